From an optimization exercise on the open Yosys and OpenROAD flow, aimed at small area, a short achievable clock period and few clock cycles per item; shortcuts taken in it are not production practice. RTL that was checked went through simulation tests only; none was proved equivalent to the original. Runs are listed by start time; runs that overlapped did not see each other's results, and the first one shown may already differ from the original design. Some runs may be left out. An edit can pass the tests and still lose a function that they never use. Only the layout flow was run in runs 1, 3 to 6, 9, 11, 15, 41, 42, 46 and 52 to 55; the RTL was not checked for function there. No activity file was given, so power comes from the tool's default toggle rates.

File: constraint.sdc
create_clock -name core_clock -period 6.0 [get_ports {clk}]
set_input_delay 1.2000 -clock core_clock [delete_from_list [all_inputs] [get_ports {clk}]]
set_output_delay 1.2000 -clock core_clock [all_outputs]
set_load 0.01 [all_outputs]
File: design.v
module magma_enc(
    input  clk,
    input  rst,
    input  start,
    input  [255:0] key,
    input  [63:0] block_in,
    output ready,
    output reg valid,
    output reg [31:0] data,
    output reg [31:0] data_out
);
wire [31:0] replace;
wire [31:0] addmod32;
wire [31:0] shift11;
reg [31:0] key_storage[7:0];
reg [63:0] inf_buf;
reg [3:0]  space[0:127];
reg [31:0] iteration_key[31:0];
reg [5:0]  kindex;
reg        busy;
reg        iteration_keys_flag;
reg        EN_CLK;
reg        RUN;
integer i;
reg [3:0] j;
    initial begin
        $readmemh("table.hex", space);
    end
assign ready = !busy;
assign addmod32 = iteration_key[kindex[4:0]] + inf_buf[31:0];
assign replace[31:24] = {space[{3'd0, addmod32[31:28]}], space[{3'd1, addmod32[27:24]}]};
assign replace[23:16] = {space[{3'd2, addmod32[23:20]}], space[{3'd3, addmod32[19:16]}]};
assign replace[15:8]  = {space[{3'd4, addmod32[15:12]}], space[{3'd5, addmod32[11:8]}]};
assign replace[7:0]   = {space[{3'd6, addmod32[7:4]}],   space[{3'd7, addmod32[3:0]}]};
assign shift11 = {replace[20:0], replace[31:21]};
    always @(posedge clk) begin
        if(start && !busy && !rst) begin
            key_storage[0] <= key[255:224];
            key_storage[1] <= key[223:192];
            key_storage[2] <= key[191:160];
            key_storage[3] <= key[159:128];
            key_storage[4] <= key[127:96];
            key_storage[5] <= key[95:64];
            key_storage[6] <= key[63:32];
            key_storage[7] <= key[31:0];
        end
    end
    always @(posedge clk) begin
        if(iteration_keys_flag) begin
            j = 4'b0000;
            for(i = 0; i <= 31; i = i + 1) begin
                if(i == 24) j = 7;
                if(i <= 23) begin
                    if(j == 8) j = 0;
                    iteration_key[i] <= key_storage[j[2:0]];
                    j = j + 1;
                end else begin
                    iteration_key[i] <= key_storage[j[2:0]];
                    j = j - 1;
                end
            end
        end
    end
    always @(posedge clk) begin
        if(start && !busy && !rst) begin
            inf_buf <= block_in;
        end else if(EN_CLK) begin
            if(kindex == 31) begin
                {inf_buf[63:32]} <= {inf_buf[63:32]^shift11};
            end else begin
                {inf_buf[63:32], inf_buf[31:0]} <= {inf_buf[31:0],inf_buf[63:32]^shift11};
            end
        end
    end
    always @(posedge clk) begin
        if(rst) begin
            busy <= 1'b0;
            iteration_keys_flag <= 1'b0;
            EN_CLK <= 1'b0;
            RUN <= 1'b0;
            kindex <= 6'd0;
            valid <= 1'b0;
        end else begin
            valid <= 1'b0;
            RUN <= 1'b0;
            if(start && !busy) begin
                busy <= 1'b1;
                iteration_keys_flag <= 1'b1;
            end
            if(iteration_keys_flag) begin
                iteration_keys_flag <= 1'b0;
                EN_CLK <= 1'b1;
                kindex <= 6'd0;
            end
            if(EN_CLK) begin
                if(kindex == 31) begin
                    kindex <= 6'd0;
                    EN_CLK <= 1'b0;
                    RUN <= 1'b1;
                end else begin
                    kindex <= kindex + 1'b1;
                end
            end
            if(RUN) begin
                valid <= 1'b1;
                busy <= 1'b0;
            end
        end
    end
    always @(posedge clk) begin
        if(RUN) begin
            data <= inf_buf[31:0];
            data_out <= inf_buf[63:32];
        end
    end
endmodule
File: config.mk
export PLATFORM = sky130hd
export DESIGN_NAME = magma_enc
export DESIGN_NICKNAME = magma_enc
export VERILOG_FILES = /design/flow/design.v
export SDC_FILE = /design/flow/constraint.sdc
export NUM_CORES = 4
export LEC_CHECK = 0
export CAP_MARGIN = 20
export CORE_MARGIN = 2
export CORE_UTILIZATION = 40
export PLACE_DENSITY = 0.6
export SLEW_MARGIN = 20
File: table.hex
1 7 E D 0 5 8 3 4 F A 6 9 C B 2
8 E 2 5 6 9 1 C F 4 B 0 D A 3 7
5 D F 6 9 2 C A B 7 8 1 4 3 E 0
7 F 5 A 8 1 6 D 0 9 3 E B 4 2 C
C 8 2 1 D 4 F 6 7 0 A 5 3 E 9 B
B 3 5 8 2 F A D E 1 7 4 C 9 6 0
6 8 2 3 9 A 5 C 1 E 4 7 B D 0 F
C 4 6 2 A 5 B 9 E 8 D 7 0 3 F 1
File: run.sh
#!/bin/bash
# synth_recipe.tcl (not shown) runs the flow's synth.tcl, then flattens the netlist and writes it again
# the make line also repeats each setting of config.mk as NAME=value (left out here)
make -C /OpenROAD-flow-scripts/flow DESIGN_CONFIG=/design/flow/config.mk WORK_HOME=/design/flow/orfs CLKGATE_MAP_FILE= SYNTH_SCRIPT=/design/flow/synth_recipe.tcl finish
==> results of run 1 <==
cells by family (layout without fill, tap and decap cells):
kind of cell / Yosys count / in the layout
AO/OA/AOI/OAI: 366 / 366
XOR/XNOR: 64 / 64
adder cells (fa/ha/maj): 79 / 79
buffers and inverters: 117 / 707
flip-flops: 651 / 651
multiplexers: 37 / 37
other: 0 / 2
AND/OR/NAND/NOR: 347 / 347
critical path, stage by stage, from the launching register on:
cell,delay (ns)
dfxtp_2,0.37
ha_1,0.17
inv_1,0.08
nor2_4,0.15
ha_2,0.21
nor4_1,0.06
o21a_1,0.15
a31o_2,0.29
or2_4,0.27
a222oi_1,0.41
nand3_1,0.25
ha_4,0.31
a21oi_2,0.18
o21ai_4,0.10
a2111oi_4,0.22
buf_4,0.17
a211oi_2,0.06
nor2_1,0.17
buf_4,0.15
mux2i_1,0.08
or2_2,0.36
inv_1,0.11
ha_1,0.16
inv_1,0.05
mux4_2,0.48
xor2_2,0.16
o211ai_1,0.11
o21a_1,0.15
what timing repair did:
item | CTS | global route
setup buffers | 3 | 1
gates resized for setup | 6 | 40
pin swaps | 3 | 11
setup endpoints to repair | 16 | 29
routing by layer:
metal,part of all wire,up-vias,GRT usage
met5,0.00014,-,0
met4,0.020,2,0.05843
met3,0.063,83,0.03417
met2,0.47,666,0.3513
met1,0.45,8270,0.3105
li1,-,7582,-
where the power goes:
part	total (mW)	switching [mW]	internal (mW)
registers	5.87	0.317	5.55
logic	6.18	3.21	2.98
clock network	4.07	1.69	2.37
total	16.1	5.22	10.9
layout make-up:
type | count | area [um^2]
diodes | 2 | 5.005
clock buffers | 85 | 1775
clock inverters | 34 | 366.6
multi-input cells | 893 | 6500
repair buffers | 538 | 5122
flip-flops and latches | 651 | 19450
fillers | 5186 | 29980
inverters | 50 | 195.2
well taps | 855 | 1070
cell usage in the layout (no fill, tap or decap), drive strengths merged, types with 10 or more instances in the layout:
master and count:
clkbuf 85, o21ai 67, buf 150, dfxtp 11, a221oi 30, nor2 69
nand3 42, xor2 28, nor3 14, ha 78, nand4 14, clkinv 22
a211oi 12, a21o 15, xnor2 36, nand2 147, and3 20, a31oi 18
mux2i 20, a222oi 33, clkdlybuf4s50 388, a22oi 21, inv 54, mux4 12
a22o 21, o21a 10, a21oi 85, edfxtp 640
how the worst min path moves through the flow:
stage	start	end	slack, ns
2_1_floorplan	key_storage[1][31]$_DFFE_PP_	iteration_key[1][31]$_DFFE_PP_	0.40
3_3_place_gp	key_storage[5][13]$_DFFE_PP_	iteration_key[26][13]$_DFFE_PP_	0.40
3_5_place_dp	key_storage[6][28]$_DFFE_PP_	iteration_key[25][28]$_DFFE_PP_	0.40
4_1_cts	key_storage[5][19]$_DFFE_PP_	iteration_key[26][19]$_DFFE_PP_	0.41
5_1_grt	key_storage[5][19]$_DFFE_PP_	iteration_key[26][19]$_DFFE_PP_	0.41
6_report	key_storage[2][17]$_DFFE_PP_	iteration_key[29][17]$_DFFE_PP_	0.41
flip-flops by register name, indices dropped and copies added, names as in the netlist:
| name | flops |
|---|---|
| iteration_key | 256 |
| key_storage | 256 |
| inf_buf | 64 |
| data | 32 |
| data_out | 32 |
| kindex | 6 |
| EN_CLK | 1 |
| RUN | 1 |
| busy | 1 |
| iteration_keys_flag | 1 |
| valid | 1 |
==> results.json, run 1 <==
{
  "clk_pin_slew_ns": 0.06,
  "outcome": "no timing/DRC/antenna violations",
  "cts.sinks": 651,
  "ant_nets": 0,
  "synthFlopType": "edfxtp_1",
  "final_area_um2": 34480,
  "fp.coreArea_um2": 64460,
  "synth_cell_types": 68,
  "slew_violations": 0,
  "area_growth_pct": 32.04,
  "final_util": 0.5349,
  "port_buffers": 388,
  "hold_viol": 0,
  "ys_ff_latch": 651,
  "drt-initial-drc-count": 1462,
  "slew-limit-headroom": 0.3409,
  "p_per_area_nw_per_um2": 467.4,
  "synth_top_cell_by_area": "edfxtp_1",
  "crit_type": "flip-flop to flip-flop",
  "ios": 389,
  "synth_fa_ha_area_frac": 0.03814,
  "crit_start": "kindex[0]$_SDFFE_PP0P_",
  "p_leak_nw": 12.14,
  "synthesis.area_um2": 26110,
  "worst_pin_slew_ns": 0.9886,
  "drc": 0,
  "syn_avg_cell_area_um2": 15.72,
  "die_y_um": 259.5,
  "crit_fanout": 6,
  "cts_inserted_buffers": 67,
  "synthArstFlopShare": 0,
  "clock_path_buffers": 3,
  "floorplan.initialDensity": 0.4051,
  "h-tree-depth": 3,
  "cts_hold_buf": 0,
  "fmax_ghz": 0.1754,
  "reg2reg_slack_ns": 0.30,
  "worst_hold_path_type": "flip-flop to flip-flop",
  "grt_pass1_wl_um": 108000,
  "synth_top_family_by_area": "compound AO/OA/AOI/OAI gates",
  "clock-skew-final_ns": 0.01813,
  "cts_tree": "built",
  "cp-end-kind": "flip-flop",
  "synth_mux_area_frac": 0.02017,
  "die_w_um": 259.5,
  "fin_crit_ns": 5.700,
  "layoutNonFillerInstCount": 3108,
  "vias": 16600,
  "synth_edf_count": 640,
  "setup_violations": 0,
  "hpwl_um": 55000,
  "arrival_ns": 6.06,
  "netlist_top_cells_area": "edfxtp_1 74%, ha_1 3.7%, nand2_1 2.1%, a21oi_1 1.6%, a222oi_1 1.3%",
  "power.total_mw": 16.12,
  "placed_cells": 2983,
  "yosys.area_share.simple": 0.06085,
  "synthCells": 1661,
  "overflow": 0,
  "die-area_um2": 67350,
  "drive_above_1_share": 0.1408,
  "wirelength_um": 73630,
  "synth.most_common_cell": "edfxtp_1",
  "track_usage": 0.2186,
  "fin_nets": 2603,
  "holdWs_ns": 0.4117,
  "syn_nets": 2063,
  "place_area_um2": 32070,
  "setup_tns_ns": 0,
  "yosysTopAreaCellShare": 0.7359,
  "place_ws_ns": -0.2046,
  "r2r_start": "kindex[0]$_SDFFE_PP0P_",
  "required_ns": 6.36,
  "grt_start_max_net_pins": 171,
  "root_buffer": "clkbuf_16",
  "maxCapViolations": 0,
  "wire_per_inst_um": 23.69,
  "ys_seq_area_frac": 0.7444,
  "synth_commonest_cells": "640 x edfxtp_1, 146 x nand2_1, 85 x a21oi_1",
  "drt_pre_antenna_iters": 7,
  "whs_path_depth": 0,
  "insertion_delay_ns": 0.60,
  "fin_ws_ns": 0.3001,
  "antenna_found_initial": 3,
  "critPathLaunchType": "flip-flop",
  "synth_compound_area_frac": 0.09765,
  "place.gp.congestion": 0.9247,
  "ys_warn_count": 3,
  "viasPerCell": 5.342,
  "worst_r2r_path_depth": 27,
  "regToRegEndpoint": "inf_buf[39]$_DFFE_PP_",
  "num_rows": 93,
  "vdd_drop_max_mv": 0.2341,
  "period_share": 0.9500,
  "synth-xor-area-share": 0.02147,
  "crit_end": "inf_buf[39]$_DFFE_PP_",
  "grt_pass1_vias": 16600
}
==> inputs of run 2 (changes only) <==
==> design.v (replaced) <==
module magma_enc(
    input  clk,
    input  rst,
    input  start,
    input  [255:0] key,
    input  [63:0] block_in,
    output ready,
    output reg valid,
    output [31:0] data,
    output [31:0] data_out
);
reg [3:0]  space[0:127];
initial begin
    $readmemh("table.hex", space);
end
reg [31:0] k0, k1, k2, k3, k4, k5, k6, k7;
reg [31:0] a1, a0;
reg [4:0]  cnt;
reg        busy;
wire load = start && !busy;
assign ready = !busy;
wire [2:0] idx = (cnt[4:3] == 2'b11) ? ~cnt[2:0] : cnt[2:0];
reg  [31:0] rk;
always @(*) begin
    case (idx)
        3'd0: rk = k0;
        3'd1: rk = k1;
        3'd2: rk = k2;
        3'd3: rk = k3;
        3'd4: rk = k4;
        3'd5: rk = k5;
        3'd6: rk = k6;
        default: rk = k7;
    endcase
end
wire [31:0] sum = a0 + rk;
wire [31:0] sb = {space[{3'd0, sum[31:28]}], space[{3'd1, sum[27:24]}],
                  space[{3'd2, sum[23:20]}], space[{3'd3, sum[19:16]}],
                  space[{3'd4, sum[15:12]}], space[{3'd5, sum[11:8]}],
                  space[{3'd6, sum[7:4]}],   space[{3'd7, sum[3:0]}]};
wire [31:0] g = {sb[20:0], sb[31:21]};
assign data_out = a0;
assign data     = a1;
always @(posedge clk) begin
    if (load) begin
        k0 <= key[255:224];
        k1 <= key[223:192];
        k2 <= key[191:160];
        k3 <= key[159:128];
        k4 <= key[127:96];
        k5 <= key[95:64];
        k6 <= key[63:32];
        k7 <= key[31:0];
    end
end
always @(posedge clk) begin
    if (load) begin
        a1 <= block_in[63:32];
        a0 <= block_in[31:0];
        cnt <= 5'd0;
    end else begin
        a1 <= a0;
        a0 <= a1 ^ g;
        cnt <= cnt + 5'd1;
    end
end
always @(posedge clk) begin
    if (rst) begin
        busy  <= 1'b0;
        valid <= 1'b0;
    end else begin
        valid <= busy && (cnt == 5'd31);
        if (load)
            busy <= 1'b1;
        else if (cnt == 5'd31)
            busy <= 1'b0;
    end
end
endmodule
==> results.json, run 2 <==
{
  "vdd_drop_max_mv": 0.3151,
  "intPower_mw": 7.965,
  "cts_inserted_buffers": 36,
  "num_rows": 70,
  "syn_avg_cell_area_um2": 12.32,
  "p_comb_frac": 0.615,
  "synthesis.area_um2": 15010,
  "slowest_stage": "dfxtp_1",
  "rsz0062_at_grt": "no",
  "grt_pass1_vias": 11350,
  "ys_seq_area_frac": 0.6068,
  "synth.most_common_cell": "edfxtp_1",
  "clock-skew-final_ns": 0.01762,
  "drt_pre_antenna_iters": 8,
  "slowest_delay_ns": 0.54,
  "ant_nets": 0,
  "slew-limit-headroom": 0.3752,
  "drt-initial-drc-count": 840,
  "setup_tns_ns": 0,
  "hold_viol": 0,
  "slew_violations": 0,
  "p_leak_nw": 7.825,
  "cts_hold_buf": 0,
  "synth_commonest_cells": "256 x edfxtp_1, 141 x nand2_1, 77 x a22oi_1, 77 x nor2_1",
  "ios": 389,
  "vias": 11330,
  "insertion_delay_ns": 0.52,
  "drive_above_1_share": 0.07360,
  "switching_power_mw": 5.767,
  "die-area_um2": 39090,
  "power.total_mw": 13.73,
  "netlist_top_cells_area": "edfxtp_1 51%, dfxtp_1 9.5%, ha_1 5.9%, a22oi_1 3.9%, nand2_1 3.5%",
  "grt_start_max_net_pins": 140,
  "critical_path_buf_inv_count": 1,
  "p_seq_frac": 0.229,
  "viasPerCell": 5.361,
  "worst_pin_slew_ns": 0.9371,
  "ys_ff_latch": 327,
  "antenna_found_initial": 5,
  "final_common_cell": "clkdlybuf4s50_1",
  "swShare": 0.4199,
  "overflow": 0,
  "setup_violations": 0,
  "syn_nets": 1613,
  "fmax_ghz": 0.1766,
  "fp.coreArea_um2": 36790,
  "clockPowerShare": 0.157,
  "die_w_um": 197.7,
  "clk_pin_slew_ns": 0.06,
  "synth_cell_types": 70,
  "crit_chain": "nand2b_1, o22ai_4, a22o_1, a221oi_1, a31oi_1, ha_1, fa_1, a21oi_2, nor2_1, o31a_1, o41a_1, a211oi_2, nor3_1, a31oi_1, xnor2_1, inv_1, ha_1, nor2_1, nor3_1, a21oi_1, mux2_1, nand4_1",
  "place.gp.congestion": 0.9055,
  "synthArstFlopShare": 0,
  "worst_hold_path_type": "flip-flop to flip-flop",
  "fin_crit_ns": 5.661,
  "yosysTopAreaCellShare": 0.5121,
  "p_per_area_nw_per_um2": 660.7,
  "cp_top_family": "compound AO/OA/AOI/OAI gates",
  "fin_nets": 2013,
  "crit_fanout": 11,
  "arrival_ns": 6.12,
  "synthCells": 1218,
  "clock_path_buffers": 3,
  "period_share": 0.9436,
  "cts.sinks": 327,
  "grt_pass1_wl_um": 68870,
  "place_ws_ns": 0.2809,
  "root_buffer": "clkbuf_16",
  "drc": 0,
  "outcome": "no timing/DRC/antenna violations",
  "synthFlopType": "edfxtp_1",
  "floorplan.initialDensity": 0.4081,
  "holdWs_ns": 0.4846,
  "die_y_um": 197.7,
  "cts_tree": "built",
  "cp-end-kind": "flip-flop",
  "hpwl_um": 36690,
  "fin_ws_ns": 0.3386,
  "h-tree-depth": 2,
  "wire_per_inst_um": 22.26,
  "ys_warn_count": 1,
  "synth_edf_count": 256,
  "critPathLaunchType": "flip-flop",
  "port_buffers": 388,
  "track_usage": 0.2385,
  "required_ns": 6.46,
  "wirelength_um": 47050,
  "area_growth_pct": 38.47,
  "maxCapViolations": 0,
  "crit_type": "flip-flop to flip-flop",
  "synth_top_cell_by_area": "edfxtp_1",
  "mostFrequentLayoutCells": "388 x clkdlybuf4s50_1, 256 x edfxtp_1, 139 x nand2_1"
}
run 2: power groups by stage:
stage | Clock (mW) | Sequential, mW | Combinational, mW
finish | 2.15 | 3.14 | 8.44
detailed placement | 0 | 3.20 | 8.44
CTS | 2.19 | 3.15 | 8.48
global route | 2.28 | 3.18 | 9.45
global placement | 0 | 3.20 | 8.25
floorplan | 0 | 3.12 | 6.10
run 2: final cells by class:
cell class	instances	area (um^2)
Clock inverter	18	198.9
Antenna cell	2	5.005
Tap cell	468	585.6
Clock buffer	46	938.4
Multi-Input combinational cell	803	5675
Fill cell	3087	16000
Inverter	36	142.6
Timing Repair Buffer	414	4129
Sequential cell	327	9110
run 2: cell families (layout without fill, tap and decap cells):
logic type	Yosys count	after routing	share of synthesized area
buffers and inverters	88	514	0.02209
AND/OR/NAND/NOR	316	316	0.09444
XOR/XNOR	55	55	0.03309
multiplexers	28	28	0.02817
AO/OA/AOI/OAI	332	332	0.1549
other	0	2	0
adder cells (fa/ha/maj)	72	72	0.06052
flip-flops	327	327	0.6068
run 2: through the flow:
| stage | utilization | cells | instance area (um^2) |
|---|---|---|---|
| 3_3_place_gp | 0.5337 | 2048 | 19630 |
| 5_1_grt | 0.5650 | 2114 | 20780 |
| 2_1_floorplan | - | 1218 | 15020 |
| 6_report | 0.5650 | 2114 | 20780 |
| 3_5_place_dp | 0.5337 | 2048 | 19630 |
| 4_1_cts | 0.5647 | 2112 | 20770 |
run 2: worst paths after layout:
check | start | end | slack, ns | cells past startpoint
setup / recovery | cnt[1]$_SDFF_PP0_ | a0[7]$_DFF_P_ | 0.34 | 22
hold / removal | a0[18]$_DFF_P_ | a1[18]$_DFF_P_ | 0.48 | 2
hold reg to reg | a0[18]$_DFF_P_ | a1[18]$_DFF_P_ | 0.48 | 2
setup reg to reg | cnt[1]$_SDFF_PP0_ | a0[7]$_DFF_P_ | 0.34 | 22
run 2: timing repair:
action	in CTS	in global routing
setup endpoints to repair	0	3
gates resized for setup	0	4
buffers inserted	0	0
run 2: per-layer routing:
layer / global-route usage / part of all wire / vias to the layer above
met3: 0.03883 / 0.056 / 67
met4: 0.07240 / 0.026 / 6
li1: - / - / 5416
met1: 0.3112 / 0.42 / 5433
met2: 0.4086 / 0.50 / 412
met5: 0 / 0.00087 / -
Testbench counts for the RTL of run 2, summed over its fixed seeds: cycles 25,344, items 768.
==> inputs of run 3 (changes only) <==
==> design.v (replaced) <==
module magma_enc(
    input  clk,
    input  rst,
    input  start,
    input  [255:0] key,
    input  [63:0] block_in,
    output ready,
    output reg valid,
    output [31:0] data,
    output [31:0] data_out
);
reg [3:0]  space[0:127];
initial begin
    $readmemh("table.hex", space);
end
reg [31:0] kr0, kr1, kr2, kr3, kr4, kr5, kr6, kr7;
reg [31:0] rk;
reg [31:0] a1, a0;
reg [4:0]  cnt;
reg        busy;
assign ready = !busy;
assign data_out = a0;
assign data     = a1;
wire [7:0]  gen, prop;
wire [31:0] t0, t1;
genvar n;
generate
    for (n = 0; n < 8; n = n + 1) begin : nib
        wire [4:0] s  = {1'b0, a0[4*n+3:4*n]} + {1'b0, rk[4*n+3:4*n]};
        wire [3:0] s1 = s[3:0] + 4'd1;
        assign gen[n]  = s[4];
        assign prop[n] = &s[3:0];
        assign t0[4*n+3:4*n] = space[{3'd7 - n[2:0], s[3:0]}];
        assign t1[4*n+3:4*n] = space[{3'd7 - n[2:0], s1}];
    end
endgenerate
wire [7:0] cin;
assign cin[0] = 1'b0;
generate
    for (n = 1; n < 8; n = n + 1) begin : cy
        assign cin[n] = gen[n-1] | (prop[n-1] & cin[n-1]);
    end
endgenerate
wire [31:0] sb;
generate
    for (n = 0; n < 8; n = n + 1) begin : sel
        assign sb[4*n+3:4*n] = cin[n] ? t1[4*n+3:4*n] : t0[4*n+3:4*n];
    end
endgenerate
wire [31:0] g = {sb[20:0], sb[31:21]};
reg [31:0] rk_next;
always @(*) begin
    if (cnt < 5'd23)
        rk_next = kr1;
    else
        case (cnt[1:0])
            2'd3: rk_next = kr0;    
            2'd0: rk_next = kr6;    
            2'd1: rk_next = kr4;    
            default: rk_next = kr2;  
        endcase
end
always @(posedge clk) begin
    if (!busy) begin
        kr0 <= key[255:224];
        kr1 <= key[223:192];
        kr2 <= key[191:160];
        kr3 <= key[159:128];
        kr4 <= key[127:96];
        kr5 <= key[95:64];
        kr6 <= key[63:32];
        kr7 <= key[31:0];
        rk  <= key[255:224];
        a1  <= block_in[63:32];
        a0  <= block_in[31:0];
        cnt <= 5'd0;
    end else begin
        kr0 <= kr1;
        kr1 <= kr2;
        kr2 <= kr3;
        kr3 <= kr4;
        kr4 <= kr5;
        kr5 <= kr6;
        kr6 <= kr7;
        kr7 <= kr0;
        rk  <= rk_next;
        a1  <= a0;
        a0  <= a1 ^ g;
        cnt <= cnt + 5'd1;
    end
end
always @(posedge clk) begin
    if (rst) begin
        busy  <= 1'b0;
        valid <= 1'b0;
    end else begin
        valid <= busy && (cnt == 5'd31);
        if (!busy)
            busy <= start;
        else if (cnt == 5'd31)
            busy <= 1'b0;
    end
end
endmodule
==> results.json, run 3 <==
{
  "outcome": "no timing/DRC/antenna violations",
  "crit_type": "flip-flop to flip-flop",
  "vias": 13290,
  "ys_ff_latch": 359,
  "cts_hold_buf": 0,
  "slew_violations": 0,
  "synthCells": 1613,
  "ant_nets": 0,
  "synthFlopType": "dfxtp_1",
  "track_usage": 0.2303,
  "drc": 0,
  "vdd_drop_max_mv": 0.2079,
  "wirelength_um": 52460,
  "hold_viol": 0,
  "netlist_top_cells_area": "dfxtp_1 42%, mux2_2 20%, ha_1 6.3%, a21oi_1 4.4%, nor2_1 3.1%",
  "root_buffer": "clkbuf_16",
  "insertion_delay_ns": 0.56,
  "cp_top_family": "compound AO/OA/AOI/OAI gates",
  "rsz0062_at_grt": "no",
  "gr-usage-met1": 0.2909,
  "p_leak_nw": 9.074,
  "p_per_area_nw_per_um2": 547.4,
  "overflow": 0,
  "drive_above_1_share": 0.2117,
  "post_cts_buffers": 0,
  "cp-end-kind": "flip-flop",
  "yosysTopAreaCellShare": 0.4174,
  "period_share": 0.6668,
  "slowest_delay_ns": 0.65,
  "final_util": 0.5331,
  "drt_pre_antenna_iters": 5,
  "clock-skew-final_ns": 0.01076,
  "busiest_layer": "met2",
  "hpwl_um": 39570,
  "worst_hold_path_type": "flip-flop to flip-flop",
  "clk_pin_slew_ns": 0.06,
  "worst_pin_slew_ns": 1.048,
  "mostFrequentLayoutCells": "388 x clkdlybuf4s50_1, 358 x dfxtp_1, 307 x mux2_2",
  "critical_path_buf_inv_count": 1,
  "setup_violations": 0,
  "maxCapViolations": 0,
  "required_ns": 6.50,
  "die_w_um": 211.5,
  "synth_cell_types": 88,
  "grt_start_max_net_pins": 189,
  "drt-initial-drc-count": 790,
  "place_area_um2": 21500,
  "num_rows": 76,
  "synth_top_cell_by_area": "dfxtp_1",
  "critPathLaunchType": "flip-flop",
  "placed_cells": 2471,
  "fp.coreArea_um2": 42790,
  "area_growth_pct": 32.48,
  "antenna_found_initial": 17,
  "slowest_stage": "fa_1",
  "final_common_cell": "clkdlybuf4s50_1",
  "grt_pass1_wl_um": 78010,
  "crit_chain": "ha_1, fa_1, ha_1, inv_1, or3_1, mux2_4, o2bb2ai_4, o31ai_4, a21boi_0, o311ai_0, a22o_1",
  "die-area_um2": 44720,
  "fin_crit_ns": 4.001,
  "grt_use_met3": 0.06290,
  "h-tree-depth": 2,
  "place.gp.congestion": 0.8493,
  "ys_seq_area_frac": 0.4174,
  "setup_tns_ns": 0,
  "viasPerCell": 5.219,
  "synth_commonest_cells": "359 x dfxtp_1, 307 x mux2_2, 152 x a21oi_1",
  "ios": 389,
  "synthArstFlopShare": 0,
  "synth_edf_count": 0,
  "floorplan.initialDensity": 0.4024,
  "cts.sinks": 359,
  "cts-resized-gates": 0,
  "clock_path_buffers": 3,
  "final_area_um2": 22810,
  "power.total_mw": 12.49,
  "grtUsageMet2": 0.3732,
  "slew-limit-headroom": 0.2982,
  "layoutNonFillerInstCount": 2547,
  "cts_inserted_buffers": 41,
  "syn_avg_cell_area_um2": 10.67,
  "grt_pass1_vias": 13410,
  "fmax_ghz": 0.2500,
  "synth.most_common_cell": "dfxtp_1",
  "crit_top_cell": "ha_1",
  "arrival_ns": 4.50,
  "port_buffers": 388,
  "synthesis.area_um2": 17220,
  "crit_fanout": 12,
  "syn_nets": 2031,
  "cts_tree": "built",
  "wire_per_inst_um": 20.60,
  "die_y_um": 211.5,
  "fin_nets": 2386,
  "ys_warn_count": 1
}
[run 3: changes by cell type in the layout (fill, tap and decap cells not counted), sizes merged, moves of 32 or more]
| cell | change |
|---|---|
| a21oi | +92 |
| a222oi | +32 |
| a22oi | -74 |
| dfxtp | +288 |
| edfxtp | -256 |
| mux2 | +304 |
| nand2 | -94 |
| nor2 | +67 |
[run 3: power by group]
part,internal (mW),total [mW],switching [mW]
clock network,1.43,2.43,1.01
logic,3.17,6.97,3.80
registers,2.77,3.08,0.315
[run 3: kinds of logic after synthesis]
kind of cell	count (synthesis)	share of synthesized area
mux	350	0.2365
flops	359	0.4174
simple gates	282	0.07296
fa+ha+maj	96	0.07310
compound gates	325	0.1269
buf+inv	135	0.03350
xor+xnor	66	0.03968
[run 3: stage by stage]
step / worst slack, ns / hold slack (ns)
floorplan: 2.729 / 0.4253
global placement: 2.102 / 0.4351
detailed placement: 2.054 / 0.4383
CTS: 2.027 / 0.4545
global route: 1.769 / 0.4610
finish: 1.999 / 0.4489
[run 3: area by class of cell]
class / count / area (um^2)
inverter: 48 / 180.2
fill: 3858 / 19980
tap: 546 / 683.2
clock buffer: 64 / 1212
multi-input combinational: 1119 / 9478
clock inverter: 9 / 80.08
timing repair buffer: 399 / 3979
antenna: 3 / 7.507
sequential: 359 / 7191
[run 3: worst register-to-register path, stage by stage (launching register included)]
cell and delay, ns:
dfxtp_1 0.32, ha_1 0.23, fa_1 0.65, ha_1 0.27
inv_1 0.09, or3_1 0.34, mux2_4 0.29, o2bb2ai_4 0.14
o31ai_4 0.64, a21boi_0 0.32, o311ai_0 0.47, a22o_1 0.19
[run 3: final timing paths]
path,from,endpoint,slack [ns],cells past startpoint
max reg2reg,a0[12]$_DFF_P_,a0[10]$_DFF_P_,2.00,11
min,kr3[1]$_DFF_P_,kr2[1]$_DFF_P_,0.45,1
min reg2reg,kr3[1]$_DFF_P_,kr2[1]$_DFF_P_,0.45,1
max,a0[12]$_DFF_P_,a0[10]$_DFF_P_,2.00,11
[run 3: per-layer routing]
layer | up-vias | share of wire
li1 | 6570 | -
met1 | 6205 | 0.43
met2 | 400 | 0.46
met3 | 98 | 0.073
met4 | 20 | 0.033
met5 | - | 0.0028
==> inputs of run 4 (changes only) <==
--- a/config.mk
+++ b/config.mk
@@ -7,2 +7,3 @@
 export LEC_CHECK = 0
+export ABC_CLOCK_PERIOD_IN_PS = 1500
 export CAP_MARGIN = 20
==> results.json, run 4 <==
{
  "grt_start_max_net_pins": 189,
  "synth_cell_types": 88,
  "cts.sinks": 359,
  "cp-end-kind": "flip-flop",
  "fin_nets": 2386,
  "synthesis.area_um2": 17220,
  "ys_ff_latch": 359,
  "whs_endpoint": "kr2[1]$_DFF_P_",
  "p_per_area_nw_per_um2": 547.4,
  "clock_path_buffers": 3,
  "r2r_start": "a0[12]$_DFF_P_",
  "grt_pass1_wl_um": 78010,
  "synth-xor-area-share": 0.03968,
  "clock-skew-final_ns": 0.01076,
  "synth_edf_count": 0,
  "yosysTopAreaCellShare": 0.4174,
  "ios": 389,
  "cp_top_family": "compound AO/OA/AOI/OAI gates",
  "synth.most_common_cell": "dfxtp_1",
  "drive_above_1_share": 0.2117,
  "h-tree-depth": 2,
  "whs_path_depth": 1,
  "worst_r2r_path_depth": 11,
  "synthFlopType": "dfxtp_1",
  "min_from": "kr3[1]$_DFF_P_",
  "setup_tns_ns": 0,
  "viasPerCell": 5.219,
  "cts_tree": "built",
  "p_leak_nw": 9.074,
  "cts-resized-gates": 0,
  "floorplan.initialDensity": 0.4024,
  "crit_fanout": 12,
  "die_y_um": 211.5,
  "met1Wirelength_um": 22820,
  "reg2reg_slack_ns": 2.00,
  "final_util": 0.5331,
  "synth_fa_ha_area_frac": 0.07311,
  "final_common_cell": "clkdlybuf4s50_1",
  "overflow": 0,
  "netlist_top_cells_area": "dfxtp_1 42%, mux2_2 20%, ha_1 6.3%, a21oi_1 4.4%, nor2_1 3.1%",
  "hpwl_um": 39570,
  "setup_violations": 0,
  "port_buffers": 388,
  "arrival_ns": 4.50,
  "grt_pass1_vias": 13410,
  "synthCells": 1613,
  "dr_wl_met3_um": 3816,
  "root_buffer": "clkbuf_16",
  "slowest_delay_ns": 0.65,
  "antenna_found_initial": 17,
  "ys_seq_area_frac": 0.4174,
  "fillers": 3858,
  "cts_hold_buf": 0,
  "synth_top_cell_by_area": "dfxtp_1",
  "fin_crit_ns": 4.001,
  "drc": 0,
  "insertion_delay_ns": 0.56,
  "vias": 13290,
  "ant_nets": 0,
  "required_ns": 6.50,
  "synthArstFlopShare": 0,
  "vdd_drop_max_mv": 0.2079,
  "fp.coreArea_um2": 42790,
  "fmax_ghz": 0.2500,
  "outcome": "no timing/DRC/antenna violations",
  "critPathLaunchType": "flip-flop",
  "regToRegEndpoint": "a0[10]$_DFF_P_",
  "wire_per_inst_um": 20.60,
  "hold_viol": 0,
  "track_usage": 0.2303,
  "synth_mux_area_frac": 0.2365,
  "drt-initial-drc-count": 790,
  "rsz0062_at_grt": "no",
  "final_area_um2": 22810,
  "slew_violations": 0,
  "syn_nets": 2031,
  "place_area_um2": 21500,
  "mostFrequentLayoutCells": "388 x clkdlybuf4s50_1, 358 x dfxtp_1, 307 x mux2_2",
  "area_growth_pct": 32.48,
  "die-area_um2": 44720,
  "holdWs_ns": 0.4489,
  "clk_pin_slew_ns": 0.06,
  "worst_pin_slew_ns": 1.048,
  "place.gp.congestion": 0.8493,
  "critical_path_buf_inv_count": 1,
  "wl_met2_um": 23960,
  "top_layer": "met5",
  "wirelength_um": 52460,
  "num_rows": 76,
  "period_share": 0.6668,
  "synth_compound_area_frac": 0.1269,
  "slew-limit-headroom": 0.2982,
  "ys_warn_count": 1,
  "crit_top_cell": "ha_1",
  "drt_pre_antenna_iters": 5,
  "cts_inserted_buffers": 41,
  "crit_chain": "ha_1, fa_1, ha_1, inv_1, or3_1, mux2_4, o2bb2ai_4, o31ai_4, a21boi_0, o311ai_0, a22o_1",
  "crit_type": "flip-flop to flip-flop",
  "place_ws_ns": 2.054,
  "synth_commonest_cells": "359 x dfxtp_1, 307 x mux2_2, 152 x a21oi_1",
  "worst_hold_path_type": "flip-flop to flip-flop",
  "synth_top_family_by_area": "multiplexers",
  "fin_ws_ns": 1.999,
  "yosys.area_share.simple": 0.07296,
  "post_cts_buffers": 0,
  "die_w_um": 211.5,
  "syn_avg_cell_area_um2": 10.67,
  "maxCapViolations": 0,
  "slowest_stage": "fa_1"
}
-- run 4: cell counts after synthesis --
Identical to the previous run, type by type.
-- run 4: how the worst max path moves through the flow --
stage                                 to           start  cells after the start  slack, ns
after global routing      a0[10]$_DFF_P_  a0[12]$_DFF_P_                     11       1.77
after CTS                  a0[6]$_DFF_P_  a0[12]$_DFF_P_                     11       2.03
after global placement     a0[6]$_DFF_P_  a0[12]$_DFF_P_                     11       2.10
final                     a0[10]$_DFF_P_  a0[12]$_DFF_P_                     11       2.00
after detailed placement   a0[6]$_DFF_P_  a0[12]$_DFF_P_                     11       2.05
after floorplan           a0[10]$_DFF_P_  a0[12]$_DFF_P_                     12       2.73
-- run 4: power breakdown --
part | leakage (nW) | internal, mW | total (mW) | switching [mW]
Combinational | 5.41 | 3.17 | 6.97 | 3.80
Clock | 0.635 | 1.43 | 2.43 | 1.01
Sequential | 3.03 | 2.77 | 3.08 | 0.315
-- run 4: layer usage --
layer  vias up  global-route usage
met2       400              0.3732
li1       6570                   -
met5         -                   0
met3        98             0.06290
met1      6205              0.2909
met4        20             0.09082
-- run 4: through the flow --
stage	power, mW	std cells
final	12.49	2547
after global routing	13.35	2547
after CTS	12.55	2544
after detailed placement	10.05	2471
after global placement	10.07	2471
after floorplan	8.078	1613
-- run 4: cell type report --
cell class / count / area, um^2 / share of cell area
Antenna cell: 3 / 7.507 / 0.0003291
Clock buffer: 64 / 1212 / 0.05315
Clock inverter: 9 / 80.08 / 0.003511
Inverter: 48 / 180.2 / 0.007899
Multi-Input combinational cell: 1119 / 9478 / 0.4155
Sequential cell: 359 / 7191 / 0.3152
Tap cell: 546 / 683.2 / 0.02995
Timing Repair Buffer: 399 / 3979 / 0.1744
-- run 4: cells by family after synthesis --
logic type,Yosys count
adder cells (fa/ha/maj),96
multiplexers,350
XOR/XNOR,66
AO/OA/AOI/OAI,325
buffers and inverters,135
flip-flops,359
AND/OR/NAND/NOR,282
==> inputs of run 5 (changes only) <==
--- a/design.v
+++ b/design.v
@@ -28,7 +28,11 @@
     for (n = 0; n < 8; n = n + 1) begin : nib
-        wire [4:0] s  = {1'b0, a0[4*n+3:4*n]} + {1'b0, rk[4*n+3:4*n]};
-        wire [3:0] s1 = s[3:0] + 4'd1;
-        assign gen[n]  = s[4];
-        assign prop[n] = &s[3:0];
-        assign t0[4*n+3:4*n] = space[{3'd7 - n[2:0], s[3:0]}];
+        wire [3:0] x = a0[4*n+3:4*n];
+        wire [3:0] k = rk[4*n+3:4*n];
+        wire [3:0] gg = x & k;
+        wire [3:0] tt = x | k;
+        wire [3:0] s  = x + k;
+        wire [3:0] s1 = x + k + 4'd1;
+        assign gen[n]  = gg[3] | tt[3] & (gg[2] | tt[2] & (gg[1] | tt[1] & gg[0]));
+        assign prop[n] = gg[3] | tt[3] & (gg[2] | tt[2] & (gg[1] | tt[1] & tt[0]));
+        assign t0[4*n+3:4*n] = space[{3'd7 - n[2:0], s}];
         assign t1[4*n+3:4*n] = space[{3'd7 - n[2:0], s1}];
==> flow/run.sh (new file) <==
#!/bin/bash
cp standard.sh standard_sh.txt
export BUFFER_PORTS_ARGS="-buffer_cell sky130_fd_sc_hd__buf_1"
bash standard.sh > standard.log 2>&1
==> standard.sh (new file) <==
#!/bin/bash
# synth_recipe.tcl (not shown) runs the flow's synth.tcl, then flattens the netlist and writes it again
# the make line also repeats each setting of config.mk as NAME=value (left out here)
make -C /OpenROAD-flow-scripts/flow DESIGN_CONFIG=/design/flow/config.mk WORK_HOME=/design/flow/orfs CLKGATE_MAP_FILE= SYNTH_SCRIPT=/design/flow/synth_recipe.tcl "${@:-finish}"
--- a/config.mk
+++ b/config.mk
@@ -7,3 +7,2 @@
 export LEC_CHECK = 0
-export ABC_CLOCK_PERIOD_IN_PS = 1500
 export CAP_MARGIN = 20
@@ -12,2 +11,3 @@
 export PLACE_DENSITY = 0.6
+export SETUP_SLACK_MARGIN = 2.0
 export SLEW_MARGIN = 20
removed: run.sh
==> results.json, run 5 <==
{
  "outcome": "no timing/DRC/antenna violations",
  "p_leak_nw": 8.567,
  "mostFrequentLayoutCells": "388 x buf_1, 358 x dfxtp_1, 302 x mux2_2",
  "crit_type": "flip-flop to flip-flop",
  "fp.coreArea_um2": 44030,
  "grt_start_max_net_pins": 184,
  "final_util": 0.4779,
  "worst_hold_path_type": "flip-flop to flip-flop",
  "setup_tns_ns": 0,
  "synth.most_common_cell": "dfxtp_1",
  "worst_pin_slew_ns": 1.036,
  "final_common_cell": "buf_1",
  "place.gp.congestion": 0.8756,
  "synth_commonest_cells": "359 x dfxtp_1, 302 x mux2_2, 167 x nor2_1",
  "overflow": 0,
  "setup_violations": 0,
  "crit_top_cell": "inv_1",
  "seq_power_mw": 3.14,
  "fin_crit_ns": 3.610,
  "drc": 0,
  "fin_ws_ns": 2.390,
  "netlist_top_cells_area": "dfxtp_1 41%, mux2_2 19%, ha_1 8.1%, a21oi_1 4.3%, nor2_1 3.5%",
  "power-top-group": "combinational logic",
  "ys_seq_area_frac": 0.4050,
  "syn_avg_cell_area_um2": 10.21,
  "swShare": 0.4208,
  "critPathLaunchType": "flip-flop",
  "clockPowerShare": 0.199,
  "synthArstFlopShare": 0,
  "p_seq_frac": 0.257,
  "die_y_um": 214.6,
  "ant_nets": 0,
  "holdWs_ns": 0.4491,
  "area_growth_pct": 18.59,
  "crit_fanout": 9,
  "cp-end-kind": "flip-flop",
  "cts_hold_buf": 0,
  "cts_tree": "built",
  "die_w_um": 214.6,
  "place_area_um2": 19740,
  "slowest_stage": "fa_1",
  "clock-skew-final_ns": 0.01994,
  "reg2reg_slack_ns": 2.39,
  "drt_pre_antenna_iters": 7,
  "p_comb_mw": 6.64,
  "viasPerCell": 5.127,
  "clock_path_buffers": 3,
  "p_per_area_nw_per_um2": 580.4,
  "synthFlopType": "dfxtp_1",
  "intPower_mw": 7.073,
  "r2r_start": "a0[8]$_DFF_P_",
  "cts_inserted_buffers": 41,
  "yosysTopAreaCellShare": 0.4050,
  "ys_ff_latch": 359,
  "clk_pin_slew_ns": 0.06,
  "wire_per_inst_um": 18.53,
  "num_rows": 77,
  "drt-initial-drc-count": 956,
  "grt_pass1_vias": 13930,
  "rsz0062_at_grt": "no",
  "synthCells": 1738,
  "vias": 13940,
  "min_from": "kr7[7]$_DFF_P_",
  "placed_cells": 2644,
  "vdd_drop_max_mv": 0.2330,
  "post_cts_buffers": 0,
  "track_usage": 0.2124,
  "whs_endpoint": "kr6[7]$_DFF_P_",
  "slew_violations": 0,
  "fin_nets": 2541,
  "layoutNonFillerInstCount": 2719,
  "die-area_um2": 46060,
  "ios": 389,
  "synth_edf_count": 0,
  "critical_path_buf_inv_count": 3,
  "required_ns": 6.45,
  "h-tree-depth": 2,
  "fmax_ghz": 0.2770,
  "ys_warn_count": 1,
  "power_clock_mw": 2.43,
  "power.total_mw": 12.21,
  "crit_chain": "ha_1, inv_1, fa_1, inv_1, ha_1, inv_1, xnor2_1, nor2_1, a21o_1, a211o_1, o21ai_0, xor2_1, mux2_2",
  "final_area_um2": 21040,
  "hpwl_um": 37850,
  "cp_top_family": "adder cells",
  "worst_r2r_path_depth": 13,
  "synth_cell_types": 75,
  "regToRegEndpoint": "a0[21]$_DFF_P_",
  "slowest_delay_ns": 0.59,
  "p_comb_frac": 0.544,
  "synthesis.area_um2": 17740,
  "synth_top_cell_by_area": "dfxtp_1",
  "cts.sinks": 359,
  "period_share": 0.6017,
  "root_buffer": "clkbuf_16",
  "insertion_delay_ns": 0.56,
  "drive_above_1_share": 0.1922,
  "hold_viol": 0,
  "floorplan.initialDensity": 0.4030,
  "port_buffers": 388,
  "slew-limit-headroom": 0.3042,
  "switching_power_mw": 5.138,
  "cts-resized-gates": 0,
  "grt_pass1_wl_um": 77160,
  "maxCapViolations": 0,
  "whs_path_depth": 1,
  "wirelength_um": 50390,
  "syn_nets": 2184,
  "antenna_found_initial": 6,
  "arrival_ns": 4.06,
  "place_ws_ns": 2.410
}
==> run 5: cell types whose count changed in the layout (fill, tap and decap cells not counted), sizes merged, moves of 7 or more <==
| cell | change |
|---|---|
| clkbuf | -10 |
| o21ai | +7 |
| clkdlybuf4s50 | -388 |
| a211oi | +11 |
| ha | +28 |
| inv | +60 |
| nand2b | +7 |
| nor2 | +24 |
| buf | +387 |
==> run 5: kinds of logic after synthesis <==
family          synth area share
simple gates             0.08074
buf+inv                  0.04041
xor+xnor                 0.03639
compound gates            0.1269
fa+ha+maj                0.09068
mux                       0.2199
flops                     0.4050
==> run 5: worst reg2reg max path, cell delays in order (launching register included) <==
cell	delay (ns)
dfxtp_1	0.47
ha_1	0.23
inv_1	0.06
fa_1	0.59
inv_1	0.18
ha_1	0.22
inv_1	0.08
xnor2_1	0.55
nor2_1	0.15
a21o_1	0.19
a211o_1	0.28
o21ai_0	0.14
xor2_1	0.10
mux2_2	0.27
==> run 5: layout make-up <==
cell class	count	area (um^2)
antenna	4	10.01
clock buffer	54	1125
clock inverter	17	156.4
fill	4222	22990
inverter	107	401.6
multi-input combinational	1188	9861
sequential	359	7191
tap	592	740.7
timing repair buffer	398	1556
==> run 5: worst max-delay path by stage <==
| stage | startpoint | to | slack (ns) | cells past startpoint |
|---|---|---|---|---|
| 3_5_place_dp | a0[9]$_DFF_P_ | a0[22]$_DFF_P_ | 2.41 | 9 |
| 2_1_floorplan | a0[24]$_DFF_P_ | a0[6]$_DFF_P_ | 2.86 | 11 |
| 6_report | a0[8]$_DFF_P_ | a0[21]$_DFF_P_ | 2.39 | 13 |
| 5_1_grt | a0[9]$_DFF_P_ | a0[21]$_DFF_P_ | 2.12 | 10 |
| 4_1_cts | a0[9]$_DFF_P_ | a0[22]$_DFF_P_ | 2.39 | 9 |
| 3_3_place_gp | a0[9]$_DFF_P_ | a0[22]$_DFF_P_ | 2.54 | 9 |
==> run 5: metal layers <==
metal  GRT usage  wire length [um]
met1      0.2784             22880
met5           0                13
met2      0.3488             23030
met4     0.05741              1124
met3     0.05234              3340
==> inputs of run 6 (changes only) <==
--- a/config.mk
+++ b/config.mk
@@ -11,3 +11,3 @@
 export PLACE_DENSITY = 0.6
-export SETUP_SLACK_MARGIN = 2.0
+export SETUP_SLACK_MARGIN = 3.0
 export SLEW_MARGIN = 20
==> results.json, run 6 <==
{
  "worst_hold_path_type": "flip-flop to flip-flop",
  "ys_seq_area_frac": 0.4050,
  "port_buffers": 388,
  "p_leak_nw": 8.783,
  "wire_per_inst_um": 18.49,
  "netlist_top_cells_area": "dfxtp_1 41%, mux2_2 19%, ha_1 8.1%, a21oi_1 4.3%, nor2_1 3.5%",
  "outcome": "no timing/DRC/antenna violations",
  "maxCapViolations": 0,
  "final_common_cell": "buf_1",
  "cts.sinks": 359,
  "grt_pass1_vias": 13820,
  "setup_violations": 0,
  "yosys.area_share.simple": 0.08074,
  "slowest_delay_ns": 0.66,
  "synth_mux_area_frac": 0.2199,
  "p_comb_frac": 0.571,
  "clockPowerShare": 0.190,
  "switching_power_mw": 5.484,
  "clock_path_buffers": 3,
  "place.gp.congestion": 0.8897,
  "intPower_mw": 7.705,
  "drt_pre_antenna_iters": 9,
  "worst_pin_slew_ns": 1.238,
  "viasPerCell": 5.166,
  "synthFlopType": "dfxtp_1",
  "track_usage": 0.2124,
  "power.total_mw": 13.19,
  "syn_nets": 2184,
  "grt_pass1_wl_um": 76940,
  "fmax_ghz": 0.3406,
  "crit_fanout": 8,
  "slew-limit-headroom": 0.1744,
  "h-tree-depth": 2,
  "vias": 14180,
  "die_w_um": 214.6,
  "setup_tns_ns": 0,
  "antenna_found_initial": 7,
  "synth_fa_ha_area_frac": 0.09068,
  "fin_crit_ns": 2.936,
  "slowest_stage": "fa_2",
  "p_seq_frac": 0.239,
  "arrival_ns": 3.39,
  "synth_edf_count": 0,
  "yosysTopAreaCellShare": 0.4050,
  "holdWs_ns": 0.4507,
  "ys_ff_latch": 359,
  "critPathLaunchType": "flip-flop",
  "fp.coreArea_um2": 44030,
  "ios": 389,
  "insertion_delay_ns": 0.57,
  "fin_nets": 2566,
  "swShare": 0.4158,
  "syn_avg_cell_area_um2": 10.21,
  "synthesis.area_um2": 17740,
  "drc": 0,
  "rsz0062_at_grt": "yes",
  "required_ns": 6.45,
  "overflow": 0,
  "cts_inserted_buffers": 41,
  "die-area_um2": 46060,
  "place_area_um2": 19770,
  "crit_type": "flip-flop to flip-flop",
  "ys_warn_count": 1,
  "grt_start_max_net_pins": 194,
  "cp-end-kind": "flip-flop",
  "final_area_um2": 21800,
  "p_per_area_nw_per_um2": 605.1,
  "wirelength_um": 50750,
  "num_rows": 77,
  "cts_tree": "built",
  "synth_commonest_cells": "359 x dfxtp_1, 302 x mux2_2, 167 x nor2_1",
  "synth.most_common_cell": "dfxtp_1",
  "floorplan.initialDensity": 0.4030,
  "synth_top_cell_by_area": "dfxtp_1",
  "hold_viol": 0,
  "synth-xor-area-share": 0.03639,
  "drt-initial-drc-count": 1122,
  "hpwl_um": 37030,
  "crit_chain": "ha_2, fa_2, ha_4, clkinvlp_4, o31ai_1, a21oi_1, o221ai_1, mux2i_1, xor2_1, mux2_2",
  "period_share": 0.4893,
  "ant_nets": 0,
  "die_y_um": 214.6,
  "mostFrequentLayoutCells": "388 x buf_1, 353 x dfxtp_1, 302 x mux2_2",
  "drive_above_1_share": 0.2356,
  "synth_top_family_by_area": "multiplexers",
  "synth_cell_types": 75,
  "synthCells": 1738,
  "vdd_drop_max_mv": 0.2735,
  "area_growth_pct": 22.84,
  "slew_violations": 0,
  "synthArstFlopShare": 0,
  "synth_compound_area_frac": 0.1269,
  "clock-skew-final_ns": 0.01417,
  "root_buffer": "clkbuf_16",
  "clk_pin_slew_ns": 0.06
}
run 6: cell counts after synthesis:
No cell type changed its count.
run 6: worst max-delay path, delay by kind of cell, from the launching register on:
kind	cells	cell delay, ns
AOI/OAI and AO/OA	3	0.55
xor gates and xnor gates	1	0.17
adders and majority gates	3	1.09
buffers and inverters	1	0.18
DFF	1	0.37
muxes	2	0.44
run 6: kinds of logic after synthesis:
kind of cell / count (synthesis)
flops: 359
simple gates: 320
fa+ha+maj: 124
buf+inv: 191
compound gates: 346
mux: 337
xor+xnor: 61
run 6: final timing paths:
check,start,endpoint,slack (ns),depth (start not counted)
max,a0[16]$_DFF_P_,a0[28]$_DFF_P_,3.06,10
min,kr5[1]$_DFF_P_,kr4[1]$_DFF_P_,0.45,1
max reg2reg,a0[16]$_DFF_P_,a0[28]$_DFF_P_,3.06,10
min reg2reg,kr5[1]$_DFF_P_,kr4[1]$_DFF_P_,0.45,1
run 6: routing by layer:
layer  routed length [um]  part of all wire  up-vias  track usage
met1                22320              0.44     6660       0.2782
met4                 1225             0.024        4      0.06620
met5                   27           0.00053        -            0
li1                     -                 -     6935            -
met2                22980              0.45      505       0.3381
met3                 4207             0.083       76      0.06113
run 6: stage by stage:
step / cells / worst slack (ns) / utilization
after floorplan: 1738 / 2.961 / -
after global placement: 2645 / 2.608 / 0.4489
after detailed placement: 2645 / 2.553 / 0.4489
after CTS: 2721 / 2.950 / 0.4852
after global routing: 2742 / 2.897 / 0.4949
final: 2745 / 3.064 / 0.4950
run 6: power groups by stage:
stage               registers [mW]  clock network (mW)  logic (mW)
global placement              3.18                   0        6.48
global route                  3.19                2.68        8.22
detailed placement            3.20                   0        6.58
CTS                           3.15                2.58        6.93
finish                        3.15                2.51        7.53
floorplan                     3.08                   0        5.11
run 6: cell type report:
| class | instances | area (um^2) |
|---|---|---|
| clock inverter | 15 | 185.2 |
| fill | 4122 | 22230 |
| timing repair buffer | 423 | 1744 |
| tap | 592 | 740.7 |
| antenna | 5 | 12.51 |
| clock buffer | 56 | 1174 |
| sequential | 359 | 7199 |
| multi-input combinational | 1188 | 10330 |
| inverter | 107 | 412.9 |
run 6: repair_timing:
item / CTS / global route
hold buffers: 0 / 0
resized for setup: 38 / 56
endpoints found under the setup margin: 28 / 27
setup buffers: 5 / 19
pin swaps: 3 / 20
==> inputs of run 7 (changes only) <==
--- a/design.v
+++ b/design.v
@@ -32,6 +32,14 @@
         wire [3:0] tt = x | k;
-        wire [3:0] s  = x + k;
-        wire [3:0] s1 = x + k + 4'd1;
-        assign gen[n]  = gg[3] | tt[3] & (gg[2] | tt[2] & (gg[1] | tt[1] & gg[0]));
-        assign prop[n] = gg[3] | tt[3] & (gg[2] | tt[2] & (gg[1] | tt[1] & tt[0]));
+        wire [3:0] pp = x ^ k;
+        wire [3:0] s, s1;
+        assign s[0]  = pp[0];
+        assign s[1]  = pp[1] ^ gg[0];
+        assign s[2]  = pp[2] ^ (gg[1] | tt[1] & x[0] & k[0]);
+        assign s[3]  = pp[3] ^ (gg[2] | tt[2] & x[1] & k[1] | tt[2] & tt[1] & x[0] & k[0]);
+        assign s1[0] = ~pp[0];
+        assign s1[1] = pp[1] ^ tt[0];
+        assign s1[2] = pp[2] ^ (gg[1] | tt[1] & (x[0] | k[0]));
+        assign s1[3] = pp[3] ^ (gg[2] | tt[2] & x[1] & k[1] | tt[2] & tt[1] & (x[0] | k[0]));
+        assign gen[n]  = gg[3] | tt[3] & gg[2] | tt[3] & tt[2] & gg[1] | tt[3] & tt[2] & tt[1] & gg[0];
+        assign prop[n] = gg[3] | tt[3] & gg[2] | tt[3] & tt[2] & gg[1] | tt[3] & tt[2] & tt[1] & tt[0];
         assign t0[4*n+3:4*n] = space[{3'd7 - n[2:0], s}];
@@ -44,3 +52,12 @@
     for (n = 1; n < 8; n = n + 1) begin : cy
-        assign cin[n] = gen[n-1] | (prop[n-1] & cin[n-1]);
+        wire [n-1:0] term;
+        genvar j;
+        for (j = 0; j < n; j = j + 1) begin : tm
+            if (j == n - 1) begin : last
+                assign term[j] = gen[j];
+            end else begin : mid
+                assign term[j] = gen[j] & (&prop[n-1:j+1]);
+            end
+        end
+        assign cin[n] = |term;
     end
--- a/config.mk
+++ b/config.mk
@@ -11,3 +11,3 @@
 export PLACE_DENSITY = 0.6
-export SETUP_SLACK_MARGIN = 3.0
+export SETUP_SLACK_MARGIN = 4.0
 export SLEW_MARGIN = 20
==> results.json, run 7 <==
{
  "outcome": "no timing/DRC/antenna violations",
  "grt_start_max_net_pins": 206,
  "fin_crit_ns": 2.748,
  "worst_hold_path_type": "flip-flop to flip-flop",
  "place_area_um2": 20290,
  "track_usage": 0.2223,
  "num_rows": 77,
  "switching_power_mw": 5.623,
  "ys_seq_area_frac": 0.4048,
  "area_growth_pct": 39.27,
  "swShare": 0.3855,
  "crit_type": "flip-flop to flip-flop",
  "synth_edf_count": 0,
  "synthCells": 1655,
  "final_util": 0.5615,
  "layoutNonFillerInstCount": 2794,
  "root_buffer": "clkbuf_16",
  "vdd_drop_max_mv": 0.3023,
  "syn_nets": 2134,
  "synth_cell_types": 58,
  "slew_violations": 0,
  "cts.sinks": 359,
  "cp-end-kind": "flip-flop",
  "cts_hold_buf": 0,
  "intPower_mw": 8.962,
  "wirelength_um": 54040,
  "p_comb_frac": 0.603,
  "vias": 14060,
  "p_per_area_nw_per_um2": 589.9,
  "syn_avg_cell_area_um2": 10.73,
  "cp.depth": 11,
  "rsz0062_at_grt": "yes",
  "arrival_ns": 3.19,
  "slew-limit-headroom": 0.4772,
  "slowest_delay_ns": 0.64,
  "synth_top_family_by_area": "multiplexers",
  "power.total_mw": 14.59,
  "wire_per_inst_um": 19.34,
  "die_y_um": 214.7,
  "place.gp.congestion": 0.8283,
  "die_w_um": 214.7,
  "die-area_um2": 46080,
  "worst_pin_slew_ns": 0.7770,
  "fin_ws_ns": 3.252,
  "yosysTopAreaCellShare": 0.4048,
  "required_ns": 6.44,
  "crit_chain": "inv_2, ha_4, fa_2, inv_2, buf_4, maj3_1, nor2_2, a21oi_2, mux2i_4, xor2_1, mux2_2",
  "drive_above_1_share": 0.4277,
  "ys_warn_count": 1,
  "ys_ff_latch": 359,
  "crit_top_cell": "inv_2",
  "insertion_delay_ns": 0.57,
  "drt_pre_antenna_iters": 7,
  "holdWs_ns": 0.4471,
  "period_share": 0.4581,
  "placed_cells": 2569,
  "setup_violations": 0,
  "netlist_top_cells_area": "dfxtp_1 40%, mux2_2 19%, ha_1 11%, a21oi_1 4.3%, mux4_2 3.7%",
  "synth_compound_area_frac": 0.08972,
  "drc": 0,
  "cp_top_family": "adder cells",
  "synth.most_common_cell": "dfxtp_1",
  "critPathLaunchType": "flip-flop",
  "antenna_found_initial": 10,
  "synth_mux_area_frac": 0.2518,
  "drt-initial-drc-count": 761,
  "whs_path_depth": 1,
  "synthesis.area_um2": 17750,
  "ant_nets": 0,
  "synth_commonest_cells": "359 x dfxtp_1, 307 x mux2_2, 154 x a21oi_1",
  "cts_tree": "built",
  "crit_fanout": 6,
  "final_area_um2": 24720,
  "hold_viol": 0,
  "mostFrequentLayoutCells": "322 x buf_1, 301 x mux2_2, 274 x dfxtp_1",
  "synthFlopType": "dfxtp_1",
  "hpwl_um": 36380,
  "clock-skew-final_ns": 0.01927,
  "p_leak_nw": 10.03,
  "fmax_ghz": 0.3638,
  "place_ws_ns": 2.879,
  "worst_r2r_path_depth": 11,
  "clockPowerShare": 0.177,
  "maxCapViolations": 0,
  "floorplan.initialDensity": 0.4032,
  "p_seq_frac": 0.221,
  "grt_pass1_wl_um": 80200,
  "overflow": 0,
  "final_common_cell": "buf_1",
  "fp.coreArea_um2": 44030,
  "ios": 389,
  "viasPerCell": 5.031,
  "cts_inserted_buffers": 40,
  "synthArstFlopShare": 0,
  "critical_path_buf_inv_count": 3,
  "h-tree-depth": 2,
  "port_buffers": 388,
  "setup_tns_ns": 0,
  "slowest_stage": "fa_2",
  "yosys.area_share.simple": 0.05794,
  "clk_pin_slew_ns": 0.06,
  "synth-xor-area-share": 0.03693,
  "fin_nets": 2646,
  "grt_pass1_vias": 14390,
  "clock_path_buffers": 3,
  "synth_fa_ha_area_frac": 0.1140,
  "synth_top_cell_by_area": "dfxtp_1"
}
-- run 7: changes by cell type after synthesis, sizes merged, moves of 11 or more --
cell	change
ha	+34
inv	+32
o21ai	-29
nand2	-21
nor3	-20
mux4	+17
nor2	-17
a21o	-13
mux2i	+13
nand3	-13
xnor2	+11
-- run 7: kinds of logic after synthesis --
| group | Yosys count |
|---|---|
| simple gates | 234 |
| buf+inv | 209 |
| xor+xnor | 74 |
| compound gates | 249 |
| flops | 359 |
| mux | 372 |
| fa+ha+maj | 158 |
-- run 7: timing repair --
| action | CTS | global route |
|---|---|---|
| gates resized for setup | 383 | 91 |
| pin swaps | 71 | 51 |
| buffers inserted | 116 | 29 |
| endpoints found under the setup margin | 368 | 160 |
| cloned | 0 | 3 |
-- run 7: area by class of cell --
class / instances / area, um^2
fill: 3822 / 19300
multi-input combinational: 1087 / 11230
sequential: 359 / 7391
timing repair buffer: 541 / 3415
clock buffer: 59 / 1142
tap: 592 / 740.7
inverter: 138 / 549.3
clock inverter: 14 / 242.7
antenna: 4 / 10.01
-- run 7: metal layers --
layer / part of all wire / routed length (um) / vias up / track usage
li1: - / - / 6780 / -
met1: 0.42 / 22760 / 6794 / 0.2737
met2: 0.49 / 26280 / 399 / 0.3787
met3: 0.062 / 3373 / 80 / 0.05078
met4: 0.030 / 1604 / 4 / 0.08287
met5: 0.00048 / 26 / - / 0
-- run 7: power by group through the flow --
stage / clock [mW] / combinational (mW) / sequential (mW)
2_1_floorplan: 0 / 4.75 / 3.14
3_3_place_gp: 0 / 6.04 / 3.22
3_5_place_dp: 0 / 6.21 / 3.24
4_1_cts: 2.65 / 8.25 / 3.21
5_1_grt: 2.73 / 9.46 / 3.26
6_report: 2.58 / 8.79 / 3.22
-- run 7: path summary, 6_finish.rpt --
check                                     start         endpoint  slack, ns
worst min-delay path            kr7[15]$_DFF_P_  kr6[15]$_DFF_P_       0.45
worst min register to register  kr7[15]$_DFF_P_  kr6[15]$_DFF_P_       0.45
worst max-delay path             a0[24]$_DFF_P_    a0[6]$_DFF_P_       3.25
worst max register to register   a0[24]$_DFF_P_    a0[6]$_DFF_P_       3.25
Testbench counts for the RTL of run 7, summed over its fixed seeds: cycles 25,344, items 768.
==> inputs of run 8 (changes only) <==
--- a/config.mk
+++ b/config.mk
@@ -9,5 +9,6 @@
 export CORE_MARGIN = 2
-export CORE_UTILIZATION = 40
-export PLACE_DENSITY = 0.6
-export SETUP_SLACK_MARGIN = 4.0
+export CORE_UTILIZATION = 60
+export CTS_BUF_LIST = sky130_fd_sc_hd__clkbuf_4 sky130_fd_sc_hd__clkbuf_8
+export PLACE_DENSITY = 0.7
+export SETUP_SLACK_MARGIN = 3.5
 export SLEW_MARGIN = 20
==> results.json, run 8 <==
{
  "reg2reg_slack_ns": 3.32,
  "synthCells": 1655,
  "cts_hold_buf": 0,
  "hold_viol": 0,
  "r2r_start": "rk[6]$_DFF_P_",
  "p_per_area_nw_per_um2": 598.0,
  "die_w_um": 176.0,
  "clock-skew-final_ns": 0.02888,
  "slew_violations": 0,
  "num_rows": 62,
  "grt_start_max_net_pins": 96,
  "fin_crit_ns": 2.677,
  "ys_seq_area_frac": 0.4048,
  "rsz0062_at_grt": "yes",
  "overflow": 0,
  "die-area_um2": 30980,
  "synthFlopType": "dfxtp_1",
  "fin_nets": 2611,
  "vias": 14280,
  "track_usage": 0.3120,
  "regToRegEndpoint": "a0[5]$_DFF_P_",
  "area_growth_pct": 29.98,
  "crit_start": "rk[6]$_DFF_P_",
  "ys_ff_latch": 359,
  "drc": 0,
  "clk_pin_slew_ns": 0.06,
  "worst_hold_path_type": "flip-flop to flip-flop",
  "root_buffer": "clkbuf_8",
  "syn_nets": 2134,
  "crit_top_cell": "inv_2",
  "synth_commonest_cells": "359 x dfxtp_1, 307 x mux2_2, 154 x a21oi_1",
  "power.total_mw": 13.80,
  "insertion_delay_ns": 0.62,
  "p_leak_nw": 9.398,
  "slowest_stage": "dfxtp_2",
  "final_area_um2": 23070,
  "die_y_um": 176.0,
  "fmax_ghz": 0.3736,
  "fillers": 1881,
  "hpwl_um": 34650,
  "viasPerCell": 5.549,
  "critPathLaunchType": "flip-flop",
  "final_common_cell": "buf_1",
  "critical_path_buf_inv_count": 3,
  "setup_violations": 0,
  "synthesis.area_um2": 17750,
  "place.gp.congestion": 0.8871,
  "synth_cell_types": 58,
  "drive_above_1_share": 0.3652,
  "slowest_delay_ns": 0.34,
  "synth_top_cell_by_area": "dfxtp_1",
  "synth.most_common_cell": "dfxtp_1",
  "floorplan.initialDensity": 0.6135,
  "cts.sinks": 359,
  "synth_edf_count": 0,
  "grt_pass1_vias": 14160,
  "cts_inserted_buffers": 57,
  "cp_top_family": "compound AO/OA/AOI/OAI gates",
  "grt_pass1_wl_um": 75070,
  "netlist_top_cells_area": "dfxtp_1 40%, mux2_2 19%, ha_1 11%, a21oi_1 4.3%, mux4_2 3.7%",
  "cts_tree": "built",
  "whs_endpoint": "kr4[19]$_DFF_P_",
  "crit_fanout": 4,
  "crit_chain": "inv_2, ha_4, inv_2, a221oi_2, nor2_2, a211oi_2, o311ai_4, a211oi_4, buf_6, mux2i_4, xnor2_1, mux2_4",
  "fp.coreArea_um2": 28940,
  "clock_path_buffers": 3,
  "synthArstFlopShare": 0,
  "drt-initial-drc-count": 889,
  "ios": 389,
  "worst_r2r_path_depth": 12,
  "vdd_drop_max_mv": 0.2812,
  "cp-end-kind": "flip-flop",
  "whs_path_depth": 1,
  "crit_type": "flip-flop to flip-flop",
  "maxCapViolations": 0,
  "antenna_found_initial": 19,
  "outcome": "no timing/DRC/antenna violations",
  "min_from": "kr5[19]$_DFF_P_",
  "yosysTopAreaCellShare": 0.4048,
  "port_buffers": 388,
  "place_area_um2": 19740,
  "wirelength_um": 51620,
  "slew-limit-headroom": 0.2813,
  "h-tree-depth": 2,
  "period_share": 0.4461,
  "ys_warn_count": 1,
  "drt_pre_antenna_iters": 5,
  "ant_nets": 0,
  "setup_tns_ns": 0,
  "worst_pin_slew_ns": 1.078,
  "mostFrequentLayoutCells": "385 x buf_1, 316 x dfxtp_1, 298 x mux2_2",
  "arrival_ns": 3.15,
  "syn_avg_cell_area_um2": 10.73,
  "wire_per_inst_um": 20.06,
  "required_ns": 6.48
}
[run 8: cell counts after synthesis]
Identical to the previous run, type by type.
[run 8: per-stage QoR]
step             util  setup slack (ns)  hold slack [ns]  cells
6_report       0.7975             3.323           0.4476   2573
5_1_grt        0.7969             3.218           0.4631   2567
4_1_cts        0.7729             3.332           0.4529   2535
3_5_place_dp   0.6823             2.901           0.4394   2365
3_3_place_gp   0.6823             2.930           0.4346   2365
2_1_floorplan       -             3.420           0.4329   1655
[run 8: per-layer routing]
layer  wire length, um  share of wire  global-route usage
met5                88         0.0017                   0
met2             25380           0.49              0.5420
met4              1916          0.037              0.1305
met3              3963          0.077             0.07687
met1             20270           0.39              0.3689
[run 8: logic make-up (layout without fill, tap and decap cells)]
group                    Yosys count  after routing  synth area share
AND/OR/NAND/NOR                  234            234           0.05793
other                              0             12                 0
AO/OA/AOI/OAI                    249            250           0.08973
buffers and inverters            209            730           0.04469
multiplexers                     372            372            0.2518
XOR/XNOR                          74             74           0.03693
flip-flops                       359            359            0.4048
adder cells (fa/ha/maj)          158            158            0.1140
[run 8: what timing repair did]
item                       in CTS  in global routing
gates resized for setup       174                107
setup endpoints to repair      95                 38
pin swaps                      65                 68
cloned                          1                  0
buffers inserted               65                 26
[run 8: how the worst max path moves through the flow]
stage	depth (start not counted)	end	slack [ns]
2_1_floorplan	9	a0[10]$_DFF_P_	3.42
3_3_place_gp	11	a0[25]$_DFF_P_	2.93
3_5_place_dp	11	a0[26]$_DFF_P_	2.90
4_1_cts	10	a0[28]$_DFF_P_	3.33
5_1_grt	12	a0[6]$_DFF_P_	3.22
6_report	12	a0[5]$_DFF_P_	3.32
[run 8: final cells by class]
cell class | count | area, um^2 | share of cell area
flip-flops and latches | 359 | 7296 | 0.3162
inverters | 138 | 533.0 | 0.02310
clock inverters | 14 | 217.7 | 0.009435
well taps | 384 | 480.5 | 0.02082
clock buffers | 90 | 1139 | 0.04934
repair buffers | 488 | 2307 | 0.09999
diodes | 12 | 30.03 | 0.001301
multi-input cells | 1088 | 11070 | 0.4798
[run 8: power by group]
group          leakage [nW]  total, mW  internal (mW)  switching (mW)
logic                  5.65       8.22           4.07            4.15
clock network         0.718       2.42           1.43           0.996
registers              3.03       3.15           2.82           0.337
total                  9.40       13.8           8.31            5.49
==> inputs of run 9 (changes only) <==
--- a/design.v
+++ b/design.v
@@ -23,4 +23,4 @@
 assign data     = a1;
-wire [7:0]  gen, prop;
-wire [31:0] t0, t1;
+wire [31:0] sum = a0 + rk;
+wire [31:0] sb;
 genvar n;
@@ -28,42 +28,3 @@
     for (n = 0; n < 8; n = n + 1) begin : nib
-        wire [3:0] x = a0[4*n+3:4*n];
-        wire [3:0] k = rk[4*n+3:4*n];
-        wire [3:0] gg = x & k;
-        wire [3:0] tt = x | k;
-        wire [3:0] pp = x ^ k;
-        wire [3:0] s, s1;
-        assign s[0]  = pp[0];
-        assign s[1]  = pp[1] ^ gg[0];
-        assign s[2]  = pp[2] ^ (gg[1] | tt[1] & x[0] & k[0]);
-        assign s[3]  = pp[3] ^ (gg[2] | tt[2] & x[1] & k[1] | tt[2] & tt[1] & x[0] & k[0]);
-        assign s1[0] = ~pp[0];
-        assign s1[1] = pp[1] ^ tt[0];
-        assign s1[2] = pp[2] ^ (gg[1] | tt[1] & (x[0] | k[0]));
-        assign s1[3] = pp[3] ^ (gg[2] | tt[2] & x[1] & k[1] | tt[2] & tt[1] & (x[0] | k[0]));
-        assign gen[n]  = gg[3] | tt[3] & gg[2] | tt[3] & tt[2] & gg[1] | tt[3] & tt[2] & tt[1] & gg[0];
-        assign prop[n] = gg[3] | tt[3] & gg[2] | tt[3] & tt[2] & gg[1] | tt[3] & tt[2] & tt[1] & tt[0];
-        assign t0[4*n+3:4*n] = space[{3'd7 - n[2:0], s}];
-        assign t1[4*n+3:4*n] = space[{3'd7 - n[2:0], s1}];
-    end
-endgenerate
-wire [7:0] cin;
-assign cin[0] = 1'b0;
-generate
-    for (n = 1; n < 8; n = n + 1) begin : cy
-        wire [n-1:0] term;
-        genvar j;
-        for (j = 0; j < n; j = j + 1) begin : tm
-            if (j == n - 1) begin : last
-                assign term[j] = gen[j];
-            end else begin : mid
-                assign term[j] = gen[j] & (&prop[n-1:j+1]);
-            end
-        end
-        assign cin[n] = |term;
-    end
-endgenerate
-wire [31:0] sb;
-generate
-    for (n = 0; n < 8; n = n + 1) begin : sel
-        assign sb[4*n+3:4*n] = cin[n] ? t1[4*n+3:4*n] : t0[4*n+3:4*n];
+        assign sb[4*n+3:4*n] = space[{3'd7 - n[2:0], sum[4*n+3:4*n]}];
     end
--- a/config.mk
+++ b/config.mk
@@ -9,5 +9,4 @@
 export CORE_MARGIN = 2
-export CORE_UTILIZATION = 60
-export CTS_BUF_LIST = sky130_fd_sc_hd__clkbuf_4 sky130_fd_sc_hd__clkbuf_8
-export PLACE_DENSITY = 0.7
+export CORE_UTILIZATION = 40
+export PLACE_DENSITY = 0.6
 export SETUP_SLACK_MARGIN = 3.5
==> results.json, run 9 <==
{
  "outcome": "no timing/DRC/antenna violations",
  "synth_cell_types": 65,
  "ys_seq_area_frac": 0.4521,
  "critPathLaunchType": "flip-flop",
  "place_area_um2": 18070,
  "num_rows": 73,
  "syn_avg_cell_area_um2": 10.73,
  "port_buffers": 388,
  "slew_violations": 0,
  "arrival_ns": 3.75,
  "vdd_drop_max_mv": 0.3177,
  "synthCells": 1481,
  "wire_per_inst_um": 19.37,
  "fillers": 3525,
  "synthArstFlopShare": 0,
  "final_util": 0.5327,
  "cts_inserted_buffers": 40,
  "setup_violations": 0,
  "hold_viol": 0,
  "grt_pass1_wl_um": 70190,
  "synthesis.area_um2": 15900,
  "setup_tns_ns": 0,
  "drc": 0,
  "netlist_top_cells_area": "dfxtp_1 45%, mux2_2 22%, ha_1 5.7%, a21oi_1 4.5%, nor2_1 3.3%",
  "fin_crit_ns": 3.313,
  "syn_nets": 1878,
  "ios": 389,
  "wirelength_um": 47830,
  "drt-initial-drc-count": 769,
  "regToRegEndpoint": "a0[22]$_DFF_P_",
  "maxCapViolations": 0,
  "grt_pass1_vias": 12600,
  "clk_pin_slew_ns": 0.06,
  "worst_pin_slew_ns": 0.9257,
  "whs_path_depth": 1,
  "crit_type": "flip-flop to flip-flop",
  "cts_hold_buf": 0,
  "final_common_cell": "buf_1",
  "r2r_start": "a0[0]$_DFF_P_",
  "placed_cells": 2330,
  "die-area_um2": 41350,
  "synth_edf_count": 0,
  "synthFlopType": "dfxtp_1",
  "holdWs_ns": 0.4505,
  "viasPerCell": 5.144,
  "ys_warn_count": 1,
  "track_usage": 0.2201,
  "overflow": 0,
  "insertion_delay_ns": 0.57,
  "slowest_stage": "or4b_4",
  "min_from": "kr5[6]$_DFF_P_",
  "worst_r2r_path_depth": 15,
  "fp.coreArea_um2": 39460,
  "yosysTopAreaCellShare": 0.4521,
  "power.total_mw": 12.76,
  "mostFrequentLayoutCells": "387 x buf_1, 342 x dfxtp_1, 300 x mux2_2",
  "reg2reg_slack_ns": 2.69,
  "cp-end-kind": "flip-flop",
  "fin_ws_ns": 2.687,
  "cts_tree": "built",
  "die_y_um": 203.4,
  "floorplan.initialDensity": 0.4029,
  "p_per_area_nw_per_um2": 607.1,
  "antenna_found_initial": 5,
  "drive_above_1_share": 0.3273,
  "hpwl_um": 34370,
  "cp.depth": 15,
  "worst_hold_path_type": "flip-flop to flip-flop",
  "cts.sinks": 359,
  "h-tree-depth": 2,
  "slowest_delay_ns": 0.53,
  "slew-limit-headroom": 0.3829,
  "vias": 12700,
  "required_ns": 6.44,
  "whs_endpoint": "kr4[6]$_DFF_P_",
  "p_leak_nw": 8.020,
  "place_ws_ns": 2.405,
  "ys_ff_latch": 359,
  "critical_path_buf_inv_count": 3,
  "rsz0062_at_grt": "yes",
  "fin_nets": 2311,
  "drt_pre_antenna_iters": 6,
  "area_growth_pct": 32.22,
  "cp_top_family": "simple AND/OR/NAND/NOR gates",
  "layoutNonFillerInstCount": 2469,
  "crit_chain": "ha_4, inv_2, fa_2, nand2b_4, a21oi_4, buf_4, buf_6, o21a_1, o21ai_2, a21boi_2, or4b_4, nand3_4, mux4_2, xnor2_1, mux2_2",
  "synth_commonest_cells": "359 x dfxtp_1, 305 x mux2_2, 143 x a21oi_1",
  "root_buffer": "clkbuf_16",
  "grt_start_max_net_pins": 165,
  "final_area_um2": 21020,
  "ant_nets": 0,
  "crit_fanout": 2,
  "period_share": 0.5521,
  "clock-skew-final_ns": 0.02474,
  "die_w_um": 203.4,
  "synth_top_cell_by_area": "dfxtp_1",
  "fmax_ghz": 0.3019,
  "clock_path_buffers": 3,
  "synth.most_common_cell": "dfxtp_1",
  "place.gp.congestion": 0.8936
}
## run 9: where the power goes
part | leakage (nW) | internal [mW] | total, mW | switching (mW)
sequential | 3.03 | 2.79 | 3.11 | 0.318
combinational | 4.36 | 3.54 | 7.23 | 3.69
clock | 0.625 | 1.41 | 2.42 | 1.01
total | 8.02 | 7.74 | 12.8 | 5.02
## run 9: cells by family (layout without fill, tap and decap cells)
group | Yosys count | in the layout | share of synthesized area
flip-flops | 359 | 359 | 0.4521
multiplexers | 327 | 327 | 0.2378
AO/OA/AOI/OAI | 296 | 296 | 0.1223
AND/OR/NAND/NOR | 260 | 260 | 0.07233
buffers and inverters | 110 | 569 | 0.02597
adder cells (fa/ha/maj) | 74 | 74 | 0.05872
XOR/XNOR | 55 | 55 | 0.03078
other | 0 | 4 | 0
## run 9: routing by layer
| metal | global-route usage | routed length [um] | up-vias |
|---|---|---|---|
| met5 | 0 | 13 | - |
| met4 | 0.09098 | 1477 | 2 |
| met3 | 0.05289 | 3089 | 82 |
| met2 | 0.3726 | 23410 | 380 |
| met1 | 0.2679 | 19840 | 6033 |
| li1 | - | - | 6203 |
## run 9: worst max-delay path by stage
| stage | from | endpoint | slack [ns] |
|---|---|---|---|
| 2_1_floorplan | a0[9]$_DFF_P_ | a0[7]$_DFF_P_ | 2.83 |
| 3_3_place_gp | a0[8]$_DFF_P_ | a0[27]$_DFF_P_ | 2.43 |
| 3_5_place_dp | a0[12]$_DFF_P_ | a0[27]$_DFF_P_ | 2.40 |
| 4_1_cts | a0[8]$_DFF_P_ | a0[27]$_DFF_P_ | 2.69 |
| 5_1_grt | rk[0]$_DFF_P_ | a0[27]$_DFF_P_ | 2.60 |
| 6_report | a0[0]$_DFF_P_ | a0[22]$_DFF_P_ | 2.69 |
## run 9: layout make-up
class / count / area, um^2 / share of cell area
flip-flops and latches: 359 / 7231 / 0.3440
clock inverters: 11 / 153.9 / 0.007322
multi-input cells: 1012 / 9584 / 0.4560
repair buffers: 464 / 2090 / 0.09941
well taps: 525 / 656.9 / 0.03125
diodes: 4 / 10.01 / 0.0004762
inverters: 37 / 158.9 / 0.007560
clock buffers: 57 / 1135 / 0.05399
## run 9: repair_timing
action	in CTS	in global routing
buffers inserted	31	36
resized for setup	133	96
setup endpoints to repair	107	66
pin swaps	59	50
==> inputs of run 10 (changes only) <==
--- a/design.v
+++ b/design.v
@@ -23,4 +23,4 @@
 assign data     = a1;
-wire [31:0] sum = a0 + rk;
-wire [31:0] sb;
+wire [7:0]  gen, prop;
+wire [31:0] t0, t1;
 genvar n;
@@ -28,3 +28,42 @@
     for (n = 0; n < 8; n = n + 1) begin : nib
-        assign sb[4*n+3:4*n] = space[{3'd7 - n[2:0], sum[4*n+3:4*n]}];
+        wire [3:0] x = a0[4*n+3:4*n];
+        wire [3:0] k = rk[4*n+3:4*n];
+        wire [3:0] gg = x & k;
+        wire [3:0] tt = x | k;
+        wire [3:0] pp = x ^ k;
+        wire [3:0] s, s1;
+        assign s[0]  = pp[0];
+        assign s[1]  = pp[1] ^ gg[0];
+        assign s[2]  = pp[2] ^ (gg[1] | tt[1] & x[0] & k[0]);
+        assign s[3]  = pp[3] ^ (gg[2] | tt[2] & x[1] & k[1] | tt[2] & tt[1] & x[0] & k[0]);
+        assign s1[0] = ~pp[0];
+        assign s1[1] = pp[1] ^ tt[0];
+        assign s1[2] = pp[2] ^ (gg[1] | tt[1] & (x[0] | k[0]));
+        assign s1[3] = pp[3] ^ (gg[2] | tt[2] & x[1] & k[1] | tt[2] & tt[1] & (x[0] | k[0]));
+        assign gen[n]  = gg[3] | tt[3] & gg[2] | tt[3] & tt[2] & gg[1] | tt[3] & tt[2] & tt[1] & gg[0];
+        assign prop[n] = gg[3] | tt[3] & gg[2] | tt[3] & tt[2] & gg[1] | tt[3] & tt[2] & tt[1] & tt[0];
+        assign t0[4*n+3:4*n] = space[{3'd7 - n[2:0], s}];
+        assign t1[4*n+3:4*n] = space[{3'd7 - n[2:0], s1}];
+    end
+endgenerate
+wire [7:0] cin;
+assign cin[0] = 1'b0;
+generate
+    for (n = 1; n < 8; n = n + 1) begin : cy
+        wire [n-1:0] term;
+        genvar j;
+        for (j = 0; j < n; j = j + 1) begin : tm
+            if (j == n - 1) begin : last
+                assign term[j] = gen[j];
+            end else begin : mid
+                assign term[j] = gen[j] & (&prop[n-1:j+1]);
+            end
+        end
+        assign cin[n] = |term;
+    end
+endgenerate
+wire [31:0] sb;
+generate
+    for (n = 0; n < 8; n = n + 1) begin : sel
+        assign sb[4*n+3:4*n] = cin[n] ? t1[4*n+3:4*n] : t0[4*n+3:4*n];
     end
==> results.json, run 10 <==
{
  "outcome": "no timing/DRC/antenna violations",
  "ys_warn_count": 1,
  "overflow": 0,
  "p_leak_nw": 9.386,
  "synthArstFlopShare": 0,
  "fillers": 3923,
  "vdd_drop_max_mv": 0.2725,
  "h-tree-depth": 2,
  "synthesis.area_um2": 17750,
  "die_w_um": 214.7,
  "track_usage": 0.2202,
  "mostFrequentLayoutCells": "384 x buf_1, 315 x dfxtp_1, 305 x mux2_2",
  "antenna_found_initial": 14,
  "intPower_mw": 8.511,
  "syn_avg_cell_area_um2": 10.73,
  "period_share": 0.4398,
  "synth_cell_types": 58,
  "cts_inserted_buffers": 41,
  "power_clock_mw": 2.70,
  "root_buffer": "clkbuf_16",
  "setup_violations": 0,
  "wire_per_inst_um": 19.04,
  "cts_tree": "built",
  "whs_path_depth": 1,
  "synth_commonest_cells": "359 x dfxtp_1, 307 x mux2_2, 154 x a21oi_1",
  "setup_tns_ns": 0,
  "multi_input_area_um2": 11030,
  "syn_nets": 2134,
  "wirelength_um": 52160,
  "wl_met2_um": 23990,
  "fin_ws_ns": 3.361,
  "synth.most_common_cell": "dfxtp_1",
  "holdWs_ns": 0.4512,
  "clockPowerShare": 0.196,
  "viasPerCell": 5.052,
  "synth_edf_count": 0,
  "crit_fanout": 6,
  "final_area_um2": 23420,
  "slew_violations": 0,
  "drt_pre_antenna_iters": 6,
  "p_comb_mw": 7.95,
  "gr-usage-met1": 0.2784,
  "met1Wirelength_um": 22740,
  "p_per_area_nw_per_um2": 589.6,
  "place.gp.congestion": 0.8698,
  "hold_viol": 0,
  "slew-limit-headroom": 0.3104,
  "synth_top_cell_by_area": "dfxtp_1",
  "floorplan.initialDensity": 0.4032,
  "cts_hold_buf": 0,
  "fp.coreArea_um2": 44030,
  "arrival_ns": 3.13,
  "p_comb_frac": 0.575,
  "top_layer": "met5",
  "required_ns": 6.49,
  "die-area_um2": 46080,
  "num_rows": 77,
  "final_common_cell": "buf_1",
  "place_area_um2": 20020,
  "cts.sinks": 359,
  "fin_nets": 2596,
  "worst_hold_path_type": "flip-flop to flip-flop",
  "power-top-group": "combinational logic",
  "clock-skew-final_ns": 0.01475,
  "clk_pin_slew_ns": 0.06,
  "die_y_um": 214.7,
  "ff_latch_area_um2": 7317,
  "port_buffers": 388,
  "seq_power_mw": 3.16,
  "p_seq_frac": 0.229,
  "insertion_delay_ns": 0.56,
  "switching_power_mw": 5.298,
  "busiest_layer": "met2",
  "grt_pass1_vias": 13990,
  "fmax_ghz": 0.3790,
  "yosysTopAreaCellShare": 0.4048,
  "ys_seq_area_frac": 0.4048,
  "grt_use_met3": 0.05887,
  "ios": 389,
  "worst_pin_slew_ns": 1.034,
  "drive_above_1_share": 0.3566,
  "fin_crit_ns": 2.639,
  "worst_r2r_path_depth": 10,
  "ant_nets": 0,
  "vias": 13840,
  "netlist_top_cells_area": "dfxtp_1 40%, mux2_2 19%, ha_1 11%, a21oi_1 4.3%, mux4_2 3.7%",
  "drc": 0,
  "grt_pass1_wl_um": 78690,
  "swShare": 0.3837,
  "critPathLaunchType": "flip-flop",
  "area_growth_pct": 31.94,
  "maxCapViolations": 0,
  "rsz0062_at_grt": "yes",
  "synthCells": 1655,
  "place_ws_ns": 2.789,
  "synthFlopType": "dfxtp_1",
  "grtUsageMet2": 0.3557,
  "crit_type": "flip-flop to flip-flop",
  "dr_wl_met3_um": 3453,
  "drt-initial-drc-count": 813,
  "hpwl_um": 37040,
  "clock_path_buffers": 3,
  "cp-end-kind": "flip-flop",
  "grt_start_max_net_pins": 206,
  "ys_ff_latch": 359
}
-- run 10: cell types whose count changed after synthesis, moves of 6 or more --
cell / change
fa_1: +6
nor2_1: +12
and3_1: -7
mux2i_1: +24
o21ai_0: -11
mux4_2: +19
inv_1: +102
xnor2_1: +17
a21oi_1: +11
nor3_1: -12
ha_1: +76
a21o_1: -13
nand2_1: -15
-- run 10: cell type report --
cell class / instances / share of cell area
Tap cell: 592 / 0.03162
Clock inverter: 19 / 0.01314
Antenna cell: 3 / 0.0003205
Sequential cell: 359 / 0.3124
Multi-Input combinational cell: 1088 / 0.4709
Clock buffer: 52 / 0.04947
Timing Repair Buffer: 489 / 0.09909
Inverter: 138 / 0.02302
-- run 10: cells by family (layout without fill, tap and decap cells) --
| logic type | after synthesis | after routing | synth area share |
|---|---|---|---|
| buffers and inverters | 209 | 698 | 0.04469 |
| AO/OA/AOI/OAI | 249 | 250 | 0.08973 |
| multiplexers | 372 | 372 | 0.2518 |
| adder cells (fa/ha/maj) | 158 | 158 | 0.1140 |
| AND/OR/NAND/NOR | 234 | 234 | 0.05793 |
| other | 0 | 3 | 0 |
| flip-flops | 359 | 359 | 0.4048 |
| XOR/XNOR | 74 | 74 | 0.03693 |
-- run 10: critical path, stage by stage, from the launching register on --
cell and delay [ns]:
dfxtp_2 0.38, inv_1 0.06, ha_2 0.22, nor4_4 0.31, nand2_2 0.14, o311ai_4 0.42
buf_4 0.18, a211oi_1 0.06, or2_4 0.32, or4_1 0.40, nand4_1 0.09
-- run 10: path summary, 6_finish.rpt --
kind / from / slack, ns / to
setup / recovery: a0[18]$_DFF_P_ / 3.36 / a0[9]$_DFF_P_
hold / removal: kr3[17]$_DFF_P_ / 0.45 / kr2[17]$_DFF_P_
setup reg to reg: a0[18]$_DFF_P_ / 3.36 / a0[9]$_DFF_P_
hold reg to reg: kr3[17]$_DFF_P_ / 0.45 / kr2[17]$_DFF_P_
-- run 10: timing repair --
item,in CTS,in global routing
buffers inserted,64,28
cloned,1,0
gates resized for setup,192,94
pin swaps,54,57
endpoints found under the setup margin,42,47
-- run 10: metrics by stage --
step	std cells	util	power (mW)
finish	2740	0.5320	13.81
global route	2739	0.5319	14.72
CTS	2709	0.5185	13.20
detailed placement	2573	0.4546	9.102
global placement	2573	0.4546	8.921
floorplan	1655	-	7.647
Testbench counts for the RTL of run 10, summed over its fixed seeds: cycles 25,344, items 768.
==> inputs of run 11 (changes only) <==
--- a/design.v
+++ b/design.v
@@ -11,6 +11,2 @@
 );
-reg [3:0]  space[0:127];
-initial begin
-    $readmemh("table.hex", space);
-end
 reg [31:0] kr0, kr1, kr2, kr3, kr4, kr5, kr6, kr7;
@@ -40,8 +36,8 @@
         assign s1[1] = pp[1] ^ tt[0];
-        assign s1[2] = pp[2] ^ (gg[1] | tt[1] & (x[0] | k[0]));
-        assign s1[3] = pp[3] ^ (gg[2] | tt[2] & x[1] & k[1] | tt[2] & tt[1] & (x[0] | k[0]));
+        assign s1[2] = pp[2] ^ (gg[1] | tt[1] & x[0] | tt[1] & k[0]);
+        assign s1[3] = pp[3] ^ (gg[2] | tt[2] & x[1] & k[1] | tt[2] & tt[1] & x[0] | tt[2] & tt[1] & k[0]);
         assign gen[n]  = gg[3] | tt[3] & gg[2] | tt[3] & tt[2] & gg[1] | tt[3] & tt[2] & tt[1] & gg[0];
         assign prop[n] = gg[3] | tt[3] & gg[2] | tt[3] & tt[2] & gg[1] | tt[3] & tt[2] & tt[1] & tt[0];
-        assign t0[4*n+3:4*n] = space[{3'd7 - n[2:0], s}];
-        assign t1[4*n+3:4*n] = space[{3'd7 - n[2:0], s1}];
+        sbox #(.ROW(7 - n)) sb0 (.a(s),  .y(t0[4*n+3:4*n]));
+        sbox #(.ROW(7 - n)) sb1 (.a(s1), .y(t1[4*n+3:4*n]));
     end
@@ -64,9 +60,13 @@
 endgenerate
-wire [31:0] sb;
+wire [31:0] a1r = {a1[10:0], a1[31:11]};
+wire [31:0] blr = {block_in[10:0], block_in[31:11]};
+wire [31:0] v0 = busy ? (a1r ^ t0) : blr;
+wire [31:0] v1 = busy ? (a1r ^ t1) : blr;
+wire [31:0] sbx;
 generate
     for (n = 0; n < 8; n = n + 1) begin : sel
-        assign sb[4*n+3:4*n] = cin[n] ? t1[4*n+3:4*n] : t0[4*n+3:4*n];
+        assign sbx[4*n+3:4*n] = cin[n] ? v1[4*n+3:4*n] : v0[4*n+3:4*n];
     end
 endgenerate
-wire [31:0] g = {sb[20:0], sb[31:21]};
+wire [31:0] a0_next = {sbx[20:0], sbx[31:21]};
 reg [31:0] rk_next;
@@ -95,3 +95,2 @@
         a1  <= block_in[63:32];
-        a0  <= block_in[31:0];
         cnt <= 5'd0;
@@ -108,5 +107,7 @@
         a1  <= a0;
-        a0  <= a1 ^ g;
         cnt <= cnt + 5'd1;
     end
+end
+always @(posedge clk) begin
+    a0 <= a0_next;
 end
@@ -125 +126,151 @@
 endmodule
+module sbox #(parameter ROW = 0) (input [3:0] a, output reg [3:0] y);
+always @(*) begin
+    case (ROW)
+    0: case (a)
+        4'h0: y = 4'h1;
+        4'h1: y = 4'h7;
+        4'h2: y = 4'he;
+        4'h3: y = 4'hd;
+        4'h4: y = 4'h0;
+        4'h5: y = 4'h5;
+        4'h6: y = 4'h8;
+        4'h7: y = 4'h3;
+        4'h8: y = 4'h4;
+        4'h9: y = 4'hf;
+        4'ha: y = 4'ha;
+        4'hb: y = 4'h6;
+        4'hc: y = 4'h9;
+        4'hd: y = 4'hc;
+        4'he: y = 4'hb;
+        4'hf: y = 4'h2;
+        endcase
+    1: case (a)
+        4'h0: y = 4'h8;
+        4'h1: y = 4'he;
+        4'h2: y = 4'h2;
+        4'h3: y = 4'h5;
+        4'h4: y = 4'h6;
+        4'h5: y = 4'h9;
+        4'h6: y = 4'h1;
+        4'h7: y = 4'hc;
+        4'h8: y = 4'hf;
+        4'h9: y = 4'h4;
+        4'ha: y = 4'hb;
+        4'hb: y = 4'h0;
+        4'hc: y = 4'hd;
+        4'hd: y = 4'ha;
+        4'he: y = 4'h3;
+        4'hf: y = 4'h7;
+        endcase
+    2: case (a)
+        4'h0: y = 4'h5;
+        4'h1: y = 4'hd;
+        4'h2: y = 4'hf;
+        4'h3: y = 4'h6;
+        4'h4: y = 4'h9;
+        4'h5: y = 4'h2;
+        4'h6: y = 4'hc;
+        4'h7: y = 4'ha;
+        4'h8: y = 4'hb;
+        4'h9: y = 4'h7;
+        4'ha: y = 4'h8;
+        4'hb: y = 4'h1;
+        4'hc: y = 4'h4;
+        4'hd: y = 4'h3;
+        4'he: y = 4'he;
+        4'hf: y = 4'h0;
+        endcase
+    3: case (a)
+        4'h0: y = 4'h7;
+        4'h1: y = 4'hf;
+        4'h2: y = 4'h5;
+        4'h3: y = 4'ha;
+        4'h4: y = 4'h8;
+        4'h5: y = 4'h1;
+        4'h6: y = 4'h6;
+        4'h7: y = 4'hd;
+        4'h8: y = 4'h0;
+        4'h9: y = 4'h9;
+        4'ha: y = 4'h3;
+        4'hb: y = 4'he;
+        4'hc: y = 4'hb;
+        4'hd: y = 4'h4;
+        4'he: y = 4'h2;
+        4'hf: y = 4'hc;
+        endcase
+    4: case (a)
+        4'h0: y = 4'hc;
+        4'h1: y = 4'h8;
+        4'h2: y = 4'h2;
+        4'h3: y = 4'h1;
+        4'h4: y = 4'hd;
+        4'h5: y = 4'h4;
+        4'h6: y = 4'hf;
+        4'h7: y = 4'h6;
+        4'h8: y = 4'h7;
+        4'h9: y = 4'h0;
+        4'ha: y = 4'ha;
+        4'hb: y = 4'h5;
+        4'hc: y = 4'h3;
+        4'hd: y = 4'he;
+        4'he: y = 4'h9;
+        4'hf: y = 4'hb;
+        endcase
+    5: case (a)
+        4'h0: y = 4'hb;
+        4'h1: y = 4'h3;
+        4'h2: y = 4'h5;
+        4'h3: y = 4'h8;
+        4'h4: y = 4'h2;
+        4'h5: y = 4'hf;
+        4'h6: y = 4'ha;
+        4'h7: y = 4'hd;
+        4'h8: y = 4'he;
+        4'h9: y = 4'h1;
+        4'ha: y = 4'h7;
+        4'hb: y = 4'h4;
+        4'hc: y = 4'hc;
+        4'hd: y = 4'h9;
+        4'he: y = 4'h6;
+        4'hf: y = 4'h0;
+        endcase
+    6: case (a)
+        4'h0: y = 4'h6;
+        4'h1: y = 4'h8;
+        4'h2: y = 4'h2;
+        4'h3: y = 4'h3;
+        4'h4: y = 4'h9;
+        4'h5: y = 4'ha;
+        4'h6: y = 4'h5;
+        4'h7: y = 4'hc;
+        4'h8: y = 4'h1;
+        4'h9: y = 4'he;
+        4'ha: y = 4'h4;
+        4'hb: y = 4'h7;
+        4'hc: y = 4'hb;
+        4'hd: y = 4'hd;
+        4'he: y = 4'h0;
+        4'hf: y = 4'hf;
+        endcase
+    7: case (a)
+        4'h0: y = 4'hc;
+        4'h1: y = 4'h4;
+        4'h2: y = 4'h6;
+        4'h3: y = 4'h2;
+        4'h4: y = 4'ha;
+        4'h5: y = 4'h5;
+        4'h6: y = 4'hb;
+        4'h7: y = 4'h9;
+        4'h8: y = 4'he;
+        4'h9: y = 4'h8;
+        4'ha: y = 4'hd;
+        4'hb: y = 4'h7;
+        4'hc: y = 4'h0;
+        4'hd: y = 4'h3;
+        4'he: y = 4'hf;
+        4'hf: y = 4'h1;
+        endcase
+    endcase
+end
+endmodule
removed: table.hex
==> results.json, run 11 <==
{
  "synthArstFlopShare": 0,
  "gr-usage-met1": 0.2684,
  "maxCapViolations": 0,
  "slew_violations": 0,
  "layoutNonFillerInstCount": 2762,
  "setup_violations": 0,
  "p_leak_nw": 9.351,
  "synthFlopType": "dfxtp_1",
  "worst_hold_path_type": "flip-flop to flip-flop",
  "placed_cells": 2630,
  "drt_pre_antenna_iters": 6,
  "grt_start_max_net_pins": 174,
  "slowest_delay_ns": 0.56,
  "grt_pass1_wl_um": 80990,
  "yosys.area_share.simple": 0.07240,
  "clock_path_buffers": 3,
  "viasPerCell": 5.122,
  "multi_input_area_um2": 11030,
  "ys_warn_count": 9,
  "track_usage": 0.2242,
  "mostFrequentLayoutCells": "382 x buf_1, 328 x dfxtp_1, 301 x mux2_2",
  "drt-initial-drc-count": 905,
  "hpwl_um": 39200,
  "floorplan.initialDensity": 0.4078,
  "syn_avg_cell_area_um2": 10.57,
  "slew-limit-headroom": 0.3190,
  "critPathLaunchType": "flip-flop",
  "ys_seq_area_frac": 0.3968,
  "fmax_ghz": 0.3685,
  "synth_compound_area_frac": 0.1120,
  "cts_hold_buf": 0,
  "ff_latch_area_um2": 7251,
  "grt_use_met3": 0.05507,
  "h-tree-depth": 2,
  "grt_pass1_vias": 14250,
  "yosysTopAreaCellShare": 0.3968,
  "rsz0062_at_grt": "yes",
  "syn_nets": 2184,
  "vias": 14150,
  "fillers": 4050,
  "cp-end-kind": "flip-flop",
  "area_growth_pct": 26.93,
  "die_y_um": 216.8,
  "drc": 0,
  "fin_ws_ns": 3.286,
  "final_area_um2": 22990,
  "fp.coreArea_um2": 44410,
  "outcome": "no timing/DRC/antenna violations",
  "setup_tns_ns": 0,
  "synth_edf_count": 0,
  "synth_cell_types": 77,
  "synth_top_cell_by_area": "dfxtp_1",
  "synth_top_family_by_area": "multiplexers",
  "ant_nets": 0,
  "clk_pin_slew_ns": 0.06,
  "synth_commonest_cells": "359 x dfxtp_1, 302 x mux2_2, 147 x ha_1",
  "crit_type": "flip-flop to flip-flop",
  "insertion_delay_ns": 0.57,
  "die_w_um": 216.8,
  "root_buffer": "clkbuf_16",
  "netlist_top_cells_area": "dfxtp_1 40%, mux2_2 19%, ha_1 10%, a21oi_1 4.0%, mux4_2 3.9%",
  "power.total_mw": 12.33,
  "synthesis.area_um2": 18110,
  "fin_crit_ns": 2.714,
  "synthCells": 1714,
  "grtUsageMet2": 0.3942,
  "place_area_um2": 20260,
  "slowest_stage": "or4_4",
  "required_ns": 6.45,
  "place.gp.congestion": 0.8516,
  "vdd_drop_max_mv": 0.3112,
  "place_ws_ns": 2.892,
  "synth_fa_ha_area_frac": 0.1027,
  "worst_pin_slew_ns": 1.022,
  "fin_nets": 2606,
  "crit_fanout": 5,
  "cts.sinks": 359,
  "die-area_um2": 47000,
  "drive_above_1_share": 0.3036,
  "cts_tree": "built",
  "period_share": 0.4523,
  "ios": 389,
  "synth_mux_area_frac": 0.2390,
  "hold_viol": 0,
  "crit_chain": "inv_2, ha_4, or4_4, a221oi_4, a2111oi_4, buf_6, o21a_4, o21ai_4, a2111oi_2, or3b_1",
  "port_buffers": 388,
  "p_per_area_nw_per_um2": 536.1,
  "num_rows": 77,
  "cts_inserted_buffers": 41,
  "antenna_found_initial": 12,
  "wire_per_inst_um": 19.74,
  "busiest_layer": "met2",
  "ys_ff_latch": 359,
  "clock-skew-final_ns": 0.01934,
  "arrival_ns": 3.16,
  "synth-xor-area-share": 0.03316,
  "final_common_cell": "buf_1",
  "wirelength_um": 54530,
  "overflow": 0,
  "synth.most_common_cell": "dfxtp_1"
}
## run 11: changes by cell type after synthesis, moves of 6 or more
cell	before	now
or3_1	4	10
nor2_1	151	141
a21oi_1	154	145
o2111ai_1	0	6
nor3_1	3	9
mux2i_1	36	23
o21ai_0	16	24
a211oi_1	5	12
fa_1	7	0
and2_1	2	9
nor2b_1	4	11
## run 11: final cells by class
class                      count  area share
multi-input combinational   1144      0.4797
sequential                   359      0.3154
timing repair buffer         453     0.08991
clock buffer                  56     0.05198
tap                          592     0.03222
inverter                     137     0.02308
clock inverter                18    0.007402
antenna                        3   0.0003265
## run 11: per-layer routing
layer  vias up  routed length, um
li1       6917                  -
met1      6731              22690
met2       406              26770
met3        82               3639
met4        10               1364
met5         -                 63
## run 11: logic make-up after synthesis
kind of cell	count (synthesis)
AOI/OAI and AO/OA	299
muxes	356
DFF	359
and+or+nand+nor	272
xor gates and xnor gates	67
adders and majority gates	149
buffers and inverters	212
## run 11: path summary, 6_finish.rpt
kind | startpoint | to | slack, ns | cells past startpoint
setup reg to reg | a0[11]$_DFF_P_ | a0[5]$_DFF_P_ | 3.29 | 10
hold reg to reg | kr3[29]$_DFF_P_ | kr2[29]$_DFF_P_ | 0.45 | 1
hold / removal | kr3[29]$_DFF_P_ | kr2[29]$_DFF_P_ | 0.45 | 1
setup / recovery | a0[11]$_DFF_P_ | a0[5]$_DFF_P_ | 3.29 | 10
## run 11: critical path, delay by kind of cell (launching register included)
family                   cells  cell delay, ns
AND/OR/NAND/NOR              2            0.93
AO/OA/AOI/OAI                5            0.90
flip-flops                   1            0.38
buffers and inverters        2            0.21
adder cells (fa/ha/maj)      1            0.18
## run 11: metrics by stage
step | hold WS [ns] | util
finish | 0.4466 | 0.5176
global route | 0.4610 | 0.5175
CTS | 0.4508 | 0.5100
detailed placement | 0.4390 | 0.4562
global placement | 0.4339 | 0.4562
floorplan | 0.4256 | -
## run 11: power breakdown
group | leakage (nW) | internal [mW] | total, mW | switching, mW
clock network | 0.678 | 1.46 | 2.51 | 1.05
registers | 3.03 | 2.79 | 3.14 | 0.354
logic | 5.64 | 3.24 | 6.67 | 3.43
## run 11: what timing repair did
action | in CTS | in global routing
cloned | 2 | 0
buffers inserted | 41 | 12
pin swaps | 53 | 20
gates resized for setup | 152 | 59
setup endpoints to repair | 77 | 60
==> inputs of run 12 (changes only) <==
==> design.v: back to that of run 7 <==
==> table.hex (new file) <==
1 7 E D 0 5 8 3 4 F A 6 9 C B 2
8 E 2 5 6 9 1 C F 4 B 0 D A 3 7
5 D F 6 9 2 C A B 7 8 1 4 3 E 0
7 F 5 A 8 1 6 D 0 9 3 E B 4 2 C
C 8 2 1 D 4 F 6 7 0 A 5 3 E 9 B
B 3 5 8 2 F A D E 1 7 4 C 9 6 0
6 8 2 3 9 A 5 C 1 E 4 7 B D 0 F
C 4 6 2 A 5 B 9 E 8 D 7 0 3 F 1
--- a/config.mk
+++ b/config.mk
@@ -10,2 +10,4 @@
 export CORE_UTILIZATION = 40
+export CTS_CLUSTER_DIAMETER = 150
+export CTS_CLUSTER_SIZE = 30
 export PLACE_DENSITY = 0.6
==> results.json, run 12 <==
{
  "outcome": "no timing/DRC/antenna violations",
  "p_leak_nw": 8.862,
  "track_usage": 0.2170,
  "insertion_delay_ns": 0.54,
  "r2r_start": "rk[6]$_DFF_P_",
  "synthFlopType": "dfxtp_1",
  "place.gp.congestion": 0.8698,
  "ys_seq_area_frac": 0.4048,
  "fin_nets": 2566,
  "viasPerCell": 5.100,
  "cp.depth": 13,
  "synth_top_cell_by_area": "dfxtp_1",
  "vias": 13710,
  "synthArstFlopShare": 0,
  "hpwl_um": 37040,
  "ff_latch_area_um2": 7308,
  "vdd_drop_max_mv": 0.2620,
  "synthesis.area_um2": 17750,
  "maxCapViolations": 0,
  "clock-skew-final_ns": 0.02053,
  "slowest_delay_ns": 0.35,
  "grt_pass1_vias": 13700,
  "place_area_um2": 20020,
  "area_growth_pct": 25.71,
  "ant_nets": 0,
  "intPower_mw": 7.263,
  "root_buffer": "clkbuf_16",
  "grt_pass1_wl_um": 77980,
  "final_common_cell": "buf_1",
  "worst_r2r_path_depth": 13,
  "synth.most_common_cell": "dfxtp_1",
  "mostFrequentLayoutCells": "382 x buf_1, 314 x dfxtp_1, 302 x mux2_2",
  "synthCells": 1655,
  "setup_violations": 0,
  "arrival_ns": 3.15,
  "swShare": 0.4095,
  "ys_warn_count": 1,
  "fmax_ghz": 0.3694,
  "multi_input_area_um2": 10960,
  "crit_chain": "inv_2, ha_4, nor2_2, a221oi_2, nor2_2, a211oi_2, o311ai_4, buf_6, a211oi_4, buf_6, mux2i_4, xor2_1, mux2_2",
  "cts_inserted_buffers": 16,
  "critical_path_buf_inv_count": 3,
  "hold_viol": 0,
  "fin_crit_ns": 2.707,
  "wirelength_um": 51770,
  "synth_edf_count": 0,
  "ios": 389,
  "floorplan.initialDensity": 0.4032,
  "cts_hold_buf": 0,
  "ys_ff_latch": 359,
  "drt_pre_antenna_iters": 8,
  "clk_pin_slew_ns": 0.12,
  "p_comb_frac": 0.638,
  "fillers": 4024,
  "yosysTopAreaCellShare": 0.4048,
  "crit_end": "a0[6]$_DFF_P_",
  "die_y_um": 214.7,
  "drive_above_1_share": 0.3321,
  "fp.coreArea_um2": 44030,
  "cts.sinks": 359,
  "h-tree-depth": 1,
  "period_share": 0.4511,
  "syn_nets": 2134,
  "num_rows": 77,
  "synth_cell_types": 58,
  "setup_tns_ns": 0,
  "clock_path_buffers": 3,
  "regToRegEndpoint": "a0[6]$_DFF_P_",
  "slew-limit-headroom": 0.3281,
  "cts_tree": "built",
  "wire_per_inst_um": 19.26,
  "clockPowerShare": 0.107,
  "overflow": 0,
  "crit_type": "flip-flop to flip-flop",
  "worst_hold_path_type": "flip-flop to flip-flop",
  "rsz0062_at_grt": "yes",
  "p_per_area_nw_per_um2": 551.2,
  "worst_pin_slew_ns": 1.008,
  "required_ns": 6.44,
  "slew_violations": 0,
  "cp_top_family": "compound AO/OA/AOI/OAI gates",
  "p_seq_frac": 0.255,
  "reg2reg_slack_ns": 3.29,
  "netlist_top_cells_area": "dfxtp_1 40%, mux2_2 19%, ha_1 11%, a21oi_1 4.3%, mux4_2 3.7%",
  "cp-end-kind": "flip-flop",
  "die-area_um2": 46080,
  "switching_power_mw": 5.038,
  "crit_fanout": 4,
  "syn_avg_cell_area_um2": 10.73,
  "final_area_um2": 22320,
  "critPathLaunchType": "flip-flop",
  "drt-initial-drc-count": 853,
  "whs_path_depth": 1,
  "slowest_stage": "dfxtp_2",
  "port_buffers": 388,
  "grt_start_max_net_pins": 206,
  "die_w_um": 214.7,
  "antenna_found_initial": 15,
  "crit_start": "rk[6]$_DFF_P_",
  "drc": 0,
  "synth_commonest_cells": "359 x dfxtp_1, 307 x mux2_2, 154 x a21oi_1"
}
-- run 12: cell types whose count changed after synthesis, moves of 8 or more --
cell / before / now
o21ai_0: 24 / 16
mux2i_1: 23 / 36
nor2_1: 141 / 151
a21oi_1: 145 / 154
-- run 12: worst min path at each step --
stage                    startpoint               to  slack, ns
finish              kr5[28]$_DFF_P_  kr4[28]$_DFF_P_       0.45
global route        kr5[30]$_DFF_P_  kr4[30]$_DFF_P_       0.45
CTS                 kr5[30]$_DFF_P_  kr4[30]$_DFF_P_       0.45
detailed placement  kr3[27]$_DFF_P_  kr2[27]$_DFF_P_       0.44
global placement    kr5[24]$_DFF_P_  kr4[24]$_DFF_P_       0.44
floorplan            kr3[0]$_DFF_P_   kr2[0]$_DFF_P_       0.43
-- run 12: logic make-up after synthesis --
kind of cell | share of synthesized area
simple gates | 0.05793
flops | 0.4048
compound gates | 0.08973
xor+xnor | 0.03693
buf+inv | 0.04469
mux | 0.2518
fa+ha+maj | 0.1140
-- run 12: layout make-up --
cell class              instances  area share
diodes                          5   0.0005607
inverters                     138     0.02394
repair buffers                484      0.1031
multi-input cells            1088      0.4911
well taps                     592     0.03319
flip-flops and latches        359      0.3275
clock buffers                  18     0.01828
clock inverters                 3    0.002355
-- run 12: routing by layer --
metal  vias up  wire, um  track usage
met1      6607     22440       0.2819
met3        69      3464      0.04596
li1       6610         -            -
met4        12      1278      0.06412
met5         -        80            0
met2       407     24500       0.3626
-- run 12: per-stage QoR --
stage	util	worst slack, ns	cells	power [mW]	hold WS (ns)
finish	0.5069	3.293	2687	12.30	0.4496
global route	0.5067	3.189	2685	13.16	0.4500
CTS	0.4965	3.309	2660	11.83	0.4504
detailed placement	0.4546	2.789	2573	9.102	0.4392
global placement	0.4546	2.815	2573	8.921	0.4355
floorplan	-	3.420	1655	7.647	0.4329
-- run 12: power groups by stage --
stage,registers (mW),logic (mW),clock network (mW)
after global routing,3.19,8.52,1.45
after floorplan,3.12,4.53,0
after global placement,3.18,5.74,0
after CTS,3.13,7.32,1.37
final,3.14,7.85,1.31
after detailed placement,3.20,5.90,0
-- run 12: timing repair --
action / CTS / global route
setup buffers: 65 / 22
resized for setup: 194 / 77
endpoints found under the setup margin: 43 / 50
endpoints found under the hold margin: 0 / 0
pin swaps: 52 / 59
gates cloned: 1 / 0
Testbench counts for the RTL of run 12, summed over its fixed seeds: cycles 25,344, items 768.
==> inputs of run 13 (changes only) <==
--- a/config.mk
+++ b/config.mk
@@ -10,4 +10,4 @@
 export CORE_UTILIZATION = 40
-export CTS_CLUSTER_DIAMETER = 150
-export CTS_CLUSTER_SIZE = 30
+export CTS_CLUSTER_DIAMETER = 100
+export CTS_CLUSTER_SIZE = 20
 export PLACE_DENSITY = 0.6
==> results.json, run 13 <==
{
  "outcome": "no timing/DRC/antenna violations",
  "fillers": 4003,
  "synth.most_common_cell": "dfxtp_1",
  "synth_cell_types": 58,
  "track_usage": 0.2151,
  "worst_hold_path_type": "flip-flop to flip-flop",
  "overflow": 0,
  "crit_fanout": 4,
  "die_y_um": 214.7,
  "fin_crit_ns": 2.771,
  "ios": 389,
  "fin_nets": 2574,
  "synthFlopType": "dfxtp_1",
  "root_buffer": "clkbuf_16",
  "cp-end-kind": "flip-flop",
  "multi_input_area_um2": 10930,
  "antenna_found_initial": 15,
  "vdd_drop_max_mv": 0.2894,
  "place.gp.congestion": 0.8698,
  "cts_tree": "built",
  "required_ns": 6.47,
  "ant_nets": 0,
  "vias": 13650,
  "floorplan.initialDensity": 0.4032,
  "clk_pin_slew_ns": 0.09,
  "netlist_top_cells_area": "dfxtp_1 40%, mux2_2 19%, ha_1 11%, a21oi_1 4.3%, mux4_2 3.7%",
  "period_share": 0.4618,
  "final_area_um2": 22490,
  "grt_pass1_wl_um": 77400,
  "setup_violations": 0,
  "synthCells": 1655,
  "cts_hold_buf": 0,
  "insertion_delay_ns": 0.57,
  "slew_violations": 0,
  "place_area_um2": 20020,
  "place_ws_ns": 2.789,
  "fmax_ghz": 0.3609,
  "drt_pre_antenna_iters": 7,
  "die-area_um2": 46080,
  "syn_nets": 2134,
  "port_buffers": 388,
  "drt-initial-drc-count": 823,
  "critPathLaunchType": "flip-flop",
  "crit_type": "flip-flop to flip-flop",
  "clock-skew-final_ns": 0.01458,
  "synthesis.area_um2": 17750,
  "cts_inserted_buffers": 22,
  "p_leak_nw": 8.977,
  "wirelength_um": 51570,
  "hpwl_um": 37040,
  "power.total_mw": 12.54,
  "synth_top_cell_by_area": "dfxtp_1",
  "fin_ws_ns": 3.229,
  "ff_latch_area_um2": 7307,
  "worst_pin_slew_ns": 1.024,
  "p_per_area_nw_per_um2": 557.6,
  "ys_seq_area_frac": 0.4048,
  "hold_viol": 0,
  "ys_ff_latch": 359,
  "h-tree-depth": 1,
  "setup_tns_ns": 0,
  "drc": 0,
  "die_w_um": 214.7,
  "synth_edf_count": 0,
  "slew-limit-headroom": 0.3171,
  "rsz0062_at_grt": "yes",
  "arrival_ns": 3.24,
  "grt_start_max_net_pins": 206,
  "fp.coreArea_um2": 44030,
  "area_growth_pct": 26.68,
  "synthArstFlopShare": 0,
  "syn_avg_cell_area_um2": 10.73,
  "clock_path_buffers": 3,
  "wire_per_inst_um": 19.12,
  "maxCapViolations": 0,
  "viasPerCell": 5.059,
  "cts.sinks": 359,
  "ys_warn_count": 1,
  "grt_pass1_vias": 13710,
  "final_common_cell": "buf_1",
  "mostFrequentLayoutCells": "384 x buf_1, 317 x dfxtp_1, 305 x mux2_2",
  "yosysTopAreaCellShare": 0.4048,
  "num_rows": 77,
  "final_util": 0.5108,
  "synth_commonest_cells": "359 x dfxtp_1, 307 x mux2_2, 154 x a21oi_1",
  "drive_above_1_share": 0.3356
}
==> run 13: cell counts after synthesis <==
Identical to the previous run, type by type.
==> run 13: layer usage <==
metal | track usage | routed length (um)
met1 | 0.2754 | 22400
met5 | 0 | 71
met3 | 0.05348 | 3342
met2 | 0.3560 | 24210
met4 | 0.06782 | 1546
==> run 13: where the power goes <==
| part | internal [mW] | switching (mW) |
|---|---|---|
| clock network | 0.702 | 0.842 |
| logic | 3.96 | 3.87 |
| registers | 2.81 | 0.347 |
| total | 7.48 | 5.06 |
==> run 13: cell type report <==
| type | instances | area share |
|---|---|---|
| well taps | 592 | 0.03294 |
| diodes | 5 | 0.0005564 |
| inverters | 138 | 0.02448 |
| flip-flops and latches | 359 | 0.3249 |
| clock inverters | 4 | 0.002281 |
| clock buffers | 26 | 0.02604 |
| repair buffers | 486 | 0.1029 |
| multi-input cells | 1088 | 0.4859 |
==> run 13: repair_timing <==
item | CTS | global route
cloned | 1 | 0
pin swaps | 44 | 61
resized for setup | 165 | 97
setup buffers | 63 | 26
endpoints found under the setup margin | 43 | 46
==> run 13: cells by family after synthesis <==
group	share of synthesized area
XOR/XNOR	0.03693
adder cells (fa/ha/maj)	0.1140
buffers and inverters	0.04469
AO/OA/AOI/OAI	0.08973
flip-flops	0.4048
AND/OR/NAND/NOR	0.05793
multiplexers	0.2518
==> run 13: metrics by stage <==
step	hold WS (ns)	instances
2_1_floorplan	0.4329	1655
3_3_place_gp	0.4355	2573
3_5_place_dp	0.4392	2573
4_1_cts	0.4561	2667
5_1_grt	0.4551	2696
6_report	0.4540	2698
==> run 13: worst max-delay path, stage by stage (launching register included) <==
cell      delay, ns
dfxtp_4        0.38
inv_4          0.06
ha_4           0.15
inv_2          0.05
a221oi_2       0.29
nor2_2         0.09
a211oi_2       0.32
o311ai_4       0.18
buf_6          0.16
a211oi_4       0.19
buf_6          0.18
mux2i_4        0.27
xor2_1         0.09
mux2_2         0.25
==> run 13: worst paths after layout <==
check,start,end,slack (ns),cells after the start
max reg2reg,a0[6]$_DFF_P_,a0[6]$_DFF_P_,3.23,13
min reg2reg,kr3[20]$_DFF_P_,kr2[20]$_DFF_P_,0.45,1
max,a0[6]$_DFF_P_,a0[6]$_DFF_P_,3.23,13
min,kr3[20]$_DFF_P_,kr2[20]$_DFF_P_,0.45,1
==> inputs of run 14 (changes only) <==
--- a/config.mk
+++ b/config.mk
@@ -9,6 +9,6 @@
 export CORE_MARGIN = 2
-export CORE_UTILIZATION = 40
+export CORE_UTILIZATION = 55
 export CTS_CLUSTER_DIAMETER = 100
-export CTS_CLUSTER_SIZE = 20
-export PLACE_DENSITY = 0.6
+export CTS_CLUSTER_SIZE = 24
+export PLACE_DENSITY = 0.7
 export SETUP_SLACK_MARGIN = 3.5
==> results.json, run 14 <==
{
  "drive_above_1_share": 0.3287,
  "outcome": "no timing/DRC/antenna violations",
  "synthFlopType": "dfxtp_1",
  "place_ws_ns": 2.912,
  "maxCapViolations": 0,
  "p_seq_frac": 0.252,
  "intPower_mw": 7.395,
  "drt_pre_antenna_iters": 6,
  "die_y_um": 183.7,
  "setup_violations": 0,
  "ys_seq_area_frac": 0.4048,
  "wirelength_um": 49890,
  "clock_path_buffers": 3,
  "fin_nets": 2557,
  "syn_nets": 2134,
  "placed_cells": 2381,
  "drc": 0,
  "crit_fanout": 4,
  "layoutNonFillerInstCount": 2499,
  "fmax_ghz": 0.3682,
  "gr-usage-met1": 0.3411,
  "grtUsageMet2": 0.4814,
  "crit_start": "a0[10]$_DFF_P_",
  "fin_crit_ns": 2.716,
  "rsz0062_at_grt": "yes",
  "area_growth_pct": 24.59,
  "wire_per_inst_um": 19.96,
  "ys_warn_count": 1,
  "fin_ws_ns": 3.284,
  "synthesis.area_um2": 17750,
  "grt_pass1_wl_um": 73370,
  "vias": 13690,
  "yosysTopAreaCellShare": 0.4048,
  "port_buffers": 388,
  "floorplan.initialDensity": 0.5611,
  "setup_tns_ns": 0,
  "crit_end": "a0[5]$_DFF_P_",
  "regToRegEndpoint": "a0[5]$_DFF_P_",
  "drt-initial-drc-count": 903,
  "clock-skew-final_ns": 0.01551,
  "switching_power_mw": 5.136,
  "p_comb_frac": 0.630,
  "power-top-group": "combinational logic",
  "p_per_area_nw_per_um2": 566.6,
  "synth_top_cell_by_area": "dfxtp_1",
  "netlist_top_cells_area": "dfxtp_1 40%, mux2_2 19%, ha_1 11%, a21oi_1 4.3%, mux4_2 3.7%",
  "p_leak_nw": 8.872,
  "synth_edf_count": 0,
  "slew-limit-headroom": 0.3806,
  "wl_met2_um": 24140,
  "dr_wl_met3_um": 3927,
  "final_common_cell": "buf_1",
  "cts-resized-gates": 142,
  "worst_r2r_path_depth": 11,
  "clk_pin_slew_ns": 0.10,
  "cts_inserted_buffers": 19,
  "met1Wirelength_um": 20030,
  "ant_nets": 0,
  "num_rows": 65,
  "grt_use_met3": 0.07191,
  "viasPerCell": 5.479,
  "root_buffer": "clkbuf_16",
  "h-tree-depth": 1,
  "die-area_um2": 33730,
  "slew_violations": 0,
  "swShare": 0.4099,
  "cts_tree": "built",
  "synth_commonest_cells": "359 x dfxtp_1, 307 x mux2_2, 154 x a21oi_1",
  "arrival_ns": 3.15,
  "vdd_drop_max_mv": 0.3083,
  "critPathLaunchType": "flip-flop",
  "insertion_delay_ns": 0.55,
  "top_layer": "met5",
  "synth.most_common_cell": "dfxtp_1",
  "r2r_start": "a0[10]$_DFF_P_",
  "ys_ff_latch": 359,
  "synthArstFlopShare": 0,
  "fp.coreArea_um2": 31640,
  "hold_viol": 0,
  "fillers": 2331,
  "mostFrequentLayoutCells": "386 x buf_1, 314 x dfxtp_1, 302 x mux2_2",
  "hpwl_um": 35080,
  "cp-end-kind": "flip-flop",
  "syn_avg_cell_area_um2": 10.73,
  "crit_type": "flip-flop to flip-flop",
  "cts_hold_buf": 0,
  "busiest_layer": "met2",
  "required_ns": 6.43,
  "synth_cell_types": 58,
  "final_area_um2": 22120,
  "reg2reg_slack_ns": 3.28,
  "synthCells": 1655,
  "ios": 389,
  "worst_pin_slew_ns": 0.9290,
  "post_cts_buffers": 45,
  "grt_pass1_vias": 13540,
  "die_w_um": 183.7,
  "seq_power_mw": 3.16,
  "antenna_found_initial": 12,
  "overflow": 0,
  "cts.sinks": 359,
  "worst_hold_path_type": "flip-flop to flip-flop",
  "power_clock_mw": 1.47,
  "place_area_um2": 19780,
  "p_comb_mw": 7.90,
  "track_usage": 0.2795,
  "period_share": 0.4527,
  "clockPowerShare": 0.117,
  "grt_start_max_net_pins": 167,
  "place.gp.congestion": 0.8623
}
## run 14: final cells by class
class,instances,area (um^2),area share
diodes,13,32.53,0.001471
clock buffers,23,511.7,0.02314
clock inverters,4,60.06,0.002715
inverters,138,535.5,0.02421
multi-input cells,1089,10990,0.4968
flip-flops and latches,359,7301,0.3301
well taps,402,503.0,0.02274
repair buffers,471,2186,0.09883
## run 14: per-stage QoR
step	total power, mW	hold WS, ns	utilization
after floorplan	7.647	0.4329	-
after global placement	8.880	0.4347	0.6251
after detailed placement	9.066	0.4413	0.6251
after CTS	11.54	0.4584	0.6746
after global routing	13.28	0.4682	0.6985
final	12.53	0.4526	0.6991
## run 14: logic make-up (layout without fill, tap and decap cells)
| group | after synthesis | count (layout) | synth area share |
|---|---|---|---|
| flip-flops | 359 | 359 | 0.4048 |
| other | 0 | 13 | 0 |
| multiplexers | 372 | 372 | 0.2518 |
| buffers and inverters | 209 | 636 | 0.04469 |
| AND/OR/NAND/NOR | 234 | 235 | 0.05793 |
| AO/OA/AOI/OAI | 249 | 250 | 0.08973 |
| XOR/XNOR | 74 | 74 | 0.03693 |
| adder cells (fa/ha/maj) | 158 | 158 | 0.1140 |
## run 14: critical path, cell delays in order, from the launching register on
cell,delay [ns]
dfxtp_2,0.36
ha_1,0.27
a221oi_4,0.37
inv_2,0.09
a21oi_2,0.19
o311ai_4,0.15
buf_6,0.16
a211oi_4,0.20
buf_6,0.18
mux2i_4,0.27
xnor2_1,0.10
mux2_2,0.26
## run 14: worst min-delay path by stage
stage / start / to / slack [ns] / cells past startpoint
finish: kr5[24]$_DFF_P_ / kr4[24]$_DFF_P_ / 0.45 / 1
global route: kr3[29]$_DFF_P_ / kr2[29]$_DFF_P_ / 0.47 / 1
CTS: kr5[24]$_DFF_P_ / kr4[24]$_DFF_P_ / 0.46 / 1
detailed placement: kr7[9]$_DFF_P_ / kr6[9]$_DFF_P_ / 0.44 / 1
global placement: kr5[1]$_DFF_P_ / kr4[1]$_DFF_P_ / 0.43 / 1
floorplan: kr3[0]$_DFF_P_ / kr2[0]$_DFF_P_ / 0.43 / 1
==> inputs of run 15 (changes only) <==
--- a/design.v
+++ b/design.v
@@ -11,6 +11,2 @@
 );
-reg [3:0]  space[0:127];
-initial begin
-    $readmemh("table.hex", space);
-end
 reg [31:0] kr0, kr1, kr2, kr3, kr4, kr5, kr6, kr7;
@@ -40,33 +36,50 @@
         assign s1[1] = pp[1] ^ tt[0];
-        assign s1[2] = pp[2] ^ (gg[1] | tt[1] & (x[0] | k[0]));
-        assign s1[3] = pp[3] ^ (gg[2] | tt[2] & x[1] & k[1] | tt[2] & tt[1] & (x[0] | k[0]));
-        assign gen[n]  = gg[3] | tt[3] & gg[2] | tt[3] & tt[2] & gg[1] | tt[3] & tt[2] & tt[1] & gg[0];
-        assign prop[n] = gg[3] | tt[3] & gg[2] | tt[3] & tt[2] & gg[1] | tt[3] & tt[2] & tt[1] & tt[0];
-        assign t0[4*n+3:4*n] = space[{3'd7 - n[2:0], s}];
-        assign t1[4*n+3:4*n] = space[{3'd7 - n[2:0], s1}];
+        assign s1[2] = pp[2] ^ (gg[1] | tt[1] & x[0] | tt[1] & k[0]);
+        assign s1[3] = pp[3] ^ (gg[2] | tt[2] & x[1] & k[1] | tt[2] & tt[1] & x[0] | tt[2] & tt[1] & k[0]);
+        wire g10 = gg[1] | tt[1] & x[0] & k[0];
+        wire t10 = gg[1] | tt[1] & x[0] | tt[1] & k[0];
+        wire g32 = gg[3] | tt[3] & x[2] & k[2];
+        wire t32 = tt[3] & tt[2];
+        assign gen[n]  = g32 | t32 & g10;
+        assign prop[n] = g32 | t32 & t10;
+        sbox #(.ROW(7 - n)) sb0 (.a(s),  .y(t0[4*n+3:4*n]));
+        sbox #(.ROW(7 - n)) sb1 (.a(s1), .y(t1[4*n+3:4*n]));
     end
 endgenerate
-wire [7:0] cin;
-assign cin[0] = 1'b0;
+wire [7:0] G1, P1, G2, P2, G3;
 generate
-    for (n = 1; n < 8; n = n + 1) begin : cy
-        wire [n-1:0] term;
-        genvar j;
-        for (j = 0; j < n; j = j + 1) begin : tm
-            if (j == n - 1) begin : last
-                assign term[j] = gen[j];
-            end else begin : mid
-                assign term[j] = gen[j] & (&prop[n-1:j+1]);
-            end
+    for (n = 0; n < 8; n = n + 1) begin : ks
+        if (n >= 1) begin : a1
+            assign G1[n] = gen[n] | prop[n] & gen[n-1];
+            assign P1[n] = prop[n] & prop[n-1];
+        end else begin : b1
+            assign G1[n] = gen[n];
+            assign P1[n] = prop[n];
         end
-        assign cin[n] = |term;
+        if (n >= 2) begin : a2
+            assign G2[n] = G1[n] | P1[n] & G1[n-2];
+            assign P2[n] = P1[n] & P1[n-2];
+        end else begin : b2
+            assign G2[n] = G1[n];
+            assign P2[n] = P1[n];
+        end
+        if (n >= 4) begin : a3
+            assign G3[n] = G2[n] | P2[n] & G2[n-4];
+        end else begin : b3
+            assign G3[n] = G2[n];
+        end
     end
 endgenerate
-wire [31:0] sb;
+wire [7:0] cin = {G3[6:0], 1'b0};
+wire [31:0] a1r = {a1[10:0], a1[31:11]};
+wire [31:0] blr = {block_in[10:0], block_in[31:11]};
+wire [31:0] v0 = busy ? (a1r ^ t0) : blr;
+wire [31:0] v1 = busy ? (a1r ^ t1) : blr;
+wire [31:0] sbx;
 generate
     for (n = 0; n < 8; n = n + 1) begin : sel
-        assign sb[4*n+3:4*n] = cin[n] ? t1[4*n+3:4*n] : t0[4*n+3:4*n];
+        assign sbx[4*n+3:4*n] = cin[n] ? v1[4*n+3:4*n] : v0[4*n+3:4*n];
     end
 endgenerate
-wire [31:0] g = {sb[20:0], sb[31:21]};
+wire [31:0] a0_next = {sbx[20:0], sbx[31:21]};
 reg [31:0] rk_next;
@@ -95,3 +108,2 @@
         a1  <= block_in[63:32];
-        a0  <= block_in[31:0];
         cnt <= 5'd0;
@@ -108,5 +120,7 @@
         a1  <= a0;
-        a0  <= a1 ^ g;
         cnt <= cnt + 5'd1;
     end
+end
+always @(posedge clk) begin
+    a0 <= a0_next;
 end
@@ -125 +139,151 @@
 endmodule
+module sbox #(parameter ROW = 0) (input [3:0] a, output reg [3:0] y);
+always @(*) begin
+    case (ROW)
+    0: case (a)
+        4'h0: y = 4'h1;
+        4'h1: y = 4'h7;
+        4'h2: y = 4'he;
+        4'h3: y = 4'hd;
+        4'h4: y = 4'h0;
+        4'h5: y = 4'h5;
+        4'h6: y = 4'h8;
+        4'h7: y = 4'h3;
+        4'h8: y = 4'h4;
+        4'h9: y = 4'hf;
+        4'ha: y = 4'ha;
+        4'hb: y = 4'h6;
+        4'hc: y = 4'h9;
+        4'hd: y = 4'hc;
+        4'he: y = 4'hb;
+        4'hf: y = 4'h2;
+        endcase
+    1: case (a)
+        4'h0: y = 4'h8;
+        4'h1: y = 4'he;
+        4'h2: y = 4'h2;
+        4'h3: y = 4'h5;
+        4'h4: y = 4'h6;
+        4'h5: y = 4'h9;
+        4'h6: y = 4'h1;
+        4'h7: y = 4'hc;
+        4'h8: y = 4'hf;
+        4'h9: y = 4'h4;
+        4'ha: y = 4'hb;
+        4'hb: y = 4'h0;
+        4'hc: y = 4'hd;
+        4'hd: y = 4'ha;
+        4'he: y = 4'h3;
+        4'hf: y = 4'h7;
+        endcase
+    2: case (a)
+        4'h0: y = 4'h5;
+        4'h1: y = 4'hd;
+        4'h2: y = 4'hf;
+        4'h3: y = 4'h6;
+        4'h4: y = 4'h9;
+        4'h5: y = 4'h2;
+        4'h6: y = 4'hc;
+        4'h7: y = 4'ha;
+        4'h8: y = 4'hb;
+        4'h9: y = 4'h7;
+        4'ha: y = 4'h8;
+        4'hb: y = 4'h1;
+        4'hc: y = 4'h4;
+        4'hd: y = 4'h3;
+        4'he: y = 4'he;
+        4'hf: y = 4'h0;
+        endcase
+    3: case (a)
+        4'h0: y = 4'h7;
+        4'h1: y = 4'hf;
+        4'h2: y = 4'h5;
+        4'h3: y = 4'ha;
+        4'h4: y = 4'h8;
+        4'h5: y = 4'h1;
+        4'h6: y = 4'h6;
+        4'h7: y = 4'hd;
+        4'h8: y = 4'h0;
+        4'h9: y = 4'h9;
+        4'ha: y = 4'h3;
+        4'hb: y = 4'he;
+        4'hc: y = 4'hb;
+        4'hd: y = 4'h4;
+        4'he: y = 4'h2;
+        4'hf: y = 4'hc;
+        endcase
+    4: case (a)
+        4'h0: y = 4'hc;
+        4'h1: y = 4'h8;
+        4'h2: y = 4'h2;
+        4'h3: y = 4'h1;
+        4'h4: y = 4'hd;
+        4'h5: y = 4'h4;
+        4'h6: y = 4'hf;
+        4'h7: y = 4'h6;
+        4'h8: y = 4'h7;
+        4'h9: y = 4'h0;
+        4'ha: y = 4'ha;
+        4'hb: y = 4'h5;
+        4'hc: y = 4'h3;
+        4'hd: y = 4'he;
+        4'he: y = 4'h9;
+        4'hf: y = 4'hb;
+        endcase
+    5: case (a)
+        4'h0: y = 4'hb;
+        4'h1: y = 4'h3;
+        4'h2: y = 4'h5;
+        4'h3: y = 4'h8;
+        4'h4: y = 4'h2;
+        4'h5: y = 4'hf;
+        4'h6: y = 4'ha;
+        4'h7: y = 4'hd;
+        4'h8: y = 4'he;
+        4'h9: y = 4'h1;
+        4'ha: y = 4'h7;
+        4'hb: y = 4'h4;
+        4'hc: y = 4'hc;
+        4'hd: y = 4'h9;
+        4'he: y = 4'h6;
+        4'hf: y = 4'h0;
+        endcase
+    6: case (a)
+        4'h0: y = 4'h6;
+        4'h1: y = 4'h8;
+        4'h2: y = 4'h2;
+        4'h3: y = 4'h3;
+        4'h4: y = 4'h9;
+        4'h5: y = 4'ha;
+        4'h6: y = 4'h5;
+        4'h7: y = 4'hc;
+        4'h8: y = 4'h1;
+        4'h9: y = 4'he;
+        4'ha: y = 4'h4;
+        4'hb: y = 4'h7;
+        4'hc: y = 4'hb;
+        4'hd: y = 4'hd;
+        4'he: y = 4'h0;
+        4'hf: y = 4'hf;
+        endcase
+    7: case (a)
+        4'h0: y = 4'hc;
+        4'h1: y = 4'h4;
+        4'h2: y = 4'h6;
+        4'h3: y = 4'h2;
+        4'h4: y = 4'ha;
+        4'h5: y = 4'h5;
+        4'h6: y = 4'hb;
+        4'h7: y = 4'h9;
+        4'h8: y = 4'he;
+        4'h9: y = 4'h8;
+        4'ha: y = 4'hd;
+        4'hb: y = 4'h7;
+        4'hc: y = 4'h0;
+        4'hd: y = 4'h3;
+        4'he: y = 4'hf;
+        4'hf: y = 4'h1;
+        endcase
+    endcase
+end
+endmodule
removed: table.hex
==> results.json, run 15 <==
{
  "syn_avg_cell_area_um2": 10.84,
  "overflow": 0,
  "p_comb_mw": 7.79,
  "synthFlopType": "dfxtp_1",
  "hold_viol": 0,
  "setup_tns_ns": 0,
  "p_comb_frac": 0.627,
  "viasPerCell": 5.468,
  "syn_nets": 2115,
  "cts_tree": "built",
  "ios": 389,
  "ys_ff_latch": 359,
  "grt_use_met3": 0.06834,
  "rsz0062_at_grt": "yes",
  "period_share": 0.4513,
  "gr-usage-met1": 0.3317,
  "synthesis.area_um2": 17810,
  "cts_inserted_buffers": 20,
  "h-tree-depth": 1,
  "p_per_area_nw_per_um2": 562.4,
  "netlist_top_cells_area": "dfxtp_1 40%, mux2_2 19%, ha_1 10%, mux4_2 4.2%, a21oi_1 3.6%",
  "die_y_um": 184.0,
  "drc": 0,
  "arrival_ns": 3.12,
  "maxCapViolations": 0,
  "ys_seq_area_frac": 0.4035,
  "area_growth_pct": 24.16,
  "final_common_cell": "buf_1",
  "fin_crit_ns": 2.708,
  "vdd_drop_max_mv": 0.3109,
  "die-area_um2": 33840,
  "clock_path_buffers": 3,
  "place_area_um2": 19700,
  "outcome": "no timing/DRC/antenna violations",
  "setup_violations": 0,
  "p_leak_nw": 9.062,
  "yosysTopAreaCellShare": 0.4035,
  "num_rows": 65,
  "drt_pre_antenna_iters": 6,
  "synth_top_cell_by_area": "dfxtp_1",
  "synthCells": 1643,
  "crit_type": "flip-flop to flip-flop",
  "power_clock_mw": 1.46,
  "crit_fanout": 5,
  "wire_per_inst_um": 19.77,
  "track_usage": 0.2727,
  "synthArstFlopShare": 0,
  "swShare": 0.4026,
  "worst_pin_slew_ns": 0.8818,
  "die_w_um": 184.0,
  "port_buffers": 388,
  "slew_violations": 0,
  "synth_cell_types": 66,
  "synth_edf_count": 0,
  "slew-limit-headroom": 0.4121,
  "hpwl_um": 34550,
  "power-top-group": "combinational logic",
  "synth.most_common_cell": "dfxtp_1",
  "antenna_found_initial": 12,
  "final_area_um2": 22110,
  "place.gp.congestion": 0.8462,
  "required_ns": 6.41,
  "p_seq_frac": 0.256,
  "cp-end-kind": "flip-flop",
  "busiest_layer": "met2",
  "seq_power_mw": 3.18,
  "clockPowerShare": 0.117,
  "switching_power_mw": 5.008,
  "cts_hold_buf": 0,
  "ys_warn_count": 9,
  "vias": 13630,
  "cts.sinks": 359,
  "final_util": 0.6972,
  "drt-initial-drc-count": 839,
  "clock-skew-final_ns": 0.03025,
  "mostFrequentLayoutCells": "386 x buf_1, 317 x dfxtp_1, 299 x mux2_2",
  "critPathLaunchType": "flip-flop",
  "ant_nets": 0,
  "grt_pass1_vias": 13210,
  "floorplan.initialDensity": 0.5615,
  "insertion_delay_ns": 0.55,
  "fin_nets": 2551,
  "grtUsageMet2": 0.4712,
  "synth_commonest_cells": "359 x dfxtp_1, 302 x mux2_2, 149 x ha_1",
  "wirelength_um": 49270,
  "fmax_ghz": 0.3693,
  "fp.coreArea_um2": 31720,
  "grt_start_max_net_pins": 185,
  "grt_pass1_wl_um": 71670,
  "worst_hold_path_type": "flip-flop to flip-flop",
  "drive_above_1_share": 0.3197,
  "clk_pin_slew_ns": 0.09,
  "intPower_mw": 7.430,
  "root_buffer": "clkbuf_16"
}
[run 15: cell types whose count changed after synthesis, sizes merged, moves of 6 or more]
cell and delta:
a21oi -28, a31oi +6, fa -7, mux2i +11, nand2 -9, nand4b -6
o21ai +7
[run 15: area by class of cell]
type	count	area, um^2
Antenna cell	7	17.52
Clock buffer	21	504.2
Clock inverter	5	86.33
Fill cell	2425	9604
Inverter	135	524.3
Multi-Input combinational cell	1080	10930
Sequential cell	359	7284
Tap cell	402	503.0
Timing Repair Buffer	483	2266
[run 15: final timing paths]
check	start	to	slack, ns	cells after the start
max	a0[19]$_DFF_P_	a0[8]$_DFF_P_	3.29	11
min	kr7[21]$_DFF_P_	kr6[21]$_DFF_P_	0.46	1
max reg2reg	a0[19]$_DFF_P_	a0[8]$_DFF_P_	3.29	11
min reg2reg	kr7[21]$_DFF_P_	kr6[21]$_DFF_P_	0.46	1
[run 15: critical path: stages (launching register included)]
cell and delay, ns:
dfxtp_1 0.41, inv_1 0.14, ha_2 0.24, inv_1 0.11, a31oi_4 0.25, o31ai_2 0.15, a211oi_2 0.29, o21ai_4 0.10
buf_12 0.15, o21ai_4 0.27, mux2i_2 0.31, a21oi_2 0.14
[run 15: cell families after synthesis]
kind of cell	after synthesis	share of synthesized area
xor+xnor	84	0.04299
compound gates	245	0.09013
buf+inv	204	0.04306
flops	359	0.4035
simple gates	214	0.05269
fa+ha+maj	151	0.1058
mux	386	0.2618
[run 15: metal layers]
layer / vias to the layer above / share of wire
li1: 6593 / -
met1: 6479 / 0.40
met2: 446 / 0.48
met3: 100 / 0.076
met4: 8 / 0.039
met5: - / 0.0011
[run 15: what timing repair did]
item	4_1_cts	5_1_grt
buffers inserted	53	34
gates cloned	0	0
setup endpoints to repair	275	113
resized for setup	141	107
pin swaps	35	63
[run 15: through the flow]
step	worst slack, ns	hold slack [ns]	std cells	power [mW]
after floorplan	3.437	0.4329	1643	7.681
after global placement	2.923	0.4347	2372	8.813
after detailed placement	2.896	0.4400	2372	9.001
after CTS	3.437	0.4557	2451	11.54
after global routing	3.298	0.4666	2489	13.19
final	3.292	0.4569	2492	12.44
==> inputs of run 16 (changes only) <==
==> design.v (replaced) <==
module magma_enc(
    input  clk,
    input  rst,
    input  start,
    input  [255:0] key,
    input  [63:0] block_in,
    output ready,
    output reg valid,
    output [31:0] data,
    output [31:0] data_out
);
reg [3:0]  space[0:127];
initial begin
    $readmemh("table.hex", space);
end
reg [31:0] kr0, kr1, kr2, kr3, kr4, kr5, kr6, kr7;
reg [31:0] rk;
reg [31:0] a1, a0;
reg [4:0]  cnt;
reg        busy;
assign ready = !busy;
assign data_out = a0;
assign data     = a1;
wire [7:0]  gen, prop;
wire [31:0] t0, t1;
genvar n;
generate
    for (n = 0; n < 8; n = n + 1) begin : nib
        wire [3:0] x = a0[4*n+3:4*n];
        wire [3:0] k = rk[4*n+3:4*n];
        wire [3:0] gg = x & k;
        wire [3:0] tt = x | k;
        wire [3:0] pp = x ^ k;
        wire [3:0] s, s1;
        assign s[0]  = pp[0];
        assign s[1]  = pp[1] ^ gg[0];
        assign s[2]  = pp[2] ^ (gg[1] | tt[1] & x[0] & k[0]);
        assign s[3]  = pp[3] ^ (gg[2] | tt[2] & x[1] & k[1] | tt[2] & tt[1] & x[0] & k[0]);
        assign s1[0] = ~pp[0];
        assign s1[1] = pp[1] ^ tt[0];
        assign s1[2] = pp[2] ^ (gg[1] | tt[1] & (x[0] | k[0]));
        assign s1[3] = pp[3] ^ (gg[2] | tt[2] & x[1] & k[1] | tt[2] & tt[1] & (x[0] | k[0]));
        assign gen[n]  = gg[3] | tt[3] & gg[2] | tt[3] & tt[2] & gg[1] | tt[3] & tt[2] & tt[1] & gg[0];
        assign prop[n] = gg[3] | tt[3] & gg[2] | tt[3] & tt[2] & gg[1] | tt[3] & tt[2] & tt[1] & tt[0];
        assign t0[4*n+3:4*n] = space[{3'd7 - n[2:0], s}];
        assign t1[4*n+3:4*n] = space[{3'd7 - n[2:0], s1}];
    end
endgenerate
wire [7:0] cin;
assign cin[0] = 1'b0;
generate
    for (n = 1; n < 8; n = n + 1) begin : cy
        wire [n-1:0] term;
        genvar j;
        for (j = 0; j < n; j = j + 1) begin : tm
            if (j == n - 1) begin : last
                assign term[j] = gen[j];
            end else begin : mid
                assign term[j] = gen[j] & (&prop[n-1:j+1]);
            end
        end
        assign cin[n] = |term;
    end
endgenerate
wire [31:0] a1r = {a1[10:0], a1[31:11]};
wire [31:0] blr = {block_in[10:0], block_in[31:11]};
wire [31:0] v0 = busy ? (a1r ^ t0) : blr;
wire [31:0] v1 = busy ? (a1r ^ t1) : blr;
wire [31:0] sbx;
generate
    for (n = 0; n < 8; n = n + 1) begin : sel
        assign sbx[4*n+3:4*n] = cin[n] ? v1[4*n+3:4*n] : v0[4*n+3:4*n];
    end
endgenerate
wire [31:0] a0_next = {sbx[20:0], sbx[31:21]};
reg [31:0] rk_next;
always @(*) begin
    if (cnt < 5'd23)
        rk_next = kr1;
    else
        case (cnt[1:0])
            2'd3: rk_next = kr0;    
            2'd0: rk_next = kr6;    
            2'd1: rk_next = kr4;    
            default: rk_next = kr2;  
        endcase
end
always @(posedge clk) begin
    if (!busy) begin
        kr0 <= key[255:224];
        kr1 <= key[223:192];
        kr2 <= key[191:160];
        kr3 <= key[159:128];
        kr4 <= key[127:96];
        kr5 <= key[95:64];
        kr6 <= key[63:32];
        kr7 <= key[31:0];
        rk  <= key[255:224];
        a1  <= block_in[63:32];
        cnt <= 5'd0;
    end else begin
        kr0 <= kr1;
        kr1 <= kr2;
        kr2 <= kr3;
        kr3 <= kr4;
        kr4 <= kr5;
        kr5 <= kr6;
        kr6 <= kr7;
        kr7 <= kr0;
        rk  <= rk_next;
        a1  <= a0;
        cnt <= cnt + 5'd1;
    end
end
always @(posedge clk) begin
    a0 <= a0_next;
end
always @(posedge clk) begin
    if (rst) begin
        busy  <= 1'b0;
        valid <= 1'b0;
    end else begin
        valid <= busy && (cnt == 5'd31);
        if (!busy)
            busy <= start;
        else if (cnt == 5'd31)
            busy <= 1'b0;
    end
end
endmodule
==> table.hex (new file) <==
1 7 E D 0 5 8 3 4 F A 6 9 C B 2
8 E 2 5 6 9 1 C F 4 B 0 D A 3 7
5 D F 6 9 2 C A B 7 8 1 4 3 E 0
7 F 5 A 8 1 6 D 0 9 3 E B 4 2 C
C 8 2 1 D 4 F 6 7 0 A 5 3 E 9 B
B 3 5 8 2 F A D E 1 7 4 C 9 6 0
6 8 2 3 9 A 5 C 1 E 4 7 B D 0 F
C 4 6 2 A 5 B 9 E 8 D 7 0 3 F 1
==> results.json, run 16 <==
{
  "synth_top_cell_by_area": "dfxtp_1",
  "cts.sinks": 359,
  "regToRegEndpoint": "a0[6]$_DFF_P_",
  "place.gp.congestion": 0.8795,
  "root_buffer": "clkbuf_16",
  "crit_type": "flip-flop to flip-flop",
  "intPower_mw": 7.308,
  "num_rows": 66,
  "wire_per_inst_um": 19.37,
  "area_growth_pct": 24.25,
  "ios": 389,
  "worst_r2r_path_depth": 10,
  "final_common_cell": "buf_1",
  "fmax_ghz": 0.3824,
  "slowest_stage": "a221o_1",
  "port_buffers": 388,
  "outcome": "no timing/DRC/antenna violations",
  "reg2reg_slack_ns": 3.39,
  "die_w_um": 184.3,
  "fp.coreArea_um2": 32290,
  "grtUsageMet2": 0.4847,
  "slew_violations": 0,
  "maxCapViolations": 0,
  "viasPerCell": 5.421,
  "h-tree-depth": 1,
  "crit_fanout": 4,
  "arrival_ns": 3.03,
  "cp_top_family": "compound AO/OA/AOI/OAI gates",
  "rsz0062_at_grt": "yes",
  "antenna_found_initial": 7,
  "slowest_delay_ns": 0.39,
  "ys_seq_area_frac": 0.4021,
  "setup_tns_ns": 0,
  "slew-limit-headroom": 0.3221,
  "mostFrequentLayoutCells": "387 x buf_1, 318 x dfxtp_1, 305 x mux2_2",
  "place_ws_ns": 2.944,
  "worst_pin_slew_ns": 1.017,
  "wirelength_um": 49640,
  "fin_nets": 2588,
  "syn_avg_cell_area_um2": 10.69,
  "synthArstFlopShare": 0,
  "floorplan.initialDensity": 0.5536,
  "ys_ff_latch": 359,
  "grt_pass1_vias": 13870,
  "drt_pre_antenna_iters": 5,
  "synth_edf_count": 0,
  "die-area_um2": 33960,
  "worst_hold_path_type": "flip-flop to flip-flop",
  "setup_violations": 0,
  "fin_ws_ns": 3.385,
  "p_comb_frac": 0.632,
  "crit_chain": "buf_4, ha_1, a221o_1, o32a_1, and2_4, a211oi_4, buf_12, mux2i_4, xnor2_1, mux2_2",
  "p_leak_nw": 8.993,
  "insertion_delay_ns": 0.52,
  "gr-usage-met1": 0.3399,
  "hpwl_um": 35540,
  "synthCells": 1672,
  "whs_path_depth": 1,
  "die_y_um": 184.3,
  "grt_start_max_net_pins": 209,
  "vias": 13890,
  "r2r_start": "a0[17]$_DFF_P_",
  "min_from": "kr3[13]$_DFF_P_",
  "overflow": 0,
  "p_seq_frac": 0.256,
  "drc": 0,
  "switching_power_mw": 4.985,
  "required_ns": 6.41,
  "yosysTopAreaCellShare": 0.4021,
  "cts_inserted_buffers": 19,
  "p_per_area_nw_per_um2": 553.5,
  "clock-skew-final_ns": 0.01777,
  "fin_crit_ns": 2.615,
  "critical_path_buf_inv_count": 2,
  "synthesis.area_um2": 17870,
  "drt-initial-drc-count": 792,
  "synth.most_common_cell": "dfxtp_1",
  "whs_endpoint": "kr2[13]$_DFF_P_",
  "busiest_layer": "met2",
  "track_usage": 0.2778,
  "syn_nets": 2149,
  "holdWs_ns": 0.4527,
  "synth_cell_types": 66,
  "clockPowerShare": 0.112,
  "synthFlopType": "dfxtp_1",
  "netlist_top_cells_area": "dfxtp_1 40%, mux2_2 19%, ha_1 10%, a21oi_1 3.8%, mux4_2 3.1%",
  "clock_path_buffers": 3,
  "hold_viol": 0,
  "grt_pass1_wl_um": 73310,
  "synth_commonest_cells": "359 x dfxtp_1, 307 x mux2_2, 147 x ha_1",
  "crit_start": "a0[17]$_DFF_P_",
  "grt_use_met3": 0.05928,
  "cts_hold_buf": 0,
  "cp-end-kind": "flip-flop",
  "critPathLaunchType": "flip-flop",
  "ant_nets": 0,
  "vdd_drop_max_mv": 0.3056,
  "cts_tree": "built",
  "period_share": 0.4358,
  "clk_pin_slew_ns": 0.10,
  "ys_warn_count": 1,
  "swShare": 0.4055,
  "drive_above_1_share": 0.3188
}
## run 16: routing by layer
layer  wire, um  share of wire
met4       1807          0.036
met5         13        0.00026
met3       3610          0.073
met1      20210           0.41
met2      23990           0.48
## run 16: logic make-up (layout without fill, tap and decap cells)
| kind of cell | Yosys count | after routing | synth area share |
|---|---|---|---|
| AND/OR/NAND/NOR | 254 | 254 | 0.06566 |
| AO/OA/AOI/OAI | 256 | 257 | 0.09387 |
| flip-flops | 359 | 359 | 0.4021 |
| buffers and inverters | 207 | 648 | 0.04389 |
| multiplexers | 372 | 372 | 0.2490 |
| adder cells (fa/ha/maj) | 155 | 155 | 0.1113 |
| other | 0 | 6 | 0 |
| XOR/XNOR | 69 | 69 | 0.03423 |
## run 16: power groups by stage
stage | sequential, mW | clock (mW) | combinational [mW]
finish | 3.15 | 1.37 | 7.77
global route | 3.18 | 1.50 | 8.42
CTS | 3.13 | 1.41 | 6.79
detailed placement | 3.18 | 0 | 5.81
global placement | 3.16 | 0 | 5.63
floorplan | 3.11 | 0 | 4.48
## run 16: final cells by class
class / count / area, um^2
antenna: 6 / 15.01
tap: 442 / 553.0
clock inverter: 3 / 32.53
inverter: 136 / 528.0
multi-input combinational: 1107 / 10990
clock buffer: 21 / 483.0
fill: 2494 / 10080
timing repair buffer: 488 / 2317
sequential: 359 / 7286
## run 16: stage by stage
step / power, mW / utilization / area [um^2] / std cells
floorplan: 7.588 / - / 18020 / 1672
global placement: 8.785 / 0.6147 / 19850 / 2439
detailed placement: 8.988 / 0.6147 / 19850 / 2439
CTS: 11.32 / 0.6613 / 21350 / 2516
global route: 13.10 / 0.6877 / 22200 / 2560
finish: 12.29 / 0.6878 / 22210 / 2562
## run 16: worst max path at each step
stage,endpoint,slack [ns],depth (start not counted)
2_1_floorplan,a0[22]$_DFF_P_,3.35,10
3_3_place_gp,a0[5]$_DFF_P_,3.09,10
3_5_place_dp,a0[6]$_DFF_P_,2.94,10
4_1_cts,ready,3.37,2
5_1_grt,a0[6]$_DFF_P_,3.30,11
6_report,a0[6]$_DFF_P_,3.39,10
## run 16: repair_timing
item,4_1_cts,5_1_grt
resized for setup,125,122
gates cloned,1,0
setup endpoints to repair,90,94
setup buffers,52,40
hold endpoints to repair,0,0
pin swaps,34,48
Testbench counts for the RTL of run 16, summed over its fixed seeds: cycles 25,344, items 768.
==> inputs of run 17 (changes only) <==
--- a/config.mk
+++ b/config.mk
@@ -13,3 +13,3 @@
 export PLACE_DENSITY = 0.7
-export SETUP_SLACK_MARGIN = 3.5
+export SETUP_SLACK_MARGIN = 3.8
 export SLEW_MARGIN = 20
==> results.json, run 17 <==
{
  "critPathLaunchType": "flip-flop",
  "yosysTopAreaCellShare": 0.4021,
  "clock-skew-final_ns": 0.02202,
  "rsz0062_at_grt": "yes",
  "slew-limit-headroom": 0.3683,
  "grt_pass1_vias": 14000,
  "fillers": 2298,
  "critical_path_buf_inv_count": 2,
  "reg2reg_slack_ns": 3.27,
  "synth_commonest_cells": "359 x dfxtp_1, 307 x mux2_2, 147 x ha_1",
  "ant_nets": 0,
  "synth_top_cell_by_area": "dfxtp_1",
  "drt_pre_antenna_iters": 7,
  "drc": 0,
  "crit_type": "flip-flop to flip-flop",
  "yosys.area_share.simple": 0.06566,
  "final_area_um2": 23530,
  "crit_chain": "inv_4, ha_4, nor2_4, a221o_1, o32a_1, and2_4, a211oi_4, buf_6, mux2i_4, xnor2_1, mux2_4",
  "num_rows": 66,
  "ys_ff_latch": 359,
  "cts_tree": "built",
  "ys_warn_count": 1,
  "h-tree-depth": 1,
  "ff_latch_area_um2": 7372,
  "insertion_delay_ns": 0.54,
  "mostFrequentLayoutCells": "324 x buf_1, 300 x mux2_2, 277 x dfxtp_1",
  "area_growth_pct": 31.63,
  "cts.sinks": 359,
  "fin_ws_ns": 3.266,
  "swShare": 0.4107,
  "place_ws_ns": 3.025,
  "ios": 389,
  "layoutNonFillerInstCount": 2597,
  "cp_top_family": "compound AO/OA/AOI/OAI gates",
  "synth-xor-area-share": 0.03423,
  "die_w_um": 184.3,
  "ys_seq_area_frac": 0.4021,
  "fin_nets": 2620,
  "synth_compound_area_frac": 0.09387,
  "floorplan.initialDensity": 0.5536,
  "fmax_ghz": 0.3658,
  "synth_top_family_by_area": "multiplexers",
  "wirelength_um": 52500,
  "outcome": "no timing/DRC/antenna violations",
  "die_y_um": 184.3,
  "cp-end-kind": "flip-flop",
  "grt_start_max_net_pins": 101,
  "clk_pin_slew_ns": 0.10,
  "maxCapViolations": 0,
  "vias": 14160,
  "track_usage": 0.2854,
  "synth_cell_types": 66,
  "final_common_cell": "buf_1",
  "switching_power_mw": 5.511,
  "fin_crit_ns": 2.734,
  "clock_path_buffers": 3,
  "worst_pin_slew_ns": 0.9475,
  "arrival_ns": 3.17,
  "syn_avg_cell_area_um2": 10.69,
  "intPower_mw": 7.907,
  "netlist_top_cells_area": "dfxtp_1 40%, mux2_2 19%, ha_1 10%, a21oi_1 3.8%, mux4_2 3.1%",
  "hold_viol": 0,
  "port_buffers": 388,
  "synth_edf_count": 0,
  "placed_cells": 2438,
  "period_share": 0.4557,
  "crit_fanout": 4,
  "hpwl_um": 35700,
  "setup_tns_ns": 0,
  "syn_nets": 2149,
  "fp.coreArea_um2": 32290,
  "synth.most_common_cell": "dfxtp_1",
  "slowest_stage": "dfxtp_4",
  "place_area_um2": 20420,
  "antenna_found_initial": 8,
  "synthFlopType": "dfxtp_1",
  "synthArstFlopShare": 0,
  "vdd_drop_max_mv": 0.3172,
  "synth_mux_area_frac": 0.2490,
  "drive_above_1_share": 0.4004,
  "overflow": 0,
  "root_buffer": "clkbuf_16",
  "multi_input_area_um2": 11390,
  "cts_inserted_buffers": 19,
  "wire_per_inst_um": 20.22,
  "p_comb_frac": 0.655,
  "drt-initial-drc-count": 849,
  "place.gp.congestion": 0.8616,
  "slew_violations": 0,
  "clockPowerShare": 0.104,
  "slowest_delay_ns": 0.40,
  "synthCells": 1672,
  "p_per_area_nw_per_um2": 570.3,
  "setup_violations": 0,
  "synth_fa_ha_area_frac": 0.1113,
  "grt_pass1_wl_um": 75340,
  "synthesis.area_um2": 17870,
  "die-area_um2": 33960,
  "viasPerCell": 5.451,
  "worst_hold_path_type": "flip-flop to flip-flop",
  "required_ns": 6.44,
  "p_seq_frac": 0.241,
  "p_leak_nw": 9.550
}
[run 17: cell count changes in the layout (fill, tap and decap cells not counted), sizes merged]
cell | previous run | this run
clkinv | 1 | 2
clkbuf | 22 | 24
clkinvlp | 3 | 2
o21ai | 25 | 24
buf | 487 | 519
diode | 6 | 7
bufbuf | 0 | 1
[run 17: layer usage]
metal  vias to the layer above  part of all wire  global-route usage
li1                       6784                 -                   -
met1                      6782              0.40              0.3435
met2                       484              0.50              0.5066
met3                       100             0.067             0.06125
met4                         6             0.032             0.09312
met5                         -           0.00078                   0
[run 17: layout make-up]
| class | instances | area share |
|---|---|---|
| inverters | 136 | 0.02319 |
| diodes | 7 | 0.0007445 |
| multi-input cells | 1106 | 0.4841 |
| clock inverters | 3 | 0.001755 |
| well taps | 442 | 0.02351 |
| repair buffers | 521 | 0.1325 |
| flip-flops and latches | 359 | 0.3133 |
| clock buffers | 23 | 0.02085 |
[run 17: cell families after synthesis]
logic type	Yosys count
and+or+nand+nor	254
adders and majority gates	155
AOI/OAI and AO/OA	256
DFF	359
muxes	372
xor gates and xnor gates	69
buffers and inverters	207
[run 17: power groups by stage]
stage,sequential [mW],combinational (mW),clock (mW)
after floorplan,3.16,4.91,0
after global placement,3.21,6.17,0
after detailed placement,3.23,6.36,0
after CTS,3.20,7.80,1.43
after global routing,3.27,9.37,1.51
final,3.23,8.79,1.40
[run 17: through the flow]
step / utilization / hold WS [ns] / power [mW]
after floorplan: - / 0.4329 / 8.064
after global placement: 0.6325 / 0.4351 / 9.378
after detailed placement: 0.6325 / 0.4393 / 9.596
after CTS: 0.7015 / 0.4465 / 12.43
after global routing: 0.7284 / 0.4609 / 14.14
final: 0.7287 / 0.4527 / 13.42
[run 17: final timing paths]
check	startpoint	endpoint	cells past startpoint
worst max-delay path	a0[18]$_DFF_P_	a0[3]$_DFF_P_	11
worst min-delay path	kr5[7]$_DFF_P_	kr4[7]$_DFF_P_	1
worst max register to register	a0[18]$_DFF_P_	a0[3]$_DFF_P_	11
worst min register to register	kr5[7]$_DFF_P_	kr4[7]$_DFF_P_	1
[run 17: what timing repair did]
action / in CTS / in global routing
hold buffers: 0 / 0
resized for setup: 282 / 126
pin swaps: 44 / 69
endpoints found under the setup margin: 226 / 121
cloned: 1 / 0
buffers inserted: 86 / 39
==> inputs of run 18 (changes only) <==
--- a/config.mk
+++ b/config.mk
@@ -13,3 +13,3 @@
 export PLACE_DENSITY = 0.7
-export SETUP_SLACK_MARGIN = 3.8
+export SETUP_SLACK_MARGIN = 3.2
 export SLEW_MARGIN = 20
==> results.json, run 18 <==
{
  "outcome": "no timing/DRC/antenna violations",
  "met1Wirelength_um": 19850,
  "synthFlopType": "dfxtp_1",
  "multi_input_area_um2": 10330,
  "cts_inserted_buffers": 19,
  "viasPerCell": 5.399,
  "syn_avg_cell_area_um2": 10.69,
  "clock_path_buffers": 3,
  "busiest_layer": "met2",
  "netlist_top_cells_area": "dfxtp_1 40%, mux2_2 19%, ha_1 10%, a21oi_1 3.8%, mux4_2 3.1%",
  "die_w_um": 184.3,
  "slew-limit-headroom": 0.3577,
  "clock-skew-final_ns": 0.01696,
  "yosysTopAreaCellShare": 0.4021,
  "place.gp.congestion": 0.8773,
  "whs_path_depth": 1,
  "p_comb_mw": 6.47,
  "top_layer": "met5",
  "regToRegEndpoint": "a0[2]$_DFF_P_",
  "critPathLaunchType": "flip-flop",
  "whs_endpoint": "kr6[11]$_DFF_P_",
  "h-tree-depth": 1,
  "fillers": 2618,
  "drc": 0,
  "switching_power_mw": 4.510,
  "syn_nets": 2149,
  "p_comb_frac": 0.588,
  "grt_pass1_wl_um": 70640,
  "ios": 389,
  "setup_violations": 0,
  "worst_pin_slew_ns": 0.9635,
  "area_growth_pct": 17.14,
  "track_usage": 0.2656,
  "setup_tns_ns": 0,
  "dr_wl_met3_um": 3159,
  "cp-end-kind": "flip-flop",
  "cts_tree": "built",
  "place_ws_ns": 2.869,
  "hpwl_um": 35880,
  "p_per_area_nw_per_um2": 526.2,
  "drive_above_1_share": 0.2389,
  "fin_crit_ns": 2.727,
  "grt_use_met3": 0.05770,
  "gr-usage-met1": 0.3307,
  "drt-initial-drc-count": 743,
  "port_buffers": 388,
  "synth.most_common_cell": "dfxtp_1",
  "cts.sinks": 359,
  "synthesis.area_um2": 17870,
  "period_share": 0.4545,
  "mostFrequentLayoutCells": "388 x buf_1, 337 x dfxtp_1, 307 x mux2_2",
  "die_y_um": 184.3,
  "swShare": 0.4094,
  "ff_latch_area_um2": 7229,
  "clk_pin_slew_ns": 0.10,
  "grt_pass1_vias": 13150,
  "overflow": 0,
  "min_from": "kr7[11]$_DFF_P_",
  "slew_violations": 0,
  "grtUsageMet2": 0.4619,
  "synth_cell_types": 66,
  "num_rows": 66,
  "final_util": 0.6485,
  "reg2reg_slack_ns": 3.27,
  "fp.coreArea_um2": 32290,
  "ys_warn_count": 1,
  "vdd_drop_max_mv": 0.2619,
  "rsz0062_at_grt": "yes",
  "crit_type": "flip-flop to flip-flop",
  "p_leak_nw": 8.630,
  "synthArstFlopShare": 0,
  "vias": 13490,
  "r2r_start": "a0[20]$_DFF_P_",
  "insertion_delay_ns": 0.54,
  "grt_start_max_net_pins": 104,
  "seq_power_mw": 3.11,
  "p_seq_frac": 0.283,
  "root_buffer": "clkbuf_16",
  "synthCells": 1672,
  "wire_per_inst_um": 18.96,
  "clockPowerShare": 0.130,
  "worst_r2r_path_depth": 9,
  "hold_viol": 0,
  "wirelength_um": 47380,
  "ys_seq_area_frac": 0.4021,
  "floorplan.initialDensity": 0.5536,
  "fin_nets": 2524,
  "ant_nets": 0,
  "fmax_ghz": 0.3667,
  "power-top-group": "combinational logic",
  "drt_pre_antenna_iters": 5,
  "synth_top_cell_by_area": "dfxtp_1",
  "die-area_um2": 33960,
  "intPower_mw": 6.507,
  "synth_edf_count": 0,
  "worst_hold_path_type": "flip-flop to flip-flop",
  "crit_fanout": 5,
  "maxCapViolations": 0,
  "fin_ws_ns": 3.273,
  "power_clock_mw": 1.43,
  "antenna_found_initial": 7,
  "final_common_cell": "buf_1",
  "ys_ff_latch": 359,
  "synth_commonest_cells": "359 x dfxtp_1, 307 x mux2_2, 147 x ha_1",
  "arrival_ns": 3.12,
  "required_ns": 6.39,
  "wl_met2_um": 22970
}
[run 18: cell counts after synthesis]
Identical to the previous run, type by type.
[run 18: how the worst max path moves through the flow]
stage	slack, ns	from	endpoint	depth (start not counted)
final	3.27	a0[20]$_DFF_P_	a0[2]$_DFF_P_	9
after global routing	3.17	a0[20]$_DFF_P_	a0[2]$_DFF_P_	9
after CTS	3.20	a0[17]$_DFF_P_	a0[6]$_DFF_P_	11
after detailed placement	2.87	a0[7]$_DFF_P_	a0[6]$_DFF_P_	10
after global placement	2.91	a0[7]$_DFF_P_	a0[6]$_DFF_P_	10
after floorplan	3.26	a0[8]$_DFF_P_	a0[22]$_DFF_P_	10
[run 18: critical path, stage by stage (launching register included)]
cell and delay, ns:
dfxtp_2 0.38, inv_1 0.05, ha_1 0.26, fa_2 0.59, inv_1 0.08, ha_1 0.30, mux4_2 0.48, mux2i_2 0.21
xnor2_1 0.14, a21oi_1 0.08
[run 18: per-stage QoR]
stage | hold WS [ns] | std cells | total power [mW] | cell area [um^2]
final | 0.4522 | 2499 | 11.02 | 20940
after global routing | 0.4731 | 2497 | 11.75 | 20930
after CTS | 0.4564 | 2473 | 10.51 | 20480
after detailed placement | 0.4399 | 2441 | 8.857 | 19710
after global placement | 0.4351 | 2441 | 8.687 | 19710
after floorplan | 0.4329 | 1672 | 7.465 | 17870
[run 18: cells by family (layout without fill, tap and decap cells)]
group / count (synthesis) / count (layout) / synth area share
buffers and inverters: 207 / 586 / 0.04389
xor gates and xnor gates: 69 / 69 / 0.03423
and+or+nand+nor: 254 / 254 / 0.06566
DFF: 359 / 359 / 0.4021
adders and majority gates: 155 / 155 / 0.1113
other: 0 / 6 / 0
AOI/OAI and AO/OA: 256 / 256 / 0.09387
muxes: 372 / 372 / 0.2490
[run 18: area by class of cell]
type	count	share of cell area
antenna	6	0.0007171
clock buffer	21	0.02307
clock inverter	4	0.003048
inverter	136	0.02456
multi-input combinational	1106	0.4934
sequential	359	0.3453
tap	442	0.02641
timing repair buffer	425	0.08354
[run 18: repair_timing]
item                                    in CTS  in global routing
endpoints found under the setup margin      28                 28
hold buffers                                 0                  0
pin swaps                                    4                 18
resized for setup                           37                 65
buffers inserted                             7                 20
==> inputs of run 19 (changes only) <==
--- a/config.mk
+++ b/config.mk
@@ -13,3 +13,3 @@
 export PLACE_DENSITY = 0.7
-export SETUP_SLACK_MARGIN = 3.2
+export SETUP_SLACK_MARGIN = 2.9
 export SLEW_MARGIN = 20
==> results.json, run 19 <==
{
  "outcome": "no timing/DRC/antenna violations",
  "cts.sinks": 359,
  "synthArstFlopShare": 0,
  "yosysTopAreaCellShare": 0.4021,
  "mostFrequentLayoutCells": "388 x buf_1, 357 x dfxtp_1, 307 x mux2_2",
  "critPathLaunchType": "flip-flop",
  "clock-skew-final_ns": 0.01892,
  "ys_ff_latch": 359,
  "wire_per_inst_um": 18.74,
  "fp.coreArea_um2": 32290,
  "worst_hold_path_type": "flip-flop to flip-flop",
  "final_common_cell": "buf_1",
  "holdWs_ns": 0.4522,
  "fin_ws_ns": 3.053,
  "overflow": 0,
  "syn_nets": 2149,
  "die_w_um": 184.3,
  "synthFlopType": "dfxtp_1",
  "p_leak_nw": 8.455,
  "hold_viol": 0,
  "grt_pass1_vias": 13080,
  "drt-initial-drc-count": 735,
  "final_util": 0.6304,
  "cp-end-kind": "output pin",
  "syn_avg_cell_area_um2": 10.69,
  "ys_seq_area_frac": 0.4021,
  "vdd_drop_max_mv": 0.2437,
  "place_area_um2": 19710,
  "ys_warn_count": 1,
  "rsz0062_at_grt": "no",
  "grt_pass1_wl_um": 70150,
  "hpwl_um": 35880,
  "cts_hold_buf": 0,
  "p_per_area_nw_per_um2": 508.1,
  "clk_pin_slew_ns": 0.10,
  "drive_above_1_share": 0.1960,
  "insertion_delay_ns": 0.54,
  "cts_inserted_buffers": 19,
  "synth_commonest_cells": "359 x dfxtp_1, 307 x mux2_2, 147 x ha_1",
  "layoutNonFillerInstCount": 2472,
  "clock_path_buffers": 3,
  "slew_violations": 0,
  "h-tree-depth": 1,
  "die_y_um": 184.3,
  "root_buffer": "clkbuf_16",
  "floorplan.initialDensity": 0.5536,
  "wirelength_um": 46320,
  "worst_pin_slew_ns": 1.103,
  "synth_edf_count": 0,
  "netlist_top_cells_area": "dfxtp_1 40%, mux2_2 19%, ha_1 10%, a21oi_1 3.8%, mux4_2 3.1%",
  "track_usage": 0.2633,
  "port_buffers": 388,
  "viasPerCell": 5.387,
  "fmax_ghz": 0.3393,
  "final_area_um2": 20360,
  "synth.most_common_cell": "dfxtp_1",
  "place.gp.congestion": 0.8773,
  "crit_type": "flip-flop to output pin",
  "power.total_mw": 10.34,
  "fin_nets": 2498,
  "slew-limit-headroom": 0.2645,
  "setup_violations": 0,
  "period_share": 0.4912,
  "vias": 13320,
  "place_ws_ns": 2.869,
  "antenna_found_initial": 6,
  "setup_tns_ns": 0,
  "arrival_ns": 1.75,
  "ios": 389,
  "crit_fanout": 28,
  "placed_cells": 2441,
  "num_rows": 66,
  "drt_pre_antenna_iters": 6,
  "area_growth_pct": 13.88,
  "synth_top_cell_by_area": "dfxtp_1",
  "cts_tree": "built",
  "fin_crit_ns": 2.947,
  "maxCapViolations": 0,
  "synthesis.area_um2": 17870,
  "ant_nets": 0,
  "drc": 0,
  "die-area_um2": 33960,
  "required_ns": 4.80,
  "grt_start_max_net_pins": 104,
  "synthCells": 1672,
  "synth_cell_types": 66
}
[run 19: where the power goes]
group | leakage (nW) | switching (mW) | total, mW | internal [mW]
logic | 5.16 | 3.12 | 5.82 | 2.70
clock network | 0.267 | 0.799 | 1.43 | 0.631
registers | 3.03 | 0.328 | 3.09 | 2.76
total | 8.46 | 4.24 | 10.3 | 6.10
[run 19: per-layer routing]
metal	vias up	wire length (um)	GRT usage
met3	69	3023	0.05770
met4	4	1202	0.07584
li1	6547	-	-
met1	6313	19650	0.3264
met5	-	27	0
met2	383	22420	0.4598
[run 19: area by class of cell]
type | instances | area (um^2)
flip-flops and latches | 359 | 7192
well taps | 442 | 553.0
clock buffers | 21 | 483.0
inverters | 136 | 510.5
fillers | 2691 | 11930
multi-input cells | 1106 | 9998
repair buffers | 399 | 1543
diodes | 5 | 12.51
clock inverters | 4 | 63.81
[run 19: cells by family (layout without fill, tap and decap cells)]
family | Yosys count | after routing | share of synthesized area
XOR/XNOR | 69 | 69 | 0.03423
AO/OA/AOI/OAI | 256 | 256 | 0.09387
other | 0 | 5 | 0
AND/OR/NAND/NOR | 254 | 254 | 0.06566
multiplexers | 372 | 372 | 0.2490
adder cells (fa/ha/maj) | 155 | 155 | 0.1113
buffers and inverters | 207 | 560 | 0.04389
flip-flops | 359 | 359 | 0.4021
[run 19: what timing repair did]
action	CTS	global route
gates resized for setup	2	10
buffers inserted	0	1
setup endpoints to repair	2	20
pin swaps	0	1
[run 19: critical path: stages, from the launching register on]
cell     delay (ns)
dfxtp_4        0.46
inv_1          0.51
buf_1          0.23
[run 19: worst paths after layout]
| kind | start | endpoint | slack [ns] | cells past startpoint |
|---|---|---|---|---|
| max | busy$_SDFF_PP0_ | ready | 3.05 | 2 |
| min reg2reg | kr7[11]$_DFF_P_ | kr6[11]$_DFF_P_ | 0.45 | 1 |
| max reg2reg | a0[7]$_DFF_P_ | a0[6]$_DFF_P_ | 3.05 | 11 |
| min | kr7[11]$_DFF_P_ | kr6[11]$_DFF_P_ | 0.45 | 1 |
==> inputs of run 20 (changes only) <==
--- a/config.mk
+++ b/config.mk
@@ -9,7 +9,7 @@
 export CORE_MARGIN = 2
-export CORE_UTILIZATION = 55
+export CORE_UTILIZATION = 65
 export CTS_CLUSTER_DIAMETER = 100
 export CTS_CLUSTER_SIZE = 24
-export PLACE_DENSITY = 0.7
-export SETUP_SLACK_MARGIN = 2.9
+export PLACE_DENSITY = 0.8
+export SETUP_SLACK_MARGIN = 3.2
 export SLEW_MARGIN = 20
==> results.json, run 20 <==
{
  "insertion_delay_ns": 0.53,
  "cts.sinks": 359,
  "yosysTopAreaCellShare": 0.4021,
  "setup_violations": 0,
  "clk_pin_slew_ns": 0.10,
  "synth_top_cell_by_area": "dfxtp_1",
  "num_rows": 60,
  "setup_tns_ns": 0,
  "clock-skew-final_ns": 0.01156,
  "grt_start_max_net_pins": 201,
  "critPathLaunchType": "flip-flop",
  "synthArstFlopShare": 0,
  "wirelength_um": 46930,
  "slew_violations": 0,
  "final_common_cell": "buf_1",
  "drt_pre_antenna_iters": 6,
  "drc": 0,
  "clock_path_buffers": 3,
  "wl_met2_um": 22970,
  "hpwl_um": 35150,
  "syn_nets": 2149,
  "grt_pass1_vias": 13520,
  "cts_inserted_buffers": 19,
  "ys_seq_area_frac": 0.4021,
  "place.gp.congestion": 0.9297,
  "holdWs_ns": 0.4582,
  "gr-usage-met1": 0.3749,
  "hold_viol": 0,
  "antenna_found_initial": 5,
  "synthFlopType": "dfxtp_1",
  "rsz0062_at_grt": "yes",
  "drt-initial-drc-count": 956,
  "busiest_layer": "met2",
  "vias": 13630,
  "grt_use_met3": 0.07047,
  "crit_fanout": 4,
  "fin_nets": 2517,
  "dr_wl_met3_um": 3676,
  "wire_per_inst_um": 19.64,
  "place_ws_ns": 2.787,
  "fp.coreArea_um2": 26950,
  "synth_cell_types": 66,
  "worst_pin_slew_ns": 1.223,
  "required_ns": 6.42,
  "synth.most_common_cell": "dfxtp_1",
  "netlist_top_cells_area": "dfxtp_1 40%, mux2_2 19%, ha_1 10%, a21oi_1 3.8%, mux4_2 3.1%",
  "area_growth_pct": 16.26,
  "maxCapViolations": 0,
  "die_w_um": 169.8,
  "viasPerCell": 5.704,
  "p_per_area_nw_per_um2": 527.8,
  "cp-end-kind": "flip-flop",
  "slew-limit-headroom": 0.1847,
  "fin_ws_ns": 3.193,
  "syn_avg_cell_area_um2": 10.69,
  "ios": 389,
  "ys_ff_latch": 359,
  "fmax_ghz": 0.3563,
  "root_buffer": "clkbuf_16",
  "mostFrequentLayoutCells": "388 x buf_1, 337 x dfxtp_1, 307 x mux2_2",
  "vdd_drop_max_mv": 0.2197,
  "floorplan.initialDensity": 0.6632,
  "die-area_um2": 28840,
  "overflow": 0,
  "grt_pass1_wl_um": 71040,
  "p_leak_nw": 8.604,
  "synthCells": 1672,
  "ant_nets": 0,
  "worst_hold_path_type": "flip-flop to flip-flop",
  "outcome": "no timing/DRC/antenna violations",
  "synthesis.area_um2": 17870,
  "synth_edf_count": 0,
  "die_y_um": 169.8,
  "drive_above_1_share": 0.2397,
  "fin_crit_ns": 2.807,
  "cts_hold_buf": 0,
  "ys_warn_count": 1,
  "period_share": 0.4678,
  "track_usage": 0.3141,
  "crit_type": "flip-flop to flip-flop",
  "grtUsageMet2": 0.5576,
  "met1Wirelength_um": 18530,
  "cts_tree": "built",
  "arrival_ns": 3.22,
  "port_buffers": 388,
  "top_layer": "met5",
  "synth_commonest_cells": "359 x dfxtp_1, 307 x mux2_2, 147 x ha_1",
  "h-tree-depth": 1
}
==> run 20: area by class of cell <==
type                    count  area, um^2
diodes                      4       10.01
clock buffers              20       479.2
clock inverters             5       68.82
fillers                  1860        6170
inverters                 136       519.2
multi-input cells        1106       10320
flip-flops and latches    359        7232
well taps                 341       426.7
repair buffers            418        1725
==> run 20: logic make-up (layout without fill, tap and decap cells) <==
logic type / Yosys count / count (layout) / share of synthesized area
simple gates: 254 / 254 / 0.06566
compound gates: 256 / 256 / 0.09387
xor+xnor: 69 / 69 / 0.03423
mux: 372 / 372 / 0.2490
buf+inv: 207 / 579 / 0.04389
other cells: 0 / 4 / 0
flops: 359 / 359 / 0.4021
fa+ha+maj: 155 / 155 / 0.1113
==> run 20: what timing repair did <==
action / CTS / global route
setup buffers: 12 / 11
gates resized for setup: 47 / 65
endpoints found under the setup margin: 98 / 24
pin swaps: 8 / 13
==> run 20: report_power, final <==
part | leakage, nW | switching [mW] | internal [mW] | total [mW]
clock | 0.269 | 0.786 | 0.630 | 1.42
sequential | 3.03 | 0.355 | 2.79 | 3.14
combinational | 5.31 | 3.35 | 3.06 | 6.41
total | 8.60 | 4.49 | 6.48 | 11.0
==> run 20: metrics by stage <==
step                      instance area, um^2  cells  power [mW]    util
after floorplan                         17870   1672       7.465       -
after global placement                  19570   2337       8.591  0.7261
after detailed placement                19570   2337       8.828  0.7261
after CTS                               20440   2374       10.56  0.7586
after global routing                    20770   2386       11.69  0.7708
final                                   20780   2389       10.97  0.7711
==> run 20: worst paths after layout <==
path / start / end / depth (start not counted) / slack [ns]
setup / recovery: a0[18]$_DFF_P_ / a0[4]$_DFF_P_ / 11 / 3.19
hold / removal: kr7[29]$_DFF_P_ / kr6[29]$_DFF_P_ / 1 / 0.46
setup reg to reg: a0[18]$_DFF_P_ / a0[4]$_DFF_P_ / 11 / 3.19
hold reg to reg: kr7[29]$_DFF_P_ / kr6[29]$_DFF_P_ / 1 / 0.46
==> run 20: critical path, stage by stage (launching register included) <==
cell and delay (ns):
dfxtp_2 0.39, inv_1 0.08, ha_2 0.24, nor2_1 0.11
a221o_1 0.37, o32a_1 0.24, and2_1 0.18, a211oi_4 0.32
buf_6 0.17, mux2i_2 0.23, xnor2_1 0.08, mux2_2 0.26
==> inputs of run 21 (changes only) <==
--- a/config.mk
+++ b/config.mk
@@ -9,7 +9,7 @@
 export CORE_MARGIN = 2
-export CORE_UTILIZATION = 65
+export CORE_UTILIZATION = 55
 export CTS_CLUSTER_DIAMETER = 100
 export CTS_CLUSTER_SIZE = 24
-export PLACE_DENSITY = 0.8
-export SETUP_SLACK_MARGIN = 3.2
+export PLACE_DENSITY = 0.7
+export SETUP_SLACK_MARGIN = 3.35
 export SLEW_MARGIN = 20
==> results.json, run 21 <==
{
  "outcome": "no timing/DRC/antenna violations",
  "grt_pass1_vias": 13390,
  "slowest_delay_ns": 0.57,
  "viasPerCell": 5.445,
  "layoutNonFillerInstCount": 2519,
  "fp.coreArea_um2": 32290,
  "ys_ff_latch": 359,
  "critPathLaunchType": "flip-flop",
  "ant_nets": 0,
  "synth_mux_area_frac": 0.2490,
  "worst_pin_slew_ns": 1.113,
  "cp-end-kind": "flip-flop",
  "yosysTopAreaCellShare": 0.4021,
  "num_rows": 66,
  "h-tree-depth": 1,
  "holdWs_ns": 0.4591,
  "root_buffer": "clkbuf_16",
  "drive_above_1_share": 0.2763,
  "p_comb_frac": 0.606,
  "grt_start_max_net_pins": 152,
  "ys_seq_area_frac": 0.4021,
  "floorplan.initialDensity": 0.5536,
  "whs_path_depth": 1,
  "die_y_um": 184.3,
  "synth_edf_count": 0,
  "crit_chain": "inv_1, ha_1, or4_1, nand3_2, mux2_2, mux2i_1, xor2_1, mux2_2",
  "cts-resized-gates": 82,
  "track_usage": 0.2733,
  "cts_inserted_buffers": 19,
  "drc": 0,
  "slowest_stage": "or4_1",
  "clock-skew-final_ns": 0.01774,
  "p_per_area_nw_per_um2": 538.1,
  "cts_hold_buf": 0,
  "swShare": 0.4059,
  "synth_compound_area_frac": 0.09387,
  "netlist_top_cells_area": "dfxtp_1 40%, mux2_2 19%, ha_1 10%, a21oi_1 3.8%, mux4_2 3.1%",
  "top_layer": "met5",
  "hold_viol": 0,
  "whs_endpoint": "kr6[14]$_DFF_P_",
  "port_buffers": 388,
  "grt_use_met3": 0.07291,
  "crit_type": "flip-flop to flip-flop",
  "wl_met2_um": 23390,
  "clockPowerShare": 0.124,
  "crit_fanout": 5,
  "seq_power_mw": 3.14,
  "hpwl_um": 35200,
  "die-area_um2": 33960,
  "synth_commonest_cells": "359 x dfxtp_1, 307 x mux2_2, 147 x ha_1",
  "required_ns": 6.42,
  "mostFrequentLayoutCells": "388 x buf_1, 326 x dfxtp_1, 306 x mux2_2",
  "worst_hold_path_type": "flip-flop to flip-flop",
  "power_clock_mw": 1.44,
  "die_w_um": 184.3,
  "arrival_ns": 3.10,
  "fin_nets": 2548,
  "synth_top_family_by_area": "multiplexers",
  "slew_violations": 0,
  "ios": 389,
  "final_common_cell": "buf_1",
  "synthesis.area_um2": 17870,
  "antenna_found_initial": 6,
  "area_growth_pct": 20.61,
  "worst_r2r_path_depth": 8,
  "intPower_mw": 6.892,
  "overflow": 0,
  "dr_wl_met3_um": 3791,
  "maxCapViolations": 0,
  "yosys.area_share.simple": 0.06566,
  "reg2reg_slack_ns": 3.33,
  "fillers": 2590,
  "p_comb_mw": 7.03,
  "p_seq_frac": 0.270,
  "power-top-group": "combinational logic",
  "syn_nets": 2149,
  "wirelength_um": 48390,
  "fmax_ghz": 0.3740,
  "vias": 13720,
  "synthArstFlopShare": 0,
  "synthFlopType": "dfxtp_1",
  "clock_path_buffers": 3,
  "grtUsageMet2": 0.4673,
  "r2r_start": "a0[23]$_DFF_P_",
  "grt_pass1_wl_um": 72170,
  "wire_per_inst_um": 19.21,
  "met1Wirelength_um": 19440,
  "fin_crit_ns": 2.674,
  "setup_tns_ns": 0,
  "regToRegEndpoint": "a0[0]$_DFF_P_",
  "synth_top_cell_by_area": "dfxtp_1",
  "rsz0062_at_grt": "yes",
  "clk_pin_slew_ns": 0.10,
  "min_from": "kr7[14]$_DFF_P_",
  "post_cts_buffers": 29,
  "synth-xor-area-share": 0.03423,
  "gr-usage-met1": 0.3314,
  "crit_top_cell": "mux2_2",
  "ys_warn_count": 1,
  "syn_avg_cell_area_um2": 10.69,
  "drt-initial-drc-count": 798,
  "drt_pre_antenna_iters": 7,
  "slew-limit-headroom": 0.2582,
  "insertion_delay_ns": 0.54,
  "place.gp.congestion": 0.9247,
  "synth_fa_ha_area_frac": 0.1113,
  "p_leak_nw": 8.790,
  "cts.sinks": 359,
  "busiest_layer": "met2",
  "switching_power_mw": 4.708,
  "vdd_drop_max_mv": 0.2763,
  "placed_cells": 2439,
  "synth.most_common_cell": "dfxtp_1",
  "cts_tree": "built",
  "synthCells": 1672,
  "period_share": 0.4457,
  "synth_cell_types": 66,
  "setup_violations": 0
}
==> run 21: cell types whose count changed in the layout (fill, tap and decap cells not counted), sizes merged <==
cell | previous run | this run
buf | 418 | 449
clkinv | 2 | 1
diode | 4 | 3
==> run 21: critical path, delay by kind of cell, from the launching register on <==
family,cells,cell delay [ns]
xor+xnor,1,0.09
fa+ha+maj,1,0.38
buf+inv,1,0.07
flops,1,0.46
mux,3,0.83
simple gates,2,0.74
==> run 21: final cells by class <==
type / count / area [um^2] / share of cell area
clock inverter: 4 / 66.31 / 0.003076
tap: 442 / 553.0 / 0.02565
clock buffer: 20 / 479.2 / 0.02223
timing repair buffer: 449 / 1987 / 0.09216
inverter: 136 / 519.2 / 0.02408
multi-input combinational: 1106 / 10690 / 0.4957
sequential: 359 / 7261 / 0.3368
antenna: 3 / 7.507 / 0.0003482
==> run 21: logic make-up (layout without fill, tap and decap cells) <==
family          Yosys count  count (layout)
mux                     372             372
flops                   359             359
compound gates          256             256
simple gates            254             254
buf+inv                 207             609
fa+ha+maj               155             155
xor+xnor                 69              69
other cells               0               3
==> run 21: how the worst max path moves through the flow <==
| stage | start | to | slack, ns | depth (start not counted) |
|---|---|---|---|---|
| 3_3_place_gp | a0[6]$_DFF_P_ | a0[4]$_DFF_P_ | 3.02 | 10 |
| 2_1_floorplan | a0[8]$_DFF_P_ | a0[22]$_DFF_P_ | 3.33 | 10 |
| 3_5_place_dp | a0[7]$_DFF_P_ | a0[6]$_DFF_P_ | 2.97 | 10 |
| 4_1_cts | busy$_SDFF_PP0_ | ready | 3.27 | 2 |
| 5_1_grt | a0[31]$_DFF_P_ | a0[9]$_DFF_P_ | 3.20 | 8 |
| 6_report | a0[23]$_DFF_P_ | a0[0]$_DFF_P_ | 3.33 | 8 |
==> run 21: stage by stage <==
| stage | power, mW | setup WS (ns) | util | area (um^2) |
|---|---|---|---|---|
| 3_3_place_gp | 8.650 | 3.024 | 0.6117 | 19750 |
| 2_1_floorplan | 7.504 | 3.333 | - | 17920 |
| 4_1_cts | 10.91 | 3.274 | 0.6488 | 20950 |
| 6_report | 11.60 | 3.326 | 0.6677 | 21560 |
| 3_5_place_dp | 8.853 | 2.972 | 0.6117 | 19750 |
| 5_1_grt | 12.38 | 3.201 | 0.6676 | 21560 |
==> inputs of run 22 (changes only) <==
--- a/design.v
+++ b/design.v
@@ -11,6 +11,4 @@
 );
-reg [3:0]  space[0:127];
-initial begin
-    $readmemh("table.hex", space);
-end
+localparam [511:0] SB0 = 512'h1f307d8e9b5a264cf0db74e1c5a93286069c471edaf2853bb9e35a076f4d128cc24be390d618a5f70e34187bac296fd573ad0b4fc19652e82bc96af43850de71;
+localparam [511:0] SB1 = 512'hc1f307d8e9b5a2646f0db74e1c5a9328b069c471edaf2853cb9e35a076f4d1287c24be390d618a5f50e34187bac296fd873ad0b4fc19652e12bc96af43850de7;
 reg [31:0] kr0, kr1, kr2, kr3, kr4, kr5, kr6, kr7;
@@ -33,3 +31,3 @@
         wire [3:0] pp = x ^ k;
-        wire [3:0] s, s1;
+        wire [3:0] s;
         assign s[0]  = pp[0];
@@ -38,10 +36,8 @@
         assign s[3]  = pp[3] ^ (gg[2] | tt[2] & x[1] & k[1] | tt[2] & tt[1] & x[0] & k[0]);
-        assign s1[0] = ~pp[0];
-        assign s1[1] = pp[1] ^ tt[0];
-        assign s1[2] = pp[2] ^ (gg[1] | tt[1] & (x[0] | k[0]));
-        assign s1[3] = pp[3] ^ (gg[2] | tt[2] & x[1] & k[1] | tt[2] & tt[1] & (x[0] | k[0]));
         assign gen[n]  = gg[3] | tt[3] & gg[2] | tt[3] & tt[2] & gg[1] | tt[3] & tt[2] & tt[1] & gg[0];
         assign prop[n] = gg[3] | tt[3] & gg[2] | tt[3] & tt[2] & gg[1] | tt[3] & tt[2] & tt[1] & tt[0];
-        assign t0[4*n+3:4*n] = space[{3'd7 - n[2:0], s}];
-        assign t1[4*n+3:4*n] = space[{3'd7 - n[2:0], s1}];
+        wire [63:0] row  = SB0[64*(7-n) +: 64];
+        wire [63:0] row1 = SB1[64*(7-n) +: 64];
+        assign t0[4*n+3:4*n] = row[4*s +: 4];
+        assign t1[4*n+3:4*n] = row1[4*s +: 4];
     end
--- a/config.mk
+++ b/config.mk
@@ -13,3 +13,3 @@
 export PLACE_DENSITY = 0.7
-export SETUP_SLACK_MARGIN = 3.35
+export SETUP_SLACK_MARGIN = 3.5
 export SLEW_MARGIN = 20
removed: table.hex
==> results.json, run 22 <==
{
  "fp.coreArea_um2": 30350,
  "ys_seq_area_frac": 0.4272,
  "maxCapViolations": 0,
  "cts_tree": "built",
  "grtUsageMet2": 0.4582,
  "busiest_layer": "met2",
  "die-area_um2": 32000,
  "dr_wl_met3_um": 3492,
  "required_ns": 6.42,
  "p_seq_frac": 0.264,
  "antenna_found_initial": 7,
  "r2r_start": "rk[18]$_DFF_P_",
  "root_buffer": "clkbuf_16",
  "slew-limit-headroom": 0.2638,
  "power.total_mw": 11.86,
  "num_rows": 64,
  "synth_top_cell_by_area": "dfxtp_1",
  "synthFlopType": "dfxtp_1",
  "synthCells": 1579,
  "cp_top_family": "simple AND/OR/NAND/NOR gates",
  "cts_inserted_buffers": 18,
  "wire_per_inst_um": 19.18,
  "synth_cell_types": 60,
  "netlist_top_cells_area": "dfxtp_1 43%, mux2_2 21%, ha_1 8.6%, a21oi_1 4.0%, nor2_1 3.4%",
  "insertion_delay_ns": 0.55,
  "area_growth_pct": 23.57,
  "met1Wirelength_um": 18510,
  "hpwl_um": 32270,
  "yosysTopAreaCellShare": 0.4272,
  "setup_tns_ns": 0,
  "ff_latch_area_um2": 7263,
  "critical_path_buf_inv_count": 3,
  "synth.most_common_cell": "dfxtp_1",
  "outcome": "no timing/DRC/antenna violations",
  "slowest_delay_ns": 0.37,
  "critPathLaunchType": "flip-flop",
  "crit_start": "rk[18]$_DFF_P_",
  "cts.sinks": 359,
  "worst_hold_path_type": "flip-flop to flip-flop",
  "drt-initial-drc-count": 836,
  "setup_violations": 0,
  "track_usage": 0.2667,
  "crit_type": "flip-flop to flip-flop",
  "drc": 0,
  "cts_hold_buf": 0,
  "overflow": 0,
  "vdd_drop_max_mv": 0.2969,
  "fmax_ghz": 0.3457,
  "yosys.area_share.simple": 0.06746,
  "multi_input_area_um2": 9955,
  "ios": 389,
  "swShare": 0.4090,
  "slowest_stage": "a221o_1",
  "p_per_area_nw_per_um2": 570.6,
  "reg2reg_slack_ns": 3.11,
  "switching_power_mw": 4.851,
  "grt_use_met3": 0.05937,
  "vias": 13150,
  "fin_nets": 2424,
  "die_y_um": 178.9,
  "synth_edf_count": 0,
  "clockPowerShare": 0.112,
  "regToRegEndpoint": "a0[8]$_DFF_P_",
  "intPower_mw": 7.009,
  "syn_nets": 2017,
  "gr-usage-met1": 0.3354,
  "p_leak_nw": 8.300,
  "grt_pass1_vias": 12290,
  "ys_warn_count": 1,
  "mostFrequentLayoutCells": "388 x buf_1, 328 x dfxtp_1, 305 x mux2_2",
  "wirelength_um": 45820,
  "worst_pin_slew_ns": 1.104,
  "wl_met2_um": 22410,
  "synthesis.area_um2": 16820,
  "worst_r2r_path_depth": 13,
  "crit_fanout": 4,
  "drt_pre_antenna_iters": 7,
  "synth_compound_area_frac": 0.09379,
  "top_layer": "met5",
  "ys_ff_latch": 359,
  "fillers": 2376,
  "synth_fa_ha_area_frac": 0.08553,
  "place.gp.congestion": 0.8671,
  "crit_end": "a0[8]$_DFF_P_",
  "hold_viol": 0,
  "grt_pass1_wl_um": 66390,
  "clk_pin_slew_ns": 0.10,
  "cp.depth": 13,
  "syn_avg_cell_area_um2": 10.65,
  "die_w_um": 178.9,
  "port_buffers": 388,
  "final_common_cell": "buf_1",
  "ant_nets": 0,
  "viasPerCell": 5.504,
  "slew_violations": 0,
  "h-tree-depth": 1,
  "synth_commonest_cells": "359 x dfxtp_1, 308 x mux2_2, 151 x nor2_1",
  "cp-end-kind": "flip-flop",
  "clock-skew-final_ns": 0.02137,
  "floorplan.initialDensity": 0.5543,
  "grt_start_max_net_pins": 182,
  "arrival_ns": 3.32,
  "synthArstFlopShare": 0,
  "crit_chain": "inv_1, ha_4, nor3b_4, nor3_2, nand2_1, a221o_1, buf_6, or2_4, a31oi_4, buf_12, mux2i_4, xnor2_1, mux2_4",
  "period_share": 0.4822,
  "synth_mux_area_frac": 0.2514,
  "fin_crit_ns": 2.893,
  "synth_top_family_by_area": "multiplexers",
  "rsz0062_at_grt": "yes",
  "synth-xor-area-share": 0.03332,
  "p_comb_frac": 0.624,
  "clock_path_buffers": 3,
  "drive_above_1_share": 0.2988
}
[run 22: what timing repair did]
item	4_1_cts	5_1_grt
setup buffers	39	30
gates resized for setup	110	92
endpoints found under the setup margin	194	35
pin swaps	28	40
hold endpoints to repair	0	0
[run 22: cell type report]
cell class / instances / share of cell area
Multi-Input combinational cell: 1035 / 0.4789
Tap cell: 396 / 0.02384
Clock buffer: 21 / 0.02221
Inverter: 110 / 0.02004
Sequential cell: 359 / 0.3494
Timing Repair Buffer: 462 / 0.1036
Antenna cell: 5 / 0.0006019
Clock inverter: 1 / 0.001445
[run 22: cell families (layout without fill, tap and decap cells)]
kind of cell / count (synthesis) / after routing
flops: 359 / 359
other cells: 0 / 5
compound gates: 244 / 244
mux: 356 / 356
buf+inv: 185 / 594
simple gates: 256 / 256
xor+xnor: 64 / 64
fa+ha+maj: 115 / 115
[run 22: through the flow]
step | std cells | utilization | cell area [um^2] | setup slack, ns | hold slack, ns
floorplan | 1579 | - | 17020 | 3.495 | 0.4256
global placement | 2293 | 0.6184 | 18770 | 2.866 | 0.4344
detailed placement | 2293 | 0.6184 | 18770 | 2.786 | 0.4412
CTS | 2354 | 0.6623 | 20100 | 3.127 | 0.4565
global route | 2385 | 0.6846 | 20780 | 3.013 | 0.4706
finish | 2389 | 0.6849 | 20790 | 3.107 | 0.4568
[run 22: power by group through the flow]
| stage | registers [mW] | logic, mW | clock network (mW) |
|---|---|---|---|
| 6_report | 3.14 | 7.40 | 1.33 |
| 5_1_grt | 3.18 | 7.92 | 1.45 |
| 4_1_cts | 3.12 | 6.55 | 1.36 |
| 3_5_place_dp | 3.18 | 5.39 | 0 |
| 3_3_place_gp | 3.16 | 5.21 | 0 |
| 2_1_floorplan | 3.11 | 4.12 | 0 |
[run 22: how the worst min path moves through the flow]
stage	cells after the start	endpoint	from
6_report	1	kr2[19]$_DFF_P_	kr3[19]$_DFF_P_
5_1_grt	1	kr2[21]$_DFF_P_	kr3[21]$_DFF_P_
4_1_cts	1	kr2[19]$_DFF_P_	kr3[19]$_DFF_P_
3_5_place_dp	1	kr6[11]$_DFF_P_	kr7[11]$_DFF_P_
3_3_place_gp	1	kr4[10]$_DFF_P_	kr5[10]$_DFF_P_
2_1_floorplan	1	cnt[0]$_SDFF_PN0_	cnt[0]$_SDFF_PN0_
Testbench counts for the RTL of run 22, summed over its fixed seeds: cycles 25,344, items 768.
==> inputs of run 23 (changes only) <==
--- a/config.mk
+++ b/config.mk
@@ -13,3 +13,3 @@
 export PLACE_DENSITY = 0.7
-export SETUP_SLACK_MARGIN = 3.5
+export SETUP_SLACK_MARGIN = 3.2
 export SLEW_MARGIN = 20
==> results.json, run 23 <==
{
  "cts_hold_buf": 0,
  "holdWs_ns": 0.4420,
  "vdd_drop_max_mv": 0.2681,
  "place_area_um2": 18610,
  "cp-end-kind": "output pin",
  "ios": 389,
  "maxCapViolations": 0,
  "synthFlopType": "dfxtp_1",
  "yosysTopAreaCellShare": 0.4272,
  "drc": 0,
  "die_w_um": 178.9,
  "antenna_found_initial": 5,
  "placed_cells": 2297,
  "die_y_um": 178.9,
  "p_per_area_nw_per_um2": 526.9,
  "grt_start_max_net_pins": 205,
  "synthArstFlopShare": 0,
  "grt_pass1_wl_um": 65070,
  "final_common_cell": "buf_1",
  "overflow": 0,
  "crit_type": "flip-flop to output pin",
  "slew-limit-headroom": 0.3477,
  "wirelength_um": 43890,
  "clock-skew-final_ns": 0.02071,
  "fin_crit_ns": 2.841,
  "layoutNonFillerInstCount": 2347,
  "hold_viol": 0,
  "arrival_ns": 1.64,
  "synthCells": 1579,
  "grt_pass1_vias": 12310,
  "die-area_um2": 32000,
  "synthesis.area_um2": 16820,
  "cts.sinks": 359,
  "wire_per_inst_um": 18.70,
  "root_buffer": "clkbuf_16",
  "fin_ws_ns": 3.159,
  "reg2reg_slack_ns": 3.19,
  "setup_violations": 0,
  "hpwl_um": 32260,
  "track_usage": 0.2612,
  "mostFrequentLayoutCells": "388 x buf_1, 343 x dfxtp_1, 307 x mux2_2",
  "place_ws_ns": 2.749,
  "required_ns": 4.80,
  "syn_avg_cell_area_um2": 10.65,
  "synth.most_common_cell": "dfxtp_1",
  "clock_path_buffers": 3,
  "syn_nets": 2017,
  "viasPerCell": 5.428,
  "period_share": 0.4735,
  "ys_warn_count": 1,
  "final_util": 0.6517,
  "fin_nets": 2382,
  "floorplan.initialDensity": 0.5543,
  "ant_nets": 0,
  "drt_pre_antenna_iters": 8,
  "synth_cell_types": 60,
  "power.total_mw": 10.42,
  "fillers": 2473,
  "synth_commonest_cells": "359 x dfxtp_1, 308 x mux2_2, 151 x nor2_1",
  "final_area_um2": 19780,
  "slew_violations": 0,
  "worst_pin_slew_ns": 0.9784,
  "outcome": "no timing/DRC/antenna violations",
  "ys_ff_latch": 359,
  "critPathLaunchType": "flip-flop",
  "fmax_ghz": 0.3520,
  "h-tree-depth": 1,
  "clk_pin_slew_ns": 0.09,
  "drt-initial-drc-count": 815,
  "synth_top_cell_by_area": "dfxtp_1",
  "insertion_delay_ns": 0.53,
  "cts_inserted_buffers": 19,
  "num_rows": 64,
  "rsz0062_at_grt": "yes",
  "place.gp.congestion": 0.8885,
  "crit_fanout": 31,
  "vias": 12740,
  "netlist_top_cells_area": "dfxtp_1 43%, mux2_2 21%, ha_1 8.6%, a21oi_1 4.0%, nor2_1 3.4%",
  "synth_edf_count": 0,
  "setup_tns_ns": 0,
  "port_buffers": 388,
  "drive_above_1_share": 0.2387,
  "worst_hold_path_type": "flip-flop to flip-flop",
  "p_leak_nw": 8.034,
  "cts_tree": "built",
  "area_growth_pct": 17.57,
  "fp.coreArea_um2": 30350,
  "ys_seq_area_frac": 0.4272
}
-- run 23: path summary, 6_finish.rpt --
kind,end,depth (start not counted),from
setup reg to reg,a0[7]$_DFF_P_,11,a0[18]$_DFF_P_
setup / recovery,ready,2,busy$_SDFF_PP0_
hold / removal,kr6[10]$_DFF_P_,1,kr7[10]$_DFF_P_
hold reg to reg,kr6[10]$_DFF_P_,1,kr7[10]$_DFF_P_
-- run 23: critical path, cell delays in order, from the launching register on --
cell and delay (ns):
dfxtp_4 0.64, clkinv_2 0.25, buf_1 0.21
-- run 23: area by class of cell --
cell class / instances / area (um^2) / area share
diodes: 3 / 7.507 / 0.0003796
clock buffers: 21 / 493.0 / 0.02493
clock inverters: 4 / 60.06 / 0.003037
inverters: 110 / 414.1 / 0.02094
multi-input cells: 1036 / 9385 / 0.4745
flip-flops and latches: 359 / 7217 / 0.3649
well taps: 396 / 495.5 / 0.02505
repair buffers: 418 / 1705 / 0.08623
-- run 23: kinds of logic (layout without fill, tap and decap cells) --
kind of cell | after synthesis | in the layout | share of synthesized area
xor+xnor | 64 | 65 | 0.03332
flops | 359 | 359 | 0.4272
mux | 356 | 356 | 0.2514
fa+ha+maj | 115 | 115 | 0.08553
buf+inv | 185 | 553 | 0.04128
other cells | 0 | 3 | 0
compound gates | 244 | 244 | 0.09379
simple gates | 256 | 256 | 0.06746
-- run 23: metal layers --
| layer | vias up | track usage | part of all wire |
|---|---|---|---|
| met5 | - | 0 | 0.00036 |
| met3 | 89 | 0.07040 | 0.080 |
| met2 | 443 | 0.4489 | 0.47 |
| li1 | 6240 | - | - |
| met1 | 5966 | 0.3162 | 0.41 |
| met4 | 2 | 0.08604 | 0.034 |
-- run 23: what timing repair did --
action | 4_1_cts | 5_1_grt
setup buffers | 7 | 14
pin swaps | 10 | 22
gates resized for setup | 41 | 49
endpoints found under the setup margin | 97 | 100
gates cloned | 0 | 1
-- run 23: where the power goes --
part | internal, mW | switching (mW) | leakage, nW | total, mW
logic | 2.83 | 3.02 | 4.73 | 5.85
clock network | 0.642 | 0.786 | 0.272 | 1.43
registers | 2.78 | 0.357 | 3.03 | 3.14
==> inputs of run 24 (changes only) <==
--- a/config.mk
+++ b/config.mk
@@ -13,3 +13,3 @@
 export PLACE_DENSITY = 0.7
-export SETUP_SLACK_MARGIN = 3.2
+export SETUP_SLACK_MARGIN = 3.0
 export SLEW_MARGIN = 20
==> results.json, run 24 <==
{
  "floorplan.initialDensity": 0.5543,
  "clock-skew-final_ns": 0.01793,
  "critPathLaunchType": "flip-flop",
  "yosys.area_share.simple": 0.06746,
  "final_util": 0.6412,
  "wire_per_inst_um": 18.76,
  "arrival_ns": 3.32,
  "synth_top_cell_by_area": "dfxtp_1",
  "netlist_top_cells_area": "dfxtp_1 43%, mux2_2 21%, ha_1 8.6%, a21oi_1 4.0%, nor2_1 3.4%",
  "cts_hold_buf": 0,
  "grt_pass1_wl_um": 64080,
  "vdd_drop_max_mv": 0.2615,
  "root_buffer": "clkbuf_16",
  "required_ns": 6.41,
  "syn_nets": 2017,
  "maxCapViolations": 0,
  "clk_pin_slew_ns": 0.09,
  "fin_crit_ns": 2.915,
  "antenna_found_initial": 9,
  "final_common_cell": "buf_1",
  "grt_start_max_net_pins": 211,
  "period_share": 0.4859,
  "vias": 12580,
  "p_per_area_nw_per_um2": 512.3,
  "drc": 0,
  "synthArstFlopShare": 0,
  "setup_violations": 0,
  "place.gp.congestion": 0.8363,
  "ios": 389,
  "synth_edf_count": 0,
  "track_usage": 0.2579,
  "wirelength_um": 43720,
  "synth_fa_ha_area_frac": 0.08553,
  "cp-end-kind": "flip-flop",
  "outcome": "no timing/DRC/antenna violations",
  "mostFrequentLayoutCells": "388 x buf_1, 356 x dfxtp_1, 308 x mux2_2",
  "crit_fanout": 6,
  "overflow": 0,
  "synth-xor-area-share": 0.03332,
  "synthCells": 1579,
  "p_leak_nw": 7.924,
  "port_buffers": 388,
  "area_growth_pct": 15.68,
  "insertion_delay_ns": 0.53,
  "die_y_um": 178.9,
  "synthFlopType": "dfxtp_1",
  "crit_type": "flip-flop to flip-flop",
  "hpwl_um": 32500,
  "hold_viol": 0,
  "holdWs_ns": 0.4582,
  "drt-initial-drc-count": 737,
  "drive_above_1_share": 0.2166,
  "synth_mux_area_frac": 0.2514,
  "fmax_ghz": 0.3430,
  "ys_seq_area_frac": 0.4272,
  "place_ws_ns": 2.750,
  "power.total_mw": 9.970,
  "die-area_um2": 32000,
  "fin_nets": 2365,
  "ant_nets": 0,
  "slew_violations": 0,
  "cts_tree": "built",
  "setup_tns_ns": 0,
  "synth_top_family_by_area": "multiplexers",
  "rsz0062_at_grt": "yes",
  "die_w_um": 178.9,
  "yosysTopAreaCellShare": 0.4272,
  "synth.most_common_cell": "dfxtp_1",
  "grt_pass1_vias": 12160,
  "ys_warn_count": 1,
  "num_rows": 64,
  "worst_hold_path_type": "flip-flop to flip-flop",
  "cts_inserted_buffers": 19,
  "ys_ff_latch": 359,
  "viasPerCell": 5.399,
  "syn_avg_cell_area_um2": 10.65,
  "clock_path_buffers": 3,
  "cts.sinks": 359,
  "fp.coreArea_um2": 30350,
  "fin_ws_ns": 3.085,
  "synth_commonest_cells": "359 x dfxtp_1, 308 x mux2_2, 151 x nor2_1",
  "drt_pre_antenna_iters": 6,
  "worst_pin_slew_ns": 1.036,
  "synth_compound_area_frac": 0.09379,
  "synthesis.area_um2": 16820,
  "slew-limit-headroom": 0.3094,
  "synth_cell_types": 60,
  "h-tree-depth": 1
}
==> run 24: cell counts after synthesis <==
No cell type changed its count.
==> run 24: metal layers <==
layer,part of all wire,vias up,global-route usage
met1,0.42,5919,0.3133
met4,0.028,4,0.08062
met2,0.48,382,0.4457
met5,0.00062,-,0
met3,0.076,59,0.06722
li1,-,6215,-
==> run 24: final timing paths <==
check	endpoint	startpoint	depth (start not counted)	slack, ns
min	kr6[12]$_DFF_P_	kr7[12]$_DFF_P_	1	0.46
max reg2reg	a0[23]$_DFF_P_	a0[13]$_DFF_P_	11	3.08
min reg2reg	kr6[12]$_DFF_P_	kr7[12]$_DFF_P_	1	0.46
max	a0[23]$_DFF_P_	a0[13]$_DFF_P_	11	3.08
==> run 24: what timing repair did <==
item,CTS,global route
pin swaps,0,11
setup endpoints to repair,70,43
resized for setup,15,25
setup buffers,1,6
==> run 24: power by group <==
group / total [mW] / switching, mW / internal, mW
Clock: 1.37 / 0.780 / 0.586
Combinational: 5.49 / 2.89 / 2.60
Sequential: 3.11 / 0.344 / 2.77
==> run 24: layout make-up <==
type / instances / area, um^2
timing repair buffer: 402 / 1607
sequential: 359 / 7193
clock inverter: 4 / 42.54
multi-input combinational: 1035 / 9219
tap: 396 / 495.5
inverter: 110 / 414.1
antenna: 4 / 10.01
fill: 2492 / 10890
clock buffer: 20 / 479.2
==> run 24: per-stage QoR <==
step | cells | area [um^2]
finish | 2330 | 19460
global route | 2328 | 19450
CTS | 2320 | 19220
detailed placement | 2295 | 18580
global placement | 2295 | 18580
floorplan | 1579 | 16820
==> run 24: cell families (layout without fill, tap and decap cells) <==
kind of cell / count (synthesis) / after routing
AOI/OAI and AO/OA: 244 / 244
xor gates and xnor gates: 64 / 64
adders and majority gates: 115 / 115
buffers and inverters: 185 / 536
DFF: 359 / 359
muxes: 356 / 356
other: 0 / 4
and+or+nand+nor: 256 / 256
==> run 24: critical path: stages, from the launching register on <==
cell and delay (ns):
dfxtp_1 0.47, inv_1 0.08, ha_1 0.33, xor2_2 0.29, inv_1 0.17, ha_1 0.26
nor3_1 0.31, o21ai_0 0.14, o31ai_1 0.10, mux2i_1 0.18, xor2_1 0.17, mux2_2 0.29
==> inputs of run 25 (changes only) <==
--- a/config.mk
+++ b/config.mk
@@ -13,3 +13,3 @@
 export PLACE_DENSITY = 0.7
-export SETUP_SLACK_MARGIN = 3.0
+export SETUP_SLACK_MARGIN = 3.1
 export SLEW_MARGIN = 20
==> results.json, run 25 <==
{
  "outcome": "no timing/DRC/antenna violations",
  "critPathLaunchType": "flip-flop",
  "die_w_um": 178.9,
  "setup_tns_ns": 0,
  "p_leak_nw": 7.989,
  "fp.coreArea_um2": 30350,
  "crit_type": "flip-flop to flip-flop",
  "slew_violations": 0,
  "floorplan.initialDensity": 0.5543,
  "die_y_um": 178.9,
  "ys_ff_latch": 359,
  "overflow": 0,
  "synthFlopType": "dfxtp_1",
  "root_buffer": "clkbuf_16",
  "syn_avg_cell_area_um2": 10.65,
  "cts_hold_buf": 0,
  "final_util": 0.6489,
  "drt-initial-drc-count": 697,
  "whs_endpoint": "kr6[12]$_DFF_P_",
  "grt_start_max_net_pins": 211,
  "maxCapViolations": 0,
  "crit_start": "a0[13]$_DFF_P_",
  "ios": 389,
  "cts_inserted_buffers": 19,
  "switching_power_mw": 4.118,
  "worst_hold_path_type": "flip-flop to flip-flop",
  "cp-end-kind": "flip-flop",
  "wirelength_um": 44240,
  "worst_pin_slew_ns": 1.030,
  "crit_fanout": 6,
  "yosysTopAreaCellShare": 0.4272,
  "rsz0062_at_grt": "yes",
  "swShare": 0.4028,
  "crit_end": "a0[23]$_DFF_P_",
  "insertion_delay_ns": 0.53,
  "ys_warn_count": 1,
  "fin_crit_ns": 2.915,
  "fin_nets": 2379,
  "synth_edf_count": 0,
  "mostFrequentLayoutCells": "388 x buf_1, 346 x dfxtp_1, 307 x mux2_2",
  "synth.most_common_cell": "dfxtp_1",
  "synth_top_cell_by_area": "dfxtp_1",
  "vias": 12720,
  "h-tree-depth": 1,
  "place.gp.congestion": 0.8363,
  "slowest_stage": "dfxtp_1",
  "cts.sinks": 359,
  "syn_nets": 2017,
  "clk_pin_slew_ns": 0.09,
  "p_comb_frac": 0.561,
  "setup_violations": 0,
  "drc": 0,
  "grt_pass1_wl_um": 64460,
  "port_buffers": 388,
  "ff_latch_area_um2": 7213,
  "slew-limit-headroom": 0.3131,
  "intPower_mw": 6.106,
  "regToRegEndpoint": "a0[23]$_DFF_P_",
  "slowest_delay_ns": 0.47,
  "synth_commonest_cells": "359 x dfxtp_1, 308 x mux2_2, 151 x nor2_1",
  "final_common_cell": "buf_1",
  "p_seq_frac": 0.306,
  "multi_input_area_um2": 9325,
  "grt_pass1_vias": 12200,
  "required_ns": 6.41,
  "hold_viol": 0,
  "hpwl_um": 32500,
  "ant_nets": 0,
  "viasPerCell": 5.425,
  "wire_per_inst_um": 18.87,
  "r2r_start": "a0[13]$_DFF_P_",
  "synthCells": 1579,
  "worst_r2r_path_depth": 11,
  "vdd_drop_max_mv": 0.2716,
  "synthesis.area_um2": 16820,
  "clockPowerShare": 0.133,
  "drive_above_1_share": 0.2366,
  "ys_seq_area_frac": 0.4272,
  "die-area_um2": 32000,
  "netlist_top_cells_area": "dfxtp_1 43%, mux2_2 21%, ha_1 8.6%, a21oi_1 4.0%, nor2_1 3.4%",
  "period_share": 0.4859,
  "cts_tree": "built",
  "fmax_ghz": 0.3430,
  "drt_pre_antenna_iters": 7,
  "crit_chain": "inv_1, ha_1, xor2_2, inv_1, ha_1, nor3_1, o21ai_0, o31ai_1, mux2i_1, xor2_1, mux2_2",
  "clock-skew-final_ns": 0.01682,
  "antenna_found_initial": 9,
  "arrival_ns": 3.32,
  "p_per_area_nw_per_um2": 519.2,
  "clock_path_buffers": 3,
  "min_from": "kr7[12]$_DFF_P_",
  "whs_path_depth": 1,
  "num_rows": 64,
  "fillers": 2468,
  "area_growth_pct": 17.07,
  "track_usage": 0.2596,
  "synthArstFlopShare": 0,
  "reg2reg_slack_ns": 3.08,
  "synth_cell_types": 60
}
[run 25: timing repair]
action,CTS,global route
setup buffers,7,14
pin swaps,8,16
setup endpoints to repair,78,81
hold endpoints to repair,0,0
gates resized for setup,31,50
[run 25: cell type report]
| class | count | share of cell area |
|---|---|---|
| Antenna cell | 4 | 0.0005083 |
| Clock buffer | 20 | 0.02433 |
| Clock inverter | 4 | 0.002160 |
| Inverter | 110 | 0.02116 |
| Multi-Input combinational cell | 1035 | 0.4735 |
| Sequential cell | 359 | 0.3663 |
| Tap cell | 396 | 0.02516 |
| Timing Repair Buffer | 416 | 0.08691 |
[run 25: critical path, delay by kind of cell, from the launching register on]
| family | cells | cell delay [ns] |
|---|---|---|
| DFF | 1 | 0.47 |
| AOI/OAI and AO/OA | 2 | 0.23 |
| muxes | 2 | 0.47 |
| and+or+nand+nor | 1 | 0.31 |
| adders and majority gates | 2 | 0.59 |
| xor gates and xnor gates | 2 | 0.47 |
| buffers and inverters | 2 | 0.25 |
[run 25: routing by layer]
layer | global-route usage | wire length [um] | vias up
met5 | 0 | 27 | -
met2 | 0.4495 | 21300 | 421
met1 | 0.3140 | 18030 | 5987
met4 | 0.08266 | 1313 | 4
met3 | 0.06743 | 3563 | 61
li1 | - | - | 6243
[run 25: cell families after synthesis]
group                    count (synthesis)  share of synthesized area
buffers and inverters                  185                    0.04128
XOR/XNOR                                64                    0.03332
multiplexers                           356                     0.2514
AO/OA/AOI/OAI                          244                    0.09379
flip-flops                             359                     0.4272
adder cells (fa/ha/maj)                115                    0.08553
AND/OR/NAND/NOR                        256                    0.06746
[run 25: stage by stage]
step	hold slack [ns]	area (um^2)	std cells	setup WS (ns)	total power, mW
3_3_place_gp	0.4339	18580	2295	2.854	8.171
2_1_floorplan	0.4256	16820	1579	3.106	7.074
4_1_cts	0.4576	19350	2326	3.018	9.905
6_report	0.4581	19690	2344	3.085	10.22
5_1_grt	0.4689	19690	2342	2.991	10.93
3_5_place_dp	0.4390	18580	2295	2.750	8.317
[run 25: power by group through the flow]
stage               clock network (mW)  logic, mW  registers (mW)
global route                      1.48       6.29            3.16
detailed placement                   0       5.15            3.17
global placement                     0       5.03            3.14
finish                            1.36       5.74            3.12
floorplan                            0       3.98            3.09
CTS                               1.41       5.39            3.11
==> inputs of run 26 (changes only) <==
--- a/config.mk
+++ b/config.mk
@@ -9,7 +9,7 @@
 export CORE_MARGIN = 2
-export CORE_UTILIZATION = 55
+export CORE_UTILIZATION = 60
 export CTS_CLUSTER_DIAMETER = 100
 export CTS_CLUSTER_SIZE = 24
-export PLACE_DENSITY = 0.7
-export SETUP_SLACK_MARGIN = 3.1
+export PLACE_DENSITY = 0.75
+export SETUP_SLACK_MARGIN = 3.2
 export SLEW_MARGIN = 20
==> results.json, run 26 <==
{
  "drt_pre_antenna_iters": 6,
  "place_ws_ns": 2.763,
  "cts_tree": "built",
  "num_rows": 61,
  "root_buffer": "clkbuf_16",
  "yosysTopAreaCellShare": 0.4272,
  "insertion_delay_ns": 0.53,
  "synthesis.area_um2": 16820,
  "synth.most_common_cell": "dfxtp_1",
  "required_ns": 6.41,
  "switching_power_mw": 4.246,
  "rsz0062_at_grt": "yes",
  "fin_ws_ns": 3.149,
  "outcome": "no timing/DRC/antenna violations",
  "holdWs_ns": 0.4527,
  "cp-end-kind": "flip-flop",
  "synth_cell_types": 60,
  "die_w_um": 171.4,
  "ant_nets": 0,
  "p_comb_frac": 0.576,
  "grt_pass1_vias": 12490,
  "viasPerCell": 5.548,
  "h-tree-depth": 1,
  "setup_violations": 0,
  "vdd_drop_max_mv": 0.2528,
  "drt-initial-drc-count": 1009,
  "clock_path_buffers": 3,
  "grt_pass1_wl_um": 66870,
  "synthCells": 1579,
  "hpwl_um": 32680,
  "placed_cells": 2276,
  "die_y_um": 171.4,
  "maxCapViolations": 0,
  "place.gp.congestion": 0.8983,
  "critPathLaunchType": "flip-flop",
  "synthArstFlopShare": 0,
  "ys_ff_latch": 359,
  "vias": 12900,
  "ys_seq_area_frac": 0.4272,
  "floorplan.initialDensity": 0.6072,
  "swShare": 0.4045,
  "fin_nets": 2385,
  "drive_above_1_share": 0.2464,
  "synth_commonest_cells": "359 x dfxtp_1, 308 x mux2_2, 151 x nor2_1",
  "grt_start_max_net_pins": 171,
  "cts_inserted_buffers": 18,
  "clockPowerShare": 0.126,
  "wirelength_um": 45120,
  "worst_pin_slew_ns": 0.9427,
  "clock-skew-final_ns": 0.02807,
  "crit_type": "flip-flop to flip-flop",
  "area_growth_pct": 17.90,
  "power.total_mw": 10.49,
  "die-area_um2": 29390,
  "port_buffers": 388,
  "final_util": 0.7159,
  "synth_top_cell_by_area": "dfxtp_1",
  "netlist_top_cells_area": "dfxtp_1 43%, mux2_2 21%, ha_1 8.6%, a21oi_1 4.0%, nor2_1 3.4%",
  "cts.sinks": 359,
  "final_common_cell": "buf_1",
  "clk_pin_slew_ns": 0.10,
  "synth_edf_count": 0,
  "wire_per_inst_um": 19.40,
  "antenna_found_initial": 1,
  "mostFrequentLayoutCells": "388 x buf_1, 345 x dfxtp_1, 306 x mux2_2",
  "p_per_area_nw_per_um2": 529.1,
  "p_leak_nw": 8.020,
  "overflow": 0,
  "worst_hold_path_type": "flip-flop to flip-flop",
  "fp.coreArea_um2": 27710,
  "ios": 389,
  "synthFlopType": "dfxtp_1",
  "final_area_um2": 19830,
  "intPower_mw": 6.249,
  "ys_warn_count": 1,
  "fmax_ghz": 0.3508,
  "layoutNonFillerInstCount": 2326,
  "period_share": 0.4752,
  "hold_viol": 0,
  "fin_crit_ns": 2.851,
  "syn_avg_cell_area_um2": 10.65,
  "track_usage": 0.2911,
  "syn_nets": 2017,
  "slew_violations": 0,
  "setup_tns_ns": 0,
  "diodes": 0,
  "p_seq_frac": 0.298,
  "slew-limit-headroom": 0.3715,
  "place_area_um2": 18570,
  "drc": 0,
  "arrival_ns": 3.26,
  "crit_fanout": 4
}
==> run 26: area by class of cell <==
cell class / instances / area (um^2)
Clock buffer: 21 / 483.0
Inverter: 110 / 416.7
Timing Repair Buffer: 423 / 1760
Multi-Input combinational cell: 1035 / 9484
Fill cell: 2074 / 7871
Tap cell: 378 / 473.0
Sequential cell: 359 / 7217
==> run 26: repair_timing <==
item                                    4_1_cts  5_1_grt
hold buffers                                  0        0
buffers inserted                             15       14
pin swaps                                    16       20
endpoints found under the setup margin       27       26
gates cloned                                  0        0
gates resized for setup                      55       52
==> run 26: power by group through the flow <==
stage                     Combinational [mW]  Clock [mW]  Sequential (mW)
final                                   6.05        1.32             3.13
after global routing                    6.56        1.43             3.16
after CTS                               5.61        1.34             3.11
after detailed placement                5.16           0             3.17
after global placement                  5.01           0             3.14
after floorplan                         3.99           0             3.09
==> run 26: path summary, 6_finish.rpt <==
kind / start / endpoint / slack [ns] / cells past startpoint
worst min register to register: kr3[25]$_DFF_P_ / kr2[25]$_DFF_P_ / 0.45 / 1
worst max-delay path: a0[17]$_DFF_P_ / a0[10]$_DFF_P_ / 3.15 / 10
worst max register to register: a0[17]$_DFF_P_ / a0[10]$_DFF_P_ / 3.15 / 10
worst min-delay path: kr3[25]$_DFF_P_ / kr2[25]$_DFF_P_ / 0.45 / 1
==> run 26: per-layer routing <==
layer  up-vias  GRT usage  share of wire
met5         -          0        0.00029
met1      6064     0.3671           0.41
met3        94    0.06926          0.084
met4         2    0.08843          0.033
li1       6245          -              -
met2       499     0.4943           0.48
==> run 26: cell families (layout without fill, tap and decap cells) <==
group	Yosys count	count (layout)	share of synthesized area
and+or+nand+nor	256	256	0.06746
AOI/OAI and AO/OA	244	244	0.09379
adders and majority gates	115	115	0.08553
xor gates and xnor gates	64	64	0.03332
muxes	356	356	0.2514
buffers and inverters	185	554	0.04128
DFF	359	359	0.4272
==> run 26: worst max-delay path: stages (launching register included) <==
cell,delay (ns)
dfxtp_4,0.39
ha_4,0.16
nor3b_4,0.14
nor3_2,0.19
nand2_2,0.09
a221o_1,0.35
or3_4,0.43
a31oi_4,0.31
mux2i_4,0.33
xnor2_1,0.08
mux2_4,0.26
==> inputs of run 27 (changes only) <==
--- a/config.mk
+++ b/config.mk
@@ -9,7 +9,7 @@
 export CORE_MARGIN = 2
-export CORE_UTILIZATION = 60
+export CORE_UTILIZATION = 55
 export CTS_CLUSTER_DIAMETER = 100
 export CTS_CLUSTER_SIZE = 24
-export PLACE_DENSITY = 0.75
-export SETUP_SLACK_MARGIN = 3.2
+export PLACE_DENSITY = 0.7
+export SETUP_SLACK_MARGIN = 3.3
 export SLEW_MARGIN = 20
==> results.json, run 27 <==
{
  "outcome": "no timing/DRC/antenna violations",
  "overflow": 0,
  "synth_cell_types": 60,
  "final_util": 0.6613,
  "ys_ff_latch": 359,
  "ys_seq_area_frac": 0.4272,
  "wirelength_um": 43640,
  "cts_hold_buf": 0,
  "vias": 12780,
  "fp.coreArea_um2": 30350,
  "synthesis.area_um2": 16820,
  "syn_avg_cell_area_um2": 10.65,
  "wire_per_inst_um": 18.38,
  "drc": 0,
  "area_growth_pct": 19.31,
  "track_usage": 0.2605,
  "synthArstFlopShare": 0,
  "num_rows": 64,
  "ys_warn_count": 1,
  "period_share": 0.4730,
  "mostFrequentLayoutCells": "388 x buf_1, 341 x dfxtp_1, 307 x mux2_2",
  "cts.sinks": 359,
  "hold_viol": 0,
  "clock-skew-final_ns": 0.01712,
  "insertion_delay_ns": 0.52,
  "synth_top_cell_by_area": "dfxtp_1",
  "arrival_ns": 3.25,
  "critical_path_buf_inv_count": 0,
  "drive_above_1_share": 0.2551,
  "yosysTopAreaCellShare": 0.4272,
  "die_y_um": 178.9,
  "cts_inserted_buffers": 19,
  "root_buffer": "clkbuf_16",
  "cp-end-kind": "flip-flop",
  "slowest_delay_ns": 0.43,
  "drt_pre_antenna_iters": 5,
  "setup_tns_ns": 0,
  "fillers": 2461,
  "netlist_top_cells_area": "dfxtp_1 43%, mux2_2 21%, ha_1 8.6%, a21oi_1 4.0%, nor2_1 3.4%",
  "floorplan.initialDensity": 0.5543,
  "clk_pin_slew_ns": 0.10,
  "holdWs_ns": 0.4558,
  "antenna_found_initial": 2,
  "synthFlopType": "dfxtp_1",
  "synthCells": 1579,
  "worst_pin_slew_ns": 0.9343,
  "grt_start_max_net_pins": 97,
  "fmax_ghz": 0.3524,
  "h-tree-depth": 1,
  "required_ns": 6.41,
  "port_buffers": 388,
  "viasPerCell": 5.381,
  "rsz0062_at_grt": "yes",
  "synth.most_common_cell": "dfxtp_1",
  "clock_path_buffers": 3,
  "placed_cells": 2297,
  "drt-initial-drc-count": 741,
  "die-area_um2": 32000,
  "grt_pass1_wl_um": 64900,
  "place.gp.congestion": 0.8262,
  "slew_violations": 0,
  "p_per_area_nw_per_um2": 532.0,
  "reg2reg_slack_ns": 3.16,
  "maxCapViolations": 0,
  "slew-limit-headroom": 0.3771,
  "die_w_um": 178.9,
  "final_common_cell": "buf_1",
  "fin_nets": 2411,
  "fin_crit_ns": 2.838,
  "setup_violations": 0,
  "layoutNonFillerInstCount": 2374,
  "ios": 389,
  "grt_pass1_vias": 12350,
  "syn_nets": 2017,
  "worst_hold_path_type": "flip-flop to flip-flop",
  "critPathLaunchType": "flip-flop",
  "ant_nets": 0,
  "crit_chain": "ha_1, a221o_1, a211oi_2, o221ai_2, or3_4, a31oi_4, mux2i_2, xnor2_1, mux2_4",
  "cp_top_family": "compound AO/OA/AOI/OAI gates",
  "vdd_drop_max_mv": 0.3134,
  "cts_tree": "built",
  "p_leak_nw": 8.191,
  "slowest_stage": "or3_4",
  "synth_edf_count": 0,
  "hpwl_um": 32300,
  "crit_type": "flip-flop to flip-flop",
  "crit_fanout": 5,
  "synth_commonest_cells": "359 x dfxtp_1, 308 x mux2_2, 151 x nor2_1"
}
[run 27: layout make-up]
type	count	area (um^2)	share of cell area
multi-input combinational	1035	9434	0.4700
sequential	359	7232	0.3603
timing repair buffer	448	1956	0.09744
tap	396	495.5	0.02469
clock buffer	21	493.0	0.02456
inverter	110	419.2	0.02088
clock inverter	3	36.28	0.001808
antenna	2	5.005	0.0002494
[run 27: through the flow]
step           setup slack, ns  total power [mW]  area (um^2)
2_1_floorplan            3.303             7.095        16850
3_3_place_gp             2.756             8.140        18600
3_5_place_dp             2.701             8.288        18600
4_1_cts                  3.180             10.18        19660
5_1_grt                  3.048             11.46        20070
6_report                 3.162             10.68        20070
[run 27: cells by family (layout without fill, tap and decap cells)]
family,count (synthesis),after routing,share of synthesized area
xor+xnor,64,64,0.03332
fa+ha+maj,115,115,0.08553
mux,356,356,0.2514
buf+inv,185,582,0.04128
other cells,0,2,0
simple gates,256,256,0.06746
compound gates,244,244,0.09379
flops,359,359,0.4272
[run 27: path summary, 6_finish.rpt]
path | from | end | depth (start not counted)
max | a0[9]$_DFF_P_ | a0[8]$_DFF_P_ | 9
min | kr7[25]$_DFF_P_ | kr6[25]$_DFF_P_ | 1
max reg2reg | a0[9]$_DFF_P_ | a0[8]$_DFF_P_ | 9
min reg2reg | kr7[25]$_DFF_P_ | kr6[25]$_DFF_P_ | 1
[run 27: what timing repair did]
| action | 4_1_cts | 5_1_grt |
|---|---|---|
| pin swaps | 17 | 8 |
| setup buffers | 20 | 30 |
| resized for setup | 75 | 33 |
| setup endpoints to repair | 102 | 93 |
| endpoints found under the hold margin | 0 | 0 |
[run 27: per-layer routing]
metal / vias to the layer above / routed length [um] / GRT usage
li1: 6304 / - / -
met1: 6021 / 18290 / 0.3247
met2: 398 / 21160 / 0.4545
met3: 52 / 3250 / 0.06361
met4: 0 / 942 / 0.05827
met5: - / 0 / 0
[run 27: report_power, final]
| part | switching (mW) | internal [mW] | total [mW] |
|---|---|---|---|
| clock | 0.774 | 0.600 | 1.37 |
| combinational | 3.07 | 3.08 | 6.16 |
| sequential | 0.360 | 2.79 | 3.15 |
==> inputs of run 28 (changes only) <==
--- a/config.mk
+++ b/config.mk
@@ -12,4 +12,5 @@
 export CTS_CLUSTER_SIZE = 24
+export GPL_ROUTABILITY_DRIVEN = 0
 export PLACE_DENSITY = 0.7
-export SETUP_SLACK_MARGIN = 3.3
+export SETUP_SLACK_MARGIN = 3.2
 export SLEW_MARGIN = 20
==> results.json, run 28 <==
{
  "cts.sinks": 359,
  "outcome": "no timing/DRC/antenna violations",
  "cts-resized-gates": 41,
  "drc": 0,
  "num_rows": 64,
  "drt-initial-drc-count": 815,
  "power_clock_mw": 1.43,
  "whs_path_depth": 1,
  "p_per_area_nw_per_um2": 526.9,
  "synth_top_cell_by_area": "dfxtp_1",
  "maxCapViolations": 0,
  "netlist_top_cells_area": "dfxtp_1 43%, mux2_2 21%, ha_1 8.6%, a21oi_1 4.0%, nor2_1 3.4%",
  "required_ns": 4.80,
  "fillers": 2473,
  "ff_latch_area_um2": 7217,
  "cp-end-kind": "output pin",
  "reg2reg_slack_ns": 3.19,
  "setup_tns_ns": 0,
  "rsz0062_at_grt": "yes",
  "grt_pass1_vias": 12310,
  "slowest_stage": "dfxtp_4",
  "p_seq_frac": 0.301,
  "hpwl_um": 32260,
  "area_growth_pct": 17.57,
  "power-top-group": "combinational logic",
  "clock_path_buffers": 3,
  "p_comb_mw": 5.85,
  "multi_input_area_um2": 9385,
  "antenna_found_initial": 5,
  "wirelength_um": 43890,
  "critPathLaunchType": "flip-flop",
  "crit_fanout": 31,
  "synth_cell_types": 60,
  "seq_power_mw": 3.14,
  "wire_per_inst_um": 18.70,
  "hold_viol": 0,
  "fp.coreArea_um2": 30350,
  "crit_chain": "clkinv_2, buf_1",
  "ant_nets": 0,
  "ys_ff_latch": 359,
  "synth_commonest_cells": "359 x dfxtp_1, 308 x mux2_2, 151 x nor2_1",
  "insertion_delay_ns": 0.53,
  "ys_warn_count": 1,
  "synth.most_common_cell": "dfxtp_1",
  "synthCells": 1579,
  "worst_hold_path_type": "flip-flop to flip-flop",
  "syn_nets": 2017,
  "crit_type": "flip-flop to output pin",
  "h-tree-depth": 1,
  "regToRegEndpoint": "a0[7]$_DFF_P_",
  "worst_r2r_path_depth": 11,
  "synthFlopType": "dfxtp_1",
  "root_buffer": "clkbuf_16",
  "grt_start_max_net_pins": 205,
  "cts_inserted_buffers": 19,
  "p_leak_nw": 8.034,
  "vias": 12740,
  "grt_pass1_wl_um": 65070,
  "syn_avg_cell_area_um2": 10.65,
  "floorplan.initialDensity": 0.5543,
  "fmax_ghz": 0.3520,
  "cp_top_family": "flip-flops",
  "fin_crit_ns": 2.841,
  "worst_pin_slew_ns": 0.9784,
  "cts_hold_buf": 0,
  "clock-skew-final_ns": 0.02071,
  "ios": 389,
  "fin_ws_ns": 3.159,
  "slowest_delay_ns": 0.64,
  "critical_path_buf_inv_count": 2,
  "viasPerCell": 5.428,
  "die_y_um": 178.9,
  "post_cts_buffers": 7,
  "final_common_cell": "buf_1",
  "intPower_mw": 6.257,
  "synthArstFlopShare": 0,
  "die_w_um": 178.9,
  "synth_edf_count": 0,
  "cts_tree": "built",
  "setup_violations": 0,
  "p_comb_frac": 0.562,
  "synthesis.area_um2": 16820,
  "port_buffers": 388,
  "swShare": 0.3996,
  "vdd_drop_max_mv": 0.2681,
  "fin_nets": 2382,
  "period_share": 0.4735,
  "whs_endpoint": "kr6[10]$_DFF_P_",
  "switching_power_mw": 4.164,
  "place_ws_ns": 2.749,
  "arrival_ns": 1.64,
  "drt_pre_antenna_iters": 8,
  "r2r_start": "a0[18]$_DFF_P_",
  "die-area_um2": 32000,
  "slew_violations": 0,
  "overflow": 0,
  "clk_pin_slew_ns": 0.09,
  "drive_above_1_share": 0.2387,
  "yosysTopAreaCellShare": 0.4272,
  "mostFrequentLayoutCells": "388 x buf_1, 343 x dfxtp_1, 307 x mux2_2",
  "clockPowerShare": 0.137,
  "track_usage": 0.2612,
  "ys_seq_area_frac": 0.4272,
  "min_from": "kr7[10]$_DFF_P_",
  "slew-limit-headroom": 0.3477
}
-- run 28: cell families (layout without fill, tap and decap cells) --
| family | count (synthesis) | in the layout | synth area share |
|---|---|---|---|
| AO/OA/AOI/OAI | 244 | 244 | 0.09379 |
| adder cells (fa/ha/maj) | 115 | 115 | 0.08553 |
| XOR/XNOR | 64 | 65 | 0.03332 |
| AND/OR/NAND/NOR | 256 | 256 | 0.06746 |
| buffers and inverters | 185 | 553 | 0.04128 |
| flip-flops | 359 | 359 | 0.4272 |
| other | 0 | 3 | 0 |
| multiplexers | 356 | 356 | 0.2514 |
-- run 28: metrics by stage --
step	total power [mW]	area [um^2]	cells	hold WS [ns]	utilization
floorplan	7.085	16840	1579	0.4256	-
detailed placement	8.305	18610	2297	0.4395	0.6130
CTS	10.04	19430	2329	0.4457	0.6404
global placement	8.141	18610	2297	0.4349	0.6130
global route	11.16	19780	2346	0.4585	0.6516
finish	10.42	19780	2347	0.4420	0.6517
-- run 28: final cells by class --
class | count | area share
clock buffers | 21 | 0.02493
well taps | 396 | 0.02505
multi-input cells | 1036 | 0.4745
repair buffers | 418 | 0.08623
clock inverters | 4 | 0.003037
diodes | 3 | 0.0003796
flip-flops and latches | 359 | 0.3649
inverters | 110 | 0.02094
-- run 28: routing by layer --
| metal | up-vias | track usage | wire, um |
|---|---|---|---|
| met1 | 5966 | 0.3162 | 18170 |
| met2 | 443 | 0.4489 | 20700 |
| met5 | - | 0 | 16 |
| met4 | 2 | 0.08604 | 1471 |
| li1 | 6240 | - | - |
| met3 | 89 | 0.07040 | 3530 |
-- run 28: worst max-delay path by stage --
| stage | slack, ns | to | from | cells past startpoint |
|---|---|---|---|---|
| 2_1_floorplan | 3.26 | a0[4]$_DFF_P_ | a0[25]$_DFF_P_ | 10 |
| 4_1_cts | 3.06 | a0[3]$_DFF_P_ | a0[27]$_DFF_P_ | 9 |
| 5_1_grt | 3.06 | a0[7]$_DFF_P_ | a0[18]$_DFF_P_ | 11 |
| 6_report | 3.16 | ready | busy$_SDFF_PP0_ | 2 |
| 3_5_place_dp | 2.75 | a0[3]$_DFF_P_ | a0[25]$_DFF_P_ | 10 |
| 3_3_place_gp | 2.79 | a0[3]$_DFF_P_ | a0[25]$_DFF_P_ | 10 |
==> inputs of run 29 (changes only) <==
--- a/config.mk
+++ b/config.mk
@@ -10,5 +10,4 @@
 export CORE_UTILIZATION = 55
-export CTS_CLUSTER_DIAMETER = 100
-export CTS_CLUSTER_SIZE = 24
-export GPL_ROUTABILITY_DRIVEN = 0
+export CTS_CLUSTER_DIAMETER = 110
+export CTS_CLUSTER_SIZE = 28
 export PLACE_DENSITY = 0.7
==> results.json, run 29 <==
{
  "fin_nets": 2377,
  "grt_pass1_vias": 12180,
  "critPathLaunchType": "flip-flop",
  "clock-skew-final_ns": 0.007893,
  "place.gp.congestion": 0.8885,
  "slew-limit-headroom": 0.3008,
  "required_ns": 4.80,
  "num_rows": 64,
  "rsz0062_at_grt": "yes",
  "grt_pass1_wl_um": 64450,
  "cts_tree": "built",
  "clk_pin_slew_ns": 0.11,
  "track_usage": 0.2578,
  "arrival_ns": 1.61,
  "synthFlopType": "dfxtp_1",
  "synth_top_cell_by_area": "dfxtp_1",
  "grt_start_max_net_pins": 205,
  "mostFrequentLayoutCells": "388 x buf_1, 344 x dfxtp_1, 307 x mux2_2",
  "drt-initial-drc-count": 777,
  "crit_start": "busy$_SDFF_PP0_",
  "worst_hold_path_type": "flip-flop to flip-flop",
  "crit_type": "flip-flop to output pin",
  "cts_hold_buf": 0,
  "p_leak_nw": 7.973,
  "p_per_area_nw_per_um2": 520.7,
  "ios": 389,
  "area_growth_pct": 16.92,
  "drc": 0,
  "final_area_um2": 19670,
  "insertion_delay_ns": 0.52,
  "ys_ff_latch": 359,
  "fin_crit_ns": 2.810,
  "synth_cell_types": 60,
  "overflow": 0,
  "fillers": 2478,
  "ff_latch_area_um2": 7221,
  "die_w_um": 178.9,
  "maxCapViolations": 0,
  "cp-end-kind": "output pin",
  "vdd_drop_max_mv": 0.2640,
  "outcome": "no timing/DRC/antenna violations",
  "clock_path_buffers": 3,
  "antenna_found_initial": 5,
  "synthArstFlopShare": 0,
  "syn_nets": 2017,
  "vias": 12710,
  "setup_tns_ns": 0,
  "worst_pin_slew_ns": 1.049,
  "synthCells": 1579,
  "drive_above_1_share": 0.2349,
  "fmax_ghz": 0.3559,
  "port_buffers": 388,
  "cts_inserted_buffers": 16,
  "die_y_um": 178.9,
  "hpwl_um": 32260,
  "yosysTopAreaCellShare": 0.4272,
  "slew_violations": 0,
  "wirelength_um": 43590,
  "die-area_um2": 32000,
  "ys_warn_count": 1,
  "floorplan.initialDensity": 0.5543,
  "final_common_cell": "buf_1",
  "ant_nets": 0,
  "viasPerCell": 5.427,
  "synthesis.area_um2": 16820,
  "root_buffer": "clkbuf_16",
  "h-tree-depth": 1,
  "wire_per_inst_um": 18.62,
  "fp.coreArea_um2": 30350,
  "multi_input_area_um2": 9398,
  "hold_viol": 0,
  "crit_fanout": 31,
  "place_area_um2": 18610,
  "setup_violations": 0,
  "r2r_start": "a0[10]$_DFF_P_",
  "netlist_top_cells_area": "dfxtp_1 43%, mux2_2 21%, ha_1 8.6%, a21oi_1 4.0%, nor2_1 3.4%",
  "syn_avg_cell_area_um2": 10.65,
  "synth.most_common_cell": "dfxtp_1",
  "synth_edf_count": 0,
  "drt_pre_antenna_iters": 8,
  "cts.sinks": 359,
  "period_share": 0.4683,
  "synth_commonest_cells": "359 x dfxtp_1, 308 x mux2_2, 151 x nor2_1",
  "min_from": "kr3[6]$_DFF_P_",
  "ys_seq_area_frac": 0.4272
}
==> run 29: per-layer routing <==
metal / GRT usage / wire length [um] / vias to the layer above
met3: 0.07209 / 3628 / 83
met4: 0.07351 / 1292 / 2
met5: 0 / 16 / -
met2: 0.4441 / 20640 / 443
li1: - / - / 6231
met1: 0.3141 / 18020 / 5946
==> run 29: worst max-delay path: stages, from the launching register on <==
cell and delay (ns):
dfxtp_4 0.64, clkinv_2 0.25, buf_1 0.21
==> run 29: where the power goes <==
group | leakage, nW | switching, mW | total (mW) | internal, mW
clock network | 0.222 | 0.738 | 1.27 | 0.529
logic | 4.72 | 3.01 | 5.84 | 2.82
registers | 3.03 | 0.354 | 3.14 | 2.78
total | 7.97 | 4.11 | 10.2 | 6.14
==> run 29: cells by family after synthesis <==
logic type,share of synthesized area
flip-flops,0.4272
multiplexers,0.2514
AND/OR/NAND/NOR,0.06746
AO/OA/AOI/OAI,0.09379
buffers and inverters,0.04128
adder cells (fa/ha/maj),0.08553
XOR/XNOR,0.03332
==> run 29: worst paths after layout <==
path         slack, ns  cells past startpoint              to
max               3.19                      2           ready
min               0.46                      1  kr2[6]$_DFF_P_
min reg2reg       0.46                      1  kr2[6]$_DFF_P_
max reg2reg       3.19                     11   a0[7]$_DFF_P_
==> run 29: cell type report <==
type | count | share of cell area
multi-input combinational | 1036 | 0.4778
sequential | 359 | 0.3671
timing repair buffer | 416 | 0.08556
inverter | 110 | 0.02106
clock buffer | 19 | 0.02252
tap | 396 | 0.02519
clock inverter | 1 | 0.0002545
antenna | 4 | 0.0005089
==> run 29: timing repair <==
| item | CTS | global route |
|---|---|---|
| buffers inserted | 6 | 13 |
| setup endpoints to repair | 97 | 99 |
| pin swaps | 5 | 19 |
| resized for setup | 40 | 49 |
| cloned | 0 | 1 |
==> run 29: per-stage QoR <==
step	util	power, mW	setup slack (ns)	std cells	hold WS [ns]
after global placement	0.6130	8.141	2.792	2297	0.4349
after detailed placement	0.6130	8.305	2.749	2297	0.4395
after global routing	0.6479	10.98	3.041	2339	0.4747
final	0.6481	10.24	3.190	2341	0.4602
after floorplan	-	7.085	3.257	1579	0.4256
after CTS	0.6370	9.874	3.057	2323	0.4602
==> inputs of run 30 (changes only) <==
--- a/config.mk
+++ b/config.mk
@@ -9,6 +9,6 @@
 export CORE_MARGIN = 2
-export CORE_UTILIZATION = 55
-export CTS_CLUSTER_DIAMETER = 110
-export CTS_CLUSTER_SIZE = 28
-export PLACE_DENSITY = 0.7
+export CORE_UTILIZATION = 50
+export CTS_CLUSTER_DIAMETER = 100
+export CTS_CLUSTER_SIZE = 24
+export PLACE_DENSITY = 0.65
 export SETUP_SLACK_MARGIN = 3.2
==> results.json, run 30 <==
{
  "yosys.area_share.simple": 0.06746,
  "synthArstFlopShare": 0,
  "grt_pass1_wl_um": 68140,
  "outcome": "no timing/DRC/antenna violations",
  "clock-skew-final_ns": 0.01498,
  "drt_pre_antenna_iters": 5,
  "required_ns": 6.43,
  "fin_ws_ns": 3.194,
  "power.total_mw": 10.36,
  "synthCells": 1579,
  "wire_per_inst_um": 18.65,
  "synth_edf_count": 0,
  "top_layer": "met5",
  "min_from": "kr5[31]$_DFF_P_",
  "cts_tree": "built",
  "vdd_drop_max_mv": 0.4091,
  "synth_commonest_cells": "359 x dfxtp_1, 308 x mux2_2, 151 x nor2_1",
  "hpwl_um": 33410,
  "drt-initial-drc-count": 764,
  "whs_path_depth": 1,
  "synth_compound_area_frac": 0.09379,
  "worst_r2r_path_depth": 11,
  "reg2reg_slack_ns": 3.19,
  "yosysTopAreaCellShare": 0.4272,
  "final_common_cell": "buf_1",
  "h-tree-depth": 1,
  "root_buffer": "clkbuf_16",
  "ios": 389,
  "wl_met2_um": 20960,
  "synth_mux_area_frac": 0.2514,
  "synth_cell_types": 60,
  "cts_inserted_buffers": 19,
  "slew_violations": 0,
  "fp.coreArea_um2": 33360,
  "place_area_um2": 18670,
  "insertion_delay_ns": 0.53,
  "fin_nets": 2389,
  "cts.sinks": 359,
  "critPathLaunchType": "flip-flop",
  "grt_pass1_vias": 12630,
  "mostFrequentLayoutCells": "388 x buf_1, 346 x dfxtp_1, 307 x mux2_2",
  "overflow": 0,
  "die_y_um": 187.4,
  "ys_ff_latch": 359,
  "synth-xor-area-share": 0.03332,
  "setup_tns_ns": 0,
  "slew-limit-headroom": 0.1448,
  "fin_crit_ns": 2.806,
  "port_buffers": 388,
  "die-area_um2": 35130,
  "final_area_um2": 19870,
  "p_per_area_nw_per_um2": 521.6,
  "syn_nets": 2017,
  "period_share": 0.4676,
  "clock_path_buffers": 3,
  "drc": 0,
  "track_usage": 0.2448,
  "fmax_ghz": 0.3564,
  "viasPerCell": 5.320,
  "r2r_start": "a0[18]$_DFF_P_",
  "dr_wl_met3_um": 3148,
  "synth_top_family_by_area": "multiplexers",
  "ant_nets": 0,
  "die_w_um": 187.4,
  "p_leak_nw": 8.051,
  "ys_warn_count": 1,
  "hold_viol": 0,
  "grt_start_max_net_pins": 223,
  "wirelength_um": 44860,
  "synthesis.area_um2": 16820,
  "rsz0062_at_grt": "yes",
  "drive_above_1_share": 0.2404,
  "synth_top_cell_by_area": "dfxtp_1",
  "crit_start": "a0[18]$_DFF_P_",
  "num_rows": 67,
  "place_ws_ns": 2.755,
  "crit_type": "flip-flop to flip-flop",
  "synth_fa_ha_area_frac": 0.08553,
  "regToRegEndpoint": "a0[8]$_DFF_P_",
  "synth.most_common_cell": "dfxtp_1",
  "maxCapViolations": 0,
  "arrival_ns": 3.23,
  "netlist_top_cells_area": "dfxtp_1 43%, mux2_2 21%, ha_1 8.6%, a21oi_1 4.0%, nor2_1 3.4%",
  "place.gp.congestion": 0.8875,
  "antenna_found_initial": 6,
  "whs_endpoint": "kr4[31]$_DFF_P_",
  "final_util": 0.5955,
  "floorplan.initialDensity": 0.5042,
  "worst_hold_path_type": "flip-flop to flip-flop",
  "vias": 12790,
  "cp-end-kind": "flip-flop",
  "area_growth_pct": 18.11,
  "ys_seq_area_frac": 0.4272,
  "met1Wirelength_um": 19450,
  "syn_avg_cell_area_um2": 10.65,
  "clk_pin_slew_ns": 0.09,
  "crit_fanout": 4,
  "synthFlopType": "dfxtp_1",
  "setup_violations": 0,
  "worst_pin_slew_ns": 1.283
}
-- run 30: logic make-up (layout without fill, tap and decap cells) --
logic type,count (synthesis),after routing
flops,359,359
mux,356,356
simple gates,256,256
compound gates,244,244
buf+inv,185,561
fa+ha+maj,115,115
xor+xnor,64,64
other cells,0,2
-- run 30: routing by layer --
layer | up-vias | track usage
met1 | 6080 | 0.3166
met3 | 61 | 0.05422
met2 | 392 | 0.4125
li1 | 6259 | -
met5 | - | 0
met4 | 2 | 0.06844
-- run 30: worst max path at each step --
stage	depth (start not counted)	endpoint
detailed placement	10	a0[3]$_DFF_P_
global route	10	a0[7]$_DFF_P_
floorplan	10	a0[4]$_DFF_P_
CTS	9	a0[3]$_DFF_P_
finish	11	a0[8]$_DFF_P_
global placement	10	a0[3]$_DFF_P_
-- run 30: power breakdown --
group,switching (mW),total (mW),internal [mW]
Sequential,0.356,3.14,2.78
Combinational,3.01,5.85,2.85
Clock,0.786,1.37,0.587
Total,4.15,10.4,6.21
-- run 30: critical path: stages, from the launching register on --
cell,delay [ns]
dfxtp_2,0.37
inv_1,0.07
ha_2,0.19
nor3b_1,0.05
nor3_1,0.22
nand2_1,0.11
a221o_1,0.34
or3_4,0.42
a31oi_4,0.31
mux2i_2,0.26
xnor2_1,0.09
mux2_4,0.26
-- run 30: what timing repair did --
item,in CTS,in global routing
pin swaps,13,19
hold buffers,0,0
buffers inserted,14,15
setup endpoints to repair,25,85
gates resized for setup,41,49
-- run 30: area by class of cell --
class                      instances  area, um^2
fill                            2962       13500
multi-input combinational       1035        9380
sequential                       359        7218
timing repair buffer             426        1769
tap                              448       560.5
clock buffer                      20       479.2
inverter                         110       416.7
clock inverter                     5       40.04
antenna                            2       5.005
-- run 30: stage by stage --
step,std cells,hold slack [ns]
finish,2405,0.4581
global placement,2349,0.4352
CTS,2388,0.4565
floorplan,1579,0.4256
detailed placement,2349,0.4391
global route,2404,0.4730
==> inputs of run 31 (changes only) <==
--- a/config.mk
+++ b/config.mk
@@ -9,7 +9,7 @@
 export CORE_MARGIN = 2
-export CORE_UTILIZATION = 50
+export CORE_UTILIZATION = 55
 export CTS_CLUSTER_DIAMETER = 100
 export CTS_CLUSTER_SIZE = 24
-export PLACE_DENSITY = 0.65
-export SETUP_SLACK_MARGIN = 3.2
+export PLACE_DENSITY = 0.7
+export SETUP_SLACK_MARGIN = 3.4
 export SLEW_MARGIN = 20
==> results.json, run 31 <==
{
  "outcome": "no timing/DRC/antenna violations",
  "ios": 389,
  "vias": 13090,
  "grt_pass1_wl_um": 66890,
  "wire_per_inst_um": 19.05,
  "h-tree-depth": 1,
  "final_area_um2": 20500,
  "synthCells": 1579,
  "area_growth_pct": 21.85,
  "place_ws_ns": 2.861,
  "grt_use_met3": 0.06170,
  "overflow": 0,
  "ant_nets": 0,
  "fmax_ghz": 0.3558,
  "regToRegEndpoint": "a0[8]$_DFF_P_",
  "grtUsageMet2": 0.4636,
  "top_layer": "met5",
  "antenna_found_initial": 8,
  "wl_met2_um": 21960,
  "ys_seq_area_frac": 0.4272,
  "min_from": "kr3[9]$_DFF_P_",
  "gr-usage-met1": 0.3338,
  "die-area_um2": 32000,
  "clockPowerShare": 0.121,
  "cts_tree": "built",
  "port_buffers": 388,
  "whs_path_depth": 1,
  "p_seq_frac": 0.280,
  "reg2reg_slack_ns": 3.19,
  "fp.coreArea_um2": 30350,
  "synth_top_cell_by_area": "dfxtp_1",
  "setup_violations": 0,
  "power.total_mw": 11.24,
  "fin_crit_ns": 2.810,
  "die_w_um": 178.9,
  "slew-limit-headroom": 0.2587,
  "crit_fanout": 4,
  "r2r_start": "a0[6]$_DFF_P_",
  "wirelength_um": 45640,
  "cts.sinks": 359,
  "ys_warn_count": 1,
  "root_buffer": "clkbuf_16",
  "power_clock_mw": 1.36,
  "period_share": 0.4684,
  "vdd_drop_max_mv": 0.2778,
  "clk_pin_slew_ns": 0.10,
  "synth.most_common_cell": "dfxtp_1",
  "drive_above_1_share": 0.2900,
  "drc": 0,
  "netlist_top_cells_area": "dfxtp_1 43%, mux2_2 21%, ha_1 8.6%, a21oi_1 4.0%, nor2_1 3.4%",
  "worst_hold_path_type": "flip-flop to flip-flop",
  "synthArstFlopShare": 0,
  "hold_viol": 0,
  "mostFrequentLayoutCells": "388 x buf_1, 332 x dfxtp_1, 307 x mux2_2",
  "clock-skew-final_ns": 0.02016,
  "met1Wirelength_um": 18700,
  "synth_cell_types": 60,
  "fin_ws_ns": 3.190,
  "crit_type": "flip-flop to flip-flop",
  "p_comb_mw": 6.74,
  "synthFlopType": "dfxtp_1",
  "slew_violations": 0,
  "critPathLaunchType": "flip-flop",
  "synth_edf_count": 0,
  "synth_commonest_cells": "359 x dfxtp_1, 308 x mux2_2, 151 x nor2_1",
  "drt_pre_antenna_iters": 8,
  "rsz0062_at_grt": "yes",
  "slowest_delay_ns": 0.41,
  "hpwl_um": 32290,
  "whs_endpoint": "kr2[9]$_DFF_P_",
  "cts_inserted_buffers": 19,
  "intPower_mw": 6.748,
  "worst_r2r_path_depth": 11,
  "drt-initial-drc-count": 968,
  "fin_nets": 2429,
  "power-top-group": "combinational logic",
  "worst_pin_slew_ns": 1.112,
  "swShare": 0.3995,
  "insertion_delay_ns": 0.52,
  "grt_pass1_vias": 12660,
  "place_area_um2": 18660,
  "synthesis.area_um2": 16820,
  "seq_power_mw": 3.14,
  "place.gp.congestion": 0.8370,
  "ys_ff_latch": 359,
  "slowest_stage": "or3_4",
  "post_cts_buffers": 43,
  "track_usage": 0.2694,
  "floorplan.initialDensity": 0.5543,
  "cp-end-kind": "flip-flop",
  "final_common_cell": "buf_1",
  "p_leak_nw": 8.261,
  "syn_avg_cell_area_um2": 10.65,
  "syn_nets": 2017,
  "crit_top_cell": "a21oi_2",
  "setup_tns_ns": 0,
  "busiest_layer": "met2",
  "required_ns": 6.41,
  "clock_path_buffers": 3,
  "cts_hold_buf": 0,
  "yosysTopAreaCellShare": 0.4272,
  "maxCapViolations": 0,
  "p_per_area_nw_per_um2": 548.2,
  "critical_path_buf_inv_count": 1,
  "cp_top_family": "compound AO/OA/AOI/OAI gates",
  "p_comb_frac": 0.600,
  "cts-resized-gates": 82,
  "viasPerCell": 5.464,
  "crit_chain": "inv_1, ha_1, nor2_1, a221o_1, a21oi_2, a21oi_2, or3_4, a31oi_4, mux2i_1, xnor2_1, mux2_4",
  "die_y_um": 178.9,
  "dr_wl_met3_um": 3620,
  "grt_start_max_net_pins": 169,
  "arrival_ns": 3.22,
  "num_rows": 64,
  "fillers": 2363,
  "switching_power_mw": 4.489
}
-- run 31: cell counts after synthesis --
No cell type changed its count.
-- run 31: layout make-up --
class | instances | area [um^2] | share of cell area
multi-input combinational | 1037 | 9721 | 0.4742
sequential | 359 | 7246 | 0.3535
timing repair buffer | 464 | 2091 | 0.1020
tap | 396 | 495.5 | 0.02417
clock buffer | 20 | 479.2 | 0.02338
inverter | 110 | 419.2 | 0.02045
clock inverter | 3 | 32.53 | 0.001587
antenna | 6 | 15.01 | 0.0007325
-- run 31: how the worst max path moves through the flow --
stage,endpoint,slack (ns),cells past startpoint,startpoint
after global routing,a0[6]$_DFF_P_,3.08,11,rk[18]$_DFF_P_
after CTS,a0[8]$_DFF_P_,3.23,10,a0[17]$_DFF_P_
after global placement,a0[0]$_DFF_P_,2.95,11,a0[21]$_DFF_P_
final,a0[8]$_DFF_P_,3.19,11,a0[6]$_DFF_P_
after detailed placement,a0[0]$_DFF_P_,2.86,11,a0[21]$_DFF_P_
after floorplan,a0[27]$_DFF_P_,3.40,10,a0[17]$_DFF_P_
-- run 31: kinds of logic (layout without fill, tap and decap cells) --
| logic type | Yosys count | count (layout) | share of synthesized area |
|---|---|---|---|
| fa+ha+maj | 115 | 115 | 0.08553 |
| compound gates | 244 | 244 | 0.09379 |
| xor+xnor | 64 | 66 | 0.03332 |
| mux | 356 | 356 | 0.2514 |
| flops | 359 | 359 | 0.4272 |
| other cells | 0 | 6 | 0 |
| simple gates | 256 | 256 | 0.06746 |
| buf+inv | 185 | 597 | 0.04128 |
-- run 31: worst reg2reg max path: stages (launching register included) --
cell and delay (ns):
dfxtp_2 0.36, inv_1 0.06, ha_1 0.20, nor2_1 0.09
a221o_1 0.35, a21oi_2 0.18, a21oi_2 0.13, or3_4 0.41
a31oi_4 0.26, mux2i_1 0.29, xnor2_1 0.10, mux2_4 0.27
-- run 31: stage by stage --
stage	hold slack [ns]	util	std cells
6_report	0.4468	0.6754	2395
3_3_place_gp	0.4347	0.6147	2297
5_1_grt	0.4649	0.6753	2393
4_1_cts	0.4529	0.6558	2363
3_5_place_dp	0.4388	0.6147	2297
2_1_floorplan	0.4256	-	1579
==> inputs of run 32 (changes only) <==
--- a/config.mk
+++ b/config.mk
@@ -10,6 +10,6 @@
 export CORE_UTILIZATION = 55
-export CTS_CLUSTER_DIAMETER = 100
-export CTS_CLUSTER_SIZE = 24
+export CTS_CLUSTER_DIAMETER = 110
+export CTS_CLUSTER_SIZE = 28
 export PLACE_DENSITY = 0.7
-export SETUP_SLACK_MARGIN = 3.4
+export SETUP_SLACK_MARGIN = 3.1
 export SLEW_MARGIN = 20
==> results.json, run 32 <==
{
  "cp.depth": 11,
  "synth_commonest_cells": "359 x dfxtp_1, 308 x mux2_2, 151 x nor2_1",
  "synth-xor-area-share": 0.03332,
  "outcome": "no timing/DRC/antenna violations",
  "num_rows": 64,
  "clock-skew-final_ns": 0.02727,
  "wire_per_inst_um": 18.86,
  "gr-usage-met1": 0.3139,
  "fin_nets": 2378,
  "synthFlopType": "dfxtp_1",
  "crit_end": "a0[10]$_DFF_P_",
  "overflow": 0,
  "setup_tns_ns": 0,
  "synth_compound_area_frac": 0.09379,
  "clk_pin_slew_ns": 0.11,
  "yosys.area_share.simple": 0.06746,
  "synthCells": 1579,
  "root_buffer": "clkbuf_16",
  "slew-limit-headroom": 0.3073,
  "vdd_drop_max_mv": 0.2668,
  "maxCapViolations": 0,
  "ios": 389,
  "grtUsageMet2": 0.4489,
  "synth_fa_ha_area_frac": 0.08553,
  "drive_above_1_share": 0.2373,
  "holdWs_ns": 0.4626,
  "cp_top_family": "simple AND/OR/NAND/NOR gates",
  "synth_top_family_by_area": "multiplexers",
  "r2r_start": "rk[19]$_DFF_P_",
  "track_usage": 0.2588,
  "synthesis.area_um2": 16820,
  "hold_viol": 0,
  "slowest_delay_ns": 0.43,
  "critical_path_buf_inv_count": 1,
  "synth_edf_count": 0,
  "netlist_top_cells_area": "dfxtp_1 43%, mux2_2 21%, ha_1 8.6%, a21oi_1 4.0%, nor2_1 3.4%",
  "synth_top_cell_by_area": "dfxtp_1",
  "ys_warn_count": 1,
  "grt_pass1_wl_um": 64180,
  "arrival_ns": 3.33,
  "worst_hold_path_type": "flip-flop to flip-flop",
  "die_w_um": 178.9,
  "clock_path_buffers": 3,
  "drc": 0,
  "wirelength_um": 44180,
  "final_common_cell": "buf_1",
  "die-area_um2": 32000,
  "crit_start": "rk[19]$_DFF_P_",
  "setup_violations": 0,
  "synth_cell_types": 60,
  "ys_ff_latch": 359,
  "synth.most_common_cell": "dfxtp_1",
  "fmax_ghz": 0.3437,
  "fp.coreArea_um2": 30350,
  "cp-end-kind": "flip-flop",
  "ant_nets": 0,
  "slew_violations": 0,
  "die_y_um": 178.9,
  "p_per_area_nw_per_um2": 519.0,
  "floorplan.initialDensity": 0.5543,
  "required_ns": 6.42,
  "crit_fanout": 4,
  "crit_type": "flip-flop to flip-flop",
  "p_leak_nw": 7.985,
  "syn_avg_cell_area_um2": 10.65,
  "antenna_found_initial": 8,
  "worst_r2r_path_depth": 11,
  "cts_tree": "built",
  "area_growth_pct": 17.11,
  "power.total_mw": 10.22,
  "viasPerCell": 5.415,
  "h-tree-depth": 1,
  "slowest_stage": "or3_4",
  "synthArstFlopShare": 0,
  "mostFrequentLayoutCells": "388 x buf_1, 343 x dfxtp_1, 308 x mux2_2",
  "synth_mux_area_frac": 0.2514,
  "rsz0062_at_grt": "yes",
  "grt_pass1_vias": 12230,
  "grt_use_met3": 0.06277,
  "crit_chain": "inv_1, ha_4, nor3b_1, nor3_2, nand2_1, a221o_1, or3_4, a31oi_4, mux2i_4, xnor2_1, mux2_2",
  "port_buffers": 388,
  "cts_inserted_buffers": 17,
  "drt-initial-drc-count": 720,
  "reg2reg_slack_ns": 3.09,
  "fin_crit_ns": 2.910,
  "critPathLaunchType": "flip-flop",
  "period_share": 0.4849,
  "yosysTopAreaCellShare": 0.4272,
  "regToRegEndpoint": "a0[10]$_DFF_P_",
  "drt_pre_antenna_iters": 5,
  "busiest_layer": "met2",
  "insertion_delay_ns": 0.53,
  "worst_pin_slew_ns": 1.039,
  "ys_seq_area_frac": 0.4272,
  "grt_start_max_net_pins": 211,
  "hpwl_um": 32500,
  "syn_nets": 2017,
  "cts.sinks": 359,
  "place.gp.congestion": 0.8363,
  "vias": 12680
}
[run 32: cell counts after synthesis]
Identical to the previous run, type by type.
[run 32: repair_timing]
action,in CTS,in global routing
hold buffers,0,0
endpoints found under the setup margin,78,81
pin swaps,8,17
buffers inserted,7,15
resized for setup,32,53
[run 32: metrics by stage]
step	util	instances	setup slack, ns	cell area, um^2
after floorplan	-	1579	3.106	16820
after global placement	0.6122	2295	2.854	18580
after detailed placement	0.6122	2295	2.750	18580
after CTS	0.6373	2324	3.026	19340
after global routing	0.6490	2340	3.009	19700
final	0.6492	2342	3.090	19700
[run 32: cell families after synthesis]
family                   after synthesis
buffers and inverters                185
XOR/XNOR                              64
AND/OR/NAND/NOR                      256
AO/OA/AOI/OAI                        244
multiplexers                         356
flip-flops                           359
adder cells (fa/ha/maj)              115
[run 32: area by class of cell]
type,count,area (um^2)
Inverter,110,416.7
Antenna cell,3,7.507
Multi-Input combinational cell,1035,9336
Clock buffer,18,429.2
Timing Repair Buffer,417,1719
Fill cell,2478,10650
Tap cell,396,495.5
Clock inverter,4,77.57
Sequential cell,359,7219
[run 32: routing by layer]
layer / vias to the layer above / routed length, um
li1: 6220 / -
met1: 6006 / 18210
met2: 390 / 21330
met3: 63 / 3277
met4: 4 / 1331
met5: - / 27
[run 32: how the worst min path moves through the flow]
stage,start,to,slack (ns),depth (start not counted)
CTS,kr5[19]$_DFF_P_,kr4[19]$_DFF_P_,0.46,1
global placement,kr5[8]$_DFF_P_,kr4[8]$_DFF_P_,0.43,1
finish,kr7[12]$_DFF_P_,kr6[12]$_DFF_P_,0.46,1
detailed placement,kr3[10]$_DFF_P_,kr2[10]$_DFF_P_,0.44,1
global route,kr3[23]$_DFF_P_,kr2[23]$_DFF_P_,0.47,1
floorplan,cnt[0]$_SDFF_PN0_,cnt[0]$_SDFF_PN0_,0.43,1
[run 32: power by group]
part	leakage, nW	internal (mW)	switching (mW)	total (mW)
Combinational	4.71	2.75	3.00	5.75
Clock	0.245	0.576	0.778	1.35
Sequential	3.03	2.78	0.343	3.12
==> inputs of run 33 (changes only) <==
--- a/config.mk
+++ b/config.mk
@@ -13,3 +13,3 @@
 export PLACE_DENSITY = 0.7
-export SETUP_SLACK_MARGIN = 3.1
+export SETUP_SLACK_MARGIN = 3.3
 export SLEW_MARGIN = 20
==> results.json, run 33 <==
{
  "outcome": "no timing/DRC/antenna violations",
  "track_usage": 0.2594,
  "mostFrequentLayoutCells": "388 x buf_1, 334 x dfxtp_1, 307 x mux2_2",
  "cp-end-kind": "flip-flop",
  "slew-limit-headroom": 0.4040,
  "clockPowerShare": 0.115,
  "drt_pre_antenna_iters": 7,
  "synthArstFlopShare": 0,
  "hpwl_um": 32300,
  "vias": 12850,
  "p_seq_frac": 0.291,
  "synth_commonest_cells": "359 x dfxtp_1, 308 x mux2_2, 151 x nor2_1",
  "p_comb_mw": 6.44,
  "required_ns": 6.42,
  "slew_violations": 0,
  "seq_power_mw": 3.15,
  "min_from": "kr5[0]$_DFF_P_",
  "yosysTopAreaCellShare": 0.4272,
  "ys_seq_area_frac": 0.4272,
  "place.gp.congestion": 0.8262,
  "fp.coreArea_um2": 30350,
  "vdd_drop_max_mv": 0.2577,
  "die_w_um": 178.9,
  "crit_start": "a0[19]$_DFF_P_",
  "synth.most_common_cell": "dfxtp_1",
  "synthFlopType": "dfxtp_1",
  "place_ws_ns": 2.701,
  "worst_pin_slew_ns": 0.8941,
  "synth_cell_types": 60,
  "setup_tns_ns": 0,
  "cts_inserted_buffers": 16,
  "grt_pass1_wl_um": 64550,
  "holdWs_ns": 0.4568,
  "syn_nets": 2017,
  "drc": 0,
  "synth_edf_count": 0,
  "drt-initial-drc-count": 819,
  "cts.sinks": 359,
  "wirelength_um": 44030,
  "p_per_area_nw_per_um2": 535.4,
  "wire_per_inst_um": 18.47,
  "fin_crit_ns": 2.852,
  "root_buffer": "clkbuf_16",
  "setup_violations": 0,
  "num_rows": 64,
  "overflow": 0,
  "ys_warn_count": 1,
  "grt_start_max_net_pins": 97,
  "arrival_ns": 3.27,
  "antenna_found_initial": 2,
  "p_comb_frac": 0.594,
  "switching_power_mw": 4.270,
  "synth_top_cell_by_area": "dfxtp_1",
  "clock-skew-final_ns": 0.02249,
  "die-area_um2": 32000,
  "netlist_top_cells_area": "dfxtp_1 43%, mux2_2 21%, ha_1 8.6%, a21oi_1 4.0%, nor2_1 3.4%",
  "synthCells": 1579,
  "intPower_mw": 6.565,
  "final_common_cell": "buf_1",
  "viasPerCell": 5.392,
  "floorplan.initialDensity": 0.5543,
  "rsz0062_at_grt": "yes",
  "ys_ff_latch": 359,
  "syn_avg_cell_area_um2": 10.65,
  "ios": 389,
  "hold_viol": 0,
  "critPathLaunchType": "flip-flop",
  "drive_above_1_share": 0.2744,
  "fmax_ghz": 0.3506,
  "maxCapViolations": 0,
  "insertion_delay_ns": 0.52,
  "placed_cells": 2297,
  "power-top-group": "combinational logic",
  "p_leak_nw": 8.215,
  "power.total_mw": 10.83,
  "area_growth_pct": 20.28,
  "worst_hold_path_type": "flip-flop to flip-flop",
  "fin_nets": 2421,
  "power_clock_mw": 1.24,
  "layoutNonFillerInstCount": 2384,
  "period_share": 0.4754,
  "grt_pass1_vias": 12210,
  "h-tree-depth": 1,
  "swShare": 0.3941,
  "clk_pin_slew_ns": 0.11,
  "fin_ws_ns": 3.148,
  "crit_type": "flip-flop to flip-flop",
  "ant_nets": 0,
  "clock_path_buffers": 3,
  "r2r_start": "a0[19]$_DFF_P_",
  "port_buffers": 388,
  "crit_fanout": 4,
  "die_y_um": 178.9,
  "synthesis.area_um2": 16820,
  "cts_tree": "built"
}
run 33: cell counts after synthesis:
No cell type changed its count.
run 33: area by class of cell:
| class | count | area, um^2 |
|---|---|---|
| clock inverters | 1 | 5.005 |
| repair buffers | 460 | 2046 |
| fillers | 2459 | 10110 |
| inverters | 110 | 420.4 |
| well taps | 396 | 495.5 |
| flip-flops and latches | 359 | 7243 |
| diodes | 2 | 5.005 |
| multi-input cells | 1036 | 9583 |
| clock buffers | 20 | 436.7 |
run 33: path summary, 6_finish.rpt:
path	to	slack (ns)	cells after the start
max	a0[8]$_DFF_P_	3.15	11
max reg2reg	a0[8]$_DFF_P_	3.15	11
min reg2reg	kr4[0]$_DFF_P_	0.46	1
min	kr4[0]$_DFF_P_	0.46	1
run 33: timing repair:
item                                    in CTS  in global routing
cloned                                       0                  1
endpoints found under the setup margin     101                 93
setup buffers                               22                 41
pin swaps                                   17                 26
hold buffers                                 0                  0
resized for setup                           88                 68
run 33: cell families (layout without fill, tap and decap cells):
family,after synthesis,in the layout,share of synthesized area
buf+inv,185,591,0.04128
mux,356,356,0.2514
other cells,0,2,0
simple gates,256,257,0.06746
compound gates,244,244,0.09379
flops,359,359,0.4272
fa+ha+maj,115,115,0.08553
xor+xnor,64,64,0.03332
run 33: layer usage:
| layer | vias up | global-route usage | wire length, um |
|---|---|---|---|
| met5 | - | 0 | 0 |
| met4 | 0 | 0.06538 | 1088 |
| met3 | 66 | 0.06022 | 3256 |
| met2 | 417 | 0.4478 | 21200 |
| met1 | 6055 | 0.3263 | 18480 |
| li1 | 6316 | - | - |
run 33: through the flow:
stage | cell area [um^2] | util
after floorplan | 16850 | -
after global placement | 18600 | 0.6130
after detailed placement | 18600 | 0.6130
after CTS | 19630 | 0.6468
after global routing | 20230 | 0.6666
final | 20230 | 0.6667
run 33: critical path: stages (launching register included):
cell and delay, ns:
dfxtp_2 0.38, inv_1 0.06, ha_1 0.20, nor2b_1 0.08, nor3_2 0.20, nand2_1 0.11, a221o_1 0.40, or3_4 0.36
a31oi_4 0.29, mux2i_2 0.30, xnor2_1 0.08, mux2_2 0.27
==> inputs of run 34 (changes only) <==
--- a/config.mk
+++ b/config.mk
@@ -12,4 +12,4 @@
 export CTS_CLUSTER_SIZE = 28
-export PLACE_DENSITY = 0.7
-export SETUP_SLACK_MARGIN = 3.3
+export PLACE_DENSITY = 0.65
+export SETUP_SLACK_MARGIN = 3.2
 export SLEW_MARGIN = 20
==> results.json, run 34 <==
{
  "outcome": "no timing/DRC/antenna violations",
  "place_ws_ns": 2.672,
  "cts_inserted_buffers": 16,
  "h-tree-depth": 1,
  "p_per_area_nw_per_um2": 522.9,
  "fillers": 2511,
  "fin_crit_ns": 2.926,
  "synthCells": 1579,
  "track_usage": 0.2601,
  "synthesis.area_um2": 16820,
  "critPathLaunchType": "flip-flop",
  "worst_r2r_path_depth": 10,
  "ys_warn_count": 1,
  "cts-resized-gates": 65,
  "overflow": 0,
  "cts.sinks": 359,
  "area_growth_pct": 18.24,
  "wirelength_um": 43580,
  "rsz0062_at_grt": "yes",
  "netlist_top_cells_area": "dfxtp_1 43%, mux2_2 21%, ha_1 8.6%, a21oi_1 4.0%, nor2_1 3.4%",
  "synth_edf_count": 0,
  "hpwl_um": 32640,
  "place_area_um2": 18620,
  "antenna_found_initial": 10,
  "grtUsageMet2": 0.4399,
  "syn_nets": 2017,
  "vias": 12510,
  "synth_cell_types": 60,
  "clk_pin_slew_ns": 0.11,
  "floorplan.initialDensity": 0.5543,
  "die_w_um": 178.9,
  "period_share": 0.4876,
  "slew-limit-headroom": 0.3134,
  "reg2reg_slack_ns": 3.07,
  "ios": 389,
  "slew_violations": 0,
  "synthFlopType": "dfxtp_1",
  "insertion_delay_ns": 0.52,
  "arrival_ns": 3.33,
  "fin_nets": 2395,
  "worst_pin_slew_ns": 1.030,
  "crit_end": "a0[10]$_DFF_P_",
  "synth_top_cell_by_area": "dfxtp_1",
  "r2r_start": "a0[17]$_DFF_P_",
  "gr-usage-met1": 0.3384,
  "synth.most_common_cell": "dfxtp_1",
  "cts_tree": "built",
  "hold_viol": 0,
  "port_buffers": 388,
  "ys_seq_area_frac": 0.4272,
  "place.gp.congestion": 0.8622,
  "post_cts_buffers": 14,
  "holdWs_ns": 0.4559,
  "grt_pass1_wl_um": 64650,
  "drt_pre_antenna_iters": 6,
  "synthArstFlopShare": 0,
  "ant_nets": 0,
  "grt_start_max_net_pins": 91,
  "synth_commonest_cells": "359 x dfxtp_1, 308 x mux2_2, 151 x nor2_1",
  "vdd_drop_max_mv": 0.2555,
  "wire_per_inst_um": 18.43,
  "mostFrequentLayoutCells": "388 x buf_1, 340 x dfxtp_1, 307 x mux2_2",
  "grt_use_met3": 0.06001,
  "setup_tns_ns": 0,
  "worst_hold_path_type": "flip-flop to flip-flop",
  "viasPerCell": 5.293,
  "regToRegEndpoint": "a0[10]$_DFF_P_",
  "fmax_ghz": 0.3418,
  "die-area_um2": 32000,
  "yosysTopAreaCellShare": 0.4272,
  "final_common_cell": "buf_1",
  "crit_type": "flip-flop to flip-flop",
  "setup_violations": 0,
  "cts_hold_buf": 0,
  "required_ns": 6.40,
  "die_y_um": 178.9,
  "crit_fanout": 4,
  "drc": 0,
  "cp-end-kind": "flip-flop",
  "root_buffer": "clkbuf_16",
  "crit_start": "a0[17]$_DFF_P_",
  "maxCapViolations": 0,
  "clock_path_buffers": 3,
  "fp.coreArea_um2": 30350,
  "p_leak_nw": 8.069,
  "fin_ws_ns": 3.074,
  "grt_pass1_vias": 11990,
  "busiest_layer": "met2",
  "syn_avg_cell_area_um2": 10.65,
  "ys_ff_latch": 359,
  "final_area_um2": 19890,
  "drive_above_1_share": 0.2449,
  "clock-skew-final_ns": 0.01691,
  "drt-initial-drc-count": 707,
  "num_rows": 64
}
run 34: cell types whose count changed in the layout (fill, tap and decap cells not counted), moves of 6 or more:
cell | before | now
buf_4 | 62 | 42
diode_2 | 2 | 8
inv_2 | 10 | 2
dfxtp_1 | 334 | 340
inv_1 | 97 | 107
run 34: cell type report:
class                      count  area, um^2  area share
inverter                     110       414.1     0.02082
antenna                        8       20.02    0.001006
multi-input combinational   1036        9434      0.4743
timing repair buffer         434        1842     0.09259
clock buffer                  21       460.4     0.02315
sequential                   359        7226      0.3633
tap                          396       495.5     0.02491
run 34: per-stage QoR:
stage                     cells  power [mW]  utilization
after CTS                  2335       10.00       0.6438
after detailed placement   2300       8.342       0.6134
after global placement     2299       8.219       0.6131
after global routing       2358       11.13       0.6549
after floorplan            1579       7.085            -
final                      2364       10.40       0.6554
run 34: layer usage:
metal  routed length (um)  part of all wire
met1                19400              0.45
met2                20410              0.47
met3                 2928             0.067
met4                  803             0.018
met5                   38           0.00087
run 34: worst min-delay path by stage:
stage	cells past startpoint	end	from
floorplan	1	cnt[0]$_SDFF_PN0_	cnt[0]$_SDFF_PN0_
global placement	1	kr4[16]$_DFF_P_	kr5[16]$_DFF_P_
detailed placement	1	kr2[9]$_DFF_P_	kr3[9]$_DFF_P_
CTS	1	kr4[9]$_DFF_P_	kr5[9]$_DFF_P_
global route	1	kr2[2]$_DFF_P_	kr3[2]$_DFF_P_
finish	1	kr4[9]$_DFF_P_	kr5[9]$_DFF_P_
run 34: cells by family (layout without fill, tap and decap cells):
family	after synthesis	in the layout	share of synthesized area
simple gates	256	256	0.06746
xor+xnor	64	65	0.03332
flops	359	359	0.4272
other cells	0	8	0
fa+ha+maj	115	115	0.08553
mux	356	356	0.2514
buf+inv	185	565	0.04128
compound gates	244	244	0.09379
run 34: critical path, cell delays in order (launching register included):
cell and delay [ns]:
dfxtp_4 0.39, ha_4 0.16, nor3b_4 0.14, nor3_2 0.20, nand2_1 0.12, a221o_1 0.38, or3_4 0.44, a31oi_4 0.30
mux2i_1 0.28, xnor2_1 0.11, mux2_4 0.27
run 34: where the power goes:
part	internal, mW	switching (mW)	total [mW]	leakage, nW
clock network	0.544	0.739	1.28	0.226
logic	2.91	3.08	5.99	4.81
registers	2.78	0.347	3.13	3.03
total	6.24	4.16	10.4	8.07
==> inputs of run 35 (changes only) <==
--- a/config.mk
+++ b/config.mk
@@ -9,3 +9,3 @@
 export CORE_MARGIN = 2
-export CORE_UTILIZATION = 55
+export CORE_UTILIZATION = 50
 export CTS_CLUSTER_DIAMETER = 110
==> results.json, run 35 <==
{
  "outcome": "no timing/DRC/antenna violations",
  "required_ns": 6.41,
  "cts_inserted_buffers": 17,
  "viasPerCell": 5.328,
  "final_area_um2": 19850,
  "hold_viol": 0,
  "drc": 0,
  "clock-skew-final_ns": 0.02396,
  "wirelength_um": 44730,
  "area_growth_pct": 18.01,
  "power.total_mw": 10.29,
  "period_share": 0.4592,
  "clock_path_buffers": 3,
  "synth_top_cell_by_area": "dfxtp_1",
  "clk_pin_slew_ns": 0.10,
  "synth_edf_count": 0,
  "synthArstFlopShare": 0,
  "synth_cell_types": 60,
  "power_clock_mw": 1.31,
  "fin_crit_ns": 2.755,
  "die-area_um2": 35130,
  "syn_avg_cell_area_um2": 10.65,
  "worst_r2r_path_depth": 11,
  "track_usage": 0.2443,
  "rsz0062_at_grt": "yes",
  "fmax_ghz": 0.3629,
  "hpwl_um": 33410,
  "placed_cells": 2349,
  "p_comb_frac": 0.568,
  "crit_type": "flip-flop to flip-flop",
  "floorplan.initialDensity": 0.5042,
  "cts_hold_buf": 0,
  "ff_latch_area_um2": 7224,
  "num_rows": 67,
  "ys_warn_count": 1,
  "top_layer": "met5",
  "ant_nets": 0,
  "antenna_found_initial": 7,
  "syn_nets": 2017,
  "dr_wl_met3_um": 3554,
  "cts.sinks": 359,
  "ys_ff_latch": 359,
  "worst_hold_path_type": "flip-flop to flip-flop",
  "netlist_top_cells_area": "dfxtp_1 43%, mux2_2 21%, ha_1 8.6%, a21oi_1 4.0%, nor2_1 3.4%",
  "power-top-group": "combinational logic",
  "synth.most_common_cell": "dfxtp_1",
  "overflow": 0,
  "fin_ws_ns": 3.245,
  "die_w_um": 187.4,
  "die_y_um": 187.4,
  "clockPowerShare": 0.127,
  "synth_commonest_cells": "359 x dfxtp_1, 308 x mux2_2, 151 x nor2_1",
  "drive_above_1_share": 0.2426,
  "fp.coreArea_um2": 33360,
  "p_comb_mw": 5.84,
  "critPathLaunchType": "flip-flop",
  "final_common_cell": "buf_1",
  "setup_violations": 0,
  "p_seq_frac": 0.305,
  "ios": 389,
  "layoutNonFillerInstCount": 2405,
  "final_util": 0.5950,
  "h-tree-depth": 1,
  "cts_tree": "built",
  "synthesis.area_um2": 16820,
  "arrival_ns": 3.17,
  "drt_pre_antenna_iters": 6,
  "switching_power_mw": 4.117,
  "worst_pin_slew_ns": 1.174,
  "multi_input_area_um2": 9394,
  "whs_endpoint": "kr6[9]$_DFF_P_",
  "port_buffers": 388,
  "seq_power_mw": 3.14,
  "insertion_delay_ns": 0.52,
  "min_from": "kr7[9]$_DFF_P_",
  "drt-initial-drc-count": 739,
  "p_per_area_nw_per_um2": 518.1,
  "ys_seq_area_frac": 0.4272,
  "wl_met2_um": 20560,
  "swShare": 0.4003,
  "place_ws_ns": 2.755,
  "r2r_start": "a0[6]$_DFF_P_",
  "place_area_um2": 18670,
  "maxCapViolations": 0,
  "p_leak_nw": 8.027,
  "slew-limit-headroom": 0.2170,
  "setup_tns_ns": 0,
  "grt_pass1_wl_um": 68080,
  "fillers": 2981,
  "grt_start_max_net_pins": 223,
  "intPower_mw": 6.169,
  "whs_path_depth": 1,
  "vdd_drop_max_mv": 0.2625,
  "fin_nets": 2388,
  "synthCells": 1579,
  "synthFlopType": "dfxtp_1",
  "slew_violations": 0,
  "vias": 12810,
  "mostFrequentLayoutCells": "388 x buf_1, 343 x dfxtp_1, 308 x mux2_2",
  "crit_fanout": 4,
  "yosysTopAreaCellShare": 0.4272,
  "met1Wirelength_um": 19140,
  "place.gp.congestion": 0.8875,
  "root_buffer": "clkbuf_16",
  "cp-end-kind": "flip-flop",
  "grt_pass1_vias": 12660,
  "wire_per_inst_um": 18.60,
  "regToRegEndpoint": "a0[10]$_DFF_P_",
  "holdWs_ns": 0.4366,
  "reg2reg_slack_ns": 3.24
}
run 35: cell count changes in the layout (fill, tap and decap cells not counted), sizes merged:
cell    delta
clkbuf     -1
clkinv     +1
nor2       +1
inv        +2
diode      -5
buf        -8
xnor2      -1
run 35: logic make-up (layout without fill, tap and decap cells):
family,Yosys count,after routing,share of synthesized area
AOI/OAI and AO/OA,244,244,0.09379
and+or+nand+nor,256,257,0.06746
adders and majority gates,115,115,0.08553
buffers and inverters,185,559,0.04128
DFF,359,359,0.4272
other,0,3,0
xor gates and xnor gates,64,64,0.03332
muxes,356,356,0.2514
run 35: routing by layer:
layer / vias to the layer above / global-route usage
li1: 6255 / -
met1: 6068 / 0.3146
met2: 415 / 0.4102
met3: 72 / 0.05666
met4: 4 / 0.07056
met5: - / 0
run 35: cell type report:
cell class	count	share of cell area
Antenna cell	3	0.0003781
Clock buffer	20	0.02250
Clock inverter	3	0.001702
Inverter	110	0.02099
Multi-Input combinational cell	1036	0.4732
Sequential cell	359	0.3639
Tap cell	448	0.02823
Timing Repair Buffer	426	0.08912
run 35: critical path, cell delays in order, from the launching register on:
cell	delay, ns
dfxtp_2	0.36
inv_1	0.06
ha_1	0.18
nor2_1	0.08
a221o_1	0.33
a21oi_2	0.21
a21oi_4	0.10
or3_4	0.40
a31oi_4	0.30
mux2i_1	0.26
xnor2_1	0.09
mux2_2	0.27
run 35: how the worst max path moves through the flow:
stage	start	endpoint	cells past startpoint
3_3_place_gp	a0[25]$_DFF_P_	a0[3]$_DFF_P_	10
6_report	a0[6]$_DFF_P_	a0[10]$_DFF_P_	11
5_1_grt	rk[11]$_DFF_P_	a0[10]$_DFF_P_	11
2_1_floorplan	a0[25]$_DFF_P_	a0[4]$_DFF_P_	10
3_5_place_dp	a0[25]$_DFF_P_	a0[3]$_DFF_P_	10
4_1_cts	a0[27]$_DFF_P_	a0[3]$_DFF_P_	9
run 35: repair_timing:
| item | 4_1_cts | 5_1_grt |
|---|---|---|
| cloned | 0 | 1 |
| setup endpoints to repair | 25 | 75 |
| gates resized for setup | 41 | 55 |
| pin swaps | 12 | 20 |
| setup buffers | 12 | 17 |
==> inputs of run 36 (changes only) <==
--- a/config.mk
+++ b/config.mk
@@ -7,8 +7,9 @@
 export LEC_CHECK = 0
+export ABC_AREA = 1
 export CAP_MARGIN = 20
 export CORE_MARGIN = 2
-export CORE_UTILIZATION = 50
+export CORE_UTILIZATION = 55
 export CTS_CLUSTER_DIAMETER = 110
 export CTS_CLUSTER_SIZE = 28
-export PLACE_DENSITY = 0.65
+export PLACE_DENSITY = 0.7
 export SETUP_SLACK_MARGIN = 3.2
==> results.json, run 36 <==
{
  "grt_pass1_vias": 16420,
  "die_w_um": 186.1,
  "synthFlopType": "dfxtp_1",
  "dr_wl_met3_um": 3930,
  "fp.coreArea_um2": 32620,
  "place_ws_ns": 2.929,
  "switching_power_mw": 4.357,
  "die_y_um": 186.1,
  "top_layer": "met5",
  "synthArstFlopShare": 0,
  "rsz0062_at_grt": "yes",
  "cts_tree": "built",
  "crit_end": "ready",
  "grt_pass1_wl_um": 84010,
  "grtUsageMet2": 0.5118,
  "ys_seq_area_frac": 0.3940,
  "cts_inserted_buffers": 17,
  "clk_pin_slew_ns": 0.11,
  "final_common_cell": "nand2_1",
  "overflow": 0,
  "place.gp.congestion": 0.9499,
  "clockPowerShare": 0.146,
  "floorplan.initialDensity": 0.5592,
  "syn_nets": 3183,
  "regToRegEndpoint": "rk[16]$_DFF_P_",
  "ys_ff_latch": 359,
  "maxCapViolations": 0,
  "mostFrequentLayoutCells": "1380 x nand2_1, 388 x buf_1, 358 x dfxtp_1",
  "fillers": 3169,
  "synth.most_common_cell": "nand2_1",
  "gr-usage-met1": 0.4127,
  "p_leak_nw": 10.56,
  "period_share": 0.4720,
  "die-area_um2": 34640,
  "r2r_start": "cnt[0]$_SDFF_PN0_",
  "drt_pre_antenna_iters": 5,
  "worst_pin_slew_ns": 1.109,
  "fin_ws_ns": 3.168,
  "required_ns": 4.80,
  "crit_type": "flip-flop to output pin",
  "clock_path_buffers": 3,
  "slew-limit-headroom": 0.2604,
  "cp.depth": 2,
  "critical_path_buf_inv_count": 2,
  "slowest_stage": "dfxtp_4",
  "hpwl_um": 41550,
  "synth_cell_types": 35,
  "wl_met2_um": 25030,
  "slew_violations": 0,
  "crit_chain": "inv_16, buf_1",
  "grt_use_met3": 0.03933,
  "worst_r2r_path_depth": 9,
  "final_util": 0.6270,
  "outcome": "no timing/DRC/antenna violations",
  "critPathLaunchType": "flip-flop",
  "vdd_drop_max_mv": 0.2462,
  "fmax_ghz": 0.3531,
  "grt_start_max_net_pins": 251,
  "synthesis.area_um2": 18240,
  "ant_nets": 0,
  "track_usage": 0.3062,
  "yosys.area_share.simple": 0.3880,
  "antenna_found_initial": 5,
  "wire_per_inst_um": 15.66,
  "viasPerCell": 5.162,
  "synth-xor-area-share": 0.007614,
  "fin_crit_ns": 2.832,
  "ys_warn_count": 1,
  "clock-skew-final_ns": 0.02640,
  "ios": 389,
  "netlist_top_cells_area": "dfxtp_1 39%, nand2_1 28%, ha_1 7.9%, nand3_1 6.2%, inv_1 3.8%",
  "arrival_ns": 1.63,
  "vias": 18100,
  "cp_top_family": "flip-flops",
  "cts.sinks": 359,
  "area_growth_pct": 12.13,
  "synthCells": 2745,
  "yosysTopAreaCellShare": 0.3940,
  "drive_above_1_share": 0.03037,
  "insertion_delay_ns": 0.52,
  "crit_start": "busy$_SDFF_PP0_",
  "synth_mux_area_frac": 0,
  "p_per_area_nw_per_um2": 454.9,
  "crit_fanout": 146,
  "setup_violations": 0,
  "root_buffer": "clkbuf_16",
  "synth_edf_count": 0,
  "synth_fa_ha_area_frac": 0.07889,
  "intPower_mw": 4.947,
  "port_buffers": 388,
  "reg2reg_slack_ns": 3.36,
  "slowest_delay_ns": 0.62,
  "synth_top_family_by_area": "simple AND/OR/NAND/NOR gates",
  "worst_hold_path_type": "flip-flop to flip-flop",
  "h-tree-depth": 1,
  "drt-initial-drc-count": 1374,
  "holdWs_ns": 0.4050,
  "wirelength_um": 54910,
  "synth_top_cell_by_area": "dfxtp_1",
  "busiest_layer": "met2",
  "synth_commonest_cells": "1380 x nand2_1, 359 x dfxtp_1, 225 x nand3_1",
  "met1Wirelength_um": 24330,
  "setup_tns_ns": 0,
  "p_comb_frac": 0.523,
  "hold_viol": 0,
  "swShare": 0.4683,
  "drc": 0,
  "cp-end-kind": "output pin",
  "p_seq_frac": 0.331,
  "syn_avg_cell_area_um2": 6.645,
  "fin_nets": 3499,
  "synth_compound_area_frac": 0.06613,
  "num_rows": 66
}
==> run 36: cell count changes in the layout (fill, tap and decap cells not counted), moves of 21 or more <==
cell      change
mux2_2      -308
o21ai_1      +24
buf_4        -25
mux2i_1      -22
nor2_1       -74
nand2_1    +1346
nand2_2      +21
nand3_1     +219
o21ai_0      +54
inv_1        +79
a21oi_1      -62
mux4_2       -22
a311oi_1     +32
a222oi_1     -32
==> run 36: power by group through the flow <==
stage | clock network, mW | registers [mW] | logic [mW]
after floorplan | 0 | 3.06 | 3.61
after global routing | 1.46 | 3.11 | 5.57
after CTS | 1.38 | 3.07 | 4.80
final | 1.36 | 3.08 | 4.86
after global placement | 0 | 3.12 | 4.70
after detailed placement | 0 | 3.13 | 4.76
==> run 36: final cells by class <==
class                           count  area [um^2]  share of cell area
Antenna cell                        2        5.005           0.0002447
Clock buffer                       17        425.4             0.02080
Clock inverter                      3        61.31            0.002997
Inverter                          194        748.2             0.03658
Multi-Input combinational cell   2089         9887              0.4834
Sequential cell                   359         7191              0.3516
Tap cell                          442        553.0             0.02704
Timing Repair Buffer              400         1583             0.07738
==> run 36: repair_timing <==
item | in CTS | in global routing
buffers inserted | 2 | 0
gates resized for setup | 3 | 4
hold buffers | 0 | 0
setup endpoints to repair | 5 | 5
==> run 36: tightest hold or removal path: cells and delay by family, from the launching register on <==
| family | cells | cell delay, ns |
|---|---|---|
| flip-flops | 1 | 0.31 |
| AND/OR/NAND/NOR | 2 | 0.10 |
==> run 36: how the worst min path moves through the flow <==
stage,to,start,cells past startpoint
5_1_grt,kr6[25]$_DFF_P_,kr7[25]$_DFF_P_,2
2_1_floorplan,kr2[0]$_DFF_P_,kr3[0]$_DFF_P_,2
3_5_place_dp,kr4[6]$_DFF_P_,kr5[6]$_DFF_P_,2
3_3_place_gp,kr4[10]$_DFF_P_,kr5[10]$_DFF_P_,2
4_1_cts,kr6[25]$_DFF_P_,kr7[25]$_DFF_P_,2
6_report,kr6[25]$_DFF_P_,kr7[25]$_DFF_P_,2
==> run 36: stage by stage <==
stage          power [mW]  cell area, um^2  instances
2_1_floorplan       6.669            18240       2745
3_3_place_gp        7.821            19880       3482
3_5_place_dp        7.888            19880       3482
4_1_cts             9.252            20420       3504
5_1_grt             10.15            20450       3506
6_report            9.304            20450       3506
==> inputs of run 37 (changes only) <==
--- a/config.mk
+++ b/config.mk
@@ -14,3 +14,3 @@
 export PLACE_DENSITY = 0.7
-export SETUP_SLACK_MARGIN = 3.2
+export SETUP_SLACK_MARGIN = 3.8
 export SLEW_MARGIN = 20
==> results.json, run 37 <==
{
  "nFlopsAndLatches": 359,
  "clock_buffers": 18,
  "slew_violations": 0,
  "grt_use_met3": 0.04109,
  "die_w_um": 186.1,
  "p_seq_frac": 0.298,
  "busiest_layer": "met2",
  "met1Wirelength_um": 24680,
  "synth_top_cell_by_area": "dfxtp_1",
  "grtUsageMet2": 0.5518,
  "critical_path_buf_inv_count": 2,
  "multi_input_area_um2": 10300,
  "track_usage": 0.3237,
  "intPower_mw": 5.635,
  "layoutNonFillerInstCount": 3602,
  "floorplan.initialDensity": 0.5592,
  "p_per_area_nw_per_um2": 462.5,
  "drt-initial-drc-count": 1357,
  "hold_viol": 0,
  "crit_fanout": 4,
  "synth.most_common_cell": "nand2_1",
  "mostFrequentLayoutCells": "1374 x nand2_1, 322 x buf_1, 283 x dfxtp_1",
  "crit_chain": "inv_16, buf_6",
  "maxCapViolations": 0,
  "grt_start_max_net_pins": 199,
  "syn_nets": 3183,
  "fmax_ghz": 0.4247,
  "cp_top_family": "flip-flops",
  "switching_power_mw": 4.656,
  "die_y_um": 186.1,
  "port_buffers": 388,
  "hpwl_um": 40870,
  "setup_tns_ns": 0,
  "gr-usage-met1": 0.4193,
  "clk_share": 0.02154,
  "cts_tree": "built",
  "yosysTopAreaCellShare": 0.3940,
  "multi_input_area_share": 0.4630,
  "worst_pin_slew_ns": 0.9114,
  "cp-end-kind": "output pin",
  "fin_nets": 3589,
  "cts.sinks": 359,
  "wirelength_um": 57780,
  "ios": 389,
  "synth_cell_types": 35,
  "insertion_delay_ns": 0.54,
  "place.gp.congestion": 0.9136,
  "fin_crit_ns": 2.355,
  "outcome": "no timing/DRC/antenna violations",
  "synthesis.area_um2": 18240,
  "h-tree-depth": 1,
  "dr_wl_met3_um": 3982,
  "tapCellCount": 442,
  "fillers": 2917,
  "required_ns": 4.80,
  "p_comb_frac": 0.572,
  "buffer_area_frac": 0.1242,
  "clock-skew-final_ns": 0.01696,
  "die-area_um2": 34640,
  "wl_met2_um": 26820,
  "netlist_top_cells_area": "dfxtp_1 39%, nand2_1 28%, ha_1 7.9%, nand3_1 6.2%, inv_1 3.8%",
  "area_growth_pct": 21.99,
  "num_rows": 66,
  "fp.coreArea_um2": 32620,
  "ff_latch_area_um2": 7360,
  "setup_violations": 0,
  "sh_seq_area": 0.3307,
  "period_share": 0.3924,
  "critPathLaunchType": "flip-flop",
  "drive_above_1_share": 0.1204,
  "diodes": 5,
  "slowest_delay_ns": 0.45,
  "arrival_ns": 1.15,
  "ys_warn_count": 1,
  "worst_hold_path_type": "flip-flop to flip-flop",
  "grt_pass1_wl_um": 88420,
  "drt_pre_antenna_iters": 6,
  "ys_seq_area_frac": 0.3940,
  "synth_edf_count": 0,
  "overflow": 0,
  "drc": 0,
  "root_buffer": "clkbuf_16",
  "slew-limit-headroom": 0.3924,
  "synthFlopType": "dfxtp_1",
  "rsz0062_at_grt": "yes",
  "viasPerCell": 5.221,
  "final_util": 0.6822,
  "clk_pin_slew_ns": 0.12,
  "top_layer": "met5",
  "swShare": 0.4525,
  "nMultiInputCombCells": 2089,
  "synthArstFlopShare": 0,
  "slowest_stage": "dfxtp_4",
  "buffers": 487,
  "wire_per_inst_um": 16.04,
  "largestClassByArea": "multi-input combinational cells",
  "syn_avg_cell_area_um2": 6.645,
  "clock_path_buffers": 3,
  "antenna_found_initial": 8,
  "cts_inserted_buffers": 17,
  "vdd_drop_max_mv": 0.2412,
  "inv_count": 197,
  "vias": 18810,
  "p_leak_nw": 11.38,
  "synth_commonest_cells": "1380 x nand2_1, 359 x dfxtp_1, 225 x nand3_1",
  "ys_ff_latch": 359,
  "clockPowerShare": 0.130,
  "ant_nets": 0,
  "grt_pass1_vias": 17370,
  "synthCells": 2745,
  "crit_type": "flip-flop to output pin",
  "placed_cells": 3481,
  "final_common_cell": "nand2_1"
}
[run 37: final timing paths]
kind | cells after the start | endpoint | from | slack, ns
worst max-delay path | 2 | ready | busy$_SDFF_PP0_ | 3.65
worst min-delay path | 2 | kr4[26]$_DFF_P_ | kr5[26]$_DFF_P_ | 0.42
worst max register to register | 4 | kr7[10]$_DFF_P_ | busy$_SDFF_PP0_ | 3.75
worst min register to register | 2 | kr4[26]$_DFF_P_ | kr5[26]$_DFF_P_ | 0.42
[run 37: what timing repair did]
action                     CTS  global route
resized for setup          265            65
hold buffers                 0             0
cloned                       3             0
pin swaps                    8            17
setup endpoints to repair  305           218
setup buffers               77            13
[run 37: stage by stage]
| stage | hold slack [ns] | cell area, um^2 | setup slack (ns) | power (mW) |
|---|---|---|---|---|
| 6_report | 0.4209 | 22250 | 3.645 | 10.29 |
| 5_1_grt | 0.4426 | 22250 | 3.615 | 11.15 |
| 4_1_cts | 0.4279 | 21830 | 3.610 | 9.938 |
| 3_5_place_dp | 0.4080 | 19890 | 3.262 | 7.907 |
| 3_3_place_gp | 0.4054 | 19890 | 3.314 | 7.830 |
| 2_1_floorplan | 0.4030 | 18250 | 3.807 | 6.676 |
[run 37: logic make-up (layout without fill, tap and decap cells)]
| family | Yosys count | in the layout | synth area share |
|---|---|---|---|
| AOI/OAI and AO/OA | 210 | 210 | 0.06613 |
| xor gates and xnor gates | 15 | 15 | 0.007614 |
| adders and majority gates | 115 | 115 | 0.07889 |
| buffers and inverters | 297 | 707 | 0.06537 |
| DFF | 359 | 359 | 0.3940 |
| other | 0 | 5 | 0 |
| and+or+nand+nor | 1749 | 1749 | 0.3880 |
[run 37: power by group through the flow]
stage          Clock [mW]  Sequential, mW  Combinational [mW]
6_report             1.34            3.07                5.89
5_1_grt              1.44            3.10                6.62
4_1_cts              1.36            3.06                5.52
3_5_place_dp            0            3.12                4.79
3_3_place_gp            0            3.11                4.72
2_1_floorplan           0            3.06                3.62
[run 37: worst reg2reg max path, stage by stage, from the launching register on]
cell and delay, ns:
dfxtp_4 0.45, buf_4 0.69, buf_6 0.76, nand2_1 0.20
nand2_1 0.10
==> inputs of run 38 (changes only) <==
--- a/config.mk
+++ b/config.mk
@@ -14,3 +14,3 @@
 export PLACE_DENSITY = 0.7
-export SETUP_SLACK_MARGIN = 3.8
+export SETUP_SLACK_MARGIN = 4.1
 export SLEW_MARGIN = 20
==> results.json, run 38 <==
{
  "synth_cell_types": 35,
  "whs_path_depth": 2,
  "inv_count": 197,
  "grt_pass1_wl_um": 92330,
  "critical_path_buf_inv_count": 2,
  "wire_per_inst_um": 17.30,
  "dr_wl_met3_um": 4775,
  "slowest_delay_ns": 0.43,
  "diodes": 9,
  "track_usage": 0.3395,
  "nMultiInputCombCells": 2091,
  "synth_edf_count": 0,
  "multi_input_area_um2": 11430,
  "holdWs_ns": 0.4312,
  "regToRegEndpoint": "a0[22]$_DFF_P_",
  "clk_pin_slew_ns": 0.11,
  "multi_input_area_share": 0.4751,
  "cp_top_family": "flip-flops",
  "outcome": "no timing/DRC/antenna violations",
  "insertion_delay_ns": 0.53,
  "syn_avg_cell_area_um2": 6.645,
  "drc": 0,
  "final_common_cell": "nand2_1",
  "grtUsageMet2": 0.5770,
  "mostFrequentLayoutCells": "1309 x nand2_1, 322 x buf_1, 277 x dfxtp_1",
  "root_buffer": "clkbuf_16",
  "ant_nets": 0,
  "ys_seq_area_frac": 0.3940,
  "arrival_ns": 1.12,
  "top_layer": "met5",
  "cts-resized-gates": 399,
  "cts_tree": "built",
  "busiest_layer": "met2",
  "r2r_start": "a0[9]$_DFF_P_",
  "synthFlopType": "dfxtp_1",
  "whs_endpoint": "kr2[24]$_DFF_P_",
  "ys_ff_latch": 359,
  "worst_pin_slew_ns": 0.6132,
  "viasPerCell": 5.360,
  "sh_seq_area": 0.3080,
  "place.gp.congestion": 0.9208,
  "hpwl_um": 41170,
  "largestClassByArea": "multi-input combinational cells",
  "drt-initial-drc-count": 1532,
  "synth_top_cell_by_area": "dfxtp_1",
  "slew-limit-headroom": 0.5912,
  "h-tree-depth": 1,
  "port_buffers": 388,
  "vias": 19580,
  "crit_fanout": 2,
  "clock-skew-final_ns": 0.01737,
  "crit_type": "flip-flop to output pin",
  "cp-end-kind": "output pin",
  "netlist_top_cells_area": "dfxtp_1 39%, nand2_1 28%, ha_1 7.9%, nand3_1 6.2%, inv_1 3.8%",
  "fin_nets": 3639,
  "wirelength_um": 63210,
  "area_growth_pct": 31.91,
  "worst_hold_path_type": "flip-flop to flip-flop",
  "clock_path_buffers": 3,
  "fin_crit_ns": 2.317,
  "synth_commonest_cells": "1380 x nand2_1, 359 x dfxtp_1, 225 x nand3_1",
  "worst_r2r_path_depth": 16,
  "crit_chain": "inv_16, buf_6",
  "yosysTopAreaCellShare": 0.3940,
  "die_w_um": 186.1,
  "overflow": 0,
  "met1Wirelength_um": 25710,
  "tapCellCount": 442,
  "grt_use_met3": 0.05322,
  "gr-usage-met1": 0.4325,
  "rsz0062_at_grt": "yes",
  "slew_violations": 0,
  "slowest_stage": "dfxtp_4",
  "floorplan.initialDensity": 0.5592,
  "post_cts_buffers": 101,
  "grt_pass1_vias": 18080,
  "antenna_found_initial": 9,
  "synthesis.area_um2": 18240,
  "ff_latch_area_um2": 7410,
  "hold_viol": 0,
  "syn_nets": 3183,
  "fillers": 2647,
  "reg2reg_slack_ns": 3.80,
  "die-area_um2": 34640,
  "synthCells": 2745,
  "buffers": 535,
  "fp.coreArea_um2": 32620,
  "fmax_ghz": 0.4316,
  "clock_buffers": 18,
  "wl_met2_um": 29980,
  "synth.most_common_cell": "nand2_1",
  "cts_inserted_buffers": 17,
  "p_per_area_nw_per_um2": 492.2,
  "grt_start_max_net_pins": 124,
  "maxCapViolations": 0,
  "die_y_um": 186.1,
  "min_from": "kr3[24]$_DFF_P_",
  "cts_hold_buf": 0,
  "buffer_area_frac": 0.1388,
  "setup_violations": 0,
  "synthArstFlopShare": 0,
  "drt_pre_antenna_iters": 7,
  "ios": 389,
  "vdd_drop_max_mv": 0.2858,
  "drive_above_1_share": 0.2014,
  "cts.sinks": 359,
  "critPathLaunchType": "flip-flop",
  "clk_share": 0.01945,
  "period_share": 0.3862,
  "required_ns": 4.80,
  "num_rows": 66,
  "setup_tns_ns": 0,
  "nFlopsAndLatches": 359,
  "p_leak_nw": 11.88,
  "ys_warn_count": 1
}
[run 38: kinds of logic (layout without fill, tap and decap cells)]
family / Yosys count / in the layout / share of synthesized area
flops: 359 / 359 / 0.3940
fa+ha+maj: 115 / 115 / 0.07889
compound gates: 210 / 210 / 0.06613
buf+inv: 297 / 753 / 0.06537
xor+xnor: 15 / 15 / 0.007614
other cells: 0 / 9 / 0
simple gates: 1749 / 1751 / 0.3880
[run 38: power by group]
| part | internal, mW | switching [mW] | leakage, nW | total, mW |
|---|---|---|---|---|
| registers | 2.81 | 0.297 | 3.05 | 3.11 |
| logic | 3.06 | 4.35 | 8.61 | 7.42 |
| clock network | 0.534 | 0.789 | 0.230 | 1.32 |
[run 38: stage by stage]
stage | total power [mW] | util | instance area, um^2 | std cells | setup slack, ns
2_1_floorplan | 6.870 | - | 18520 | 2745 | 3.987
5_1_grt | 12.70 | 0.7375 | 24060 | 3652 | 3.487
4_1_cts | 10.62 | 0.6979 | 22760 | 3607 | 3.680
3_5_place_dp | 8.118 | 0.6176 | 20140 | 3480 | 3.266
3_3_place_gp | 8.033 | 0.6176 | 20140 | 3480 | 3.306
6_report | 11.84 | 0.7376 | 24060 | 3654 | 3.683
[run 38: worst max path at each step]
stage | end | startpoint | slack (ns) | depth (start not counted)
after global routing | a0[20]$_DFF_P_ | a0[9]$_DFF_P_ | 3.49 | 17
after CTS | ready | busy$_SDFF_PP0_ | 3.68 | 2
after floorplan | ready | busy$_SDFF_PP0_ | 3.99 | 5
after global placement | a0[18]$_DFF_P_ | busy$_SDFF_PP0_ | 3.31 | 6
final | ready | busy$_SDFF_PP0_ | 3.68 | 2
after detailed placement | a0[18]$_DFF_P_ | busy$_SDFF_PP0_ | 3.27 | 6
[run 38: worst register-to-register path, stage by stage, from the launching register on]
cell and delay [ns]:
dfxtp_4 0.39, buf_6 0.12, buf_6 0.10, buf_6 0.12
inv_4 0.05, ha_4 0.20, xnor2_4 0.20, inv_2 0.10
ha_4 0.23, inv_2 0.06, nor2_1 0.04, o21ai_1 0.18
nand2_1 0.08, nand2_1 0.06, nand2_1 0.05, nand2_1 0.06
nand3_1 0.07
==> inputs of run 39 (changes only) <==
--- a/config.mk
+++ b/config.mk
@@ -14,3 +14,3 @@
 export PLACE_DENSITY = 0.7
-export SETUP_SLACK_MARGIN = 4.1
+export SETUP_SLACK_MARGIN = 3.5
 export SLEW_MARGIN = 20
==> results.json, run 39 <==
{
  "slew_violations": 0,
  "grt_pass1_vias": 16550,
  "root_buffer": "clkbuf_16",
  "hpwl_um": 41550,
  "outcome": "no timing/DRC/antenna violations",
  "area_growth_pct": 13.39,
  "rsz0062_at_grt": "yes",
  "clockPowerShare": 0.145,
  "cts.sinks": 359,
  "critical_path_buf_inv_count": 1,
  "num_rows": 66,
  "track_usage": 0.3132,
  "ys_ff_latch": 359,
  "cp-end-kind": "output pin",
  "grt_start_max_net_pins": 251,
  "fmax_ghz": 0.4093,
  "cts_tree": "built",
  "die-area_um2": 34640,
  "drive_above_1_share": 0.03899,
  "wirelength_um": 56310,
  "synth_edf_count": 0,
  "ys_seq_area_frac": 0.3940,
  "power.total_mw": 9.424,
  "fin_crit_ns": 2.443,
  "p_seq_frac": 0.327,
  "dr_wl_met3_um": 4119,
  "vdd_drop_max_mv": 0.2455,
  "p_leak_nw": 10.67,
  "cts_inserted_buffers": 17,
  "seq_power_mw": 3.08,
  "netlist_top_cells_area": "dfxtp_1 39%, nand2_1 28%, ha_1 7.9%, nand3_1 6.2%, inv_1 3.8%",
  "ys_warn_count": 1,
  "critPathLaunchType": "flip-flop",
  "clock_path_buffers": 3,
  "setup_violations": 0,
  "power_clock_mw": 1.36,
  "fin_nets": 3515,
  "syn_nets": 3183,
  "port_buffers": 388,
  "synth_top_cell_by_area": "dfxtp_1",
  "drt_pre_antenna_iters": 7,
  "power-top-group": "combinational logic",
  "syn_avg_cell_area_um2": 6.645,
  "die_w_um": 186.1,
  "period_share": 0.4072,
  "met1Wirelength_um": 24620,
  "arrival_ns": 1.24,
  "drt-initial-drc-count": 1470,
  "crit_fanout": 4,
  "ios": 389,
  "h-tree-depth": 1,
  "drc": 0,
  "p_comb_mw": 4.98,
  "required_ns": 4.80,
  "swShare": 0.4667,
  "wl_met2_um": 25900,
  "synth_cell_types": 35,
  "slowest_delay_ns": 0.49,
  "worst_hold_path_type": "flip-flop to flip-flop",
  "insertion_delay_ns": 0.52,
  "cp_top_family": "flip-flops",
  "setup_tns_ns": 0,
  "yosysTopAreaCellShare": 0.3940,
  "hold_viol": 0,
  "crit_chain": "buf_1",
  "intPower_mw": 5.026,
  "slowest_stage": "dfxtp_1",
  "mostFrequentLayoutCells": "1379 x nand2_1, 388 x buf_1, 355 x dfxtp_1",
  "top_layer": "met5",
  "p_comb_frac": 0.528,
  "ant_nets": 0,
  "synthArstFlopShare": 0,
  "place.gp.congestion": 0.9499,
  "synthFlopType": "dfxtp_1",
  "grt_pass1_wl_um": 85590,
  "clk_pin_slew_ns": 0.11,
  "wire_per_inst_um": 15.99,
  "overflow": 0,
  "final_common_cell": "nand2_1",
  "vias": 18280,
  "synth.most_common_cell": "nand2_1",
  "synthCells": 2745,
  "p_per_area_nw_per_um2": 455.7,
  "antenna_found_initial": 6,
  "die_y_um": 186.1,
  "fp.coreArea_um2": 32620,
  "synthesis.area_um2": 18240,
  "slew-limit-headroom": 0.2668,
  "crit_type": "flip-flop to output pin",
  "maxCapViolations": 0,
  "worst_pin_slew_ns": 1.100,
  "switching_power_mw": 4.398,
  "viasPerCell": 5.190,
  "clock-skew-final_ns": 0.02946,
  "synth_commonest_cells": "1380 x nand2_1, 359 x dfxtp_1, 225 x nand3_1",
  "floorplan.initialDensity": 0.5592
}
run 39: final cells by class:
| type | count | area (um^2) |
|---|---|---|
| Fill cell | 3147 | 11940 |
| Multi-Input combinational cell | 2089 | 9961 |
| Sequential cell | 359 | 7197 |
| Timing Repair Buffer | 413 | 1693 |
| Inverter | 194 | 758.2 |
| Tap cell | 442 | 553.0 |
| Clock buffer | 17 | 425.4 |
| Clock inverter | 3 | 61.31 |
| Timing Repair inverter | 3 | 28.78 |
| Antenna cell | 2 | 5.005 |
run 39: stage by stage:
step           std cells  setup slack, ns  hold slack [ns]  utilization  instance area (um^2)
2_1_floorplan       2745            3.720           0.4030            -                 18240
3_3_place_gp        3482            2.942           0.4050       0.6096                 19880
3_5_place_dp        3482            2.929           0.4083       0.6096                 19880
4_1_cts             3509            3.422           0.4112       0.6287                 20510
5_1_grt             3522            3.434           0.4217       0.6341                 20680
6_report            3522            3.557           0.4050       0.6341                 20680
run 39: routing by layer:
| metal | vias to the layer above | track usage |
|---|---|---|
| met4 | 4 | 0.09732 |
| met2 | 674 | 0.5240 |
| met1 | 8257 | 0.4212 |
| li1 | 9256 | - |
| met5 | - | 0 |
| met3 | 89 | 0.04031 |
run 39: final timing paths:
kind,depth (start not counted),slack (ns),endpoint,start
worst max register to register,9,3.63,rk[16]$_DFF_P_,cnt[0]$_SDFF_PN0_
worst max-delay path,1,3.56,data_out[1],a0[1]$_DFF_P_
worst min-delay path,2,0.41,kr6[25]$_DFF_P_,kr7[25]$_DFF_P_
worst min register to register,2,0.41,kr6[25]$_DFF_P_,kr7[25]$_DFF_P_
run 39: cells by family after synthesis:
| logic type | count (synthesis) | synth area share |
|---|---|---|
| adders and majority gates | 115 | 0.07889 |
| DFF | 359 | 0.3940 |
| buffers and inverters | 297 | 0.06537 |
| xor gates and xnor gates | 15 | 0.007614 |
| AOI/OAI and AO/OA | 210 | 0.06613 |
| and+or+nand+nor | 1749 | 0.3880 |
run 39: what timing repair did:
action / 4_1_cts / 5_1_grt
buffers inserted: 5 / 10
gates cloned: 2 / 1
pin swaps: 0 / 2
hold buffers: 0 / 0
resized for setup: 8 / 14
endpoints found under the setup margin: 27 / 38
endpoints found under the hold margin: 0 / 0
==> inputs of run 40 (changes only) <==
--- a/config.mk
+++ b/config.mk
@@ -11,4 +11,4 @@
 export CORE_UTILIZATION = 55
-export CTS_CLUSTER_DIAMETER = 110
-export CTS_CLUSTER_SIZE = 28
+export CTS_CLUSTER_DIAMETER = 100
+export CTS_CLUSTER_SIZE = 24
 export PLACE_DENSITY = 0.7
==> results.json, run 40 <==
{
  "yosysTopAreaCellShare": 0.3940,
  "crit_type": "flip-flop to output pin",
  "area_growth_pct": 13.34,
  "syn_avg_cell_area_um2": 6.645,
  "holdWs_ns": 0.4279,
  "grt_pass1_vias": 16420,
  "multi_input_area_um2": 9952,
  "setup_tns_ns": 0,
  "syn_nets": 3183,
  "clk_pin_slew_ns": 0.10,
  "p_per_area_nw_per_um2": 455.5,
  "critical_path_buf_inv_count": 1,
  "synth-xor-area-share": 0.007614,
  "clock_path_buffers": 3,
  "ys_ff_latch": 359,
  "wirelength_um": 56010,
  "netlist_top_cells_area": "dfxtp_1 39%, nand2_1 28%, ha_1 7.9%, nand3_1 6.2%, inv_1 3.8%",
  "arrival_ns": 1.26,
  "hold_viol": 0,
  "final_common_cell": "nand2_1",
  "grt_start_max_net_pins": 251,
  "synth_fa_ha_area_frac": 0.07889,
  "synth_top_cell_by_area": "dfxtp_1",
  "drc": 0,
  "drt-initial-drc-count": 1429,
  "synthCells": 2745,
  "synth_compound_area_frac": 0.06613,
  "synth_commonest_cells": "1380 x nand2_1, 359 x dfxtp_1, 225 x nand3_1",
  "ys_warn_count": 1,
  "clockPowerShare": 0.146,
  "cts_inserted_buffers": 19,
  "fillers": 3140,
  "place_area_um2": 19880,
  "whs_endpoint": "kr2[24]$_DFF_P_",
  "synthArstFlopShare": 0,
  "drt_pre_antenna_iters": 5,
  "floorplan.initialDensity": 0.5592,
  "placed_cells": 3482,
  "crit_fanout": 5,
  "p_leak_nw": 10.67,
  "synth_top_family_by_area": "simple AND/OR/NAND/NOR gates",
  "cts_tree": "built",
  "place.gp.congestion": 0.9499,
  "root_buffer": "clkbuf_16",
  "slew-limit-headroom": 0.2763,
  "drive_above_1_share": 0.03960,
  "num_rows": 66,
  "maxCapViolations": 0,
  "die_y_um": 186.1,
  "synth_mux_area_frac": 0,
  "critPathLaunchType": "flip-flop",
  "ys_seq_area_frac": 0.3940,
  "hpwl_um": 41550,
  "worst_hold_path_type": "flip-flop to flip-flop",
  "grt_pass1_wl_um": 84700,
  "antenna_found_initial": 5,
  "outcome": "no timing/DRC/antenna violations",
  "ff_latch_area_um2": 7197,
  "worst_r2r_path_depth": 15,
  "overflow": 0,
  "wire_per_inst_um": 15.89,
  "p_comb_frac": 0.527,
  "mostFrequentLayoutCells": "1379 x nand2_1, 388 x buf_1, 355 x dfxtp_1",
  "track_usage": 0.3093,
  "switching_power_mw": 4.395,
  "p_seq_frac": 0.327,
  "insertion_delay_ns": 0.53,
  "synthesis.area_um2": 18240,
  "die_w_um": 186.1,
  "fin_nets": 3516,
  "required_ns": 4.80,
  "crit_chain": "buf_1",
  "cp-end-kind": "output pin",
  "cts.sinks": 359,
  "whs_path_depth": 2,
  "ios": 389,
  "setup_violations": 0,
  "worst_pin_slew_ns": 1.085,
  "min_from": "kr3[24]$_DFF_P_",
  "synthFlopType": "dfxtp_1",
  "fp.coreArea_um2": 32620,
  "viasPerCell": 5.167,
  "synth_cell_types": 35,
  "r2r_start": "a0[29]$_DFF_P_",
  "die-area_um2": 34640,
  "slowest_delay_ns": 0.54,
  "ant_nets": 0,
  "cp_top_family": "flip-flops",
  "synth.most_common_cell": "nand2_1",
  "port_buffers": 388,
  "fmax_ghz": 0.4061,
  "yosys.area_share.simple": 0.3880,
  "slowest_stage": "dfxtp_1",
  "layoutNonFillerInstCount": 3525,
  "slew_violations": 0,
  "intPower_mw": 5.022,
  "period_share": 0.4104,
  "fin_crit_ns": 2.462,
  "swShare": 0.4667,
  "h-tree-depth": 1,
  "clock-skew-final_ns": 0.01235,
  "power.total_mw": 9.417,
  "regToRegEndpoint": "a0[10]$_DFF_P_",
  "final_area_um2": 20670,
  "vdd_drop_max_mv": 0.2376,
  "vias": 18220,
  "rsz0062_at_grt": "yes",
  "synth_edf_count": 0,
  "reg2reg_slack_ns": 3.61
}
-- run 40: cells by family (layout without fill, tap and decap cells) --
| logic type | after synthesis | after routing |
|---|---|---|
| other cells | 0 | 2 |
| compound gates | 210 | 210 |
| flops | 359 | 359 |
| simple gates | 1749 | 1749 |
| buf+inv | 297 | 633 |
| fa+ha+maj | 115 | 115 |
| xor+xnor | 15 | 15 |
-- run 40: routing by layer --
metal,vias up,global-route usage,share of wire
met3,81,0.04246,0.068
met1,8236,0.4174,0.44
met2,636,0.5194,0.46
li1,9258,-,-
met5,-,0,0.00046
met4,4,0.08441,0.027
-- run 40: power groups by stage --
stage	Combinational (mW)	Clock, mW	Sequential, mW
2_1_floorplan	3.61	0	3.06
3_3_place_gp	4.70	0	3.12
3_5_place_dp	4.76	0	3.13
4_1_cts	4.82	1.40	3.07
5_1_grt	5.67	1.48	3.12
6_report	4.96	1.38	3.08
-- run 40: final cells by class --
type / count / area share
multi-input cells: 2089 / 0.4814
flip-flops and latches: 359 / 0.3481
repair buffers: 412 / 0.08031
inverters: 194 / 0.03668
well taps: 442 / 0.02675
clock buffers: 20 / 0.02318
clock inverters: 4 / 0.001816
repair inverters: 3 / 0.001513
diodes: 2 / 0.0002421
-- run 40: worst max-delay path by stage --
stage,startpoint,end,slack (ns),cells after the start
floorplan,a0[9]$_DFF_P_,a0[22]$_DFF_P_,3.72,13
global placement,cnt[0]$_SDFF_PN0_,rk[25]$_DFF_P_,2.94,9
detailed placement,cnt[0]$_SDFF_PN0_,rk[25]$_DFF_P_,2.93,9
CTS,busy$_SDFF_PP0_,ready,3.41,2
global route,a0[29]$_DFF_P_,a0[10]$_DFF_P_,3.43,15
finish,a0[20]$_DFF_P_,data_out[20],3.54,1
-- run 40: what timing repair did --
item	CTS	global route
buffers inserted	5	9
pin swaps	0	2
resized for setup	8	14
endpoints found under the hold margin	0	0
gates cloned	1	2
hold buffers	0	0
setup endpoints to repair	28	36
-- run 40: metrics by stage --
| stage | util | worst slack (ns) |
|---|---|---|
| 3_5_place_dp | 0.6096 | 2.929 |
| 6_report | 0.6338 | 3.538 |
| 2_1_floorplan | - | 3.720 |
| 5_1_grt | 0.6338 | 3.425 |
| 3_3_place_gp | 0.6096 | 2.942 |
| 4_1_cts | 0.6286 | 3.410 |
==> inputs of run 41 (changes only) <==
--- a/design.v
+++ b/design.v
@@ -71,14 +71,13 @@
 wire [31:0] a0_next = {sbx[20:0], sbx[31:21]};
-reg [31:0] rk_next;
-always @(*) begin
-    if (cnt < 5'd23)
-        rk_next = kr1;
-    else
-        case (cnt[1:0])
-            2'd3: rk_next = kr0;    
-            2'd0: rk_next = kr6;    
-            2'd1: rk_next = kr4;    
-            default: rk_next = kr2;  
-        endcase
+wire [4:0] cnt_n = busy ? cnt + 5'd1 : 5'd0;
+reg  [4:0] rksel;
+always @(posedge clk) begin
+    rksel[4] <= cnt_n < 5'd23;
+    rksel[3] <= cnt_n >= 5'd23 && cnt_n[1:0] == 2'd3;    
+    rksel[2] <= cnt_n >= 5'd23 && cnt_n[1:0] == 2'd0;    
+    rksel[1] <= cnt_n >= 5'd23 && cnt_n[1:0] == 2'd1;    
+    rksel[0] <= cnt_n >= 5'd23 && cnt_n[1:0] == 2'd2;    
 end
+wire [31:0] rk_next = kr1 & {32{rksel[4]}} | kr0 & {32{rksel[3]}} | kr6 & {32{rksel[2]}}
+                    | kr4 & {32{rksel[1]}} | kr2 & {32{rksel[0]}};
 always @(posedge clk) begin
--- a/config.mk
+++ b/config.mk
@@ -14,3 +14,3 @@
 export PLACE_DENSITY = 0.7
-export SETUP_SLACK_MARGIN = 3.5
+export SETUP_SLACK_MARGIN = 3.7
 export SLEW_MARGIN = 20
==> results.json, run 41 <==
{
  "yosys.area_share.simple": 0.3150,
  "slew_violations": 0,
  "critPathLaunchType": "flip-flop",
  "die_y_um": 187.4,
  "rsz0062_at_grt": "yes",
  "synth_commonest_cells": "1039 x nand2_1, 364 x dfxtp_1, 339 x inv_1",
  "fin_ws_ns": 3.608,
  "area_growth_pct": 15.87,
  "antenna_found_initial": 10,
  "grt_start_max_net_pins": 297,
  "syn_nets": 3127,
  "h-tree-depth": 1,
  "mostFrequentLayoutCells": "1038 x nand2_1, 346 x buf_1, 329 x inv_1",
  "netlist_top_cells_area": "dfxtp_1 39%, nand2_1 21%, o21ai_0 7.6%, ha_1 7.6%, inv_1 6.9%",
  "vdd_drop_max_mv": 0.2691,
  "hold_viol": 0,
  "crit_type": "flip-flop to output pin",
  "synth_top_cell_by_area": "dfxtp_1",
  "synth_mux_area_frac": 0,
  "layoutNonFillerInstCount": 3499,
  "syn_avg_cell_area_um2": 6.872,
  "synthCells": 2692,
  "arrival_ns": 1.19,
  "final_area_um2": 21440,
  "placed_cells": 3437,
  "cts_inserted_buffers": 20,
  "overflow": 0,
  "vias": 18160,
  "slew-limit-headroom": 0.4302,
  "worst_pin_slew_ns": 0.8547,
  "period_share": 0.3986,
  "die_w_um": 187.4,
  "num_rows": 67,
  "clk_pin_slew_ns": 0.09,
  "place_area_um2": 20110,
  "fin_nets": 3473,
  "cts_hold_buf": 0,
  "wire_per_inst_um": 16.25,
  "hpwl_um": 41410,
  "setup_violations": 0,
  "outcome": "no timing/DRC/antenna violations",
  "ys_ff_latch": 364,
  "grt_pass1_vias": 17110,
  "clock_path_buffers": 3,
  "viasPerCell": 5.191,
  "clock-skew-final_ns": 0.02186,
  "synth_compound_area_frac": 0.1100,
  "final_util": 0.6425,
  "synthArstFlopShare": 0,
  "drt_pre_antenna_iters": 5,
  "ant_nets": 0,
  "power.total_mw": 9.794,
  "root_buffer": "clkbuf_16",
  "synth_fa_ha_area_frac": 0.07575,
  "place.gp.congestion": 0.9418,
  "p_per_area_nw_per_um2": 456.9,
  "yosysTopAreaCellShare": 0.3939,
  "synthesis.area_um2": 18500,
  "port_buffers": 388,
  "ios": 389,
  "track_usage": 0.3130,
  "fmax_ghz": 0.4181,
  "setup_tns_ns": 0,
  "ys_seq_area_frac": 0.3939,
  "fin_crit_ns": 2.392,
  "synth_cell_types": 42,
  "drive_above_1_share": 0.09399,
  "wirelength_um": 56870,
  "floorplan.initialDensity": 0.5545,
  "cts.sinks": 364,
  "drc": 0,
  "place_ws_ns": 2.919,
  "ys_warn_count": 1,
  "cts_tree": "built",
  "fp.coreArea_um2": 33360,
  "synth.most_common_cell": "nand2_1",
  "synth_top_family_by_area": "simple AND/OR/NAND/NOR gates",
  "grt_pass1_wl_um": 87600,
  "holdWs_ns": 0.4157,
  "p_leak_nw": 10.93,
  "cp-end-kind": "output pin",
  "insertion_delay_ns": 0.53,
  "die-area_um2": 35120,
  "synth_edf_count": 0,
  "worst_hold_path_type": "flip-flop to flip-flop",
  "maxCapViolations": 0,
  "synth-xor-area-share": 0.007440,
  "drt-initial-drc-count": 1316,
  "final_common_cell": "nand2_1",
  "crit_fanout": 4,
  "required_ns": 4.80,
  "synthFlopType": "dfxtp_1"
}
[run 41: final timing paths]
kind                        start  slack (ns)               to  depth (start not counted)
setup / recovery  busy$_SDFF_PP0_        3.61            ready                          2
hold / removal    kr5[23]$_DFF_P_        0.42  kr4[23]$_DFF_P_                          2
setup reg to reg   rk[21]$_DFF_P_        3.83    a0[1]$_DFF_P_                         15
hold reg to reg   kr5[23]$_DFF_P_        0.42  kr4[23]$_DFF_P_                          2
[run 41: layout make-up]
cell class / count / area (um^2)
timing repair buffer: 419 / 1818
tap: 448 / 560.5
multi-input combinational: 1878 / 9628
inverter: 351 / 1344
sequential: 364 / 7418
antenna: 8 / 20.02
fill: 3207 / 11930
clock inverter: 5 / 52.55
clock buffer: 22 / 529.3
timing repair inverter: 4 / 65.06
[run 41: critical path, stage by stage (launching register included)]
cell and delay (ns):
dfxtp_4 0.45, clkinv_16 0.08, buf_6 0.12
[run 41: cells by family after synthesis]
| family | Yosys count |
|---|---|
| buf+inv | 450 |
| fa+ha+maj | 112 |
| simple gates | 1387 |
| compound gates | 365 |
| flops | 364 |
| xor+xnor | 14 |
[run 41: metal layers]
| metal | routed length [um] | vias up | GRT usage |
|---|---|---|---|
| met1 | 23530 | 8206 | 0.3945 |
| met4 | 2262 | 2 | 0.1245 |
| li1 | - | 9169 | - |
| met2 | 26100 | 682 | 0.5252 |
| met3 | 4960 | 105 | 0.06454 |
| met5 | 11 | - | 0 |
[run 41: what timing repair did]
item                                    in CTS  in global routing
endpoints found under the setup margin     284                 79
pin swaps                                    2                  8
setup buffers                               10                 12
gates resized for setup                     98                 77
gates cloned                                 4                  0
[run 41: where the power goes]
group | switching (mW) | total, mW | internal [mW]
Combinational | 3.34 | 5.21 | 1.87
Sequential | 0.288 | 3.11 | 2.82
Clock | 0.825 | 1.47 | 0.649
==> inputs of run 42 (changes only) <==
--- a/config.mk
+++ b/config.mk
@@ -14,3 +14,3 @@
 export PLACE_DENSITY = 0.7
-export SETUP_SLACK_MARGIN = 3.7
+export SETUP_SLACK_MARGIN = 3.5
 export SLEW_MARGIN = 20
==> results.json, run 42 <==
{
  "cts_inserted_buffers": 20,
  "met1Wirelength_um": 23300,
  "grt_pass1_wl_um": 86150,
  "die_y_um": 187.4,
  "busiest_layer": "met2",
  "grt_use_met3": 0.06116,
  "wirelength_um": 56420,
  "h-tree-depth": 1,
  "drc": 0,
  "critPathLaunchType": "flip-flop",
  "viasPerCell": 5.195,
  "wire_per_inst_um": 16.17,
  "place_area_um2": 20110,
  "clk_pin_slew_ns": 0.09,
  "mostFrequentLayoutCells": "1038 x nand2_1, 388 x buf_1, 357 x dfxtp_1",
  "vias": 18130,
  "drt_pre_antenna_iters": 8,
  "worst_hold_path_type": "flip-flop to flip-flop",
  "fillers": 3252,
  "syn_nets": 3127,
  "place.gp.congestion": 0.9418,
  "port_buffers": 388,
  "num_rows": 67,
  "crit_fanout": 10,
  "synthCells": 2692,
  "fin_ws_ns": 3.535,
  "fp.coreArea_um2": 33360,
  "required_ns": 4.80,
  "final_common_cell": "nand2_1",
  "slew-limit-headroom": 0.3113,
  "root_buffer": "clkbuf_16",
  "synth_commonest_cells": "1039 x nand2_1, 364 x dfxtp_1, 339 x inv_1",
  "fmax_ghz": 0.4057,
  "ios": 389,
  "ys_ff_latch": 364,
  "cts.sinks": 364,
  "floorplan.initialDensity": 0.5545,
  "synthArstFlopShare": 0,
  "ant_nets": 0,
  "cts_tree": "built",
  "die-area_um2": 35120,
  "synth_cell_types": 42,
  "dr_wl_met3_um": 4964,
  "netlist_top_cells_area": "dfxtp_1 39%, nand2_1 21%, o21ai_0 7.6%, ha_1 7.6%, inv_1 6.9%",
  "place_ws_ns": 2.919,
  "yosysTopAreaCellShare": 0.3939,
  "syn_avg_cell_area_um2": 6.872,
  "top_layer": "met5",
  "hpwl_um": 41410,
  "fin_nets": 3464,
  "gr-usage-met1": 0.3864,
  "synthFlopType": "dfxtp_1",
  "rsz0062_at_grt": "yes",
  "slew_violations": 0,
  "cts_hold_buf": 0,
  "final_area_um2": 21020,
  "synth_top_cell_by_area": "dfxtp_1",
  "setup_violations": 0,
  "track_usage": 0.3064,
  "cp-end-kind": "output pin",
  "drive_above_1_share": 0.05043,
  "setup_tns_ns": 0,
  "ys_seq_area_frac": 0.3939,
  "ys_warn_count": 1,
  "insertion_delay_ns": 0.53,
  "worst_pin_slew_ns": 1.033,
  "antenna_found_initial": 10,
  "overflow": 0,
  "grtUsageMet2": 0.5180,
  "die_w_um": 187.4,
  "grt_start_max_net_pins": 297,
  "fin_crit_ns": 2.465,
  "clock-skew-final_ns": 0.02268,
  "outcome": "no timing/DRC/antenna violations",
  "drt-initial-drc-count": 1247,
  "wl_met2_um": 26050,
  "period_share": 0.4108,
  "synth.most_common_cell": "nand2_1",
  "clock_path_buffers": 3,
  "hold_viol": 0,
  "final_util": 0.6299,
  "holdWs_ns": 0.4180,
  "grt_pass1_vias": 16870,
  "arrival_ns": 1.27,
  "maxCapViolations": 0,
  "synth_edf_count": 0,
  "synthesis.area_um2": 18500,
  "vdd_drop_max_mv": 0.2713,
  "area_growth_pct": 13.61,
  "crit_type": "flip-flop to output pin",
  "p_per_area_nw_per_um2": 454.3,
  "p_leak_nw": 10.74
}
## run 42: cell counts after synthesis
No cell type changed its count.
## run 42: what timing repair did
action	CTS	global route
setup endpoints to repair	201	29
pin swaps	0	2
resized for setup	5	18
buffers inserted	4	9
cloned	1	3
## run 42: cell type report
class | count | area [um^2] | area share
flip-flops and latches | 364 | 7301 | 0.3474
clock inverters | 5 | 52.55 | 0.002500
diodes | 8 | 20.02 | 0.0009526
repair inverters | 4 | 50.05 | 0.002381
clock buffers | 22 | 529.3 | 0.02518
well taps | 448 | 560.5 | 0.02667
repair buffers | 410 | 1678 | 0.07984
multi-input cells | 1878 | 9482 | 0.4512
inverters | 351 | 1344 | 0.06394
## run 42: path summary, 6_finish.rpt
kind         cells past startpoint  slack [ns]            start               to
max                              2        3.53  busy$_SDFF_PP0_            ready
min                              2        0.42  kr5[23]$_DFF_P_  kr4[23]$_DFF_P_
max reg2reg                     13        3.60    a0[9]$_DFF_P_   a0[22]$_DFF_P_
min reg2reg                      2        0.42  kr5[23]$_DFF_P_  kr4[23]$_DFF_P_
## run 42: kinds of logic (layout without fill, tap and decap cells)
| group | count (synthesis) | after routing | synth area share |
|---|---|---|---|
| AND/OR/NAND/NOR | 1387 | 1387 | 0.3150 |
| buffers and inverters | 450 | 792 | 0.09787 |
| AO/OA/AOI/OAI | 365 | 365 | 0.1100 |
| flip-flops | 364 | 364 | 0.3939 |
| adder cells (fa/ha/maj) | 112 | 112 | 0.07575 |
| XOR/XNOR | 14 | 14 | 0.007440 |
| other | 0 | 8 | 0 |
## run 42: where the power goes
part           total, mW  internal (mW)  switching [mW]  leakage, nW
logic               5.00           1.73            3.27         7.39
registers           3.07           2.77           0.300         3.07
clock network       1.47          0.649           0.824        0.282
## run 42: critical path, cell delays in order, from the launching register on
cell and delay, ns:
dfxtp_4 0.46, clkinv_16 0.12, buf_1 0.14
## run 42: through the flow
step	total power [mW]	instances
6_report	9.549	3490
5_1_grt	10.42	3487
4_1_cts	9.428	3469
3_5_place_dp	7.930	3437
3_3_place_gp	7.797	3437
2_1_floorplan	6.754	2692
==> inputs of run 43 (changes only) <==
--- a/design.v
+++ b/design.v
@@ -71,13 +71,14 @@
 wire [31:0] a0_next = {sbx[20:0], sbx[31:21]};
-wire [4:0] cnt_n = busy ? cnt + 5'd1 : 5'd0;
-reg  [4:0] rksel;
-always @(posedge clk) begin
-    rksel[4] <= cnt_n < 5'd23;
-    rksel[3] <= cnt_n >= 5'd23 && cnt_n[1:0] == 2'd3;    
-    rksel[2] <= cnt_n >= 5'd23 && cnt_n[1:0] == 2'd0;    
-    rksel[1] <= cnt_n >= 5'd23 && cnt_n[1:0] == 2'd1;    
-    rksel[0] <= cnt_n >= 5'd23 && cnt_n[1:0] == 2'd2;    
+reg [31:0] rk_next;
+always @(*) begin
+    if (cnt < 5'd23)
+        rk_next = kr1;
+    else
+        case (cnt[1:0])
+            2'd3: rk_next = kr0;    
+            2'd0: rk_next = kr6;    
+            2'd1: rk_next = kr4;    
+            default: rk_next = kr2;  
+        endcase
 end
-wire [31:0] rk_next = kr1 & {32{rksel[4]}} | kr0 & {32{rksel[3]}} | kr6 & {32{rksel[2]}}
-                    | kr4 & {32{rksel[1]}} | kr2 & {32{rksel[0]}};
 always @(posedge clk) begin
--- a/config.mk
+++ b/config.mk
@@ -14,3 +14,3 @@
 export PLACE_DENSITY = 0.7
-export SETUP_SLACK_MARGIN = 3.5
+export SETUP_SLACK_MARGIN = 3.75
 export SLEW_MARGIN = 20
==> results.json, run 43 <==
{
  "p_leak_nw": 11.24,
  "insertion_delay_ns": 0.54,
  "die-area_um2": 34640,
  "worst_pin_slew_ns": 0.8896,
  "slowest_stage": "dfxtp_4",
  "fp.coreArea_um2": 32620,
  "final_util": 0.6673,
  "grt_pass1_vias": 17090,
  "fmax_ghz": 0.4220,
  "maxCapViolations": 0,
  "root_buffer": "clkbuf_16",
  "worst_hold_path_type": "flip-flop to flip-flop",
  "cts_hold_buf": 0,
  "worst_r2r_path_depth": 6,
  "period_share": 0.3949,
  "outcome": "no timing/DRC/antenna violations",
  "ios": 389,
  "ff_latch_area_um2": 7363,
  "wirelength_um": 58400,
  "yosysTopAreaCellShare": 0.3940,
  "setup_tns_ns": 0,
  "drc": 0,
  "cp-end-kind": "output pin",
  "num_rows": 66,
  "synthArstFlopShare": 0,
  "die_w_um": 186.1,
  "cp_top_family": "flip-flops",
  "slew_violations": 0,
  "clock-skew-final_ns": 0.02784,
  "crit_fanout": 3,
  "synth_top_cell_by_area": "dfxtp_1",
  "critPathLaunchType": "flip-flop",
  "synth_edf_count": 0,
  "ys_warn_count": 1,
  "antenna_found_initial": 11,
  "die_y_um": 186.1,
  "drive_above_1_share": 0.1112,
  "required_ns": 4.80,
  "ant_nets": 0,
  "h-tree-depth": 1,
  "track_usage": 0.3197,
  "layoutNonFillerInstCount": 3588,
  "placed_cells": 3481,
  "fillers": 3023,
  "synth.most_common_cell": "nand2_1",
  "synth_cell_types": 35,
  "cts.sinks": 359,
  "place.gp.congestion": 0.9107,
  "whs_path_depth": 2,
  "clock_path_buffers": 3,
  "netlist_top_cells_area": "dfxtp_1 39%, nand2_1 28%, ha_1 7.9%, nand3_1 6.2%, inv_1 3.8%",
  "ys_seq_area_frac": 0.3940,
  "slowest_delay_ns": 0.46,
  "crit_type": "flip-flop to output pin",
  "vias": 18790,
  "synthFlopType": "dfxtp_1",
  "port_buffers": 388,
  "hold_viol": 0,
  "ys_ff_latch": 359,
  "vdd_drop_max_mv": 0.2272,
  "grt_pass1_wl_um": 86730,
  "clk_pin_slew_ns": 0.10,
  "syn_nets": 3183,
  "mostFrequentLayoutCells": "1376 x nand2_1, 323 x buf_1, 284 x dfxtp_1",
  "setup_violations": 0,
  "wire_per_inst_um": 16.28,
  "final_common_cell": "nand2_1",
  "grt_start_max_net_pins": 255,
  "area_growth_pct": 19.34,
  "crit_chain": "inv_16, buf_6",
  "overflow": 0,
  "arrival_ns": 1.17,
  "holdWs_ns": 0.4262,
  "hpwl_um": 41550,
  "drt-initial-drc-count": 1398,
  "p_per_area_nw_per_um2": 464.1,
  "synth_commonest_cells": "1380 x nand2_1, 359 x dfxtp_1, 225 x nand3_1",
  "viasPerCell": 5.238,
  "cts_inserted_buffers": 19,
  "synthesis.area_um2": 18240,
  "cts_tree": "built",
  "synthCells": 2745,
  "syn_avg_cell_area_um2": 6.645,
  "slew-limit-headroom": 0.4069,
  "rsz0062_at_grt": "yes",
  "critical_path_buf_inv_count": 2,
  "floorplan.initialDensity": 0.5592,
  "fin_nets": 3574,
  "drt_pre_antenna_iters": 5,
  "fin_crit_ns": 2.370,
  "cp.depth": 2,
  "multi_input_area_um2": 10160
}
-- run 43: cell families (layout without fill, tap and decap cells) --
kind of cell | after synthesis | in the layout | synth area share
buf+inv | 297 | 690 | 0.06537
flops | 359 | 359 | 0.3940
xor+xnor | 15 | 15 | 0.007614
fa+ha+maj | 115 | 115 | 0.07889
other cells | 0 | 8 | 0
compound gates | 210 | 210 | 0.06613
simple gates | 1749 | 1749 | 0.3880
-- run 43: report_power, final --
group | switching [mW] | total, mW | internal [mW]
clock network | 0.799 | 1.43 | 0.627
logic | 3.49 | 5.59 | 2.10
registers | 0.285 | 3.08 | 2.80
-- run 43: path summary, 6_finish.rpt --
kind | from | slack (ns) | end
worst max-delay path | busy$_SDFF_PP0_ | 3.63 | ready
worst min-delay path | kr3[2]$_DFF_P_ | 0.43 | kr2[2]$_DFF_P_
worst min register to register | kr3[2]$_DFF_P_ | 0.43 | kr2[2]$_DFF_P_
worst max register to register | busy$_SDFF_PP0_ | 3.78 | rk[24]$_DFF_P_
-- run 43: area by class of cell --
class                      instances  area share
antenna                            8   0.0009197
clock buffer                      20     0.02202
clock inverter                     3    0.002644
inverter                         194     0.03437
multi-input combinational       2089      0.4670
sequential                       359      0.3383
tap                              442     0.02541
timing repair buffer             470      0.1082
timing repair inverter             3    0.001207
-- run 43: layer usage --
layer,share of wire,global-route usage
met1,0.41,0.3940
met2,0.47,0.5463
met3,0.079,0.06378
met4,0.038,0.1310
met5,0.00075,0
-- run 43: worst reg2reg max path, stage by stage, from the launching register on --
cell	delay [ns]
dfxtp_4	0.41
inv_16	0.08
buf_4	0.10
buf_4	0.28
buf_4	0.76
nand2_1	0.21
o21ai_1	0.24
-- run 43: per-stage QoR --
step           area [um^2]  power (mW)  worst slack (ns)
3_3_place_gp         19890       7.812             3.494
3_5_place_dp         19890       7.901             3.479
5_1_grt              21760       10.94             3.620
6_report             21770       10.10             3.630
2_1_floorplan        18250       6.675             3.775
4_1_cts              21130       9.680             3.625
-- run 43: timing repair --
item | CTS | global route
pin swaps | 6 | 8
gates cloned | 3 | 1
setup endpoints to repair | 239 | 82
setup buffers | 33 | 39
endpoints found under the hold margin | 0 | 0
resized for setup | 185 | 77
Testbench counts for the RTL of run 43, summed over its fixed seeds: cycles 25,344, items 768.
==> inputs of run 44 (changes only) <==
--- a/config.mk
+++ b/config.mk
@@ -10,7 +10,7 @@
 export CORE_MARGIN = 2
-export CORE_UTILIZATION = 55
+export CORE_UTILIZATION = 60
 export CTS_CLUSTER_DIAMETER = 100
 export CTS_CLUSTER_SIZE = 24
-export PLACE_DENSITY = 0.7
-export SETUP_SLACK_MARGIN = 3.75
+export PLACE_DENSITY = 0.75
+export SETUP_SLACK_MARGIN = 3.65
 export SLEW_MARGIN = 20
==> results.json, run 44 <==
{
  "slowest_delay_ns": 0.41,
  "place.gp.congestion": 0.9246,
  "clockPowerShare": 0.142,
  "switching_power_mw": 4.437,
  "clock-skew-final_ns": 0.01854,
  "cts_inserted_buffers": 19,
  "syn_avg_cell_area_um2": 6.645,
  "swShare": 0.4624,
  "p_comb_mw": 5.13,
  "reg2reg_slack_ns": 3.76,
  "maxCapViolations": 0,
  "overflow": 0,
  "seq_power_mw": 3.10,
  "synth_edf_count": 0,
  "syn_nets": 3183,
  "power.total_mw": 9.594,
  "final_util": 0.6980,
  "drt_pre_antenna_iters": 7,
  "critPathLaunchType": "flip-flop",
  "drt-initial-drc-count": 1284,
  "final_common_cell": "nand2_1",
  "mostFrequentLayoutCells": "1379 x nand2_1, 379 x buf_1, 316 x dfxtp_1",
  "p_comb_frac": 0.535,
  "multi_input_area_um2": 10030,
  "crit_fanout": 4,
  "crit_end": "data_out[17]",
  "slew_violations": 0,
  "synth.most_common_cell": "nand2_1",
  "area_growth_pct": 14.01,
  "clk_pin_slew_ns": 0.09,
  "ff_latch_area_um2": 7248,
  "r2r_start": "rk[9]$_DFF_P_",
  "cts_hold_buf": 0,
  "vdd_drop_max_mv": 0.2795,
  "clock_path_buffers": 3,
  "grt_pass1_vias": 16830,
  "cp-end-kind": "output pin",
  "required_ns": 4.80,
  "cp_top_family": "flip-flops",
  "worst_pin_slew_ns": 0.9918,
  "setup_violations": 0,
  "power-top-group": "combinational logic",
  "worst_hold_path_type": "flip-flop to flip-flop",
  "floorplan.initialDensity": 0.6122,
  "ys_seq_area_frac": 0.3940,
  "intPower_mw": 5.158,
  "ios": 389,
  "fin_nets": 3520,
  "cp.depth": 1,
  "cts_tree": "built",
  "drc": 0,
  "arrival_ns": 1.15,
  "die_y_um": 178.4,
  "hold_viol": 0,
  "antenna_found_initial": 6,
  "die-area_um2": 31810,
  "synth_top_cell_by_area": "dfxtp_1",
  "h-tree-depth": 1,
  "p_per_area_nw_per_um2": 461.4,
  "ant_nets": 0,
  "p_seq_frac": 0.323,
  "grt_start_max_net_pins": 241,
  "holdWs_ns": 0.4251,
  "synthesis.area_um2": 18240,
  "synthCells": 2745,
  "netlist_top_cells_area": "dfxtp_1 39%, nand2_1 28%, ha_1 7.9%, nand3_1 6.2%, inv_1 3.8%",
  "outcome": "no timing/DRC/antenna violations",
  "ys_ff_latch": 359,
  "grt_pass1_wl_um": 83790,
  "insertion_delay_ns": 0.52,
  "worst_r2r_path_depth": 13,
  "port_buffers": 388,
  "synth_commonest_cells": "1380 x nand2_1, 359 x dfxtp_1, 225 x nand3_1",
  "synthFlopType": "dfxtp_1",
  "slew-limit-headroom": 0.3388,
  "num_rows": 63,
  "critical_path_buf_inv_count": 1,
  "wirelength_um": 54330,
  "track_usage": 0.3305,
  "drive_above_1_share": 0.05934,
  "slowest_stage": "dfxtp_1",
  "crit_type": "flip-flop to output pin",
  "cts.sinks": 359,
  "power_clock_mw": 1.37,
  "hpwl_um": 40450,
  "layoutNonFillerInstCount": 3482,
  "p_leak_nw": 10.73,
  "yosysTopAreaCellShare": 0.3940,
  "fillers": 2667,
  "period_share": 0.3912,
  "die_w_um": 178.4,
  "fp.coreArea_um2": 29800,
  "root_buffer": "clkbuf_16",
  "crit_chain": "buf_1",
  "synth_cell_types": 35,
  "ys_warn_count": 1,
  "crit_start": "a0[17]$_DFF_P_",
  "setup_tns_ns": 0,
  "fin_crit_ns": 2.347,
  "vias": 18400,
  "placed_cells": 3431,
  "rsz0062_at_grt": "yes",
  "wire_per_inst_um": 15.60,
  "fmax_ghz": 0.4260,
  "viasPerCell": 5.285,
  "synthArstFlopShare": 0,
  "regToRegEndpoint": "a0[22]$_DFF_P_"
}
## run 44: cell count changes in the layout (fill, tap and decap cells not counted), moves of 5 or more
cell and change:
nand3_2 -5, buf_4 -56, ha_1 +12, buf_2 -34, nand3_1 +5, ha_2 -8
buf_1 +56, dfxtp_4 -30, buf_6 -20, dfxtp_1 +32
## run 44: through the flow
stage / instance area [um^2] / worst slack, ns
after floorplan: 18240 / 3.720
after global placement: 19830 / 3.309
after detailed placement: 19830 / 3.243
after CTS: 20550 / 3.650
after global routing: 20790 / 3.617
final: 20800 / 3.653
## run 44: area by class of cell
type,count,share of cell area
clock inverters,3,0.001444
multi-input cells,2089,0.4822
diodes,8,0.0009626
repair buffers,417,0.08303
clock buffers,20,0.02352
repair inverters,2,0.0008423
inverters,194,0.03598
well taps,390,0.02346
flip-flops and latches,359,0.3485
## run 44: logic make-up after synthesis
| logic type | synth area share |
|---|---|
| xor+xnor | 0.007614 |
| simple gates | 0.3880 |
| fa+ha+maj | 0.07889 |
| flops | 0.3940 |
| compound gates | 0.06613 |
| buf+inv | 0.06537 |
## run 44: metal layers
| metal | vias up | wire length, um | global-route usage |
|---|---|---|---|
| li1 | 9273 | - | - |
| met5 | - | 0 | 0 |
| met4 | 0 | 2029 | 0.1301 |
| met3 | 115 | 4061 | 0.04966 |
| met2 | 673 | 25080 | 0.5566 |
| met1 | 8342 | 23150 | 0.4257 |
## run 44: worst min-delay path by stage
stage / start / endpoint / slack [ns] / cells past startpoint
after floorplan: kr3[0]$_DFF_P_ / kr2[0]$_DFF_P_ / 0.40 / 2
after global placement: kr5[4]$_DFF_P_ / kr4[4]$_DFF_P_ / 0.41 / 2
after detailed placement: kr3[9]$_DFF_P_ / kr2[9]$_DFF_P_ / 0.41 / 2
after CTS: kr5[24]$_DFF_P_ / kr4[24]$_DFF_P_ / 0.42 / 2
after global routing: kr5[24]$_DFF_P_ / kr4[24]$_DFF_P_ / 0.42 / 2
final: kr5[23]$_DFF_P_ / kr4[23]$_DFF_P_ / 0.43 / 2
## run 44: what timing repair did
item | 4_1_cts | 5_1_grt
cloned | 2 | 0
pin swaps | 1 | 7
resized for setup | 40 | 50
setup buffers | 6 | 12
setup endpoints to repair | 132 | 68
==> inputs of run 45 (changes only) <==
--- a/config.mk
+++ b/config.mk
@@ -10,6 +10,6 @@
 export CORE_MARGIN = 2
-export CORE_UTILIZATION = 60
+export CORE_UTILIZATION = 55
 export CTS_CLUSTER_DIAMETER = 100
 export CTS_CLUSTER_SIZE = 24
-export PLACE_DENSITY = 0.75
+export PLACE_DENSITY = 0.7
 export SETUP_SLACK_MARGIN = 3.65
==> results.json, run 45 <==
{
  "clock_path_buffers": 3,
  "mostFrequentLayoutCells": "1379 x nand2_1, 376 x buf_1, 309 x dfxtp_1",
  "fp.coreArea_um2": 32620,
  "die_w_um": 186.1,
  "h-tree-depth": 1,
  "crit_type": "flip-flop to output pin",
  "grt_start_max_net_pins": 251,
  "holdWs_ns": 0.4267,
  "syn_nets": 3183,
  "final_common_cell": "nand2_1",
  "p_leak_nw": 10.74,
  "fillers": 3110,
  "synthesis.area_um2": 18240,
  "cp_top_family": "flip-flops",
  "hpwl_um": 41550,
  "ys_warn_count": 1,
  "layoutNonFillerInstCount": 3530,
  "yosysTopAreaCellShare": 0.3940,
  "overflow": 0,
  "cts_hold_buf": 0,
  "cp-end-kind": "output pin",
  "dr_wl_met3_um": 3795,
  "met1Wirelength_um": 24900,
  "critical_path_buf_inv_count": 2,
  "syn_avg_cell_area_um2": 6.645,
  "cts_inserted_buffers": 19,
  "fmax_ghz": 0.4233,
  "grt_use_met3": 0.04050,
  "critPathLaunchType": "flip-flop",
  "num_rows": 66,
  "place.gp.congestion": 0.9499,
  "outcome": "no timing/DRC/antenna violations",
  "netlist_top_cells_area": "dfxtp_1 39%, nand2_1 28%, ha_1 7.9%, nand3_1 6.2%, inv_1 3.8%",
  "antenna_found_initial": 5,
  "synthArstFlopShare": 0,
  "drt_pre_antenna_iters": 5,
  "ant_nets": 0,
  "die-area_um2": 34640,
  "wire_per_inst_um": 15.99,
  "viasPerCell": 5.191,
  "busiest_layer": "met2",
  "hold_viol": 0,
  "port_buffers": 388,
  "slew_violations": 0,
  "crit_chain": "inv_16, buf_6",
  "crit_fanout": 5,
  "clk_pin_slew_ns": 0.10,
  "gr-usage-met1": 0.4225,
  "slowest_delay_ns": 0.45,
  "final_util": 0.6400,
  "grtUsageMet2": 0.5224,
  "power.total_mw": 9.590,
  "setup_violations": 0,
  "rsz0062_at_grt": "yes",
  "drc": 0,
  "drive_above_1_share": 0.06384,
  "insertion_delay_ns": 0.53,
  "wirelength_um": 56440,
  "track_usage": 0.3137,
  "grt_pass1_wl_um": 85620,
  "place_ws_ns": 2.929,
  "grt_pass1_vias": 16530,
  "ios": 389,
  "required_ns": 4.80,
  "wl_met2_um": 25990,
  "fin_crit_ns": 2.362,
  "fin_nets": 3521,
  "setup_tns_ns": 0,
  "drt-initial-drc-count": 1392,
  "synth_top_cell_by_area": "dfxtp_1",
  "place_area_um2": 19880,
  "synthFlopType": "dfxtp_1",
  "worst_hold_path_type": "flip-flop to flip-flop",
  "synth.most_common_cell": "nand2_1",
  "period_share": 0.3937,
  "root_buffer": "clkbuf_16",
  "top_layer": "met5",
  "slew-limit-headroom": 0.3422,
  "synth_commonest_cells": "1380 x nand2_1, 359 x dfxtp_1, 225 x nand3_1",
  "slowest_stage": "dfxtp_4",
  "fin_ws_ns": 3.638,
  "synthCells": 2745,
  "ys_seq_area_frac": 0.3940,
  "arrival_ns": 1.16,
  "maxCapViolations": 0,
  "p_per_area_nw_per_um2": 459.4,
  "vias": 18320,
  "area_growth_pct": 14.45,
  "floorplan.initialDensity": 0.5592,
  "die_y_um": 186.1,
  "ys_ff_latch": 359,
  "placed_cells": 3482,
  "clock-skew-final_ns": 0.01831,
  "synth_edf_count": 0,
  "synth_cell_types": 35,
  "worst_pin_slew_ns": 0.9867,
  "cts_tree": "built",
  "vdd_drop_max_mv": 0.2379,
  "cts.sinks": 359,
  "final_area_um2": 20880
}
## run 45: cell types whose count changed in the layout (fill, tap and decap cells not counted), moves of 2 or more
| cell | delta |
|---|---|
| buf_1 | -3 |
| buf_4 | +2 |
| clkbuf_2 | +5 |
| dfxtp_2 | +5 |
| o21ai_2 | +3 |
| dfxtp_4 | +2 |
| buf_2 | -2 |
| buf_6 | -2 |
| diode_2 | -6 |
| o21ai_0 | -3 |
| dfxtp_1 | -7 |
## run 45: cells by family (layout without fill, tap and decap cells)
kind of cell | after synthesis | count (layout) | share of synthesized area
and+or+nand+nor | 1749 | 1749 | 0.3880
DFF | 359 | 359 | 0.3940
buffers and inverters | 297 | 638 | 0.06537
AOI/OAI and AO/OA | 210 | 210 | 0.06613
adders and majority gates | 115 | 115 | 0.07889
xor gates and xnor gates | 15 | 15 | 0.007614
other | 0 | 2 | 0
## run 45: power breakdown
group	internal, mW	switching [mW]
Sequential	2.77	0.338
Clock	0.584	0.795
Combinational	1.78	3.32
## run 45: worst reg2reg max path: stages (launching register included)
cell        delay (ns)
dfxtp_1           0.43
inv_1             0.10
ha_1              0.20
buf_4             0.28
clkinvlp_4        0.18
buf_6             0.21
nor2_1            0.07
a311oi_1          0.28
a21oi_1           0.09
o21ai_2           0.33
## run 45: path summary, 6_finish.rpt
kind                           from         endpoint  slack (ns)  depth (start not counted)
setup / recovery    busy$_SDFF_PP0_            ready        3.64                          2
hold / removal      kr3[24]$_DFF_P_  kr2[24]$_DFF_P_        0.43                          2
setup reg to reg  cnt[0]$_SDFF_PN0_   rk[17]$_DFF_P_        3.73                          9
hold reg to reg     kr3[24]$_DFF_P_  kr2[24]$_DFF_P_        0.43                          2
## run 45: area by class of cell
type / instances / area (um^2) / area share
repair buffers: 417 / 1730 / 0.08289
inverters: 194 / 748.2 / 0.03584
flip-flops and latches: 359 / 7262 / 0.3479
clock buffers: 20 / 479.2 / 0.02295
multi-input cells: 2089 / 10030 / 0.4807
diodes: 2 / 5.005 / 0.0002397
clock inverters: 4 / 37.54 / 0.001798
repair inverters: 3 / 26.28 / 0.001259
well taps: 442 / 553.0 / 0.02649
## run 45: repair_timing
item / CTS / global route
setup endpoints to repair: 102 / 67
pin swaps: 1 / 5
gates cloned: 3 / 0
buffers inserted: 7 / 12
gates resized for setup: 48 / 56
==> inputs of run 46 (changes only) <==
--- a/design.v
+++ b/design.v
@@ -31,7 +31,3 @@
         wire [3:0] pp = x ^ k;
-        wire [3:0] s;
-        assign s[0]  = pp[0];
-        assign s[1]  = pp[1] ^ gg[0];
-        assign s[2]  = pp[2] ^ (gg[1] | tt[1] & x[0] & k[0]);
-        assign s[3]  = pp[3] ^ (gg[2] | tt[2] & x[1] & k[1] | tt[2] & tt[1] & x[0] & k[0]);
+        wire [3:0] s = x + k;
         assign gen[n]  = gg[3] | tt[3] & gg[2] | tt[3] & tt[2] & gg[1] | tt[3] & tt[2] & tt[1] & gg[0];
==> results.json, run 46 <==
{
  "whs_endpoint": "kr2[10]$_DFF_P_",
  "die_y_um": 184.5,
  "slew-limit-headroom": 0.3045,
  "clock_path_buffers": 3,
  "ys_seq_area_frac": 0.4011,
  "insertion_delay_ns": 0.53,
  "fmax_ghz": 0.4053,
  "floorplan.initialDensity": 0.5549,
  "cts.sinks": 359,
  "r2r_start": "rk[4]$_DFF_P_",
  "synthArstFlopShare": 0,
  "rsz0062_at_grt": "yes",
  "worst_pin_slew_ns": 1.043,
  "syn_nets": 3099,
  "power.total_mw": 9.450,
  "final_common_cell": "nand2_1",
  "grt_pass1_wl_um": 83210,
  "min_from": "kr3[10]$_DFF_P_",
  "drt-initial-drc-count": 1318,
  "place_area_um2": 19510,
  "fillers": 3080,
  "grt_start_max_net_pins": 221,
  "crit_fanout": 5,
  "synth_cell_types": 41,
  "ys_warn_count": 1,
  "fin_crit_ns": 2.467,
  "final_area_um2": 20610,
  "cp-end-kind": "output pin",
  "multi_input_area_um2": 9733,
  "area_growth_pct": 15.04,
  "hold_viol": 0,
  "worst_r2r_path_depth": 10,
  "p_leak_nw": 10.48,
  "synth_top_cell_by_area": "dfxtp_1",
  "worst_hold_path_type": "flip-flop to flip-flop",
  "vias": 17720,
  "place_ws_ns": 3.142,
  "place.gp.congestion": 0.9509,
  "fin_nets": 3438,
  "netlist_top_cells_area": "dfxtp_1 40%, nand2_1 29%, ha_1 7.9%, nand3_1 4.1%, inv_1 3.7%",
  "fp.coreArea_um2": 32290,
  "setup_violations": 0,
  "cts_inserted_buffers": 19,
  "synth_commonest_cells": "1365 x nand2_1, 359 x dfxtp_1, 175 x inv_1",
  "drt_pre_antenna_iters": 5,
  "holdWs_ns": 0.4300,
  "ant_nets": 0,
  "track_usage": 0.3111,
  "synth.most_common_cell": "nand2_1",
  "ff_latch_area_um2": 7272,
  "synthCells": 2655,
  "final_util": 0.6383,
  "synthFlopType": "dfxtp_1",
  "drive_above_1_share": 0.06773,
  "p_per_area_nw_per_um2": 458.5,
  "wire_per_inst_um": 16.22,
  "root_buffer": "clkbuf_16",
  "placed_cells": 3387,
  "antenna_found_initial": 5,
  "cts_tree": "built",
  "wirelength_um": 55820,
  "viasPerCell": 5.149,
  "layoutNonFillerInstCount": 3442,
  "clk_pin_slew_ns": 0.10,
  "syn_avg_cell_area_um2": 6.748,
  "clock-skew-final_ns": 0.01250,
  "whs_path_depth": 2,
  "port_buffers": 388,
  "required_ns": 4.80,
  "setup_tns_ns": 0,
  "num_rows": 66,
  "die_w_um": 184.5,
  "vdd_drop_max_mv": 0.2335,
  "slew_violations": 0,
  "drc": 0,
  "regToRegEndpoint": "a0[16]$_DFF_P_",
  "crit_type": "flip-flop to output pin",
  "arrival_ns": 1.27,
  "period_share": 0.4112,
  "reg2reg_slack_ns": 3.75,
  "grt_pass1_vias": 16000,
  "mostFrequentLayoutCells": "1362 x nand2_1, 375 x buf_1, 309 x dfxtp_1",
  "h-tree-depth": 1,
  "fin_ws_ns": 3.533,
  "ys_ff_latch": 359,
  "overflow": 0,
  "yosysTopAreaCellShare": 0.4011,
  "critPathLaunchType": "flip-flop",
  "outcome": "no timing/DRC/antenna violations",
  "hpwl_um": 40270,
  "synth_edf_count": 0,
  "maxCapViolations": 0,
  "die-area_um2": 34030,
  "ios": 389,
  "synthesis.area_um2": 17920
}
run 46: changes by cell type in the layout (fill, tap and decap cells not counted), sizes merged, moves of 3 or more:
cell / previous run / this run
a21oi: 74 / 86
buf: 409 / 413
clkbuf: 28 / 25
fa: 0 / 8
inv: 196 / 187
nand2: 1401 / 1385
nand3: 237 / 150
nand3b: 5 / 9
nand4: 19 / 4
nor2: 81 / 65
o211ai: 1 / 6
o21ai: 100 / 130
xnor2: 11 / 3
run 46: timing repair:
action | in CTS | in global routing
endpoints found under the setup margin | 201 | 81
resized for setup | 51 | 78
cloned | 1 | 2
buffers inserted | 5 | 20
hold buffers | 0 | 0
pin swaps | 1 | 18
run 46: layer usage:
metal,GRT usage,routed length [um],vias to the layer above
met3,0.03715,4458,88
li1,-,-,8951
met2,0.5083,25250,698
met4,0.08768,1653,4
met1,0.4334,24430,7981
met5,0,27,-
run 46: final cells by class:
| type | instances | share of cell area |
|---|---|---|
| Timing Repair Buffer | 419 | 0.08626 |
| Timing Repair inverter | 3 | 0.001518 |
| Clock buffer | 19 | 0.02307 |
| Sequential cell | 359 | 0.3528 |
| Tap cell | 442 | 0.02683 |
| Inverter | 182 | 0.03497 |
| Clock inverter | 5 | 0.001943 |
| Antenna cell | 3 | 0.0003642 |
| Multi-Input combinational cell | 2010 | 0.4722 |
run 46: worst max-delay path by stage:
stage                          end  cells past startpoint       startpoint  slack (ns)
detailed placement           ready                      2  busy$_SDFF_PP0_        3.14
CTS                          ready                      2  busy$_SDFF_PP0_        3.42
finish                       ready                      2  busy$_SDFF_PP0_        3.53
floorplan           a0[10]$_DFF_P_                     15   a0[28]$_DFF_P_        3.76
global placement             ready                      2  busy$_SDFF_PP0_        3.16
global route                 ready                      2  busy$_SDFF_PP0_        3.50
run 46: logic make-up after synthesis:
family,count (synthesis),share of synthesized area
compound gates,259,0.08178
xor+xnor,8,0.004330
fa+ha+maj,121,0.08786
buf+inv,286,0.06579
flops,359,0.4011
simple gates,1622,0.3591
run 46: worst max-delay path, cell delays in order, from the launching register on:
cell and delay (ns):
dfxtp_4 0.50, clkinv_16 0.09, clkbuf_2 0.13
run 46: where the power goes:
part           leakage, nW  internal, mW  total (mW)  switching (mW)
registers             3.03          2.77        3.12           0.345
logic                 7.20          1.76        4.94            3.18
clock network        0.252         0.585        1.39           0.806
==> inputs of run 47 (changes only) <==
--- a/design.v
+++ b/design.v
@@ -31,3 +31,7 @@
         wire [3:0] pp = x ^ k;
-        wire [3:0] s = x + k;
+        wire [3:0] s;
+        assign s[0]  = pp[0];
+        assign s[1]  = pp[1] ^ gg[0];
+        assign s[2]  = pp[2] ^ (gg[1] | tt[1] & x[0] & k[0]);
+        assign s[3]  = pp[3] ^ (gg[2] | tt[2] & x[1] & k[1] | tt[2] & tt[1] & x[0] & k[0]);
         assign gen[n]  = gg[3] | tt[3] & gg[2] | tt[3] & tt[2] & gg[1] | tt[3] & tt[2] & tt[1] & gg[0];
--- a/config.mk
+++ b/config.mk
@@ -16 +16,2 @@
 export SLEW_MARGIN = 20
+export TNS_END_PERCENT = 10
==> results.json, run 47 <==
{
  "outcome": "no timing/DRC/antenna violations",
  "p_per_area_nw_per_um2": 457.9,
  "place_area_um2": 19880,
  "intPower_mw": 5.045,
  "fp.coreArea_um2": 32620,
  "crit_fanout": 5,
  "mostFrequentLayoutCells": "1379 x nand2_1, 387 x buf_1, 353 x dfxtp_1",
  "synth.most_common_cell": "nand2_1",
  "slowest_stage": "dfxtp_1",
  "place.gp.congestion": 0.9499,
  "vias": 18180,
  "setup_violations": 0,
  "cp_top_family": "flip-flops",
  "final_util": 0.6343,
  "area_growth_pct": 13.43,
  "port_buffers": 388,
  "grt_pass1_vias": 16540,
  "slew_violations": 0,
  "cp-end-kind": "output pin",
  "cts.sinks": 359,
  "die_w_um": 186.1,
  "worst_r2r_path_depth": 10,
  "synthCells": 2745,
  "worst_pin_slew_ns": 1.056,
  "insertion_delay_ns": 0.53,
  "final_common_cell": "nand2_1",
  "synth_edf_count": 0,
  "fmax_ghz": 0.4109,
  "cp.depth": 1,
  "fin_nets": 3512,
  "final_area_um2": 20690,
  "synth_cell_types": 35,
  "placed_cells": 3482,
  "period_share": 0.4056,
  "synth_commonest_cells": "1380 x nand2_1, 359 x dfxtp_1, 225 x nand3_1",
  "synthFlopType": "dfxtp_1",
  "fin_crit_ns": 2.434,
  "ys_ff_latch": 359,
  "slew-limit-headroom": 0.2959,
  "track_usage": 0.3133,
  "overflow": 0,
  "slowest_delay_ns": 0.51,
  "critical_path_buf_inv_count": 1,
  "synthArstFlopShare": 0,
  "rsz0062_at_grt": "yes",
  "drt_pre_antenna_iters": 5,
  "ys_warn_count": 1,
  "required_ns": 4.80,
  "antenna_found_initial": 4,
  "whs_path_depth": 2,
  "holdWs_ns": 0.4287,
  "place_ws_ns": 2.929,
  "fin_ws_ns": 3.566,
  "cts_inserted_buffers": 19,
  "switching_power_mw": 4.429,
  "vdd_drop_max_mv": 0.2382,
  "layoutNonFillerInstCount": 3522,
  "swShare": 0.4675,
  "floorplan.initialDensity": 0.5592,
  "num_rows": 66,
  "h-tree-depth": 1,
  "ios": 389,
  "die_y_um": 186.1,
  "clockPowerShare": 0.146,
  "ys_seq_area_frac": 0.3940,
  "cts_tree": "built",
  "arrival_ns": 1.23,
  "setup_tns_ns": 0,
  "grt_start_max_net_pins": 251,
  "netlist_top_cells_area": "dfxtp_1 39%, nand2_1 28%, ha_1 7.9%, nand3_1 6.2%, inv_1 3.8%",
  "wirelength_um": 56310,
  "hpwl_um": 41550,
  "wire_per_inst_um": 15.99,
  "syn_nets": 3183,
  "clk_pin_slew_ns": 0.10,
  "crit_type": "flip-flop to output pin",
  "worst_hold_path_type": "flip-flop to flip-flop",
  "p_comb_frac": 0.529,
  "die-area_um2": 34640,
  "grt_pass1_wl_um": 85570,
  "clock-skew-final_ns": 0.01290,
  "yosysTopAreaCellShare": 0.3940,
  "root_buffer": "clkbuf_16",
  "maxCapViolations": 0,
  "syn_avg_cell_area_um2": 6.645,
  "clock_path_buffers": 3,
  "critPathLaunchType": "flip-flop",
  "p_leak_nw": 10.65,
  "drt-initial-drc-count": 1336,
  "ant_nets": 0,
  "viasPerCell": 5.160,
  "p_seq_frac": 0.325,
  "hold_viol": 0,
  "synth_top_cell_by_area": "dfxtp_1",
  "drc": 0,
  "drive_above_1_share": 0.04127,
  "cts_hold_buf": 0,
  "synthesis.area_um2": 18240,
  "power.total_mw": 9.474,
  "crit_chain": "buf_1"
}
[run 47: final timing paths]
path,from,endpoint,slack [ns]
max,a0[28]$_DFF_P_,data_out[28],3.57
min,kr3[26]$_DFF_P_,kr2[26]$_DFF_P_,0.43
max reg2reg,a0[1]$_DFF_P_,a0[12]$_DFF_P_,3.62
min reg2reg,kr3[26]$_DFF_P_,kr2[26]$_DFF_P_,0.43
[run 47: layout make-up]
class,count,area [um^2]
Timing Repair inverter,3,26.28
Timing Repair Buffer,408,1632
Clock buffer,20,479.2
Inverter,194,748.2
Multi-Input combinational cell,2089,10010
Tap cell,442,553.0
Antenna cell,3,7.507
Fill cell,3146,11930
Sequential cell,359,7199
Clock inverter,4,37.54
[run 47: cell families (layout without fill, tap and decap cells)]
| kind of cell | Yosys count | after routing | share of synthesized area |
|---|---|---|---|
| compound gates | 210 | 210 | 0.06613 |
| xor+xnor | 15 | 15 | 0.007614 |
| fa+ha+maj | 115 | 115 | 0.07889 |
| buf+inv | 297 | 629 | 0.06537 |
| flops | 359 | 359 | 0.3940 |
| other cells | 0 | 3 | 0 |
| simple gates | 1749 | 1749 | 0.3880 |
[run 47: what timing repair did]
action	in CTS	in global routing
gates resized for setup	11	24
buffers inserted	7	3
pin swaps	1	2
cloned	3	0
setup endpoints to repair	102	91
[run 47: routing by layer]
| layer | up-vias | global-route usage | wire, um |
|---|---|---|---|
| met1 | 8196 | 0.4207 | 24830 |
| met2 | 633 | 0.5209 | 25730 |
| met3 | 82 | 0.04344 | 3955 |
| li1 | 9262 | - | - |
| met4 | 2 | 0.1014 | 1782 |
| met5 | - | 0 | 15 |
[run 47: power by group through the flow]
stage | Combinational (mW) | Sequential, mW | Clock [mW]
floorplan | 3.61 | 3.06 | 0
global placement | 4.70 | 3.12 | 0
detailed placement | 4.76 | 3.13 | 0
CTS | 4.84 | 3.07 | 1.40
global route | 5.72 | 3.11 | 1.48
finish | 5.02 | 3.08 | 1.38
Testbench counts for the RTL of run 47, summed over its fixed seeds: cycles 25,344, items 768.
==> inputs of run 48 (changes only) <==
--- a/config.mk
+++ b/config.mk
@@ -16,2 +16,2 @@
 export SLEW_MARGIN = 20
-export TNS_END_PERCENT = 10
+export TNS_END_PERCENT = 30
==> results.json, run 48 <==
{
  "outcome": "no timing/DRC/antenna violations",
  "drt-initial-drc-count": 1358,
  "clk_pin_slew_ns": 0.10,
  "port_buffers": 388,
  "worst_hold_path_type": "flip-flop to flip-flop",
  "synthesis.area_um2": 18240,
  "arrival_ns": 1.23,
  "rsz0062_at_grt": "yes",
  "synth_cell_types": 35,
  "slowest_stage": "dfxtp_1",
  "vdd_drop_max_mv": 0.2354,
  "slowest_delay_ns": 0.51,
  "h-tree-depth": 1,
  "yosysTopAreaCellShare": 0.3940,
  "ff_latch_area_um2": 7207,
  "overflow": 0,
  "floorplan.initialDensity": 0.5592,
  "fin_ws_ns": 3.569,
  "root_buffer": "clkbuf_16",
  "fmax_ghz": 0.4114,
  "ios": 389,
  "fin_nets": 3517,
  "clock_path_buffers": 3,
  "synthCells": 2745,
  "p_per_area_nw_per_um2": 459.1,
  "insertion_delay_ns": 0.53,
  "grt_pass1_wl_um": 85600,
  "netlist_top_cells_area": "dfxtp_1 39%, nand2_1 28%, ha_1 7.9%, nand3_1 6.2%, inv_1 3.8%",
  "track_usage": 0.3135,
  "place.gp.congestion": 0.9499,
  "cts_tree": "built",
  "setup_tns_ns": 0,
  "cts_hold_buf": 0,
  "mostFrequentLayoutCells": "1379 x nand2_1, 386 x buf_1, 349 x dfxtp_1",
  "fin_crit_ns": 2.431,
  "power.total_mw": 9.530,
  "wirelength_um": 56210,
  "antenna_found_initial": 4,
  "grt_start_max_net_pins": 251,
  "grt_pass1_vias": 16540,
  "cp_top_family": "flip-flops",
  "hpwl_um": 41550,
  "maxCapViolations": 0,
  "cts.sinks": 359,
  "ys_ff_latch": 359,
  "setup_violations": 0,
  "drt_pre_antenna_iters": 5,
  "fillers": 3126,
  "critPathLaunchType": "flip-flop",
  "worst_pin_slew_ns": 1.017,
  "ys_warn_count": 1,
  "wire_per_inst_um": 15.94,
  "placed_cells": 3482,
  "synth_top_cell_by_area": "dfxtp_1",
  "drive_above_1_share": 0.04607,
  "crit_type": "flip-flop to output pin",
  "ys_seq_area_frac": 0.3940,
  "synthFlopType": "dfxtp_1",
  "vias": 18260,
  "multi_input_area_um2": 10030,
  "synth.most_common_cell": "nand2_1",
  "final_util": 0.6363,
  "fp.coreArea_um2": 32620,
  "layoutNonFillerInstCount": 3526,
  "synth_commonest_cells": "1380 x nand2_1, 359 x dfxtp_1, 225 x nand3_1",
  "cts_inserted_buffers": 19,
  "required_ns": 4.80,
  "syn_nets": 3183,
  "slew-limit-headroom": 0.3218,
  "period_share": 0.4051,
  "die-area_um2": 34640,
  "synthArstFlopShare": 0,
  "syn_avg_cell_area_um2": 6.645,
  "final_common_cell": "nand2_1",
  "drc": 0,
  "ant_nets": 0,
  "die_y_um": 186.1,
  "hold_viol": 0,
  "crit_fanout": 5,
  "place_ws_ns": 2.929,
  "num_rows": 66,
  "critical_path_buf_inv_count": 1,
  "synth_edf_count": 0,
  "die_w_um": 186.1,
  "crit_chain": "buf_1",
  "cp-end-kind": "output pin",
  "p_leak_nw": 10.68,
  "clock-skew-final_ns": 0.01397,
  "slew_violations": 0,
  "viasPerCell": 5.178,
  "area_growth_pct": 13.79
}
## run 48: report_power, final
group | internal (mW) | switching, mW | leakage (nW)
logic | 1.77 | 3.31 | 7.40
registers | 2.75 | 0.338 | 3.03
clock network | 0.584 | 0.789 | 0.250
## run 48: worst paths after layout
kind                      from         endpoint  slack (ns)  cells past startpoint
max              a0[0]$_DFF_P_      data_out[0]        3.57                      1
min            kr3[26]$_DFF_P_  kr2[26]$_DFF_P_        0.43                      2
max reg2reg  cnt[0]$_SDFF_PN0_   rk[23]$_DFF_P_        3.66                      9
min reg2reg    kr3[26]$_DFF_P_  kr2[26]$_DFF_P_        0.43                      2
## run 48: cell families after synthesis
| kind of cell | share of synthesized area |
|---|---|
| compound gates | 0.06613 |
| xor+xnor | 0.007614 |
| buf+inv | 0.06537 |
| fa+ha+maj | 0.07889 |
| flops | 0.3940 |
| simple gates | 0.3880 |
## run 48: per-stage QoR
stage / area, um^2 / hold slack (ns)
6_report: 20760 / 0.4291
5_1_grt: 20760 / 0.4438
4_1_cts: 20560 / 0.4305
3_5_place_dp: 19880 / 0.4083
3_3_place_gp: 19880 / 0.4050
2_1_floorplan: 18240 / 0.4030
## run 48: routing by layer
layer | up-vias | GRT usage | routed length, um | share of wire
li1 | 9266 | - | - | -
met1 | 8254 | 0.4224 | 24650 | 0.44
met2 | 657 | 0.5231 | 25880 | 0.46
met3 | 79 | 0.04031 | 3975 | 0.071
met4 | 2 | 0.09858 | 1686 | 0.030
met5 | - | 0 | 15 | 0.00027
## run 48: final cells by class
cell class                      instances  share of cell area
Multi-Input combinational cell       2089              0.4832
Antenna cell                            2           0.0002411
Clock buffer                           20             0.02309
Timing Repair inverter                  3            0.001266
Tap cell                              442             0.02664
Timing Repair Buffer                  413             0.08047
Clock inverter                          4            0.001808
Inverter                              194             0.03605
Sequential cell                       359              0.3472
## run 48: timing repair
item                                    CTS  global route
pin swaps                                 1             5
resized for setup                        13            34
cloned                                    3             0
endpoints found under the setup margin  102            91
setup buffers                             7             8
==> inputs of run 49 (changes only) <==
--- a/design.v
+++ b/design.v
@@ -62,4 +62,4 @@
 wire [31:0] blr = {block_in[10:0], block_in[31:11]};
-wire [31:0] v0 = busy ? (a1r ^ t0) : blr;
-wire [31:0] v1 = busy ? (a1r ^ t1) : blr;
+wire [31:0] v0 = a1r ^ t0;
+wire [31:0] v1 = a1r ^ t1;
 wire [31:0] sbx;
@@ -67,3 +67,3 @@
     for (n = 0; n < 8; n = n + 1) begin : sel
-        assign sbx[4*n+3:4*n] = cin[n] ? v1[4*n+3:4*n] : v0[4*n+3:4*n];
+        assign sbx[4*n+3:4*n] = !busy ? blr[4*n+3:4*n] : cin[n] ? v1[4*n+3:4*n] : v0[4*n+3:4*n];
     end
--- a/config.mk
+++ b/config.mk
@@ -14,4 +14,3 @@
 export PLACE_DENSITY = 0.7
-export SETUP_SLACK_MARGIN = 3.65
+export SETUP_SLACK_MARGIN = 3.7
 export SLEW_MARGIN = 20
-export TNS_END_PERCENT = 30
==> results.json, run 49 <==
{
  "outcome": "no timing/DRC/antenna violations",
  "synth_edf_count": 0,
  "intPower_mw": 4.776,
  "place.gp.congestion": 0.9382,
  "synth_fa_ha_area_frac": 0.07962,
  "ys_ff_latch": 359,
  "ant_nets": 0,
  "root_buffer": "clkbuf_16",
  "num_rows": 66,
  "slew-limit-headroom": 0.3886,
  "synthesis.area_um2": 18070,
  "cts_inserted_buffers": 19,
  "port_buffers": 388,
  "switching_power_mw": 3.648,
  "p_seq_frac": 0.355,
  "grt_pass1_vias": 16450,
  "syn_nets": 3138,
  "area_growth_pct": 16.70,
  "cts_tree": "built",
  "synth_mux_area_frac": 0,
  "ios": 389,
  "drt_pre_antenna_iters": 8,
  "synthFlopType": "dfxtp_1",
  "antenna_found_initial": 3,
  "required_ns": 4.80,
  "fin_crit_ns": 2.315,
  "slowest_stage": "dfxtp_4",
  "setup_tns_ns": 0,
  "vias": 18170,
  "track_usage": 0.3220,
  "critical_path_buf_inv_count": 1,
  "period_share": 0.3858,
  "reg2reg_slack_ns": 3.84,
  "crit_fanout": 3,
  "power.total_mw": 8.424,
  "die_w_um": 185.3,
  "synthArstFlopShare": 0,
  "synth_top_cell_by_area": "dfxtp_1",
  "place_area_um2": 19760,
  "synth_compound_area_frac": 0.06404,
  "setup_violations": 0,
  "clockPowerShare": 0.165,
  "overflow": 0,
  "mostFrequentLayoutCells": "1392 x nand2_1, 333 x buf_1, 291 x dfxtp_1",
  "final_area_um2": 21090,
  "cts_hold_buf": 0,
  "place_ws_ns": 2.942,
  "netlist_top_cells_area": "dfxtp_1 40%, nand2_1 29%, ha_1 8.0%, nand3_1 5.0%, inv_1 4.0%",
  "final_common_cell": "nand2_1",
  "swShare": 0.4330,
  "p_per_area_nw_per_um2": 399.5,
  "slowest_delay_ns": 0.43,
  "floorplan.initialDensity": 0.5568,
  "p_comb_frac": 0.479,
  "arrival_ns": 1.11,
  "synth_commonest_cells": "1394 x nand2_1, 359 x dfxtp_1, 193 x inv_1",
  "ys_warn_count": 1,
  "clock-skew-final_ns": 0.02023,
  "synth_top_family_by_area": "simple AND/OR/NAND/NOR gates",
  "clock_path_buffers": 3,
  "hpwl_um": 41420,
  "layoutNonFillerInstCount": 3502,
  "grt_start_max_net_pins": 227,
  "drt-initial-drc-count": 1101,
  "grtUsageMet2": 0.5427,
  "h-tree-depth": 1,
  "die_y_um": 185.3,
  "placed_cells": 3442,
  "fin_ws_ns": 3.685,
  "slew_violations": 0,
  "gr-usage-met1": 0.4189,
  "synth_cell_types": 34,
  "worst_hold_path_type": "flip-flop to flip-flop",
  "synthCells": 2700,
  "wire_per_inst_um": 16.49,
  "synth.most_common_cell": "nand2_1",
  "worst_pin_slew_ns": 0.9171,
  "busiest_layer": "met2",
  "grt_use_met3": 0.04738,
  "hold_viol": 0,
  "insertion_delay_ns": 0.54,
  "holdWs_ns": 0.4306,
  "clk_pin_slew_ns": 0.10,
  "critPathLaunchType": "flip-flop",
  "p_leak_nw": 10.97,
  "syn_avg_cell_area_um2": 6.693,
  "drc": 0,
  "yosysTopAreaCellShare": 0.3977,
  "cts.sinks": 359,
  "viasPerCell": 5.188,
  "synth-xor-area-share": 0.007547,
  "grt_pass1_wl_um": 86600,
  "fmax_ghz": 0.4320,
  "fin_nets": 3494,
  "vdd_drop_max_mv": 0.2298,
  "cp-end-kind": "output pin",
  "yosys.area_share.simple": 0.3851,
  "ys_seq_area_frac": 0.3977,
  "fp.coreArea_um2": 32450,
  "wirelength_um": 57730,
  "rsz0062_at_grt": "yes",
  "die-area_um2": 34320,
  "final_util": 0.6498,
  "cp_top_family": "flip-flops",
  "crit_type": "flip-flop to output pin",
  "drive_above_1_share": 0.09284,
  "maxCapViolations": 0,
  "crit_chain": "buf_6"
}
==> run 49: cell types whose count changed in the layout (fill, tap and decap cells not counted), moves of 11 or more <==
cell / change
dfxtp_1: -58
buf_1: -53
nand3_1: -47
dfxtp_2: +36
buf_2: +34
dfxtp_4: +22
nor2_1: -22
buf_4: +19
o21ai_1: -17
nand2_1: +13
clkbuf_2: +11
o21ai_0: +11
==> run 49: cells by family after synthesis <==
family | Yosys count
AOI/OAI and AO/OA | 202
buffers and inverters | 299
adders and majority gates | 115
and+or+nand+nor | 1712
xor gates and xnor gates | 13
DFF | 359
==> run 49: power by group through the flow <==
stage | Combinational (mW) | Sequential (mW) | Clock [mW]
final | 4.04 | 2.99 | 1.39
after global routing | 4.58 | 3.02 | 1.50
after CTS | 3.84 | 2.98 | 1.41
after detailed placement | 3.67 | 3.01 | 0
after global placement | 3.62 | 3.01 | 0
after floorplan | 2.75 | 2.95 | 0
==> run 49: layout make-up <==
type	count	area (um^2)
multi-input cells	2042	9922
fillers	3037	11360
clock buffers	20	479.2
diodes	1	2.502
flip-flops and latches	359	7335
well taps	442	553.0
repair buffers	430	1954
repair inverters	3	26.28
clock inverters	4	40.04
inverters	201	777.0
==> run 49: layer usage <==
metal  part of all wire  up-vias  routed length (um)
li1                   -     9131                   -
met1               0.43     8232               24920
met2               0.46      685               26810
met3              0.068      116                3905
met4              0.036        4                2072
met5            0.00047        -                  27
==> run 49: repair_timing <==
item                       CTS  global route
cloned                       3             1
resized for setup          126            76
setup buffers               15            16
setup endpoints to repair  115            92
pin swaps                    3             7
==> run 49: path summary, 6_finish.rpt <==
path	from	to	depth (start not counted)
setup / recovery	a0[28]$_DFF_P_	data_out[28]	1
setup reg to reg	a0[13]$_DFF_P_	a0[24]$_DFF_P_	16
hold / removal	kr5[9]$_DFF_P_	kr4[9]$_DFF_P_	2
hold reg to reg	kr5[9]$_DFF_P_	kr4[9]$_DFF_P_	2
Testbench counts for the RTL of run 49, summed over its fixed seeds: cycles 25,344, items 768.
==> inputs of run 50 (changes only) <==
--- a/config.mk
+++ b/config.mk
@@ -14,3 +14,3 @@
 export PLACE_DENSITY = 0.7
-export SETUP_SLACK_MARGIN = 3.7
+export SETUP_SLACK_MARGIN = 3.6
 export SLEW_MARGIN = 20
==> results.json, run 50 <==
{
  "drt_pre_antenna_iters": 5,
  "crit_chain": "inv_1, ha_1, buf_6, clkinvlp_4, buf_8, nor2_1, a311oi_1, a21oi_1, o21ai_2",
  "power.total_mw": 8.289,
  "placed_cells": 3442,
  "p_per_area_nw_per_um2": 398.9,
  "synthArstFlopShare": 0,
  "reg2reg_slack_ns": 3.62,
  "regToRegEndpoint": "rk[25]$_DFF_P_",
  "rsz0062_at_grt": "yes",
  "whs_path_depth": 2,
  "place_ws_ns": 2.942,
  "wirelength_um": 57050,
  "num_rows": 66,
  "grt_start_max_net_pins": 227,
  "arrival_ns": 2.79,
  "ios": 389,
  "wire_per_inst_um": 16.33,
  "worst_hold_path_type": "flip-flop to flip-flop",
  "r2r_start": "cnt[0]$_SDFF_PN0_",
  "period_share": 0.3969,
  "ant_nets": 0,
  "drt-initial-drc-count": 1086,
  "holdWs_ns": 0.4306,
  "synth_commonest_cells": "1394 x nand2_1, 359 x dfxtp_1, 193 x inv_1",
  "vdd_drop_max_mv": 0.2140,
  "hold_viol": 0,
  "worst_pin_slew_ns": 0.8676,
  "insertion_delay_ns": 0.54,
  "fin_crit_ns": 2.381,
  "setup_tns_ns": 0,
  "drive_above_1_share": 0.06096,
  "synth_top_cell_by_area": "dfxtp_1",
  "root_buffer": "clkbuf_16",
  "synthFlopType": "dfxtp_1",
  "setup_violations": 0,
  "die-area_um2": 34320,
  "place.gp.congestion": 0.9382,
  "p_leak_nw": 10.77,
  "fmax_ghz": 0.4199,
  "place_area_um2": 19760,
  "whs_endpoint": "kr4[1]$_DFF_P_",
  "synthCells": 2700,
  "ys_ff_latch": 359,
  "clock_path_buffers": 3,
  "outcome": "no timing/DRC/antenna violations",
  "antenna_found_initial": 3,
  "port_buffers": 388,
  "min_from": "kr5[1]$_DFF_P_",
  "cp_top_family": "buffers and inverters",
  "syn_avg_cell_area_um2": 6.693,
  "grt_pass1_vias": 16400,
  "crit_type": "flip-flop to flip-flop",
  "clock-skew-final_ns": 0.02051,
  "clk_pin_slew_ns": 0.10,
  "syn_nets": 3138,
  "critPathLaunchType": "flip-flop",
  "cts_tree": "built",
  "cts_inserted_buffers": 19,
  "final_area_um2": 20780,
  "synth_edf_count": 0,
  "floorplan.initialDensity": 0.5568,
  "netlist_top_cells_area": "dfxtp_1 40%, nand2_1 29%, ha_1 8.0%, nand3_1 5.0%, inv_1 4.0%",
  "grt_pass1_wl_um": 85890,
  "slew_violations": 0,
  "final_common_cell": "nand2_1",
  "die_w_um": 185.3,
  "h-tree-depth": 1,
  "yosysTopAreaCellShare": 0.3977,
  "synthesis.area_um2": 18070,
  "slowest_stage": "dfxtp_1",
  "synth.most_common_cell": "nand2_1",
  "fin_ws_ns": 3.619,
  "track_usage": 0.3192,
  "synth_cell_types": 34,
  "ys_warn_count": 1,
  "cts.sinks": 359,
  "area_growth_pct": 14.97,
  "required_ns": 6.40,
  "slowest_delay_ns": 0.46,
  "worst_r2r_path_depth": 9,
  "cp-end-kind": "flip-flop",
  "layoutNonFillerInstCount": 3494,
  "ys_seq_area_frac": 0.3977,
  "mostFrequentLayoutCells": "1392 x nand2_1, 377 x buf_1, 329 x dfxtp_1",
  "fin_nets": 3486,
  "overflow": 0,
  "final_util": 0.6402,
  "drc": 0,
  "hpwl_um": 41420,
  "die_y_um": 185.3,
  "viasPerCell": 5.168,
  "slew-limit-headroom": 0.4216,
  "maxCapViolations": 0,
  "crit_fanout": 33,
  "critical_path_buf_inv_count": 4,
  "fp.coreArea_um2": 32450,
  "vias": 18060
}
## run 50: timing repair
item,4_1_cts,5_1_grt
pin swaps,1,6
cloned,3,1
gates resized for setup,37,43
endpoints found under the setup margin,68,66
hold buffers,0,0
buffers inserted,6,17
## run 50: cells by family after synthesis
family,after synthesis,synth area share
adder cells (fa/ha/maj),115,0.07962
buffers and inverters,299,0.06598
XOR/XNOR,13,0.007547
AND/OR/NAND/NOR,1712,0.3851
AO/OA/AOI/OAI,202,0.06405
flip-flops,359,0.3977
## run 50: area by class of cell
class | count | area (um^2)
diodes | 1 | 2.502
clock buffers | 20 | 479.2
clock inverters | 4 | 40.04
fillers | 3101 | 11680
inverters | 201 | 777.0
multi-input cells | 2042 | 9867
flip-flops and latches | 359 | 7234
well taps | 442 | 553.0
repair buffers | 422 | 1797
repair inverters | 3 | 26.28
## run 50: per-layer routing
metal | up-vias | share of wire | GRT usage
li1 | 9103 | - | -
met1 | 8178 | 0.43 | 0.4173
met2 | 664 | 0.46 | 0.5334
met3 | 109 | 0.065 | 0.04483
met4 | 4 | 0.037 | 0.1219
met5 | - | 0.00047 | 0
## run 50: worst max path at each step
| stage | from | cells after the start | end | slack [ns] |
|---|---|---|---|---|
| global route | cnt[0]$_SDFF_PN0_ | 9 | rk[25]$_DFF_P_ | 3.53 |
| floorplan | a0[21]$_DFF_P_ | 14 | a0[2]$_DFF_P_ | 3.75 |
| detailed placement | cnt[0]$_SDFF_PN0_ | 9 | rk[25]$_DFF_P_ | 2.94 |
| CTS | cnt[0]$_SDFF_PN0_ | 9 | rk[25]$_DFF_P_ | 3.56 |
| finish | cnt[0]$_SDFF_PN0_ | 9 | rk[25]$_DFF_P_ | 3.62 |
| global placement | cnt[0]$_SDFF_PN0_ | 9 | rk[25]$_DFF_P_ | 2.93 |
## run 50: where the power goes
group	internal, mW	leakage, nW	switching, mW	total [mW]
clock network	0.589	0.256	0.796	1.38
logic	1.38	7.49	2.54	3.92
registers	2.71	3.03	0.272	2.98
## run 50: tightest hold or removal path: stages, from the launching register on
cell and delay, ns:
dfxtp_1 0.32, nand2_1 0.05, nand2_1 0.05
==> inputs of run 51 (changes only) <==
--- a/design.v
+++ b/design.v
@@ -62,4 +62,4 @@
 wire [31:0] blr = {block_in[10:0], block_in[31:11]};
-wire [31:0] v0 = a1r ^ t0;
-wire [31:0] v1 = a1r ^ t1;
+wire [31:0] v0 = busy ? (a1r ^ t0) : blr;
+wire [31:0] v1 = busy ? (a1r ^ t1) : blr;
 wire [31:0] sbx;
@@ -67,3 +67,3 @@
     for (n = 0; n < 8; n = n + 1) begin : sel
-        assign sbx[4*n+3:4*n] = !busy ? blr[4*n+3:4*n] : cin[n] ? v1[4*n+3:4*n] : v0[4*n+3:4*n];
+        assign sbx[4*n+3:4*n] = cin[n] ? v1[4*n+3:4*n] : v0[4*n+3:4*n];
     end
--- a/config.mk
+++ b/config.mk
@@ -13,4 +13,4 @@
 export CTS_CLUSTER_SIZE = 24
-export PLACE_DENSITY = 0.7
-export SETUP_SLACK_MARGIN = 3.6
+export PLACE_DENSITY = 0.75
+export SETUP_SLACK_MARGIN = 3.65
 export SLEW_MARGIN = 20
==> results.json, run 51 <==
{
  "outcome": "no timing/DRC/antenna violations",
  "ant_nets": 0,
  "yosysTopAreaCellShare": 0.3940,
  "wire_per_inst_um": 16.05,
  "period_share": 0.3901,
  "netlist_top_cells_area": "dfxtp_1 39%, nand2_1 28%, ha_1 7.9%, nand3_1 6.2%, inv_1 3.8%",
  "maxCapViolations": 0,
  "vias": 18560,
  "port_buffers": 388,
  "drt-initial-drc-count": 1302,
  "num_rows": 66,
  "fin_ws_ns": 3.659,
  "whs_path_depth": 2,
  "arrival_ns": 1.14,
  "synthFlopType": "dfxtp_1",
  "p_per_area_nw_per_um2": 458.8,
  "worst_hold_path_type": "flip-flop to flip-flop",
  "drc": 0,
  "whs_endpoint": "kr6[29]$_DFF_P_",
  "clock-skew-final_ns": 0.01945,
  "cts_tree": "built",
  "h-tree-depth": 1,
  "drive_above_1_share": 0.05785,
  "required_ns": 4.80,
  "viasPerCell": 5.268,
  "fin_nets": 3512,
  "final_util": 0.6390,
  "slew_violations": 0,
  "layoutNonFillerInstCount": 3523,
  "slowest_delay_ns": 0.45,
  "die_w_um": 186.1,
  "place_area_um2": 19880,
  "cp-end-kind": "output pin",
  "area_growth_pct": 14.28,
  "reg2reg_slack_ns": 3.71,
  "grt_pass1_vias": 16780,
  "synthArstFlopShare": 0,
  "drt_pre_antenna_iters": 8,
  "p_leak_nw": 10.72,
  "ys_warn_count": 1,
  "crit_type": "flip-flop to output pin",
  "synth_cell_types": 35,
  "mostFrequentLayoutCells": "1379 x nand2_1, 376 x buf_1, 318 x dfxtp_1",
  "crit_fanout": 5,
  "fp.coreArea_um2": 32620,
  "root_buffer": "clkbuf_16",
  "worst_r2r_path_depth": 9,
  "floorplan.initialDensity": 0.5592,
  "syn_nets": 3183,
  "clk_pin_slew_ns": 0.10,
  "syn_avg_cell_area_um2": 6.645,
  "hold_viol": 0,
  "clock_path_buffers": 3,
  "vdd_drop_max_mv": 0.2098,
  "synth_top_cell_by_area": "dfxtp_1",
  "fmax_ghz": 0.4272,
  "r2r_start": "cnt[0]$_SDFF_PN0_",
  "holdWs_ns": 0.4298,
  "ys_seq_area_frac": 0.3940,
  "wirelength_um": 56560,
  "grt_start_max_net_pins": 254,
  "grt_pass1_wl_um": 85430,
  "die-area_um2": 34640,
  "ios": 389,
  "power.total_mw": 9.563,
  "setup_violations": 0,
  "overflow": 0,
  "synthesis.area_um2": 18240,
  "ys_ff_latch": 359,
  "cts_inserted_buffers": 19,
  "critical_path_buf_inv_count": 2,
  "fin_crit_ns": 2.341,
  "regToRegEndpoint": "rk[9]$_DFF_P_",
  "setup_tns_ns": 0,
  "crit_chain": "inv_16, buf_6",
  "synth_commonest_cells": "1380 x nand2_1, 359 x dfxtp_1, 225 x nand3_1",
  "synthCells": 2745,
  "place.gp.congestion": 0.9213,
  "final_common_cell": "nand2_1",
  "worst_pin_slew_ns": 1.042,
  "hpwl_um": 40930,
  "place_ws_ns": 3.305,
  "critPathLaunchType": "flip-flop",
  "antenna_found_initial": 5,
  "track_usage": 0.3128,
  "die_y_um": 186.1,
  "cp_top_family": "flip-flops",
  "insertion_delay_ns": 0.53,
  "synth.most_common_cell": "nand2_1",
  "rsz0062_at_grt": "yes",
  "slew-limit-headroom": 0.3051,
  "cts.sinks": 359,
  "final_area_um2": 20850,
  "synth_edf_count": 0,
  "min_from": "kr7[29]$_DFF_P_",
  "slowest_stage": "dfxtp_4",
  "placed_cells": 3480
}
## run 51: cell types whose count changed after synthesis, sizes merged, moves of 3 or more
cell / change
o21ai: +6
xnor2: +3
nand3b: -3
nor2: +20
buf: +3
or2: -5
inv: -7
nand3: +46
nand2: -21
## run 51: where the power goes
group / switching [mW] / leakage [nW] / internal, mW
Clock: 0.793 / 0.251 / 0.585
Sequential: 0.338 / 3.03 / 2.77
Combinational: 3.32 / 7.44 / 1.76
Total: 4.45 / 10.7 / 5.11
## run 51: cell type report
type	count	area [um^2]
sequential	359	7251
clock inverter	4	33.78
clock buffer	20	479.2
antenna	4	10.01
multi-input combinational	2089	10030
timing repair buffer	408	1710
tap	442	553.0
fill	3148	11770
inverter	194	748.2
timing repair inverter	3	26.28
## run 51: what timing repair did
action                                  4_1_cts  5_1_grt
endpoints found under the setup margin      143       70
pin swaps                                     2        4
hold buffers                                  0        0
buffers inserted                              6        5
gates cloned                                  3        1
resized for setup                            42       52
hold endpoints to repair                      0        0
## run 51: cell families (layout without fill, tap and decap cells)
logic type      Yosys count  in the layout  share of synthesized area
other cells               0              4                          0
compound gates          210            210                    0.06613
buf+inv                 297            629                    0.06537
fa+ha+maj               115            115                    0.07889
simple gates           1749           1749                     0.3880
xor+xnor                 15             15                   0.007614
flops                   359            359                     0.3940
## run 51: worst max-delay path by stage
stage / startpoint / slack (ns) / cells past startpoint / endpoint
2_1_floorplan: a0[9]$_DFF_P_ / 3.72 / 13 / a0[22]$_DFF_P_
3_3_place_gp: cnt[0]$_SDFF_PN0_ / 3.29 / 9 / rk[25]$_DFF_P_
3_5_place_dp: cnt[0]$_SDFF_PN0_ / 3.30 / 9 / rk[25]$_DFF_P_
4_1_cts: busy$_SDFF_PP0_ / 3.56 / 2 / ready
5_1_grt: a0[25]$_DFF_P_ / 3.62 / 15 / a0[3]$_DFF_P_
6_report: busy$_SDFF_PP0_ / 3.66 / 2 / ready
## run 51: routing by layer
| metal | share of wire | vias up | global-route usage |
|---|---|---|---|
| met5 | 0.00023 | - | 0 |
| met4 | 0.035 | 2 | 0.1131 |
| met3 | 0.071 | 113 | 0.03913 |
| met2 | 0.46 | 761 | 0.5169 |
| met1 | 0.44 | 8428 | 0.4206 |
| li1 | - | 9256 | - |
Testbench counts for the RTL of run 51, summed over its fixed seeds: cycles 25,344, items 768.
==> inputs of run 52 (changes only) <==
--- a/design.v
+++ b/design.v
@@ -13,2 +13,4 @@
 localparam [511:0] SB1 = 512'hc1f307d8e9b5a2646f0db74e1c5a9328b069c471edaf2853cb9e35a076f4d1287c24be390d618a5f50e34187bac296fd873ad0b4fc19652e12bc96af43850de7;
+localparam [511:0] SB4 = 512'h264c1f307d8e9b5a3286f0db74e1c5a9853b069c471edaf2128cb9e35a076f4da5f7c24be390d6186fd50e34187bac2952e873ad0b4fc196de712bc96af43850;
+localparam [511:0] SB5 = 512'ha264c1f307d8e9b593286f0db74e1c5a2853b069c471edafd128cb9e35a076f48a5f7c24be390d6196fd50e34187bac2652e873ad0b4fc190de712bc96af4385;
 reg [31:0] kr0, kr1, kr2, kr3, kr4, kr5, kr6, kr7;
@@ -31,13 +33,16 @@
         wire [3:0] pp = x ^ k;
-        wire [3:0] s;
-        assign s[0]  = pp[0];
-        assign s[1]  = pp[1] ^ gg[0];
-        assign s[2]  = pp[2] ^ (gg[1] | tt[1] & x[0] & k[0]);
-        assign s[3]  = pp[3] ^ (gg[2] | tt[2] & x[1] & k[1] | tt[2] & tt[1] & x[0] & k[0]);
+        wire [3:0] v;
+        assign v[0] = pp[0];
+        assign v[1] = pp[1] ^ gg[0];
+        assign v[2] = pp[2];
+        assign v[3] = pp[3] ^ gg[2];
+        wire lc = gg[1] | tt[1] & x[0] & k[0];
         assign gen[n]  = gg[3] | tt[3] & gg[2] | tt[3] & tt[2] & gg[1] | tt[3] & tt[2] & tt[1] & gg[0];
         assign prop[n] = gg[3] | tt[3] & gg[2] | tt[3] & tt[2] & gg[1] | tt[3] & tt[2] & tt[1] & tt[0];
-        wire [63:0] row  = SB0[64*(7-n) +: 64];
-        wire [63:0] row1 = SB1[64*(7-n) +: 64];
-        assign t0[4*n+3:4*n] = row[4*s +: 4];
-        assign t1[4*n+3:4*n] = row1[4*s +: 4];
+        wire [63:0] r0 = SB0[64*(7-n) +: 64];
+        wire [63:0] r1 = SB1[64*(7-n) +: 64];
+        wire [63:0] r4 = SB4[64*(7-n) +: 64];
+        wire [63:0] r5 = SB5[64*(7-n) +: 64];
+        assign t0[4*n+3:4*n] = lc ? r4[4*v +: 4] : r0[4*v +: 4];
+        assign t1[4*n+3:4*n] = lc ? r5[4*v +: 4] : r1[4*v +: 4];
     end
--- a/config.mk
+++ b/config.mk
@@ -13,3 +13,3 @@
 export CTS_CLUSTER_SIZE = 24
-export PLACE_DENSITY = 0.75
+export PLACE_DENSITY = 0.7
 export SETUP_SLACK_MARGIN = 3.65
==> results.json, run 52 <==
{
  "synthArstFlopShare": 0,
  "area_growth_pct": 14.65,
  "power_clock_mw": 1.38,
  "place.gp.congestion": 0.9267,
  "worst_pin_slew_ns": 1.155,
  "crit_fanout": 6,
  "p_comb_mw": 5.99,
  "switching_power_mw": 5.070,
  "p_leak_nw": 11.10,
  "critical_path_buf_inv_count": 2,
  "holdWs_ns": 0.4229,
  "vias": 19880,
  "syn_nets": 3365,
  "fin_crit_ns": 2.322,
  "drt-initial-drc-count": 1615,
  "yosysTopAreaCellShare": 0.3746,
  "insertion_delay_ns": 0.53,
  "maxCapViolations": 0,
  "synth_top_cell_by_area": "dfxtp_1",
  "cp_top_family": "flip-flops",
  "ys_warn_count": 1,
  "num_rows": 68,
  "fp.coreArea_um2": 34460,
  "crit_type": "flip-flop to output pin",
  "hpwl_um": 45780,
  "drive_above_1_share": 0.07511,
  "fin_nets": 3699,
  "place_ws_ns": 3.420,
  "final_common_cell": "nand2_1",
  "clock-skew-final_ns": 0.01739,
  "clk_pin_slew_ns": 0.10,
  "hold_viol": 0,
  "rsz0062_at_grt": "yes",
  "cp-end-kind": "output pin",
  "synthFlopType": "dfxtp_1",
  "die-area_um2": 36400,
  "synth_commonest_cells": "1399 x nand2_1, 359 x dfxtp_1, 261 x nand3_1",
  "port_buffers": 388,
  "required_ns": 4.80,
  "netlist_top_cells_area": "dfxtp_1 37%, nand2_1 27%, ha_1 7.2%, nand3_1 6.8%, inv_1 4.1%",
  "drt_pre_antenna_iters": 5,
  "slowest_stage": "dfxtp_4",
  "ios": 389,
  "cts.sinks": 359,
  "ys_ff_latch": 359,
  "synthCells": 2925,
  "synth_cell_types": 43,
  "arrival_ns": 1.12,
  "setup_tns_ns": 0,
  "viasPerCell": 5.346,
  "slew_violations": 0,
  "outcome": "no timing/DRC/antenna violations",
  "seq_power_mw": 3.10,
  "drc": 0,
  "grt_start_max_net_pins": 269,
  "vdd_drop_max_mv": 0.2388,
  "clock_path_buffers": 3,
  "die_y_um": 190.8,
  "worst_hold_path_type": "flip-flop to flip-flop",
  "final_area_um2": 22000,
  "ys_seq_area_frac": 0.3746,
  "wire_per_inst_um": 16.65,
  "antenna_found_initial": 3,
  "floorplan.initialDensity": 0.5568,
  "ant_nets": 0,
  "setup_violations": 0,
  "track_usage": 0.3238,
  "overflow": 0,
  "root_buffer": "clkbuf_16",
  "grt_pass1_vias": 17790,
  "slew-limit-headroom": 0.2298,
  "crit_chain": "inv_16, buf_6",
  "cts_inserted_buffers": 19,
  "syn_avg_cell_area_um2": 6.560,
  "grt_pass1_wl_um": 93760,
  "intPower_mw": 5.398,
  "period_share": 0.3869,
  "synth.most_common_cell": "nand2_1",
  "die_w_um": 190.8,
  "fmax_ghz": 0.4307,
  "mostFrequentLayoutCells": "1392 x nand2_1, 375 x buf_1, 309 x dfxtp_1",
  "p_seq_frac": 0.296,
  "fin_ws_ns": 3.678,
  "p_comb_frac": 0.572,
  "synthesis.area_um2": 19190,
  "critPathLaunchType": "flip-flop",
  "final_util": 0.6384,
  "power-top-group": "combinational logic",
  "h-tree-depth": 1,
  "slowest_delay_ns": 0.44,
  "cts_tree": "built",
  "synth_edf_count": 0,
  "clockPowerShare": 0.132,
  "swShare": 0.4843,
  "place_area_um2": 20710,
  "wirelength_um": 61890,
  "p_per_area_nw_per_um2": 475.9
}
run 52: changes by cell type after synthesis, sizes merged, moves of 7 or more:
cell    change
a21oi      +16
buf        +10
clkbuf     +15
fa          +7
inv        +26
nand2      +20
nand3      +27
nand4       -8
nor2        +9
o211ai     +29
o21ai      +29
xnor2       -9
run 52: what timing repair did:
item / CTS / global route
pin swaps: 0 / 15
setup buffers: 2 / 38
gates cloned: 1 / 2
gates resized for setup: 58 / 94
hold buffers: 0 / 0
setup endpoints to repair: 56 / 53
run 52: kinds of logic after synthesis:
| group | synth area share |
|---|---|
| DFF | 0.3746 |
| and+or+nand+nor | 0.3796 |
| buffers and inverters | 0.07525 |
| xor gates and xnor gates | 0.005413 |
| adders and majority gates | 0.07903 |
| AOI/OAI and AO/OA | 0.08614 |
run 52: tightest hold or removal path, stage by stage (launching register included):
cell and delay (ns):
dfxtp_1 0.31, nand2_1 0.04, nand2_1 0.05
run 52: worst paths after layout:
path,from,to,slack (ns),cells after the start
max,busy$_SDFF_PP0_,ready,3.68,2
min reg2reg,kr5[28]$_DFF_P_,kr4[28]$_DFF_P_,0.42,2
max reg2reg,a0[25]$_DFF_P_,a0[4]$_DFF_P_,3.74,18
min,kr5[28]$_DFF_P_,kr4[28]$_DFF_P_,0.42,2
run 52: layer usage:
metal / share of wire / track usage
met1: 0.44 / 0.4412
met2: 0.46 / 0.5369
met3: 0.077 / 0.04361
met4: 0.028 / 0.08915
met5: 0.00044 / 0
run 52: stage by stage:
| stage | instances | power [mW] |
|---|---|---|
| final | 3718 | 10.47 |
| after CTS | 3676 | 10.04 |
| after floorplan | 2925 | 7.199 |
| after global placement | 3649 | 8.571 |
| after global routing | 3717 | 11.31 |
| after detailed placement | 3649 | 8.585 |
run 52: final cells by class:
cell class | instances | area [um^2]
inverters | 223 | 875.8
multi-input cells | 2215 | 10810
flip-flops and latches | 359 | 7269
diodes | 1 | 2.502
clock buffers | 21 | 493.0
well taps | 455 | 569.3
fillers | 3261 | 12460
repair buffers | 438 | 1919
repair inverters | 3 | 25.02
clock inverters | 3 | 30.03
==> inputs of run 53 (changes only) <==
--- a/config.mk
+++ b/config.mk
@@ -14,3 +14,3 @@
 export PLACE_DENSITY = 0.7
-export SETUP_SLACK_MARGIN = 3.65
+export SETUP_SLACK_MARGIN = 3.8
 export SLEW_MARGIN = 20
==> results.json, run 53 <==
{
  "critPathLaunchType": "flip-flop",
  "slowest_delay_ns": 0.43,
  "drc": 0,
  "crit_chain": "inv_16, buf_6",
  "setup_tns_ns": 0,
  "setup_violations": 0,
  "maxCapViolations": 0,
  "ios": 389,
  "place_area_um2": 20700,
  "vias": 20620,
  "clock-skew-final_ns": 0.01686,
  "vdd_drop_max_mv": 0.2852,
  "die_w_um": 190.8,
  "synthesis.area_um2": 19190,
  "fin_ws_ns": 3.686,
  "p_per_area_nw_per_um2": 487.6,
  "rsz0062_at_grt": "yes",
  "wirelength_um": 65280,
  "hpwl_um": 45500,
  "hold_viol": 0,
  "power.total_mw": 11.65,
  "synth_commonest_cells": "1399 x nand2_1, 359 x dfxtp_1, 261 x nand3_1",
  "cts.sinks": 359,
  "mostFrequentLayoutCells": "1368 x nand2_1, 322 x buf_1, 278 x dfxtp_1",
  "regToRegEndpoint": "a0[29]$_DFF_P_",
  "cp_top_family": "flip-flops",
  "grt_start_max_net_pins": 109,
  "crit_fanout": 3,
  "root_buffer": "clkbuf_16",
  "p_leak_nw": 11.91,
  "fin_nets": 3798,
  "place_ws_ns": 3.060,
  "cts_tree": "built",
  "h-tree-depth": 1,
  "slew-limit-headroom": 0.5033,
  "synthCells": 2925,
  "area_growth_pct": 24.58,
  "die-area_um2": 36400,
  "synth.most_common_cell": "nand2_1",
  "ys_ff_latch": 359,
  "num_rows": 68,
  "cts_inserted_buffers": 19,
  "yosysTopAreaCellShare": 0.3746,
  "crit_type": "flip-flop to output pin",
  "overflow": 0,
  "layoutNonFillerInstCount": 3818,
  "drt-initial-drc-count": 1774,
  "placed_cells": 3650,
  "synthArstFlopShare": 0,
  "final_area_um2": 23900,
  "insertion_delay_ns": 0.53,
  "ys_warn_count": 1,
  "drive_above_1_share": 0.1592,
  "synthFlopType": "dfxtp_1",
  "r2r_start": "a0[18]$_DFF_P_",
  "fmax_ghz": 0.4322,
  "fp.coreArea_um2": 34460,
  "synth_edf_count": 0,
  "wire_per_inst_um": 17.10,
  "synth_top_cell_by_area": "dfxtp_1",
  "floorplan.initialDensity": 0.5568,
  "period_share": 0.3857,
  "ys_seq_area_frac": 0.3746,
  "crit_start": "busy$_SDFF_PP0_",
  "syn_nets": 3365,
  "required_ns": 4.80,
  "worst_pin_slew_ns": 0.7451,
  "reg2reg_slack_ns": 3.78,
  "final_util": 0.6937,
  "multi_input_area_um2": 11240,
  "clk_pin_slew_ns": 0.10,
  "worst_hold_path_type": "flip-flop to flip-flop",
  "netlist_top_cells_area": "dfxtp_1 37%, nand2_1 27%, ha_1 7.2%, nand3_1 6.8%, inv_1 4.1%",
  "worst_r2r_path_depth": 11,
  "slew_violations": 0,
  "grt_pass1_wl_um": 98650,
  "track_usage": 0.3425,
  "fillers": 3031,
  "critical_path_buf_inv_count": 2,
  "grt_pass1_vias": 18850,
  "ant_nets": 0,
  "arrival_ns": 1.11,
  "drt_pre_antenna_iters": 5,
  "final_common_cell": "nand2_1",
  "place.gp.congestion": 0.9126,
  "outcome": "no timing/DRC/antenna violations",
  "viasPerCell": 5.399,
  "cp-end-kind": "output pin",
  "holdWs_ns": 0.4266,
  "antenna_found_initial": 3,
  "clock_path_buffers": 3,
  "crit_end": "ready",
  "cp.depth": 2,
  "synth_cell_types": 43,
  "syn_avg_cell_area_um2": 6.560,
  "slowest_stage": "dfxtp_4",
  "port_buffers": 388,
  "fin_crit_ns": 2.314,
  "ff_latch_area_um2": 7383,
  "whs_path_depth": 2,
  "die_y_um": 190.8
}
## run 53: worst min path at each step
stage | from | to
after global placement | kr7[18]$_DFF_P_ | kr6[18]$_DFF_P_
after CTS | kr3[19]$_DFF_P_ | kr2[19]$_DFF_P_
final | kr3[19]$_DFF_P_ | kr2[19]$_DFF_P_
after global routing | kr7[2]$_DFF_P_ | kr6[2]$_DFF_P_
after detailed placement | kr3[19]$_DFF_P_ | kr2[19]$_DFF_P_
after floorplan | kr3[0]$_DFF_P_ | kr2[0]$_DFF_P_
## run 53: power by group
part | internal, mW | switching, mW
Sequential | 2.80 | 0.295
Combinational | 2.78 | 4.36
Clock | 0.629 | 0.785
## run 53: cells by family (layout without fill, tap and decap cells)
group           count (synthesis)  in the layout  share of synthesized area
buf+inv                       351            787                    0.07525
compound gates                286            286                    0.08614
other cells                     0              2                          0
flops                         359            359                     0.3746
xor+xnor                       11             11                   0.005413
fa+ha+maj                     117            117                    0.07903
simple gates                 1801           1801                     0.3796
## run 53: area by class of cell
class                   count  share of cell area
repair inverters            5            0.001675
inverters                 223             0.03842
clock buffers              21             0.02021
flip-flops and latches    359              0.3089
well taps                 455             0.02382
clock inverters             3            0.002408
repair buffers            535              0.1341
multi-input cells        2215              0.4703
diodes                      2           0.0002094
## run 53: timing repair
action | 4_1_cts | 5_1_grt
pin swaps | 8 | 58
resized for setup | 280 | 209
buffers inserted | 73 | 63
endpoints found under the setup margin | 278 | 124
cloned | 6 | 0
hold endpoints to repair | 0 | 0
hold buffers | 0 | 0
## run 53: worst reg2reg max path: stages (launching register included)
cell and delay, ns:
dfxtp_4 0.37, buf_6 0.11, ha_2 0.16, inv_2 0.04, fa_2 0.62, clkinvlp_4 0.22, a21oi_2 0.18, nand2_1 0.11
nand2_1 0.08, nand2_1 0.06, nand3_2 0.08, nand3_2 0.08
## run 53: per-layer routing
layer / part of all wire / track usage
met5: 0.00017 / 0
met4: 0.035 / 0.1082
met3: 0.088 / 0.05981
met2: 0.46 / 0.5661
met1: 0.42 / 0.4541
==> inputs of run 54 (changes only) <==
--- a/design.v
+++ b/design.v
@@ -76,14 +76,13 @@
 wire [31:0] a0_next = {sbx[20:0], sbx[31:21]};
-reg [31:0] rk_next;
-always @(*) begin
-    if (cnt < 5'd23)
-        rk_next = kr1;
-    else
-        case (cnt[1:0])
-            2'd3: rk_next = kr0;    
-            2'd0: rk_next = kr6;    
-            2'd1: rk_next = kr4;    
-            default: rk_next = kr2;  
-        endcase
+wire [4:0] cnt_n = busy ? cnt + 5'd1 : 5'd0;
+reg  [4:0] rksel;
+always @(posedge clk) begin
+    rksel[4] <= cnt_n < 5'd23;
+    rksel[3] <= cnt_n >= 5'd23 && cnt_n[1:0] == 2'd3;    
+    rksel[2] <= cnt_n >= 5'd23 && cnt_n[1:0] == 2'd0;    
+    rksel[1] <= cnt_n >= 5'd23 && cnt_n[1:0] == 2'd1;    
+    rksel[0] <= cnt_n >= 5'd23 && cnt_n[1:0] == 2'd2;    
 end
+wire [31:0] rk_next = kr1 & {32{rksel[4]}} | kr0 & {32{rksel[3]}} | kr6 & {32{rksel[2]}}
+                    | kr4 & {32{rksel[1]}} | kr2 & {32{rksel[0]}};
 always @(posedge clk) begin
--- a/config.mk
+++ b/config.mk
@@ -14,3 +14,3 @@
 export PLACE_DENSITY = 0.7
-export SETUP_SLACK_MARGIN = 3.8
+export SETUP_SLACK_MARGIN = 3.65
 export SLEW_MARGIN = 20
==> results.json, run 54 <==
{
  "outcome": "no timing/DRC/antenna violations",
  "cts.sinks": 364,
  "hold_viol": 0,
  "placed_cells": 3592,
  "p_leak_nw": 11.03,
  "holdWs_ns": 0.4146,
  "vias": 19650,
  "die_w_um": 191.4,
  "ios": 389,
  "maxCapViolations": 0,
  "slew-limit-headroom": 0.2907,
  "synth_cell_types": 44,
  "num_rows": 68,
  "synthesis.area_um2": 19310,
  "worst_hold_path_type": "flip-flop to flip-flop",
  "syn_nets": 3305,
  "power.total_mw": 10.29,
  "wire_per_inst_um": 16.99,
  "place_area_um2": 20800,
  "fp.coreArea_um2": 34540,
  "grt_pass1_wl_um": 95250,
  "h-tree-depth": 1,
  "synth.most_common_cell": "nand2_1",
  "synthCells": 2868,
  "fin_crit_ns": 2.390,
  "regToRegEndpoint": "a0[4]$_DFF_P_",
  "setup_tns_ns": 0,
  "rsz0062_at_grt": "yes",
  "clock_path_buffers": 3,
  "synth_top_cell_by_area": "dfxtp_1",
  "cts_hold_buf": 0,
  "crit_fanout": 3,
  "final_common_cell": "nand2_1",
  "fin_nets": 3623,
  "layoutNonFillerInstCount": 3652,
  "cts_tree": "built",
  "synthFlopType": "dfxtp_1",
  "final_util": 0.6372,
  "critPathLaunchType": "flip-flop",
  "grt_pass1_vias": 18070,
  "drc": 0,
  "synth_commonest_cells": "1058 x nand2_1, 370 x inv_1, 364 x dfxtp_1",
  "netlist_top_cells_area": "dfxtp_1 38%, nand2_1 21%, o21ai_0 7.3%, nand3_1 7.3%, inv_1 7.2%",
  "insertion_delay_ns": 0.58,
  "viasPerCell": 5.379,
  "worst_r2r_path_depth": 14,
  "ys_seq_area_frac": 0.3774,
  "die-area_um2": 36620,
  "p_per_area_nw_per_um2": 467.6,
  "wirelength_um": 62040,
  "synthArstFlopShare": 0,
  "cts_inserted_buffers": 20,
  "r2r_start": "a0[25]$_DFF_P_",
  "vdd_drop_max_mv": 0.3053,
  "whs_endpoint": "kr6[31]$_DFF_P_",
  "cp-end-kind": "output pin",
  "syn_avg_cell_area_um2": 6.732,
  "overflow": 0,
  "hpwl_um": 44370,
  "drt-initial-drc-count": 1463,
  "period_share": 0.3983,
  "root_buffer": "clkbuf_16",
  "worst_pin_slew_ns": 1.064,
  "fmax_ghz": 0.4184,
  "min_from": "kr7[31]$_DFF_P_",
  "ys_warn_count": 1,
  "setup_violations": 0,
  "port_buffers": 388,
  "floorplan.initialDensity": 0.5589,
  "ant_nets": 0,
  "drt_pre_antenna_iters": 6,
  "area_growth_pct": 14.01,
  "crit_type": "flip-flop to output pin",
  "final_area_um2": 22010,
  "clock-skew-final_ns": 0.04496,
  "die_y_um": 191.4,
  "synth_edf_count": 0,
  "drive_above_1_share": 0.07331,
  "place.gp.congestion": 0.9580,
  "clk_pin_slew_ns": 0.11,
  "arrival_ns": 1.19,
  "mostFrequentLayoutCells": "1048 x nand2_1, 375 x buf_1, 363 x inv_1",
  "crit_start": "busy$_SDFF_PP0_",
  "reg2reg_slack_ns": 3.78,
  "required_ns": 4.80,
  "antenna_found_initial": 7,
  "slew_violations": 0,
  "whs_path_depth": 2,
  "place_ws_ns": 3.323,
  "ys_ff_latch": 364,
  "grt_start_max_net_pins": 282,
  "fin_ws_ns": 3.610,
  "track_usage": 0.3280,
  "yosysTopAreaCellShare": 0.3774
}
[run 54: power by group]
part	internal, mW	switching, mW	leakage [nW]
combinational	1.95	3.78	7.67
clock	0.633	0.856	0.287
sequential	2.80	0.272	3.07
total	5.38	4.91	11.0
[run 54: layer usage]
| metal | up-vias | track usage | share of wire |
|---|---|---|---|
| met1 | 8969 | 0.4282 | 0.42 |
| met3 | 126 | 0.05967 | 0.083 |
| met5 | - | 0 | 0.00040 |
| li1 | 9715 | - | - |
| met2 | 831 | 0.5460 | 0.46 |
| met4 | 4 | 0.1083 | 0.036 |
[run 54: layout make-up]
cell class,count,area (um^2)
multi-input cells,1991,10140
inverters,386,1478
flip-flops and latches,364,7372
fillers,3303,12530
clock inverters,6,85.08
repair buffers,420,1817
clock buffers,22,508.0
well taps,455,569.3
diodes,5,12.51
repair inverters,3,26.28
[run 54: repair_timing]
action | in CTS | in global routing
cloned | 4 | 1
setup endpoints to repair | 44 | 65
setup buffers | 7 | 15
pin swaps | 0 | 7
resized for setup | 43 | 93
[run 54: worst max path at each step]
stage | to | slack, ns
after CTS | ready | 3.60
final | ready | 3.61
after floorplan | ready | 3.75
after global routing | ready | 3.59
after global placement | ready | 3.34
after detailed placement | ready | 3.32
[run 54: critical path, stage by stage, from the launching register on]
cell and delay (ns):
dfxtp_4 0.44, inv_16 0.05, buf_6 0.12
[run 54: kinds of logic after synthesis]
| group | after synthesis | synth area share |
|---|---|---|
| buffers and inverters | 513 | 0.1076 |
| AOI/OAI and AO/OA | 419 | 0.1235 |
| xor gates and xnor gates | 8 | 0.003629 |
| and+or+nand+nor | 1450 | 0.3112 |
| adders and majority gates | 114 | 0.07660 |
| DFF | 364 | 0.3774 |
==> inputs of run 55 (changes only) <==
--- a/config.mk
+++ b/config.mk
@@ -14,3 +14,3 @@
 export PLACE_DENSITY = 0.7
-export SETUP_SLACK_MARGIN = 3.65
+export SETUP_SLACK_MARGIN = 3.8
 export SLEW_MARGIN = 20
==> results.json, run 55 <==
{
  "drive_above_1_share": 0.1544,
  "clock_path_buffers": 3,
  "syn_avg_cell_area_um2": 6.732,
  "ys_ff_latch": 364,
  "reg2reg_slack_ns": 3.85,
  "drt-initial-drc-count": 1543,
  "viasPerCell": 5.345,
  "clockPowerShare": 0.133,
  "drc": 0,
  "top_layer": "met5",
  "period_share": 0.3957,
  "outcome": "no timing/DRC/antenna violations",
  "whs_path_depth": 2,
  "die-area_um2": 36620,
  "final_util": 0.6919,
  "place.gp.congestion": 0.9554,
  "worst_pin_slew_ns": 0.9787,
  "floorplan.initialDensity": 0.5589,
  "fp.coreArea_um2": 34540,
  "clk_pin_slew_ns": 0.11,
  "cts.sinks": 364,
  "synthCells": 2868,
  "crit_type": "flip-flop to output pin",
  "synth_top_cell_by_area": "dfxtp_1",
  "wirelength_um": 64350,
  "busiest_layer": "met2",
  "crit_fanout": 2,
  "track_usage": 0.3297,
  "hold_viol": 0,
  "port_buffers": 388,
  "met1Wirelength_um": 27050,
  "synth_edf_count": 0,
  "vdd_drop_max_mv": 0.3798,
  "grt_pass1_wl_um": 95640,
  "fillers": 2946,
  "multi_input_area_um2": 10670,
  "fin_crit_ns": 2.374,
  "p_seq_frac": 0.263,
  "fmax_ghz": 0.4212,
  "seq_power_mw": 3.04,
  "holdWs_ns": 0.4313,
  "antenna_found_initial": 11,
  "die_y_um": 191.4,
  "p_leak_nw": 11.85,
  "die_w_um": 191.4,
  "regToRegEndpoint": "a0[29]$_DFF_P_",
  "netlist_top_cells_area": "dfxtp_1 38%, nand2_1 21%, o21ai_0 7.3%, nand3_1 7.3%, inv_1 7.2%",
  "h-tree-depth": 1,
  "insertion_delay_ns": 0.57,
  "ys_warn_count": 1,
  "ff_latch_area_um2": 7427,
  "cts_inserted_buffers": 20,
  "hpwl_um": 44690,
  "vias": 20090,
  "required_ns": 4.80,
  "num_rows": 68,
  "p_per_area_nw_per_um2": 483.2,
  "clock-skew-final_ns": 0.02870,
  "worst_hold_path_type": "flip-flop to flip-flop",
  "synthFlopType": "dfxtp_1",
  "grt_use_met3": 0.05691,
  "setup_violations": 0,
  "synth_commonest_cells": "1058 x nand2_1, 370 x inv_1, 364 x dfxtp_1",
  "synthArstFlopShare": 0,
  "power-top-group": "combinational logic",
  "fin_nets": 3727,
  "power_clock_mw": 1.54,
  "slew-limit-headroom": 0.3407,
  "cts_tree": "built",
  "wire_per_inst_um": 17.12,
  "slew_violations": 0,
  "ios": 389,
  "cp-end-kind": "output pin",
  "grt_start_max_net_pins": 254,
  "drt_pre_antenna_iters": 5,
  "p_comb_mw": 6.97,
  "crit_start": "busy$_SDFF_PP0_",
  "synth_cell_types": 44,
  "worst_r2r_path_depth": 13,
  "switching_power_mw": 5.341,
  "mostFrequentLayoutCells": "1030 x nand2_1, 338 x inv_1, 322 x buf_1",
  "grtUsageMet2": 0.5492,
  "root_buffer": "clkbuf_16",
  "ys_seq_area_frac": 0.3774,
  "final_common_cell": "nand2_1",
  "critPathLaunchType": "flip-flop",
  "setup_tns_ns": 0,
  "synth.most_common_cell": "nand2_1",
  "p_comb_frac": 0.604,
  "yosysTopAreaCellShare": 0.3774,
  "grt_pass1_vias": 18570,
  "gr-usage-met1": 0.4273,
  "synthesis.area_um2": 19310,
  "maxCapViolations": 0,
  "intPower_mw": 6.209,
  "r2r_start": "a0[16]$_DFF_P_",
  "crit_end": "ready",
  "syn_nets": 3305,
  "area_growth_pct": 23.80,
  "wl_met2_um": 29550,
  "swShare": 0.4624,
  "rsz0062_at_grt": "yes",
  "overflow": 0,
  "arrival_ns": 1.17,
  "dr_wl_met3_um": 5248,
  "ant_nets": 0
}
-- run 55: cell counts after synthesis --
Identical to the previous run, type by type.
-- run 55: repair_timing --
action | CTS | global route
pin swaps | 4 | 46
gates resized for setup | 261 | 176
cloned | 3 | 1
hold buffers | 0 | 0
setup buffers | 63 | 62
endpoints found under the setup margin | 172 | 109
-- run 55: cell type report --
cell class	instances	area share
Timing Repair Buffer	524	0.1274
Clock buffer	21	0.02110
Sequential cell	364	0.3108
Multi-Input combinational cell	1991	0.4466
Tap cell	455	0.02382
Clock inverter	7	0.004607
Antenna cell	7	0.0007329
Inverter	386	0.06387
Timing Repair inverter	3	0.001099
-- run 55: cell families (layout without fill, tap and decap cells) --
group | after synthesis | count (layout) | synth area share
AND/OR/NAND/NOR | 1450 | 1450 | 0.3112
buffers and inverters | 513 | 941 | 0.1076
AO/OA/AOI/OAI | 419 | 419 | 0.1235
flip-flops | 364 | 364 | 0.3774
adder cells (fa/ha/maj) | 114 | 114 | 0.07660
XOR/XNOR | 8 | 8 | 0.003629
other | 0 | 7 | 0
-- run 55: critical path, stage by stage (launching register included) --
cell	delay, ns
dfxtp_4	0.44
inv_16	0.05
buf_6	0.11
-- run 55: through the flow --
step	std cells	instance area, um^2	power, mW	setup WS [ns]
6_report	3758	23900	11.55	3.626
5_1_grt	3757	23900	12.41	3.595
4_1_cts	3688	22690	10.52	3.602
3_5_place_dp	3594	20800	8.429	3.549
3_3_place_gp	3594	20800	8.403	3.556
2_1_floorplan	2868	19310	7.161	3.809
-- run 55: worst min-delay path by stage --
| stage | start | end | slack [ns] |
|---|---|---|---|
| after floorplan | kr3[0]$_DFF_P_ | kr2[0]$_DFF_P_ | 0.40 |
| after global placement | kr5[9]$_DFF_P_ | kr4[9]$_DFF_P_ | 0.41 |
| after detailed placement | kr3[0]$_DFF_P_ | kr2[0]$_DFF_P_ | 0.41 |
| after CTS | kr7[11]$_DFF_P_ | kr6[11]$_DFF_P_ | 0.43 |
| after global routing | kr5[24]$_DFF_P_ | kr4[24]$_DFF_P_ | 0.45 |
| final | kr5[8]$_DFF_P_ | kr4[8]$_DFF_P_ | 0.43 |
==> inputs of run 56 (changes only) <==
==> design.v: back to that of run 49 <==
--- a/config.mk
+++ b/config.mk
@@ -14,3 +14,3 @@
 export PLACE_DENSITY = 0.7
-export SETUP_SLACK_MARGIN = 3.8
+export SETUP_SLACK_MARGIN = 3.65
 export SLEW_MARGIN = 20
==> results.json, run 56 <==
{
  "viasPerCell": 5.171,
  "seq_power_mw": 2.99,
  "hpwl_um": 41420,
  "netlist_top_cells_area": "dfxtp_1 40%, nand2_1 29%, ha_1 8.0%, nand3_1 5.0%, inv_1 4.0%",
  "syn_avg_cell_area_um2": 6.693,
  "cts-resized-gates": 63,
  "final_area_um2": 20860,
  "vias": 18080,
  "fin_nets": 3488,
  "grt_pass1_vias": 16450,
  "clock_path_buffers": 3,
  "ys_seq_area_frac": 0.3977,
  "synth_cell_types": 34,
  "synth_top_family_by_area": "simple AND/OR/NAND/NOR gates",
  "grt_start_max_net_pins": 227,
  "synth_compound_area_frac": 0.06404,
  "area_growth_pct": 15.45,
  "required_ns": 4.80,
  "post_cts_buffers": 10,
  "h-tree-depth": 1,
  "cp_top_family": "flip-flops",
  "ys_ff_latch": 359,
  "clockPowerShare": 0.166,
  "floorplan.initialDensity": 0.5568,
  "vdd_drop_max_mv": 0.2157,
  "period_share": 0.3881,
  "p_per_area_nw_per_um2": 400.1,
  "drc": 0,
  "worst_r2r_path_depth": 9,
  "p_comb_frac": 0.476,
  "power-top-group": "combinational logic",
  "intPower_mw": 4.720,
  "cp-end-kind": "output pin",
  "wirelength_um": 57340,
  "slew_violations": 0,
  "layoutNonFillerInstCount": 3496,
  "crit_start": "a0[28]$_DFF_P_",
  "fmax_ghz": 0.4294,
  "place_area_um2": 19760,
  "crit_fanout": 3,
  "regToRegEndpoint": "rk[25]$_DFF_P_",
  "slowest_stage": "dfxtp_4",
  "cts_hold_buf": 0,
  "synthCells": 2700,
  "rsz0062_at_grt": "no",
  "synthFlopType": "dfxtp_1",
  "syn_nets": 3138,
  "die_y_um": 185.3,
  "arrival_ns": 1.13,
  "reg2reg_slack_ns": 3.77,
  "placed_cells": 3442,
  "synthArstFlopShare": 0,
  "critPathLaunchType": "flip-flop",
  "critical_path_buf_inv_count": 1,
  "worst_hold_path_type": "flip-flop to flip-flop",
  "yosysTopAreaCellShare": 0.3977,
  "ios": 389,
  "setup_violations": 0,
  "worst_pin_slew_ns": 0.8643,
  "overflow": 0,
  "synth_top_cell_by_area": "dfxtp_1",
  "maxCapViolations": 0,
  "switching_power_mw": 3.629,
  "synth-xor-area-share": 0.007547,
  "crit_chain": "buf_4",
  "outcome": "no timing/DRC/antenna violations",
  "fin_crit_ns": 2.329,
  "cts.sinks": 359,
  "synth.most_common_cell": "nand2_1",
  "drt-initial-drc-count": 1143,
  "clock-skew-final_ns": 0.01718,
  "mostFrequentLayoutCells": "1392 x nand2_1, 362 x buf_1, 311 x dfxtp_1",
  "num_rows": 66,
  "power.total_mw": 8.349,
  "grt_pass1_wl_um": 86160,
  "synth_edf_count": 0,
  "cp.depth": 1,
  "slew-limit-headroom": 0.4238,
  "p_comb_mw": 3.98,
  "crit_type": "flip-flop to output pin",
  "root_buffer": "clkbuf_16",
  "power_clock_mw": 1.39,
  "setup_tns_ns": 0,
  "ant_nets": 0,
  "ys_warn_count": 1,
  "place.gp.congestion": 0.9382,
  "cts_tree": "built",
  "synth_mux_area_frac": 0,
  "slowest_delay_ns": 0.42,
  "swShare": 0.4346,
  "clk_pin_slew_ns": 0.09,
  "drt_pre_antenna_iters": 5,
  "synth_fa_ha_area_frac": 0.07962,
  "antenna_found_initial": 3,
  "synthesis.area_um2": 18070,
  "insertion_delay_ns": 0.54,
  "cts_inserted_buffers": 19,
  "drive_above_1_share": 0.07304,
  "r2r_start": "cnt[0]$_SDFF_PN0_",
  "final_common_cell": "nand2_1",
  "p_leak_nw": 10.83,
  "crit_end": "data_out[28]",
  "die-area_um2": 34320,
  "fp.coreArea_um2": 32450,
  "synth_commonest_cells": "1394 x nand2_1, 359 x dfxtp_1, 193 x inv_1",
  "p_seq_frac": 0.358,
  "wire_per_inst_um": 16.40,
  "die_w_um": 185.3,
  "yosys.area_share.simple": 0.3851,
  "hold_viol": 0,
  "track_usage": 0.3202,
  "port_buffers": 388
}
==> run 56: worst min path at each step <==
stage / from / endpoint / slack, ns / cells after the start
floorplan: kr3[0]$_DFF_P_ / kr2[0]$_DFF_P_ / 0.40 / 2
global placement: kr5[9]$_DFF_P_ / kr4[9]$_DFF_P_ / 0.41 / 2
detailed placement: kr5[9]$_DFF_P_ / kr4[9]$_DFF_P_ / 0.41 / 2
CTS: kr5[1]$_DFF_P_ / kr4[1]$_DFF_P_ / 0.43 / 2
global route: kr5[1]$_DFF_P_ / kr4[1]$_DFF_P_ / 0.44 / 2
finish: kr5[9]$_DFF_P_ / kr4[9]$_DFF_P_ / 0.43 / 2
==> run 56: cells by family (layout without fill, tap and decap cells) <==
family	Yosys count	after routing
buffers and inverters	299	652
adders and majority gates	115	115
DFF	359	359
xor gates and xnor gates	13	13
other	0	1
and+or+nand+nor	1712	1712
AOI/OAI and AO/OA	202	202
==> run 56: worst register-to-register path: stages, from the launching register on <==
cell and delay [ns]:
dfxtp_2 0.40, inv_1 0.08, ha_1 0.21, buf_6 0.23, clkinvlp_4 0.16, buf_8 0.22, nor2_1 0.08, a311oi_1 0.29
a21oi_1 0.09, o21ai_2 0.35
==> run 56: cell type report <==
| cell class | instances | area [um^2] |
|---|---|---|
| Tap cell | 442 | 553.0 |
| Antenna cell | 1 | 2.502 |
| Sequential cell | 359 | 7267 |
| Clock inverter | 4 | 40.04 |
| Timing Repair inverter | 3 | 26.28 |
| Timing Repair Buffer | 424 | 1839 |
| Inverter | 201 | 777.0 |
| Multi-Input combinational cell | 2042 | 9879 |
| Fill cell | 3084 | 11590 |
| Clock buffer | 20 | 479.2 |
==> run 56: per-stage QoR <==
stage,util,hold WS [ns],worst slack [ns]
after global placement,0.6088,0.4060,2.926
after global routing,0.6428,0.4354,3.647
after detailed placement,0.6088,0.4088,2.942
after CTS,0.6331,0.4266,3.651
final,0.6429,0.4301,3.671
after floorplan,-,0.4030,3.752
==> run 56: layer usage <==
metal  track usage  up-vias  part of all wire
met1        0.4173     8150              0.43
met3       0.04444      121             0.069
met4        0.1206        4             0.038
li1              -     9113                 -
met2        0.5379      691              0.46
met5             0        -           0.00047
Testbench counts for the RTL of run 56, summed over its fixed seeds: cycles 25,344, items 768.

## static timing again, ports no longer ideal
The flow's constraints put no driver on any port. The routed layouts listed below were extracted and timed again, unchanged, in two steps. Step 1 sets driving cells, clkbuf_16 on the clock port and buf_2 on the other inputs (assumed; they add their load-dependent delay and slew). Step 2 times the ports against the registers' clock, not the clock port: input delays grow and output delays shrink by t, the midpoint of the rising clock arrivals with the driver on. a / b / c = no drivers / after step 1 / after step 2; a / b = the first two.
run	t (ns)	setup slack, ns	hold WS [ns]	worst setup path at the end	cell pins on the clock port's net
run 1	0.653	0.300 / 0.300 / 0.300	0.412 / 0.412 / 0.412	register to register	1
run 2	0.571	0.339 / 0.339 / 0.339	0.485 / 0.485 / 0.485	register to register	1
run 3	0.611	1.999 / 1.999 / 1.999	0.449 / 0.449 / 0.449	register to register	1
run 4	0.611	1.999 / 1.999 / 1.999	0.449 / 0.449 / 0.449	register to register	1
run 5	0.603	2.390 / 2.390 / 2.390	0.449 / 0.449 / 0.449	register to register	1
run 6	0.615	3.064 / 3.064 / 3.064	0.451 / 0.451 / 0.451	register to register	1
run 7	0.613	3.252 / 3.252 / 3.252	0.447 / 0.447 / 0.447	register to register	1
run 8	0.656	3.323 / 3.323 / 3.323	0.448 / 0.448 / 0.448	register to register	1
run 9	0.611	2.687 / 2.687 / 2.687	0.450 / 0.450 / 0.450	register to register	1
run 10	0.606	3.361 / 3.361 / 3.361	0.451 / 0.451 / 0.451	register to register	1
run 11	0.621	3.286 / 3.286 / 3.286	0.447 / 0.447 / 0.447	register to register	1
run 12	0.589	3.293 / 3.293 / 3.293	0.450 / 0.450 / 0.450	register to register	1
run 13	0.621	3.229 / 3.229 / 3.229	0.454 / 0.454 / 0.454	register to register	1
run 14	0.589	3.284 / 3.284 / 3.284	0.453 / 0.453 / 0.453	register to register	1
run 15	0.587	3.292 / 3.292 / 3.292	0.457 / 0.457 / 0.457	register to register	1
run 16	0.565	3.385 / 3.385 / 3.385	0.453 / 0.453 / 0.453	register to register	1
run 17	0.583	3.266 / 3.266 / 3.266	0.453 / 0.453 / 0.453	register to register	1
run 18	0.583	3.273 / 3.273 / 3.273	0.452 / 0.452 / 0.452	register to register	1
run 19	0.581	3.053 / 3.000 / 3.053	0.452 / 0.452 / 0.452	register to register	1
run 20	0.579	3.193 / 3.193 / 3.193	0.458 / 0.458 / 0.458	register to register	1
run 21	0.583	3.326 / 3.326 / 3.326	0.459 / 0.459 / 0.459	register to register	1
run 22	0.589	3.107 / 3.107 / 3.107	0.457 / 0.457 / 0.457	register to register	1
run 23	0.577	3.159 / 3.106 / 3.185	0.442 / 0.442 / 0.442	register to register	1
run 24	0.576	3.085 / 3.085 / 3.085	0.458 / 0.458 / 0.458	register to register	1
run 25	0.576	3.085 / 3.085 / 3.085	0.458 / 0.458 / 0.458	register to register	1
run 26	0.564	3.149 / 3.149 / 3.149	0.453 / 0.453 / 0.453	register to register	1
run 27	0.571	3.162 / 3.162 / 3.162	0.456 / 0.456 / 0.456	register to register	1
run 28	0.577	3.159 / 3.106 / 3.185	0.442 / 0.442 / 0.442	register to register	1
run 29	0.564	3.190 / 3.138 / 3.195	0.460 / 0.460 / 0.460	register to register	1
run 30	0.577	3.194 / 3.194 / 3.194	0.458 / 0.458 / 0.458	register to register	1
run 31	0.560	3.190 / 3.190 / 3.190	0.447 / 0.447 / 0.447	register to register	1
run 32	0.572	3.090 / 3.090 / 3.090	0.463 / 0.463 / 0.463	register to register	1
run 33	0.561	3.148 / 3.148 / 3.148	0.457 / 0.457 / 0.457	register to register	1
run 34	0.564	3.074 / 3.074 / 3.074	0.456 / 0.456 / 0.456	register to register	1
run 35	0.558	3.245 / 3.245 / 3.245	0.437 / 0.437 / 0.437	register to register	1
run 36	0.559	3.168 / 3.116 / 3.363	0.405 / 0.405 / 0.405	register to register	1
run 37	0.591	3.645 / 3.589 / 3.753	0.421 / 0.421 / 0.421	register to register	1
run 38	0.575	3.683 / 3.629 / 3.795	0.431 / 0.431 / 0.431	register to register	1
run 39	0.560	3.557 / 3.506 / 3.634	0.405 / 0.405 / 0.405	register to register	1
run 40	0.577	3.538 / 3.484 / 3.615	0.428 / 0.428 / 0.428	register to register	1
run 41	0.576	3.608 / 3.554 / 3.833	0.416 / 0.416 / 0.416	register to register	1
run 42	0.577	3.535 / 3.480 / 3.601	0.418 / 0.418 / 0.418	register to register	1
run 43	0.579	3.630 / 3.578 / 3.781	0.426 / 0.426 / 0.426	register to register	1
run 44	0.559	3.653 / 3.602 / 3.761	0.425 / 0.425 / 0.425	register to register	1
run 45	0.577	3.638 / 3.584 / 3.735	0.427 / 0.427 / 0.427	register to register	1
run 46	0.579	3.533 / 3.480 / 3.747	0.430 / 0.430 / 0.430	register to register	1
run 47	0.577	3.566 / 3.512 / 3.624	0.429 / 0.429 / 0.429	register to register	1
run 48	0.575	3.569 / 3.514 / 3.659	0.429 / 0.429 / 0.429	register to register	1
run 49	0.577	3.685 / 3.635 / 3.838	0.431 / 0.431 / 0.431	register to register	1
run 50	0.576	3.619 / 3.582 / 3.619	0.431 / 0.431 / 0.431	register to register	1
run 51	0.570	3.659 / 3.606 / 3.714	0.430 / 0.430 / 0.430	register to register	1
run 52	0.579	3.678 / 3.624 / 3.743	0.423 / 0.423 / 0.423	register to register	1
run 53	0.581	3.686 / 3.629 / 3.781	0.427 / 0.427 / 0.427	register to register	1
run 54	0.607	3.610 / 3.556 / 3.778	0.415 / 0.415 / 0.415	register to register	1
run 55	0.609	3.626 / 3.572 / 3.677	0.431 / 0.431 / 0.431	input to register	1
run 56	0.576	3.671 / 3.621 / 3.768	0.430 / 0.430 / 0.430	register to register	1
After both steps every run listed still meets setup and hold.
